What follows belongs to an exercise in optimizing a design on an open flow for small area and a short achievable clock period; a production flow would make more cautious choices. Where RTL was checked, it was by simulation tests only, not by an equivalence proof against the original. The runs stand in the order in which they began. Some may have run side by side, so a run need not build on the results above it, and the first need not be the original design. The series may have gaps, and a smaller design here may also do less where the tests do not look. Function not checked in runs 2 to 4, 6, 8 to 11, 18, 19, 22, 23, 26, 28, 30, 31, 34, 48, 50 and 52: the RTL went through the layout flow alone.

==> flow/design.v <==
module sigma_delta_dac_3rdorder(
  input clk,
  input reset_n,
  input [15:0] d, 
  output reg q
);
wire clk_ena=1'b1;
wire [23:0] w_data_in_p0;
wire [23:0] w_data_err_p0;
wire [23:0] w_data_int_p0;
reg  [23:0] r_data_fwd_p1;
assign w_data_in_p0  = { {5{!d[15]}}, d[14:0],4'b0 };
assign w_data_err_p0 = w_data_in_p0 - w_data_qt_p2;
assign w_data_int_p0 = { {3{w_data_err_p0[23]}}, w_data_err_p0[22:2] }  
                     + r_data_fwd_p1;
always @(negedge reset_n or posedge clk)
  if (!reset_n)
    r_data_fwd_p1 <= 24'd0;
  else if (clk_ena)
    r_data_fwd_p1 <= w_data_int_p0;
wire [23:0] w_data_fb1_p1;
wire [23:0] w_data_fb2_p1;
wire [23:0] w_data_lpf_p1;
reg  [23:0] r_data_lpf_p2;
assign w_data_fb1_p1 = { {3{r_data_fwd_p1[23]}}, r_data_fwd_p1[22:2] }  
                     - { {3{w_data_qt_p2[23]}},  w_data_qt_p2[22:2] };  
assign w_data_fb2_p1 = w_data_fb1_p1
                     - { {14{r_data_fwd_p2[23]}}, r_data_fwd_p2[22:13] };  
assign w_data_lpf_p1 = w_data_fb2_p1 + r_data_lpf_p2;
always @(negedge reset_n or posedge clk)
  if (!reset_n)
    r_data_lpf_p2 <= 24'd0;
  else if (clk_ena)
    r_data_lpf_p2 <= w_data_lpf_p1;
wire [23:0] w_data_fb3_p1;
wire [23:0] w_data_int_p1;
reg  [23:0] r_data_fwd_p2;
assign w_data_fb3_p1 = { {2{w_data_lpf_p1[23]}}, w_data_lpf_p1[22:1] }  
                     - { {2{w_data_qt_p2[23]}},  w_data_qt_p2[22:1] };  
assign w_data_int_p1 = w_data_fb3_p1 + r_data_fwd_p2;
always @(negedge reset_n or posedge clk)
  if (!reset_n)
    r_data_fwd_p2 <= 24'd0;
  else if (clk_ena)
    r_data_fwd_p2 <= w_data_int_p1;
wire [23:0] w_data_qt_p2;
assign w_data_qt_p2 = (r_data_fwd_p2[23]) ? 24'hF00000 : 24'h100000;
always @(negedge reset_n or posedge clk)
  if (!reset_n)
    q <= 1'b0;
  else if (clk_ena)
    q <= ~r_data_fwd_p2[23];
endmodule
==> flow/run.sh <==
#!/bin/bash
# synth_recipe.tcl (not shown) runs the flow's synth.tcl, then flattens the netlist and writes it again
# the make line also repeats each setting of config.mk as NAME=value (left out here)
make -C /OpenROAD-flow-scripts/flow DESIGN_CONFIG=/design/flow/config.mk WORK_HOME=/design/flow/orfs CLKGATE_MAP_FILE= SYNTH_SCRIPT=/design/flow/synth_recipe.tcl finish
==> flow/config.mk <==
export PLATFORM = sky130hd
export DESIGN_NAME = sigma_delta_dac_3rdorder
export DESIGN_NICKNAME = sigma_delta_dac_3rdorder
export VERILOG_FILES = /design/flow/design.v
export SDC_FILE = /design/flow/constraint.sdc
export NUM_CORES = 4
export LEC_CHECK = 0
export CAP_MARGIN = 20
export CORE_MARGIN = 2
export CORE_UTILIZATION = 40
export SLEW_MARGIN = 20
==> flow/constraint.sdc <==
create_clock -name core_clock -period 7.0 [get_ports {clk}]
set_input_delay 1.4000 -clock core_clock [delete_from_list [all_inputs] [get_ports {clk}]]
set_output_delay 1.4000 -clock core_clock [all_outputs]
set_load 0.01 [all_outputs]
==> results of run 1 <==
[worst register-to-register path: stages, from the launching register on]
cell       delay (ns)
dfrtp_1          0.34
inv_1            0.05
ha_1             0.29
fa_1             0.43
inv_1            0.06
ha_1             0.15
inv_1            0.05
fa_1             0.40
nor2b_1          0.12
o21ai_1          0.08
a21oi_1          0.37
o2111ai_1        0.37
nand3_1          0.15
nor4bb_1         0.46
fa_1             0.51
ha_1             0.36
a21o_1           0.19
or2_2            0.28
o31ai_1          0.21
a211oi_1         0.09
o211ai_1         0.10
[registers in the layout, summed over array words and instances (netlist names)]
signal and flops:
q 1, r_data_fwd_p2 24, r_data_lpf_p2 24, r_data_fwd_p1 22
[layer usage]
| layer | wire length, um | vias to the layer above | share of wire | GRT usage |
|---|---|---|---|---|
| met5 | 0 | - | 0 | 0 |
| met4 | 263 | 0 | 0.017 | 0.0499 |
| met3 | 555 | 20 | 0.035 | 0.0343 |
| met2 | 7480 | 105 | 0.47 | 0.294 |
| met1 | 7460 | 2587 | 0.47 | 0.226 |
| li1 | - | 2839 | - | - |
[Yosys cell counts (4+ instances only)]
master      n
inv_1     164
ha_1      109
dfrtp_1    71
a21oi_1    60
nand2_1    51
xnor2_1    44
a21o_1     34
nor2_1     30
fa_1       27
xor2_1     26
o21ai_0    22
nand3_1    17
nor3_1     13
clkbuf_1   12
nand4_1    11
o211ai_1   11
o21a_1     11
and2_1     10
o21bai_1    8
a211oi_1    7
and3_1      7
a31oi_1     6
nand2b_1    5
nor2b_1     5
nor3b_1     4
o21ai_1     4
[cell families after synthesis]
kind of cell             Yosys count  share of synthesized area
multiplexers                       2                    0.00313
flip-flops                        71                      0.247
adder cells (fa/ha/maj)          136                      0.265
buffers and inverters            180                     0.0954
AND/OR/NAND/NOR                  173                      0.124
XOR/XNOR                          70                     0.0853
AO/OA/AOI/OAI                    195                      0.180
[stage by stage]
step	instance area, um^2	setup WS (ns)	hold WS (ns)	utilization
3_5_place_dp	7590	1.85	0.471	0.427
5_1_grt	7930	1.39	0.515	0.446
2_1_floorplan	7190	1.86	0.456	-
6_report	7930	1.85	0.481	0.446
4_1_cts	7910	1.81	0.486	0.445
3_3_place_gp	7590	1.85	0.466	0.427
[layout by cell type (no fill, tap or decap), types with 8 or more instances in the layout]
cell	n
inv_1	164
ha_1	109
dfrtp_1	71
a21oi_1	60
nand2_1	51
xnor2_1	44
a21o_1	34
nor2_1	30
fa_1	27
xor2_1	26
o21ai_0	22
nand3_1	17
clkdlybuf4s50_1	17
nor3_1	13
o21a_1	11
nand4_1	11
o211ai_1	11
and2_1	10
clkbuf_16	9
o21bai_1	8
[layout make-up]
class	count	area (um^2)	area share
repair buffers	20	205	0.0259
flip-flops and latches	71	1780	0.224
multi-input cells	576	4720	0.596
clock buffers	9	225	0.0284
clock inverters	7	96.3	0.0121
inverters	164	616	0.0776
well taps	229	287	0.0361
[worst max path at each step]
| stage | end | slack [ns] | startpoint | cells past startpoint |
|---|---|---|---|---|
| 4_1_cts | r_data_fwd_p2[23] | 1.81 | r_data_fwd_p1[2] | 20 |
| 3_5_place_dp | r_data_fwd_p2[23] | 1.85 | r_data_fwd_p2[23] | 21 |
| 3_3_place_gp | r_data_fwd_p2[23] | 1.85 | r_data_fwd_p2[23] | 21 |
| 5_1_grt | r_data_fwd_p2[22] | 1.39 | r_data_fwd_p1[2] | 22 |
| 6_report | r_data_fwd_p2[23] | 1.85 | r_data_fwd_p1[2] | 20 |
| 2_1_floorplan | r_data_fwd_p2[23] | 1.86 | r_data_fwd_p2[23] | 22 |
==> reports/summary.txt, run 1 <==
status: finished clean
Starting Density: 0.404
CP Capture Type: flop
H-tree depth: 3
Largest delay share family, worst path: adder cells
fin. max-slew vios: 0
Hold Crit Depth: 1
Yosys cell types: 64
CTS Buf Count: 9
Synthesis Warnings: 1
Clock Tree Root: clkbuf_16
fin cells: 1,076
reg2reg end: r_data_fwd_p2[23]
Tmin final: 5.15 ns
Main synth FF type: dfrtp_1
Fmax achieved: 194 MHz
period utilization: 0.736
asr flop ratio synth: 1.00
initial antenna violation count: 0
fraction of layout cells with a size suffix above 1: 0.0354
Slew Limit Headroom: 0.597
final setup fails: 0
dpl cells: 1,059
# DRC: 0
Worst-Skew Late Latency: 0.34 ns
DR vias: 5,551
All-Layer GR Usage: 0.173
DIE AREA: 19,100 um^2
# IOs: 19
post-CTS resize count: 0
largest cells by area after synthesis: dfrtp_1, ha_1, inv_1
#FFs+latches synth: 71
via-per-instance ratio: 5.16
first-pass GRT wire length: 26.9 mm
crit path cell chain: inv_1, ha_1, fa_1, inv_1, ha_1, inv_1, fa_1, nor2b_1, o21ai_1, a21oi_1, o2111ai_1, nand3_1, nor4bb_1, fa_1, ha_1, a21o_1, or2_2, o31ai_1, a211oi_1, o211ai_1
Filler Cells Inserted: 1,782
EDFF count, synth: 0
min-delay src: r_data_fwd_p2[0]
n_diodes: 0
CP required: 7.26 ns
Post-Synthesis Cells: 827
worst stage delay on the critical path: 0.51 ns
Crit-path slowest cell: fa_1
FP Rows: 49
CTS Buffer Depth: 2
Clock Skew: 0.00658 ns
drt initial violations: 276
Routed Antenna Nets: 0
peak fanout along the critical path: 5
dpl hpwl: 12.6 mm
Die Ht: 138 um
CTS Sinks: 71
gpl congestion: 0.898
vias in the first global route: 5,520
Worst-path clk slew: 0.06 ns
average wire per cell in the routed design: 14.6 um
CTS tree: yes
DR pass1 iterations: 6
syn_nets: 981
PortBufs: 18
routed wire length: 15.8 mm
Avg Inst Size Synth: 8.69 um^2
Reg-to-Reg Start: r_data_fwd_p1[2]
R2R depth: 20
Final Hold Viols: 0
Hold Crit Class: flop to flop
Layout area overhead: 10.3%
CP Data Arrival Time: 5.41 ns
Register-to-Register Setup Slack: 1.85 ns
GRT overflow: 0
Synth top area share: 0.247
WP buf/inv: 3
CTS Hold Bufs: 0
Post-CTS Setup Repair Bufs: 0
synthesized cell area: 7190 um^2
Worst-Margin Slew: 0.598 ns
Worst setup SP type: flop
setup TNS: 0 ns
RSZ-0062 raised after global routing: false
max cap viols: 0
largest net degree at the start of global routing: 72
Worst Hold End: r_data_fwd_p2[0]
Crit Path Class: flop to flop
Core Box Area: 17,800 um^2
sequential-to-total area share from yosys stat: 0.247
Die W: 138 um
Final nets: 996
Yosys top cell by area: dfrtp_1
Power of run 1 is left out: the tool's default activity adds up to more than one toggle a clock period on the data nets, which glitch-free logic cannot reach.
==> inputs of run 2 (changes only) <==
==> flow/design.v (replaced) <==
module sigma_delta_dac_3rdorder(
  input clk,
  input reset_n,
  input [15:0] d,
  output reg q
);
reg  [21:0] a;
reg  [23:0] l;
reg  [23:0] f;
wire        s = f[23];
wire [21:0] a_in = { {5{~s}}, d[15], ~d[15], d[14:0] };
wire [21:0] a_nx = a + a_in;
wire [23:0] o2 = { {2{a[21]}}, a };
wire [23:0] o3 = { {5{~s}}, s, {8{~s}}, ~f[22:13] };
wire [23:0] x  = l ^ o2 ^ o3;
wire [23:0] y  = { (l[22:0] & o2[22:0]) | (l[22:0] & o3[22:0]) | (o2[22:0] & o3[22:0]), 1'b1 };
wire [24:0] l_sum = {1'b0, x} + {1'b0, y};
wire [23:0] fc = { f[23:19] + {~s, ~s, ~s, ~s, 1'b1}, f[18:0] };
wire [23:0] xs = { 1'b0, x[23:1] };
wire [23:0] ys = { 1'b0, y[23:1] };
wire [23:0] s1 = fc ^ xs ^ ys;
wire [23:0] c1 = (fc & xs) | (fc & ys) | (xs & ys);
wire [23:0] t  = s1 + { c1[22:0], x[0] };
wire [23:0] f_nx = { t[23] ^ l_sum[23] ^ l_sum[24], t[22:0] };
always @(negedge reset_n or posedge clk)
  if (!reset_n) begin
    a <= 22'd0;
    l <= 24'd0;
    f <= 24'd0;
    q <= 1'b0;
  end else begin
    a <= a_nx;
    l <= l_sum[23:0];
    f <= f_nx;
    q <= ~s;
  end
endmodule
==> run 2 against run 1 <==
Core utilization is 1.0 points higher. Clock skew is 0.00062 ns higher. Count of clock-buffer cells in the layout is 3 higher. Non-clock buffer count is 2 lower. Cell area is 8.6% lower. Flip-flop and latch count stayed put. Wire length is 8.4% lower. Global-route usage is 0.55 points higher.
==> reports/summary.txt, run 2 <==
status: finished clean
# DRC: 0
Tmin final: 4.26 ns
asr flop ratio synth: 1.00
H-tree depth: 3
CP Data Arrival Time: 4.47 ns
Slew Limit Headroom: 0.374
initial antenna violation count: 0
Worst setup SP type: flop
period utilization: 0.609
sequential-to-total area share from yosys stat: 0.273
Crit Path Class: flop to flop
Layout area overhead: 11.3%
most frequent cells in the layout: inv_1, ha_1, dfrtp_1, fa_1, a21oi_1
Post-CTS Setup Repair Bufs: 0
synthesized cell area: 6510 um^2
Filler Cells Inserted: 1,532
DIE AREA: 17,300 um^2
Core Box Area: 15,900 um^2
DR vias: 4,826
fraction of layout cells with a size suffix above 1: 0.0351
CP Capture Type: flop
Clock Tree Root: clkbuf_16
n_diodes: 0
GRT overflow: 0
Hold Crit Class: flop to flop
Final Hold Viols: 0
count leader, synth: inv_1
Yosys cell types: 57
EDFF count, synth: 0
All-Layer GR Usage: 0.179
gpl congestion: 0.881
Fmax achieved: 235 MHz
Worst-path clk slew: 0.06 ns
CTS Buffer Depth: 2
Avg Inst Size Synth: 9.55 um^2
CTS Sinks: 71
Die Ht: 132 um
Core Util, Final: 0.456
Post-Synthesis Cells: 682
most common cell after layout, fill and taps aside: inv_1
max cap viols: 0
first-pass GRT wire length: 24.7 mm
Clock Skew: 0.00720 ns
Synth top area share: 0.273
Worst-Skew Late Latency: 0.34 ns
Starting Density: 0.410
via-per-instance ratio: 5.20
#FFs+latches synth: 71
biggest regs: f x24, l x24, a x22
# IOs: 19
Worst-Margin Slew: 0.939 ns
peak fanout along the critical path: 15
post-CTS resize count: 0
PortBufs: 18
average wire per cell in the routed design: 15.6 um
CTS Hold Bufs: 0
most frequent cells after synthesis: inv_1, dfrtp_1, ha_1, fa_1, a21oi_1
vias in the first global route: 5,056
DR pass1 iterations: 5
dpl hpwl: 11.5 mm
Synthesis Warnings: 1
FP Rows: 46
CP required: 7.21 ns
Yosys top cell by area: dfrtp_1
routed wire length: 14.4 mm
CTS Buf Count: 9
fin. max-slew vios: 0
Die W: 132 um
RSZ-0062 raised after global routing: false
setup TNS: 0 ns
Main synth FF type: dfrtp_1
syn_nets: 821
drt initial violations: 225
final setup fails: 0
CTS tree: yes
largest net degree at the start of global routing: 72
largest cells by area after synthesis: dfrtp_1, fa_1, ha_1
Final nets: 847
Routed Antenna Nets: 0
## run 2: changes by cell type after synthesis, sizes merged, moves of 5 or more
cell / previous run / this run
nor2b: 6 / 14
nand2: 51 / 30
clkbuf: 12 / 3
fa: 27 / 50
ha: 109 / 71
nand4: 11 / 6
nor2: 31 / 36
a21o: 34 / 25
inv: 164 / 118
xor2: 26 / 19
a21oi: 60 / 46
and2: 10 / 3
## run 2: logic make-up after synthesis
logic type / Yosys count / synth area share
AO/OA/AOI/OAI: 164 / 0.172
XOR/XNOR: 63 / 0.0868
adder cells (fa/ha/maj): 121 / 0.290
buffers and inverters: 121 / 0.0697
flip-flops: 71 / 0.273
AND/OR/NAND/NOR: 142 / 0.109
## run 2: final timing paths
check                      cells past startpoint     to    start  slack (ns)
min in group asynchronous                      1   a[3]  reset_n        1.20
setup reg to reg                              12  f[23]    f[23]        2.74
max in group asynchronous                      1  l[13]  reset_n        5.19
hold / removal                                 1   a[0]     a[0]        0.50
setup / recovery                              12  f[23]    f[23]        2.74
hold reg to reg                                1   a[0]     a[0]        0.50
## run 2: layout make-up
type                       count  area (um^2)  area share
clock inverter                 3         42.5     0.00587
sequential                    71         1780       0.245
tap                          216          270      0.0373
inverter                     118          443      0.0611
clock buffer                  12          256      0.0354
multi-input combinational    490         4280       0.591
timing repair buffer          18          178      0.0245
## run 2: through the flow
step | cells | setup WS, ns | hold WS [ns] | cell area [um^2]
after floorplan | 682 | 3.31 | 0.478 | 6520
after CTS | 928 | 2.76 | 0.509 | 7250
final | 928 | 2.74 | 0.503 | 7250
after detailed placement | 913 | 2.63 | 0.495 | 6950
after global placement | 913 | 2.69 | 0.493 | 6950
after global routing | 928 | 2.53 | 0.549 | 7250
## run 2: worst max-delay path, stage by stage (launching register included)
cell      delay [ns]
dfrtp_1         0.87
fa_1            0.54
inv_1           0.11
fa_1            0.43
ha_1            0.36
a21oi_1         0.23
o21ai_0         0.12
a31oi_1         0.24
o41ai_2         0.15
a221oi_2        0.32
o211ai_1        0.19
xnor2_1         0.23
xnor3_1         0.34
## run 2: layer usage
metal / vias up / GRT usage / part of all wire
met3: 27 / 0.0212 / 0.028
li1: 2374 / - / -
met4: 0 / 0.0779 / 0.031
met5: - / 0 / 0
met1: 2327 / 0.246 / 0.49
met2: 98 / 0.285 / 0.46
Power of run 2 is left out for the same reason.
==> inputs of run 3 (changes only) <==
--- a/flow/config.mk
+++ b/flow/config.mk
@@ -8,4 +8,5 @@
 export CAP_MARGIN = 20
 export CORE_MARGIN = 2
 export CORE_UTILIZATION = 40
+export SETUP_SLACK_MARGIN = 4.0
 export SLEW_MARGIN = 20
==> run 3 against run 2 <==
Critical path depth is 4 higher. Worst hold slack gained 0.050 ns. Die area is the same. Sequential share of layout area down 4.3 points. Via count grew 12%. Clock skew increased by 0.00076 ns. Global-route usage increased by 2.1 points. Fmax up 13%. Core utilization is 10 points higher. Critical endpoint is now f[14]. Largest cell class unchanged.
==> reports/summary.txt, run 3 <==
Largest delay share family, worst path: adder cells
Final nets: 929
Worst path most repeated cell: inv_2
Synth Area in Simple Gates: 0.109
Worst-path clk slew: 0.06 ns
Worst setup SP type: flop
first-pass GRT wire length: 27.4 mm
Clock Skew: 0.00796 ns
Synth top area share: 0.273
H-tree depth: 3
DIE AREA: 17,300 um^2
Layout area overhead: 35.7%
synthesized cell area: 6510 um^2
routed wire length: 17.6 mm
Synth Area in Compound Gates: 0.171
most frequent cells in the layout: inv_1, buf_4, dfrtp_1, fa_1, xnor2_1
CTS Hold Bufs: 0
most frequent cells after synthesis: inv_1, dfrtp_1, ha_1, fa_1, a21oi_1
R2R depth: 16
Core Box Area: 15,900 um^2
Final Hold Viols: 0
Hold Crit Class: flop to flop
Avg Inst Size Synth: 9.55 um^2
Synthesis Warnings: 1
CP required: 7.23 ns
gpl congestion: 0.853
period utilization: 0.541
EDFF count, synth: 0
Yosys cell types: 57
crit path cell chain: inv_2, fa_1, inv_2, fa_1, inv_2, ha_4, inv_2, fa_2, nor2b_2, o21ai_2, a21boi_2, o211ai_1, a21boi_2, o311ai_2, or4b_4, o311ai_2
CTS tree: yes
Tmin final: 3.79 ns
vias in the first global route: 5,455
worst stage delay on the critical path: 0.54 ns
Synth Area in Adders: 0.290
Clock Tree Root: clkbuf_16
fin. max-slew vios: 0
PortBufs: 18
Worst-Skew Late Latency: 0.35 ns
#FFs+latches synth: 71
WP depth: 16
post-synthesis mux area share: 0
sequential-to-total area share from yosys stat: 0.273
# IOs: 19
dpl hpwl: 11.9 mm
Register-to-Register Setup Slack: 3.21 ns
biggest regs: f x24, l x24, a x22
CP Capture Type: flop
CTS Buf Count: 9
All-Layer GR Usage: 0.200
Post-Synthesis Cells: 682
FP Rows: 46
Slew Limit Headroom: 0.367
syn_nets: 821
Post-Synth XOR/XNOR Area: 0.0868
CTS Sinks: 71
Main synth FF type: dfrtp_1
Die W: 132 um
Crit-path slowest cell: fa_1
largest family of logic cells by synthesized area: adder cells
via-per-instance ratio: 5.36
# DRC: 0
initial antenna violation count: 0
GRT overflow: 0
n_diodes: 0
fraction of layout cells with a size suffix above 1: 0.318
WP buf/inv: 4
Hold Crit Depth: 1
largest cells by area after synthesis: dfrtp_1, fa_1, ha_1
Die Ht: 132 um
DR pass1 iterations: 5
Worst-Margin Slew: 0.949 ns
peak fanout along the critical path: 2
asr flop ratio synth: 1.00
max cap viols: 0
most common cell after layout, fill and taps aside: inv_1
Starting Density: 0.410
largest net degree at the start of global routing: 72
CTS Buffer Depth: 2
Crit Path Class: flop to flop
RSZ-0062 raised after global routing: true
setup TNS: 0 ns
status: finished clean
drt initial violations: 385
Fmax achieved: 264 MHz
CP Data Arrival Time: 4.02 ns
count leader, synth: inv_1
DR vias: 5,414
average wire per cell in the routed design: 17.4 um
Yosys top cell by area: dfrtp_1
Routed Antenna Nets: 0
final setup fails: 0
-- run 3: cell counts after synthesis --
No cell type changed its count.
-- run 3: cell type report --
cell class	count	area, um^2
clock inverter	3	42.5
clock buffer	13	250
fill	1323	7050
timing repair buffer	100	838
inverter	118	447
sequential	71	1790
multi-input combinational	490	5200
tap	216	270
-- run 3: repair_timing --
item | 4_1_cts | 5_1_grt
pin swaps | 63 | 79
setup endpoints to repair | 36 | 38
endpoints found under the hold margin | 0 | 0
setup buffers | 50 | 32
resized for setup | 125 | 69
-- run 3: worst paths after layout --
| kind | startpoint | endpoint |
|---|---|---|
| max in group asynchronous | reset_n | f[23] |
| worst max register to register | f[14] | f[14] |
| worst min register to register | a[0] | a[0] |
| worst max-delay path | f[14] | f[14] |
| min in group asynchronous | reset_n | a[6] |
| worst min-delay path | a[0] | a[0] |
-- run 3: cells by family (layout without fill, tap and decap cells) --
family / after synthesis / in the layout
AND/OR/NAND/NOR: 142 / 142
buffers and inverters: 121 / 234
flip-flops: 71 / 71
XOR/XNOR: 63 / 63
AO/OA/AOI/OAI: 164 / 164
adder cells (fa/ha/maj): 121 / 121
-- run 3: worst register-to-register path, stage by stage, from the launching register on --
cell and delay (ns):
dfrtp_2 0.41, inv_2 0.05, fa_1 0.54, inv_2 0.06, fa_1 0.54, inv_2 0.06, ha_4 0.15, inv_2 0.04
fa_2 0.21, nor2b_2 0.05, o21ai_2 0.14, a21boi_2 0.09, o211ai_1 0.29, a21boi_2 0.13, o311ai_2 0.29, or4b_4 0.51
o311ai_2 0.10
-- run 3: per-layer routing --
layer / routed length, um / track usage / vias up
li1: - / - / 2544
met2: 8660 / 0.337 / 122
met5: 0 / 0 / -
met3: 688 / 0.0305 / 25
met1: 7930 / 0.263 / 2723
met4: 283 / 0.0628 / 0
-- run 3: through the flow --
| step | utilization | cell area [um^2] | setup slack, ns | std cells | hold WS [ns] |
|---|---|---|---|---|---|
| 4_1_cts | 0.521 | 8280 | 3.26 | 979 | 0.542 |
| 5_1_grt | 0.556 | 8840 | 3.11 | 1011 | 0.567 |
| 3_5_place_dp | 0.445 | 7060 | 3.04 | 913 | 0.547 |
| 2_1_floorplan | - | 6630 | 3.53 | 682 | 0.530 |
| 6_report | 0.556 | 8840 | 3.21 | 1011 | 0.554 |
| 3_3_place_gp | 0.445 | 7060 | 3.06 | 913 | 0.541 |
Power of run 3 is left out for the same reason.
==> inputs of run 4 (changes only) <==
--- a/flow/config.mk
+++ b/flow/config.mk
@@ -5,8 +5,8 @@
 export SDC_FILE = /design/flow/constraint.sdc
 export NUM_CORES = 4
 export LEC_CHECK = 0
+export ABC_AREA = 1
 export CAP_MARGIN = 20
 export CORE_MARGIN = 2
 export CORE_UTILIZATION = 40
-export SETUP_SLACK_MARGIN = 4.0
 export SLEW_MARGIN = 20
==> run 4 against run 3 <==
Area after synthesis rose by 11%. Setup slack got worse by 0.12 ns. Largest cell class unchanged. Fmax fell by 2.9%. Core utilization fell by 11 points. Non-clock buffer count fell by 82. Worst hold slack got worse by 0.038 ns. Flip-flop and latch count did not move.
==> reports/summary.txt, run 4 <==
CTS Buf Count: 9
first-pass GRT wire length: 30.5 mm
Hold Crit Class: flop to flop
largest cells by area after synthesis: dfrtp_1, fa_1, ha_1
biggest regs: f x24, l x24, a x22
post-synthesis mux area share: 0
Crit-path slowest cell: dfrtp_1
status: finished clean
largest net degree at the start of global routing: 72
Yosys cell types: 37
fin. max-slew vios: 0
CP Capture Type: flop
Routed Antenna Nets: 0
Avg Inst Size Synth: 7.90 um^2
FP Rows: 49
Worst-Margin Slew: 0.761 ns
Largest delay share family, worst path: adder cells
CTS tree: yes
Yosys top cell by area: dfrtp_1
Synthesis Warnings: 1
Post-Synth XOR/XNOR Area: 0.0741
# IOs: 19
via-per-instance ratio: 4.92
Final nets: 1,080
Clock Skew: 0.00869 ns
max cap viols: 0
count leader, synth: nand2_1
worst stage delay on the critical path: 0.83 ns
most frequent cells in the layout: nand2_1, inv_1, ha_1, dfrtp_1, a21oi_1
crit path cell chain: inv_1, ha_1, a21oi_1, nand2_1, xor2_1, fa_1, ha_1, nand2_1, inv_1, nand2_1, nand2_1, a21oi_1, nand4_1, nand2_1, nand2_1, nand3_1, nand2_1
Post-CTS Setup Repair Bufs: 0
period utilization: 0.557
CP Data Arrival Time: 4.14 ns
Filler Cells Inserted: 1,801
R2R depth: 17
vias in the first global route: 5,977
Hold Crit Depth: 1
EDFF count, synth: 0
GRT overflow: 0
largest family of logic cells by synthesized area: adder cells
Synth Area in Compound Gates: 0.110
Clock Tree Root: clkbuf_16
RSZ-0062 raised after global routing: false
synthesized cell area: 7210 um^2
Tmin final: 3.90 ns
WP depth: 17
final setup fails: 0
dpl hpwl: 15.4 mm
routed wire length: 18.2 mm
Starting Density: 0.404
n_diodes: 0
fraction of layout cells with a size suffix above 1: 0.0634
Die W: 138 um
PortBufs: 18
Worst-path clk slew: 0.06 ns
All-Layer GR Usage: 0.204
CTS Sinks: 71
gpl congestion: 0.875
Main synth FF type: dfrtp_1
sequential-to-total area share from yosys stat: 0.246
most frequent cells after synthesis: nand2_1, inv_1, dfrtp_1, ha_1, a21oi_1
CTS Hold Bufs: 0
DR vias: 5,783
Reg-to-Reg Start: f[23]
Final Hold Viols: 0
H-tree depth: 3
average wire per cell in the routed design: 15.5 um
Worst setup SP type: flop
peak fanout along the critical path: 15
Core Box Area: 17,800 um^2
asr flop ratio synth: 1.00
setup TNS: 0 ns
Fmax achieved: 256 MHz
Crit Path Class: flop to flop
Post-Synthesis Cells: 912
DIE AREA: 19,100 um^2
Worst path most repeated cell: nand2_1
initial antenna violation count: 0
Synth Area in Adders: 0.262
Die Ht: 138 um
Worst-Skew Late Latency: 0.35 ns
WP buf/inv: 2
CP required: 7.24 ns
post-CTS resize count: 0
CTS Buffer Depth: 2
min-delay src: a[0]
syn_nets: 1,051
DR pass1 iterations: 5
Synth top area share: 0.246
#FFs+latches synth: 71
drt initial violations: 334
# DRC: 0
Critical path origin: f[23]
Synth Area in Simple Gates: 0.213
Slew Limit Headroom: 0.493
most common cell after layout, fill and taps aside: nand2_1
Layout area overhead: 11.6%
run 4: path summary, 6_finish.rpt:
| path | endpoint | slack (ns) |
|---|---|---|
| max in group asynchronous | f[21] | 5.39 |
| max | f[23] | 3.10 |
| max reg2reg | f[23] | 3.10 |
| min in group asynchronous | f[23] | 1.05 |
| min reg2reg | a[0] | 0.52 |
| min | a[0] | 0.52 |
run 4: area by class of cell:
| type | count | area, um^2 | share of cell area |
|---|---|---|---|
| clock inverters | 7 | 145 | 0.0180 |
| inverters | 181 | 679 | 0.0844 |
| repair buffers | 18 | 181 | 0.0225 |
| flip-flops and latches | 71 | 1780 | 0.221 |
| multi-input cells | 660 | 4750 | 0.591 |
| clock buffers | 9 | 225 | 0.0280 |
| well taps | 229 | 287 | 0.0356 |
run 4: stage by stage:
step,setup slack (ns),util,hold WS [ns],std cells,area (um^2)
after floorplan,3.60,-,0.478,912,7210
after global placement,3.24,0.430,0.497,1159,7670
after detailed placement,3.14,0.430,0.517,1159,7670
after CTS,3.13,0.451,0.526,1175,8040
after global routing,2.72,0.451,0.561,1175,8050
final,3.10,0.451,0.515,1175,8050
run 4: routing by layer:
metal  part of all wire  global-route usage
met1               0.48               0.282
met2               0.47               0.335
met3              0.030              0.0339
met4              0.020              0.0542
met5                  0                   0
run 4: cells by family after synthesis:
logic type               count (synthesis)
adder cells (fa/ha/maj)                121
AO/OA/AOI/OAI                          132
buffers and inverters                  181
AND/OR/NAND/NOR                        346
flip-flops                              71
XOR/XNOR                                61
Power of run 4 is left out for the same reason.
==> run 5: too many edits to list; what changed since run 4 <==
flow/design.v: 37 -> 352 lines; modules unchanged: 0
  sigma_delta_dac_3rdorder: edited, 37 -> 352 lines, not shown
--- a/flow/config.mk
+++ b/flow/config.mk
@@ -5,7 +5,6 @@
 export SDC_FILE = /design/flow/constraint.sdc
 export NUM_CORES = 4
 export LEC_CHECK = 0
-export ABC_AREA = 1
 export CAP_MARGIN = 20
 export CORE_MARGIN = 2
 export CORE_UTILIZATION = 40
==> run 5 against run 4 <==
Die area fell by 21%. Cell count fell by 39%. Area after synthesis shrank 22%. Via count decreased by 40%.
==> reports/summary.txt, run 5 <==
post-CTS resize count: 0
peak fanout along the critical path: 4
Worst-path clk slew: 0.06 ns
# DRC: 0
# IOs: 19
most common cell after layout, fill and taps aside: inv_1
Register-to-Register Setup Slack: 2.92 ns
Worst-Skew Late Latency: 0.33 ns
Worst-Margin Slew: 0.947 ns
max reg flops: 24
Die W: 123 um
CP Data Arrival Time: 4.46 ns
CTS Buf Count: 9
max cap viols: 0
largest cells by area after synthesis: dfrtp_1, fa_1, ha_1
Core Box Area: 13,800 um^2
count leader, synth: inv_1
H-tree depth: 3
initial antenna violation count: 0
syn_nets: 652
Avg Inst Size Synth: 11.1 um^2
Final nets: 681
Synth Area in Compound Gates: 0.115
CTS tree: yes
Hold Crit Depth: 1
setup TNS: 0 ns
sequential-to-total area share from yosys stat: 0.317
CTS Hold Bufs: 0
vias in the first global route: 3,848
Routed Antenna Nets: 0
CTS Sinks: 71
PortBufs: 18
Yosys top cell by area: dfrtp_1
Filler Cells Inserted: 1,325
Setup Slack @ Placement: 2.43 ns
gpl congestion: 0.849
Synthesis Warnings: 1
Slew Limit Headroom: 0.369
period utilization: 0.601
R2R depth: 12
Crit-path slowest cell: nor4bb_1
CP required: 7.25 ns
largest register by flop count: lr
worst setup margin: 2.79 ns
Yosys cell types: 39
largest family of logic cells by synthesized area: adder cells
status: finished clean
synthesized cell area: 5620 um^2
via-per-instance ratio: 4.83
Post-CTS Setup Repair Bufs: 0
Clock Skew: 0.00303 ns
DR vias: 3,470
routed wire length: 10.1 mm
biggest regs: lr x24, f x23, ao x22
CP Capture Type: flop
final setup fails: 0
Layout area overhead: 12.7%
post-synthesis mux area share: 0
All-Layer GR Usage: 0.156
asr flop ratio synth: 1.00
most frequent cells in the layout: inv_1, ha_1, dfrtp_1, fa_1, a21oi_1
Fmax achieved: 238 MHz
Post-Synth XOR/XNOR Area: 0.0733
Starting Density: 0.408
Crit Path Class: input pin to flop
Die Ht: 123 um
Worst setup SP type: input pin
EDFF count, synth: 0
n_diodes: 0
DR pass1 iterations: 4
average wire per cell in the routed design: 14.0 um
hold slack: 0.514 ns
drt initial violations: 156
Synth top area share: 0.307
worst stage delay on the critical path: 0.47 ns
crit path cell chain: clkdlybuf4s50_1, ha_1, inv_1, fa_1, nor2b_1, o31a_1, o41a_1, o211a_1, a31oi_2, a31o_4, nor4bb_1, a2111oi_4, xor2_1
Synth Area in Simple Gates: 0.0655
dpl hpwl: 8.05 mm
min-delay src: ao[0]
Hold Crit Class: flop to flop
largest net degree at the start of global routing: 72
first-pass GRT wire length: 18.1 mm
most frequent cells after synthesis: inv_1, dfrtp_1, ha_1, fa_1, a21oi_1
Main synth FF type: dfrtp_1
FP Rows: 43
RSZ-0062 raised after global routing: false
Worst Hold End: ao[0]
Clock Tree Root: clkbuf_16
fraction of layout cells with a size suffix above 1: 0.0409
GRT overflow: 0
Synth Area in Adders: 0.371
DIE AREA: 15,000 um^2
Tmin final: 4.21 ns
Reg-to-Reg Start: nf23
reg2reg end: nf23
Final Hold Viols: 0
#FFs+latches synth: 71
CTS Buffer Depth: 2
Post-Synthesis Cells: 504
fin. max-slew vios: 0
-- run 5: changes by cell type in the layout (fill, tap and decap cells not counted), sizes merged, moves of 8 or more --
cell | before | now
nand4 | 16 | 2
xor2 | 38 | 23
a21oi | 67 | 30
nor3 | 17 | 8
fa | 50 | 61
o21a | 3 | 11
nor2 | 68 | 23
nand2b | 0 | 8
inv | 181 | 87
nand3 | 37 | 6
nand2 | 197 | 10
o21ai | 33 | 13
-- run 5: worst max-delay path: cells and delay by family --
kind                     cells  cell delay (ns)
AND/OR/NAND/NOR              2             0.64
AO/OA/AOI/OAI                6             1.16
buffers and inverters        2             0.51
XOR/XNOR                     1             0.16
adder cells (fa/ha/maj)      2             0.58
-- run 5: worst max path at each step --
stage | startpoint | end | slack, ns | depth (start not counted)
2_1_floorplan | d[0] | ao[21] | 3.32 | 12
3_3_place_gp | d[0] | ao[21] | 2.50 | 13
3_5_place_dp | d[0] | ao[21] | 2.43 | 13
4_1_cts | d[0] | ao[21] | 2.77 | 13
5_1_grt | d[0] | ao[21] | 2.60 | 13
6_report | d[0] | ao[21] | 2.79 | 13
-- run 5: layout make-up --
cell class / count / area, um^2 / share of cell area
tap: 180 / 225 / 0.0356
clock buffer: 13 / 270 / 0.0427
multi-input combinational: 346 / 3510 / 0.555
sequential: 71 / 1780 / 0.281
inverter: 87 / 327 / 0.0516
timing repair buffer: 18 / 178 / 0.0281
clock inverter: 3 / 40.0 / 0.00632
-- run 5: through the flow --
stage | instance area (um^2) | utilization | instances
2_1_floorplan | 5620 | - | 504
3_3_place_gp | 6020 | 0.437 | 702
3_5_place_dp | 6020 | 0.437 | 702
4_1_cts | 6330 | 0.460 | 718
5_1_grt | 6330 | 0.460 | 718
6_report | 6330 | 0.460 | 718
-- run 5: routing by layer --
| metal | track usage | up-vias | share of wire |
|---|---|---|---|
| met5 | 0 | - | 0 |
| met3 | 0.0279 | 12 | 0.027 |
| met2 | 0.252 | 37 | 0.46 |
| li1 | - | 1720 | - |
| met4 | 0.0453 | 0 | 0.014 |
| met1 | 0.216 | 1701 | 0.50 |
Power of run 5 is left out for the same reason.
==> inputs of run 6 (changes only) <==
--- a/flow/design.v
+++ b/flow/design.v
@@ -7,8 +7,8 @@
 reg  [21:0] ao;
 reg  [23:0] lr;
 reg  [22:0] f;
-reg         nf23;
-wire        s = ~nf23;
+reg         nf23;   
+reg         s;      
 wire [23:0] l = lr ^ 24'd0;
 wire [21:0] a_in = { {5{nf23}}, d[15], ~d[15], d[14:0] };
 wire [21:0] a_sum_p = ao ^ a_in;
@@ -341,12 +341,14 @@
     lr   <= 24'd0;
     f    <= 23'd0;
     nf23 <= 1'b1;
+    s    <= 1'b0;
     q    <= 1'b0;
   end else begin
     ao   <= a_sum[21:0];
     lr   <= l_sum[23:0] ^ 24'd0;
     f    <= t[22:0];
     nf23 <= ~(t[23] ^ l_sum[23] ^ l_sum[24]);
+    s    <= t[23] ^ l_sum[23] ^ l_sum[24];
     q    <= nf23;
   end
 endmodule
==> run 6 against run 5 <==
Still clean. Global-route usage up 0.75 points. Cell area about the same. Synthesized cell count down 2.2%. Critical path depth up 1. Setup slack better by 0.030 ns. Cell count down 1.5%. Core utilization down 0.22 points. Highest routed layer unchanged.
==> reports/summary.txt, run 6 <==
Routed Antenna Nets: 0
All-Layer GR Usage: 0.164
Yosys cell types: 45
Die Ht: 123 um
#FFs+latches synth: 72
Die W: 123 um
CP required: 7.27 ns
gpl congestion: 0.808
GRT overflow: 0
Fmax achieved: 239 MHz
setup TNS: 0 ns
Final nets: 668
Core Util, Final: 0.458
Worst Hold End: ao[0]
largest net degree at the start of global routing: 73
Main synth FF type: dfrtp_1
# IOs: 19
post-CTS resize count: 0
most frequent cells in the layout: inv_1, dfrtp_1, ha_1, fa_1, xnor2_1
Final Hold Viols: 0
count leader, synth: inv_1
Reg-to-Reg Start: f[14]
Worst-Skew Late Latency: 0.34 ns
largest register by flop count: lr
sequential-to-total area share from yosys stat: 0.319
peak fanout along the critical path: 3
EDFF count, synth: 0
Worst-Margin Slew: 0.980 ns
first-pass GRT wire length: 18.6 mm
Avg Inst Size Synth: 11.5 um^2
Hold Crit Depth: 1
CTS Sinks: 72
Post-Synthesis Cells: 493
CTS Buffer Depth: 2
Starting Density: 0.409
Clock Tree Root: clkbuf_16
drt initial violations: 137
reg2reg end: s
fin. max-slew vios: 0
DR pass1 iterations: 4
synthesized cell area: 5660 um^2
status: finished clean
DIE AREA: 15,100 um^2
FP Rows: 43
via-per-instance ratio: 4.94
Worst-path clk slew: 0.06 ns
most common cell after layout, fill and taps aside: inv_1
average wire per cell in the routed design: 14.9 um
final setup fails: 0
CP Capture Type: flop
# DRC: 0
CTS Hold Bufs: 0
PortBufs: 18
CTS Buf Count: 9
n_diodes: 0
max cap viols: 0
dpl hpwl: 8.46 mm
initial antenna violation count: 0
CTS tree: yes
max reg flops: 24
Slew Limit Headroom: 0.347
Post-CTS Setup Repair Bufs: 0
biggest regs: lr x24, f x23, ao x22
largest cells by area after synthesis: dfrtp_1, fa_1, ha_1
Register-to-Register Setup Slack: 2.82 ns
min-delay src: ao[0]
vias in the first global route: 3,925
Core Box Area: 13,800 um^2
fraction of layout cells with a size suffix above 1: 0.0531
Yosys top cell by area: dfrtp_1
routed wire length: 10.6 mm
Worst setup SP type: flop
Clock Skew: 0.00537 ns
DR vias: 3,491
R2R depth: 14
asr flop ratio synth: 1.00
most frequent cells after synthesis: inv_1, dfrtp_1, ha_1, fa_1, xnor2_1
H-tree depth: 3
Synth top area share: 0.310
RSZ-0062 raised after global routing: false
Hold Crit Class: flop to flop
period utilization: 0.597
Layout area overhead: 11.9%
Crit Path Class: flop to flop
syn_nets: 639
Synthesis Warnings: 1
Tmin final: 4.18 ns
CP Data Arrival Time: 4.45 ns
==> run 6: changes by cell type after synthesis, sizes merged, moves of 3 or more <==
cell    before  now
a211oi       3    0
a21o        16   22
a21oi       30   26
nand2b       8    2
nor2        23   18
o21a        11    7
o21ai       13    9
o21bai       3    6
xnor2       24   35
==> run 6: final cells by class <==
class / instances / area (um^2)
clock buffers: 13 / 250
inverters: 86 / 323
repair buffers: 18 / 178
flip-flops and latches: 72 / 1800
multi-input cells: 335 / 3530
fillers: 1280 / 7500
clock inverters: 3 / 17.5
well taps: 180 / 225
==> run 6: how the worst max path moves through the flow <==
stage / slack [ns] / startpoint / to / cells after the start
final: 2.82 / f[14] / s / 14
after global routing: 2.50 / ao[1] / s / 15
after CTS: 2.78 / nf23 / s / 12
after detailed placement: 2.58 / d[0] / ao[17] / 13
after global placement: 2.60 / d[0] / ao[16] / 13
after floorplan: 3.24 / f[14] / s / 14
==> run 6: logic make-up (layout without fill, tap and decap cells) <==
family | after synthesis | count (layout) | synth area share
buffers and inverters | 86 | 120 | 0.0571
AND/OR/NAND/NOR | 58 | 58 | 0.0498
XOR/XNOR | 56 | 56 | 0.0867
AO/OA/AOI/OAI | 93 | 93 | 0.123
adder cells (fa/ha/maj) | 128 | 128 | 0.364
flip-flops | 72 | 72 | 0.319
==> run 6: critical path: stages (launching register included) <==
cell and delay, ns:
dfrtp_1 0.43, fa_1 0.52, inv_1 0.07, fa_1 0.44, ha_1 0.22, fa_1 0.43, a21o_1 0.18, a21o_1 0.23
a2111oi_4 0.42, o21a_1 0.28, o21ai_1 0.16, nand4_1 0.15, nand3_1 0.15, a41oi_2 0.27, xor2_1 0.16
==> run 6: per-stage QoR <==
step	instance area (um^2)	worst slack, ns	hold WS (ns)	cells
after floorplan	5660	3.24	0.466	493
after global placement	6060	2.60	0.479	691
after detailed placement	6060	2.58	0.506	691
after CTS	6330	2.78	0.524	707
after global routing	6330	2.50	0.564	707
final	6330	2.82	0.517	707
==> run 6: layer usage <==
layer / global-route usage / vias up / part of all wire
li1: - / 1689 / -
met5: 0 / - / 0
met1: 0.200 / 1748 / 0.46
met2: 0.284 / 40 / 0.50
met3: 0.0369 / 14 / 0.031
met4: 0.0589 / 0 / 0.017
Power of run 6 is left out for the same reason.
==> inputs of run 7 (changes only) <==
--- a/flow/design.v
+++ b/flow/design.v
@@ -7,8 +7,8 @@
 reg  [21:0] ao;
 reg  [23:0] lr;
 reg  [22:0] f;
-reg         nf23;   
-reg         s;      
+reg         nf23;
+wire        s = ~nf23;
 wire [23:0] l = lr ^ 24'd0;
 wire [21:0] a_in = { {5{nf23}}, d[15], ~d[15], d[14:0] };
 wire [21:0] a_sum_p = ao ^ a_in;
@@ -341,14 +341,12 @@
     lr   <= 24'd0;
     f    <= 23'd0;
     nf23 <= 1'b1;
-    s    <= 1'b0;
     q    <= 1'b0;
   end else begin
     ao   <= a_sum[21:0];
     lr   <= l_sum[23:0] ^ 24'd0;
     f    <= t[22:0];
     nf23 <= ~(t[23] ^ l_sum[23] ^ l_sum[24]);
-    s    <= t[23] ^ l_sum[23] ^ l_sum[24];
     q    <= nf23;
   end
 endmodule
--- a/flow/config.mk
+++ b/flow/config.mk
@@ -8,4 +8,5 @@
 export CAP_MARGIN = 20
 export CORE_MARGIN = 2
 export CORE_UTILIZATION = 40
+export SETUP_SLACK_MARGIN = 3.0
 export SLEW_MARGIN = 20
==> run 7 against run 6 <==
Global-route usage decreased by 0.76 points. Flip-flop and latch count decreased by 1. Core utilization grew 1.0 points. Worst hold slack better by 0.037 ns. Highest routed layer unchanged. Largest cell class unchanged. Critical endpoint is now ao[15].
==> reports/summary.txt, run 7 <==
status: finished clean
CTS Buffer Depth: 2
Register-to-Register Setup Slack: 3.19 ns
largest cells by area after synthesis: dfrtp_1, fa_1, ha_1
asr flop ratio synth: 1.00
Die W: 123 um
CP Capture Type: flop
drt initial violations: 137
All-Layer GR Usage: 0.156
FP Rows: 43
CTS Buf Count: 9
via-per-instance ratio: 4.82
average wire per cell in the routed design: 14.2 um
count leader, synth: inv_1
Worst setup SP type: input pin
most common cell after layout, fill and taps aside: inv_1
R2R depth: 11
biggest regs: lr x24, f x23, ao x22
hold slack: 0.554 ns
Yosys top cell by area: dfrtp_1
CTS tree: yes
Synth top area share: 0.307
largest register by flop count: lr
largest family of logic cells by synthesized area: adder cells
PortBufs: 18
gpl congestion: 0.849
Clock Tree Root: clkbuf_16
peak fanout along the critical path: 3
max cap viols: 0
CTS Sinks: 71
syn_nets: 652
max reg flops: 24
Hold Crit Class: flop to flop
post-synthesis mux area share: 0
Fmax achieved: 257 MHz
DR pass1 iterations: 4
GRT overflow: 0
initial antenna violation count: 0
Worst-path clk slew: 0.06 ns
Post-Synth XOR/XNOR Area: 0.0733
# IOs: 19
Synth Area in Simple Gates: 0.0655
Critical path origin: d[1]
sequential-to-total area share from yosys stat: 0.317
Yosys cell types: 39
Worst-Skew Late Latency: 0.33 ns
Reg-to-Reg Start: nf23
Main synth FF type: dfrtp_1
Synthesis Warnings: 1
Core Box Area: 13,800 um^2
period utilization: 0.556
RSZ-0062 raised after global routing: true
most frequent cells after synthesis: inv_1, dfrtp_1, ha_1, fa_1, a21oi_1
synthesized cell area: 5620 um^2
Clock Skew: 0.00344 ns
Synth Area in Adders: 0.371
Routed Antenna Nets: 0
dpl hpwl: 8.05 mm
CTS Hold Bufs: 0
DIE AREA: 15,000 um^2
Metal-1 WL: 5.11 mm
H-tree depth: 3
met3 WL post-DR: 259 um
Post-Synthesis Cells: 504
Slew Limit Headroom: 0.371
DR vias: 3,473
Tmin final: 3.89 ns
Avg Inst Size Synth: 11.1 um^2
largest net degree at the start of global routing: 72
Worst setup endpoint: ao[15]
EDFF count, synth: 0
# DRC: 0
Worst-Margin Slew: 0.944 ns
#FFs+latches synth: 71
final setup fails: 0
Met2 Wirelength: 4.75 mm
max layer used: met4
reg2reg end: f[20]
fin. max-slew vios: 0
n_diodes: 0
Starting Density: 0.408
Die Ht: 123 um
Layout area overhead: 14.7%
CP required: 7.26 ns
CP Data Arrival Time: 4.15 ns
first-pass GRT wire length: 18.1 mm
Final Hold Viols: 0
fraction of layout cells with a size suffix above 1: 0.0702
setup TNS: 0 ns
most frequent cells in the layout: inv_1, dfrtp_1, ha_1, fa_1, a21oi_1
Final nets: 684
vias in the first global route: 3,843
routed wire length: 10.3 mm
Crit Path Class: input pin to flop
Synth Area in Compound Gates: 0.115
[run 7: worst min-delay path by stage]
| stage | startpoint | endpoint | cells past startpoint |
|---|---|---|---|
| 2_1_floorplan | ao[0] | ao[0] | 1 |
| 3_3_place_gp | ao[0] | ao[0] | 1 |
| 3_5_place_dp | ao[0] | ao[0] | 1 |
| 4_1_cts | ao[0] | ao[0] | 1 |
| 5_1_grt | ao[0] | ao[0] | 1 |
| 6_report | ao[0] | ao[0] | 1 |
[run 7: logic make-up (layout without fill, tap and decap cells)]
family | after synthesis | in the layout
and+or+nand+nor | 74 | 74
buffers and inverters | 87 | 124
xor gates and xnor gates | 47 | 47
adders and majority gates | 130 | 130
DFF | 71 | 71
AOI/OAI and AO/OA | 95 | 95
[run 7: worst max-delay path, stage by stage]
cell and delay [ns]:
clkdlybuf4s50_1 0.40, inv_1 0.07, fa_2 0.25, nor2b_2 0.06, o31a_1 0.30, o41a_1 0.44, o211a_4 0.29, buf_6 0.12
o211ai_1 0.22, a21boi_1 0.13, o21a_1 0.22, nor2_2 0.12, xnor2_1 0.12
[run 7: stage by stage]
stage / instances / util / area, um^2 / worst slack (ns)
2_1_floorplan: 504 / - / 5620 / 3.32
4_1_cts: 718 / 0.460 / 6340 / 2.87
6_report: 721 / 0.468 / 6440 / 3.11
3_3_place_gp: 702 / 0.437 / 6020 / 2.50
3_5_place_dp: 702 / 0.437 / 6020 / 2.43
5_1_grt: 721 / 0.468 / 6440 / 2.98
[run 7: routing by layer]
metal,up-vias,track usage
met5,-,0
li1,1723,-
met1,1707,0.216
met3,12,0.0279
met2,31,0.252
met4,0,0.0453
[run 7: final cells by class]
cell class | instances | area [um^2]
Clock buffer | 13 | 270
Clock inverter | 3 | 40.0
Fill cell | 1324 | 7330
Inverter | 87 | 327
Multi-Input combinational cell | 346 | 3580
Sequential cell | 71 | 1780
Tap cell | 180 | 225
Timing Repair Buffer | 21 | 213
[run 7: what timing repair did]
action                     CTS  global route
gates resized for setup      2            19
cloned                       0             0
buffers inserted             0             3
pin swaps                    0            14
setup endpoints to repair    3            12
Power of run 7 is left out for the same reason.
==> inputs of run 8 (changes only) <==
--- a/flow/design.v
+++ b/flow/design.v
@@ -7,8 +7,8 @@
 reg  [21:0] ao;
 reg  [23:0] lr;
 reg  [22:0] f;
-reg         nf23;
-wire        s = ~nf23;
+reg         nf23;   
+reg         s;      
 wire [23:0] l = lr ^ 24'd0;
 wire [21:0] a_in = { {5{nf23}}, d[15], ~d[15], d[14:0] };
 wire [21:0] a_sum_p = ao ^ a_in;
@@ -341,12 +341,14 @@
     lr   <= 24'd0;
     f    <= 23'd0;
     nf23 <= 1'b1;
+    s    <= 1'b0;
     q    <= 1'b0;
   end else begin
     ao   <= a_sum[21:0];
     lr   <= l_sum[23:0] ^ 24'd0;
     f    <= t[22:0];
     nf23 <= ~(t[23] ^ l_sum[23] ^ l_sum[24]);
+    s    <= t[23] ^ l_sum[23] ^ l_sum[24];
     q    <= nf23;
   end
 endmodule
==> run 8 against run 7 <==
Setup slack worse by 0.022 ns. Register-to-register slack got worse by 0.02 ns. Synthesized cell count decreased by 2.2%. Worst hold slack better by 0.0017 ns. Area after synthesis grew 0.67%. Count of clock-buffer cells in the layout did not move. Sequential share of layout area rose by 0.22 points. Wire length rose by 5.1%.
==> reports/summary.txt, run 8 <==
largest cells by area after synthesis: dfrtp_1, fa_1, ha_1
# IOs: 19
CTS Sinks: 72
RSZ-0062 raised after global routing: true
Core Util, Final: 0.469
CP Data Arrival Time: 4.16 ns
vias in the first global route: 3,940
routed wire length: 10.8 mm
Tmin final: 3.91 ns
most common cell after layout, fill and taps aside: inv_1
initial antenna violation count: 0
peak fanout along the critical path: 4
Worst-path clk slew: 0.06 ns
Layout area overhead: 14.7%
largest family of logic cells by synthesized area: adder cells
Routed Antenna Nets: 0
Core Box Area: 13,800 um^2
dpl hpwl: 8.46 mm
Worst-Margin Slew: 0.988 ns
average wire per cell in the routed design: 15.0 um
Crit Path Class: input pin to flop
largest net degree at the start of global routing: 73
CP required: 7.24 ns
syn_nets: 639
All-Layer GR Usage: 0.164
first-pass GRT wire length: 18.6 mm
EDFF count, synth: 0
#FFs+latches synth: 72
Filler Cells Inserted: 1,274
Synth Area in Adders: 0.364
Fmax achieved: 255 MHz
Worst-Skew Late Latency: 0.34 ns
crit path cell chain: clkdlybuf4s50_1, inv_1, fa_2, nor2b_1, o21ai_1, a21bo_2, a311o_2, nor2_2, o21a_1, a21oi_2, fa_2, inv_1
most frequent cells after synthesis: inv_1, dfrtp_1, ha_1, fa_1, xnor2_1
worst stage delay on the critical path: 0.53 ns
setup TNS: 0 ns
n_diodes: 0
Die Ht: 123 um
status: finished clean
Yosys cell types: 45
biggest regs: lr x24, f x23, ao x22
Yosys top cell by area: dfrtp_1
Slew Limit Headroom: 0.341
max reg flops: 24
gpl congestion: 0.808
CP Capture Type: flop
asr flop ratio synth: 1.00
Synth Area in Compound Gates: 0.123
drt initial violations: 107
Final Hold Viols: 0
Clock Tree Root: clkbuf_16
Synthesis Warnings: 1
Worst setup SP type: input pin
CTS Buffer Depth: 2
DR vias: 3,536
fraction of layout cells with a size suffix above 1: 0.111
Avg Inst Size Synth: 11.5 um^2
CTS Buf Count: 9
FP Rows: 43
sequential-to-total area share from yosys stat: 0.319
largest register by flop count: lr
DIE AREA: 15,100 um^2
synthesized cell area: 5660 um^2
post-synthesis mux area share: 0
Hold Crit Class: flop to flop
Die W: 123 um
# DRC: 0
most frequent cells in the layout: inv_1, dfrtp_1, ha_1, fa_1, xnor2_1
via-per-instance ratio: 4.90
period utilization: 0.559
Synth top area share: 0.310
count leader, synth: inv_1
final setup fails: 0
Crit-path slowest cell: fa_2
Final nets: 682
Main synth FF type: dfrtp_1
Post-Synthesis Cells: 493
fin. max-slew vios: 0
PortBufs: 18
hold slack: 0.556 ns
Starting Density: 0.409
H-tree depth: 3
Post-Synth XOR/XNOR Area: 0.0867
DR pass1 iterations: 4
GRT overflow: 0
Synth Area in Simple Gates: 0.0498
fin cells: 721
max cap viols: 0
dpl cells: 691
Clock Skew: 0.00511 ns
CTS tree: yes
[run 8: cell types whose count changed after synthesis, moves of 3 or more]
cell      change
o21bai_1      +3
a21o_1        +5
xnor2_1      +11
o21ai_0       -3
a21oi_1       -7
o21ai_1       -3
a31oi_1       +3
a21oi_2       +3
nand2b_1      -6
o21a_1        -4
nor2_1        -5
a211oi_1      -3
[run 8: critical path, delay by kind of cell]
| family | cells | cell delay, ns |
|---|---|---|
| AO/OA/AOI/OAI | 5 | 1.02 |
| adder cells (fa/ha/maj) | 2 | 0.91 |
| buffers and inverters | 3 | 0.54 |
| AND/OR/NAND/NOR | 2 | 0.27 |
[run 8: cell type report]
type	count	area, um^2	area share
inverter	86	323	0.0498
clock buffer	13	250	0.0386
sequential	72	1810	0.279
clock inverter	3	17.5	0.00270
timing repair buffer	32	289	0.0446
multi-input combinational	335	3570	0.551
tap	180	225	0.0347
[run 8: stage by stage]
stage / setup WS, ns / cell area (um^2)
after detailed placement: 2.58 / 6060
after global placement: 2.60 / 6060
final: 3.09 / 6480
after floorplan: 3.24 / 5660
after global routing: 2.97 / 6480
after CTS: 3.01 / 6350
[run 8: final timing paths]
kind	to	startpoint	depth (start not counted)	slack [ns]
max in group asynchronous	f[22]	reset_n	1	5.14
min reg2reg	ao[0]	ao[0]	1	0.56
min	ao[0]	ao[0]	1	0.56
max	ao[16]	d[1]	12	3.09
max reg2reg	f[15]	f[14]	15	3.17
min in group asynchronous	lr[2]	reset_n	1	1.20
[run 8: cells by family (layout without fill, tap and decap cells)]
kind of cell / after synthesis / in the layout
AOI/OAI and AO/OA: 93 / 93
xor gates and xnor gates: 56 / 56
adders and majority gates: 128 / 128
buffers and inverters: 86 / 134
DFF: 72 / 72
and+or+nand+nor: 58 / 58
[run 8: per-layer routing]
metal | global-route usage | share of wire
met1 | 0.200 | 0.46
met2 | 0.285 | 0.50
met3 | 0.0369 | 0.032
met4 | 0.0589 | 0.014
met5 | 0 | 0
[run 8: timing repair]
action,CTS,global route
setup endpoints to repair,9,14
resized for setup,3,19
setup buffers,2,12
pin swaps,6,21
hold buffers,0,0
endpoints found under the hold margin,0,0
Power of run 8 is left out for the same reason.
==> inputs of run 9 (changes only) <==
--- a/flow/config.mk
+++ b/flow/config.mk
@@ -8,5 +8,5 @@
 export CAP_MARGIN = 20
 export CORE_MARGIN = 2
 export CORE_UTILIZATION = 40
-export SETUP_SLACK_MARGIN = 3.0
+export SETUP_SLACK_MARGIN = 3.5
 export SLEW_MARGIN = 20
==> run 9 against run 8 <==
Non-clock buffer count up 9. Cell count up 1.1%. Sequential share of layout area down 1.3 points. Worst hold slack better by 0.0086 ns. Core utilization up 2.2 points. Via count up 2.0%. Critical endpoint is now f[11]. Count of clock-buffer cells in the layout down 2. Cell area up 4.8%. Global-route usage up 0.60 points. Die area unchanged. Clock skew up 0.0016 ns.
==> reports/summary.txt, run 9 <==
first-pass GRT wire length: 19.2 mm
GRT overflow: 0
Clock Skew: 0.00672 ns
Met2 Wirelength: 5.70 mm
CTS tree: yes
synthesized cell area: 5660 um^2
Die Ht: 123 um
Hold Crit Class: flop to flop
Crit Path Class: flop to flop
count leader, synth: inv_1
routed wire length: 11.1 mm
Starting Density: 0.409
Post-Synthesis Cells: 493
Main synth FF type: dfrtp_1
most frequent cells after synthesis: inv_1, dfrtp_1, ha_1, fa_1, xnor2_1
CTS Sinks: 72
period utilization: 0.544
DIE AREA: 15,100 um^2
Final Hold Viols: 0
Synthesis Warnings: 1
final setup fails: 0
via-per-instance ratio: 4.95
syn_nets: 639
Worst-Skew Late Latency: 0.34 ns
min-delay src: ao[0]
Die W: 123 um
CP Data Arrival Time: 4.06 ns
fin. max-slew vios: 0
Synth Area in Compound Gates: 0.123
most frequent cells in the layout: inv_1, dfrtp_1, fa_1, ha_1, xnor2_1
Avg Inst Size Synth: 11.5 um^2
Final nets: 691
average wire per cell in the routed design: 15.2 um
Reg-to-Reg Start: ao[0]
largest cells by area after synthesis: dfrtp_1, fa_1, ha_1
RSZ-0062 raised after global routing: true
DR vias: 3,607
# IOs: 19
largest net degree at the start of global routing: 73
max cap viols: 0
drt initial violations: 93
dpl hpwl: 8.48 mm
Register-to-Register Setup Slack: 3.19 ns
Clock Tree Root: clkbuf_16
status: finished clean
Critical path origin: ao[0]
PortBufs: 18
DR pass1 iterations: 4
Worst setup SP type: flop
most common cell after layout, fill and taps aside: inv_1
post-synthesis mux area share: 0
gpl congestion: 0.796
Synth Area in Simple Gates: 0.0498
Slew Limit Headroom: 0.360
peak fanout along the critical path: 2
max layer used: met4
Layout area overhead: 20.1%
Metal-1 WL: 4.98 mm
CP required: 7.26 ns
max reg flops: 24
asr flop ratio synth: 1.00
#FFs+latches synth: 72
Yosys top cell by area: dfrtp_1
Worst-path clk slew: 0.05 ns
largest register by flop count: lr
fraction of layout cells with a size suffix above 1: 0.182
Routed Antenna Nets: 0
sequential-to-total area share from yosys stat: 0.319
largest family of logic cells by synthesized area: adder cells
initial antenna violation count: 0
Synth Area in Adders: 0.364
biggest regs: lr x24, f x23, ao x22
Fmax achieved: 263 MHz
Synth top area share: 0.310
All-Layer GR Usage: 0.170
Tmin final: 3.81 ns
met3 WL post-DR: 296 um
Post-Synth XOR/XNOR Area: 0.0867
CTS Buffer Depth: 2
Core Box Area: 13,800 um^2
CTS Buf Count: 9
setup TNS: 0 ns
EDFF count, synth: 0
FP Rows: 43
CTS Hold Bufs: 0
CP Capture Type: flop
n_diodes: 0
H-tree depth: 3
Yosys cell types: 45
Worst-Margin Slew: 0.960 ns
vias in the first global route: 4,045
# DRC: 0
==> run 9: cell counts after synthesis <==
Identical to the previous run, type by type.
==> run 9: worst paths after layout <==
check                        end  depth (start not counted)
setup reg to reg           f[11]                         17
min in group asynchronous  ao[3]                          1
hold reg to reg            ao[0]                          1
hold / removal             ao[0]                          1
max in group asynchronous  f[19]                          1
setup / recovery           f[11]                         17
==> run 9: metal layers <==
layer | track usage | vias up
li1 | - | 1741
met3 | 0.0424 | 10
met2 | 0.301 | 30
met1 | 0.204 | 1826
met4 | 0.0489 | 0
met5 | 0 | -
==> run 9: cell families after synthesis <==
| logic type | count (synthesis) |
|---|---|
| fa+ha+maj | 128 |
| compound gates | 93 |
| buf+inv | 86 |
| flops | 72 |
| simple gates | 58 |
| xor+xnor | 56 |
==> run 9: layout make-up <==
cell class	count	area [um^2]
Fill cell	1219	7030
Multi-Input combinational cell	335	3780
Sequential cell	72	1810
Timing Repair Buffer	41	368
Inverter	86	323
Clock buffer	11	243
Tap cell	180	225
Clock inverter	4	45.0
==> run 9: timing repair <==
item                                   CTS  global route
resized for setup                       28            28
gates cloned                             0             0
endpoints found under the hold margin    0             0
setup endpoints to repair               25            23
buffers inserted                        14             9
pin swaps                               24            25
==> run 9: critical path: stages (launching register included) <==
cell and delay (ns):
dfrtp_1 0.39, inv_1 0.08, fa_1 0.40, inv_1 0.12, fa_1 0.45, ha_2 0.20
fa_2 0.36, a21o_1 0.17, a21o_1 0.21, a2111oi_4 0.36, buf_4 0.18, buf_6 0.10
o21bai_4 0.07, a21oi_2 0.16, nor2b_2 0.06, o21a_1 0.19, nor2_2 0.09, xnor2_1 0.13
==> run 9: metrics by stage <==
| stage | cell area (um^2) | utilization | instances | hold WS [ns] | setup slack, ns |
|---|---|---|---|---|---|
| 2_1_floorplan | 5710 | - | 493 | 0.511 | 3.43 |
| 3_3_place_gp | 6110 | 0.442 | 691 | 0.525 | 2.68 |
| 3_5_place_dp | 6110 | 0.442 | 691 | 0.536 | 2.65 |
| 4_1_cts | 6590 | 0.477 | 720 | 0.549 | 3.17 |
| 5_1_grt | 6790 | 0.491 | 729 | 0.577 | 3.02 |
| 6_report | 6790 | 0.491 | 729 | 0.565 | 3.19 |
Power of run 9 is left out for the same reason.
--- run 10: outline of the changes from run 9 ---
flow/design.v: 354 -> 378 lines; modules unchanged: 0
  sigma_delta_dac_3rdorder: edited, 354 -> 378 lines, not shown
--- a/flow/config.mk
+++ b/flow/config.mk
@@ -8,5 +8,5 @@
 export CAP_MARGIN = 20
 export CORE_MARGIN = 2
 export CORE_UTILIZATION = 40
-export SETUP_SLACK_MARGIN = 3.5
+export SETUP_SLACK_MARGIN = 3.0
 export SLEW_MARGIN = 20
==> run 10 against run 9 <==
Die area is 1.0% lower. Cell area is 3.2% lower. Count of clock-buffer cells in the layout is 2 lower. Synthesized cell count is 7.5% higher.
==> reports/summary.txt, run 10 <==
dpl hpwl: 8.70 mm
CP Data Arrival Time: 4.28 ns
H-tree depth: 3
vias in the first global route: 4,077
#FFs+latches synth: 72
Post-Synthesis Cells: 530
most frequent cells after synthesis: dfrtp_1, ha_1, inv_1, fa_1, nor2_1
CP required: 7.22 ns
Worst-Skew Late Latency: 0.35 ns
drt initial violations: 165
Layout area overhead: 17.6%
Hold Crit Class: flop to flop
Synthesis Warnings: 1
Starting Density: 0.406
Final Hold Viols: 0
Filler Cells Inserted: 1,305
max reg flops: 24
Worst setup SP type: flop
most common cell after layout, fill and taps aside: dfrtp_1
post-synthesis mux area share: 0
Synth Area in Adders: 0.325
largest cells by area after synthesis: dfrtp_1, fa_1, ha_1
CTS Hold Bufs: 0
status: finished clean
DR vias: 3,809
GRT overflow: 0
initial antenna violation count: 0
biggest regs: lr x24, f x23, ao x22
max cap viols: 0
Die W: 122 um
Tmin final: 4.06 ns
via-per-instance ratio: 5.02
Synth top area share: 0.313
n_diodes: 0
average wire per cell in the routed design: 14.8 um
# IOs: 19
routed wire length: 11.3 mm
Clock Tree Root: clkbuf_16
largest family of logic cells by synthesized area: adder cells
Main synth FF type: dfrtp_1
CTS Sinks: 72
DIE AREA: 14,900 um^2
Crit Path Class: flop to flop
Crit-path slowest cell: fa_1
gpl congestion: 0.818
DR pass1 iterations: 4
Routed Antenna Nets: 0
first-pass GRT wire length: 20.0 mm
CTS Buf Count: 9
PortBufs: 18
final setup fails: 0
largest net degree at the start of global routing: 73
setup TNS: 0 ns
Final nets: 709
worst stage delay on the critical path: 0.54 ns
FP Rows: 43
Yosys top cell by area: dfrtp_1
asr flop ratio synth: 1.00
Yosys cell types: 40
RSZ-0062 raised after global routing: true
Synth Area in Simple Gates: 0.0832
Synth Area in Compound Gates: 0.132
EDFF count, synth: 0
sequential-to-total area share from yosys stat: 0.323
# DRC: 0
Fmax achieved: 246 MHz
Avg Inst Size Synth: 10.6 um^2
synthesized cell area: 5590 um^2
most frequent cells in the layout: dfrtp_1, inv_1, ha_1, fa_1, nor2_1
fraction of layout cells with a size suffix above 1: 0.102
Worst-Margin Slew: 0.939 ns
crit path cell chain: inv_2, fa_1, inv_1, fa_1, inv_2, ha_4, or3_4, o221ai_4, o22ai_4, a21bo_2, a221o_1, a21o_1, o41a_1, xnor2_2, xor2_1
syn_nets: 665
CP Capture Type: flop
largest register by flop count: lr
Die Ht: 122 um
Post-Synth XOR/XNOR Area: 0.0906
Slew Limit Headroom: 0.374
CTS Buffer Depth: 2
Clock Skew: 0.00490 ns
Worst-path clk slew: 0.06 ns
period utilization: 0.580
fin. max-slew vios: 0
fin cells: 759
Core Box Area: 13,800 um^2
All-Layer GR Usage: 0.176
CTS tree: yes
peak fanout along the critical path: 4
dpl cells: 728
[run 10: cell types whose count changed in the layout (fill, tap and decap cells not counted), sizes merged, moves of 7 or more]
cell           previous run  this run
buf                      25        16
fa                       61        47
nor2                     18        46
clkdlybuf4s50            10        17
inv                      86        71
o21a                      7        17
nor3                      7        16
[run 10: final cells by class]
cell class                      count  area [um^2]  area share
Clock inverter                      7         95.1      0.0145
Multi-Input combinational cell    388         3670       0.558
Tap cell                          180          225      0.0342
Timing Repair Buffer               33          290      0.0441
Inverter                           70          263      0.0400
Clock buffer                        9          225      0.0342
Sequential cell                    72         1810       0.275
[run 10: path summary, 6_finish.rpt]
kind / startpoint / end / slack, ns / depth (start not counted)
hold / removal: ao[0] / ao[0] / 0.53 / 1
min in group asynchronous: reset_n / lr[19] / 1.19 / 1
setup / recovery: f[15] / s / 2.94 / 15
hold reg to reg: ao[0] / ao[0] / 0.53 / 1
max in group asynchronous: reset_n / f[16] / 5.16 / 1
setup reg to reg: f[15] / s / 2.94 / 15
[run 10: through the flow]
step	setup slack, ns	cell area (um^2)	util	hold WS, ns
after floorplan	3.02	5600	-	0.480
after global placement	2.54	6000	0.436	0.522
after detailed placement	2.43	6000	0.436	0.522
after CTS	2.89	6490	0.472	0.536
after global routing	2.79	6580	0.477	0.568
final	2.94	6580	0.477	0.533
[run 10: cell families (layout without fill, tap and decap cells)]
kind of cell             after synthesis  after routing
AO/OA/AOI/OAI                        111            111
buffers and inverters                 70            119
flip-flops                            72             72
AND/OR/NAND/NOR                      103            103
adder cells (fa/ha/maj)              117            117
XOR/XNOR                              57             57
[run 10: critical path: cells and delay by family, from the launching register on]
| family | cells | cell delay (ns) |
|---|---|---|
| AO/OA/AOI/OAI | 6 | 1.51 |
| adder cells (fa/ha/maj) | 3 | 1.18 |
| AND/OR/NAND/NOR | 1 | 0.38 |
| flip-flops | 1 | 0.37 |
| XOR/XNOR | 2 | 0.34 |
| buffers and inverters | 3 | 0.16 |
[run 10: timing repair]
item	in CTS	in global routing
buffers inserted	12	3
gates resized for setup	17	12
setup endpoints to repair	10	7
gates cloned	0	0
pin swaps	9	6
[run 10: layer usage]
layer	GRT usage	wire (um)	vias up
li1	-	-	1891
met1	0.218	5000	1874
met2	0.298	5690	30
met3	0.0469	335	14
met4	0.0553	245	0
met5	0	0	-
Power of run 10 is left out for the same reason.
==> inputs of run 11 (changes only) <==
--- a/flow/design.v
+++ b/flow/design.v
@@ -9,8 +9,9 @@
 reg  [22:0] f;
 reg         nf23;   
 reg         s;      
+reg         na;     
 wire [23:0] l = lr ^ 24'd0;
-wire [21:0] a_in = { {5{nf23}}, d[15], ~d[15], d[14:0] };
+wire [21:0] a_in = { {5{na}}, d[15], ~d[15], d[14:0] };
 wire [21:0] a_sum_p = ao ^ a_in;
 wire [21:0] a_sum_g0 = ao & a_in;
 wire a_sum_G1 = a_sum_g0[1] | ((a_sum_p[1] & ao[0]) & a_in[0]);
@@ -366,6 +367,7 @@
     f    <= 23'd0;
     nf23 <= 1'b1;
     s    <= 1'b0;
+    na   <= 1'b1;
     q    <= 1'b0;
   end else begin
     ao   <= a_sum[21:0];
@@ -373,6 +375,7 @@
     f    <= t[22:0];
     nf23 <= ~(t[23] ^ l_sum[23] ^ l_sum[24]);
     s    <= t[23] ^ l_sum[23] ^ l_sum[24];
-    q    <= nf23;
+    na   <= (t[23] ^ l_sum[24]) ~^ l_sum[23];
+    q    <= na;
   end
 endmodule
==> run 11 against run 10 <==
Still clean on timing, DRC and antenna. Area after synthesis rose by 3.6%. First-iteration DRC count fell by 30%. Flip-flop and latch count rose by 1. Cell area rose by 1.0%. Setup slack improved by 0.19 ns. Synthesized cell count fell by 0.75%. Clock skew barely moved. Wire length fell by 0.11%. Global-route usage fell by 1.7 points. Register-to-register slack improved by 0.19 ns.
==> reports/summary.txt, run 11 <==
synthesized cell area: 5790 um^2
Yosys cell types: 53
CTS Sinks: 73
Clock Tree Root: clkbuf_16
average wire per cell in the routed design: 14.9 um
crit path cell chain: fa_1, inv_2, fa_1, ha_4, or3_4, o2111a_2, a311oi_4, o211a_4, o41ai_4, o41ai_4, xnor2_2, xor2_1
# DRC: 0
Largest delay share family, worst path: compound AO/OA/AOI/OAI gates
routed wire length: 11.3 mm
syn_nets: 661
CP Capture Type: flop
Hold Crit Class: flop to flop
Hold Crit Depth: 0
Worst-Skew Late Latency: 0.34 ns
#FFs+latches synth: 73
via-per-instance ratio: 4.97
max reg flops: 24
Final Hold Viols: 0
Worst setup SP type: flop
n_diodes: 0
Synth Area in Compound Gates: 0.145
Slew Limit Headroom: 0.536
CP Data Arrival Time: 4.14 ns
Worst-path clk slew: 0.05 ns
Yosys top cell by area: dfrtp_1
Post-Synth XOR/XNOR Area: 0.101
Tmin final: 3.87 ns
Avg Inst Size Synth: 11.0 um^2
setup TNS: 0 ns
CTS tree: yes
largest cells by area after synthesis: dfrtp_1, fa_1, ha_1
Final nets: 705
Core Box Area: 14,000 um^2
Worst Hold End: q
PortBufs: 18
first-pass GRT wire length: 19.6 mm
count leader, synth: inv_1
Crit-path slowest cell: fa_1
Register-to-Register Setup Slack: 3.13 ns
# IOs: 19
most frequent cells after synthesis: inv_1, dfrtp_1, ha_1, xnor2_1, fa_1
GRT overflow: 0
Reg-to-Reg Start: f[16]
min-delay src: na
Synthesis Warnings: 1
Die W: 124 um
Starting Density: 0.414
WP buf/inv: 1
EDFF count, synth: 0
Routed Antenna Nets: 0
Crit Path Class: flop to flop
largest net degree at the start of global routing: 74
initial antenna violation count: 0
dpl hpwl: 8.91 mm
DR vias: 3,755
final setup fails: 0
worst stage delay on the critical path: 0.52 ns
CTS Buffer Depth: 2
CTS Buf Count: 9
vias in the first global route: 4,014
Main synth FF type: dfrtp_1
DR pass1 iterations: 5
drt initial violations: 115
asr flop ratio synth: 1.00
sequential-to-total area share from yosys stat: 0.316
peak fanout along the critical path: 4
post-synthesis mux area share: 0
Synth Area in Adders: 0.314
RSZ-0062 raised after global routing: false
Fmax achieved: 258 MHz
Worst-Margin Slew: 0.696 ns
H-tree depth: 3
Layout area overhead: 14.7%
reg2reg end: na
gpl congestion: 0.865
biggest regs: lr x24, f x23, ao x22
Post-Synthesis Cells: 526
Synth Area in Simple Gates: 0.0784
Synth top area share: 0.302
period utilization: 0.553
CP required: 7.27 ns
status: finished clean
largest family of logic cells by synthesized area: adder cells
fraction of layout cells with a size suffix above 1: 0.101
DIE AREA: 15,500 um^2
most frequent cells in the layout: inv_1, dfrtp_1, ha_1, xnor2_1, fa_1
Clock Skew: 0.00539 ns
R2R depth: 12
Die Ht: 124 um
All-Layer GR Usage: 0.158
FP Rows: 43
max cap viols: 0
fin. max-slew vios: 0
largest register by flop count: lr
==> run 11: final cells by class <==
cell class                 count  area (um^2)
inverter                      71          267
tap                          180          225
clock buffer                  15          248
sequential                    73         1840
multi-input combinational    382         3740
fill                        1304         7340
timing repair buffer          33          294
clock inverter                 1         30.0
==> run 11: worst max path at each step <==
stage           from     end  cells after the start
3_3_place_gp    d[2]  ao[21]                     11
5_1_grt        f[17]      na                     14
2_1_floorplan  ao[2]      na                     13
3_5_place_dp    d[2]  ao[21]                     11
6_report       f[16]      na                     12
4_1_cts        f[17]      na                     14
==> run 11: repair_timing <==
item                                    CTS  global route
resized for setup                         2            10
buffers inserted                          0            14
hold buffers                              0             0
pin swaps                                 0            12
endpoints found under the setup margin    3             5
==> run 11: cells by family after synthesis <==
group,count (synthesis)
fa+ha+maj,117
compound gates,107
simple gates,91
flops,73
buf+inv,71
xor+xnor,67
==> run 11: routing by layer <==
layer / GRT usage / part of all wire / vias to the layer above
li1: - / - / 1879
met1: 0.209 / 0.47 / 1835
met2: 0.258 / 0.48 / 25
met3: 0.0296 / 0.021 / 16
met4: 0.0628 / 0.024 / 0
met5: 0 / 0 / -
==> run 11: stage by stage <==
stage               cell area [um^2]  hold slack (ns)   util  setup WS (ns)  cells
global route                    6640            0.471  0.475           3.01    755
CTS                             6490            0.462  0.464           3.02    741
detailed placement              6200            0.455  0.444           2.86    725
floorplan                       5790            0.428      -           3.30    526
global placement                6200            0.456  0.444           2.91    725
finish                          6640            0.462  0.475           3.13    755
Power of run 11 is left out for the same reason.
==> inputs of run 12 (changes only) <==
==> flow/design.v: back to that of run 5 <==
--- a/flow/config.mk
+++ b/flow/config.mk
@@ -8,5 +8,8 @@
 export CAP_MARGIN = 20
 export CORE_MARGIN = 2
 export CORE_UTILIZATION = 40
+export CTS_BUF_LIST = sky130_fd_sc_hd__clkbuf_8
+export CTS_CLUSTER_DIAMETER = 100
+export CTS_CLUSTER_SIZE = 40
 export SETUP_SLACK_MARGIN = 3.0
 export SLEW_MARGIN = 20
==> run 12 against run 11 <==
Global-route usage fell by 0.061 points. Setup slack lost 0.051 ns. Area after synthesis decreased by 3.0%. Count of clock-buffer cells in the layout fell by 3. Largest cell class unchanged. Highest routed layer unchanged.
==> reports/summary.txt, run 12 <==
Layout area overhead: 12.9%
count leader, synth: inv_1
final setup fails: 0
footprint of the multi-input gates: 3590 um^2
Avg Inst Size Synth: 11.1 um^2
register cell area after layout: 1780 um^2
Worst setup SP type: input pin
most frequent cells after synthesis: inv_1, dfrtp_1, ha_1, fa_1, a21oi_1
setup TNS: 0 ns
Clock Tree Root: clkbuf_8
Worst-Margin Slew: 0.938 ns
largest cells by area after synthesis: dfrtp_1, fa_1, ha_1
DIE AREA: 15,000 um^2
Yosys cell types: 39
RSZ-0062 raised after global routing: false
biggest regs: lr x24, f x23, ao x22
CTS Buffer Depth: 2
Filler Cells Inserted: 1,328
status: finished clean
Routed Antenna Nets: 0
GRT overflow: 0
fin cells: 721
vias in the first global route: 3,845
Worst-path clk slew: 0.08 ns
Critical path origin: d[1]
average wire per cell in the routed design: 14.3 um
All-Layer GR Usage: 0.158
Starting Density: 0.408
Main synth FF type: dfrtp_1
DR pass1 iterations: 4
CP Capture Type: flop
via-per-instance ratio: 4.86
most common cell after layout, fill and taps aside: inv_1
CP Data Arrival Time: 4.21 ns
syn_nets: 652
synthesized cell area: 5620 um^2
first-pass GRT wire length: 18.1 mm
Post-Synthesis Cells: 504
Reg-to-Reg Start: nf23
Die W: 123 um
Clock Skew: 0.00838 ns
sequential-to-total area share from yosys stat: 0.317
gpl congestion: 0.849
dpl cells: 702
min-delay src: ao[0]
peak fanout along the critical path: 3
initial antenna violation count: 0
Core Box Area: 13,800 um^2
largest register by flop count: lr
CTS tree: yes
CTS Buf Count: 9
largest net degree at the start of global routing: 72
Crit Path Class: input pin to flop
drt initial violations: 136
DR vias: 3,504
Fmax achieved: 255 MHz
asr flop ratio synth: 1.00
#FFs+latches synth: 71
# DRC: 0
most frequent cells in the layout: inv_1, dfrtp_1, ha_1, fa_1, a21oi_1
dpl hpwl: 8.05 mm
Final nets: 684
Die Ht: 123 um
max reg flops: 24
fraction of layout cells with a size suffix above 1: 0.0739
PortBufs: 18
Synth top area share: 0.307
Slew Limit Headroom: 0.375
Synthesis Warnings: 1
CTS Sinks: 71
H-tree depth: 3
max cap viols: 0
EDFF count, synth: 0
Worst-Skew Late Latency: 0.36 ns
routed wire length: 10.3 mm
CP required: 7.29 ns
fin. max-slew vios: 0
Tmin final: 3.92 ns
FP Rows: 43
period utilization: 0.560
# IOs: 19
Yosys top cell by area: dfrtp_1
CTS Hold Bufs: 0
Final Hold Viols: 0
n_diodes: 0
Hold Crit Class: flop to flop
## run 12: cell types whose count changed after synthesis, moves of 4 or more
cell | previous run | this run
xnor2_1 | 51 | 24
fa_1 | 47 | 61
xor2_1 | 16 | 23
inv_1 | 71 | 87
or3_1 | 7 | 1
o21ai_1 | 0 | 4
nor2_1 | 37 | 23
nand2b_1 | 0 | 8
a21oi_1 | 26 | 30
o21bai_1 | 8 | 3
## run 12: logic make-up after synthesis
group,count (synthesis),share of synthesized area
fa+ha+maj,130,0.371
buf+inv,87,0.0581
xor+xnor,47,0.0733
flops,71,0.317
simple gates,74,0.0655
compound gates,95,0.115
## run 12: final timing paths
path / to / slack, ns / cells past startpoint
max: ao[15] / 3.08 / 13
min: ao[0] / 0.56 / 1
max reg2reg: f[20] / 3.19 / 11
min reg2reg: ao[0] / 0.56 / 1
max in group asynchronous: ao[15] / 5.22 / 1
min in group asynchronous: ao[5] / 1.18 / 1
## run 12: layout make-up
class	count	area share
Clock buffer	12	0.0260
Clock inverter	4	0.00690
Inverter	87	0.0515
Multi-Input combinational cell	346	0.566
Sequential cell	71	0.281
Tap cell	180	0.0355
Timing Repair Buffer	21	0.0329
## run 12: stage by stage
step	hold slack, ns	util	worst slack, ns	area (um^2)
2_1_floorplan	0.466	-	3.32	5620
4_1_cts	0.530	0.453	2.91	6240
6_report	0.559	0.461	3.08	6340
3_3_place_gp	0.488	0.437	2.50	6020
5_1_grt	0.583	0.461	3.00	6340
3_5_place_dp	0.511	0.437	2.43	6020
## run 12: timing repair
item	CTS	global route
gates resized for setup	2	20
hold endpoints to repair	0	0
pin swaps	0	16
buffers inserted	0	3
setup endpoints to repair	3	13
## run 12: critical path: stages
cell and delay (ns):
clkdlybuf4s50_1 0.40, inv_1 0.07, fa_2 0.25, nor2b_2 0.06, o31a_1 0.30, o41a_1 0.45, o211a_4 0.29, buf_4 0.14
o211ai_1 0.25, a21boi_1 0.13, o21a_1 0.23, nor2_2 0.12, xnor2_1 0.12
## run 12: per-layer routing
metal,global-route usage,share of wire,up-vias,wire length [um]
met5,0,0,-,0
met4,0.0582,0.018,0,184
met3,0.0274,0.026,12,268
met2,0.251,0.46,37,4720
met1,0.217,0.50,1732,5110
li1,-,-,1723,-
Power of run 12 is left out for the same reason.
==> inputs of run 13 (changes only) <==
==> flow/flow/run.sh (new file) <==
#!/bin/bash
# The standard layout (standard.sh), with two changes to how it is made:
#  - clock tree synthesis without dummy loads, from clkbuf_8 buffers only;
#  - port buffers of the smallest buffer cell (every port still gets one).
# Each tool's full output is in the ORFS logs under orfs/logs; make's own
# output is in standard.log.
bash standard.sh \
  "CTS_ARGS=-sink_clustering_enable -repair_clock_nets -buf_list sky130_fd_sc_hd__clkbuf_8 -dont_use_dummy_load" \
  "BUFFER_PORTS_ARGS=-buffer_cell sky130_fd_sc_hd__buf_1" \
  finish > standard.log 2>&1
==> flow/standard.sh (new file) <==
#!/bin/bash
# synth_recipe.tcl (not shown) runs the flow's synth.tcl, then flattens the netlist and writes it again
# the make line also repeats each setting of config.mk as NAME=value (left out here)
make -C /OpenROAD-flow-scripts/flow DESIGN_CONFIG=/design/flow/config.mk WORK_HOME=/design/flow/orfs CLKGATE_MAP_FILE= SYNTH_SCRIPT=/design/flow/synth_recipe.tcl "${@:-finish}"
--- a/flow/config.mk
+++ b/flow/config.mk
@@ -9,7 +9,5 @@
 export CORE_MARGIN = 2
 export CORE_UTILIZATION = 40
 export CTS_BUF_LIST = sky130_fd_sc_hd__clkbuf_8
-export CTS_CLUSTER_DIAMETER = 100
-export CTS_CLUSTER_SIZE = 40
 export SETUP_SLACK_MARGIN = 3.0
 export SLEW_MARGIN = 20
removed: flow/run.sh
==> run 13 against run 12 <==
Die area stayed put. Still clean. Fmax is 3.5% higher. Critical path depth stayed put. Clock skew is 0.0032 ns higher. Setup slack better by 0.13 ns. Area after synthesis stayed put. Sequential share of layout area is 1.3 points higher. Highest routed layer unchanged.
==> reports/summary.txt, run 13 <==
status: finished clean
Die Ht: 123 um
Final nets: 682
largest net degree at the start of global routing: 72
n_diodes: 0
drt initial violations: 89
DR vias: 3,439
dpl cells: 702
Tmin final: 3.79 ns
peak fanout along the critical path: 4
Starting Density: 0.408
CTS Sinks: 71
Layout area overhead: 8.00%
CP Capture Type: flop
period utilization: 0.541
Worst-Margin Slew: 0.943 ns
fin cells: 712
biggest regs: lr x24, f x23, ao x22
routed wire length: 9.97 mm
average wire per cell in the routed design: 14.0 um
first-pass GRT wire length: 18.1 mm
worst stage delay on the critical path: 0.45 ns
FP Rows: 43
fraction of layout cells with a size suffix above 1: 0.0376
register cell area after layout: 1780 um^2
asr flop ratio synth: 1.00
H-tree depth: 3
Main synth FF type: dfrtp_1
largest register by flop count: lr
initial antenna violation count: 0
fin. max-slew vios: 0
Avg Inst Size Synth: 11.1 um^2
footprint of the multi-input gates: 3530 um^2
Fmax achieved: 264 MHz
RSZ-0062 raised after global routing: true
via-per-instance ratio: 4.83
EDFF count, synth: 0
largest cells by area after synthesis: dfrtp_1, fa_1, ha_1
GRT overflow: 0
PortBufs: 18
most frequent cells after synthesis: inv_1, dfrtp_1, ha_1, fa_1, a21oi_1
synthesized cell area: 5620 um^2
count leader, synth: inv_1
max reg flops: 24
# IOs: 19
most frequent cells in the layout: inv_1, ha_1, dfrtp_1, fa_1, a21oi_1
dpl hpwl: 8.01 mm
Worst-path clk slew: 0.07 ns
DR pass1 iterations: 4
final setup fails: 0
setup TNS: 0 ns
CTS Buf Count: 9
max cap viols: 0
CP required: 7.27 ns
design area: 6070 um^2
Synthesis Warnings: 1
Worst-Skew Late Latency: 0.35 ns
CP Data Arrival Time: 4.06 ns
Crit Path Class: input pin to flop
Yosys cell types: 39
Final Hold Viols: 0
Crit-path slowest cell: nor4bb_1
Post-Synthesis Cells: 504
DIE AREA: 15,000 um^2
Filler Cells Inserted: 1,355
Routed Antenna Nets: 0
gpl congestion: 0.807
syn_nets: 652
most common cell after layout, fill and taps aside: inv_1
crit path cell chain: buf_1, ha_1, inv_1, fa_1, nor2b_1, o31a_1, o41a_1, o211a_1, a31oi_2, a31o_4, nor4bb_1, a2111oi_4, xor2_1
vias in the first global route: 3,855
Hold Crit Class: flop to flop
Worst setup SP type: input pin
# DRC: 0
Slew Limit Headroom: 0.372
CTS tree: yes
Clock Tree Root: clkbuf_8
sequential-to-total area share from yosys stat: 0.317
Die W: 123 um
CTS Buffer Depth: 2
Clock Skew: 0.0115 ns
Core Box Area: 13,800 um^2
Post-DP Area: 5910 um^2
Yosys top cell by area: dfrtp_1
All-Layer GR Usage: 0.157
#FFs+latches synth: 71
Synth top area share: 0.307
## run 13: through the flow
stage | utilization | hold WS [ns] | worst slack (ns)
after floorplan | - | 0.466 | 3.32
after global placement | 0.429 | 0.492 | 2.89
after detailed placement | 0.429 | 0.502 | 2.82
after CTS | 0.439 | 0.520 | 3.10
after global routing | 0.440 | 0.533 | 2.96
final | 0.440 | 0.515 | 3.21
## run 13: layout make-up
class                      instances  share of cell area
clock buffer                       9              0.0204
timing repair buffer              19              0.0136
tap                              180              0.0371
inverter                          87              0.0538
multi-input combinational        346               0.581
sequential                        71               0.294
## run 13: final timing paths
kind / end / start / depth (start not counted) / slack [ns]
max in group asynchronous: lr[18] / reset_n / 1 / 5.20
min in group asynchronous: ao[5] / reset_n / 1 / 1.20
worst max register to register: nf23 / nf23 / 12 / 3.22
worst min register to register: ao[0] / ao[0] / 1 / 0.51
worst max-delay path: ao[21] / d[0] / 13 / 3.21
worst min-delay path: ao[0] / ao[0] / 1 / 0.51
## run 13: per-layer routing
layer  track usage  vias to the layer above  wire length, um
li1              -                     1713                -
met4        0.0625                        0              190
met1         0.217                     1674             4910
met5             0                        -                0
met3        0.0232                       15              309
met2         0.248                       37             4560
## run 13: cells by family (layout without fill, tap and decap cells)
| logic type | after synthesis | count (layout) | share of synthesized area |
|---|---|---|---|
| AOI/OAI and AO/OA | 95 | 95 | 0.115 |
| xor gates and xnor gates | 47 | 47 | 0.0733 |
| adders and majority gates | 130 | 130 | 0.371 |
| buffers and inverters | 87 | 115 | 0.0581 |
| DFF | 71 | 71 | 0.317 |
| and+or+nand+nor | 74 | 74 | 0.0655 |
## run 13: what timing repair did
item / 4_1_cts / 5_1_grt
setup endpoints to repair: 2 / 3
gates resized for setup: 1 / 3
pin swaps: 0 / 0
hold buffers: 0 / 0
buffers inserted: 0 / 1
## run 13: critical path, delay by kind of cell
kind / cells / cell delay, ns
compound gates: 6 / 1.17
buf+inv: 2 / 0.12
simple gates: 2 / 0.62
fa+ha+maj: 2 / 0.57
xor+xnor: 1 / 0.17
Power of run 13 is left out for the same reason.
==> inputs of run 14 (changes only) <==
==> flow/flow/run.sh (replaced) <==
#!/bin/bash
# The standard layout (standard.sh), with two changes to how it is made:
#  - clock tree synthesis with its own options (below), without dummy loads;
#  - port buffers of the smallest buffer cell (every port still gets one).
# Each tool's full output is in the ORFS logs under orfs/logs; make's own
# output is in standard.log.
bash standard.sh \
  "CTS_ARGS=-sink_clustering_enable -repair_clock_nets -buf_list sky130_fd_sc_hd__clkbuf_8 -dont_use_dummy_load -sink_clustering_size 30 -sink_clustering_max_diameter 150" \
  "BUFFER_PORTS_ARGS=-buffer_cell sky130_fd_sc_hd__buf_1" \
  finish > standard.log 2>&1
--- a/flow/config.mk
+++ b/flow/config.mk
@@ -8,6 +8,5 @@
 export CAP_MARGIN = 20
 export CORE_MARGIN = 2
 export CORE_UTILIZATION = 40
-export CTS_BUF_LIST = sky130_fd_sc_hd__clkbuf_8
 export SETUP_SLACK_MARGIN = 3.0
 export SLEW_MARGIN = 20
==> run 14 against run 13 <==
Register-to-register slack hardly changed. Sequential share of layout area stayed put. First-iteration DRC count stayed put. Global-route usage is the same. Die area did not move. Critical endpoint unchanged.
==> reports/summary.txt, run 14 <==
first-pass GRT wire length: 18.1 mm
#FFs+latches synth: 71
PortBufs: 18
Hold Crit Class: flop to flop
WP depth: 13
Die Ht: 123 um
synthesized cell area: 5620 um^2
Filler Cells Inserted: 1,355
Synth Area in Simple Gates: 0.0655
count leader, synth: inv_1
worst stage delay on the critical path: 0.45 ns
Tmin final: 3.79 ns
DR vias: 3,439
DR pass1 iterations: 4
largest cells by area after synthesis: dfrtp_1, fa_1, ha_1
Yosys top cell by area: dfrtp_1
peak fanout along the critical path: 4
worst setup margin: 3.21 ns
Setup Slack @ Placement: 2.82 ns
Fmax achieved: 264 MHz
Slew Limit Headroom: 0.372
initial antenna violation count: 0
status: finished clean
Starting Density: 0.408
EDFF count, synth: 0
Register-to-Register Setup Slack: 3.22 ns
fin. max-slew vios: 0
R2R depth: 12
Reg-to-Reg Start: nf23
fraction of layout cells with a size suffix above 1: 0.0376
Hold Crit Depth: 1
Layout area overhead: 8.00%
Post-Synthesis Cells: 504
Clock Tree Root: clkbuf_8
FP Rows: 43
period utilization: 0.541
GRT overflow: 0
routed wire length: 9.97 mm
Routed Antenna Nets: 0
Yosys cell types: 39
All-Layer GR Usage: 0.157
Worst-Skew Late Latency: 0.35 ns
# IOs: 19
vias in the first global route: 3,855
gpl congestion: 0.807
most frequent cells in the layout: inv_1, ha_1, dfrtp_1, fa_1, a21oi_1
setup TNS: 0 ns
biggest regs: lr x24, f x23, ao x22
CTS tree: yes
CTS Buf Count: 9
via-per-instance ratio: 4.83
# DRC: 0
Post-Synth XOR/XNOR Area: 0.0733
Main synth FF type: dfrtp_1
Synth Area in Adders: 0.371
final setup fails: 0
drt initial violations: 89
Worst setup SP type: input pin
post-synthesis mux area share: 0
Die W: 123 um
WP buf/inv: 2
syn_nets: 652
footprint of the multi-input gates: 3530 um^2
Worst-Margin Slew: 0.943 ns
largest register by flop count: lr
largest family of logic cells by synthesized area: adder cells
CTS Hold Bufs: 0
Synthesis Warnings: 1
CTS Buffer Depth: 2
CP Capture Type: flop
n_diodes: 0
Final nets: 682
DIE AREA: 15,000 um^2
Largest delay share family, worst path: compound AO/OA/AOI/OAI gates
Worst-path clk slew: 0.07 ns
Synth Area in Compound Gates: 0.115
CTS Sinks: 71
crit path cell chain: buf_1, ha_1, inv_1, fa_1, nor2b_1, o31a_1, o41a_1, o211a_1, a31oi_2, a31o_4, nor4bb_1, a2111oi_4, xor2_1
dpl hpwl: 8.01 mm
RSZ-0062 raised after global routing: true
most frequent cells after synthesis: inv_1, dfrtp_1, ha_1, fa_1, a21oi_1
Synth top area share: 0.307
Critical path origin: d[0]
H-tree depth: 3
Final Hold Viols: 0
min-delay src: ao[0]
max cap viols: 0
CP Data Arrival Time: 4.06 ns
Avg Inst Size Synth: 11.1 um^2
most common cell after layout, fill and taps aside: inv_1
CP required: 7.27 ns
register cell area after layout: 1780 um^2
largest net degree at the start of global routing: 72
average wire per cell in the routed design: 14.0 um
Crit Path Class: input pin to flop
sequential-to-total area share from yosys stat: 0.317
max reg flops: 24
asr flop ratio synth: 1.00
Clock Skew: 0.0115 ns
Core Box Area: 13,800 um^2
Crit-path slowest cell: nor4bb_1
run 14: logic make-up after synthesis:
kind of cell	after synthesis
DFF	71
and+or+nand+nor	74
adders and majority gates	130
AOI/OAI and AO/OA	95
buffers and inverters	87
xor gates and xnor gates	47
run 14: worst paths after layout:
path,to
max reg2reg,nf23
max,ao[21]
min reg2reg,ao[0]
max in group asynchronous,lr[18]
min in group asynchronous,ao[5]
min,ao[0]
run 14: cell type report:
cell class	instances	area share
multi-input cells	346	0.581
flip-flops and latches	71	0.294
inverters	87	0.0538
well taps	180	0.0371
clock buffers	9	0.0204
repair buffers	19	0.0136
run 14: per-stage QoR:
step	utilization	hold slack, ns	cells	area [um^2]
after floorplan	-	0.466	504	5620
after global placement	0.429	0.492	702	5910
after detailed placement	0.429	0.502	702	5910
after CTS	0.439	0.520	711	6040
after global routing	0.440	0.533	712	6070
final	0.440	0.515	712	6070
run 14: timing repair:
| item | in CTS | in global routing |
|---|---|---|
| resized for setup | 1 | 3 |
| endpoints found under the hold margin | 0 | 0 |
| endpoints found under the setup margin | 2 | 3 |
| buffers inserted | 0 | 1 |
run 14: layer usage:
metal | share of wire | GRT usage | wire length [um] | vias up
li1 | - | - | - | 1713
met1 | 0.49 | 0.217 | 4910 | 1674
met2 | 0.46 | 0.248 | 4560 | 37
met3 | 0.031 | 0.0232 | 309 | 15
met4 | 0.019 | 0.0625 | 190 | 0
met5 | 0 | 0 | 0 | -
Power of run 14 is left out for the same reason.
==> inputs of run 15 (changes only) <==
==> flow/flow/run.sh (replaced) <==
#!/bin/bash
# The standard layout (standard.sh), with two changes to how it is made:
#  - clock tree synthesis with its own options (below), without dummy loads;
#  - port buffers of the smallest buffer cell (every port still gets one).
# Each tool's full output is in the ORFS logs under orfs/logs; make's own
# output is in standard.log.
bash standard.sh \
  "CTS_ARGS=-repair_clock_nets -buf_list sky130_fd_sc_hd__clkbuf_8 -dont_use_dummy_load" \
  "BUFFER_PORTS_ARGS=-buffer_cell sky130_fd_sc_hd__buf_1" \
  finish > standard.log 2>&1
==> run 15 against run 14 <==
Still clean on timing, DRC and antenna. Core utilization stayed put. Flip-flop and latch count stayed put. Fmax stayed put. Count of clock-buffer cells in the layout stayed put. Cell count stayed put. Global-route usage stayed put. Critical path depth stayed put. First-iteration DRC count stayed put. Synthesized cell count stayed put. Largest cell class unchanged.
==> reports/summary.txt, run 15 <==
hold slack: 0.515 ns
max cap viols: 0
#FFs+latches synth: 71
Worst-Margin Slew: 0.943 ns
CP Data Arrival Time: 4.06 ns
fraction of layout cells with a size suffix above 1: 0.0376
CP required: 7.27 ns
status: finished clean
asr flop ratio synth: 1.00
vias in the first global route: 3,855
# DRC: 0
CTS Buffer Depth: 2
drt initial violations: 89
most common cell after layout, fill and taps aside: inv_1
dpl hpwl: 8.01 mm
Core Util, Final: 0.440
# IOs: 19
CTS tree: yes
DIE AREA: 15,000 um^2
RSZ-0062 raised after global routing: true
Fmax achieved: 264 MHz
n_diodes: 0
EDFF count, synth: 0
Layout area overhead: 8.00%
average wire per cell in the routed design: 14.0 um
largest register by flop count: lr
Final nets: 682
Avg Inst Size Synth: 11.1 um^2
Post-Synthesis Cells: 504
most frequent cells after synthesis: inv_1, dfrtp_1, ha_1, fa_1, a21oi_1
CP Capture Type: flop
first-pass GRT wire length: 18.1 mm
period utilization: 0.541
largest cells by area after synthesis: dfrtp_1, fa_1, ha_1
Final Hold Viols: 0
Die Ht: 123 um
Hold Crit Class: flop to flop
fin. max-slew vios: 0
GRT overflow: 0
Slew Limit Headroom: 0.372
routed wire length: 9.97 mm
initial antenna violation count: 0
biggest regs: lr x24, f x23, ao x22
Yosys cell types: 39
sequential-to-total area share from yosys stat: 0.317
CTS Buf Count: 9
gpl congestion: 0.807
most frequent cells in the layout: inv_1, ha_1, dfrtp_1, fa_1, a21oi_1
final setup fails: 0
H-tree depth: 3
Core Box Area: 13,800 um^2
setup TNS: 0 ns
via-per-instance ratio: 4.83
Clock Skew: 0.0115 ns
Crit Path Class: input pin to flop
Die W: 123 um
PortBufs: 18
count leader, synth: inv_1
DR pass1 iterations: 4
Yosys top cell by area: dfrtp_1
Synth top area share: 0.307
Worst-path clk slew: 0.07 ns
Worst setup SP type: input pin
syn_nets: 652
All-Layer GR Usage: 0.157
Routed Antenna Nets: 0
peak fanout along the critical path: 4
synthesized cell area: 5620 um^2
Clock Tree Root: clkbuf_8
CTS Sinks: 71
DR vias: 3,439
CTS Hold Bufs: 0
Starting Density: 0.408
Tmin final: 3.79 ns
largest net degree at the start of global routing: 72
max reg flops: 24
Synthesis Warnings: 1
Main synth FF type: dfrtp_1
FP Rows: 43
Worst-Skew Late Latency: 0.35 ns
-- run 15: final cells by class --
type	count	area [um^2]
tap	180	225
timing repair buffer	19	82.6
clock buffer	9	124
fill	1355	7710
multi-input combinational	346	3530
sequential	71	1780
inverter	87	327
-- run 15: what timing repair did --
| action | in CTS | in global routing |
|---|---|---|
| setup buffers | 0 | 1 |
| resized for setup | 1 | 3 |
| setup endpoints to repair | 2 | 3 |
-- run 15: final timing paths --
| path | startpoint | end | slack, ns | cells past startpoint |
|---|---|---|---|---|
| max in group asynchronous | reset_n | lr[18] | 5.20 | 1 |
| worst max-delay path | d[0] | ao[21] | 3.21 | 13 |
| min in group asynchronous | reset_n | ao[5] | 1.20 | 1 |
| worst max register to register | nf23 | nf23 | 3.22 | 12 |
| worst min register to register | ao[0] | ao[0] | 0.51 | 1 |
| worst min-delay path | ao[0] | ao[0] | 0.51 | 1 |
-- run 15: logic make-up (layout without fill, tap and decap cells) --
logic type / after synthesis / after routing / synth area share
flops: 71 / 71 / 0.317
xor+xnor: 47 / 47 / 0.0733
compound gates: 95 / 95 / 0.115
fa+ha+maj: 130 / 130 / 0.371
buf+inv: 87 / 115 / 0.0581
simple gates: 74 / 74 / 0.0655
-- run 15: layer usage --
layer  wire length, um  part of all wire  up-vias  global-route usage
li1                  -                 -     1713                   -
met1              4910              0.49     1674               0.217
met2              4560              0.46       37               0.248
met3               309             0.031       15              0.0232
met4               190             0.019        0              0.0625
met5                 0                 0        -                   0
-- run 15: per-stage QoR --
step / std cells / worst slack (ns) / cell area [um^2]
after global routing: 712 / 2.96 / 6070
after global placement: 702 / 2.89 / 5910
after detailed placement: 702 / 2.82 / 5910
after CTS: 711 / 3.10 / 6040
final: 712 / 3.21 / 6070
after floorplan: 504 / 3.32 / 5620
-- run 15: critical path, stage by stage --
cell	delay [ns]
buf_1	0.07
ha_1	0.14
inv_1	0.05
fa_1	0.43
nor2b_1	0.17
o31a_1	0.16
o41a_1	0.21
o211a_1	0.32
a31oi_2	0.14
a31o_4	0.24
nor4bb_1	0.45
a2111oi_4	0.10
xor2_1	0.17
Power of run 15 is left out for the same reason.
==> inputs of run 16 (changes only) <==
--- a/flow/flow/run.sh
+++ b/flow/flow/run.sh
@@ -5,6 +5,6 @@
 # Each tool's full output is in the ORFS logs under orfs/logs; make's own
 # output is in standard.log.
 bash standard.sh \
-  "CTS_ARGS=-repair_clock_nets -buf_list sky130_fd_sc_hd__clkbuf_8 -dont_use_dummy_load" \
+  "CTS_ARGS=-sink_clustering_enable -repair_clock_nets -buf_list sky130_fd_sc_hd__clkbuf_8 -dont_use_dummy_load" \
   "BUFFER_PORTS_ARGS=-buffer_cell sky130_fd_sc_hd__buf_1" \
   finish > standard.log 2>&1
--- a/flow/config.mk
+++ b/flow/config.mk
@@ -8,5 +8,5 @@
 export CAP_MARGIN = 20
 export CORE_MARGIN = 2
 export CORE_UTILIZATION = 40
-export SETUP_SLACK_MARGIN = 3.0
+export SETUP_SLACK_MARGIN = 3.6
 export SLEW_MARGIN = 20
==> run 16 against run 15 <==
Area after synthesis is the same. Wire length is 7.5% higher. Via count increased by 4.5%. Critical path type is now flop to flop. Register-to-register slack better by 0.22 ns. Flip-flop and latch count unchanged. Sequential share of layout area shrank 2.5 points. Global-route usage grew 0.68 points.
==> reports/summary.txt, run 16 <==
status: finished clean
Routed Antenna Nets: 0
CP Capture Type: flop
Starting Density: 0.408
Fmax achieved: 281 MHz
drt initial violations: 155
Synth top area share: 0.307
#FFs+latches synth: 71
routed wire length: 10.7 mm
Main synth FF type: dfrtp_1
largest cells by area after synthesis: dfrtp_1, fa_1, ha_1
footprint of the multi-input gates: 3830 um^2
Hold Crit Class: flop to flop
period utilization: 0.508
Clock Tree Root: clkbuf_8
Crit Path Class: flop to flop
gpl congestion: 0.804
biggest regs: lr x24, f x23, ao x22
largest register by flop count: lr
CP required: 7.29 ns
reg2reg end: f[16]
Tmin final: 3.56 ns
initial antenna violation count: 0
register cell area after layout: 1780 um^2
fraction of layout cells with a size suffix above 1: 0.186
Register-to-Register Setup Slack: 3.44 ns
Avg Inst Size Synth: 11.1 um^2
largest net degree at the start of global routing: 72
design area: 6640 um^2
GR Layer Usage met3: 0.0274
H-tree depth: 3
most frequent cells in the layout: inv_1, dfrtp_1, ha_1, fa_1, buf_4
Slew Limit Headroom: 0.361
# IOs: 19
DIE AREA: 15,000 um^2
Yosys top cell by area: dfrtp_1
FP Rows: 43
dpl hpwl: 7.96 mm
fin. max-slew vios: 0
R2R depth: 13
DR pass1 iterations: 4
Critical path origin: f[14]
Die Ht: 123 um
GRT overflow: 0
CTS Sinks: 71
Worst-Margin Slew: 0.958 ns
RSZ-0062 raised after global routing: true
CTS Buf Count: 9
CP Data Arrival Time: 3.85 ns
All-Layer GR Usage: 0.164
PortBufs: 18
via-per-instance ratio: 4.83
setup TNS: 0 ns
average wire per cell in the routed design: 14.4 um
vias in the first global route: 3,995
sequential-to-total area share from yosys stat: 0.317
Final Hold Viols: 0
Worst-path clk slew: 0.07 ns
# DRC: 0
Worst setup endpoint: f[16]
Yosys cell types: 39
count leader, synth: inv_1
CTS tree: yes
first-pass GRT wire length: 18.9 mm
Clock Skew: 0.0250 ns
Post-DP Area: 5970 um^2
Die W: 123 um
met1 usage: 0.227
most common cell after layout, fill and taps aside: inv_1
Layout area overhead: 18.2%
final setup fails: 0
Worst setup SP type: flop
Reg-to-Reg Start: f[14]
CTS Buffer Depth: 2
Synthesis Warnings: 1
Filler Cells Inserted: 1,270
most frequent cells after synthesis: inv_1, dfrtp_1, ha_1, fa_1, a21oi_1
Post-Synthesis Cells: 504
n_diodes: 0
DR vias: 3,593
max reg flops: 24
Final nets: 714
EDFF count, synth: 0
peak fanout along the critical path: 3
Top Usage Layer GRT: met2
max cap viols: 0
Core Box Area: 13,800 um^2
syn_nets: 652
asr flop ratio synth: 1.00
synthesized cell area: 5620 um^2
met2 Use GR: 0.266
Worst-Skew Late Latency: 0.36 ns
run 16: metal layers:
metal  wire length (um)  part of all wire
met1               5200              0.49
met2               5090              0.48
met5                  0                 0
met3                221             0.021
met4                198             0.018
run 16: worst max-delay path, cell delays in order, from the launching register on:
cell,delay [ns]
dfrtp_1,0.40
fa_1,0.53
inv_2,0.05
fa_1,0.44
ha_2,0.19
fa_2,0.34
a21o_1,0.18
nand4_1,0.12
a21oi_2,0.10
o21a_1,0.21
o21a_1,0.22
a21oi_2,0.22
fa_1,0.44
inv_1,0.06
run 16: cell families (layout without fill, tap and decap cells):
logic type	count (synthesis)	in the layout	synth area share
compound gates	95	95	0.115
fa+ha+maj	130	130	0.371
xor+xnor	47	47	0.0733
flops	71	71	0.317
buf+inv	87	147	0.0581
simple gates	74	74	0.0655
run 16: how the worst min path moves through the flow:
stage	start	to	cells past startpoint
floorplan	ao[0]	ao[0]	1
global placement	ao[0]	ao[0]	1
detailed placement	ao[0]	ao[0]	1
CTS	ao[0]	ao[0]	2
global route	ao[5]	ao[5]	2
finish	ao[8]	ao[8]	1
run 16: timing repair:
action,4_1_cts,5_1_grt
setup buffers,26,7
setup endpoints to repair,23,24
hold buffers,0,0
pin swaps,33,21
resized for setup,33,26
run 16: area by class of cell:
class	instances	area share
sequential	71	0.269
timing repair buffer	51	0.0522
tap	180	0.0339
inverter	87	0.0492
multi-input combinational	346	0.578
clock buffer	9	0.0187
run 16: metrics by stage:
| stage | std cells | hold slack (ns) | worst slack [ns] | utilization |
|---|---|---|---|---|
| floorplan | 504 | 0.511 | 3.45 | - |
| global placement | 702 | 0.523 | 3.01 | 0.434 |
| detailed placement | 702 | 0.530 | 2.97 | 0.434 |
| CTS | 737 | 0.605 | 3.41 | 0.469 |
| global route | 744 | 0.663 | 3.27 | 0.482 |
| finish | 744 | 0.620 | 3.44 | 0.482 |
Power of run 16 is left out for the same reason.
==> inputs of run 17 (changes only) <==
--- a/flow/config.mk
+++ b/flow/config.mk
@@ -8,5 +8,5 @@
 export CAP_MARGIN = 20
 export CORE_MARGIN = 2
 export CORE_UTILIZATION = 40
-export SETUP_SLACK_MARGIN = 3.6
+export SETUP_SLACK_MARGIN = 3.3
 export SLEW_MARGIN = 20
==> run 17 against run 16 <==
Still clean on timing, DRC and antenna. Critical path depth up 1. Synthesized cell count did not move. Flip-flop and latch count is the same. Non-clock buffer count down 22. First-iteration DRC count is 22% lower. Clock skew fell by 0.013 ns. Die area unchanged. Cell area fell by 5.4%. Via count is 2.4% lower. Setup slack got worse by 0.033 ns. Count of clock-buffer cells in the layout stayed put. Highest routed layer unchanged.
==> reports/summary.txt, run 17 <==
DIE AREA: 15,000 um^2
Post-Synth XOR/XNOR Area: 0.0733
most frequent cells after synthesis: inv_1, dfrtp_1, ha_1, fa_1, a21oi_1
Worst-Margin Slew: 0.959 ns
CP required: 7.28 ns
Core Box Area: 13,800 um^2
PortBufs: 18
setup TNS: 0 ns
Hold Crit Class: flop to flop
Post-Synthesis Cells: 504
status: finished clean
worst setup margin: 3.41 ns
Worst-Skew Late Latency: 0.36 ns
Reg-to-Reg Start: nf23
Die W: 123 um
Critical path origin: d[0]
Synth Area in Simple Gates: 0.0655
first-pass GRT wire length: 18.4 mm
DR pass1 iterations: 4
Final nets: 692
Starting Density: 0.408
R2R depth: 12
gpl congestion: 0.807
Synth Area in Adders: 0.371
count leader, synth: inv_1
#FFs+latches synth: 71
final setup fails: 0
Routed Antenna Nets: 0
largest net degree at the start of global routing: 72
largest register by flop count: lr
GRT overflow: 0
dpl hpwl: 8.01 mm
Slew Limit Headroom: 0.361
period utilization: 0.513
Tmin final: 3.59 ns
Yosys cell types: 39
fraction of layout cells with a size suffix above 1: 0.105
Synth top area share: 0.307
# IOs: 19
FP Rows: 43
worst stage delay on the critical path: 0.44 ns
max reg flops: 24
Avg Inst Size Synth: 11.1 um^2
Worst-path clk slew: 0.07 ns
synthesized cell area: 5620 um^2
EDFF count, synth: 0
asr flop ratio synth: 1.00
Final Hold Viols: 0
n_diodes: 0
via-per-instance ratio: 4.85
peak fanout along the critical path: 4
crit path cell chain: buf_1, ha_1, inv_2, fa_2, nor2b_1, o31a_1, o41a_1, o211a_4, a31oi_4, a31o_4, buf_4, o21bai_2, a21oi_2, xnor2_1
post-synthesis mux area share: 0
Main synth FF type: dfrtp_1
drt initial violations: 121
largest family of logic cells by synthesized area: adder cells
Fmax achieved: 278 MHz
Yosys top cell by area: dfrtp_1
Crit Path Class: input pin to flop
Clock Skew: 0.0124 ns
max cap viols: 0
Synthesis Warnings: 1
fin. max-slew vios: 0
min-delay src: ao[0]
Hold Crit Depth: 1
initial antenna violation count: 0
Setup Slack @ Placement: 2.82 ns
Synth Area in Compound Gates: 0.115
# DRC: 0
H-tree depth: 3
CP Data Arrival Time: 3.87 ns
biggest regs: lr x24, f x23, ao x22
Die Ht: 123 um
routed wire length: 10.3 mm
CTS tree: yes
CTS Hold Bufs: 0
syn_nets: 652
All-Layer GR Usage: 0.160
Crit-path slowest cell: o41a_1
vias in the first global route: 3,905
CTS Buf Count: 9
sequential-to-total area share from yosys stat: 0.317
most frequent cells in the layout: inv_1, dfrtp_1, ha_1, fa_1
CTS Buffer Depth: 2
CTS Sinks: 71
Layout area overhead: 11.8%
RSZ-0062 raised after global routing: true
largest cells by area after synthesis: dfrtp_1, fa_1, ha_1
CP Capture Type: flop
average wire per cell in the routed design: 14.3 um
DR vias: 3,505
Clock Tree Root: clkbuf_8
Worst setup SP type: input pin
most common cell after layout, fill and taps aside: inv_1
[run 17: cell counts after synthesis]
No cell type changed its count.
[run 17: repair_timing]
item | 4_1_cts | 5_1_grt
pin swaps | 5 | 26
gates resized for setup | 10 | 27
buffers inserted | 5 | 6
setup endpoints to repair | 12 | 11
[run 17: cell type report]
cell class	count	area, um^2
clock buffers	9	124
fillers	1335	7490
inverters	87	327
multi-input cells	346	3670
flip-flops and latches	71	1780
well taps	180	225
repair buffers	29	158
[run 17: logic make-up after synthesis]
family,count (synthesis)
XOR/XNOR,47
adder cells (fa/ha/maj),130
buffers and inverters,87
AND/OR/NAND/NOR,74
AO/OA/AOI/OAI,95
flip-flops,71
[run 17: worst max-delay path: cells and delay by family]
kind	cells	cell delay [ns]
compound gates	7	1.58
fa+ha+maj	2	0.43
buf+inv	3	0.24
xor+xnor	1	0.13
simple gates	1	0.07
[run 17: path summary, 6_finish.rpt]
path                       endpoint  slack (ns)
min reg2reg                   ao[0]        0.52
min                           ao[0]        0.52
max reg2reg                    nf23        3.41
min in group asynchronous     ao[5]        1.19
max in group asynchronous     ao[2]        5.16
max                          ao[20]        3.41
[run 17: metal layers]
layer	GRT usage	vias up	share of wire
met1	0.222	1718	0.50
li1	-	1734	-
met3	0.0232	17	0.023
met2	0.255	36	0.45
met5	0	-	0
met4	0.0625	0	0.023
[run 17: per-stage QoR]
| step | cell area, um^2 | cells | utilization | hold slack (ns) |
|---|---|---|---|---|
| floorplan | 5620 | 504 | - | 0.466 |
| CTS | 6120 | 716 | 0.444 | 0.520 |
| finish | 6280 | 722 | 0.456 | 0.518 |
| global placement | 5910 | 702 | 0.429 | 0.492 |
| global route | 6280 | 722 | 0.456 | 0.533 |
| detailed placement | 5910 | 702 | 0.429 | 0.502 |
Power of run 17 is left out for the same reason.
==> inputs of run 18 (changes only) <==
==> flow/design.v: back to that of run 11 <==
==> run 18 against run 17 <==
Still clean. Worst hold slack lost 0.037 ns. Via count grew 6.2%. Core utilization up 0.99 points. Largest cell class unchanged.
==> reports/summary.txt, run 18 <==
worst stage delay on the critical path: 0.57 ns
Avg Inst Size Synth: 11.0 um^2
Largest delay share family, worst path: adder cells
Tmin final: 3.70 ns
Clock Tree Root: clkbuf_8
Layout area overhead: 12.5%
synthesized cell area: 5790 um^2
Routed Antenna Nets: 0
RSZ-0062 raised after global routing: true
Worst-Margin Slew: 0.971 ns
#FFs+latches synth: 73
Main synth FF type: dfrtp_1
DR pass1 iterations: 4
average wire per cell in the routed design: 15.1 um
sequential-to-total area share from yosys stat: 0.316
FP Rows: 43
Worst setup SP type: flop
largest net degree at the start of global routing: 74
CTS Sinks: 73
fin. max-slew vios: 0
final setup fails: 0
largest register by flop count: lr
# DRC: 0
largest family of logic cells by synthesized area: adder cells
max reg flops: 24
Core Util, Final: 0.466
period utilization: 0.529
initial antenna violation count: 0
post-synthesis mux area share: 0
Synth Area in Compound Gates: 0.145
most frequent cells after synthesis: inv_1, dfrtp_1, ha_1, xnor2_1, fa_1
Post-Synthesis Cells: 526
first-pass GRT wire length: 19.7 mm
peak fanout along the critical path: 4
largest cells by area after synthesis: dfrtp_1, fa_1, ha_1
gpl congestion: 0.788
GRT overflow: 0
biggest regs: lr x24, f x23, ao x22
CTS Buffer Depth: 2
Yosys cell types: 53
CTS tree: yes
max cap viols: 0
All-Layer GR Usage: 0.159
syn_nets: 661
most frequent cells in the layout: inv_1, dfrtp_1, ha_1, xnor2_1, fa_1
via-per-instance ratio: 4.94
Starting Density: 0.414
Crit-path slowest cell: fa_1
routed wire length: 11.4 mm
fraction of layout cells with a size suffix above 1: 0.124
asr flop ratio synth: 1.00
DR vias: 3,723
DIE AREA: 15,500 um^2
CTS Buf Count: 9
Worst-Skew Late Latency: 0.37 ns
Synth top area share: 0.302
EDFF count, synth: 0
dpl hpwl: 8.91 mm
n_diodes: 0
Post-Synth XOR/XNOR Area: 0.101
Yosys top cell by area: dfrtp_1
Core Box Area: 14,000 um^2
crit path cell chain: fa_1, inv_1, fa_1, inv_2, ha_4, or3_4, o2111a_2, a311oi_4, o211a_4, o41ai_4, o41ai_4, xnor2_2, xor2_1
Hold Crit Class: flop to flop
Worst-path clk slew: 0.07 ns
drt initial violations: 87
Synth Area in Simple Gates: 0.0784
CP Data Arrival Time: 3.99 ns
CP Capture Type: flop
Final nets: 710
Die Ht: 124 um
Synth Area in Adders: 0.314
Crit Path Class: flop to flop
# IOs: 19
WP buf/inv: 2
CP required: 7.28 ns
Synthesis Warnings: 1
Die W: 124 um
Final Hold Viols: 0
Slew Limit Headroom: 0.353
CTS Hold Bufs: 0
PortBufs: 18
Fmax achieved: 270 MHz
H-tree depth: 3
Clock Skew: 0.0155 ns
count leader, synth: inv_1
setup TNS: 0 ns
vias in the first global route: 4,088
status: finished clean
[run 18: changes by cell type after synthesis, moves of 3 or more]
cell	change
xor2_1	-7
inv_1	-16
or3_1	+6
a21oi_1	-4
fa_1	-14
o21bai_1	+5
xnor2_1	+27
o21ai_1	-4
a311oi_1	+3
nor2_1	+14
and3_1	-3
nand2b_1	-8
[run 18: cell type report]
type	count	area [um^2]
Multi-Input combinational cell	382	3840
Sequential cell	73	1830
Inverter	71	267
Fill cell	1306	7470
Clock buffer	9	124
Tap cell	180	225
Timing Repair Buffer	38	225
[run 18: layer usage]
metal  share of wire  global-route usage  wire (um)
met5               0                   0          0
met4           0.031              0.0753        352
met3           0.020              0.0232        230
met2            0.47               0.255       5360
met1            0.48               0.212       5420
[run 18: path summary, 6_finish.rpt]
kind / slack, ns / cells after the start / to / start
max in group asynchronous: 5.18 / 1 / ao[12] / reset_n
max: 3.30 / 13 / na / ao[4]
max reg2reg: 3.30 / 13 / na / ao[4]
min in group asynchronous: 1.17 / 1 / ao[5] / reset_n
min: 0.48 / 0 / q / na
min reg2reg: 0.48 / 0 / q / na
[run 18: worst reg2reg max path, cell delays in order (launching register included)]
cell and delay (ns):
dfrtp_1 0.41, fa_1 0.57, inv_1 0.06, fa_1 0.49
inv_2 0.05, ha_4 0.15, or3_4 0.36, o2111a_2 0.29
a311oi_4 0.28, o211a_4 0.23, o41ai_4 0.09, o41ai_4 0.27
xnor2_2 0.19, xor2_1 0.19
[run 18: kinds of logic (layout without fill, tap and decap cells)]
kind of cell,count (synthesis),after routing
flops,73,73
xor+xnor,67,67
compound gates,107,107
buf+inv,71,118
fa+ha+maj,117,117
simple gates,91,91
[run 18: through the flow]
| stage | setup WS, ns | std cells | area, um^2 | hold slack (ns) |
|---|---|---|---|---|
| 2_1_floorplan | 3.33 | 526 | 5800 | 0.428 |
| 3_3_place_gp | 3.10 | 725 | 6110 | 0.469 |
| 3_5_place_dp | 3.00 | 725 | 6110 | 0.469 |
| 4_1_cts | 3.25 | 743 | 6310 | 0.482 |
| 5_1_grt | 3.14 | 753 | 6520 | 0.491 |
| 6_report | 3.30 | 753 | 6520 | 0.480 |
[run 18: timing repair]
item                       in CTS  in global routing
buffers inserted                9                 10
resized for setup               4                 23
pin swaps                       5                  9
setup endpoints to repair      11                 15
Power of run 18 is left out for the same reason.
--- run 19: outline of the changes from run 18 ---
flow/design.v: 381 -> 671 lines; modules unchanged: 0
  sigma_delta_dac_3rdorder: edited, 381 -> 671 lines, not shown
==> run 19 against run 18 <==
Synthesized cell count rose by 2.5%. Cell count is 1.9% higher. Critical path depth is 2 higher. Global-route usage is 0.37 points higher. Wire length up 4.2%. Register-to-register slack got worse by 0.06 ns. Worst hold slack gained 0.18 ns. Setup slack got worse by 0.056 ns. Critical endpoint is now nf23.
==> reports/summary.txt, run 19 <==
most frequent cells after synthesis: ha_1, inv_1, fa_1, xnor2_1, dfrtp_1
largest net degree at the start of global routing: 72
most frequent cells in the layout: ha_1, inv_1, xnor2_1, fa_1, dfrtp_1
GRT overflow: 0
status: finished clean
FP Rows: 44
Avg Inst Size Synth: 10.8 um^2
#FFs+latches synth: 71
H-tree depth: 3
sequential-to-total area share from yosys stat: 0.311
Synth Area in Adders: 0.332
Slew Limit Headroom: 0.385
post-synthesis mux area share: 0
drt initial violations: 91
DR pass1 iterations: 4
Tmin final: 3.76 ns
Crit-path slowest cell: fa_1
Largest delay share family, worst path: compound AO/OA/AOI/OAI gates
Clock Tree Root: clkbuf_8
CTS Buffer Depth: 2
via-per-instance ratio: 5.08
Clock Skew: 0.0240 ns
period utilization: 0.537
largest cells by area after synthesis: fa_1, dfrtp_1, ha_1
Routed Antenna Nets: 0
final setup fails: 0
# DRC: 0
Synthesis Warnings: 1
setup TNS: 0 ns
RSZ-0062 raised after global routing: true
register cell area after layout: 1820 um^2
max reg flops: 24
EDFF count, synth: 0
most common cell after layout, fill and taps aside: ha_1
peak fanout along the critical path: 3
CP Data Arrival Time: 4.05 ns
CTS Buf Count: 9
routed wire length: 11.8 mm
Worst setup SP type: flop
CTS Sinks: 71
count leader, synth: ha_1
vias in the first global route: 4,181
DIE AREA: 15,600 um^2
WP buf/inv: 2
syn_nets: 682
CP Capture Type: flop
biggest regs: lr x24, fr x23, aor x22
asr flop ratio synth: 1.00
max cap viols: 0
Layout area overhead: 12.8%
Die W: 125 um
crit path cell chain: inv_2, fa_1, inv_2, fa_1, ha_4, o21ai_2, o21bai_2, o2111ai_2, a31o_4, a221oi_4, o2111ai_2, and2_4, o21a_1, nor2_2, xnor2_1
Worst-Skew Late Latency: 0.37 ns
gpl congestion: 0.857
Crit Path Class: flop to flop
first-pass GRT wire length: 19.9 mm
largest register by flop count: lr
Yosys top cell by area: fa_1
dpl hpwl: 9.25 mm
Post-Synthesis Cells: 539
DR vias: 3,900
Main synth FF type: dfrtp_1
average wire per cell in the routed design: 15.4 um
Core Util, Final: 0.457
Core Box Area: 14,400 um^2
Starting Density: 0.405
CP required: 7.29 ns
Final nets: 728
Die Ht: 125 um
Worst-path clk slew: 0.07 ns
Hold Crit Class: flop to flop
initial antenna violation count: 0
Post-Synth XOR/XNOR Area: 0.0945
CTS tree: yes
Filler Cells Inserted: 1,344
fin. max-slew vios: 0
largest family of logic cells by synthesized area: adder cells
worst stage delay on the critical path: 0.54 ns
# IOs: 19
fraction of layout cells with a size suffix above 1: 0.166
Yosys cell types: 48
footprint of the multi-input gates: 3940 um^2
Synth Area in Compound Gates: 0.136
Synth Area in Simple Gates: 0.0831
synthesized cell area: 5840 um^2
Final Hold Viols: 0
n_diodes: 0
Synth top area share: 0.171
Fmax achieved: 266 MHz
PortBufs: 18
All-Layer GR Usage: 0.163
Worst-Margin Slew: 0.922 ns
run 19: worst paths after layout:
path                            startpoint       to  slack (ns)  cells past startpoint
worst min register to register     aor[19]  aor[19]        0.66                      2
worst max-delay path                 lr[2]     nf23        3.24                     15
min in group asynchronous          reset_n   fr[14]        1.29                      2
worst min-delay path               aor[19]  aor[19]        0.66                      2
max in group asynchronous          reset_n   lr[14]        5.12                      2
worst max register to register       lr[2]     nf23        3.24                     15
run 19: layout make-up:
cell class | count | share of cell area
sequential | 71 | 0.276
inverter | 68 | 0.0388
clock buffer | 9 | 0.0188
tap | 184 | 0.0350
timing repair buffer | 35 | 0.0332
multi-input combinational | 400 | 0.598
run 19: repair_timing:
action	4_1_cts	5_1_grt
pin swaps	21	9
endpoints found under the hold margin	0	0
setup endpoints to repair	8	19
cloned	0	0
gates resized for setup	9	22
hold buffers	0	0
buffers inserted	8	8
run 19: cells by family after synthesis:
family	count (synthesis)
and+or+nand+nor	97
DFF	71
adders and majority gates	125
AOI/OAI and AO/OA	115
buffers and inverters	68
xor gates and xnor gates	63
run 19: tightest hold or removal path, cell delays in order, from the launching register on:
cell     delay (ns)
dfrtp_1        0.38
ha_1           0.18
xor2_1         0.07
run 19: layer usage:
| layer | track usage | routed length (um) | vias up |
|---|---|---|---|
| li1 | - | - | 1908 |
| met5 | 0 | 0 | - |
| met2 | 0.270 | 5870 | 44 |
| met1 | 0.203 | 5300 | 1928 |
| met3 | 0.0442 | 424 | 20 |
| met4 | 0.0614 | 247 | 0 |
run 19: metrics by stage:
step / std cells / hold slack (ns) / cell area (um^2) / setup WS, ns
global route: 767 / 0.695 / 6590 / 3.07
detailed placement: 742 / 0.660 / 6150 / 2.90
floorplan: 539 / 0.619 / 5840 / 3.36
CTS: 759 / 0.670 / 6380 / 3.10
finish: 767 / 0.661 / 6590 / 3.24
global placement: 742 / 0.643 / 6150 / 2.99
Power of run 19 is left out for the same reason.
==> inputs of run 20 (changes only) <==
==> flow/design.v (replaced) <==
module sigma_delta_dac_3rdorder(
  input clk,
  input reset_n,
  input [15:0] d,
  output reg q
);
reg  [21:0] ao;
reg  [23:0] lr;
reg  [22:0] fr;
reg         nf23;
wire        s = ~nf23;
wire [23:0] l = lr ^ 24'd0;
wire [22:0] f = fr ^ 23'h7fe000;
wire [21:0] a_in = { {5{nf23}}, d[15], ~d[15], d[14:0] };
wire [21:0] a_sum_p = ao ^ a_in;
wire [21:0] a_sum_g0 = ao & a_in;
wire a_sum_G1 = a_sum_g0[1] | (a_sum_p[1] & a_sum_g0[0]);
wire a_sum_G2 = a_sum_g0[3] | (a_sum_p[3] & a_sum_g0[2]);
wire a_sum_P2 = a_sum_p[3] & a_sum_p[2];
wire a_sum_G3 = a_sum_g0[5] | (a_sum_p[5] & a_sum_g0[4]);
wire a_sum_P3 = a_sum_p[5] & a_sum_p[4];
wire a_sum_G4 = a_sum_g0[7] | (a_sum_p[7] & a_sum_g0[6]);
wire a_sum_P4 = a_sum_p[7] & a_sum_p[6];
wire a_sum_G5 = a_sum_g0[9] | (a_sum_p[9] & a_sum_g0[8]);
wire a_sum_P5 = a_sum_p[9] & a_sum_p[8];
wire a_sum_G6 = a_sum_g0[11] | (a_sum_p[11] & a_sum_g0[10]);
wire a_sum_P6 = a_sum_p[11] & a_sum_p[10];
wire a_sum_G7 = a_sum_g0[13] | (a_sum_p[13] & a_sum_g0[12]);
wire a_sum_P7 = a_sum_p[13] & a_sum_p[12];
wire a_sum_G8 = a_sum_g0[15] | (a_sum_p[15] & a_sum_g0[14]);
wire a_sum_P8 = a_sum_p[15] & a_sum_p[14];
wire a_sum_G9 = a_sum_g0[17] | (a_sum_p[17] & a_sum_g0[16]);
wire a_sum_P9 = a_sum_p[17] & a_sum_p[16];
wire a_sum_G10 = a_sum_g0[19] | (a_sum_p[19] & a_sum_g0[18]);
wire a_sum_P10 = a_sum_p[19] & a_sum_p[18];
wire a_sum_G11 = a_sum_g0[21] | (a_sum_p[21] & a_sum_g0[20]);
wire a_sum_P11 = a_sum_p[21] & a_sum_p[20];
wire a_sum_G12 = a_sum_g0[2] | (a_sum_p[2] & a_sum_G1);
wire a_sum_G13 = a_sum_G2 | (a_sum_P2 & a_sum_G1);
wire a_sum_G14 = a_sum_g0[6] | (a_sum_p[6] & a_sum_G3);
wire a_sum_P14 = a_sum_p[6] & a_sum_P3;
wire a_sum_G15 = a_sum_G4 | (a_sum_P4 & a_sum_G3);
wire a_sum_P15 = a_sum_P4 & a_sum_P3;
wire a_sum_G16 = a_sum_g0[10] | (a_sum_p[10] & a_sum_G5);
wire a_sum_P16 = a_sum_p[10] & a_sum_P5;
wire a_sum_G17 = a_sum_G6 | (a_sum_P6 & a_sum_G5);
wire a_sum_P17 = a_sum_P6 & a_sum_P5;
wire a_sum_G18 = a_sum_g0[14] | (a_sum_p[14] & a_sum_G7);
wire a_sum_P18 = a_sum_p[14] & a_sum_P7;
wire a_sum_G19 = a_sum_G8 | (a_sum_P8 & a_sum_G7);
wire a_sum_P19 = a_sum_P8 & a_sum_P7;
wire a_sum_G20 = a_sum_g0[18] | (a_sum_p[18] & a_sum_G9);
wire a_sum_P20 = a_sum_p[18] & a_sum_P9;
wire a_sum_G21 = a_sum_G10 | (a_sum_P10 & a_sum_G9);
wire a_sum_P21 = a_sum_P10 & a_sum_P9;
wire a_sum_G22 = a_sum_g0[4] | (a_sum_p[4] & a_sum_G13);
wire a_sum_G23 = a_sum_G3 | (a_sum_P3 & a_sum_G13);
wire a_sum_G24 = a_sum_G14 | (a_sum_P14 & a_sum_G13);
wire a_sum_G25 = a_sum_G15 | (a_sum_P15 & a_sum_G13);
wire a_sum_G26 = a_sum_g0[12] | (a_sum_p[12] & a_sum_G17);
wire a_sum_P26 = a_sum_p[12] & a_sum_P17;
wire a_sum_G27 = a_sum_G7 | (a_sum_P7 & a_sum_G17);
wire a_sum_P27 = a_sum_P7 & a_sum_P17;
wire a_sum_G28 = a_sum_G18 | (a_sum_P18 & a_sum_G17);
wire a_sum_P28 = a_sum_P18 & a_sum_P17;
wire a_sum_G29 = a_sum_G19 | (a_sum_P19 & a_sum_G17);
wire a_sum_P29 = a_sum_P19 & a_sum_P17;
wire a_sum_G30 = a_sum_g0[20] | (a_sum_p[20] & a_sum_G21);
wire a_sum_P30 = a_sum_p[20] & a_sum_P21;
wire a_sum_G31 = a_sum_G11 | (a_sum_P11 & a_sum_G21);
wire a_sum_P31 = a_sum_P11 & a_sum_P21;
wire a_sum_G32 = a_sum_g0[8] | (a_sum_p[8] & a_sum_G25);
wire a_sum_G33 = a_sum_G5 | (a_sum_P5 & a_sum_G25);
wire a_sum_G34 = a_sum_G16 | (a_sum_P16 & a_sum_G25);
wire a_sum_G35 = a_sum_G17 | (a_sum_P17 & a_sum_G25);
wire a_sum_G36 = a_sum_G26 | (a_sum_P26 & a_sum_G25);
wire a_sum_G37 = a_sum_G27 | (a_sum_P27 & a_sum_G25);
wire a_sum_G38 = a_sum_G28 | (a_sum_P28 & a_sum_G25);
wire a_sum_G39 = a_sum_G29 | (a_sum_P29 & a_sum_G25);
wire a_sum_G40 = a_sum_g0[16] | (a_sum_p[16] & a_sum_G39);
wire a_sum_G41 = a_sum_G9 | (a_sum_P9 & a_sum_G39);
wire a_sum_G42 = a_sum_G20 | (a_sum_P20 & a_sum_G39);
wire a_sum_G43 = a_sum_G21 | (a_sum_P21 & a_sum_G39);
wire a_sum_G44 = a_sum_G30 | (a_sum_P30 & a_sum_G39);
wire a_sum_G45 = a_sum_G31 | (a_sum_P31 & a_sum_G39);
wire [22:0] a_sum;
assign a_sum[0] = a_sum_p[0];
assign a_sum[1] = a_sum_p[1] ^ a_sum_g0[0];
assign a_sum[2] = a_sum_p[2] ^ a_sum_G1;
assign a_sum[3] = a_sum_p[3] ^ a_sum_G12;
assign a_sum[4] = a_sum_p[4] ^ a_sum_G13;
assign a_sum[5] = a_sum_p[5] ^ a_sum_G22;
assign a_sum[6] = a_sum_p[6] ^ a_sum_G23;
assign a_sum[7] = a_sum_p[7] ^ a_sum_G24;
assign a_sum[8] = a_sum_p[8] ^ a_sum_G25;
assign a_sum[9] = a_sum_p[9] ^ a_sum_G32;
assign a_sum[10] = a_sum_p[10] ^ a_sum_G33;
assign a_sum[11] = a_sum_p[11] ^ a_sum_G34;
assign a_sum[12] = a_sum_p[12] ^ a_sum_G35;
assign a_sum[13] = a_sum_p[13] ^ a_sum_G36;
assign a_sum[14] = a_sum_p[14] ^ a_sum_G37;
assign a_sum[15] = a_sum_p[15] ^ a_sum_G38;
assign a_sum[16] = a_sum_p[16] ^ a_sum_G39;
assign a_sum[17] = a_sum_p[17] ^ a_sum_G40;
assign a_sum[18] = a_sum_p[18] ^ a_sum_G41;
assign a_sum[19] = a_sum_p[19] ^ a_sum_G42;
assign a_sum[20] = a_sum_p[20] ^ a_sum_G43;
assign a_sum[21] = a_sum_p[21] ^ a_sum_G44;
assign a_sum[22] = a_sum_G45;
wire [23:0] o2 = { 2'b00, ao };
wire [23:0] o3 = { 2'b11, s, nf23, nf23, s, {8{nf23}}, ~f[22:13] };
wire [23:0] x  = l ^ o2 ^ o3;
wire [23:0] y  = { (l[22:0] & o2[22:0]) | (l[22:0] & o3[22:0]) | (o2[22:0] & o3[22:0]), 1'b1 };
wire [23:0] l_sum_p = x ^ y;
wire [23:0] l_sum_g0 = x & y;
wire l_sum_G1 = l_sum_g0[1] | (l_sum_p[1] & l_sum_g0[0]);
wire l_sum_G2 = l_sum_g0[3] | (l_sum_p[3] & l_sum_g0[2]);
wire l_sum_P2 = l_sum_p[3] & l_sum_p[2];
wire l_sum_G3 = l_sum_g0[5] | (l_sum_p[5] & l_sum_g0[4]);
wire l_sum_P3 = l_sum_p[5] & l_sum_p[4];
wire l_sum_G4 = l_sum_g0[7] | (l_sum_p[7] & l_sum_g0[6]);
wire l_sum_P4 = l_sum_p[7] & l_sum_p[6];
wire l_sum_G5 = l_sum_g0[9] | (l_sum_p[9] & l_sum_g0[8]);
wire l_sum_P5 = l_sum_p[9] & l_sum_p[8];
wire l_sum_G6 = l_sum_g0[11] | (l_sum_p[11] & l_sum_g0[10]);
wire l_sum_P6 = l_sum_p[11] & l_sum_p[10];
wire l_sum_G7 = l_sum_g0[13] | (l_sum_p[13] & l_sum_g0[12]);
wire l_sum_P7 = l_sum_p[13] & l_sum_p[12];
wire l_sum_G8 = l_sum_g0[15] | (l_sum_p[15] & l_sum_g0[14]);
wire l_sum_P8 = l_sum_p[15] & l_sum_p[14];
wire l_sum_G9 = l_sum_g0[17] | (l_sum_p[17] & l_sum_g0[16]);
wire l_sum_P9 = l_sum_p[17] & l_sum_p[16];
wire l_sum_G10 = l_sum_g0[19] | (l_sum_p[19] & l_sum_g0[18]);
wire l_sum_P10 = l_sum_p[19] & l_sum_p[18];
wire l_sum_G11 = l_sum_g0[21] | (l_sum_p[21] & l_sum_g0[20]);
wire l_sum_P11 = l_sum_p[21] & l_sum_p[20];
wire l_sum_G12 = l_sum_g0[23] | (l_sum_p[23] & l_sum_g0[22]);
wire l_sum_P12 = l_sum_p[23] & l_sum_p[22];
wire l_sum_G13 = l_sum_g0[2] | (l_sum_p[2] & l_sum_G1);
wire l_sum_G14 = l_sum_G2 | (l_sum_P2 & l_sum_G1);
wire l_sum_G15 = l_sum_g0[6] | (l_sum_p[6] & l_sum_G3);
wire l_sum_P15 = l_sum_p[6] & l_sum_P3;
wire l_sum_G16 = l_sum_G4 | (l_sum_P4 & l_sum_G3);
wire l_sum_P16 = l_sum_P4 & l_sum_P3;
wire l_sum_G17 = l_sum_g0[10] | (l_sum_p[10] & l_sum_G5);
wire l_sum_P17 = l_sum_p[10] & l_sum_P5;
wire l_sum_G18 = l_sum_G6 | (l_sum_P6 & l_sum_G5);
wire l_sum_P18 = l_sum_P6 & l_sum_P5;
wire l_sum_G19 = l_sum_g0[14] | (l_sum_p[14] & l_sum_G7);
wire l_sum_P19 = l_sum_p[14] & l_sum_P7;
wire l_sum_G20 = l_sum_G8 | (l_sum_P8 & l_sum_G7);
wire l_sum_P20 = l_sum_P8 & l_sum_P7;
wire l_sum_G21 = l_sum_g0[18] | (l_sum_p[18] & l_sum_G9);
wire l_sum_P21 = l_sum_p[18] & l_sum_P9;
wire l_sum_G22 = l_sum_G10 | (l_sum_P10 & l_sum_G9);
wire l_sum_P22 = l_sum_P10 & l_sum_P9;
wire l_sum_G23 = l_sum_g0[22] | (l_sum_p[22] & l_sum_G11);
wire l_sum_P23 = l_sum_p[22] & l_sum_P11;
wire l_sum_G24 = l_sum_G12 | (l_sum_P12 & l_sum_G11);
wire l_sum_P24 = l_sum_P12 & l_sum_P11;
wire l_sum_G25 = l_sum_g0[4] | (l_sum_p[4] & l_sum_G14);
wire l_sum_G26 = l_sum_G3 | (l_sum_P3 & l_sum_G14);
wire l_sum_G27 = l_sum_G15 | (l_sum_P15 & l_sum_G14);
wire l_sum_G28 = l_sum_G16 | (l_sum_P16 & l_sum_G14);
wire l_sum_G29 = l_sum_g0[12] | (l_sum_p[12] & l_sum_G18);
wire l_sum_P29 = l_sum_p[12] & l_sum_P18;
wire l_sum_G30 = l_sum_G7 | (l_sum_P7 & l_sum_G18);
wire l_sum_P30 = l_sum_P7 & l_sum_P18;
wire l_sum_G31 = l_sum_G19 | (l_sum_P19 & l_sum_G18);
wire l_sum_P31 = l_sum_P19 & l_sum_P18;
wire l_sum_G32 = l_sum_G20 | (l_sum_P20 & l_sum_G18);
wire l_sum_P32 = l_sum_P20 & l_sum_P18;
wire l_sum_G33 = l_sum_g0[20] | (l_sum_p[20] & l_sum_G22);
wire l_sum_P33 = l_sum_p[20] & l_sum_P22;
wire l_sum_G34 = l_sum_G11 | (l_sum_P11 & l_sum_G22);
wire l_sum_P34 = l_sum_P11 & l_sum_P22;
wire l_sum_G35 = l_sum_G23 | (l_sum_P23 & l_sum_G22);
wire l_sum_P35 = l_sum_P23 & l_sum_P22;
wire l_sum_G36 = l_sum_G24 | (l_sum_P24 & l_sum_G22);
wire l_sum_P36 = l_sum_P24 & l_sum_P22;
wire l_sum_G37 = l_sum_g0[8] | (l_sum_p[8] & l_sum_G28);
wire l_sum_G38 = l_sum_G5 | (l_sum_P5 & l_sum_G28);
wire l_sum_G39 = l_sum_G17 | (l_sum_P17 & l_sum_G28);
wire l_sum_G40 = l_sum_G18 | (l_sum_P18 & l_sum_G28);
wire l_sum_G41 = l_sum_G29 | (l_sum_P29 & l_sum_G28);
wire l_sum_G42 = l_sum_G30 | (l_sum_P30 & l_sum_G28);
wire l_sum_G43 = l_sum_G31 | (l_sum_P31 & l_sum_G28);
wire l_sum_G44 = l_sum_G32 | (l_sum_P32 & l_sum_G28);
wire l_sum_G45 = l_sum_g0[16] | (l_sum_p[16] & l_sum_G44);
wire l_sum_G46 = l_sum_G9 | (l_sum_P9 & l_sum_G44);
wire l_sum_G47 = l_sum_G21 | (l_sum_P21 & l_sum_G44);
wire l_sum_G48 = l_sum_G22 | (l_sum_P22 & l_sum_G44);
wire l_sum_G49 = l_sum_G33 | (l_sum_P33 & l_sum_G44);
wire l_sum_G50 = l_sum_G34 | (l_sum_P34 & l_sum_G44);
wire l_sum_G51 = l_sum_G35 | (l_sum_P35 & l_sum_G44);
wire l_sum_G52 = l_sum_G36 | (l_sum_P36 & l_sum_G44);
wire [24:0] l_sum;
assign l_sum[0] = l_sum_p[0];
assign l_sum[1] = l_sum_p[1] ^ l_sum_g0[0];
assign l_sum[2] = l_sum_p[2] ^ l_sum_G1;
assign l_sum[3] = l_sum_p[3] ^ l_sum_G13;
assign l_sum[4] = l_sum_p[4] ^ l_sum_G14;
assign l_sum[5] = l_sum_p[5] ^ l_sum_G25;
assign l_sum[6] = l_sum_p[6] ^ l_sum_G26;
assign l_sum[7] = l_sum_p[7] ^ l_sum_G27;
assign l_sum[8] = l_sum_p[8] ^ l_sum_G28;
assign l_sum[9] = l_sum_p[9] ^ l_sum_G37;
assign l_sum[10] = l_sum_p[10] ^ l_sum_G38;
assign l_sum[11] = l_sum_p[11] ^ l_sum_G39;
assign l_sum[12] = l_sum_p[12] ^ l_sum_G40;
assign l_sum[13] = l_sum_p[13] ^ l_sum_G41;
assign l_sum[14] = l_sum_p[14] ^ l_sum_G42;
assign l_sum[15] = l_sum_p[15] ^ l_sum_G43;
assign l_sum[16] = l_sum_p[16] ^ l_sum_G44;
assign l_sum[17] = l_sum_p[17] ^ l_sum_G45;
assign l_sum[18] = l_sum_p[18] ^ l_sum_G46;
assign l_sum[19] = l_sum_p[19] ^ l_sum_G47;
assign l_sum[20] = l_sum_p[20] ^ l_sum_G48;
assign l_sum[21] = l_sum_p[21] ^ l_sum_G49;
assign l_sum[22] = l_sum_p[22] ^ l_sum_G50;
assign l_sum[23] = l_sum_p[23] ^ l_sum_G51;
assign l_sum[24] = l_sum_G52;
wire [4:0]  fh = { s, f[22:19] } + { nf23, nf23, nf23, nf23, 1'b1 };
wire [23:0] fc = { fh, f[18:0] };
wire [23:0] xs = { 1'b0, x[23:1] };
wire [23:0] ys = { 1'b0, y[23:1] };
wire [23:0] s1 = fc ^ xs ^ ys;
wire [23:0] c1 = (fc & xs) | (fc & ys) | (xs & ys);
wire [23:0] c1s = { c1[22:0], x[0] };
wire [23:0] t_p = s1 ^ c1s;
wire [23:0] t_g0 = s1 & c1s;
wire t_G1 = t_g0[1] | (t_p[1] & t_g0[0]);
wire t_G2 = t_g0[3] | (t_p[3] & t_g0[2]);
wire t_P2 = t_p[3] & t_p[2];
wire t_G3 = t_g0[5] | (t_p[5] & t_g0[4]);
wire t_P3 = t_p[5] & t_p[4];
wire t_G4 = t_g0[7] | (t_p[7] & t_g0[6]);
wire t_P4 = t_p[7] & t_p[6];
wire t_G5 = t_g0[9] | (t_p[9] & t_g0[8]);
wire t_P5 = t_p[9] & t_p[8];
wire t_G6 = t_g0[11] | (t_p[11] & t_g0[10]);
wire t_P6 = t_p[11] & t_p[10];
wire t_G7 = t_g0[13] | (t_p[13] & t_g0[12]);
wire t_P7 = t_p[13] & t_p[12];
wire t_G8 = t_g0[15] | (t_p[15] & t_g0[14]);
wire t_P8 = t_p[15] & t_p[14];
wire t_G9 = t_g0[17] | (t_p[17] & t_g0[16]);
wire t_P9 = t_p[17] & t_p[16];
wire t_G10 = t_g0[19] | (t_p[19] & t_g0[18]);
wire t_P10 = t_p[19] & t_p[18];
wire t_G11 = t_g0[21] | (t_p[21] & t_g0[20]);
wire t_P11 = t_p[21] & t_p[20];
wire t_G12 = t_g0[23] | (t_p[23] & t_g0[22]);
wire t_P12 = t_p[23] & t_p[22];
wire t_G13 = t_g0[2] | (t_p[2] & t_G1);
wire t_G14 = t_G2 | (t_P2 & t_G1);
wire t_G15 = t_g0[6] | (t_p[6] & t_G3);
wire t_P15 = t_p[6] & t_P3;
wire t_G16 = t_G4 | (t_P4 & t_G3);
wire t_P16 = t_P4 & t_P3;
wire t_G17 = t_g0[10] | (t_p[10] & t_G5);
wire t_P17 = t_p[10] & t_P5;
wire t_G18 = t_G6 | (t_P6 & t_G5);
wire t_P18 = t_P6 & t_P5;
wire t_G19 = t_g0[14] | (t_p[14] & t_G7);
wire t_P19 = t_p[14] & t_P7;
wire t_G20 = t_G8 | (t_P8 & t_G7);
wire t_P20 = t_P8 & t_P7;
wire t_G21 = t_g0[18] | (t_p[18] & t_G9);
wire t_P21 = t_p[18] & t_P9;
wire t_G22 = t_G10 | (t_P10 & t_G9);
wire t_P22 = t_P10 & t_P9;
wire t_G23 = t_g0[22] | (t_p[22] & t_G11);
wire t_P23 = t_p[22] & t_P11;
wire t_G24 = t_G12 | (t_P12 & t_G11);
wire t_P24 = t_P12 & t_P11;
wire t_G25 = t_g0[4] | (t_p[4] & t_G14);
wire t_G26 = t_G3 | (t_P3 & t_G14);
wire t_G27 = t_G15 | (t_P15 & t_G14);
wire t_G28 = t_G16 | (t_P16 & t_G14);
wire t_G29 = t_g0[12] | (t_p[12] & t_G18);
wire t_P29 = t_p[12] & t_P18;
wire t_G30 = t_G7 | (t_P7 & t_G18);
wire t_P30 = t_P7 & t_P18;
wire t_G31 = t_G19 | (t_P19 & t_G18);
wire t_P31 = t_P19 & t_P18;
wire t_G32 = t_G20 | (t_P20 & t_G18);
wire t_P32 = t_P20 & t_P18;
wire t_G33 = t_g0[20] | (t_p[20] & t_G22);
wire t_P33 = t_p[20] & t_P22;
wire t_G34 = t_G11 | (t_P11 & t_G22);
wire t_P34 = t_P11 & t_P22;
wire t_G35 = t_G23 | (t_P23 & t_G22);
wire t_P35 = t_P23 & t_P22;
wire t_G36 = t_G24 | (t_P24 & t_G22);
wire t_P36 = t_P24 & t_P22;
wire t_G37 = t_g0[8] | (t_p[8] & t_G28);
wire t_G38 = t_G5 | (t_P5 & t_G28);
wire t_G39 = t_G17 | (t_P17 & t_G28);
wire t_G40 = t_G18 | (t_P18 & t_G28);
wire t_G41 = t_G29 | (t_P29 & t_G28);
wire t_G42 = t_G30 | (t_P30 & t_G28);
wire t_G43 = t_G31 | (t_P31 & t_G28);
wire t_G44 = t_G32 | (t_P32 & t_G28);
wire t_G45 = t_g0[16] | (t_p[16] & t_G44);
wire t_G46 = t_G9 | (t_P9 & t_G44);
wire t_G47 = t_G21 | (t_P21 & t_G44);
wire t_G48 = t_G22 | (t_P22 & t_G44);
wire t_G49 = t_G33 | (t_P33 & t_G44);
wire t_G50 = t_G34 | (t_P34 & t_G44);
wire t_G51 = t_G35 | (t_P35 & t_G44);
wire t_G52 = t_G36 | (t_P36 & t_G44);
wire [24:0] t;
assign t[0] = t_p[0];
assign t[1] = t_p[1] ^ t_g0[0];
assign t[2] = t_p[2] ^ t_G1;
assign t[3] = t_p[3] ^ t_G13;
assign t[4] = t_p[4] ^ t_G14;
assign t[5] = t_p[5] ^ t_G25;
assign t[6] = t_p[6] ^ t_G26;
assign t[7] = t_p[7] ^ t_G27;
assign t[8] = t_p[8] ^ t_G28;
assign t[9] = t_p[9] ^ t_G37;
assign t[10] = t_p[10] ^ t_G38;
assign t[11] = t_p[11] ^ t_G39;
assign t[12] = t_p[12] ^ t_G40;
assign t[13] = t_p[13] ^ t_G41;
assign t[14] = t_p[14] ^ t_G42;
assign t[15] = t_p[15] ^ t_G43;
assign t[16] = t_p[16] ^ t_G44;
assign t[17] = t_p[17] ^ t_G45;
assign t[18] = t_p[18] ^ t_G46;
assign t[19] = t_p[19] ^ t_G47;
assign t[20] = t_p[20] ^ t_G48;
assign t[21] = t_p[21] ^ t_G49;
assign t[22] = t_p[22] ^ t_G50;
assign t[23] = t_p[23] ^ t_G51;
assign t[24] = t_G52;
always @(negedge reset_n or posedge clk)
  if (!reset_n) begin
    ao   <= 22'h200000;
    lr   <= 24'd0;
    fr   <= 23'h7fe000;
    nf23 <= 1'b1;
    q    <= 1'b0;
  end else begin
    ao   <= a_sum[21:0];
    lr   <= l_sum[23:0] ^ 24'd0;
    fr   <= t[22:0] ^ 23'h7fe000;
    nf23 <= ~(t[23] ^ l_sum[23] ^ l_sum[24]);
    q    <= nf23;
  end
endmodule
==> run 20 against run 19 <==
Still clean on timing, DRC and antenna. Register-to-register slack better by 0.22 ns. Count of clock-buffer cells in the layout unchanged. Cell area down 7.5%. Critical path type unchanged. Largest cell class unchanged.
==> reports/summary.txt, run 20 <==
Largest delay share family, worst path: adder cells
DR pass1 iterations: 4
fraction of layout cells with a size suffix above 1: 0.0849
Crit-path slowest cell: dfstp_2
CP Capture Type: flop
Fmax achieved: 283 MHz
Synth top area share: 0.265
Tmin final: 3.53 ns
asr flop ratio synth: 1.00
Core Box Area: 13,800 um^2
crit path cell chain: fa_1, fa_1, ha_1, fa_2, a211oi_2, o21ai_1, and2_1, nand2_1, nand2_1, fa_1, xor2_1
final setup fails: 0
most frequent cells after synthesis: inv_1, ha_1, fa_1, dfrtp_1, a21oi_1
period utilization: 0.505
max cap viols: 0
average wire per cell in the routed design: 14.4 um
CTS Buf Count: 9
drt initial violations: 140
Yosys top cell by area: dfrtp_1
setup TNS: 0 ns
Final Hold Viols: 0
register cell area after layout: 1800 um^2
footprint of the multi-input gates: 3560 um^2
Worst-Margin Slew: 0.928 ns
CP required: 7.24 ns
fin. max-slew vios: 0
CTS Sinks: 71
PortBufs: 18
Worst path most repeated cell: fa_1
CTS Hold Bufs: 0
most common cell after layout, fill and taps aside: inv_1
Routed Antenna Nets: 0
Post-Synthesis Cells: 498
GRT overflow: 0
Clock Tree Root: clkbuf_8
RSZ-0062 raised after global routing: false
All-Layer GR Usage: 0.159
largest net degree at the start of global routing: 72
# IOs: 19
max reg flops: 24
worst stage delay on the critical path: 0.57 ns
EDFF count, synth: 0
Synthesis Warnings: 1
biggest regs: lr x24, fr x23, ao x22
Filler Cells Inserted: 1,352
CTS tree: yes
Main synth FF type: dfrtp_1
Yosys cell types: 39
vias in the first global route: 3,754
Clock Skew: 0.0205 ns
CTS Buffer Depth: 2
H-tree depth: 3
largest cells by area after synthesis: dfrtp_1, fa_1, ha_1
DIE AREA: 14,900 um^2
Worst-path clk slew: 0.08 ns
dpl hpwl: 8.19 mm
Worst-Skew Late Latency: 0.36 ns
n_diodes: 0
Layout area overhead: 9.29%
Starting Density: 0.405
Worst setup SP type: flop
Slew Limit Headroom: 0.381
DR vias: 3,460
Hold Crit Class: flop to flop
CP Data Arrival Time: 3.78 ns
peak fanout along the critical path: 3
Avg Inst Size Synth: 11.2 um^2
initial antenna violation count: 0
count leader, synth: inv_1
#FFs+latches synth: 71
Final nets: 680
status: finished clean
largest register by flop count: lr
first-pass GRT wire length: 18.0 mm
hold slack: 0.570 ns
synthesized cell area: 5580 um^2
Die Ht: 122 um
sequential-to-total area share from yosys stat: 0.321
# DRC: 0
Die W: 122 um
via-per-instance ratio: 4.87
most frequent cells in the layout: inv_1, ha_1, fa_1, dfrtp_1, a21oi_1
routed wire length: 10.2 mm
syn_nets: 646
WP buf/inv: 0
FP Rows: 43
gpl congestion: 0.781
Crit Path Class: flop to flop
==> run 20: what timing repair did <==
| item | in CTS | in global routing |
|---|---|---|
| resized for setup | 10 | 11 |
| pin swaps | 2 | 9 |
| endpoints found under the setup margin | 13 | 10 |
| setup buffers | 1 | 4 |
==> run 20: final timing paths <==
kind / from / end / slack (ns) / cells past startpoint
worst min register to register: ao[0] / ao[0] / 0.57 / 1
max in group asynchronous: reset_n / lr[11] / 5.21 / 1
min in group asynchronous: reset_n / lr[9] / 1.18 / 1
worst max-delay path: fr[14] / fr[9] / 3.47 / 11
worst max register to register: fr[14] / fr[9] / 3.47 / 11
worst min-delay path: ao[0] / ao[0] / 0.57 / 1
==> run 20: final cells by class <==
class	instances	area share
multi-input combinational	352	0.584
sequential	71	0.295
inverter	75	0.0462
tap	180	0.0370
clock buffer	9	0.0203
timing repair buffer	23	0.0179
==> run 20: per-stage QoR <==
| stage | instances | utilization | setup WS [ns] | area [um^2] |
|---|---|---|---|---|
| after detailed placement | 696 | 0.426 | 2.86 | 5870 |
| after CTS | 706 | 0.438 | 3.31 | 6030 |
| after floorplan | 498 | - | 3.43 | 5580 |
| after global routing | 710 | 0.442 | 3.31 | 6090 |
| after global placement | 696 | 0.426 | 2.96 | 5870 |
| final | 710 | 0.442 | 3.47 | 6090 |
==> run 20: logic make-up after synthesis <==
family | Yosys count | synth area share
compound gates | 95 | 0.109
xor+xnor | 52 | 0.0817
fa+ha+maj | 130 | 0.374
buf+inv | 75 | 0.0505
flops | 71 | 0.321
mux | 1 | 0.00180
simple gates | 74 | 0.0615
==> run 20: metal layers <==
metal / wire (um) / track usage / part of all wire
met1: 4900 / 0.214 / 0.48
met2: 4820 / 0.255 / 0.47
met3: 242 / 0.0225 / 0.024
met4: 226 / 0.0690 / 0.022
met5: 0 / 0 / 0
Power of run 20 is left out for the same reason.
==> inputs of run 21 (changes only) <==
==> flow/flow/run.sh (replaced) <==
#!/bin/bash
# The standard layout (standard.sh) with changes to how it is made:
#  - clock tree synthesis with its own options (below), without dummy loads;
#  - port buffers of the smallest buffer cell (every port still gets one);
#  - extra make settings: SYNTH_ARGS=-noabc
# Each tool's full output is in the ORFS logs under orfs/logs; make's own
# output is in standard.log.
bash standard.sh \
  "CTS_ARGS=-sink_clustering_enable -repair_clock_nets -buf_list sky130_fd_sc_hd__clkbuf_8 -dont_use_dummy_load" \
  "BUFFER_PORTS_ARGS=-buffer_cell sky130_fd_sc_hd__buf_1" \
  SYNTH_ARGS=-noabc \
  finish > standard.log 2>&1
==> run 21 against run 20 <==
Critical endpoint is now fr[22]. Synthesized cell count shrank 1.8%. Die area rose by 1.2%. Non-clock buffer count increased by 9. Wire length grew 11%. Via count is 4.3% higher. Clock skew is 0.0031 ns lower. Flip-flop and latch count stayed put. Cell count unchanged. Setup slack worse by 0.11 ns. Fmax fell by 3.1%. Largest cell class unchanged.
==> reports/summary.txt, run 21 <==
status: finished clean
worst setup margin: 3.35 ns
Clock Skew: 0.0174 ns
largest cells by area after synthesis: dfrtp_1, fa_1, ha_1
Die Ht: 123 um
Crit-path slowest cell: dfstp_4
# IOs: 19
Hold Crit Depth: 1
Worst Hold End: ao[0]
DIE AREA: 15,100 um^2
Worst-Skew Late Latency: 0.37 ns
asr flop ratio synth: 1.00
Routed Antenna Nets: 0
peak fanout along the critical path: 8
Slew Limit Headroom: 0.375
most common cell after layout, fill and taps aside: ha_1
CP Data Arrival Time: 3.93 ns
Clock Tree Root: clkbuf_8
sequential-to-total area share from yosys stat: 0.317
CTS tree: yes
Worst path most repeated cell: fa_1
Avg Inst Size Synth: 11.5 um^2
#FFs+latches synth: 71
# DRC: 0
min-delay src: ao[0]
Starting Density: 0.408
Register-to-Register Setup Slack: 3.35 ns
largest register by flop count: lr
Fmax achieved: 274 MHz
H-tree depth: 3
fraction of layout cells with a size suffix above 1: 0.151
Setup Slack @ Placement: 2.90 ns
CTS Sinks: 71
Core Box Area: 13,800 um^2
Filler Cells Inserted: 1,269
gpl congestion: 0.751
Yosys top cell by area: dfrtp_1
CP required: 7.28 ns
Reg-to-Reg Start: nf23
most frequent cells in the layout: ha_1, dfrtp_1, fa_1, inv_1, xor2_1
DR vias: 3,609
Worst-Margin Slew: 0.938 ns
Hold Crit Class: flop to flop
PortBufs: 18
DR pass1 iterations: 4
first-pass GRT wire length: 19.2 mm
GRT overflow: 0
Largest delay share family, worst path: compound AO/OA/AOI/OAI gates
CTS Hold Bufs: 0
WP depth: 12
setup TNS: 0 ns
WP buf/inv: 2
RSZ-0062 raised after global routing: true
CTS Buf Count: 9
syn_nets: 637
R2R depth: 12
Worst setup SP type: flop
All-Layer GR Usage: 0.169
max reg flops: 24
FP Rows: 43
Layout area overhead: 11.8%
Post-Synthesis Cells: 489
period utilization: 0.521
Tmin final: 3.65 ns
n_diodes: 0
fin. max-slew vios: 0
Main synth FF type: dfrtp_1
routed wire length: 11.3 mm
most frequent cells after synthesis: ha_1, fa_1, dfrtp_1, inv_1
worst stage delay on the critical path: 0.69 ns
average wire per cell in the routed design: 15.9 um
Crit Path Class: flop to flop
Final Hold Viols: 0
Synth top area share: 0.262
crit path cell chain: buf_4, fa_1, fa_1, ha_4, a21o_1, a21oi_2, nor2b_1, o41a_1, o211ai_1, nand2_1, buf_6, a221o_1
max cap viols: 0
via-per-instance ratio: 5.08
biggest regs: lr x24, fr x23, ao x22
CTS Buffer Depth: 2
Die W: 123 um
Synthesis Warnings: 1
count leader, synth: ha_1
Final nets: 680
CP Capture Type: flop
largest net degree at the start of global routing: 72
final setup fails: 0
vias in the first global route: 3,935
Worst-path clk slew: 0.07 ns
synthesized cell area: 5650 um^2
initial antenna violation count: 0
EDFF count, synth: 0
dpl hpwl: 8.90 mm
Yosys cell types: 53
reg2reg end: fr[22]
drt initial violations: 119
-- run 21: changes by cell type in the layout (fill, tap and decap cells not counted), moves of 5 or more --
cell	change
inv_1	-27
a21oi_1	-14
nand2_1	-8
buf_4	+7
o21a_1	+7
and3_1	+6
nand3_1	+6
ha_1	-5
inv_2	+5
xnor2_1	-5
-- run 21: kinds of logic after synthesis --
| kind of cell | count (synthesis) | synth area share |
|---|---|---|
| compound gates | 100 | 0.123 |
| xor+xnor | 45 | 0.0698 |
| fa+ha+maj | 130 | 0.369 |
| buf+inv | 53 | 0.0352 |
| flops | 71 | 0.317 |
| simple gates | 90 | 0.0853 |
-- run 21: area by class of cell --
cell class | count | area (um^2) | share of cell area
Timing Repair Buffer | 32 | 184 | 0.0291
Sequential cell | 71 | 1800 | 0.284
Inverter | 53 | 199 | 0.0315
Multi-Input combinational cell | 365 | 3780 | 0.600
Tap cell | 180 | 225 | 0.0357
Clock buffer | 9 | 124 | 0.0196
-- run 21: how the worst max path moves through the flow --
stage                     slack (ns)   start  endpoint
after detailed placement        2.90    d[0]    ao[21]
after floorplan                 3.33    nf23    fr[17]
after global placement          2.96    d[0]    ao[15]
after CTS                       3.27  fr[14]    fr[17]
after global routing            3.20    nf23      nf23
final                           3.35    nf23    fr[22]
-- run 21: repair_timing --
| action | 4_1_cts | 5_1_grt |
|---|---|---|
| pin swaps | 1 | 16 |
| endpoints found under the setup margin | 12 | 13 |
| resized for setup | 7 | 29 |
| setup buffers | 4 | 10 |
-- run 21: layer usage --
metal | up-vias | routed length [um] | GRT usage
met5 | - | 0 | 0
met4 | 0 | 188 | 0.0596
met3 | 13 | 287 | 0.0386
met2 | 32 | 5670 | 0.282
met1 | 1799 | 5150 | 0.215
li1 | 1765 | - | -
-- run 21: metrics by stage --
| stage | cell area, um^2 | util | hold slack, ns | std cells |
|---|---|---|---|---|
| 2_1_floorplan | 5650 | - | 0.507 | 489 |
| 4_1_cts | 6120 | 0.443 | 0.543 | 700 |
| 6_report | 6310 | 0.457 | 0.536 | 710 |
| 3_3_place_gp | 5940 | 0.430 | 0.529 | 687 |
| 5_1_grt | 6310 | 0.457 | 0.556 | 710 |
| 3_5_place_dp | 5940 | 0.430 | 0.527 | 687 |
Power of run 21 is left out for the same reason.
==> run 22: too many edits to list; what changed since run 21 <==
flow/design.v: 353 -> 377 lines; modules unchanged: 0
  sigma_delta_dac_3rdorder: edited, 353 -> 377 lines, not shown
==> flow/flow/run.sh (replaced) <==
#!/bin/bash
# The standard layout (standard.sh) with changes to how it is made:
#  - clock tree synthesis with its own options (below), without dummy loads;
#  - port buffers of the smallest buffer cell (every port still gets one);
#  - extra make settings: 
# Each tool's full output is in the ORFS logs under orfs/logs; make's own
# output is in standard.log.
bash standard.sh \
  "CTS_ARGS=-sink_clustering_enable -repair_clock_nets -buf_list sky130_fd_sc_hd__clkbuf_8 -dont_use_dummy_load" \
  "BUFFER_PORTS_ARGS=-buffer_cell sky130_fd_sc_hd__buf_1" \
   \
  finish > standard.log 2>&1
--- a/flow/config.mk
+++ b/flow/config.mk
@@ -8,5 +8,5 @@
 export CAP_MARGIN = 20
 export CORE_MARGIN = 2
 export CORE_UTILIZATION = 40
-export SETUP_SLACK_MARGIN = 3.3
+export SETUP_SLACK_MARGIN = 3.6
 export SLEW_MARGIN = 20
==> run 22 against run 21 <==
Clock skew is 0.0046 ns lower. Fmax is 0.32% lower. Register-to-register slack hardly changed. Flip-flop and latch count stayed put. Non-clock buffer count is 8 higher. Core utilization is 1.8 points higher. Via count is 6.7% higher. Sequential share of layout area is 1.3 points lower. Critical path type unchanged. Highest routed layer unchanged.
==> reports/summary.txt, run 22 <==
Worst-path clk slew: 0.07 ns
Post-DP Area: 6060 um^2
Die Ht: 124 um
# IOs: 19
routed wire length: 11.6 mm
final setup fails: 0
Reg-to-Reg Start: nf23
R2R depth: 11
Post-Synthesis Cells: 535
GRT overflow: 0
dpl hpwl: 9.04 mm
first-pass GRT wire length: 20.1 mm
CTS tree: yes
#FFs+latches synth: 71
Worst Hold End: ao[0]
min-delay src: ao[0]
Core Box Area: 13,900 um^2
Clock Skew: 0.0128 ns
Die W: 124 um
max cap viols: 0
drt initial violations: 84
Hold Crit Depth: 1
CTS Buffer Depth: 2
worst setup margin: 3.34 ns
peak fanout along the critical path: 6
EDFF count, synth: 0
Clock Tree Root: clkbuf_8
biggest regs: lr x24, fr x23, ao x22
Layout area overhead: 15.4%
n_diodes: 0
sequential-to-total area share from yosys stat: 0.313
Tmin final: 3.66 ns
CP Capture Type: flop
gpl congestion: 0.817
asr flop ratio synth: 1.00
Yosys top cell by area: dfrtp_1
Synthesis Warnings: 1
FP Rows: 43
syn_nets: 672
largest net degree at the start of global routing: 72
Register-to-Register Setup Slack: 3.34 ns
Routed Antenna Nets: 0
Worst-Skew Late Latency: 0.37 ns
Starting Density: 0.411
synthesized cell area: 5730 um^2
largest register by flop count: lr
setup TNS: 0 ns
vias in the first global route: 4,275
RSZ-0062 raised after global routing: true
Avg Inst Size Synth: 10.7 um^2
DR pass1 iterations: 4
Worst-Margin Slew: 0.945 ns
average wire per cell in the routed design: 15.2 um
most frequent cells after synthesis: inv_1, ha_1, dfrtp_1, fa_1, xnor2_1
H-tree depth: 3
Crit Path Class: flop to flop
most frequent cells in the layout: inv_1, ha_1, dfrtp_1, fa_1, xnor2_1
Slew Limit Headroom: 0.370
DIE AREA: 15,300 um^2
hold slack: 0.620 ns
CP required: 7.29 ns
fin. max-slew vios: 0
CTS Buf Count: 9
Main synth FF type: dfrtp_1
All-Layer GR Usage: 0.173
fraction of layout cells with a size suffix above 1: 0.166
Fmax achieved: 273 MHz
largest cells by area after synthesis: dfrtp_1, fa_1, ha_1
initial antenna violation count: 0
# DRC: 0
via-per-instance ratio: 5.04
PortBufs: 18
Worst setup SP type: flop
CTS Hold Bufs: 0
CTS Sinks: 71
Yosys cell types: 49
reg2reg end: nf23
Final Hold Viols: 0
Synth top area share: 0.258
period utilization: 0.523
CP Data Arrival Time: 3.95 ns
Setup Slack @ Placement: 3.02 ns
design area: 6610 um^2
DR vias: 3,850
status: finished clean
count leader, synth: inv_1
Hold Crit Class: flop to flop
max reg flops: 24
most common cell after layout, fill and taps aside: inv_1
Final nets: 723
[run 22: cell types whose count changed after synthesis, moves of 7 or more]
cell,change
inv_1,+34
xnor2_1,+20
a21oi_1,+16
fa_1,-14
nor2_1,+12
a21o_1,+7
[run 22: how the worst max path moves through the flow]
stage / start / slack [ns] / depth (start not counted) / to
6_report: nf23 / 3.34 / 11 / nf23
3_5_place_dp: nf23 / 3.02 / 11 / nf23
3_3_place_gp: nf23 / 3.20 / 11 / nf23
2_1_floorplan: nf23 / 3.46 / 11 / fr[22]
5_1_grt: nf23 / 3.15 / 14 / nf23
4_1_cts: nf23 / 3.32 / 11 / nf23
[run 22: cell families after synthesis]
logic type	count (synthesis)	share of synthesized area
flops	71	0.313
compound gates	112	0.141
fa+ha+maj	119	0.321
mux	2	0.00349
simple gates	82	0.0694
buf+inv	87	0.0570
xor+xnor	62	0.0948
[run 22: routing by layer]
metal | global-route usage | vias to the layer above | part of all wire
li1 | - | 1895 | -
met1 | 0.219 | 1908 | 0.46
met2 | 0.293 | 34 | 0.50
met3 | 0.0357 | 13 | 0.025
met4 | 0.0625 | 0 | 0.015
met5 | 0 | - | 0
[run 22: layout make-up]
cell class                      count  area, um^2
Tap cell                          180         225
Sequential cell                    71        1800
Multi-Input combinational cell    377        3890
Fill cell                        1321        7320
Inverter                           87         327
Timing Repair Buffer               40         248
Clock buffer                        9         124
[run 22: what timing repair did]
action,CTS,global route
pin swaps,23,23
gates resized for setup,21,26
buffers inserted,12,10
setup endpoints to repair,17,19
[run 22: through the flow]
stage,std cells,utilization
floorplan,535,-
global placement,733,0.435
detailed placement,733,0.435
CTS,754,0.459
global route,764,0.475
finish,764,0.475
[run 22: worst max-delay path: stages, from the launching register on]
cell and delay (ns):
dfstp_4 0.68, fa_1 0.47, fa_1 0.54, ha_4 0.22, a21o_1 0.17, a311oi_2 0.25
nor3b_4 0.24, o32a_1 0.27, o31ai_4 0.10, o41ai_2 0.32, xnor2_1 0.17, xnor2_1 0.14
Power of run 22 is left out for the same reason.
==> run 23: too many edits to list; what changed since run 22 <==
flow/design.v: 377 -> 361 lines; modules unchanged: 0
  sigma_delta_dac_3rdorder: edited, 377 -> 361 lines, not shown
==> run 23 against run 22 <==
Die area is 2.0% lower. Wire length is 5.4% lower. Fmax decreased by 2.3%. Cell count down 5.5%. Setup slack worse by 0.085 ns. Flip-flop and latch count did not move. Sequential share of layout area rose by 0.97 points. Global-route usage fell by 0.31 points. First-iteration DRC count is 38% higher. Non-clock buffer count shrank 7. Critical endpoint unchanged.
==> reports/summary.txt, run 23 <==
Synth top area share: 0.263
max reg flops: 24
Critical path origin: nf23
design area: 6380 um^2
peak fanout along the critical path: 8
status: finished clean
Tmin final: 3.74 ns
DR pass1 iterations: 4
Crit-path slowest cell: dfstp_4
first-pass GRT wire length: 19.6 mm
Worst-Skew Late Latency: 0.36 ns
n_diodes: 0
Hold Crit Class: flop to flop
dpl cells: 698
biggest regs: lr x24, fr x23, ao x22
CTS Sinks: 71
Final nets: 688
largest register by flop count: lr
gpl congestion: 0.813
most common cell after layout, fill and taps aside: ha_1
Worst Hold End: ao[0]
Slew Limit Headroom: 0.380
H-tree depth: 3
reg2reg end: nf23
#FFs+latches synth: 71
GRT overflow: 0
Yosys cell types: 48
setup TNS: 0 ns
Reg-to-Reg Start: nf23
FP Rows: 43
worst stage delay on the critical path: 0.71 ns
Layout area overhead: 13.8%
Fmax achieved: 267 MHz
synthesized cell area: 5610 um^2
Worst path most repeated cell: a21o_1
# IOs: 19
CTS Buf Count: 9
max cap viols: 0
period utilization: 0.535
fin. max-slew vios: 0
most frequent cells after synthesis: ha_1, inv_1, dfrtp_1, fa_1, nor2_1
initial antenna violation count: 0
Worst setup SP type: flop
Final Hold Viols: 0
fin cells: 722
min-delay src: ao[0]
asr flop ratio synth: 1.00
Clock Tree Root: clkbuf_8
Core Box Area: 13,800 um^2
Clock Skew: 0.0112 ns
RSZ-0062 raised after global routing: true
Yosys top cell by area: dfrtp_1
Worst-Margin Slew: 0.930 ns
Die W: 122 um
CP Capture Type: flop
count leader, synth: ha_1
largest cells by area after synthesis: dfrtp_1, fa_1, ha_1
PortBufs: 18
Filler Cells Inserted: 1,332
Register-to-Register Setup Slack: 3.26 ns
DR vias: 3,653
Post-DP Area: 5970 um^2
Hold Crit Depth: 1
# DRC: 0
sequential-to-total area share from yosys stat: 0.319
fraction of layout cells with a size suffix above 1: 0.164
register cell area after layout: 1800 um^2
routed wire length: 11.0 mm
Synthesis Warnings: 1
Routed Antenna Nets: 0
most frequent cells in the layout: ha_1, inv_1, dfrtp_1, fa_1
CTS Buffer Depth: 2
R2R depth: 14
final setup fails: 0
syn_nets: 644
Die Ht: 122 um
All-Layer GR Usage: 0.170
Avg Inst Size Synth: 11.2 um^2
CTS tree: yes
CP Data Arrival Time: 4.03 ns
footprint of the multi-input gates: 3810 um^2
CP required: 7.29 ns
drt initial violations: 116
Starting Density: 0.407
via-per-instance ratio: 5.06
Worst-path clk slew: 0.07 ns
Post-Synthesis Cells: 500
vias in the first global route: 4,135
average wire per cell in the routed design: 15.3 um
largest net degree at the start of global routing: 72
DIE AREA: 15,000 um^2
crit path cell chain: fa_1, inv_2, fa_1, inv_2, ha_4, a21o_1, a21o_1, a21o_1, or3_4, o221ai_4, o21ai_4, a311oi_2, xnor2_1, xnor2_1
EDFF count, synth: 0
Main synth FF type: dfrtp_1
hold slack: 0.593 ns
Crit Path Class: flop to flop
dpl hpwl: 8.42 mm
==> run 23: kinds of logic (layout without fill, tap and decap cells) <==
family,after synthesis,in the layout,synth area share
AND/OR/NAND/NOR,96,96,0.0874
adder cells (fa/ha/maj),126,126,0.356
AO/OA/AOI/OAI,95,95,0.119
buffers and inverters,63,105,0.0421
flip-flops,71,71,0.319
XOR/XNOR,49,49,0.0765
==> run 23: final cells by class <==
class	instances	share of cell area
Multi-Input combinational cell	366	0.597
Sequential cell	71	0.281
Inverter	63	0.0370
Tap cell	180	0.0353
Timing Repair Buffer	33	0.0300
Clock buffer	9	0.0194
==> run 23: worst max-delay path: cells and delay by family, from the launching register on <==
family / cells / cell delay (ns)
AO/OA/AOI/OAI: 6 / 1.06
flip-flops: 1 / 0.71
AND/OR/NAND/NOR: 1 / 0.35
buffers and inverters: 2 / 0.16
XOR/XNOR: 2 / 0.30
adder cells (fa/ha/maj): 3 / 1.09
==> run 23: how the worst max path moves through the flow <==
stage,endpoint,slack (ns),cells past startpoint
finish,nf23,3.26,14
global route,nf23,3.04,14
global placement,ao[21],2.99,13
floorplan,nf23,3.31,14
CTS,nf23,3.24,14
detailed placement,ao[21],2.97,13
==> run 23: repair_timing <==
action | CTS | global route
setup buffers | 8 | 7
pin swaps | 14 | 10
setup endpoints to repair | 24 | 22
hold buffers | 0 | 0
gates resized for setup | 22 | 18
==> run 23: layer usage <==
metal	wire, um	vias to the layer above	GRT usage
li1	-	1791	-
met1	5410	1825	0.231
met2	5190	24	0.276
met3	211	13	0.0251
met4	210	0	0.0661
met5	0	-	0
==> run 23: through the flow <==
step	utilization	setup WS, ns
3_3_place_gp	0.433	2.99
3_5_place_dp	0.433	2.97
5_1_grt	0.463	3.04
2_1_floorplan	-	3.31
6_report	0.463	3.26
4_1_cts	0.456	3.24
Power of run 23 is left out for the same reason.
==> inputs of run 24 (changes only) <==
==> flow/design.v: back to that of run 20 <==
==> run 24 against run 23 <==
Global-route usage fell by 0.74 points. Still clean. Die area is 0.63% lower. Fmax is 9.0% higher. Critical path type unchanged. Wire length fell by 2.3%. Area after synthesis is 0.65% lower. Non-clock buffer count down 4. Register-to-register slack better by 0.31 ns.
==> reports/summary.txt, run 24 <==
status: finished clean
Crit Path Class: flop to flop
Slew Limit Headroom: 0.374
DR vias: 3,526
CTS Sinks: 71
largest register by flop count: lr
EDFF count, synth: 0
reg2reg end: fr[9]
n_diodes: 0
Avg Inst Size Synth: 11.2 um^2
fraction of layout cells with a size suffix above 1: 0.127
Post-Synthesis Cells: 498
max cap viols: 0
Worst-Skew Late Latency: 0.36 ns
CTS tree: yes
Yosys top cell by area: dfrtp_1
Die Ht: 122 um
Layout area overhead: 11.4%
Filler Cells Inserted: 1,315
Yosys cell types: 39
Register-to-Register Setup Slack: 3.56 ns
dpl hpwl: 8.30 mm
Top Usage Layer GRT: met2
Starting Density: 0.405
H-tree depth: 3
CP required: 7.25 ns
met3 WL post-DR: 209 um
CP Data Arrival Time: 3.69 ns
All-Layer GR Usage: 0.163
Synth top area share: 0.265
# DRC: 0
largest cells by area after synthesis: dfrtp_1, fa_1, ha_1
Routed Antenna Nets: 0
syn_nets: 646
Hold Crit Class: flop to flop
DR pass1 iterations: 4
setup TNS: 0 ns
Clock Tree Root: clkbuf_8
synthesized cell area: 5580 um^2
Worst setup SP type: flop
CP Capture Type: flop
Final Hold Viols: 0
gpl congestion: 0.797
Core Box Area: 13,800 um^2
PortBufs: 18
Synthesis Warnings: 1
CTS Hold Bufs: 0
drt initial violations: 118
Tmin final: 3.44 ns
GR Layer Usage met3: 0.0187
met2 Use GR: 0.261
DIE AREA: 14,900 um^2
sequential-to-total area share from yosys stat: 0.321
CTS Buffer Depth: 2
GRT overflow: 0
Metal-1 WL: 5.11 mm
RSZ-0062 raised after global routing: true
Worst-Margin Slew: 0.939 ns
R2R depth: 12
count leader, synth: inv_1
largest net degree at the start of global routing: 72
via-per-instance ratio: 4.92
peak fanout along the critical path: 3
max reg flops: 24
asr flop ratio synth: 1.00
FP Rows: 43
Critical path origin: fr[14]
most frequent cells in the layout: inv_1, ha_1, dfrtp_1, fa_1, a21oi_1
Die W: 122 um
Final nets: 686
average wire per cell in the routed design: 15.0 um
most frequent cells after synthesis: inv_1, ha_1, fa_1, dfrtp_1, a21oi_1
most common cell after layout, fill and taps aside: inv_1
routed wire length: 10.8 mm
Met2 Wirelength: 5.21 mm
Worst-path clk slew: 0.07 ns
biggest regs: lr x24, fr x23, ao x22
max layer used: met4
final setup fails: 0
Fmax achieved: 291 MHz
met1 usage: 0.222
#FFs+latches synth: 71
first-pass GRT wire length: 18.4 mm
Main synth FF type: dfrtp_1
CTS Buf Count: 9
Worst setup endpoint: fr[9]
Clock Skew: 0.00738 ns
initial antenna violation count: 0
vias in the first global route: 3,822
Reg-to-Reg Start: fr[14]
# IOs: 19
period utilization: 0.491
fin. max-slew vios: 0
[run 24: cell types whose count changed in the layout (fill, tap and decap cells not counted), sizes merged, moves of 6 or more]
cell | before | now
nor3 | 11 | 5
a21oi | 27 | 37
inv | 63 | 75
o21a | 8 | 2
nand2 | 11 | 23
nor2b | 8 | 2
a21o | 19 | 12
nor2 | 31 | 22
[run 24: worst min path at each step]
stage	start	endpoint	depth (start not counted)
floorplan	ao[0]	ao[0]	1
global route	ao[0]	ao[0]	1
finish	ao[0]	ao[0]	1
detailed placement	ao[0]	ao[0]	1
CTS	ao[0]	ao[0]	1
global placement	ao[0]	ao[0]	1
[run 24: cell type report]
cell class	instances	area (um^2)	area share
inverters	75	282	0.0453
repair buffers	29	161	0.0260
clock buffers	9	124	0.0200
well taps	180	225	0.0363
flip-flops and latches	71	1800	0.289
multi-input cells	352	3620	0.583
[run 24: cells by family (layout without fill, tap and decap cells)]
logic type,after synthesis,after routing,share of synthesized area
fa+ha+maj,130,130,0.374
compound gates,95,95,0.109
buf+inv,75,113,0.0505
simple gates,74,74,0.0615
flops,71,71,0.321
xor+xnor,52,52,0.0817
mux,1,1,0.00180
[run 24: stage by stage]
step | setup WS (ns) | util | instance area [um^2] | std cells | hold slack [ns]
after floorplan | 3.60 | - | 5590 | 498 | 0.507
after CTS | 3.51 | 0.447 | 6150 | 715 | 0.588
after detailed placement | 3.19 | 0.427 | 5890 | 696 | 0.568
after global placement | 3.29 | 0.427 | 5890 | 696 | 0.549
final | 3.56 | 0.451 | 6210 | 716 | 0.565
after global routing | 3.40 | 0.451 | 6210 | 716 | 0.601
[run 24: worst max-delay path: stages (launching register included)]
cell and delay, ns:
dfstp_2 0.55, fa_2 0.47, fa_1 0.45, ha_2 0.19, fa_2 0.38, a211oi_4 0.27, buf_4 0.16, o21ai_2 0.05
and2_4 0.17, nand2_2 0.07, nand2_2 0.06, fa_2 0.34, xor2_1 0.15
[run 24: timing repair]
| action | CTS | global route |
|---|---|---|
| setup endpoints to repair | 17 | 26 |
| resized for setup | 19 | 17 |
| setup buffers | 10 | 1 |
| gates cloned | 0 | 0 |
| pin swaps | 19 | 6 |
| endpoints found under the hold margin | 0 | 0 |
Power of run 24 is left out for the same reason.
==> inputs of run 25 (changes only) <==
--- a/flow/config.mk
+++ b/flow/config.mk
@@ -8,5 +8,5 @@
 export CAP_MARGIN = 20
 export CORE_MARGIN = 2
 export CORE_UTILIZATION = 40
-export SETUP_SLACK_MARGIN = 3.6
+export SETUP_SLACK_MARGIN = 3.9
 export SLEW_MARGIN = 20
==> run 25 against run 24 <==
Count of clock-buffer cells in the layout stayed put. Critical path depth grew 1. Non-clock buffer count rose by 20. Area after synthesis is the same. Flip-flop and latch count unchanged.
==> reports/summary.txt, run 25 <==
status: finished clean
Core Box Area: 13,800 um^2
Starting Density: 0.405
peak fanout along the critical path: 3
FP Rows: 43
biggest regs: lr x24, fr x23, ao x22
CTS Sinks: 71
Worst-Margin Slew: 0.927 ns
Main synth FF type: dfrtp_1
worst stage delay on the critical path: 0.54 ns
PortBufs: 18
Yosys top cell by area: dfrtp_1
Fmax achieved: 289 MHz
R2R depth: 13
setup TNS: 0 ns
# IOs: 19
CTS Hold Bufs: 0
Final nets: 706
crit path cell chain: fa_1, fa_1, ha_2, fa_2, a211oi_4, nor3_2, o21ai_2, buf_4, a21boi_1, o21a_1, buf_4, nor2_2, xor2_1
average wire per cell in the routed design: 14.6 um
Worst setup SP type: flop
Slew Limit Headroom: 0.382
routed wire length: 10.8 mm
CTS Buf Count: 9
Layout area overhead: 18.3%
largest cells by area after synthesis: dfrtp_1, fa_1, ha_1
DR pass1 iterations: 6
fin. max-slew vios: 0
register cell area after layout: 1800 um^2
Final Hold Viols: 0
Crit Path Class: flop to flop
Avg Inst Size Synth: 11.2 um^2
H-tree depth: 3
# DRC: 0
Crit-path slowest cell: dfstp_2
count leader, synth: inv_1
dpl hpwl: 8.17 mm
drt initial violations: 124
period utilization: 0.494
max cap viols: 0
Synthesis Warnings: 1
sequential-to-total area share from yosys stat: 0.321
RSZ-0062 raised after global routing: true
DIE AREA: 14,900 um^2
Clock Skew: 0.0118 ns
CTS tree: yes
asr flop ratio synth: 1.00
syn_nets: 646
largest net degree at the start of global routing: 72
Hold Crit Class: flop to flop
final setup fails: 0
Post-Synthesis Cells: 498
most frequent cells after synthesis: inv_1, ha_1, fa_1, dfrtp_1, a21oi_1
CP Data Arrival Time: 3.75 ns
Die Ht: 122 um
n_diodes: 0
Tmin final: 3.46 ns
Clock Tree Root: clkbuf_8
via-per-instance ratio: 4.91
All-Layer GR Usage: 0.166
footprint of the multi-input gates: 3810 um^2
fraction of layout cells with a size suffix above 1: 0.221
initial antenna violation count: 0
Worst-Skew Late Latency: 0.37 ns
GRT overflow: 0
EDFF count, synth: 0
Die W: 122 um
#FFs+latches synth: 71
vias in the first global route: 3,957
max reg flops: 24
DR vias: 3,615
Worst-path clk slew: 0.07 ns
Routed Antenna Nets: 0
most frequent cells in the layout: inv_1, ha_1, dfrtp_1, fa_1
gpl congestion: 0.810
most common cell after layout, fill and taps aside: inv_1
CTS Buffer Depth: 2
Synth top area share: 0.265
Hold Crit Depth: 1
Filler Cells Inserted: 1,282
first-pass GRT wire length: 19.0 mm
synthesized cell area: 5580 um^2
CP Capture Type: flop
largest register by flop count: lr
Yosys cell types: 39
CP required: 7.30 ns
-- run 25: stage by stage --
| stage | cell area [um^2] | hold slack (ns) | utilization | std cells | setup slack [ns] |
|---|---|---|---|---|---|
| CTS | 6350 | 0.582 | 0.461 | 723 | 3.50 |
| global route | 6600 | 0.619 | 0.479 | 736 | 3.37 |
| floorplan | 5680 | 0.546 | - | 498 | 3.72 |
| detailed placement | 5980 | 0.566 | 0.434 | 696 | 3.31 |
| global placement | 5980 | 0.563 | 0.434 | 696 | 3.35 |
| finish | 6600 | 0.584 | 0.479 | 736 | 3.54 |
-- run 25: per-layer routing --
layer | vias up | wire (um) | global-route usage | part of all wire
met5 | - | 0 | 0 | 0
met4 | 0 | 216 | 0.0711 | 0.020
met3 | 13 | 222 | 0.0234 | 0.021
met2 | 39 | 5280 | 0.267 | 0.49
met1 | 1815 | 5060 | 0.224 | 0.47
li1 | 1748 | - | - | -
-- run 25: cells by family after synthesis --
kind of cell,after synthesis,synth area share
buf+inv,75,0.0505
fa+ha+maj,130,0.374
compound gates,95,0.109
flops,71,0.321
xor+xnor,52,0.0817
simple gates,74,0.0615
mux,1,0.00180
-- run 25: path summary, 6_finish.rpt --
| check | from | to | slack [ns] |
|---|---|---|---|
| worst max-delay path | fr[14] | fr[14] | 3.54 |
| worst min-delay path | ao[0] | ao[0] | 0.58 |
| max in group asynchronous | reset_n | ao[12] | 5.23 |
| worst max register to register | fr[14] | fr[14] | 3.54 |
| worst min register to register | ao[0] | ao[0] | 0.58 |
| min in group asynchronous | reset_n | lr[9] | 1.18 |
-- run 25: what timing repair did --
item / 4_1_cts / 5_1_grt
endpoints found under the hold margin: 0 / 0
setup endpoints to repair: 27 / 40
gates resized for setup: 31 / 39
buffers inserted: 18 / 13
pin swaps: 32 / 37
-- run 25: worst max-delay path: cells and delay by family, from the launching register on --
kind	cells	cell delay, ns
adders and majority gates	4	1.47
AOI/OAI and AO/OA	4	0.79
DFF	1	0.54
buffers and inverters	2	0.27
and+or+nand+nor	2	0.16
xor gates and xnor gates	1	0.16
-- run 25: area by class of cell --
cell class                 instances  share of cell area
sequential                        71               0.272
timing repair buffer              49              0.0539
tap                              180              0.0341
clock buffer                       9              0.0188
inverter                          75              0.0427
multi-input combinational        352               0.578
Power of run 25 is left out for the same reason.
==> inputs of run 26 (changes only) <==
--- a/flow/design.v
+++ b/flow/design.v
@@ -229,113 +229,187 @@
 wire [23:0] c1s = { c1[22:0], x[0] };
 wire [23:0] t_p = s1 ^ c1s;
 wire [23:0] t_g0 = s1 & c1s;
-wire t_G1 = t_g0[1] | (t_p[1] & t_g0[0]);
-wire t_G2 = t_g0[3] | (t_p[3] & t_g0[2]);
-wire t_P2 = t_p[3] & t_p[2];
-wire t_G3 = t_g0[5] | (t_p[5] & t_g0[4]);
-wire t_P3 = t_p[5] & t_p[4];
-wire t_G4 = t_g0[7] | (t_p[7] & t_g0[6]);
-wire t_P4 = t_p[7] & t_p[6];
-wire t_G5 = t_g0[9] | (t_p[9] & t_g0[8]);
-wire t_P5 = t_p[9] & t_p[8];
-wire t_G6 = t_g0[11] | (t_p[11] & t_g0[10]);
-wire t_P6 = t_p[11] & t_p[10];
-wire t_G7 = t_g0[13] | (t_p[13] & t_g0[12]);
-wire t_P7 = t_p[13] & t_p[12];
-wire t_G8 = t_g0[15] | (t_p[15] & t_g0[14]);
-wire t_P8 = t_p[15] & t_p[14];
-wire t_G9 = t_g0[17] | (t_p[17] & t_g0[16]);
-wire t_P9 = t_p[17] & t_p[16];
-wire t_G10 = t_g0[19] | (t_p[19] & t_g0[18]);
-wire t_P10 = t_p[19] & t_p[18];
-wire t_G11 = t_g0[21] | (t_p[21] & t_g0[20]);
-wire t_P11 = t_p[21] & t_p[20];
-wire t_G12 = t_g0[23] | (t_p[23] & t_g0[22]);
-wire t_P12 = t_p[23] & t_p[22];
-wire t_G13 = t_g0[2] | (t_p[2] & t_G1);
-wire t_G14 = t_G2 | (t_P2 & t_G1);
-wire t_G15 = t_g0[6] | (t_p[6] & t_G3);
-wire t_P15 = t_p[6] & t_P3;
-wire t_G16 = t_G4 | (t_P4 & t_G3);
-wire t_P16 = t_P4 & t_P3;
-wire t_G17 = t_g0[10] | (t_p[10] & t_G5);
-wire t_P17 = t_p[10] & t_P5;
-wire t_G18 = t_G6 | (t_P6 & t_G5);
-wire t_P18 = t_P6 & t_P5;
-wire t_G19 = t_g0[14] | (t_p[14] & t_G7);
-wire t_P19 = t_p[14] & t_P7;
-wire t_G20 = t_G8 | (t_P8 & t_G7);
-wire t_P20 = t_P8 & t_P7;
-wire t_G21 = t_g0[18] | (t_p[18] & t_G9);
-wire t_P21 = t_p[18] & t_P9;
-wire t_G22 = t_G10 | (t_P10 & t_G9);
-wire t_P22 = t_P10 & t_P9;
-wire t_G23 = t_g0[22] | (t_p[22] & t_G11);
-wire t_P23 = t_p[22] & t_P11;
-wire t_G24 = t_G12 | (t_P12 & t_G11);
-wire t_P24 = t_P12 & t_P11;
-wire t_G25 = t_g0[4] | (t_p[4] & t_G14);
-wire t_G26 = t_G3 | (t_P3 & t_G14);
-wire t_G27 = t_G15 | (t_P15 & t_G14);
-wire t_G28 = t_G16 | (t_P16 & t_G14);
-wire t_G29 = t_g0[12] | (t_p[12] & t_G18);
-wire t_P29 = t_p[12] & t_P18;
-wire t_G30 = t_G7 | (t_P7 & t_G18);
-wire t_P30 = t_P7 & t_P18;
-wire t_G31 = t_G19 | (t_P19 & t_G18);
-wire t_P31 = t_P19 & t_P18;
-wire t_G32 = t_G20 | (t_P20 & t_G18);
-wire t_P32 = t_P20 & t_P18;
-wire t_G33 = t_g0[20] | (t_p[20] & t_G22);
-wire t_P33 = t_p[20] & t_P22;
-wire t_G34 = t_G11 | (t_P11 & t_G22);
-wire t_P34 = t_P11 & t_P22;
-wire t_G35 = t_G23 | (t_P23 & t_G22);
-wire t_P35 = t_P23 & t_P22;
-wire t_G36 = t_G24 | (t_P24 & t_G22);
-wire t_P36 = t_P24 & t_P22;
-wire t_G37 = t_g0[8] | (t_p[8] & t_G28);
-wire t_G38 = t_G5 | (t_P5 & t_G28);
-wire t_G39 = t_G17 | (t_P17 & t_G28);
-wire t_G40 = t_G18 | (t_P18 & t_G28);
-wire t_G41 = t_G29 | (t_P29 & t_G28);
-wire t_G42 = t_G30 | (t_P30 & t_G28);
-wire t_G43 = t_G31 | (t_P31 & t_G28);
-wire t_G44 = t_G32 | (t_P32 & t_G28);
-wire t_G45 = t_g0[16] | (t_p[16] & t_G44);
-wire t_G46 = t_G9 | (t_P9 & t_G44);
-wire t_G47 = t_G21 | (t_P21 & t_G44);
-wire t_G48 = t_G22 | (t_P22 & t_G44);
-wire t_G49 = t_G33 | (t_P33 & t_G44);
-wire t_G50 = t_G34 | (t_P34 & t_G44);
-wire t_G51 = t_G35 | (t_P35 & t_G44);
-wire t_G52 = t_G36 | (t_P36 & t_G44);
+wire t_G1 = t_g0[23] | (t_p[23] & t_g0[22]);
+wire t_P1 = t_p[23] & t_p[22];
+wire t_G2 = t_g0[22] | (t_p[22] & t_g0[21]);
+wire t_P2 = t_p[22] & t_p[21];
+wire t_G3 = t_g0[21] | (t_p[21] & t_g0[20]);
+wire t_P3 = t_p[21] & t_p[20];
+wire t_G4 = t_g0[20] | (t_p[20] & t_g0[19]);
+wire t_P4 = t_p[20] & t_p[19];
+wire t_G5 = t_g0[19] | (t_p[19] & t_g0[18]);
+wire t_P5 = t_p[19] & t_p[18];
+wire t_G6 = t_g0[18] | (t_p[18] & t_g0[17]);
+wire t_P6 = t_p[18] & t_p[17];
+wire t_G7 = t_g0[17] | (t_p[17] & t_g0[16]);
+wire t_P7 = t_p[17] & t_p[16];
+wire t_G8 = t_g0[16] | (t_p[16] & t_g0[15]);
+wire t_P8 = t_p[16] & t_p[15];
+wire t_G9 = t_g0[15] | (t_p[15] & t_g0[14]);
+wire t_P9 = t_p[15] & t_p[14];
+wire t_G10 = t_g0[14] | (t_p[14] & t_g0[13]);
+wire t_P10 = t_p[14] & t_p[13];
+wire t_G11 = t_g0[13] | (t_p[13] & t_g0[12]);
+wire t_P11 = t_p[13] & t_p[12];
+wire t_G12 = t_g0[12] | (t_p[12] & t_g0[11]);
+wire t_P12 = t_p[12] & t_p[11];
+wire t_G13 = t_g0[11] | (t_p[11] & t_g0[10]);
+wire t_P13 = t_p[11] & t_p[10];
+wire t_G14 = t_g0[10] | (t_p[10] & t_g0[9]);
+wire t_P14 = t_p[10] & t_p[9];
+wire t_G15 = t_g0[9] | (t_p[9] & t_g0[8]);
+wire t_P15 = t_p[9] & t_p[8];
+wire t_G16 = t_g0[8] | (t_p[8] & t_g0[7]);
+wire t_P16 = t_p[8] & t_p[7];
+wire t_G17 = t_g0[7] | (t_p[7] & t_g0[6]);
+wire t_P17 = t_p[7] & t_p[6];
+wire t_G18 = t_g0[6] | (t_p[6] & t_g0[5]);
+wire t_P18 = t_p[6] & t_p[5];
+wire t_G19 = t_g0[5] | (t_p[5] & t_g0[4]);
+wire t_P19 = t_p[5] & t_p[4];
+wire t_G20 = t_g0[4] | (t_p[4] & t_g0[3]);
+wire t_P20 = t_p[4] & t_p[3];
+wire t_G21 = t_g0[3] | (t_p[3] & t_g0[2]);
+wire t_P21 = t_p[3] & t_p[2];
+wire t_G22 = t_g0[2] | (t_p[2] & t_g0[1]);
+wire t_P22 = t_p[2] & t_p[1];
+wire t_G23 = t_g0[1] | (t_p[1] & t_g0[0]);
+wire t_G24 = t_G1 | (t_P1 & t_G3);
+wire t_P24 = t_P1 & t_P3;
+wire t_G25 = t_G2 | (t_P2 & t_G4);
+wire t_P25 = t_P2 & t_P4;
+wire t_G26 = t_G3 | (t_P3 & t_G5);
+wire t_P26 = t_P3 & t_P5;
+wire t_G27 = t_G4 | (t_P4 & t_G6);
+wire t_P27 = t_P4 & t_P6;
+wire t_G28 = t_G5 | (t_P5 & t_G7);
+wire t_P28 = t_P5 & t_P7;
+wire t_G29 = t_G6 | (t_P6 & t_G8);
+wire t_P29 = t_P6 & t_P8;
+wire t_G30 = t_G7 | (t_P7 & t_G9);
+wire t_P30 = t_P7 & t_P9;
+wire t_G31 = t_G8 | (t_P8 & t_G10);
+wire t_P31 = t_P8 & t_P10;
+wire t_G32 = t_G9 | (t_P9 & t_G11);
+wire t_P32 = t_P9 & t_P11;
+wire t_G33 = t_G10 | (t_P10 & t_G12);
+wire t_P33 = t_P10 & t_P12;
+wire t_G34 = t_G11 | (t_P11 & t_G13);
+wire t_P34 = t_P11 & t_P13;
+wire t_G35 = t_G12 | (t_P12 & t_G14);
+wire t_P35 = t_P12 & t_P14;
+wire t_G36 = t_G13 | (t_P13 & t_G15);
+wire t_P36 = t_P13 & t_P15;
+wire t_G37 = t_G14 | (t_P14 & t_G16);
+wire t_P37 = t_P14 & t_P16;
+wire t_G38 = t_G15 | (t_P15 & t_G17);
+wire t_P38 = t_P15 & t_P17;
+wire t_G39 = t_G16 | (t_P16 & t_G18);
+wire t_P39 = t_P16 & t_P18;
+wire t_G40 = t_G17 | (t_P17 & t_G19);
+wire t_P40 = t_P17 & t_P19;
+wire t_G41 = t_G18 | (t_P18 & t_G20);
+wire t_P41 = t_P18 & t_P20;
+wire t_G42 = t_G19 | (t_P19 & t_G21);
+wire t_P42 = t_P19 & t_P21;
+wire t_G43 = t_G20 | (t_P20 & t_G22);
+wire t_P43 = t_P20 & t_P22;
+wire t_G44 = t_G21 | (t_P21 & t_G23);
+wire t_G45 = t_G22 | (t_P22 & t_g0[0]);
+wire t_G46 = t_G24 | (t_P24 & t_G28);
+wire t_P46 = t_P24 & t_P28;
+wire t_G47 = t_G25 | (t_P25 & t_G29);
+wire t_P47 = t_P25 & t_P29;
+wire t_G48 = t_G26 | (t_P26 & t_G30);
+wire t_P48 = t_P26 & t_P30;
+wire t_G49 = t_G27 | (t_P27 & t_G31);
+wire t_P49 = t_P27 & t_P31;
+wire t_G50 = t_G28 | (t_P28 & t_G32);
+wire t_P50 = t_P28 & t_P32;
+wire t_G51 = t_G29 | (t_P29 & t_G33);
+wire t_P51 = t_P29 & t_P33;
+wire t_G52 = t_G30 | (t_P30 & t_G34);
+wire t_P52 = t_P30 & t_P34;
+wire t_G53 = t_G31 | (t_P31 & t_G35);
+wire t_P53 = t_P31 & t_P35;
+wire t_G54 = t_G32 | (t_P32 & t_G36);
+wire t_P54 = t_P32 & t_P36;
+wire t_G55 = t_G33 | (t_P33 & t_G37);
+wire t_P55 = t_P33 & t_P37;
+wire t_G56 = t_G34 | (t_P34 & t_G38);
+wire t_P56 = t_P34 & t_P38;
+wire t_G57 = t_G35 | (t_P35 & t_G39);
+wire t_P57 = t_P35 & t_P39;
+wire t_G58 = t_G36 | (t_P36 & t_G40);
+wire t_P58 = t_P36 & t_P40;
+wire t_G59 = t_G37 | (t_P37 & t_G41);
+wire t_P59 = t_P37 & t_P41;
+wire t_G60 = t_G38 | (t_P38 & t_G42);
+wire t_P60 = t_P38 & t_P42;
+wire t_G61 = t_G39 | (t_P39 & t_G43);
+wire t_P61 = t_P39 & t_P43;
+wire t_G62 = t_G40 | (t_P40 & t_G44);
+wire t_G63 = t_G41 | (t_P41 & t_G45);
+wire t_G64 = t_G42 | (t_P42 & t_G23);
+wire t_G65 = t_G43 | (t_P43 & t_g0[0]);
+wire t_G66 = t_G46 | (t_P46 & t_G54);
+wire t_P66 = t_P46 & t_P54;
+wire t_G67 = t_G47 | (t_P47 & t_G55);
+wire t_P67 = t_P47 & t_P55;
+wire t_G68 = t_G48 | (t_P48 & t_G56);
+wire t_P68 = t_P48 & t_P56;
+wire t_G69 = t_G49 | (t_P49 & t_G57);
+wire t_P69 = t_P49 & t_P57;
+wire t_G70 = t_G50 | (t_P50 & t_G58);
+wire t_P70 = t_P50 & t_P58;
+wire t_G71 = t_G51 | (t_P51 & t_G59);
+wire t_P71 = t_P51 & t_P59;
+wire t_G72 = t_G52 | (t_P52 & t_G60);
+wire t_P72 = t_P52 & t_P60;
+wire t_G73 = t_G53 | (t_P53 & t_G61);
+wire t_P73 = t_P53 & t_P61;
+wire t_G74 = t_G54 | (t_P54 & t_G62);
+wire t_G75 = t_G55 | (t_P55 & t_G63);
+wire t_G76 = t_G56 | (t_P56 & t_G64);
+wire t_G77 = t_G57 | (t_P57 & t_G65);
+wire t_G78 = t_G58 | (t_P58 & t_G44);
+wire t_G79 = t_G59 | (t_P59 & t_G45);
+wire t_G80 = t_G60 | (t_P60 & t_G23);
+wire t_G81 = t_G61 | (t_P61 & t_g0[0]);
+wire t_G82 = t_G66 | (t_P66 & t_G62);
+wire t_G83 = t_G67 | (t_P67 & t_G63);
+wire t_G84 = t_G68 | (t_P68 & t_G64);
+wire t_G85 = t_G69 | (t_P69 & t_G65);
+wire t_G86 = t_G70 | (t_P70 & t_G44);
+wire t_G87 = t_G71 | (t_P71 & t_G45);
+wire t_G88 = t_G72 | (t_P72 & t_G23);
+wire t_G89 = t_G73 | (t_P73 & t_g0[0]);
 wire [24:0] t;
 assign t[0] = t_p[0];
 assign t[1] = t_p[1] ^ t_g0[0];
-assign t[2] = t_p[2] ^ t_G1;
-assign t[3] = t_p[3] ^ t_G13;
-assign t[4] = t_p[4] ^ t_G14;
-assign t[5] = t_p[5] ^ t_G25;
-assign t[6] = t_p[6] ^ t_G26;
-assign t[7] = t_p[7] ^ t_G27;
-assign t[8] = t_p[8] ^ t_G28;
-assign t[9] = t_p[9] ^ t_G37;
-assign t[10] = t_p[10] ^ t_G38;
-assign t[11] = t_p[11] ^ t_G39;
-assign t[12] = t_p[12] ^ t_G40;
-assign t[13] = t_p[13] ^ t_G41;
-assign t[14] = t_p[14] ^ t_G42;
-assign t[15] = t_p[15] ^ t_G43;
-assign t[16] = t_p[16] ^ t_G44;
-assign t[17] = t_p[17] ^ t_G45;
-assign t[18] = t_p[18] ^ t_G46;
-assign t[19] = t_p[19] ^ t_G47;
-assign t[20] = t_p[20] ^ t_G48;
-assign t[21] = t_p[21] ^ t_G49;
-assign t[22] = t_p[22] ^ t_G50;
-assign t[23] = t_p[23] ^ t_G51;
-assign t[24] = t_G52;
+assign t[2] = t_p[2] ^ t_G23;
+assign t[3] = t_p[3] ^ t_G45;
+assign t[4] = t_p[4] ^ t_G44;
+assign t[5] = t_p[5] ^ t_G65;
+assign t[6] = t_p[6] ^ t_G64;
+assign t[7] = t_p[7] ^ t_G63;
+assign t[8] = t_p[8] ^ t_G62;
+assign t[9] = t_p[9] ^ t_G81;
+assign t[10] = t_p[10] ^ t_G80;
+assign t[11] = t_p[11] ^ t_G79;
+assign t[12] = t_p[12] ^ t_G78;
+assign t[13] = t_p[13] ^ t_G77;
+assign t[14] = t_p[14] ^ t_G76;
+assign t[15] = t_p[15] ^ t_G75;
+assign t[16] = t_p[16] ^ t_G74;
+assign t[17] = t_p[17] ^ t_G89;
+assign t[18] = t_p[18] ^ t_G88;
+assign t[19] = t_p[19] ^ t_G87;
+assign t[20] = t_p[20] ^ t_G86;
+assign t[21] = t_p[21] ^ t_G85;
+assign t[22] = t_p[22] ^ t_G84;
+assign t[23] = t_p[23] ^ t_G83;
+assign t[24] = t_G82;
 always @(negedge reset_n or posedge clk)
   if (!reset_n) begin
     ao   <= 22'h200000;
--- a/flow/config.mk
+++ b/flow/config.mk
@@ -8,5 +8,5 @@
 export CAP_MARGIN = 20
 export CORE_MARGIN = 2
 export CORE_UTILIZATION = 40
-export SETUP_SLACK_MARGIN = 3.9
+export SETUP_SLACK_MARGIN = 3.6
 export SLEW_MARGIN = 20
==> run 26 against run 25 <==
Register-to-register slack improved by 0.02 ns. Flip-flop and latch count stayed put. Synthesized cell count grew 8.0%. Critical path depth fell by 2. First-iteration DRC count up 100%. Setup slack improved by 0.016 ns. Cell count increased by 5.0%. Global-route usage up 0.36 points.
==> reports/summary.txt, run 26 <==
CP required: 7.27 ns
Clock Skew: 0.0245 ns
largest register by flop count: lr
most frequent cells after synthesis: inv_1, ha_1, dfrtp_1, fa_1, a21oi_1
Fmax achieved: 291 MHz
register cell area after layout: 1800 um^2
syn_nets: 683
Starting Density: 0.407
reg2reg end: nf23
CP Data Arrival Time: 3.71 ns
fraction of layout cells with a size suffix above 1: 0.200
Worst-Margin Slew: 0.949 ns
CP Capture Type: flop
Setup Slack @ Placement: 3.22 ns
asr flop ratio synth: 1.00
n_diodes: 0
count leader, synth: inv_1
Synth top area share: 0.251
min-delay src: ao[0]
Routed Antenna Nets: 0
Clock Tree Root: clkbuf_8
PortBufs: 18
fin. max-slew vios: 0
DR vias: 3,927
largest family of logic cells by synthesized area: adder cells
footprint of the multi-input gates: 4110 um^2
Hold Crit Depth: 1
All-Layer GR Usage: 0.169
Synth Area in Compound Gates: 0.144
CTS Buf Count: 9
DIE AREA: 15,700 um^2
drt initial violations: 254
Final Hold Viols: 0
Worst Hold End: ao[0]
status: finished clean
CTS Sinks: 71
final setup fails: 0
GRT overflow: 0
# IOs: 19
largest cells by area after synthesis: dfrtp_1, fa_1, ha_1
Post-Synth XOR/XNOR Area: 0.0789
Final nets: 736
max reg flops: 24
Worst-path clk slew: 0.07 ns
RSZ-0062 raised after global routing: true
FP Rows: 44
Avg Inst Size Synth: 10.9 um^2
initial antenna violation count: 0
dpl hpwl: 9.47 mm
gpl congestion: 0.858
period utilization: 0.491
biggest regs: lr x24, fr x23, ao x22
Main synth FF type: dfrtp_1
most common cell after layout, fill and taps aside: inv_1
R2R depth: 11
EDFF count, synth: 0
Die W: 125 um
synthesized cell area: 5890 um^2
largest net degree at the start of global routing: 72
post-synthesis mux area share: 0
Worst-Skew Late Latency: 0.35 ns
Synth Area in Simple Gates: 0.0852
CTS Buffer Depth: 2
Slew Limit Headroom: 0.367
#FFs+latches synth: 71
vias in the first global route: 4,200
Yosys top cell by area: dfrtp_1
Core Box Area: 14,500 um^2
# DRC: 0
CTS tree: yes
routed wire length: 12.3 mm
max cap viols: 0
Yosys cell types: 54
via-per-instance ratio: 5.08
Crit Path Class: flop to flop
Reg-to-Reg Start: fr[15]
Worst setup SP type: flop
average wire per cell in the routed design: 15.9 um
DR pass1 iterations: 4
Register-to-Register Setup Slack: 3.56 ns
H-tree depth: 3
worst setup margin: 3.56 ns
sequential-to-total area share from yosys stat: 0.304
setup TNS: 0 ns
Die Ht: 125 um
Layout area overhead: 15.5%
Synthesis Warnings: 1
Core Util, Final: 0.470
first-pass GRT wire length: 21.2 mm
Synth Area in Adders: 0.343
Tmin final: 3.44 ns
Post-Synthesis Cells: 538
Filler Cells Inserted: 1,325
most frequent cells in the layout: inv_1, ha_1, dfrtp_1, fa_1, xnor2_1
Hold Crit Class: flop to flop
peak fanout along the critical path: 4
## run 26: changes by cell type in the layout (fill, tap and decap cells not counted), sizes merged, moves of 5 or more
cell	delta
a21o	+5
nor2b	+5
buf	-7
nor3	+5
o21ai	-5
o21a	+14
## run 26: metal layers
| metal | up-vias | track usage | wire [um] |
|---|---|---|---|
| met1 | 1931 | 0.240 | 5810 |
| met5 | - | 0 | 0 |
| met4 | 0 | 0.0451 | 179 |
| li1 | 1932 | - | - |
| met2 | 51 | 0.270 | 5850 |
| met3 | 13 | 0.0282 | 454 |
## run 26: final cells by class
type / count / share of cell area
clock buffer: 9 / 0.0182
inverter: 71 / 0.0392
multi-input combinational: 396 / 0.605
sequential: 71 / 0.264
tap: 184 / 0.0339
timing repair buffer: 42 / 0.0394
## run 26: critical path, stage by stage (launching register included)
cell	delay (ns)
dfstp_2	0.56
fa_2	0.48
fa_1	0.48
ha_1	0.29
a21o_1	0.17
a21oi_2	0.18
nor2b_2	0.10
o211ai_1	0.32
a31oi_2	0.18
a221o_1	0.36
a21oi_2	0.13
xnor2_1	0.12
## run 26: per-stage QoR
stage	hold WS [ns]	instance area, um^2	instances
6_report	0.560	6800	773
5_1_grt	0.575	6800	773
4_1_cts	0.550	6640	767
3_3_place_gp	0.529	6220	740
3_5_place_dp	0.531	6220	740
2_1_floorplan	0.511	5920	538
## run 26: kinds of logic (layout without fill, tap and decap cells)
logic type / after synthesis / after routing
adders and majority gates: 127 / 127
and+or+nand+nor: 98 / 98
AOI/OAI and AO/OA: 118 / 118
buffers and inverters: 71 / 122
xor gates and xnor gates: 53 / 53
DFF: 71 / 71
## run 26: worst max path at each step
| stage | startpoint | to | slack [ns] | cells past startpoint |
|---|---|---|---|---|
| after global routing | fr[17] | nf23 | 3.44 | 11 |
| after detailed placement | d[0] | ao[16] | 3.22 | 14 |
| after global placement | d[0] | ao[16] | 3.28 | 14 |
| final | fr[15] | nf23 | 3.56 | 11 |
| after CTS | nf23 | nf23 | 3.54 | 10 |
| after floorplan | d[0] | ao[16] | 3.56 | 13 |
## run 26: timing repair
item,in CTS,in global routing
pin swaps,36,27
resized for setup,37,25
setup buffers,18,6
hold buffers,0,0
gates cloned,0,0
endpoints found under the setup margin,17,18
Power of run 26 is left out for the same reason.
==> inputs of run 27 (changes only) <==
==> flow/design.v: back to that of run 20 <==
--- a/flow/config.mk
+++ b/flow/config.mk
@@ -7,6 +7,6 @@
 export LEC_CHECK = 0
 export CAP_MARGIN = 20
 export CORE_MARGIN = 2
-export CORE_UTILIZATION = 40
+export CORE_UTILIZATION = 60
 export SETUP_SLACK_MARGIN = 3.6
 export SLEW_MARGIN = 20
==> run 27 against run 26 <==
Fmax is 0.92% higher. Global-route usage is 6.7 points higher. Cell count is 17% lower. Critical path depth is 1 lower. Flip-flop and latch count stayed put. Count of clock-buffer cells in the layout stayed put. Die area is 36% lower. Wire length is 14% lower. Sequential share of layout area is 2.9 points higher.
==> reports/summary.txt, run 27 <==
CP Data Arrival Time: 3.68 ns
syn_nets: 646
fraction of layout cells with a size suffix above 1: 0.118
design area: 6120 um^2
sequential-to-total area share from yosys stat: 0.321
# IOs: 19
CTS tree: yes
most frequent cells in the layout: inv_1, ha_1, dfrtp_1, fa_1, a21oi_1
Post-CTS Setup Repair Bufs: 6
average wire per cell in the routed design: 16.5 um
Worst Hold End: ao[0]
WP buf/inv: 0
Clock Skew: 0.0134 ns
Reg-to-Reg Start: nf23
FP Rows: 35
Yosys cell types: 39
Slew Limit Headroom: 0.397
RSZ-0062 raised after global routing: true
Synthesis Warnings: 1
Tmin final: 3.41 ns
CTS Hold Bufs: 0
Post-Synthesis Cells: 498
initial antenna violation count: 0
Die W: 100 um
max reg flops: 24
Avg Inst Size Synth: 11.2 um^2
PortBufs: 18
All-Layer GR Usage: 0.236
drt initial violations: 94
Worst-Margin Slew: 0.905 ns
dpl hpwl: 8.37 mm
final setup fails: 0
largest net degree at the start of global routing: 72
# DRC: 0
CTS Sinks: 71
most common cell after layout, fill and taps aside: inv_1
biggest regs: lr x24, fr x23, ao x22
largest cells by area after synthesis: dfrtp_1, fa_1, ha_1
Hold Crit Class: flop to flop
routed wire length: 10.6 mm
n_diodes: 0
Synth top area share: 0.265
Routed Antenna Nets: 0
Crit-path slowest cell: dfstp_4
DR vias: 3,521
Largest delay share family, worst path: adder cells
fin. max-slew vios: 0
Final Hold Viols: 0
Main synth FF type: dfrtp_1
post-CTS resize count: 23
Crit Path Class: flop to flop
via-per-instance ratio: 5.48
Layout area overhead: 9.85%
worst stage delay on the critical path: 0.68 ns
Core Box Area: 9110 um^2
asr flop ratio synth: 1.00
peak fanout along the critical path: 4
first-pass GRT wire length: 18.0 mm
max cap viols: 0
synthesized cell area: 5580 um^2
Post-DP Area: 5800 um^2
Die Ht: 100 um
CTS Buffer Depth: 2
DR pass1 iterations: 4
Final nets: 682
CP Capture Type: flop
Hold Crit Depth: 1
DIE AREA: 10,100 um^2
Worst path most repeated cell: fa_1
setup TNS: 0 ns
vias in the first global route: 3,754
EDFF count, synth: 0
status: finished clean
Fmax achieved: 293 MHz
min-delay src: ao[0]
R2R depth: 10
Worst setup SP type: flop
Register-to-Register Setup Slack: 3.59 ns
Worst-Skew Late Latency: 0.35 ns
crit path cell chain: fa_1, fa_1, ha_4, nand4_1, o22ai_1, o21ai_2, a21oi_4, nor2_4, fa_1, xor2_1
count leader, synth: inv_1
Core Util, Final: 0.672
most frequent cells after synthesis: inv_1, ha_1, fa_1, dfrtp_1, a21oi_1
Worst-path clk slew: 0.08 ns
CTS Buf Count: 9
#FFs+latches synth: 71
period utilization: 0.487
CP required: 7.27 ns
Yosys top cell by area: dfrtp_1
Starting Density: 0.612
gpl congestion: 0.835
largest register by flop count: lr
Clock Tree Root: clkbuf_8
reg2reg end: fr[17]
GRT overflow: 0
H-tree depth: 3
[run 27: changes by cell type in the layout (fill, tap and decap cells not counted), sizes merged, moves of 3 or more]
cell | previous run | this run
fa | 57 | 61
a21o | 17 | 12
nor2b | 7 | 2
buf | 41 | 25
o21ai | 14 | 19
nand4 | 2 | 5
xnor2 | 28 | 25
inv | 71 | 75
nor3 | 10 | 5
a31o | 4 | 0
and4 | 4 | 0
o21a | 16 | 2
[run 27: worst register-to-register path, cell delays in order, from the launching register on]
cell     delay, ns
dfstp_4       0.68
fa_1          0.47
fa_1          0.49
ha_4          0.31
nand4_1       0.14
o22ai_1       0.22
o21ai_2       0.13
a21oi_4       0.22
nor2_4        0.07
fa_1          0.44
xor2_1        0.15
[run 27: final cells by class]
| type | count | area [um^2] |
|---|---|---|
| clock buffers | 9 | 124 |
| fillers | 738 | 2980 |
| inverters | 75 | 282 |
| multi-input cells | 352 | 3650 |
| flip-flops and latches | 71 | 1800 |
| well taps | 111 | 139 |
| repair buffers | 25 | 136 |
[run 27: cells by family (layout without fill, tap and decap cells)]
logic type / Yosys count / after routing / synth area share
XOR/XNOR: 52 / 52 / 0.0817
AND/OR/NAND/NOR: 74 / 74 / 0.0615
AO/OA/AOI/OAI: 95 / 95 / 0.109
adder cells (fa/ha/maj): 130 / 130 / 0.374
flip-flops: 71 / 71 / 0.321
buffers and inverters: 75 / 109 / 0.0505
multiplexers: 1 / 1 / 0.00180
[run 27: stage by stage]
step / setup slack, ns / std cells / hold slack, ns
finish: 3.59 / 643 / 0.549
global route: 3.45 / 643 / 0.585
CTS: 3.59 / 642 / 0.562
detailed placement: 3.17 / 627 / 0.542
global placement: 3.27 / 627 / 0.540
floorplan: 3.60 / 498 / 0.507
[run 27: worst max path at each step]
stage,from,endpoint,slack (ns),cells after the start
4_1_cts,nf23,nf23,3.59,12
2_1_floorplan,nf23,nf23,3.60,10
6_report,nf23,fr[17],3.59,10
3_3_place_gp,nf23,nf23,3.27,10
3_5_place_dp,nf23,nf23,3.17,10
5_1_grt,fr[19],nf23,3.45,10
[run 27: routing by layer]
layer / part of all wire / routed length, um / global-route usage
met5: 0 / 0 / 0
met4: 0.022 / 233 / 0.0706
met3: 0.029 / 306 / 0.0515
met2: 0.47 / 4940 / 0.365
met1: 0.48 / 5110 / 0.339
Power of run 27 is left out for the same reason.
==> inputs of run 28 (changes only) <==
--- a/flow/design.v
+++ b/flow/design.v
@@ -336,7 +336,7 @@
 assign t[22] = t_p[22] ^ t_G50;
 assign t[23] = t_p[23] ^ t_G51;
 assign t[24] = t_G52;
-always @(negedge reset_n or posedge clk)
+always @(posedge clk)
   if (!reset_n) begin
     ao   <= 22'h200000;
     lr   <= 24'd0;
--- a/flow/config.mk
+++ b/flow/config.mk
@@ -7,6 +7,6 @@
 export LEC_CHECK = 0
 export CAP_MARGIN = 20
 export CORE_MARGIN = 2
-export CORE_UTILIZATION = 60
+export CORE_UTILIZATION = 40
 export SETUP_SLACK_MARGIN = 3.6
 export SLEW_MARGIN = 20
==> run 28 against run 27 <==
Still clean on timing, DRC and antenna. Count of clock-buffer cells in the layout stayed put. Cell count increased by 21%. Wire length rose by 8.3%. Clock skew up 0.0030 ns. Core utilization down 20 points. Fmax is 0.79% lower. Sequential share of layout area decreased by 6.6 points. Setup slack got worse by 0.027 ns. Worst hold slack better by 0.084 ns. Critical path depth grew 2. Global-route usage is 6.3 points lower. Area after synthesis is 1.4% lower. Highest routed layer unchanged.
==> reports/summary.txt, run 28 <==
Clock Tree Root: clkbuf_8
largest cells by area after synthesis: dfxtp_1, fa_1, ha_1
CP Data Arrival Time: 3.68 ns
status: finished clean
R2R depth: 12
Avg Inst Size Synth: 9.85 um^2
largest net degree at the start of global routing: 47
EDFF count, synth: 0
DR pass1 iterations: 4
Routed Antenna Nets: 0
Slew Limit Headroom: 0.380
n_diodes: 0
largest register by flop count: lr
Fmax achieved: 291 MHz
CTS Sinks: 71
DIE AREA: 14,700 um^2
routed wire length: 11.5 mm
PortBufs: 18
Clock Skew: 0.0164 ns
vias in the first global route: 4,071
Register-to-Register Setup Slack: 3.56 ns
Post-Synthesis Cells: 558
initial antenna violation count: 0
Core Util, Final: 0.473
gpl congestion: 0.820
Worst Hold End: ao[0]
Main synth FF type: dfxtp_1
Layout area overhead: 14.7%
synthesized cell area: 5500 um^2
worst setup margin: 3.56 ns
min-delay src: ao[0]
dpl cells: 746
fraction of layout cells with a size suffix above 1: 0.140
Hold Crit Depth: 2
Die Ht: 121 um
# IOs: 19
period utilization: 0.491
Yosys top cell by area: dfxtp_1
Synth top area share: 0.259
average wire per cell in the routed design: 14.7 um
dpl hpwl: 8.52 mm
All-Layer GR Usage: 0.173
syn_nets: 706
Synthesis Warnings: 1
H-tree depth: 3
Worst-Margin Slew: 0.928 ns
hold slack: 0.633 ns
Top Usage Layer GRT: met2
DR vias: 3,895
most frequent cells in the layout: inv_1, ha_1, dfxtp_1, fa_1, nor2_1
Crit Path Class: flop to flop
# DRC: 0
GRT overflow: 0
Reg-to-Reg Start: lr[1]
CTS Buf Count: 9
GR Layer Usage met3: 0.0258
drt initial violations: 168
Hold Crit Class: flop to flop
Tmin final: 3.44 ns
FP Rows: 42
most frequent cells after synthesis: dfxtp_1, ha_1, inv_1, fa_1, nor2_1
Yosys cell types: 47
#FFs+latches synth: 71
biggest regs: lr x24, fr x23, ao x22
Final nets: 755
Die W: 121 um
max reg flops: 24
reg2reg end: fr[14]
sequential-to-total area share from yosys stat: 0.259
final setup fails: 0
CTS Buffer Depth: 2
via-per-instance ratio: 4.99
CP Capture Type: flop
CP required: 7.24 ns
fin. max-slew vios: 0
fin cells: 781
max cap viols: 0
Worst-Skew Late Latency: 0.37 ns
peak fanout along the critical path: 3
count leader, synth: dfxtp_1
asr flop ratio synth: 0
Starting Density: 0.412
Worst-path clk slew: 0.07 ns
first-pass GRT wire length: 19.8 mm
Post-DP Area: 5780 um^2
met1 usage: 0.245
Final Hold Viols: 0
RSZ-0062 raised after global routing: true
Setup Slack @ Placement: 3.05 ns
design area: 6310 um^2
setup TNS: 0 ns
Worst setup SP type: flop
Core Box Area: 13,300 um^2
met2 Use GR: 0.263
CTS tree: yes
==> run 28: changes by cell type after synthesis, sizes merged, moves of 6 or more <==
cell   change
xor2      -12
dfxtp     +71
dfstp     -12
dfrtp     -59
o21a       +6
nor3      +11
inv        -8
and2      +14
nor2      +27
==> run 28: metal layers <==
metal,up-vias,wire (um)
met2,46,5170
li1,1957,-
met5,-,0
met3,18,302
met4,0,312
met1,1874,5680
==> run 28: kinds of logic (layout without fill, tap and decap cells) <==
| logic type | Yosys count | after routing | share of synthesized area |
|---|---|---|---|
| AND/OR/NAND/NOR | 138 | 138 | 0.120 |
| adder cells (fa/ha/maj) | 130 | 130 | 0.379 |
| AO/OA/AOI/OAI | 99 | 99 | 0.118 |
| buffers and inverters | 74 | 121 | 0.0505 |
| flip-flops | 71 | 71 | 0.259 |
| XOR/XNOR | 45 | 45 | 0.0717 |
| multiplexers | 1 | 1 | 0.00182 |
==> run 28: cell type report <==
| cell class | count | area, um^2 |
|---|---|---|
| Clock buffer | 9 | 124 |
| Timing Repair Buffer | 45 | 274 |
| Inverter | 67 | 251 |
| Fill cell | 1270 | 7040 |
| Tap cell | 176 | 220 |
| Sequential cell | 71 | 1430 |
| Multi-Input combinational cell | 413 | 4010 |
==> run 28: what timing repair did <==
item | in CTS | in global routing
pin swaps | 15 | 28
gates cloned | 0 | 0
setup endpoints to repair | 21 | 23
gates resized for setup | 25 | 29
hold buffers | 0 | 0
buffers inserted | 12 | 14
hold endpoints to repair | 0 | 0
==> run 28: worst max path at each step <==
stage / to / cells after the start / start
5_1_grt: fr[14] / 12 / lr[1]
3_3_place_gp: ao[20] / 12 / d[0]
4_1_cts: nf23 / 12 / lr[1]
2_1_floorplan: fr[16] / 11 / ao[1]
3_5_place_dp: ao[17] / 13 / d[0]
6_report: fr[14] / 12 / lr[1]
==> run 28: worst max-delay path: stages (launching register included) <==
cell and delay [ns]:
dfxtp_2 0.33, fa_1 0.58, fa_1 0.43, ha_2 0.19, fa_2 0.37, a211oi_4 0.26
o211a_1 0.24, o21ai_0 0.20, a21oi_1 0.26, inv_1 0.06, a21oi_1 0.19, xnor2_1 0.15
nand2_1 0.06
Power of run 28 is left out for the same reason.
==> inputs of run 29 (changes only) <==
--- a/flow/design.v
+++ b/flow/design.v
@@ -336,7 +336,7 @@
 assign t[22] = t_p[22] ^ t_G50;
 assign t[23] = t_p[23] ^ t_G51;
 assign t[24] = t_G52;
-always @(posedge clk)
+always @(negedge reset_n or posedge clk)
   if (!reset_n) begin
     ao   <= 22'h200000;
     lr   <= 24'd0;
--- a/flow/config.mk
+++ b/flow/config.mk
@@ -7,6 +7,6 @@
 export LEC_CHECK = 0
 export CAP_MARGIN = 20
 export CORE_MARGIN = 2
-export CORE_UTILIZATION = 40
+export CORE_UTILIZATION = 75
 export SETUP_SLACK_MARGIN = 3.6
 export SLEW_MARGIN = 20
==> run 29 against run 28 <==
Die area is 45% lower. Count of clock-buffer cells in the layout unchanged. First-iteration DRC count decreased by 18%. Non-clock buffer count shrank 16. Sequential share of layout area is 6.4 points higher. Flip-flop and latch count is the same. Register-to-register slack lost 0.06 ns. Cell area shrank 2.2%. Via count is 5.0% lower. Synthesized cell count shrank 11%.
==> reports/summary.txt, run 29 <==
Largest delay share family, worst path: adder cells
most frequent cells in the layout: inv_1, ha_1, dfrtp_1, fa_1, a21oi_1
n_diodes: 0
register cell area after layout: 1800 um^2
Filler Cells Inserted: 389
dpl cells: 615
Setup Slack @ Placement: 3.24 ns
Synth top area share: 0.265
Hold Crit Class: flop to flop
fraction of area in multi-input gates: 0.596
Worst setup SP type: flop
EDFF count, synth: 0
# DRC: 0
drt initial violations: 137
Yosys cell types: 39
fin. max-slew vios: 0
Signal inverters: 75
Seq Cell Count: 71
# IOs: 19
most common cell after layout, fill and taps aside: inv_1
Worst path most repeated cell: fa_2
Post-Synthesis Cells: 498
largest register by flop count: lr
most frequent cells after synthesis: inv_1, ha_1, fa_1, dfrtp_1, a21oi_1
Final nets: 686
sequential fraction of total cell area: 0.291
Tmin final: 3.49 ns
Core Box Area: 7210 um^2
Non-clk bufs: 29
CP Capture Type: flop
count leader, synth: inv_1
peak fanout along the critical path: 3
max cap viols: 0
syn_nets: 646
CTS Sinks: 71
max reg flops: 24
H-tree depth: 3
Avg Inst Size Synth: 11.2 um^2
Starting Density: 0.773
via-per-instance ratio: 5.83
CTS Hold Bufs: 0
Routed Antenna Nets: 0
initial antenna violation count: 0
worst setup margin: 3.51 ns
Layout area overhead: 10.6%
GRT overflow: 0
worst stage delay on the critical path: 0.54 ns
#FFs+latches synth: 71
Crit-path slowest cell: dfstp_2
CP Data Arrival Time: 3.78 ns
setup TNS: 0 ns
largest cells by area after synthesis: dfrtp_1, fa_1, ha_1
final setup fails: 0
clk cell area share: 0.0201
RSZ-0062 raised after global routing: true
WP buf/inv: 1
Die Ht: 90.2 um
status: finished clean
period utilization: 0.499
Worst-Margin Slew: 0.984 ns
Fmax achieved: 286 MHz
largest class: multi-input combinational cells
Clock Tree Root: clkbuf_8
Worst-path clk slew: 0.07 ns
fraction of layout cells with a size suffix above 1: 0.132
gpl congestion: 0.864
Synthesis Warnings: 1
Final Hold Viols: 0
CTS tree: yes
non-clk buf share: 0.0270
CTS Buffer Depth: 2
vias in the first global route: 4,109
Die W: 90.2 um
Worst-Skew Late Latency: 0.36 ns
FP Rows: 31
footprint of the multi-input gates: 3680 um^2
DR pass1 iterations: 4
synthesized cell area: 5580 um^2
routed wire length: 11.6 mm
clock buffers: 9
crit path cell chain: fa_2, fa_1, ha_2, fa_2, a211oi_2, nor3_2, o21ai_2, buf_4, a21boi_4, o21a_1, o21ai_1, nand2b_1, xnor2_1
largest net degree at the start of global routing: 72
Slew Limit Headroom: 0.344
tapcell count: 99
fin cells: 635
CP required: 7.29 ns
average wire per cell in the routed design: 18.3 um
Main synth FF type: dfrtp_1
CTS Buf Count: 9
comb_multi_in: 352
All-Layer GR Usage: 0.309
sequential-to-total area share from yosys stat: 0.321
biggest regs: lr x24, fr x23, ao x22
first-pass GRT wire length: 19.3 mm
Yosys top cell by area: dfrtp_1
DR vias: 3,699
PortBufs: 18
asr flop ratio synth: 1.00
dpl hpwl: 8.53 mm
DIE AREA: 8140 um^2
Clock Skew: 0.0105 ns
Crit Path Class: flop to flop
-- run 29: cell count changes after synthesis, moves of 6 or more --
cell / before / now
and2_1: 16 / 3
dfrtp_1: 0 / 59
dfstp_2: 0 / 12
dfxtp_1: 71 / 0
inv_1: 66 / 75
nor2_1: 49 / 22
nor3_1: 15 / 5
o21a_1: 8 / 2
o21ai_0: 13 / 19
xor2_1: 15 / 27
-- run 29: per-layer routing --
| metal | global-route usage | up-vias | share of wire |
|---|---|---|---|
| met5 | 0 | - | 0 |
| met2 | 0.502 | 88 | 0.50 |
| met1 | 0.411 | 1854 | 0.42 |
| met4 | 0.135 | 0 | 0.031 |
| li1 | - | 1725 | - |
| met3 | 0.0587 | 32 | 0.040 |
-- run 29: per-stage QoR --
stage                     utilization  cell area (um^2)  hold slack [ns]
final                           0.855              6170            0.619
after global placement          0.802              5780            0.550
after CTS                       0.840              6060            0.621
after floorplan                     -              5590            0.507
after detailed placement        0.802              5780            0.601
after global routing            0.855              6170            0.639
-- run 29: path summary, 6_finish.rpt --
| kind | from | end | slack [ns] | depth (start not counted) |
|---|---|---|---|---|
| worst max-delay path | fr[14] | fr[15] | 3.51 | 13 |
| worst min-delay path | ao[0] | ao[0] | 0.62 | 1 |
| worst max register to register | fr[14] | fr[15] | 3.51 | 13 |
| worst min register to register | ao[0] | ao[0] | 0.62 | 1 |
| max in group asynchronous | reset_n | fr[9] | 5.15 | 1 |
| min in group asynchronous | reset_n | ao[7] | 1.22 | 1 |
-- run 29: kinds of logic (layout without fill, tap and decap cells) --
group / Yosys count / after routing / share of synthesized area
AOI/OAI and AO/OA: 95 / 95 / 0.109
buffers and inverters: 75 / 113 / 0.0505
and+or+nand+nor: 74 / 74 / 0.0615
xor gates and xnor gates: 52 / 52 / 0.0817
DFF: 71 / 71 / 0.321
muxes: 1 / 1 / 0.00180
adders and majority gates: 130 / 130 / 0.374
-- run 29: repair_timing --
| item | 4_1_cts | 5_1_grt |
|---|---|---|
| endpoints found under the setup margin | 15 | 24 |
| gates cloned | 0 | 0 |
| buffers inserted | 9 | 2 |
| resized for setup | 19 | 19 |
| endpoints found under the hold margin | 0 | 0 |
| pin swaps | 22 | 17 |
Power of run 29 is left out for the same reason.
==> inputs of run 30 (changes only) <==
--- a/flow/design.v
+++ b/flow/design.v
@@ -7,11 +7,12 @@
 reg  [21:0] ao;
 reg  [23:0] lr;
 reg  [22:0] fr;
-reg         nf23;
-wire        s = ~nf23;
+reg         nf23;   
+reg         s;      
+reg         na;     
 wire [23:0] l = lr ^ 24'd0;
 wire [22:0] f = fr ^ 23'h7fe000;
-wire [21:0] a_in = { {5{nf23}}, d[15], ~d[15], d[14:0] };
+wire [21:0] a_in = { {5{na}}, d[15], ~d[15], d[14:0] };
 wire [21:0] a_sum_p = ao ^ a_in;
 wire [21:0] a_sum_g0 = ao & a_in;
 wire a_sum_G1 = a_sum_g0[1] | (a_sum_p[1] & a_sum_g0[0]);
@@ -220,7 +221,7 @@
 assign l_sum[22] = l_sum_p[22] ^ l_sum_G50;
 assign l_sum[23] = l_sum_p[23] ^ l_sum_G51;
 assign l_sum[24] = l_sum_G52;
-wire [4:0]  fh = { s, f[22:19] } + { nf23, nf23, nf23, nf23, 1'b1 };
+wire [4:0]  fh = { s, f[22:19] } + { ~s, ~s, ~s, ~s, 1'b1 };
 wire [23:0] fc = { fh, f[18:0] };
 wire [23:0] xs = { 1'b0, x[23:1] };
 wire [23:0] ys = { 1'b0, y[23:1] };
@@ -342,12 +343,16 @@
     lr   <= 24'd0;
     fr   <= 23'h7fe000;
     nf23 <= 1'b1;
+    s    <= 1'b0;
+    na   <= 1'b1;
     q    <= 1'b0;
   end else begin
     ao   <= a_sum[21:0];
     lr   <= l_sum[23:0] ^ 24'd0;
     fr   <= t[22:0] ^ 23'h7fe000;
     nf23 <= ~(t[23] ^ l_sum[23] ^ l_sum[24]);
-    q    <= nf23;
+    s    <= t[23] ^ l_sum[23] ^ l_sum[24];
+    na   <= (t[23] ^ l_sum[24]) ~^ l_sum[23];
+    q    <= na;
   end
 endmodule
--- a/flow/config.mk
+++ b/flow/config.mk
@@ -7,6 +7,6 @@
 export LEC_CHECK = 0
 export CAP_MARGIN = 20
 export CORE_MARGIN = 2
-export CORE_UTILIZATION = 75
+export CORE_UTILIZATION = 60
 export SETUP_SLACK_MARGIN = 3.6
 export SLEW_MARGIN = 20
==> run 30 against run 29 <==
Die area up 28%. Area after synthesis up 3.6%. Register-to-register slack worse by 0.31 ns. Cell count up 5.5%. Setup slack worse by 0.31 ns. Flip-flop and latch count up 2. Count of clock-buffer cells in the layout unchanged. Cell area up 4.8%. Still clean on timing, DRC and antenna. Core utilization down 16 points. Clock skew up 0.010 ns. First-iteration DRC count down 39%. Via count down 3.9%.
==> reports/summary.txt, run 30 <==
max layer used: met4
fin cells: 670
largest register by flop count: lr
Worst setup endpoint: s
WP depth: 12
All-Layer GR Usage: 0.229
status: finished clean
most frequent cells after synthesis: inv_1, ha_1, fa_1, dfrtp_1, a21oi_1
#FFs+latches synth: 73
fraction of layout cells with a size suffix above 1: 0.165
average wire per cell in the routed design: 15.8 um
Avg Inst Size Synth: 11.6 um^2
Met2 Wirelength: 5.05 mm
dpl hpwl: 8.39 mm
synthesized cell area: 5770 um^2
dpl cells: 645
CP Data Arrival Time: 4.01 ns
Reg-to-Reg Start: fr[14]
largest net degree at the start of global routing: 74
Worst setup SP type: flop
n_diodes: 0
Clock Skew: 0.0207 ns
worst stage delay on the critical path: 0.56 ns
Worst-path clk slew: 0.08 ns
gpl congestion: 0.863
met3 WL post-DR: 212 um
PortBufs: 18
RSZ-0062 raised after global routing: true
Worst-Margin Slew: 0.950 ns
Slew Limit Headroom: 0.367
Fmax achieved: 263 MHz
Critical path origin: fr[14]
final setup fails: 0
EDFF count, synth: 0
Final Hold Viols: 0
Final nets: 689
sequential-to-total area share from yosys stat: 0.319
biggest regs: lr x24, fr x23, ao x22
Synthesis Warnings: 1
via-per-instance ratio: 5.31
Crit Path Class: flop to flop
# IOs: 19
Metal-1 WL: 5.25 mm
Die W: 102 um
period utilization: 0.543
CP required: 7.21 ns
Post-Synthesis Cells: 498
drt initial violations: 84
Clock Tree Root: clkbuf_8
R2R depth: 12
CTS Sinks: 73
syn_nets: 644
reg2reg end: s
Worst path most repeated cell: fa_2
DR vias: 3,555
asr flop ratio synth: 1.00
peak fanout along the critical path: 3
Core Box Area: 9280 um^2
Largest delay share family, worst path: adder cells
crit path cell chain: fa_2, fa_1, ha_2, fa_2, a211oi_4, o211ai_2, nor4b_4, o41a_1, o211a_4, nor4_4, a311oi_4, xor2_1
max reg flops: 24
Crit-path slowest cell: dfstp_2
count leader, synth: inv_1
Register-to-Register Setup Slack: 3.20 ns
Worst-Skew Late Latency: 0.34 ns
Main synth FF type: dfrtp_1
Starting Density: 0.622
Synth top area share: 0.260
initial antenna violation count: 0
Hold Crit Class: flop to flop
DIE AREA: 10,400 um^2
H-tree depth: 3
Layout area overhead: 12.0%
CTS Buf Count: 9
Yosys top cell by area: dfrtp_1
largest cells by area after synthesis: dfrtp_1, fa_1, ha_1
Routed Antenna Nets: 0
routed wire length: 10.6 mm
most frequent cells in the layout: inv_1, ha_1, dfrtp_1, fa_1, a21oi_1
WP buf/inv: 0
Tmin final: 3.80 ns
first-pass GRT wire length: 18.1 mm
DR pass1 iterations: 4
vias in the first global route: 3,756
CP Capture Type: flop
FP Rows: 35
GRT overflow: 0
fin. max-slew vios: 0
max cap viols: 0
CTS Buffer Depth: 2
Die Ht: 102 um
setup TNS: 0 ns
most common cell after layout, fill and taps aside: inv_1
CTS tree: yes
# DRC: 0
Yosys cell types: 57
[run 30: cell count changes after synthesis, sizes merged, moves of 3 or more]
cell	change
nor2	+3
a21oi	-7
nand2b	+3
nor3	+4
o21a	+6
inv	-7
nand2	-12
[run 30: routing by layer]
layer | vias to the layer above | GRT usage
met2 | 29 | 0.367
met3 | 9 | 0.0260
met4 | 0 | 0.0533
met1 | 1755 | 0.339
met5 | - | 0
li1 | 1762 | -
[run 30: layout make-up]
type / count / area [um^2]
inverter: 68 / 255
fill: 739 / 2820
multi-input combinational: 357 / 3880
timing repair buffer: 34 / 199
tap: 129 / 161
clock buffer: 9 / 124
sequential: 73 / 1850
[run 30: worst min path at each step]
stage / start / depth (start not counted) / endpoint
2_1_floorplan: na / 0 / q
3_3_place_gp: na / 0 / q
4_1_cts: na / 0 / q
5_1_grt: na / 0 / q
3_5_place_dp: na / 0 / q
6_report: na / 0 / q
[run 30: kinds of logic (layout without fill, tap and decap cells)]
family	count (synthesis)	after routing	share of synthesized area
adder cells (fa/ha/maj)	128	128	0.357
buffers and inverters	68	111	0.0442
AO/OA/AOI/OAI	96	96	0.118
AND/OR/NAND/NOR	82	82	0.0817
flip-flops	73	73	0.319
XOR/XNOR	51	51	0.0806
[run 30: timing repair]
action / in CTS / in global routing
setup buffers: 8 / 8
hold buffers: 0 / 0
pin swaps: 7 / 20
endpoints found under the hold margin: 0 / 0
gates resized for setup: 11 / 30
setup endpoints to repair: 24 / 26
[run 30: stage by stage]
step           setup WS [ns]  hold slack [ns]  cell area [um^2]  utilization
2_1_floorplan           3.34            0.428              5790            -
3_3_place_gp            3.07            0.463              6020        0.649
3_5_place_dp            3.02            0.475              6020        0.649
4_1_cts                 3.17            0.474              6260        0.674
5_1_grt                 3.07            0.479              6460        0.696
6_report                3.20            0.480              6460        0.696
Power of run 30 is left out for the same reason.
==> inputs of run 31 (changes only) <==
--- a/flow/design.v
+++ b/flow/design.v
@@ -7,12 +7,11 @@
 reg  [21:0] ao;
 reg  [23:0] lr;
 reg  [22:0] fr;
-reg         nf23;   
-reg         s;      
-reg         na;     
+reg         nf23;
+wire        s = ~nf23;
 wire [23:0] l = lr ^ 24'd0;
 wire [22:0] f = fr ^ 23'h7fe000;
-wire [21:0] a_in = { {5{na}}, d[15], ~d[15], d[14:0] };
+wire [21:0] a_in = { {5{nf23}}, d[15], ~d[15], d[14:0] };
 wire [21:0] a_sum_p = ao ^ a_in;
 wire [21:0] a_sum_g0 = ao & a_in;
 wire a_sum_G1 = a_sum_g0[1] | (a_sum_p[1] & a_sum_g0[0]);
@@ -36,78 +35,60 @@
 wire a_sum_P10 = a_sum_p[19] & a_sum_p[18];
 wire a_sum_G11 = a_sum_g0[21] | (a_sum_p[21] & a_sum_g0[20]);
 wire a_sum_P11 = a_sum_p[21] & a_sum_p[20];
-wire a_sum_G12 = a_sum_g0[2] | (a_sum_p[2] & a_sum_G1);
-wire a_sum_G13 = a_sum_G2 | (a_sum_P2 & a_sum_G1);
-wire a_sum_G14 = a_sum_g0[6] | (a_sum_p[6] & a_sum_G3);
-wire a_sum_P14 = a_sum_p[6] & a_sum_P3;
-wire a_sum_G15 = a_sum_G4 | (a_sum_P4 & a_sum_G3);
-wire a_sum_P15 = a_sum_P4 & a_sum_P3;
-wire a_sum_G16 = a_sum_g0[10] | (a_sum_p[10] & a_sum_G5);
-wire a_sum_P16 = a_sum_p[10] & a_sum_P5;
-wire a_sum_G17 = a_sum_G6 | (a_sum_P6 & a_sum_G5);
-wire a_sum_P17 = a_sum_P6 & a_sum_P5;
-wire a_sum_G18 = a_sum_g0[14] | (a_sum_p[14] & a_sum_G7);
-wire a_sum_P18 = a_sum_p[14] & a_sum_P7;
-wire a_sum_G19 = a_sum_G8 | (a_sum_P8 & a_sum_G7);
-wire a_sum_P19 = a_sum_P8 & a_sum_P7;
-wire a_sum_G20 = a_sum_g0[18] | (a_sum_p[18] & a_sum_G9);
-wire a_sum_P20 = a_sum_p[18] & a_sum_P9;
-wire a_sum_G21 = a_sum_G10 | (a_sum_P10 & a_sum_G9);
-wire a_sum_P21 = a_sum_P10 & a_sum_P9;
-wire a_sum_G22 = a_sum_g0[4] | (a_sum_p[4] & a_sum_G13);
-wire a_sum_G23 = a_sum_G3 | (a_sum_P3 & a_sum_G13);
-wire a_sum_G24 = a_sum_G14 | (a_sum_P14 & a_sum_G13);
-wire a_sum_G25 = a_sum_G15 | (a_sum_P15 & a_sum_G13);
-wire a_sum_G26 = a_sum_g0[12] | (a_sum_p[12] & a_sum_G17);
-wire a_sum_P26 = a_sum_p[12] & a_sum_P17;
-wire a_sum_G27 = a_sum_G7 | (a_sum_P7 & a_sum_G17);
-wire a_sum_P27 = a_sum_P7 & a_sum_P17;
-wire a_sum_G28 = a_sum_G18 | (a_sum_P18 & a_sum_G17);
-wire a_sum_P28 = a_sum_P18 & a_sum_P17;
-wire a_sum_G29 = a_sum_G19 | (a_sum_P19 & a_sum_G17);
-wire a_sum_P29 = a_sum_P19 & a_sum_P17;
-wire a_sum_G30 = a_sum_g0[20] | (a_sum_p[20] & a_sum_G21);
-wire a_sum_P30 = a_sum_p[20] & a_sum_P21;
-wire a_sum_G31 = a_sum_G11 | (a_sum_P11 & a_sum_G21);
-wire a_sum_P31 = a_sum_P11 & a_sum_P21;
-wire a_sum_G32 = a_sum_g0[8] | (a_sum_p[8] & a_sum_G25);
-wire a_sum_G33 = a_sum_G5 | (a_sum_P5 & a_sum_G25);
-wire a_sum_G34 = a_sum_G16 | (a_sum_P16 & a_sum_G25);
-wire a_sum_G35 = a_sum_G17 | (a_sum_P17 & a_sum_G25);
-wire a_sum_G36 = a_sum_G26 | (a_sum_P26 & a_sum_G25);
-wire a_sum_G37 = a_sum_G27 | (a_sum_P27 & a_sum_G25);
-wire a_sum_G38 = a_sum_G28 | (a_sum_P28 & a_sum_G25);
-wire a_sum_G39 = a_sum_G29 | (a_sum_P29 & a_sum_G25);
-wire a_sum_G40 = a_sum_g0[16] | (a_sum_p[16] & a_sum_G39);
-wire a_sum_G41 = a_sum_G9 | (a_sum_P9 & a_sum_G39);
-wire a_sum_G42 = a_sum_G20 | (a_sum_P20 & a_sum_G39);
-wire a_sum_G43 = a_sum_G21 | (a_sum_P21 & a_sum_G39);
-wire a_sum_G44 = a_sum_G30 | (a_sum_P30 & a_sum_G39);
-wire a_sum_G45 = a_sum_G31 | (a_sum_P31 & a_sum_G39);
+wire a_sum_G12 = a_sum_G2 | (a_sum_P2 & a_sum_G1);
+wire a_sum_G13 = a_sum_G4 | (a_sum_P4 & a_sum_G3);
+wire a_sum_P13 = a_sum_P4 & a_sum_P3;
+wire a_sum_G14 = a_sum_G6 | (a_sum_P6 & a_sum_G5);
+wire a_sum_P14 = a_sum_P6 & a_sum_P5;
+wire a_sum_G15 = a_sum_G8 | (a_sum_P8 & a_sum_G7);
+wire a_sum_P15 = a_sum_P8 & a_sum_P7;
+wire a_sum_G16 = a_sum_G10 | (a_sum_P10 & a_sum_G9);
+wire a_sum_P16 = a_sum_P10 & a_sum_P9;
+wire a_sum_G17 = a_sum_G13 | (a_sum_P13 & a_sum_G12);
+wire a_sum_G18 = a_sum_G15 | (a_sum_P15 & a_sum_G14);
+wire a_sum_P18 = a_sum_P15 & a_sum_P14;
+wire a_sum_G19 = a_sum_G18 | (a_sum_P18 & a_sum_G17);
+wire a_sum_G20 = a_sum_G14 | (a_sum_P14 & a_sum_G17);
+wire a_sum_G21 = a_sum_G16 | (a_sum_P16 & a_sum_G19);
+wire a_sum_G22 = a_sum_G3 | (a_sum_P3 & a_sum_G12);
+wire a_sum_G23 = a_sum_G5 | (a_sum_P5 & a_sum_G17);
+wire a_sum_G24 = a_sum_G7 | (a_sum_P7 & a_sum_G20);
+wire a_sum_G25 = a_sum_G9 | (a_sum_P9 & a_sum_G19);
+wire a_sum_G26 = a_sum_G11 | (a_sum_P11 & a_sum_G21);
+wire a_sum_G27 = a_sum_g0[2] | (a_sum_p[2] & a_sum_G1);
+wire a_sum_G28 = a_sum_g0[4] | (a_sum_p[4] & a_sum_G12);
+wire a_sum_G29 = a_sum_g0[6] | (a_sum_p[6] & a_sum_G22);
+wire a_sum_G30 = a_sum_g0[8] | (a_sum_p[8] & a_sum_G17);
+wire a_sum_G31 = a_sum_g0[10] | (a_sum_p[10] & a_sum_G23);
+wire a_sum_G32 = a_sum_g0[12] | (a_sum_p[12] & a_sum_G20);
+wire a_sum_G33 = a_sum_g0[14] | (a_sum_p[14] & a_sum_G24);
+wire a_sum_G34 = a_sum_g0[16] | (a_sum_p[16] & a_sum_G19);
+wire a_sum_G35 = a_sum_g0[18] | (a_sum_p[18] & a_sum_G25);
+wire a_sum_G36 = a_sum_g0[20] | (a_sum_p[20] & a_sum_G21);
 wire [22:0] a_sum;
 assign a_sum[0] = a_sum_p[0];
 assign a_sum[1] = a_sum_p[1] ^ a_sum_g0[0];
 assign a_sum[2] = a_sum_p[2] ^ a_sum_G1;
-assign a_sum[3] = a_sum_p[3] ^ a_sum_G12;
-assign a_sum[4] = a_sum_p[4] ^ a_sum_G13;
-assign a_sum[5] = a_sum_p[5] ^ a_sum_G22;
-assign a_sum[6] = a_sum_p[6] ^ a_sum_G23;
-assign a_sum[7] = a_sum_p[7] ^ a_sum_G24;
-assign a_sum[8] = a_sum_p[8] ^ a_sum_G25;
-assign a_sum[9] = a_sum_p[9] ^ a_sum_G32;
-assign a_sum[10] = a_sum_p[10] ^ a_sum_G33;
-assign a_sum[11] = a_sum_p[11] ^ a_sum_G34;
-assign a_sum[12] = a_sum_p[12] ^ a_sum_G35;
-assign a_sum[13] = a_sum_p[13] ^ a_sum_G36;
-assign a_sum[14] = a_sum_p[14] ^ a_sum_G37;
-assign a_sum[15] = a_sum_p[15] ^ a_sum_G38;
-assign a_sum[16] = a_sum_p[16] ^ a_sum_G39;
-assign a_sum[17] = a_sum_p[17] ^ a_sum_G40;
-assign a_sum[18] = a_sum_p[18] ^ a_sum_G41;
-assign a_sum[19] = a_sum_p[19] ^ a_sum_G42;
-assign a_sum[20] = a_sum_p[20] ^ a_sum_G43;
-assign a_sum[21] = a_sum_p[21] ^ a_sum_G44;
-assign a_sum[22] = a_sum_G45;
+assign a_sum[3] = a_sum_p[3] ^ a_sum_G27;
+assign a_sum[4] = a_sum_p[4] ^ a_sum_G12;
+assign a_sum[5] = a_sum_p[5] ^ a_sum_G28;
+assign a_sum[6] = a_sum_p[6] ^ a_sum_G22;
+assign a_sum[7] = a_sum_p[7] ^ a_sum_G29;
+assign a_sum[8] = a_sum_p[8] ^ a_sum_G17;
+assign a_sum[9] = a_sum_p[9] ^ a_sum_G30;
+assign a_sum[10] = a_sum_p[10] ^ a_sum_G23;
+assign a_sum[11] = a_sum_p[11] ^ a_sum_G31;
+assign a_sum[12] = a_sum_p[12] ^ a_sum_G20;
+assign a_sum[13] = a_sum_p[13] ^ a_sum_G32;
+assign a_sum[14] = a_sum_p[14] ^ a_sum_G24;
+assign a_sum[15] = a_sum_p[15] ^ a_sum_G33;
+assign a_sum[16] = a_sum_p[16] ^ a_sum_G19;
+assign a_sum[17] = a_sum_p[17] ^ a_sum_G34;
+assign a_sum[18] = a_sum_p[18] ^ a_sum_G25;
+assign a_sum[19] = a_sum_p[19] ^ a_sum_G35;
+assign a_sum[20] = a_sum_p[20] ^ a_sum_G21;
+assign a_sum[21] = a_sum_p[21] ^ a_sum_G36;
+assign a_sum[22] = a_sum_G26;
 wire [23:0] o2 = { 2'b00, ao };
 wire [23:0] o3 = { 2'b11, s, nf23, nf23, s, {8{nf23}}, ~f[22:13] };
 wire [23:0] x  = l ^ o2 ^ o3;
@@ -221,7 +202,7 @@
 assign l_sum[22] = l_sum_p[22] ^ l_sum_G50;
 assign l_sum[23] = l_sum_p[23] ^ l_sum_G51;
 assign l_sum[24] = l_sum_G52;
-wire [4:0]  fh = { s, f[22:19] } + { ~s, ~s, ~s, ~s, 1'b1 };
+wire [4:0]  fh = { s, f[22:19] } + { nf23, nf23, nf23, nf23, 1'b1 };
 wire [23:0] fc = { fh, f[18:0] };
 wire [23:0] xs = { 1'b0, x[23:1] };
 wire [23:0] ys = { 1'b0, y[23:1] };
@@ -343,16 +324,12 @@
     lr   <= 24'd0;
     fr   <= 23'h7fe000;
     nf23 <= 1'b1;
-    s    <= 1'b0;
-    na   <= 1'b1;
     q    <= 1'b0;
   end else begin
     ao   <= a_sum[21:0];
     lr   <= l_sum[23:0] ^ 24'd0;
     fr   <= t[22:0] ^ 23'h7fe000;
     nf23 <= ~(t[23] ^ l_sum[23] ^ l_sum[24]);
-    s    <= t[23] ^ l_sum[23] ^ l_sum[24];
-    na   <= (t[23] ^ l_sum[24]) ~^ l_sum[23];
-    q    <= na;
+    q    <= nf23;
   end
 endmodule
==> run 31 against run 30 <==
Area after synthesis is 2.4% lower. Synthesized cell count is 2.4% lower. Cell area is 0.25% lower. Register-to-register slack better by 0.05 ns. Flip-flop and latch count is 2 lower. Largest cell class unchanged. Non-clock buffer count is 10 higher. Critical endpoint is now fr[20]. Clock skew is 0.0053 ns lower. Cell count is 3.0% lower. Highest routed layer unchanged. Count of clock-buffer cells in the layout stayed put. First-iteration DRC count is 29% lower.
==> reports/summary.txt, run 31 <==
status: finished clean
WP buf/inv: 2
Layout area overhead: 14.5%
Main synth FF type: dfrtp_1
Worst setup SP type: flop
EDFF count, synth: 0
Worst-Skew Late Latency: 0.35 ns
Die W: 101 um
Synth Area in Simple Gates: 0.0773
All-Layer GR Usage: 0.238
Hold Crit Class: flop to flop
Routed Antenna Nets: 0
Crit Path Class: flop to flop
most frequent cells in the layout: inv_1, ha_1, dfrtp_1, fa_1, xor2_1
peak fanout along the critical path: 3
RSZ-0062 raised after global routing: true
sequential-to-total area share from yosys stat: 0.318
most common cell after layout, fill and taps aside: inv_1
DIE AREA: 10,200 um^2
Synth top area share: 0.262
gpl congestion: 0.787
DR vias: 3,546
synthesized cell area: 5630 um^2
FP Rows: 35
H-tree depth: 3
max reg flops: 24
final setup fails: 0
GRT overflow: 0
Die Ht: 101 um
fraction of layout cells with a size suffix above 1: 0.193
Post-Synthesis Cells: 486
biggest regs: lr x24, fr x23, ao x22
first-pass GRT wire length: 18.2 mm
Final nets: 694
setup TNS: 0 ns
CTS tree: yes
Avg Inst Size Synth: 11.6 um^2
period utilization: 0.536
largest cells by area after synthesis: dfrtp_1, fa_1, ha_1
Clock Skew: 0.0153 ns
routed wire length: 10.8 mm
reg2reg end: fr[20]
initial antenna violation count: 0
Filler Cells Inserted: 672
largest net degree at the start of global routing: 72
# DRC: 0
post-synthesis mux area share: 0
Synth Area in Compound Gates: 0.0960
Core Box Area: 9150 um^2
Synthesis Warnings: 1
count leader, synth: inv_1
Worst path most repeated cell: fa_1
drt initial violations: 60
Starting Density: 0.615
min-delay src: ao[0]
largest register by flop count: lr
Yosys cell types: 42
via-per-instance ratio: 5.46
asr flop ratio synth: 1.00
Tmin final: 3.75 ns
CTS Buf Count: 9
largest family of logic cells by synthesized area: adder cells
CTS Sinks: 71
Worst Hold End: ao[0]
worst stage delay on the critical path: 0.54 ns
CP required: 7.31 ns
Register-to-Register Setup Slack: 3.25 ns
Fmax achieved: 267 MHz
average wire per cell in the routed design: 16.7 um
most frequent cells after synthesis: inv_1, ha_1, fa_1, dfrtp_1
#FFs+latches synth: 71
# IOs: 19
CTS Hold Bufs: 0
DR pass1 iterations: 4
PortBufs: 18
Synth Area in Adders: 0.389
dpl hpwl: 8.12 mm
Largest delay share family, worst path: adder cells
Worst-path clk slew: 0.08 ns
Clock Tree Root: clkbuf_8
Final Hold Viols: 0
crit path cell chain: fa_1, fa_1, ha_2, fa_2, a211oi_4, o21ai_2, and3_4, o211ai_4, o211ai_2, buf_4, buf_6, and2_4, o21a_1, nor3_2, or2_4
n_diodes: 0
syn_nets: 639
fin. max-slew vios: 0
vias in the first global route: 3,776
CTS Buffer Depth: 2
Yosys top cell by area: dfrtp_1
CP Data Arrival Time: 4.06 ns
Crit-path slowest cell: dfstp_2
Hold Crit Depth: 1
CP Capture Type: flop
max cap viols: 0
R2R depth: 15
Slew Limit Headroom: 0.370
Reg-to-Reg Start: fr[14]
Worst-Margin Slew: 0.945 ns
Post-Synth XOR/XNOR Area: 0.0715
## run 31: changes by cell type in the layout (fill, tap and decap cells not counted), sizes merged, moves of 4 or more
cell | previous run | this run
nand2 | 11 | 15
a21oi | 30 | 19
fa | 61 | 67
xor2 | 27 | 23
buf | 34 | 43
nor3 | 9 | 5
a21o | 14 | 18
o21a | 8 | 2
inv | 68 | 72
nand3 | 5 | 10
## run 31: worst max-delay path by stage
stage,end,cells past startpoint,start
3_3_place_gp,ao[20],14,d[0]
2_1_floorplan,ao[20],13,d[0]
4_1_cts,nf23,13,fr[14]
5_1_grt,fr[20],17,nf23
3_5_place_dp,ao[20],14,d[0]
6_report,fr[20],15,fr[14]
## run 31: cells by family after synthesis
kind of cell / count (synthesis)
fa+ha+maj: 135
buf+inv: 72
flops: 71
xor+xnor: 46
compound gates: 77
simple gates: 85
## run 31: layout make-up
type | instances | area (um^2) | area share
multi-input cells | 343 | 3800 | 0.590
clock buffers | 9 | 124 | 0.0192
well taps | 111 | 139 | 0.0215
inverters | 72 | 270 | 0.0419
flip-flops and latches | 71 | 1800 | 0.279
repair buffers | 44 | 314 | 0.0487
## run 31: repair_timing
action / 4_1_cts / 5_1_grt
resized for setup: 13 / 33
setup buffers: 16 / 10
endpoints found under the setup margin: 16 / 25
pin swaps: 17 / 24
## run 31: per-stage QoR
stage	util	worst slack, ns	instance area [um^2]	cells	hold slack (ns)
detailed placement	0.647	2.97	5930	615	0.607
global route	0.705	3.14	6450	650	0.642
finish	0.705	3.25	6450	650	0.612
global placement	0.647	3.06	5930	615	0.586
CTS	0.680	3.25	6230	640	0.621
floorplan	-	3.41	5720	486	0.546
## run 31: per-layer routing
metal | routed length (um) | share of wire | track usage
met5 | 0 | 0 | 0
met2 | 5140 | 0.47 | 0.374
met3 | 196 | 0.018 | 0.0437
met1 | 5360 | 0.50 | 0.346
met4 | 127 | 0.012 | 0.0624
Power of run 31 is left out for the same reason.
==> inputs of run 32 (changes only) <==
==> flow/design.v: back to that of run 20 <==
--- a/flow/config.mk
+++ b/flow/config.mk
@@ -8,5 +8,6 @@
 export CAP_MARGIN = 20
 export CORE_MARGIN = 2
 export CORE_UTILIZATION = 60
-export SETUP_SLACK_MARGIN = 3.6
+export SETUP_SLACK_MARGIN = 3.5
 export SLEW_MARGIN = 20
+export TNS_END_PERCENT = 0
==> run 32 against run 31 <==
Count of clock-buffer cells in the layout did not move. Global-route usage fell by 1.1 points. Area after synthesis fell by 1.0%. Sequential share of layout area rose by 1.5 points. Via count fell by 1.6%. Critical path depth fell by 4. Critical path type unchanged. Register-to-register slack improved by 0.24 ns. Cell count fell by 0.46%. Setup slack improved by 0.24 ns. Critical endpoint is now nf23. Wire length fell by 7.2%.
==> reports/summary.txt, run 32 <==
average wire per cell in the routed design: 15.5 um
RSZ-0062 raised after global routing: true
syn_nets: 646
dpl cells: 627
# IOs: 19
Avg Inst Size Synth: 11.2 um^2
status: finished clean
Synth top area share: 0.265
Hold Crit Class: flop to flop
largest net degree at the start of global routing: 72
Synthesis Warnings: 1
Layout area overhead: 9.76%
largest register by flop count: lr
max reg flops: 24
Crit Path Class: flop to flop
All-Layer GR Usage: 0.227
Yosys cell types: 39
Tmin final: 3.51 ns
max cap viols: 0
Worst-Skew Late Latency: 0.34 ns
DIE AREA: 10,100 um^2
fin cells: 647
Post-Synth XOR/XNOR Area: 0.0817
dpl hpwl: 7.89 mm
EDFF count, synth: 0
Worst-path clk slew: 0.07 ns
CP required: 7.27 ns
setup TNS: 0 ns
final setup fails: 0
biggest regs: lr x24, fr x23, ao x22
Core Util, Final: 0.672
most frequent cells after synthesis: inv_1, ha_1, fa_1, dfrtp_1, a21oi_1
DR pass1 iterations: 4
Setup Slack @ Placement: 2.96 ns
Yosys top cell by area: dfrtp_1
gpl congestion: 0.812
CTS Buffer Depth: 2
Fmax achieved: 285 MHz
synthesized cell area: 5580 um^2
fin. max-slew vios: 0
routed wire length: 10.0 mm
vias in the first global route: 3,753
Filler Cells Inserted: 729
Synth Area in Simple Gates: 0.0615
Final nets: 686
Slew Limit Headroom: 0.405
Die W: 100 um
largest family of logic cells by synthesized area: adder cells
CP Capture Type: flop
fraction of layout cells with a size suffix above 1: 0.110
Synth Area in Compound Gates: 0.109
CP Data Arrival Time: 3.78 ns
largest cells by area after synthesis: dfrtp_1, fa_1, ha_1
drt initial violations: 105
design area: 6120 um^2
sequential-to-total area share from yosys stat: 0.321
peak fanout along the critical path: 7
n_diodes: 0
Starting Density: 0.612
hold slack: 0.538 ns
most common cell after layout, fill and taps aside: inv_1
Worst-Margin Slew: 0.893 ns
Post-Synthesis Cells: 498
count leader, synth: inv_1
asr flop ratio synth: 1.00
Post-DP Area: 5790 um^2
Die Ht: 100 um
DR vias: 3,490
Routed Antenna Nets: 0
CTS tree: yes
#FFs+latches synth: 71
initial antenna violation count: 0
CTS Buf Count: 9
Worst setup SP type: flop
PortBufs: 18
H-tree depth: 3
worst setup margin: 3.49 ns
Final Hold Viols: 0
FP Rows: 35
post-synthesis mux area share: 0.00180
via-per-instance ratio: 5.39
first-pass GRT wire length: 17.6 mm
GRT overflow: 0
Clock Tree Root: clkbuf_8
period utilization: 0.501
Synth Area in Adders: 0.374
Core Box Area: 9110 um^2
Main synth FF type: dfrtp_1
most frequent cells in the layout: inv_1, ha_1, dfrtp_1, fa_1, a21oi_1
CTS Sinks: 71
# DRC: 0
Clock Skew: 0.0156 ns
==> run 32: cell types whose count changed in the layout (fill, tap and decap cells not counted), moves of 6 or more <==
| cell | delta |
|---|---|
| nand2_1 | +10 |
| ha_1 | +6 |
| a21oi_1 | +19 |
| buf_4 | -7 |
| a21o_1 | -7 |
| buf_6 | -8 |
| fa_2 | -8 |
==> run 32: cells by family (layout without fill, tap and decap cells) <==
kind of cell             count (synthesis)  count (layout)
AO/OA/AOI/OAI                           95              95
XOR/XNOR                                52              52
adder cells (fa/ha/maj)                130             130
buffers and inverters                   75             113
flip-flops                              71              71
multiplexers                             1               1
AND/OR/NAND/NOR                         74              74
==> run 32: routing by layer <==
layer / vias to the layer above / routed length, um / GRT usage
met4: 0 / 119 / 0.0590
met5: - / 0 / 0
li1: 1717 / - / -
met2: 41 / 4800 / 0.357
met3: 11 / 193 / 0.0383
met1: 1721 / 4930 / 0.332
==> run 32: path summary, 6_finish.rpt <==
| check | start | endpoint | slack (ns) | depth (start not counted) |
|---|---|---|---|---|
| setup / recovery | nf23 | nf23 | 3.49 | 11 |
| setup reg to reg | nf23 | nf23 | 3.49 | 11 |
| max in group asynchronous | reset_n | fr[5] | 5.23 | 1 |
| hold / removal | ao[0] | ao[0] | 0.54 | 1 |
| hold reg to reg | ao[0] | ao[0] | 0.54 | 1 |
| min in group asynchronous | reset_n | ao[3] | 1.18 | 1 |
==> run 32: repair_timing <==
action / CTS / global route
endpoints found under the setup margin: 17 / 17
hold buffers: 0 / 0
buffers inserted: 6 / 5
cloned: 0 / 0
resized for setup: 17 / 14
pin swaps: 14 / 10
endpoints found under the hold margin: 0 / 0
==> run 32: cell type report <==
type	count	area, um^2	area share
Multi-Input combinational cell	352	3630	0.593
Sequential cell	71	1800	0.293
Inverter	75	282	0.0460
Timing Repair Buffer	29	154	0.0251
Tap cell	111	139	0.0227
Clock buffer	9	124	0.0202
==> run 32: worst max-delay path: stages (launching register included) <==
cell	delay, ns
dfstp_4	0.68
fa_2	0.48
fa_1	0.63
ha_4	0.23
buf_4	0.14
a21o_1	0.19
a221oi_4	0.28
a21oi_2	0.14
o21ai_2	0.24
a21boi_2	0.10
o211ai_1	0.20
xnor2_1	0.14
Power of run 32 is left out for the same reason.
==> inputs of run 33 (changes only) <==
--- a/flow/config.mk
+++ b/flow/config.mk
@@ -8,6 +8,6 @@
 export CAP_MARGIN = 20
 export CORE_MARGIN = 2
 export CORE_UTILIZATION = 60
-export SETUP_SLACK_MARGIN = 3.5
+export SETUP_SLACK_MARGIN = 3.7
 export SLEW_MARGIN = 20
 export TNS_END_PERCENT = 0
==> run 33 against run 32 <==
Still clean. Cell count fell by 0.62%. Fmax rose by 0.34%. Area after synthesis did not move. Flip-flop and latch count did not move. Core utilization fell by 0.56 points. Die area did not move. Critical endpoint is now fr[9].
==> reports/summary.txt, run 33 <==
CP required: 7.24 ns
Slew Limit Headroom: 0.383
Metal-1 WL: 4.91 mm
Final nets: 682
reg2reg end: fr[9]
vias in the first global route: 3,743
Core Box Area: 9110 um^2
R2R depth: 11
DR pass1 iterations: 4
DR vias: 3,490
CTS Sinks: 71
max cap viols: 0
largest net degree at the start of global routing: 72
Worst-Margin Slew: 0.925 ns
count leader, synth: inv_1
Layout area overhead: 8.84%
Final Hold Viols: 0
Die W: 100 um
Crit Path Class: flop to flop
final setup fails: 0
via-per-instance ratio: 5.43
CTS tree: yes
Met2 Wirelength: 4.96 mm
H-tree depth: 3
setup TNS: 0 ns
Starting Density: 0.612
CP Data Arrival Time: 3.73 ns
# IOs: 19
Synth top area share: 0.265
PortBufs: 18
EDFF count, synth: 0
Die Ht: 100 um
FP Rows: 35
Fmax achieved: 286 MHz
CTS Buffer Depth: 2
drt initial violations: 124
Tmin final: 3.50 ns
Yosys top cell by area: dfrtp_1
largest register by flop count: lr
most frequent cells in the layout: inv_1, ha_1, dfrtp_1, fa_1, a21oi_1
DIE AREA: 10,100 um^2
Crit-path slowest cell: dfstp_2
Reg-to-Reg Start: fr[14]
Clock Tree Root: clkbuf_8
worst stage delay on the critical path: 0.54 ns
met3 WL post-DR: 288 um
Setup Slack @ Placement: 3.12 ns
most common cell after layout, fill and taps aside: inv_1
Hold Crit Depth: 1
n_diodes: 0
largest cells by area after synthesis: dfrtp_1, fa_1, ha_1
min-delay src: ao[0]
Avg Inst Size Synth: 11.2 um^2
synthesized cell area: 5580 um^2
CTS Buf Count: 9
dpl hpwl: 8.25 mm
GRT overflow: 0
average wire per cell in the routed design: 16.0 um
WP buf/inv: 0
Worst Hold End: ao[0]
# DRC: 0
Post-Synthesis Cells: 498
max layer used: met4
#FFs+latches synth: 71
Main synth FF type: dfrtp_1
All-Layer GR Usage: 0.231
fraction of layout cells with a size suffix above 1: 0.102
peak fanout along the critical path: 3
worst setup margin: 3.50 ns
Worst-path clk slew: 0.07 ns
asr flop ratio synth: 1.00
Worst-Skew Late Latency: 0.35 ns
Largest delay share family, worst path: adder cells
Register-to-Register Setup Slack: 3.50 ns
Worst setup SP type: flop
initial antenna violation count: 0
Yosys cell types: 39
most frequent cells after synthesis: inv_1, ha_1, fa_1, dfrtp_1, a21oi_1
CP Capture Type: flop
hold slack: 0.559 ns
Hold Crit Class: flop to flop
Filler Cells Inserted: 736
routed wire length: 10.3 mm
syn_nets: 646
sequential-to-total area share from yosys stat: 0.321
Synthesis Warnings: 1
gpl congestion: 0.809
crit path cell chain: fa_1, fa_1, ha_2, fa_2, a211oi_4, o21ai_2, and2_1, nand2_1, nand2_1, fa_2, xor2_1
RSZ-0062 raised after global routing: true
fin. max-slew vios: 0
status: finished clean
period utilization: 0.499
biggest regs: lr x24, fr x23, ao x22
Clock Skew: 0.0211 ns
max reg flops: 24
first-pass GRT wire length: 17.8 mm
Routed Antenna Nets: 0
run 33: area by class of cell:
type | instances | area, um^2 | share of cell area
Inverter | 75 | 282 | 0.0464
Tap cell | 111 | 139 | 0.0229
Timing Repair Buffer | 25 | 136 | 0.0225
Sequential cell | 71 | 1800 | 0.296
Clock buffer | 9 | 124 | 0.0204
Multi-Input combinational cell | 352 | 3590 | 0.592
run 33: what timing repair did:
action                                  in CTS  in global routing
pin swaps                                   12                 11
buffers inserted                             6                  1
endpoints found under the setup margin      26                 29
hold buffers                                 0                  0
resized for setup                            9                 10
run 33: logic make-up after synthesis:
logic type | share of synthesized area
AOI/OAI and AO/OA | 0.109
xor gates and xnor gates | 0.0817
adders and majority gates | 0.374
buffers and inverters | 0.0505
DFF | 0.321
muxes | 0.00180
and+or+nand+nor | 0.0615
run 33: stage by stage:
stage | cell area (um^2) | util | std cells
after floorplan | 5600 | - | 498
after global placement | 5810 | 0.638 | 627
after detailed placement | 5810 | 0.638 | 627
after CTS | 6020 | 0.661 | 642
after global routing | 6070 | 0.666 | 643
final | 6070 | 0.666 | 643
run 33: worst reg2reg max path, stage by stage (launching register included):
cell,delay (ns)
dfstp_2,0.54
fa_1,0.46
fa_1,0.46
ha_2,0.19
fa_2,0.37
a211oi_4,0.34
o21ai_2,0.11
and2_1,0.20
nand2_1,0.07
nand2_1,0.09
fa_2,0.41
xor2_1,0.15
run 33: per-layer routing:
layer  track usage  vias up
li1              -     1712
met1         0.326     1727
met2         0.376       37
met3        0.0397       14
met4        0.0611        0
met5             0        -
run 33: worst max-delay path by stage:
| stage | end | start | slack [ns] | cells past startpoint |
|---|---|---|---|---|
| final | fr[9] | fr[14] | 3.50 | 11 |
| after global routing | nf23 | fr[14] | 3.37 | 12 |
| after CTS | fr[17] | nf23 | 3.49 | 10 |
| after detailed placement | ao[20] | d[0] | 3.12 | 12 |
| after global placement | ao[17] | d[0] | 3.19 | 12 |
| after floorplan | fr[17] | nf23 | 3.68 | 10 |
Power of run 33 is left out for the same reason.
==> inputs of run 34 (changes only) <==
==> flow/design.v: back to that of run 22 <==
--- a/flow/config.mk
+++ b/flow/config.mk
@@ -8,6 +8,6 @@
 export CAP_MARGIN = 20
 export CORE_MARGIN = 2
 export CORE_UTILIZATION = 60
-export SETUP_SLACK_MARGIN = 3.7
+export SETUP_SLACK_MARGIN = 3.6
 export SLEW_MARGIN = 20
 export TNS_END_PERCENT = 0
==> run 34 against run 33 <==
Sequential share of layout area fell by 1.2 points. Critical endpoint is now nf23. Cell count rose by 9.8%. First-iteration DRC count fell by 17%. Via count rose by 9.6%. Wire length rose by 11%. Largest cell class unchanged. Worst hold slack improved by 0.0050 ns. Area after synthesis rose by 2.8%.
==> reports/summary.txt, run 34 <==
Hold Crit Class: flop to flop
Slew Limit Headroom: 0.332
Yosys cell types: 49
# IOs: 19
RSZ-0062 raised after global routing: true
vias in the first global route: 4,121
Core Box Area: 9240 um^2
dpl cells: 682
fraction of layout cells with a size suffix above 1: 0.121
# DRC: 0
Avg Inst Size Synth: 10.7 um^2
largest net degree at the start of global routing: 72
Worst-Skew Late Latency: 0.35 ns
#FFs+latches synth: 71
CTS Hold Bufs: 0
synthesized cell area: 5730 um^2
design area: 6330 um^2
CTS Sinks: 71
EDFF count, synth: 0
Post-Synth XOR/XNOR Area: 0.0948
CTS Buffer Depth: 2
Main synth FF type: dfrtp_1
most common cell after layout, fill and taps aside: inv_1
Post-DP Area: 5990 um^2
setup TNS: 0 ns
most frequent cells after synthesis: inv_1, ha_1, dfrtp_1, fa_1, xnor2_1
Synthesis Warnings: 1
largest register by flop count: lr
Worst-Margin Slew: 1.00 ns
Die Ht: 102 um
gpl congestion: 0.851
CP Data Arrival Time: 3.99 ns
Yosys top cell by area: dfrtp_1
drt initial violations: 103
GRT overflow: 0
status: finished clean
All-Layer GR Usage: 0.250
largest cells by area after synthesis: dfrtp_1, fa_1, ha_1
Final nets: 716
CTS Buf Count: 9
Worst-path clk slew: 0.07 ns
fin. max-slew vios: 0
syn_nets: 672
max cap viols: 0
CTS tree: yes
Clock Skew: 0.0161 ns
Synth Area in Compound Gates: 0.141
count leader, synth: inv_1
dpl hpwl: 8.97 mm
H-tree depth: 3
Synth Area in Adders: 0.321
asr flop ratio synth: 1.00
Worst setup SP type: flop
most frequent cells in the layout: inv_1, ha_1, dfrtp_1, fa_1, xnor2_1
Starting Density: 0.620
Clock Tree Root: clkbuf_8
period utilization: 0.531
Layout area overhead: 10.5%
average wire per cell in the routed design: 16.2 um
Synth Area in Simple Gates: 0.0694
FP Rows: 35
post-synthesis mux area share: 0.00349
PortBufs: 18
via-per-instance ratio: 5.42
first-pass GRT wire length: 19.6 mm
Filler Cells Inserted: 739
Die W: 102 um
max reg flops: 24
CP Capture Type: flop
Post-Synthesis Cells: 535
peak fanout along the critical path: 6
biggest regs: lr x24, fr x23, ao x22
sequential-to-total area share from yosys stat: 0.313
Tmin final: 3.71 ns
Crit Path Class: flop to flop
DR vias: 3,825
Synth top area share: 0.258
Final Hold Viols: 0
Fmax achieved: 269 MHz
fin cells: 706
initial antenna violation count: 0
largest family of logic cells by synthesized area: adder cells
DR pass1 iterations: 4
final setup fails: 0
DIE AREA: 10,300 um^2
routed wire length: 11.4 mm
Routed Antenna Nets: 0
CP required: 7.27 ns
n_diodes: 0
run 34: cell types whose count changed in the layout (fill, tap and decap cells not counted), moves of 8 or more:
| cell | before | now |
|---|---|---|
| nor2_1 | 21 | 34 |
| a21o_1 | 11 | 21 |
| nand2_1 | 23 | 11 |
| fa_1 | 58 | 45 |
| buf_4 | 7 | 15 |
| xnor2_1 | 25 | 41 |
| inv_1 | 75 | 86 |
run 34: timing repair:
item	in CTS	in global routing
setup buffers	8	7
pin swaps	9	18
resized for setup	9	11
setup endpoints to repair	18	24
run 34: through the flow:
step	worst slack, ns	hold WS [ns]	utilization
detailed placement	3.12	0.550	0.648
global route	3.17	0.594	0.685
global placement	3.23	0.547	0.648
finish	3.29	0.564	0.685
CTS	3.35	0.567	0.675
floorplan	3.46	0.528	-
run 34: cell families (layout without fill, tap and decap cells):
group	after synthesis	in the layout
compound gates	112	112
xor+xnor	62	62
fa+ha+maj	119	119
buf+inv	87	129
flops	71	71
mux	2	2
simple gates	82	82
run 34: area by class of cell:
cell class / count / area [um^2] / area share
Multi-Input combinational cell: 377 / 3740 / 0.591
Timing Repair Buffer: 33 / 184 / 0.0291
Tap cell: 129 / 161 / 0.0255
Sequential cell: 71 / 1800 / 0.284
Clock buffer: 9 / 124 / 0.0196
Inverter: 87 / 327 / 0.0516
run 34: per-layer routing:
layer  GRT usage  wire length, um  vias up  part of all wire
li1            -                -     1879                 -
met1       0.314             5090     1903              0.44
met2       0.444             6020       36              0.53
met3      0.0531              227        7             0.020
met4      0.0530              106        0            0.0093
met5           0                0        -                 0
run 34: worst max-delay path: stages, from the launching register on:
cell and delay (ns):
dfstp_4 0.50, buf_4 0.15, buf_4 0.15, fa_1 0.51, inv_1 0.07, fa_1 0.50, inv_2 0.05, ha_4 0.26
and4_1 0.20, nand2_1 0.07, o32a_1 0.40, o31ai_2 0.30, o41ai_2 0.13, xnor2_1 0.21, xnor2_1 0.14
run 34: path summary, 6_finish.rpt:
path / startpoint / end / slack [ns] / cells past startpoint
hold reg to reg: ao[0] / ao[0] / 0.56 / 1
setup / recovery: nf23 / nf23 / 3.29 / 14
min in group asynchronous: reset_n / ao[1] / 1.21 / 1
setup reg to reg: nf23 / nf23 / 3.29 / 14
hold / removal: ao[0] / ao[0] / 0.56 / 1
max in group asynchronous: reset_n / ao[16] / 5.11 / 1
Power of run 34 is left out for the same reason.
==> inputs of run 35 (changes only) <==
==> flow/design.v: back to that of run 20 <==
==> flow/flow/run.sh (replaced) <==
#!/bin/bash
# The standard layout (standard.sh) with changes to how it is made:
#  - clock tree synthesis with its own options (below), without dummy loads;
#  - port buffers of the smallest buffer cell (every port still gets one);
#  - extra make settings: SYNTH_ARGS=-noabc
# Each tool's full output is in the ORFS logs under orfs/logs; make's own
# output is in standard.log.
bash standard.sh \
  "CTS_ARGS=-sink_clustering_enable -repair_clock_nets -buf_list sky130_fd_sc_hd__clkbuf_8 -dont_use_dummy_load" \
  "BUFFER_PORTS_ARGS=-buffer_cell sky130_fd_sc_hd__buf_1" \
  SYNTH_ARGS=-noabc \
  finish > standard.log 2>&1
==> run 35 against run 34 <==
Flip-flop and latch count is the same. Synthesized cell count shrank 8.6%. Count of clock-buffer cells in the layout is the same. Worst hold slack gained 0.0050 ns. Cell area shrank 0.89%. Critical endpoint is now fr[17].
==> reports/summary.txt, run 35 <==
CTS Sinks: 71
Die Ht: 101 um
EDFF count, synth: 0
Tmin final: 3.68 ns
Crit-path slowest cell: dfstp_2
Core Box Area: 9200 um^2
synthesized cell area: 5650 um^2
Critical path origin: fr[14]
Synth top area share: 0.262
average wire per cell in the routed design: 17.3 um
Avg Inst Size Synth: 11.5 um^2
Worst setup endpoint: fr[17]
Filler Cells Inserted: 738
worst stage delay on the critical path: 0.56 ns
All-Layer GR Usage: 0.245
post-synthesis mux area share: 0
sequential-to-total area share from yosys stat: 0.317
routed wire length: 11.2 mm
Slew Limit Headroom: 0.684
Starting Density: 0.614
drt initial violations: 77
setup TNS: 0 ns
Reg-to-Reg Start: fr[14]
period utilization: 0.526
count leader, synth: ha_1
WP buf/inv: 1
via-per-instance ratio: 5.62
fraction of layout cells with a size suffix above 1: 0.152
Hold Crit Class: flop to flop
RSZ-0062 raised after global routing: true
largest net degree at the start of global routing: 72
# DRC: 0
initial antenna violation count: 0
CP required: 7.25 ns
Synth Area in Compound Gates: 0.123
Worst-path clk slew: 0.09 ns
#FFs+latches synth: 71
Clock Skew: 0.0290 ns
CTS Hold Bufs: 0
most common cell after layout, fill and taps aside: ha_1
Post-Synth XOR/XNOR Area: 0.0698
fin. max-slew vios: 0
PortBufs: 18
CTS Buf Count: 9
Layout area overhead: 11.1%
Synthesis Warnings: 1
Post-Synthesis Cells: 489
R2R depth: 12
most frequent cells after synthesis: ha_1, fa_1, dfrtp_1, inv_1
gpl congestion: 0.809
CP Capture Type: flop
Yosys cell types: 53
FP Rows: 35
dpl hpwl: 8.89 mm
final setup fails: 0
asr flop ratio synth: 1.00
largest cells by area after synthesis: dfrtp_1, fa_1, ha_1
n_diodes: 0
crit path cell chain: fa_2, fa_1, ha_2, fa_2, a21o_1, nand3_2, a211o_1, buf_4, a21boi_2, a211o_1, fa_1, xnor2_1
Register-to-Register Setup Slack: 3.32 ns
max reg flops: 24
syn_nets: 637
Crit Path Class: flop to flop
Routed Antenna Nets: 0
status: finished clean
Synth Area in Adders: 0.369
CP Data Arrival Time: 3.93 ns
Worst setup SP type: flop
CTS Buffer Depth: 2
vias in the first global route: 3,936
Synth Area in Simple Gates: 0.0853
largest family of logic cells by synthesized area: adder cells
reg2reg end: fr[17]
Yosys top cell by area: dfrtp_1
max cap viols: 0
WP depth: 12
Worst-Margin Slew: 0.471 ns
most frequent cells in the layout: ha_1, dfrtp_1, fa_1, inv_1, xor2_1
Final nets: 684
CTS tree: yes
largest register by flop count: lr
# IOs: 19
biggest regs: lr x24, fr x23, ao x22
DIE AREA: 10,200 um^2
H-tree depth: 3
Clock Tree Root: clkbuf_8
Final Hold Viols: 0
Worst-Skew Late Latency: 0.35 ns
Largest delay share family, worst path: adder cells
DR vias: 3,627
Die W: 101 um
first-pass GRT wire length: 19.1 mm
GRT overflow: 0
Fmax achieved: 272 MHz
peak fanout along the critical path: 4
Main synth FF type: dfrtp_1
DR pass1 iterations: 4
run 35: cell count changes in the layout (fill, tap and decap cells not counted), sizes merged, moves of 4 or more:
cell and change:
a211oi +4, a21o -7, a21oi -15, a31oi -4, and3 +4, fa +14, inv -34, nand2 +4
nand3 +5, nor2 -12, nor2b +4, o211ai +4, o21ai +6, xnor2 -20
run 35: area by class of cell:
cell class	count	area, um^2	share of cell area
inverters	53	199	0.0317
flip-flops and latches	71	1800	0.286
clock buffers	9	124	0.0197
repair buffers	36	239	0.0381
well taps	111	139	0.0221
multi-input cells	365	3780	0.602
run 35: cells by family after synthesis:
logic type	after synthesis
adders and majority gates	130
AOI/OAI and AO/OA	100
and+or+nand+nor	90
DFF	71
buffers and inverters	53
xor gates and xnor gates	45
run 35: stage by stage:
stage          cells  setup WS [ns]  utilization  hold WS, ns  area, um^2
6_report         645           3.32        0.682        0.569        6270
3_5_place_dp     618           3.10        0.640        0.561        5880
3_3_place_gp     618           3.12        0.640        0.533        5880
2_1_floorplan    489           3.59            -        0.507        5670
5_1_grt          645           3.20        0.682        0.588        6270
4_1_cts          638           3.34        0.670        0.582        6160
run 35: worst reg2reg max path, stage by stage, from the launching register on:
cell and delay (ns):
dfstp_2 0.56, fa_2 0.46, fa_1 0.48, ha_2 0.21
fa_2 0.36, a21o_1 0.20, nand3_2 0.09, a211o_1 0.21
buf_4 0.14, a21boi_2 0.07, a211o_1 0.28, fa_1 0.38
xnor2_1 0.15
run 35: layer usage:
layer	routed length, um	track usage	vias up
met5	0	0	-
li1	-	-	1767
met4	220	0.0811	0
met1	5160	0.329	1819
met2	5640	0.416	28
met3	158	0.0291	13
run 35: what timing repair did:
| action | in CTS | in global routing |
|---|---|---|
| buffers inserted | 11 | 6 |
| pin swaps | 10 | 12 |
| hold endpoints to repair | 0 | 0 |
| resized for setup | 15 | 10 |
| gates cloned | 0 | 0 |
| setup endpoints to repair | 21 | 26 |
run 35: worst min path at each step:
stage	startpoint	endpoint	slack, ns	cells after the start
after floorplan	ao[0]	ao[0]	0.51	1
after global placement	ao[0]	ao[0]	0.53	1
after detailed placement	ao[0]	ao[0]	0.56	1
after CTS	ao[0]	ao[0]	0.58	1
after global routing	ao[0]	ao[0]	0.59	1
final	ao[0]	ao[0]	0.57	1
Power of run 35 is left out for the same reason.
==> inputs of run 36 (changes only) <==
==> flow/flow/run.sh (replaced) <==
#!/bin/bash
# The standard layout (standard.sh) with changes to how it is made:
#  - clock tree synthesis with its own options (below), without dummy loads;
#  - port buffers of the smallest buffer cell (every port still gets one);
#  - extra make settings: 
# Each tool's full output is in the ORFS logs under orfs/logs; make's own
# output is in standard.log.
bash standard.sh \
  "CTS_ARGS=-sink_clustering_enable -repair_clock_nets -buf_list sky130_fd_sc_hd__clkbuf_8 -dont_use_dummy_load" \
  "BUFFER_PORTS_ARGS=-buffer_cell sky130_fd_sc_hd__buf_1" \
   \
  finish > standard.log 2>&1
--- a/flow/config.mk
+++ b/flow/config.mk
@@ -8,6 +8,7 @@
 export CAP_MARGIN = 20
 export CORE_MARGIN = 2
 export CORE_UTILIZATION = 60
+export GPL_TIMING_DRIVEN = 1
 export SETUP_SLACK_MARGIN = 3.6
 export SLEW_MARGIN = 20
 export TNS_END_PERCENT = 0
==> run 36 against run 35 <==
Still clean. Die area down 1.2%. Core utilization down 1.3 points. Cell area down 2.8%. Fmax increased by 8.1%. Critical path depth fell by 2. Worst hold slack got worse by 0.020 ns. Cell count shrank 0.47%. Global-route usage fell by 0.92 points. Flip-flop and latch count did not move. Clock skew is 0.016 ns lower. Critical path type unchanged. Largest cell class unchanged.
==> reports/summary.txt, run 36 <==
Metal-1 WL: 5.08 mm
Routed Antenna Nets: 0
peak fanout along the critical path: 4
Fmax achieved: 294 MHz
Hold Crit Depth: 1
Final Hold Viols: 0
average wire per cell in the routed design: 16.4 um
GRT overflow: 0
Worst-Skew Late Latency: 0.35 ns
Worst-path clk slew: 0.08 ns
All-Layer GR Usage: 0.236
period utilization: 0.486
Worst path most repeated cell: fa_1
fin. max-slew vios: 0
max reg flops: 24
Starting Density: 0.612
max layer used: met4
# DRC: 0
synthesized cell area: 5580 um^2
sequential-to-total area share from yosys stat: 0.321
Core Util, Final: 0.670
CP required: 7.28 ns
asr flop ratio synth: 1.00
n_diodes: 0
CP Capture Type: flop
Post-DP Area: 5800 um^2
DR vias: 3,494
count leader, synth: inv_1
#FFs+latches synth: 71
Slew Limit Headroom: 0.396
most common cell after layout, fill and taps aside: inv_1
dpl cells: 627
largest register by flop count: lr
Final nets: 681
most frequent cells after synthesis: inv_1, ha_1, fa_1, dfrtp_1, a21oi_1
Clock Tree Root: clkbuf_8
Yosys top cell by area: dfrtp_1
Worst-Margin Slew: 0.905 ns
DIE AREA: 10,100 um^2
WP buf/inv: 0
Synthesis Warnings: 1
most frequent cells in the layout: inv_1, ha_1, fa_1, dfrtp_1, a21oi_1
Die W: 100 um
CTS tree: yes
FP Rows: 35
setup TNS: 0 ns
Avg Inst Size Synth: 11.2 um^2
design area: 6100 um^2
# IOs: 19
WP depth: 10
Largest delay share family, worst path: adder cells
Core Box Area: 9110 um^2
CTS Buffer Depth: 2
EDFF count, synth: 0
Tmin final: 3.40 ns
dpl hpwl: 8.37 mm
vias in the first global route: 3,749
PortBufs: 18
Crit-path slowest cell: dfstp_4
H-tree depth: 3
Clock Skew: 0.0130 ns
first-pass GRT wire length: 17.9 mm
Hold Crit Class: flop to flop
Main synth FF type: dfrtp_1
initial antenna violation count: 0
largest cells by area after synthesis: dfrtp_1, fa_1, ha_1
DR pass1 iterations: 6
Post-Synthesis Cells: 498
fin cells: 642
worst stage delay on the critical path: 0.68 ns
biggest regs: lr x24, fr x23, ao x22
max cap viols: 0
gpl congestion: 0.835
final setup fails: 0
routed wire length: 10.5 mm
RSZ-0062 raised after global routing: true
largest net degree at the start of global routing: 72
Worst setup SP type: flop
CTS Sinks: 71
Crit Path Class: flop to flop
Met2 Wirelength: 4.88 mm
status: finished clean
CTS Buf Count: 9
met3 WL post-DR: 319 um
drt initial violations: 72
fraction of layout cells with a size suffix above 1: 0.105
R2R depth: 10
Die Ht: 100 um
crit path cell chain: fa_1, fa_1, ha_1, and2_1, a221oi_4, a21oi_4, o21ai_4, a21boi_2, o211ai_1, xnor2_1
Layout area overhead: 9.38%
via-per-instance ratio: 5.44
Synth top area share: 0.265
CP Data Arrival Time: 3.68 ns
Yosys cell types: 39
syn_nets: 646
-- run 36: cell count changes after synthesis, moves of 7 or more --
cell	previous run	this run
inv_1	53	75
a21oi_1	24	37
nand2_1	15	23
o21a_1	9	2
-- run 36: path summary, 6_finish.rpt --
kind	startpoint	to	slack [ns]
worst max-delay path	nf23	nf23	3.60
worst min-delay path	ao[0]	ao[0]	0.55
worst max register to register	nf23	nf23	3.60
worst min register to register	ao[0]	ao[0]	0.55
max in group asynchronous	reset_n	fr[6]	5.22
min in group asynchronous	reset_n	ao[7]	1.16
-- run 36: area by class of cell --
| type | instances | area (um^2) |
|---|---|---|
| flip-flops and latches | 71 | 1800 |
| well taps | 111 | 139 |
| inverters | 75 | 282 |
| clock buffers | 9 | 124 |
| multi-input cells | 352 | 3630 |
| repair buffers | 24 | 129 |
| fillers | 739 | 3010 |
-- run 36: kinds of logic (layout without fill, tap and decap cells) --
logic type | Yosys count | in the layout | share of synthesized area
AOI/OAI and AO/OA | 95 | 95 | 0.109
xor gates and xnor gates | 52 | 52 | 0.0817
adders and majority gates | 130 | 130 | 0.374
buffers and inverters | 75 | 108 | 0.0505
DFF | 71 | 71 | 0.321
muxes | 1 | 1 | 0.00180
and+or+nand+nor | 74 | 74 | 0.0615
-- run 36: metal layers --
layer / track usage / vias up
met5: 0 / -
met4: 0.0706 / 0
met3: 0.0515 / 15
met2: 0.364 / 54
met1: 0.338 / 1723
li1: - / 1702
-- run 36: per-stage QoR --
step	hold slack, ns	setup WS [ns]
global route	0.585	3.45
CTS	0.562	3.58
global placement	0.540	3.27
detailed placement	0.542	3.17
finish	0.549	3.60
floorplan	0.507	3.60
-- run 36: repair_timing --
item | 4_1_cts | 5_1_grt
buffers inserted | 6 | 0
hold buffers | 0 | 0
hold endpoints to repair | 0 | 0
endpoints found under the setup margin | 15 | 18
gates resized for setup | 21 | 8
pin swaps | 12 | 6
Power of run 36 is left out for the same reason.
==> inputs of run 37 (changes only) <==
--- a/flow/config.mk
+++ b/flow/config.mk
@@ -8,7 +8,7 @@
 export CAP_MARGIN = 20
 export CORE_MARGIN = 2
 export CORE_UTILIZATION = 60
-export GPL_TIMING_DRIVEN = 1
+export PLACE_DENSITY = 0.8
 export SETUP_SLACK_MARGIN = 3.6
 export SLEW_MARGIN = 20
 export TNS_END_PERCENT = 0
==> run 37 against run 36 <==
Still clean on timing, DRC and antenna. Clock skew increased by 0.013 ns. Fmax decreased by 3.6%. Cell area increased by 0.16%. Die area unchanged. Cell count increased by 1.2%. Count of clock-buffer cells in the layout unchanged. Setup slack got worse by 0.13 ns. Critical path type unchanged. Largest cell class unchanged.
==> reports/summary.txt, run 37 <==
status: finished clean
FP Rows: 35
Synth top area share: 0.265
EDFF count, synth: 0
period utilization: 0.505
max reg flops: 24
GRT overflow: 0
Final nets: 689
H-tree depth: 3
most frequent cells after synthesis: inv_1, ha_1, fa_1, dfrtp_1, a21oi_1
CP required: 7.26 ns
Core Box Area: 9110 um^2
Layout area overhead: 9.56%
DR pass1 iterations: 4
most frequent cells in the layout: inv_1, ha_1, dfrtp_1, fa_1, a21oi_1
# DRC: 0
asr flop ratio synth: 1.00
Slew Limit Headroom: 0.391
synthesized cell area: 5580 um^2
Avg Inst Size Synth: 11.2 um^2
vias in the first global route: 3,887
design area: 6110 um^2
fraction of layout cells with a size suffix above 1: 0.113
CTS Buffer Depth: 2
Hold Crit Class: flop to flop
CTS Hold Bufs: 0
Synthesis Warnings: 1
Main synth FF type: dfrtp_1
Yosys top cell by area: dfrtp_1
setup TNS: 0 ns
footprint of the multi-input gates: 3590 um^2
fin. max-slew vios: 0
largest register by flop count: lr
largest net degree at the start of global routing: 72
most common cell after layout, fill and taps aside: inv_1
biggest regs: lr x24, fr x23, ao x22
Fmax achieved: 283 MHz
CP Data Arrival Time: 3.79 ns
dpl hpwl: 8.15 mm
sequential-to-total area share from yosys stat: 0.321
max cap viols: 0
Post-DP Area: 5800 um^2
Crit Path Class: flop to flop
Yosys cell types: 39
drt initial violations: 89
All-Layer GR Usage: 0.232
register cell area after layout: 1800 um^2
average wire per cell in the routed design: 16.0 um
CTS Sinks: 71
Routed Antenna Nets: 0
Clock Tree Root: clkbuf_8
CTS Buf Count: 9
n_diodes: 0
RSZ-0062 raised after global routing: true
syn_nets: 646
via-per-instance ratio: 5.57
Worst-Skew Late Latency: 0.35 ns
final setup fails: 0
CP Capture Type: flop
Worst-path clk slew: 0.09 ns
# IOs: 19
Final Hold Viols: 0
#FFs+latches synth: 71
Filler Cells Inserted: 698
largest cells by area after synthesis: dfrtp_1, fa_1, ha_1
Clock Skew: 0.0259 ns
routed wire length: 10.4 mm
DR vias: 3,620
dpl cells: 628
Die Ht: 100 um
gpl congestion: 0.848
PortBufs: 18
first-pass GRT wire length: 18.1 mm
Worst setup SP type: flop
peak fanout along the critical path: 7
Tmin final: 3.53 ns
DIE AREA: 10,100 um^2
CTS tree: yes
Die W: 100 um
fin cells: 650
Post-Synthesis Cells: 498
initial antenna violation count: 0
Worst-Margin Slew: 0.914 ns
Starting Density: 0.612
count leader, synth: inv_1
run 37: kinds of logic (layout without fill, tap and decap cells):
| logic type | after synthesis | count (layout) | share of synthesized area |
|---|---|---|---|
| mux | 1 | 1 | 0.00180 |
| fa+ha+maj | 130 | 130 | 0.374 |
| xor+xnor | 52 | 52 | 0.0817 |
| buf+inv | 75 | 116 | 0.0505 |
| compound gates | 95 | 95 | 0.109 |
| flops | 71 | 71 | 0.321 |
| simple gates | 74 | 74 | 0.0615 |
run 37: worst paths after layout:
path / start / endpoint / slack [ns] / depth (start not counted)
worst max-delay path: nf23 / fr[17] / 3.47 / 11
worst min-delay path: ao[0] / ao[0] / 0.60 / 1
worst max register to register: nf23 / fr[17] / 3.47 / 11
worst min register to register: ao[0] / ao[0] / 0.60 / 1
max in group asynchronous: reset_n / ao[2] / 5.11 / 2
min in group asynchronous: reset_n / ao[7] / 1.27 / 2
run 37: final cells by class:
class | count | share of cell area
tap | 111 | 0.0227
inverter | 75 | 0.0461
sequential | 71 | 0.294
timing repair buffer | 32 | 0.0285
multi-input combinational | 352 | 0.588
clock buffer | 9 | 0.0203
run 37: repair_timing:
item | in CTS | in global routing
pin swaps | 9 | 7
setup endpoints to repair | 20 | 25
resized for setup | 8 | 12
setup buffers | 9 | 4
run 37: per-stage QoR:
stage | util | setup slack [ns] | hold slack (ns)
2_1_floorplan | - | 3.60 | 0.507
3_3_place_gp | 0.637 | 3.32 | 0.539
3_5_place_dp | 0.637 | 3.19 | 0.586
4_1_cts | 0.661 | 3.49 | 0.606
5_1_grt | 0.671 | 3.35 | 0.622
6_report | 0.671 | 3.47 | 0.599
run 37: routing by layer:
layer  up-vias  routed length, um  part of all wire  GRT usage
met5         -                  0                 0          0
met4         0                218             0.021     0.0801
met3        18                191             0.018     0.0327
met2        37               5300              0.51      0.387
met1      1837               4670              0.45      0.313
li1       1728                  -                 -          -
run 37: worst max-delay path, cell delays in order, from the launching register on:
cell and delay, ns:
dfstp_4 0.68, fa_1 0.47, fa_1 0.49, ha_4 0.31
nand4_1 0.14, nor3_2 0.24, o21ai_1 0.08, buf_4 0.15
a21oi_2 0.19, nor2_2 0.09, fa_1 0.47, xor2_1 0.16
Power of run 37 is left out for the same reason.
==> inputs of run 38 (changes only) <==
--- a/flow/config.mk
+++ b/flow/config.mk
@@ -8,7 +8,6 @@
 export CAP_MARGIN = 20
 export CORE_MARGIN = 2
 export CORE_UTILIZATION = 60
-export PLACE_DENSITY = 0.8
 export SETUP_SLACK_MARGIN = 3.6
 export SLEW_MARGIN = 20
 export TNS_END_PERCENT = 0
==> run 38 against run 37 <==
Highest routed layer unchanged. Worst hold slack worse by 0.050 ns. First-iteration DRC count is 19% lower. Largest cell class unchanged. Critical path depth down 1. Critical endpoint is now nf23.
==> reports/summary.txt, run 38 <==
Routed Antenna Nets: 0
Yosys cell types: 39
Worst-Margin Slew: 0.905 ns
footprint of the multi-input gates: 3630 um^2
most frequent cells after synthesis: inv_1, ha_1, fa_1, dfrtp_1, a21oi_1
CTS tree: yes
Synthesis Warnings: 1
Worst path most repeated cell: fa_1
Register-to-Register Setup Slack: 3.60 ns
Clock Tree Root: clkbuf_8
synthesized cell area: 5580 um^2
first-pass GRT wire length: 17.9 mm
most frequent cells in the layout: inv_1, ha_1, fa_1, dfrtp_1, a21oi_1
drt initial violations: 72
Layout area overhead: 9.38%
biggest regs: lr x24, fr x23, ao x22
DIE AREA: 10,100 um^2
syn_nets: 646
EDFF count, synth: 0
average wire per cell in the routed design: 16.4 um
fin. max-slew vios: 0
GRT overflow: 0
Slew Limit Headroom: 0.396
CP required: 7.28 ns
period utilization: 0.486
Core Util, Final: 0.670
DR vias: 3,494
register cell area after layout: 1800 um^2
All-Layer GR Usage: 0.236
RSZ-0062 raised after global routing: true
Fmax achieved: 294 MHz
dpl hpwl: 8.37 mm
max cap viols: 0
fraction of layout cells with a size suffix above 1: 0.105
largest cells by area after synthesis: dfrtp_1, fa_1, ha_1
peak fanout along the critical path: 4
initial antenna violation count: 0
#FFs+latches synth: 71
Final nets: 681
setup TNS: 0 ns
CTS Sinks: 71
DR pass1 iterations: 6
n_diodes: 0
crit path cell chain: fa_1, fa_1, ha_1, and2_1, a221oi_4, a21oi_4, o21ai_4, a21boi_2, o211ai_1, xnor2_1
Die Ht: 100 um
sequential-to-total area share from yosys stat: 0.321
# IOs: 19
Clock Skew: 0.0130 ns
H-tree depth: 3
via-per-instance ratio: 5.44
asr flop ratio synth: 1.00
Worst-Skew Late Latency: 0.35 ns
Hold Crit Class: flop to flop
Crit Path Class: flop to flop
gpl congestion: 0.835
largest net degree at the start of global routing: 72
status: finished clean
# DRC: 0
Core Box Area: 9110 um^2
routed wire length: 10.5 mm
count leader, synth: inv_1
Worst-path clk slew: 0.08 ns
PortBufs: 18
most common cell after layout, fill and taps aside: inv_1
Main synth FF type: dfrtp_1
Worst setup SP type: flop
WP buf/inv: 0
max reg flops: 24
Post-Synthesis Cells: 498
vias in the first global route: 3,749
Filler Cells Inserted: 739
Crit-path slowest cell: dfstp_4
final setup fails: 0
Synth top area share: 0.265
Die W: 100 um
CTS Buf Count: 9
Avg Inst Size Synth: 11.2 um^2
Reg-to-Reg Start: nf23
Tmin final: 3.40 ns
Final Hold Viols: 0
worst stage delay on the critical path: 0.68 ns
FP Rows: 35
CTS Buffer Depth: 2
CP Data Arrival Time: 3.68 ns
largest register by flop count: lr
Critical path origin: nf23
Largest delay share family, worst path: adder cells
Starting Density: 0.612
min-delay src: ao[0]
Yosys top cell by area: dfrtp_1
CP Capture Type: flop
## run 38: final cells by class
class,instances,share of cell area
sequential,71,0.294
inverter,75,0.0462
tap,111,0.0228
timing repair buffer,24,0.0211
multi-input combinational,352,0.595
clock buffer,9,0.0203
## run 38: repair_timing
action / 4_1_cts / 5_1_grt
resized for setup: 21 / 8
setup buffers: 6 / 0
setup endpoints to repair: 15 / 18
pin swaps: 12 / 6
hold buffers: 0 / 0
## run 38: worst paths after layout
check                           cells after the start  endpoint
worst max-delay path                               10      nf23
worst min-delay path                                1     ao[0]
worst max register to register                     10      nf23
worst min register to register                      1     ao[0]
max in group asynchronous                           1     fr[6]
min in group asynchronous                           1     ao[7]
## run 38: cells by family after synthesis
kind of cell	Yosys count	share of synthesized area
AO/OA/AOI/OAI	95	0.109
XOR/XNOR	52	0.0817
buffers and inverters	75	0.0505
AND/OR/NAND/NOR	74	0.0615
multiplexers	1	0.00180
flip-flops	71	0.321
adder cells (fa/ha/maj)	130	0.374
## run 38: stage by stage
stage          worst slack, ns  hold WS, ns  std cells  area, um^2
2_1_floorplan             3.60        0.507        498        5590
3_3_place_gp              3.27        0.540        627        5800
3_5_place_dp              3.17        0.542        627        5800
4_1_cts                   3.58        0.562        642        6050
5_1_grt                   3.45        0.585        642        6100
6_report                  3.60        0.549        642        6100
## run 38: layer usage
layer  global-route usage  part of all wire  up-vias
met1                0.338              0.48     1723
met2                0.364              0.46       54
met4               0.0706             0.022        0
li1                     -                 -     1702
met5                    0                 0        -
met3               0.0515             0.030       15
Power of run 38 is left out for the same reason.
==> inputs of run 39 (changes only) <==
==> flow/flow/run.sh (replaced) <==
#!/bin/bash
# The standard layout (standard.sh) with changes to how it is made:
#  - clock tree synthesis with its own options (below), without dummy loads;
#  - port buffers of the smallest buffer cell (every port still gets one);
#  - extra make settings: SKIP_GATE_CLONING=1
# Each tool's full output is in the ORFS logs under orfs/logs; make's own
# output is in standard.log.
bash standard.sh \
  "CTS_ARGS=-sink_clustering_enable -repair_clock_nets -buf_list sky130_fd_sc_hd__clkbuf_8 -dont_use_dummy_load" \
  "BUFFER_PORTS_ARGS=-buffer_cell sky130_fd_sc_hd__buf_1" \
  SKIP_GATE_CLONING=1 \
  finish > standard.log 2>&1
==> run 39 against run 38 <==
Core utilization unchanged. Via count unchanged. Critical path depth unchanged. Wire length is the same. Die area unchanged. Clock skew did not move. Count of clock-buffer cells in the layout stayed put. Sequential share of layout area did not move. Synthesized cell count did not move. First-iteration DRC count stayed put. Register-to-register slack about the same. Setup slack is the same. Critical endpoint unchanged.
==> reports/summary.txt, run 39 <==
status: finished clean
fraction of layout cells with a size suffix above 1: 0.105
initial antenna violation count: 0
syn_nets: 646
CP Data Arrival Time: 3.68 ns
Synth top area share: 0.265
period utilization: 0.486
All-Layer GR Usage: 0.236
Worst Hold End: ao[0]
Final Hold Viols: 0
average wire per cell in the routed design: 16.4 um
Die W: 100 um
Reg-to-Reg Start: nf23
Worst-Skew Late Latency: 0.35 ns
Hold Crit Depth: 1
via-per-instance ratio: 5.44
first-pass GRT wire length: 17.9 mm
worst stage delay on the critical path: 0.68 ns
vias in the first global route: 3,749
asr flop ratio synth: 1.00
R2R depth: 10
routed wire length: 10.5 mm
dpl hpwl: 8.37 mm
RSZ-0062 raised after global routing: true
Slew Limit Headroom: 0.396
GRT overflow: 0
DR vias: 3,494
most frequent cells in the layout: inv_1, ha_1, fa_1, dfrtp_1, a21oi_1
#FFs+latches synth: 71
Die Ht: 100 um
DIE AREA: 10,100 um^2
count leader, synth: inv_1
Post-Synthesis Cells: 498
CTS tree: yes
drt initial violations: 72
PortBufs: 18
Synth Area in Compound Gates: 0.109
Layout area overhead: 9.38%
CTS Sinks: 71
register cell area after layout: 1800 um^2
most common cell after layout, fill and taps aside: inv_1
CP Capture Type: flop
Worst setup SP type: flop
gpl congestion: 0.835
biggest regs: lr x24, fr x23, ao x22
# DRC: 0
Largest delay share family, worst path: adder cells
peak fanout along the critical path: 4
CP required: 7.28 ns
crit path cell chain: fa_1, fa_1, ha_1, and2_1, a221oi_4, a21oi_4, o21ai_4, a21boi_2, o211ai_1, xnor2_1
Post-Synth XOR/XNOR Area: 0.0817
Clock Tree Root: clkbuf_8
largest family of logic cells by synthesized area: adder cells
largest register by flop count: lr
Synthesis Warnings: 1
Crit-path slowest cell: dfstp_4
final setup fails: 0
Avg Inst Size Synth: 11.2 um^2
Worst path most repeated cell: fa_1
CTS Buffer Depth: 2
Yosys top cell by area: dfrtp_1
Hold Crit Class: flop to flop
max reg flops: 24
Main synth FF type: dfrtp_1
Routed Antenna Nets: 0
footprint of the multi-input gates: 3630 um^2
sequential-to-total area share from yosys stat: 0.321
Register-to-Register Setup Slack: 3.60 ns
reg2reg end: nf23
Core Box Area: 9110 um^2
FP Rows: 35
CTS Hold Bufs: 0
synthesized cell area: 5580 um^2
Crit Path Class: flop to flop
DR pass1 iterations: 6
Worst-Margin Slew: 0.905 ns
largest cells by area after synthesis: dfrtp_1, fa_1, ha_1
Synth Area in Simple Gates: 0.0615
Filler Cells Inserted: 739
min-delay src: ao[0]
max cap viols: 0
H-tree depth: 3
most frequent cells after synthesis: inv_1, ha_1, fa_1, dfrtp_1, a21oi_1
Synth Area in Adders: 0.374
Tmin final: 3.40 ns
Worst-path clk slew: 0.08 ns
EDFF count, synth: 0
fin. max-slew vios: 0
# IOs: 19
Final nets: 681
Starting Density: 0.612
setup TNS: 0 ns
Clock Skew: 0.0130 ns
Fmax achieved: 294 MHz
n_diodes: 0
WP buf/inv: 0
Yosys cell types: 39
CTS Buf Count: 9
post-synthesis mux area share: 0.00180
largest net degree at the start of global routing: 72
run 39: cell counts in the layout (fill, tap and decap cells not counted):
Identical to the previous run, type by type.
run 39: per-layer routing:
metal,vias up,global-route usage,wire (um)
met3,15,0.0515,319
met5,-,0,0
met2,54,0.364,4880
met1,1723,0.338,5080
met4,0,0.0706,233
li1,1702,-,-
run 39: area by class of cell:
class / count / share of cell area
Multi-Input combinational cell: 352 / 0.595
Sequential cell: 71 / 0.294
Inverter: 75 / 0.0462
Tap cell: 111 / 0.0228
Timing Repair Buffer: 24 / 0.0211
Clock buffer: 9 / 0.0203
run 39: worst max path at each step:
stage	startpoint	endpoint	slack, ns	cells past startpoint
floorplan	nf23	nf23	3.60	10
global placement	nf23	nf23	3.27	10
detailed placement	nf23	nf23	3.17	10
CTS	ao[2]	fr[9]	3.58	10
global route	fr[14]	nf23	3.45	12
finish	nf23	nf23	3.60	10
run 39: timing repair:
action | CTS | global route
pin swaps | 12 | 6
endpoints found under the setup margin | 15 | 18
gates cloned | 0 | 0
setup buffers | 6 | 0
resized for setup | 21 | 8
run 39: cells by family (layout without fill, tap and decap cells):
kind of cell | after synthesis | after routing
multiplexers | 1 | 1
adder cells (fa/ha/maj) | 130 | 130
XOR/XNOR | 52 | 52
flip-flops | 71 | 71
AND/OR/NAND/NOR | 74 | 74
buffers and inverters | 75 | 108
AO/OA/AOI/OAI | 95 | 95
run 39: worst register-to-register path, cell delays in order (launching register included):
cell      delay [ns]
dfstp_4         0.68
fa_1            0.47
fa_1            0.48
ha_1            0.37
and2_1          0.22
a221oi_4        0.36
a21oi_4         0.13
o21ai_4         0.19
a21boi_2        0.08
o211ai_1        0.21
xnor2_1         0.14
run 39: metrics by stage:
step / util / hold slack [ns] / instances / worst slack, ns / cell area [um^2]
after global routing: 0.670 / 0.585 / 642 / 3.45 / 6100
after floorplan: - / 0.507 / 498 / 3.60 / 5590
after detailed placement: 0.637 / 0.542 / 627 / 3.17 / 5800
after global placement: 0.637 / 0.540 / 627 / 3.27 / 5800
after CTS: 0.664 / 0.562 / 642 / 3.58 / 6050
final: 0.670 / 0.549 / 642 / 3.60 / 6100
Power of run 39 is left out for the same reason.
==> inputs of run 40 (changes only) <==
==> flow/flow/run.sh (replaced) <==
#!/bin/bash
# The standard layout (standard.sh) with changes to how it is made:
#  - synthesis: synth_recipe.tcl with the final ABC mapping script
#    flow/abc_map.script (flow/synth_abc.tcl);
#  - clock tree synthesis with clkbuf_8 buffers and no dummy loads;
#  - port buffers of the smallest buffer cell (every port still gets one).
# Each tool's full output is in the ORFS logs under orfs/logs; make's own
# output is in standard.log.
export FLOW_ABC_SCRIPT=$PWD/flow/abc_map.script
bash standard.sh \
  "SYNTH_SCRIPT=$PWD/flow/synth_abc.tcl" \
  "CTS_ARGS=-sink_clustering_enable -repair_clock_nets -buf_list sky130_fd_sc_hd__clkbuf_8 -dont_use_dummy_load" \
  "BUFFER_PORTS_ARGS=-buffer_cell sky130_fd_sc_hd__buf_1" \
   finish > standard.log 2>&1
==> flow/flow/abc_map.script (new file) <==
strash
dch -f
map -p
topo
stime -c
buffer -c
upsize -c
dnsize -c
==> flow/flow/synth_abc.tcl (new file) <==
# synth_recipe.tcl (the standard synthesis) with one change: the final ABC
# technology mapping runs flow/abc_map.script instead of ORFS's
# abc_speed.script.  Registers, flattening and renaming are as in
# synth_recipe.tcl.
proc synth {args} { yosys synth -nofsm -noshare {*}$args }
proc abc {args} {
  set i [lsearch -exact $args -script]
  if { $i >= 0 } { lset args [expr {$i + 1}] $::env(FLOW_ABC_SCRIPT) }
  puts "abc with script $::env(FLOW_ABC_SCRIPT)"
  yosys abc {*}$args
}
source $::env(SCRIPTS_DIR)/synth.tcl
# left out here: clear keep_hierarchy, flatten, clean up, hide names made inside functions, write 1_2_yosys.v
==> run 40 against run 39 <==
Still clean. Cell count is 14% higher. Global-route usage is 1.6 points higher. Setup slack better by 0.053 ns. Critical path type unchanged. Largest cell class unchanged.
==> reports/summary.txt, run 40 <==
crit path cell chain: buf_8, buf_12, fa_1, xnor2_1, fa_1, inv_1, ha_2, inv_1, nor4_4, inv_2, a21oi_4, o22ai_2, nand4_1, nand3_1, nand2_1
Crit Path Class: flop to flop
Critical path origin: nf23
max cap viols: 0
Worst setup SP type: flop
Synthesis Warnings: 1
fraction of layout cells with a size suffix above 1: 0.155
Clock Tree Root: clkbuf_8
Crit-path slowest cell: dfstp_4
Die W: 104 um
hold slack: 0.551 ns
# IOs: 19
syn_nets: 705
CP Capture Type: flop
Filler Cells Inserted: 758
dpl hpwl: 9.53 mm
PortBufs: 18
DR vias: 4,003
R2R depth: 15
design area: 6750 um^2
first-pass GRT wire length: 21.2 mm
CTS Buf Count: 9
Core Box Area: 9770 um^2
min-delay src: ao[0]
Post-Synthesis Cells: 557
Register-to-Register Setup Slack: 3.65 ns
largest net degree at the start of global routing: 72
GRT overflow: 0
RSZ-0062 raised after global routing: true
n_diodes: 0
routed wire length: 12.4 mm
DIE AREA: 10,900 um^2
peak fanout along the critical path: 11
Worst-path clk slew: 0.07 ns
synthesized cell area: 6020 um^2
Routed Antenna Nets: 0
CTS Hold Bufs: 0
Worst-Margin Slew: 0.925 ns
most frequent cells after synthesis: inv_1, ha_1, fa_1, dfrtp_1, xor2_1
worst stage delay on the critical path: 0.49 ns
biggest regs: lr x24, fr x23, ao x22
reg2reg end: nf23
sequential-to-total area share from yosys stat: 0.298
Clock Skew: 0.0163 ns
Reg-to-Reg Start: nf23
Die Ht: 104 um
average wire per cell in the routed design: 16.9 um
max reg flops: 24
WP buf/inv: 5
Largest delay share family, worst path: adder cells
FP Rows: 36
vias in the first global route: 4,432
final setup fails: 0
# DRC: 0
Main synth FF type: dfrtp_1
most common cell after layout, fill and taps aside: inv_1
CTS Buffer Depth: 2
Yosys top cell by area: dfrtp_1
setup TNS: 0 ns
Avg Inst Size Synth: 10.8 um^2
gpl congestion: 0.869
largest register by flop count: lr
count leader, synth: inv_1
Yosys cell types: 56
#FFs+latches synth: 71
Final Hold Viols: 0
CP Data Arrival Time: 3.65 ns
largest cells by area after synthesis: dfrtp_1, fa_1, ha_1
Final nets: 750
Fmax achieved: 298 MHz
status: finished clean
EDFF count, synth: 0
Tmin final: 3.35 ns
via-per-instance ratio: 5.46
period utilization: 0.479
fin. max-slew vios: 0
Worst Hold End: ao[0]
most frequent cells in the layout: inv_1, ha_1, dfrtp_1, fa_1, xor2_1
Synth top area share: 0.245
CP required: 7.30 ns
Starting Density: 0.616
WP depth: 15
initial antenna violation count: 0
Hold Crit Depth: 1
CTS tree: yes
Hold Crit Class: flop to flop
H-tree depth: 3
Post-DP Area: 6260 um^2
All-Layer GR Usage: 0.252
Worst-Skew Late Latency: 0.37 ns
CTS Sinks: 71
drt initial violations: 125
DR pass1 iterations: 4
asr flop ratio synth: 1.00
Layout area overhead: 12.1%
Slew Limit Headroom: 0.384
run 40: layer usage:
| layer | share of wire | routed length (um) | vias up | track usage |
|---|---|---|---|---|
| li1 | - | - | 1965 | - |
| met1 | 0.49 | 6030 | 1968 | 0.347 |
| met2 | 0.47 | 5790 | 55 | 0.393 |
| met3 | 0.032 | 397 | 15 | 0.0620 |
| met4 | 0.016 | 202 | 0 | 0.0888 |
| met5 | 0 | 0 | - | 0 |
run 40: layout make-up:
type | instances | area, um^2 | area share
clock buffers | 9 | 124 | 0.0184
repair buffers | 34 | 224 | 0.0332
well taps | 133 | 166 | 0.0247
inverters | 103 | 387 | 0.0573
multi-input cells | 383 | 4050 | 0.600
flip-flops and latches | 71 | 1800 | 0.266
run 40: worst max-delay path by stage:
stage,slack (ns),endpoint
after global routing,3.52,fr[17]
after global placement,3.29,fr[17]
after floorplan,3.62,fr[17]
after detailed placement,3.16,nf23
final,3.65,nf23
after CTS,3.60,fr[17]
run 40: through the flow:
stage           util  std cells  setup WS (ns)
2_1_floorplan      -        557           3.62
3_3_place_gp   0.640        708           3.29
3_5_place_dp   0.640        708           3.16
4_1_cts        0.680        731           3.60
5_1_grt        0.690        733           3.52
6_report       0.690        733           3.65
run 40: logic make-up after synthesis:
| kind of cell | count (synthesis) | share of synthesized area |
|---|---|---|
| adders and majority gates | 130 | 0.346 |
| AOI/OAI and AO/OA | 104 | 0.128 |
| buffers and inverters | 103 | 0.0642 |
| and+or+nand+nor | 102 | 0.0956 |
| DFF | 71 | 0.298 |
| xor gates and xnor gates | 47 | 0.0684 |
run 40: repair_timing:
action                     CTS  global route
setup buffers               14             2
gates cloned                 0             0
pin swaps                   16            10
resized for setup           23            17
setup endpoints to repair   12            14
Power of run 40 is left out for the same reason.
==> inputs of run 41 (changes only) <==
==> flow/flow/abc_map.script (replaced) <==
strash
dch -f
map
topo
stime -c
buffer -c
upsize -c
dnsize -c
==> run 41 against run 40 <==
Non-clock buffer count is 5 higher. Area after synthesis decreased by 0.71%. Synthesized cell count rose by 3.9%. Setup slack worse by 0.039 ns. Critical path type unchanged. Critical endpoint unchanged.
==> reports/summary.txt, run 41 <==
Hold Crit Depth: 1
Worst-Margin Slew: 0.920 ns
CTS tree: yes
Crit Path Class: flop to flop
initial antenna violation count: 0
Final Hold Viols: 0
first-pass GRT wire length: 20.4 mm
biggest regs: lr x24, fr x23, ao x22
fraction of layout cells with a size suffix above 1: 0.196
FP Rows: 36
Largest delay share family, worst path: adder cells
count leader, synth: inv_1
largest net degree at the start of global routing: 72
fin. max-slew vios: 0
CTS Buffer Depth: 2
Starting Density: 0.615
Synth top area share: 0.247
Die W: 104 um
dpl hpwl: 9.39 mm
Routed Antenna Nets: 0
Worst Hold End: ao[0]
most frequent cells in the layout: inv_1, dfrtp_1, ha_1, fa_1, nand2_1
largest register by flop count: lr
register cell area after layout: 1800 um^2
Crit-path slowest cell: fa_2
max reg flops: 24
PortBufs: 18
status: finished clean
Core Box Area: 9730 um^2
period utilization: 0.484
All-Layer GR Usage: 0.241
Worst setup SP type: flop
Reg-to-Reg Start: nf23
gpl congestion: 0.840
worst stage delay on the critical path: 0.53 ns
H-tree depth: 3
GRT overflow: 0
min-delay src: ao[0]
n_diodes: 0
Avg Inst Size Synth: 10.3 um^2
Tmin final: 3.39 ns
Clock Tree Root: clkbuf_8
CP required: 7.28 ns
# IOs: 19
Worst-path clk slew: 0.08 ns
Worst-Skew Late Latency: 0.36 ns
WP buf/inv: 4
CTS Sinks: 71
Clock Skew: 0.0188 ns
DIE AREA: 10,800 um^2
Filler Cells Inserted: 745
CP Capture Type: flop
DR vias: 4,063
most frequent cells after synthesis: inv_1, ha_1, fa_1, dfrtp_1, nand2_1
CTS Hold Bufs: 0
most common cell after layout, fill and taps aside: inv_1
Yosys cell types: 46
via-per-instance ratio: 5.35
largest cells by area after synthesis: dfrtp_1, fa_1, ha_1
routed wire length: 12.0 mm
Fmax achieved: 295 MHz
Slew Limit Headroom: 0.387
synthesized cell area: 5980 um^2
vias in the first global route: 4,229
drt initial violations: 122
DR pass1 iterations: 4
#FFs+latches synth: 71
max cap viols: 0
Post-Synthesis Cells: 579
Worst path most repeated cell: buf_6
reg2reg end: nf23
peak fanout along the critical path: 7
EDFF count, synth: 0
sequential-to-total area share from yosys stat: 0.300
Final nets: 777
crit path cell chain: buf_6, fa_2, inv_1, fa_1, inv_2, ha_4, nand2_4, nor4_4, o21ai_2, buf_6, a21o_1, o211ai_2, nand4_1, nand3_1, nand2_1
Register-to-Register Setup Slack: 3.61 ns
footprint of the multi-input gates: 4040 um^2
asr flop ratio synth: 1.00
setup TNS: 0 ns
RSZ-0062 raised after global routing: true
CP Data Arrival Time: 3.67 ns
Synthesis Warnings: 1
Layout area overhead: 13.4%
Main synth FF type: dfrtp_1
CTS Buf Count: 9
final setup fails: 0
R2R depth: 15
Yosys top cell by area: dfrtp_1
Die Ht: 104 um
syn_nets: 727
Hold Crit Class: flop to flop
average wire per cell in the routed design: 15.7 um
# DRC: 0
## run 41: cell count changes in the layout (fill, tap and decap cells not counted), moves of 9 or more
cell | before | now
inv_2 | 1 | 12
nand2_1 | 21 | 40
inv_1 | 102 | 93
o21ai_1 | 4 | 16
nor2_1 | 5 | 31
## run 41: metal layers
layer  global-route usage  vias up  routed length, um  part of all wire
met5                    0        -                  0                 0
met1                0.341     2015               5690              0.48
met3               0.0384       14                240             0.020
li1                     -     1995                  -                 -
met4               0.0695        0                157             0.013
met2                0.388       39               5880              0.49
## run 41: per-stage QoR
| step | utilization | instances | instance area [um^2] | worst slack, ns | hold slack (ns) |
|---|---|---|---|---|---|
| 2_1_floorplan | - | 579 | 5980 | 3.69 | 0.507 |
| 6_report | 0.697 | 760 | 6780 | 3.61 | 0.539 |
| 3_3_place_gp | 0.639 | 730 | 6220 | 3.39 | 0.521 |
| 5_1_grt | 0.697 | 760 | 6780 | 3.45 | 0.577 |
| 3_5_place_dp | 0.639 | 730 | 6220 | 3.29 | 0.533 |
| 4_1_cts | 0.674 | 754 | 6560 | 3.57 | 0.553 |
## run 41: logic make-up after synthesis
family,Yosys count,share of synthesized area
adders and majority gates,130,0.349
and+or+nand+nor,126,0.103
buffers and inverters,107,0.0676
AOI/OAI and AO/OA,104,0.121
DFF,71,0.300
xor gates and xnor gates,41,0.0601
## run 41: what timing repair did
item                       4_1_cts  5_1_grt
setup endpoints to repair       10       15
setup buffers                   15        6
hold endpoints to repair         0        0
gates resized for setup         17       38
pin swaps                       12       23
## run 41: worst max-delay path by stage
stage | from | end | slack (ns) | cells past startpoint
2_1_floorplan | nf23 | fr[17] | 3.69 | 10
3_3_place_gp | nf23 | fr[17] | 3.39 | 10
3_5_place_dp | nf23 | fr[17] | 3.29 | 10
4_1_cts | nf23 | fr[19] | 3.57 | 16
5_1_grt | fr[14] | fr[19] | 3.45 | 13
6_report | nf23 | nf23 | 3.61 | 15
## run 41: area by class of cell
| cell class | count | area share |
|---|---|---|
| flip-flops and latches | 71 | 0.265 |
| inverters | 107 | 0.0600 |
| clock buffers | 9 | 0.0183 |
| multi-input cells | 401 | 0.596 |
| repair buffers | 39 | 0.0365 |
| well taps | 133 | 0.0245 |
Power of run 41 is left out for the same reason.
==> inputs of run 42 (changes only) <==
==> flow/flow/abc_map.script (replaced) <==
strash
dch -f
map -a
topo
stime -c
buffer -c
upsize -c
dnsize -c
--- a/flow/config.mk
+++ b/flow/config.mk
@@ -8,6 +8,6 @@
 export CAP_MARGIN = 20
 export CORE_MARGIN = 2
 export CORE_UTILIZATION = 60
-export SETUP_SLACK_MARGIN = 3.6
+export SETUP_SLACK_MARGIN = 3.3
 export SLEW_MARGIN = 20
 export TNS_END_PERCENT = 0
==> run 42 against run 41 <==
Non-clock buffer count fell by 9. Core utilization fell by 3.4 points. Critical path depth grew 2. Flip-flop and latch count unchanged. Register-to-register slack lost 0.21 ns. Critical path type unchanged. Cell area decreased by 11%. Synthesized cell count down 10%. Highest routed layer unchanged. Die area decreased by 5.8%. Still clean.
==> reports/summary.txt, run 42 <==
Worst path most repeated cell: inv_2
Clock Tree Root: clkbuf_8
setup TNS: 0 ns
Crit Path Class: flop to flop
Hold Crit Depth: 1
sequential-to-total area share from yosys stat: 0.319
DR pass1 iterations: 4
Avg Inst Size Synth: 10.8 um^2
via-per-instance ratio: 5.17
Filler Cells Inserted: 754
status: finished clean
#FFs+latches synth: 71
worst stage delay on the critical path: 0.56 ns
drt initial violations: 77
largest net degree at the start of global routing: 72
CP Data Arrival Time: 3.87 ns
Synth Area in Adders: 0.371
most frequent cells in the layout: inv_1, ha_1, fa_1, dfrtp_1, xor2_1
Layout area overhead: 8.02%
H-tree depth: 3
synthesized cell area: 5620 um^2
Yosys cell types: 39
Synth Area in Compound Gates: 0.0844
CTS Buffer Depth: 2
Post-Synthesis Cells: 519
Worst Hold End: ao[0]
Tmin final: 3.60 ns
n_diodes: 0
Reg-to-Reg Start: fr[14]
post-synthesis mux area share: 0
Synthesis Warnings: 1
CP Capture Type: flop
EDFF count, synth: 0
Final Hold Viols: 0
Die Ht: 101 um
All-Layer GR Usage: 0.228
Worst-path clk slew: 0.07 ns
Register-to-Register Setup Slack: 3.40 ns
gpl congestion: 0.803
Worst-Skew Late Latency: 0.35 ns
Routed Antenna Nets: 0
Worst setup SP type: flop
fin. max-slew vios: 0
reg2reg end: nf23
GRT overflow: 0
# DRC: 0
max cap viols: 0
average wire per cell in the routed design: 14.8 um
Yosys top cell by area: dfrtp_1
Starting Density: 0.614
min-delay src: ao[0]
DIE AREA: 10,200 um^2
CTS Buf Count: 9
max reg flops: 24
CTS Hold Bufs: 0
Post-Synth XOR/XNOR Area: 0.0871
Hold Crit Class: flop to flop
Main synth FF type: dfrtp_1
most frequent cells after synthesis: inv_1, ha_1, fa_1, dfrtp_1, xor2_1
Core Box Area: 9150 um^2
CTS tree: yes
count leader, synth: inv_1
Slew Limit Headroom: 0.354
Final nets: 708
FP Rows: 35
Largest delay share family, worst path: adder cells
initial antenna violation count: 0
Synth Area in Simple Gates: 0.0677
largest register by flop count: lr
Synth top area share: 0.263
R2R depth: 17
DR vias: 3,459
most common cell after layout, fill and taps aside: inv_1
first-pass GRT wire length: 17.5 mm
largest cells by area after synthesis: dfrtp_1, fa_1, ha_1
peak fanout along the critical path: 3
routed wire length: 9.91 mm
largest family of logic cells by synthesized area: adder cells
Worst-Margin Slew: 0.969 ns
dpl hpwl: 8.01 mm
# IOs: 19
Clock Skew: 0.00973 ns
CTS Sinks: 71
Crit-path slowest cell: dfstp_2
period utilization: 0.514
CP required: 7.27 ns
fraction of layout cells with a size suffix above 1: 0.108
crit path cell chain: fa_1, fa_1, ha_2, fa_2, nand3_1, nand2_1, inv_2, nor3_1, nor2_1, inv_2, nand3_2, nand2_2, inv_2, o221ai_2, xor2_1, xnor2_1, xor2_1
Fmax achieved: 278 MHz
RSZ-0062 raised after global routing: true
PortBufs: 18
Die W: 101 um
biggest regs: lr x24, fr x23, ao x22
vias in the first global route: 3,750
asr flop ratio synth: 1.00
final setup fails: 0
syn_nets: 667
WP buf/inv: 3
[run 42: cell types whose count changed after synthesis, moves of 4 or more]
cell / previous run / this run
nand2_1: 42 / 26
nand3_1: 17 / 7
xor2_1: 28 / 40
nand4_1: 11 / 4
nand2_2: 5 / 1
a21oi_2: 6 / 2
o21ai_2: 5 / 1
o21ai_1: 15 / 7
a211oi_1: 1 / 6
o21bai_1: 5 / 1
[run 42: area by class of cell]
cell class / instances / area, um^2 / share of cell area
Multi-Input combinational cell: 342 / 3450 / 0.569
Sequential cell: 71 / 1800 / 0.296
Inverter: 106 / 398 / 0.0656
Timing Repair Buffer: 30 / 161 / 0.0266
Tap cell: 111 / 139 / 0.0229
Clock buffer: 9 / 124 / 0.0204
[run 42: layer usage]
layer	GRT usage	vias up	part of all wire
met1	0.299	1686	0.46
met5	0	-	0
met2	0.384	31	0.50
met4	0.0717	0	0.014
met3	0.0423	9	0.020
li1	-	1733	-
[run 42: worst max path at each step]
stage               depth (start not counted)  endpoint  slack, ns   start
global placement                           14    ao[17]       3.07    d[0]
global route                               17      nf23       3.21  fr[14]
finish                                     17      nf23       3.40  fr[14]
detailed placement                         14    ao[17]       3.03    d[0]
floorplan                                  16      nf23       3.41    nf23
CTS                                        16      nf23       3.32    nf23
[run 42: per-stage QoR]
step	worst slack (ns)	utilization	cells	hold WS (ns)	instance area [um^2]
2_1_floorplan	3.41	-	519	0.507	5620
3_3_place_gp	3.07	0.637	648	0.533	5830
3_5_place_dp	3.03	0.637	648	0.538	5830
4_1_cts	3.32	0.658	665	0.555	6020
5_1_grt	3.21	0.663	669	0.567	6070
6_report	3.40	0.663	669	0.545	6070
[run 42: repair_timing]
| action | CTS | global route |
|---|---|---|
| setup buffers | 8 | 4 |
| cloned | 0 | 0 |
| gates resized for setup | 2 | 6 |
| pin swaps | 3 | 3 |
| setup endpoints to repair | 7 | 8 |
[run 42: kinds of logic after synthesis]
logic type / Yosys count
fa+ha+maj: 130
flops: 71
xor+xnor: 55
compound gates: 72
simple gates: 85
buf+inv: 106
Power of run 42 is left out for the same reason.
==> inputs of run 43 (changes only) <==
--- a/flow/config.mk
+++ b/flow/config.mk
@@ -8,6 +8,6 @@
 export CAP_MARGIN = 20
 export CORE_MARGIN = 2
 export CORE_UTILIZATION = 60
-export SETUP_SLACK_MARGIN = 3.3
+export SETUP_SLACK_MARGIN = 3.6
 export SLEW_MARGIN = 20
 export TNS_END_PERCENT = 0
==> run 43 against run 42 <==
Clock skew up 0.0076 ns. Synthesized cell count unchanged. Register-to-register slack worse by 0.03 ns. Via count up 1.9%. Fmax down 0.84%. Setup slack worse by 0.031 ns. Largest cell class unchanged. Critical endpoint unchanged. Count of clock-buffer cells in the layout unchanged. Core utilization up 0.79 points. Non-clock buffer count up 1.
==> reports/summary.txt, run 43 <==
syn_nets: 667
count leader, synth: inv_1
vias in the first global route: 3,840
CTS Sinks: 71
Core Box Area: 9150 um^2
GRT overflow: 0
Clock Tree Root: clkbuf_8
hold slack: 0.556 ns
CP required: 7.27 ns
largest net degree at the start of global routing: 72
max cap viols: 0
n_diodes: 0
Crit-path slowest cell: dfstp_2
initial antenna violation count: 0
Routed Antenna Nets: 0
largest register by flop count: lr
#FFs+latches synth: 71
routed wire length: 10.2 mm
Layout area overhead: 9.31%
# DRC: 0
Crit Path Class: flop to flop
Synthesis Warnings: 1
final setup fails: 0
Worst setup SP type: flop
EDFF count, synth: 0
period utilization: 0.518
RSZ-0062 raised after global routing: true
reg2reg end: nf23
Die W: 101 um
Slew Limit Headroom: 0.379
DR vias: 3,524
asr flop ratio synth: 1.00
worst stage delay on the critical path: 0.55 ns
CP Capture Type: flop
Post-Synthesis Cells: 519
fin. max-slew vios: 0
Register-to-Register Setup Slack: 3.37 ns
R2R depth: 17
most frequent cells after synthesis: inv_1, ha_1, fa_1, dfrtp_1, xor2_1
Worst Hold End: ao[0]
setup TNS: 0 ns
Hold Crit Class: flop to flop
most frequent cells in the layout: inv_1, ha_1, fa_1, dfrtp_1, xor2_1
average wire per cell in the routed design: 15.2 um
Largest delay share family, worst path: adder cells
first-pass GRT wire length: 17.9 mm
CTS tree: yes
Die Ht: 101 um
CP Data Arrival Time: 3.90 ns
Hold Crit Depth: 1
peak fanout along the critical path: 3
min-delay src: ao[0]
H-tree depth: 3
Fmax achieved: 276 MHz
Clock Skew: 0.0173 ns
Final Hold Viols: 0
WP buf/inv: 3
max reg flops: 24
Yosys cell types: 39
dpl hpwl: 8.27 mm
# IOs: 19
All-Layer GR Usage: 0.231
largest cells by area after synthesis: dfrtp_1, fa_1, ha_1
Final nets: 709
sequential-to-total area share from yosys stat: 0.319
status: finished clean
Worst-Margin Slew: 0.932 ns
DIE AREA: 10,200 um^2
fraction of layout cells with a size suffix above 1: 0.120
CTS Buffer Depth: 2
FP Rows: 35
Main synth FF type: dfrtp_1
synthesized cell area: 5620 um^2
Avg Inst Size Synth: 10.8 um^2
Worst-path clk slew: 0.07 ns
gpl congestion: 0.854
crit path cell chain: fa_1, fa_1, ha_2, fa_1, nand3_1, nand2_1, inv_2, nor3_1, nor2_1, inv_2, nand3_1, nand2_2, inv_2, o221ai_2, xor2_1, xnor2_1, xor2_1
Tmin final: 3.63 ns
DR pass1 iterations: 4
via-per-instance ratio: 5.26
Yosys top cell by area: dfrtp_1
most common cell after layout, fill and taps aside: inv_1
CTS Hold Bufs: 0
Synth top area share: 0.263
Reg-to-Reg Start: fr[14]
drt initial violations: 55
Starting Density: 0.614
Worst-Skew Late Latency: 0.35 ns
PortBufs: 18
CTS Buf Count: 9
biggest regs: lr x24, fr x23, ao x22
WP depth: 17
-- run 43: cell type report --
type,instances,area [um^2]
Clock buffer,9,124
Fill cell,732,3010
Inverter,106,398
Multi-Input combinational cell,342,3500
Sequential cell,71,1800
Tap cell,111,139
Timing Repair Buffer,31,181
-- run 43: how the worst max path moves through the flow --
stage               slack [ns]      to   start
floorplan                 3.52    nf23    nf23
detailed placement        3.19  ao[16]    d[0]
finish                    3.37    nf23  fr[14]
global placement          3.23  ao[17]    d[0]
global route              3.18    nf23    nf23
CTS                       3.38    nf23    nf23
-- run 43: logic make-up (layout without fill, tap and decap cells) --
kind of cell             after synthesis  count (layout)  share of synthesized area
adder cells (fa/ha/maj)              130             130                      0.371
flip-flops                            71              71                      0.319
AO/OA/AOI/OAI                         72              72                     0.0844
buffers and inverters                106             146                     0.0708
AND/OR/NAND/NOR                       85              85                     0.0677
XOR/XNOR                              55              55                     0.0871
-- run 43: per-stage QoR --
step,setup WS [ns],area (um^2),util,cells
finish,3.37,6140,0.671,670
CTS,3.38,6090,0.666,669
global placement,3.23,5850,0.639,648
global route,3.18,6140,0.671,670
floorplan,3.52,5640,-,519
detailed placement,3.19,5850,0.639,648
-- run 43: what timing repair did --
action,CTS,global route
setup endpoints to repair,12,17
buffers inserted,12,1
resized for setup,4,5
pin swaps,6,4
-- run 43: per-layer routing --
layer | vias to the layer above | routed length (um) | global-route usage
li1 | 1740 | - | -
met1 | 1742 | 4690 | 0.302
met2 | 28 | 5050 | 0.389
met3 | 14 | 261 | 0.0506
met4 | 0 | 185 | 0.0685
met5 | - | 0 | 0
Power of run 43 is left out for the same reason.
==> inputs of run 44 (changes only) <==
==> flow/flow/run.sh (replaced) <==
#!/bin/bash
# The standard layout (standard.sh) with changes to how it is made:
#  - clock tree synthesis with its own options (below), without dummy loads;
#  - port buffers of the smallest buffer cell (every port still gets one);
#  - extra make settings: 
# Each tool's full output is in the ORFS logs under orfs/logs; make's own
# output is in standard.log.
bash standard.sh \
  "CTS_ARGS=-sink_clustering_enable -repair_clock_nets -buf_list sky130_fd_sc_hd__clkbuf_8 -dont_use_dummy_load" \
  "BUFFER_PORTS_ARGS=-buffer_cell sky130_fd_sc_hd__buf_1" \
   \
  finish > standard.log 2>&1
--- a/flow/config.mk
+++ b/flow/config.mk
@@ -5,9 +5,9 @@
 export SDC_FILE = /design/flow/constraint.sdc
 export NUM_CORES = 4
 export LEC_CHECK = 0
-export CAP_MARGIN = 20
+export CAP_MARGIN = 0
 export CORE_MARGIN = 2
 export CORE_UTILIZATION = 60
 export SETUP_SLACK_MARGIN = 3.6
-export SLEW_MARGIN = 20
+export SLEW_MARGIN = 0
 export TNS_END_PERCENT = 0
removed: flow/flow/abc_map.script
removed: flow/flow/synth_abc.tcl
==> run 44 against run 43 <==
Die area is 0.73% lower. Register-to-register slack better by 0.22 ns. Cell count is 4.2% lower. Via count fell by 0.85%. Area after synthesis fell by 0.76%. Core utilization decreased by 0.14 points. First-iteration DRC count grew 31%. Critical endpoint unchanged.
==> reports/summary.txt, run 44 <==
largest cells by area after synthesis: dfrtp_1, fa_1, ha_1
CTS Sinks: 71
routed wire length: 10.5 mm
DIE AREA: 10,100 um^2
crit path cell chain: fa_1, fa_1, ha_1, and2_1, a221oi_4, a21oi_4, o21ai_4, a21boi_2, o211ai_1, xnor2_1
Crit-path slowest cell: dfstp_4
Worst-path clk slew: 0.08 ns
setup TNS: 0 ns
fin. max-slew vios: 0
Reg-to-Reg Start: nf23
min-delay src: ao[0]
EDFF count, synth: 0
reg2reg end: nf23
status: finished clean
fraction of layout cells with a size suffix above 1: 0.105
CTS tree: yes
Die W: 100 um
FP Rows: 35
Final nets: 681
via-per-instance ratio: 5.44
#FFs+latches synth: 71
Yosys cell types: 39
Tmin final: 3.40 ns
Worst-Skew Late Latency: 0.35 ns
max cap viols: 0
WP buf/inv: 0
count leader, synth: inv_1
Register-to-Register Setup Slack: 3.60 ns
GRT overflow: 0
Synthesis Warnings: 1
period utilization: 0.486
peak fanout along the critical path: 4
Final Hold Viols: 0
Fmax achieved: 294 MHz
# IOs: 19
# DRC: 0
All-Layer GR Usage: 0.236
R2R depth: 10
largest net degree at the start of global routing: 72
Synth top area share: 0.265
most common cell after layout, fill and taps aside: inv_1
Hold Crit Depth: 1
drt initial violations: 72
Worst Hold End: ao[0]
Routed Antenna Nets: 0
sequential-to-total area share from yosys stat: 0.321
Post-Synthesis Cells: 498
Starting Density: 0.612
Worst path most repeated cell: fa_1
Yosys top cell by area: dfrtp_1
CP required: 7.28 ns
H-tree depth: 3
DR pass1 iterations: 6
biggest regs: lr x24, fr x23, ao x22
gpl congestion: 0.835
most frequent cells in the layout: inv_1, ha_1, fa_1, dfrtp_1, a21oi_1
dpl hpwl: 8.37 mm
Layout area overhead: 9.38%
worst stage delay on the critical path: 0.68 ns
PortBufs: 18
Crit Path Class: flop to flop
max reg flops: 24
Clock Skew: 0.0130 ns
CTS Buf Count: 9
CP Capture Type: flop
Clock Tree Root: clkbuf_8
CP Data Arrival Time: 3.68 ns
Worst-Margin Slew: 0.983 ns
syn_nets: 646
Avg Inst Size Synth: 11.2 um^2
synthesized cell area: 5580 um^2
RSZ-0062 raised after global routing: true
final setup fails: 0
Largest delay share family, worst path: adder cells
CTS Buffer Depth: 2
Slew Limit Headroom: 0.345
average wire per cell in the routed design: 16.4 um
first-pass GRT wire length: 17.9 mm
Main synth FF type: dfrtp_1
Hold Crit Class: flop to flop
Core Box Area: 9110 um^2
Worst setup SP type: flop
Die Ht: 100 um
largest register by flop count: lr
most frequent cells after synthesis: inv_1, ha_1, fa_1, dfrtp_1, a21oi_1
vias in the first global route: 3,749
n_diodes: 0
asr flop ratio synth: 1.00
DR vias: 3,494
initial antenna violation count: 0
-- run 44: metrics by stage --
stage / hold slack (ns) / std cells / setup WS [ns] / area, um^2 / util
final: 0.549 / 642 / 3.60 / 6100 / 0.670
after global routing: 0.585 / 642 / 3.45 / 6100 / 0.670
after CTS: 0.562 / 642 / 3.58 / 6050 / 0.664
after detailed placement: 0.542 / 627 / 3.17 / 5800 / 0.637
after global placement: 0.540 / 627 / 3.27 / 5800 / 0.637
after floorplan: 0.507 / 498 / 3.60 / 5590 / -
-- run 44: kinds of logic after synthesis --
logic type,Yosys count,share of synthesized area
mux,1,0.00180
xor+xnor,52,0.0817
buf+inv,75,0.0505
fa+ha+maj,130,0.374
simple gates,74,0.0615
flops,71,0.321
compound gates,95,0.109
-- run 44: timing repair --
action	in CTS	in global routing
pin swaps	12	6
hold buffers	0	0
buffers inserted	6	0
resized for setup	21	8
endpoints found under the setup margin	15	18
-- run 44: worst max-delay path by stage --
stage	start	end	slack, ns	cells past startpoint
2_1_floorplan	nf23	nf23	3.60	10
3_3_place_gp	nf23	nf23	3.27	10
3_5_place_dp	nf23	nf23	3.17	10
4_1_cts	ao[2]	fr[9]	3.58	10
5_1_grt	fr[14]	nf23	3.45	12
6_report	nf23	nf23	3.60	10
-- run 44: cell type report --
| type | instances | area (um^2) |
|---|---|---|
| flip-flops and latches | 71 | 1800 |
| multi-input cells | 352 | 3630 |
| well taps | 111 | 139 |
| clock buffers | 9 | 124 |
| inverters | 75 | 282 |
| fillers | 739 | 3010 |
| repair buffers | 24 | 129 |
-- run 44: metal layers --
layer  GRT usage  wire length (um)  vias to the layer above
met1       0.338              5080                     1723
met3      0.0515               318                       15
li1            -                 -                     1702
met2       0.364              4880                       54
met4      0.0706               233                        0
met5           0                 0                        -
Power of run 44 is left out for the same reason.
==> inputs of run 45 (changes only) <==
--- a/flow/config.mk
+++ b/flow/config.mk
@@ -5,9 +5,9 @@
 export SDC_FILE = /design/flow/constraint.sdc
 export NUM_CORES = 4
 export LEC_CHECK = 0
-export CAP_MARGIN = 0
+export CAP_MARGIN = 20
 export CORE_MARGIN = 2
-export CORE_UTILIZATION = 60
+export CORE_UTILIZATION = 50
 export SETUP_SLACK_MARGIN = 3.6
-export SLEW_MARGIN = 0
+export SLEW_MARGIN = 20
 export TNS_END_PERCENT = 0
==> run 45 against run 44 <==
Count of clock-buffer cells in the layout unchanged. Cell area decreased by 0.25%. Flip-flop and latch count unchanged. Global-route usage decreased by 3.0 points. Setup slack got worse by 0.14 ns. Via count increased by 0.80%. Largest cell class unchanged. Register-to-register slack got worse by 0.14 ns. Non-clock buffer count increased by 4. Die area increased by 19%. Worst hold slack got worse by 0.0027 ns. Cell count increased by 5.1%.
==> reports/summary.txt, run 45 <==
status: finished clean
period utilization: 0.507
CP Capture Type: flop
syn_nets: 646
Main synth FF type: dfrtp_1
PortBufs: 18
Reg-to-Reg Start: fr[14]
max reg flops: 24
max cap viols: 0
Worst-Skew Late Latency: 0.37 ns
CTS Hold Bufs: 0
via-per-instance ratio: 5.22
Critical path origin: fr[14]
Filler Cells Inserted: 928
register cell area after layout: 1800 um^2
first-pass GRT wire length: 18.5 mm
initial antenna violation count: 0
CTS Sinks: 71
largest cells by area after synthesis: dfrtp_1, fa_1, ha_1
largest net degree at the start of global routing: 72
Die W: 110 um
asr flop ratio synth: 1.00
average wire per cell in the routed design: 15.4 um
most frequent cells in the layout: inv_1, ha_1, fa_1, dfrtp_1, a21oi_1
CP required: 7.24 ns
Die Ht: 110 um
EDFF count, synth: 0
Synth top area share: 0.265
Routed Antenna Nets: 0
Worst-Margin Slew: 0.920 ns
DR pass1 iterations: 5
Tmin final: 3.55 ns
Post-Synthesis Cells: 498
fin. max-slew vios: 0
# DRC: 0
Starting Density: 0.514
Yosys cell types: 39
largest register by flop count: lr
Core Box Area: 10,800 um^2
# IOs: 19
setup TNS: 0 ns
Clock Skew: 0.0254 ns
RSZ-0062 raised after global routing: true
CTS Buffer Depth: 2
vias in the first global route: 3,834
min-delay src: ao[0]
Yosys top cell by area: dfrtp_1
DR vias: 3,522
Slew Limit Headroom: 0.387
gpl congestion: 0.805
footprint of the multi-input gates: 3560 um^2
FP Rows: 38
sequential-to-total area share from yosys stat: 0.321
most frequent cells after synthesis: inv_1, ha_1, fa_1, dfrtp_1, a21oi_1
Crit Path Class: flop to flop
Worst-path clk slew: 0.08 ns
#FFs+latches synth: 71
Final nets: 685
Synthesis Warnings: 1
CTS Buf Count: 9
Clock Tree Root: clkbuf_8
Worst setup SP type: flop
count leader, synth: inv_1
most common cell after layout, fill and taps aside: inv_1
GRT overflow: 0
peak fanout along the critical path: 3
drt initial violations: 169
DIE AREA: 12,000 um^2
Final Hold Viols: 0
Avg Inst Size Synth: 11.2 um^2
H-tree depth: 3
Layout area overhead: 9.11%
All-Layer GR Usage: 0.206
final setup fails: 0
dpl hpwl: 8.14 mm
biggest regs: lr x24, fr x23, ao x22
synthesized cell area: 5580 um^2
fraction of layout cells with a size suffix above 1: 0.0991
CP Data Arrival Time: 3.79 ns
n_diodes: 0
routed wire length: 10.4 mm
Fmax achieved: 282 MHz
Hold Crit Class: flop to flop
CTS tree: yes
run 45: changes by cell type in the layout (fill, tap and decap cells not counted), sizes merged:
cell and change:
buf +5, clkbuf -1
run 45: path summary, 6_finish.rpt:
check | end | slack (ns) | cells past startpoint
min in group asynchronous | ao[1] | 1.16 | 1
max in group asynchronous | lr[7] | 5.22 | 1
worst max register to register | fr[9] | 3.45 | 11
worst min-delay path | ao[0] | 0.55 | 1
worst min register to register | ao[0] | 0.55 | 1
worst max-delay path | fr[9] | 3.45 | 11
run 45: what timing repair did:
| action | in CTS | in global routing |
|---|---|---|
| cloned | 0 | 0 |
| endpoints found under the setup margin | 21 | 28 |
| resized for setup | 14 | 1 |
| pin swaps | 12 | 4 |
| setup buffers | 10 | 0 |
run 45: worst max-delay path: stages, from the launching register on:
cell and delay (ns):
dfstp_2 0.56, fa_1 0.45, fa_1 0.46, ha_2 0.20, fa_2 0.37, a211oi_4 0.33, o21ai_1 0.14, and2_4 0.20
nand2_1 0.06, nand2_1 0.07, fa_1 0.43, xor2_1 0.15
run 45: cell families after synthesis:
group	after synthesis	synth area share
buf+inv	75	0.0505
xor+xnor	52	0.0817
mux	1	0.00180
fa+ha+maj	130	0.374
compound gates	95	0.109
flops	71	0.321
simple gates	74	0.0615
run 45: cell type report:
type	instances	share of cell area
clock buffer	9	0.0204
inverter	75	0.0463
multi-input combinational	352	0.585
sequential	71	0.295
tap	140	0.0288
timing repair buffer	28	0.0241
run 45: layer usage:
| metal | vias to the layer above | track usage | part of all wire |
|---|---|---|---|
| met1 | 1723 | 0.283 | 0.48 |
| met3 | 24 | 0.0504 | 0.038 |
| met2 | 63 | 0.321 | 0.46 |
| met4 | 0 | 0.0723 | 0.021 |
| li1 | 1712 | - | - |
| met5 | - | 0 | 0 |
run 45: per-stage QoR:
step	hold slack [ns]	area (um^2)	util	worst slack (ns)	cells
after CTS	0.550	6080	0.561	3.47	675
after global routing	0.602	6080	0.561	3.34	675
final	0.546	6080	0.561	3.45	675
after global placement	0.517	5840	0.538	3.22	656
after detailed placement	0.530	5840	0.538	3.15	656
after floorplan	0.507	5590	-	3.60	498
Power of run 45 is left out for the same reason.
==> inputs of run 46 (changes only) <==
--- a/flow/config.mk
+++ b/flow/config.mk
@@ -7,7 +7,7 @@
 export LEC_CHECK = 0
 export CAP_MARGIN = 20
 export CORE_MARGIN = 2
-export CORE_UTILIZATION = 50
+export CORE_UTILIZATION = 65
 export SETUP_SLACK_MARGIN = 3.6
 export SLEW_MARGIN = 20
 export TNS_END_PERCENT = 0
==> run 46 against run 45 <==
Area after synthesis unchanged. Die area decreased by 22%. Synthesized cell count unchanged. Critical path depth decreased by 1. Critical endpoint is now fr[17]. Highest routed layer unchanged.
==> reports/summary.txt, run 46 <==
status: finished clean
syn_nets: 646
FP Rows: 33
vias in the first global route: 3,948
CTS Buf Count: 9
Fmax achieved: 288 MHz
average wire per cell in the routed design: 16.8 um
Yosys top cell by area: dfrtp_1
Post-Synthesis Cells: 498
initial antenna violation count: 0
Yosys cell types: 39
Synth top area share: 0.265
Main synth FF type: dfrtp_1
reg2reg end: fr[17]
fraction of layout cells with a size suffix above 1: 0.112
Worst setup endpoint: fr[17]
fin. max-slew vios: 0
most frequent cells in the layout: inv_1, ha_1, dfrtp_1, fa_1, a21oi_1
PortBufs: 18
WP depth: 10
Routed Antenna Nets: 0
n_diodes: 0
H-tree depth: 3
Worst-Skew Late Latency: 0.35 ns
CP Data Arrival Time: 3.75 ns
Starting Density: 0.675
Synthesis Warnings: 1
DIE AREA: 9330 um^2
WP buf/inv: 0
CTS Buffer Depth: 2
Crit Path Class: flop to flop
max cap viols: 0
All-Layer GR Usage: 0.254
gpl congestion: 0.794
Tmin final: 3.48 ns
period utilization: 0.497
DR pass1 iterations: 5
Reg-to-Reg Start: nf23
CP Capture Type: flop
peak fanout along the critical path: 6
RSZ-0062 raised after global routing: true
R2R depth: 10
GRT overflow: 0
Register-to-Register Setup Slack: 3.52 ns
CP required: 7.27 ns
# DRC: 0
EDFF count, synth: 0
dpl hpwl: 8.26 mm
Avg Inst Size Synth: 11.2 um^2
Worst path most repeated cell: fa_1
Slew Limit Headroom: 0.379
biggest regs: lr x24, fr x23, ao x22
Die W: 96.6 um
CTS Sinks: 71
setup TNS: 0 ns
routed wire length: 10.7 mm
Die Ht: 96.6 um
Critical path origin: nf23
Hold Crit Class: flop to flop
most frequent cells after synthesis: inv_1, ha_1, fa_1, dfrtp_1, a21oi_1
#FFs+latches synth: 71
# IOs: 19
worst stage delay on the critical path: 0.68 ns
CTS Hold Bufs: 0
Worst-path clk slew: 0.07 ns
asr flop ratio synth: 1.00
synthesized cell area: 5580 um^2
most common cell after layout, fill and taps aside: inv_1
Final Hold Viols: 0
Clock Tree Root: clkbuf_8
via-per-instance ratio: 5.57
largest net degree at the start of global routing: 72
largest cells by area after synthesis: dfrtp_1, fa_1, ha_1
crit path cell chain: fa_1, fa_1, ha_4, nand4_1, nor3_2, o21ai_2, a21oi_4, nor2_4, fa_1, xor2_1
Layout area overhead: 9.34%
Clock Skew: 0.00994 ns
sequential-to-total area share from yosys stat: 0.321
Final nets: 684
DR vias: 3,561
CTS tree: yes
Worst-Margin Slew: 0.932 ns
drt initial violations: 80
largest register by flop count: lr
count leader, synth: inv_1
Core Box Area: 8260 um^2
Largest delay share family, worst path: adder cells
Worst setup SP type: flop
first-pass GRT wire length: 18.6 mm
final setup fails: 0
Crit-path slowest cell: dfstp_4
max reg flops: 24
-- run 46: cell counts after synthesis --
Identical to the previous run, type by type.
-- run 46: kinds of logic (layout without fill, tap and decap cells) --
family,after synthesis,after routing,synth area share
adder cells (fa/ha/maj),130,130,0.374
AO/OA/AOI/OAI,95,95,0.109
buffers and inverters,75,111,0.0505
AND/OR/NAND/NOR,74,74,0.0615
flip-flops,71,71,0.321
XOR/XNOR,52,52,0.0817
multiplexers,1,1,0.00180
-- run 46: worst reg2reg max path: cells and delay by family (launching register included) --
| family | cells | cell delay, ns |
|---|---|---|
| xor+xnor | 1 | 0.15 |
| simple gates | 3 | 0.48 |
| fa+ha+maj | 4 | 1.71 |
| compound gates | 2 | 0.38 |
| flops | 1 | 0.68 |
-- run 46: worst min-delay path by stage --
stage | start | to | slack [ns] | cells past startpoint
detailed placement | ao[0] | ao[0] | 0.56 | 1
floorplan | ao[0] | ao[0] | 0.51 | 1
global route | ao[0] | ao[0] | 0.62 | 1
finish | ao[0] | ao[0] | 0.58 | 1
CTS | ao[0] | ao[0] | 0.59 | 1
global placement | ao[0] | ao[0] | 0.54 | 1
-- run 46: routing by layer --
metal	up-vias	wire length [um]	track usage
met5	-	0	0
li1	1720	-	-
met4	0	216	0.0769
met3	15	329	0.0470
met1	1760	5040	0.353
met2	66	5130	0.410
-- run 46: repair_timing --
item                       CTS  global route
setup endpoints to repair   24            24
pin swaps                   10            13
setup buffers                6             3
gates resized for setup     10            19
-- run 46: cell type report --
| cell class | count | area, um^2 |
|---|---|---|
| multi-input cells | 352 | 3620 |
| fillers | 607 | 2160 |
| flip-flops and latches | 71 | 1800 |
| inverters | 75 | 282 |
| repair buffers | 27 | 139 |
| well taps | 105 | 131 |
| clock buffers | 9 | 124 |
-- run 46: through the flow --
stage | util | instance area (um^2) | cells | setup slack [ns] | hold WS [ns]
final | 0.738 | 6100 | 639 | 3.52 | 0.576
after global routing | 0.738 | 6100 | 639 | 3.40 | 0.617
after CTS | 0.726 | 5990 | 636 | 3.49 | 0.588
after detailed placement | 0.701 | 5790 | 621 | 3.03 | 0.564
after global placement | 0.701 | 5790 | 621 | 3.18 | 0.536
after floorplan | - | 5590 | 498 | 3.60 | 0.507
Power of run 46 is left out for the same reason.
==> inputs of run 47 (changes only) <==
--- a/flow/config.mk
+++ b/flow/config.mk
@@ -7,7 +7,7 @@
 export LEC_CHECK = 0
 export CAP_MARGIN = 20
 export CORE_MARGIN = 2
-export CORE_UTILIZATION = 65
-export SETUP_SLACK_MARGIN = 3.6
+export CORE_UTILIZATION = 60
+export SETUP_SLACK_MARGIN = 3.65
 export SLEW_MARGIN = 20
 export TNS_END_PERCENT = 0
==> run 47 against run 46 <==
Synthesized cell count unchanged. Flip-flop and latch count did not move. Non-clock buffer count rose by 3. Core utilization shrank 7.0 points. Worst hold slack got worse by 0.0092 ns. Critical path type unchanged. Critical endpoint is now fr[19]. Fmax increased by 0.27%. Count of clock-buffer cells in the layout stayed put. Cell count rose by 1.4%. Die area increased by 8.0%.
==> reports/summary.txt, run 47 <==
status: finished clean
dpl cells: 627
register cell area after layout: 1800 um^2
#FFs+latches synth: 71
period utilization: 0.495
Filler Cells Inserted: 720
CP Data Arrival Time: 3.72 ns
sequential-to-total area share from yosys stat: 0.321
Routed Antenna Nets: 0
Avg Inst Size Synth: 11.2 um^2
CTS Buf Count: 9
Clock Skew: 0.0257 ns
n_diodes: 0
first-pass GRT wire length: 17.9 mm
Core Box Area: 9110 um^2
GRT overflow: 0
Worst-Skew Late Latency: 0.35 ns
largest net degree at the start of global routing: 72
worst stage delay on the critical path: 0.55 ns
most common cell after layout, fill and taps aside: inv_1
dpl hpwl: 8.16 mm
# IOs: 19
Die Ht: 100 um
synthesized cell area: 5580 um^2
final setup fails: 0
routed wire length: 10.3 mm
largest register by flop count: lr
Crit Path Class: flop to flop
max reg flops: 24
# DRC: 0
Main synth FF type: dfrtp_1
syn_nets: 646
setup TNS: 0 ns
average wire per cell in the routed design: 15.9 um
largest cells by area after synthesis: dfrtp_1, fa_1, ha_1
PortBufs: 18
CP Capture Type: flop
asr flop ratio synth: 1.00
CTS Sinks: 71
max cap viols: 0
Fmax achieved: 288 MHz
via-per-instance ratio: 5.39
vias in the first global route: 3,741
crit path cell chain: fa_1, fa_1, ha_2, fa_2, a211oi_4, nor3_2, o21ai_2, a21oi_2, nor2_2, o21bai_1, a21oi_1, xor2_1
H-tree depth: 3
drt initial violations: 89
biggest regs: lr x24, fr x23, ao x22
peak fanout along the critical path: 3
CTS Buffer Depth: 2
Final Hold Viols: 0
Synth top area share: 0.265
gpl congestion: 0.782
All-Layer GR Usage: 0.234
DR vias: 3,493
Largest delay share family, worst path: adder cells
fraction of layout cells with a size suffix above 1: 0.104
Post-Synthesis Cells: 498
DR pass1 iterations: 4
FP Rows: 35
Hold Crit Class: flop to flop
Worst-Margin Slew: 0.926 ns
DIE AREA: 10,100 um^2
Layout area overhead: 9.11%
Yosys top cell by area: dfrtp_1
Starting Density: 0.612
WP buf/inv: 0
most frequent cells after synthesis: inv_1, ha_1, fa_1, dfrtp_1, a21oi_1
CTS tree: yes
Slew Limit Headroom: 0.383
Worst-path clk slew: 0.08 ns
Tmin final: 3.47 ns
CP required: 7.25 ns
Synthesis Warnings: 1
fin cells: 648
initial antenna violation count: 0
Worst setup SP type: flop
Yosys cell types: 39
Clock Tree Root: clkbuf_8
footprint of the multi-input gates: 3570 um^2
Crit-path slowest cell: dfstp_2
RSZ-0062 raised after global routing: true
fin. max-slew vios: 0
most frequent cells in the layout: inv_1, ha_1, fa_1, dfrtp_1, a21oi_1
EDFF count, synth: 0
Worst path most repeated cell: fa_1
Die W: 100 um
Final nets: 687
count leader, synth: inv_1
## run 47: cell counts after synthesis
Identical to the previous run, type by type.
## run 47: timing repair
item / in CTS / in global routing
endpoints found under the setup margin: 24 / 28
pin swaps: 13 / 5
hold buffers: 0 / 0
setup buffers: 12 / 0
gates resized for setup: 13 / 3
## run 47: logic make-up (layout without fill, tap and decap cells)
kind of cell | after synthesis | count (layout) | share of synthesized area
DFF | 71 | 71 | 0.321
buffers and inverters | 75 | 114 | 0.0505
AOI/OAI and AO/OA | 95 | 95 | 0.109
adders and majority gates | 130 | 130 | 0.374
xor gates and xnor gates | 52 | 52 | 0.0817
and+or+nand+nor | 74 | 74 | 0.0615
muxes | 1 | 1 | 0.00180
## run 47: metal layers
metal | global-route usage | share of wire | vias up
met1 | 0.328 | 0.48 | 1716
met4 | 0.0643 | 0.018 | 0
met5 | 0 | 0 | -
met3 | 0.0467 | 0.030 | 15
met2 | 0.374 | 0.48 | 40
li1 | - | - | 1722
## run 47: worst paths after layout
| kind | start | cells after the start | slack [ns] | endpoint |
|---|---|---|---|---|
| hold reg to reg | ao[0] | 1 | 0.57 | ao[0] |
| min in group asynchronous | reset_n | 1 | 1.16 | fr[0] |
| hold / removal | ao[0] | 1 | 0.57 | ao[0] |
| setup reg to reg | fr[14] | 12 | 3.53 | fr[19] |
| setup / recovery | fr[14] | 12 | 3.53 | fr[19] |
| max in group asynchronous | reset_n | 1 | 5.19 | lr[20] |
## run 47: cell type report
type | instances | area share
multi-input combinational | 352 | 0.587
sequential | 71 | 0.295
inverter | 75 | 0.0463
timing repair buffer | 30 | 0.0286
tap | 111 | 0.0228
clock buffer | 9 | 0.0204
## run 47: metrics by stage
stage | setup slack [ns] | area [um^2] | hold WS [ns] | utilization
3_5_place_dp | 3.17 | 5810 | 0.559 | 0.637
5_1_grt | 3.36 | 6080 | 0.603 | 0.668
3_3_place_gp | 3.22 | 5810 | 0.533 | 0.637
4_1_cts | 3.51 | 6070 | 0.579 | 0.667
6_report | 3.53 | 6080 | 0.567 | 0.668
2_1_floorplan | 3.63 | 5600 | 0.507 | -
Power of run 47 is left out for the same reason.
==> inputs of run 48 (changes only) <==
--- a/flow/design.v
+++ b/flow/design.v
@@ -136,90 +136,68 @@
 wire l_sum_P11 = l_sum_p[21] & l_sum_p[20];
 wire l_sum_G12 = l_sum_g0[23] | (l_sum_p[23] & l_sum_g0[22]);
 wire l_sum_P12 = l_sum_p[23] & l_sum_p[22];
-wire l_sum_G13 = l_sum_g0[2] | (l_sum_p[2] & l_sum_G1);
-wire l_sum_G14 = l_sum_G2 | (l_sum_P2 & l_sum_G1);
-wire l_sum_G15 = l_sum_g0[6] | (l_sum_p[6] & l_sum_G3);
-wire l_sum_P15 = l_sum_p[6] & l_sum_P3;
-wire l_sum_G16 = l_sum_G4 | (l_sum_P4 & l_sum_G3);
-wire l_sum_P16 = l_sum_P4 & l_sum_P3;
-wire l_sum_G17 = l_sum_g0[10] | (l_sum_p[10] & l_sum_G5);
-wire l_sum_P17 = l_sum_p[10] & l_sum_P5;
-wire l_sum_G18 = l_sum_G6 | (l_sum_P6 & l_sum_G5);
-wire l_sum_P18 = l_sum_P6 & l_sum_P5;
-wire l_sum_G19 = l_sum_g0[14] | (l_sum_p[14] & l_sum_G7);
-wire l_sum_P19 = l_sum_p[14] & l_sum_P7;
-wire l_sum_G20 = l_sum_G8 | (l_sum_P8 & l_sum_G7);
-wire l_sum_P20 = l_sum_P8 & l_sum_P7;
-wire l_sum_G21 = l_sum_g0[18] | (l_sum_p[18] & l_sum_G9);
-wire l_sum_P21 = l_sum_p[18] & l_sum_P9;
-wire l_sum_G22 = l_sum_G10 | (l_sum_P10 & l_sum_G9);
-wire l_sum_P22 = l_sum_P10 & l_sum_P9;
-wire l_sum_G23 = l_sum_g0[22] | (l_sum_p[22] & l_sum_G11);
-wire l_sum_P23 = l_sum_p[22] & l_sum_P11;
-wire l_sum_G24 = l_sum_G12 | (l_sum_P12 & l_sum_G11);
-wire l_sum_P24 = l_sum_P12 & l_sum_P11;
-wire l_sum_G25 = l_sum_g0[4] | (l_sum_p[4] & l_sum_G14);
-wire l_sum_G26 = l_sum_G3 | (l_sum_P3 & l_sum_G14);
-wire l_sum_G27 = l_sum_G15 | (l_sum_P15 & l_sum_G14);
-wire l_sum_G28 = l_sum_G16 | (l_sum_P16 & l_sum_G14);
-wire l_sum_G29 = l_sum_g0[12] | (l_sum_p[12] & l_sum_G18);
-wire l_sum_P29 = l_sum_p[12] & l_sum_P18;
-wire l_sum_G30 = l_sum_G7 | (l_sum_P7 & l_sum_G18);
-wire l_sum_P30 = l_sum_P7 & l_sum_P18;
-wire l_sum_G31 = l_sum_G19 | (l_sum_P19 & l_sum_G18);
-wire l_sum_P31 = l_sum_P19 & l_sum_P18;
-wire l_sum_G32 = l_sum_G20 | (l_sum_P20 & l_sum_G18);
-wire l_sum_P32 = l_sum_P20 & l_sum_P18;
-wire l_sum_G33 = l_sum_g0[20] | (l_sum_p[20] & l_sum_G22);
-wire l_sum_P33 = l_sum_p[20] & l_sum_P22;
-wire l_sum_G34 = l_sum_G11 | (l_sum_P11 & l_sum_G22);
-wire l_sum_P34 = l_sum_P11 & l_sum_P22;
-wire l_sum_G35 = l_sum_G23 | (l_sum_P23 & l_sum_G22);
-wire l_sum_P35 = l_sum_P23 & l_sum_P22;
-wire l_sum_G36 = l_sum_G24 | (l_sum_P24 & l_sum_G22);
-wire l_sum_P36 = l_sum_P24 & l_sum_P22;
-wire l_sum_G37 = l_sum_g0[8] | (l_sum_p[8] & l_sum_G28);
-wire l_sum_G38 = l_sum_G5 | (l_sum_P5 & l_sum_G28);
-wire l_sum_G39 = l_sum_G17 | (l_sum_P17 & l_sum_G28);
-wire l_sum_G40 = l_sum_G18 | (l_sum_P18 & l_sum_G28);
-wire l_sum_G41 = l_sum_G29 | (l_sum_P29 & l_sum_G28);
-wire l_sum_G42 = l_sum_G30 | (l_sum_P30 & l_sum_G28);
-wire l_sum_G43 = l_sum_G31 | (l_sum_P31 & l_sum_G28);
-wire l_sum_G44 = l_sum_G32 | (l_sum_P32 & l_sum_G28);
-wire l_sum_G45 = l_sum_g0[16] | (l_sum_p[16] & l_sum_G44);
-wire l_sum_G46 = l_sum_G9 | (l_sum_P9 & l_sum_G44);
-wire l_sum_G47 = l_sum_G21 | (l_sum_P21 & l_sum_G44);
-wire l_sum_G48 = l_sum_G22 | (l_sum_P22 & l_sum_G44);
-wire l_sum_G49 = l_sum_G33 | (l_sum_P33 & l_sum_G44);
-wire l_sum_G50 = l_sum_G34 | (l_sum_P34 & l_sum_G44);
-wire l_sum_G51 = l_sum_G35 | (l_sum_P35 & l_sum_G44);
-wire l_sum_G52 = l_sum_G36 | (l_sum_P36 & l_sum_G44);
+wire l_sum_G13 = l_sum_G2 | (l_sum_P2 & l_sum_G1);
+wire l_sum_G14 = l_sum_G4 | (l_sum_P4 & l_sum_G3);
+wire l_sum_P14 = l_sum_P4 & l_sum_P3;
+wire l_sum_G15 = l_sum_G6 | (l_sum_P6 & l_sum_G5);
+wire l_sum_P15 = l_sum_P6 & l_sum_P5;
+wire l_sum_G16 = l_sum_G8 | (l_sum_P8 & l_sum_G7);
+wire l_sum_P16 = l_sum_P8 & l_sum_P7;
+wire l_sum_G17 = l_sum_G10 | (l_sum_P10 & l_sum_G9);
+wire l_sum_P17 = l_sum_P10 & l_sum_P9;
+wire l_sum_G18 = l_sum_G12 | (l_sum_P12 & l_sum_G11);
+wire l_sum_P18 = l_sum_P12 & l_sum_P11;
+wire l_sum_G19 = l_sum_G14 | (l_sum_P14 & l_sum_G13);
+wire l_sum_G20 = l_sum_G16 | (l_sum_P16 & l_sum_G15);
+wire l_sum_P20 = l_sum_P16 & l_sum_P15;
+wire l_sum_G21 = l_sum_G18 | (l_sum_P18 & l_sum_G17);
+wire l_sum_P21 = l_sum_P18 & l_sum_P17;
+wire l_sum_G22 = l_sum_G20 | (l_sum_P20 & l_sum_G19);
+wire l_sum_G23 = l_sum_G21 | (l_sum_P21 & l_sum_G22);
+wire l_sum_G24 = l_sum_G15 | (l_sum_P15 & l_sum_G19);
+wire l_sum_G25 = l_sum_G17 | (l_sum_P17 & l_sum_G22);
+wire l_sum_G26 = l_sum_G3 | (l_sum_P3 & l_sum_G13);
+wire l_sum_G27 = l_sum_G5 | (l_sum_P5 & l_sum_G19);
+wire l_sum_G28 = l_sum_G7 | (l_sum_P7 & l_sum_G24);
+wire l_sum_G29 = l_sum_G9 | (l_sum_P9 & l_sum_G22);
+wire l_sum_G30 = l_sum_G11 | (l_sum_P11 & l_sum_G25);
+wire l_sum_G31 = l_sum_g0[2] | (l_sum_p[2] & l_sum_G1);
+wire l_sum_G32 = l_sum_g0[4] | (l_sum_p[4] & l_sum_G13);
+wire l_sum_G33 = l_sum_g0[6] | (l_sum_p[6] & l_sum_G26);
+wire l_sum_G34 = l_sum_g0[8] | (l_sum_p[8] & l_sum_G19);
+wire l_sum_G35 = l_sum_g0[10] | (l_sum_p[10] & l_sum_G27);
+wire l_sum_G36 = l_sum_g0[12] | (l_sum_p[12] & l_sum_G24);
+wire l_sum_G37 = l_sum_g0[14] | (l_sum_p[14] & l_sum_G28);
+wire l_sum_G38 = l_sum_g0[16] | (l_sum_p[16] & l_sum_G22);
+wire l_sum_G39 = l_sum_g0[18] | (l_sum_p[18] & l_sum_G29);
+wire l_sum_G40 = l_sum_g0[20] | (l_sum_p[20] & l_sum_G25);
+wire l_sum_G41 = l_sum_g0[22] | (l_sum_p[22] & l_sum_G30);
 wire [24:0] l_sum;
 assign l_sum[0] = l_sum_p[0];
 assign l_sum[1] = l_sum_p[1] ^ l_sum_g0[0];
 assign l_sum[2] = l_sum_p[2] ^ l_sum_G1;
-assign l_sum[3] = l_sum_p[3] ^ l_sum_G13;
-assign l_sum[4] = l_sum_p[4] ^ l_sum_G14;
-assign l_sum[5] = l_sum_p[5] ^ l_sum_G25;
+assign l_sum[3] = l_sum_p[3] ^ l_sum_G31;
+assign l_sum[4] = l_sum_p[4] ^ l_sum_G13;
+assign l_sum[5] = l_sum_p[5] ^ l_sum_G32;
 assign l_sum[6] = l_sum_p[6] ^ l_sum_G26;
-assign l_sum[7] = l_sum_p[7] ^ l_sum_G27;
-assign l_sum[8] = l_sum_p[8] ^ l_sum_G28;
-assign l_sum[9] = l_sum_p[9] ^ l_sum_G37;
-assign l_sum[10] = l_sum_p[10] ^ l_sum_G38;
-assign l_sum[11] = l_sum_p[11] ^ l_sum_G39;
-assign l_sum[12] = l_sum_p[12] ^ l_sum_G40;
-assign l_sum[13] = l_sum_p[13] ^ l_sum_G41;
-assign l_sum[14] = l_sum_p[14] ^ l_sum_G42;
-assign l_sum[15] = l_sum_p[15] ^ l_sum_G43;
-assign l_sum[16] = l_sum_p[16] ^ l_sum_G44;
-assign l_sum[17] = l_sum_p[17] ^ l_sum_G45;
-assign l_sum[18] = l_sum_p[18] ^ l_sum_G46;
-assign l_sum[19] = l_sum_p[19] ^ l_sum_G47;
-assign l_sum[20] = l_sum_p[20] ^ l_sum_G48;
-assign l_sum[21] = l_sum_p[21] ^ l_sum_G49;
-assign l_sum[22] = l_sum_p[22] ^ l_sum_G50;
-assign l_sum[23] = l_sum_p[23] ^ l_sum_G51;
-assign l_sum[24] = l_sum_G52;
+assign l_sum[7] = l_sum_p[7] ^ l_sum_G33;
+assign l_sum[8] = l_sum_p[8] ^ l_sum_G19;
+assign l_sum[9] = l_sum_p[9] ^ l_sum_G34;
+assign l_sum[10] = l_sum_p[10] ^ l_sum_G27;
+assign l_sum[11] = l_sum_p[11] ^ l_sum_G35;
+assign l_sum[12] = l_sum_p[12] ^ l_sum_G24;
+assign l_sum[13] = l_sum_p[13] ^ l_sum_G36;
+assign l_sum[14] = l_sum_p[14] ^ l_sum_G28;
+assign l_sum[15] = l_sum_p[15] ^ l_sum_G37;
+assign l_sum[16] = l_sum_p[16] ^ l_sum_G22;
+assign l_sum[17] = l_sum_p[17] ^ l_sum_G38;
+assign l_sum[18] = l_sum_p[18] ^ l_sum_G29;
+assign l_sum[19] = l_sum_p[19] ^ l_sum_G39;
+assign l_sum[20] = l_sum_p[20] ^ l_sum_G25;
+assign l_sum[21] = l_sum_p[21] ^ l_sum_G40;
+assign l_sum[22] = l_sum_p[22] ^ l_sum_G30;
+assign l_sum[23] = l_sum_p[23] ^ l_sum_G41;
+assign l_sum[24] = l_sum_G23;
 wire [4:0]  fh = { s, f[22:19] } + { nf23, nf23, nf23, nf23, 1'b1 };
 wire [23:0] fc = { fh, f[18:0] };
 wire [23:0] xs = { 1'b0, x[23:1] };
--- a/flow/config.mk
+++ b/flow/config.mk
@@ -8,6 +8,6 @@
 export CAP_MARGIN = 20
 export CORE_MARGIN = 2
 export CORE_UTILIZATION = 60
-export SETUP_SLACK_MARGIN = 3.65
+export SETUP_SLACK_MARGIN = 3.6
 export SLEW_MARGIN = 20
 export TNS_END_PERCENT = 0
==> run 48 against run 47 <==
Count of clock-buffer cells in the layout stayed put. Area after synthesis is 1.8% higher. Worst hold slack worse by 0.040 ns. Cell count shrank 0.31%. Core utilization up 1.8 points. Flip-flop and latch count did not move. Die area up 1.7%.
==> reports/summary.txt, run 48 <==
Core Box Area: 9200 um^2
Yosys cell types: 42
CTS Buf Count: 9
synthesized cell area: 5670 um^2
first-pass GRT wire length: 18.3 mm
Worst-path clk slew: 0.08 ns
Clock Tree Root: clkbuf_8
Worst Hold End: ao[0]
max cap viols: 0
Filler Cells Inserted: 707
initial antenna violation count: 0
peak fanout along the critical path: 3
CP Capture Type: flop
average wire per cell in the routed design: 15.9 um
Starting Density: 0.617
CP required: 7.27 ns
min-delay src: ao[0]
Crit Path Class: flop to flop
Layout area overhead: 11.1%
Fmax achieved: 237 MHz
largest net degree at the start of global routing: 72
fraction of layout cells with a size suffix above 1: 0.138
Worst setup SP type: flop
drt initial violations: 71
Routed Antenna Nets: 0
DIE AREA: 10,300 um^2
Synth top area share: 0.260
Worst-Skew Late Latency: 0.34 ns
FP Rows: 35
Clock Skew: 0.0187 ns
period utilization: 0.603
H-tree depth: 3
Critical path origin: fr[13]
Hold Crit Depth: 1
vias in the first global route: 3,774
biggest regs: lr x24, fr x23, ao x22
# IOs: 19
largest cells by area after synthesis: dfrtp_1, fa_1, ha_1
GRT overflow: 0
Main synth FF type: dfrtp_1
sequential-to-total area share from yosys stat: 0.316
reg2reg end: nf23
Worst-Margin Slew: 0.994 ns
#FFs+latches synth: 71
All-Layer GR Usage: 0.232
count leader, synth: inv_1
Tmin final: 4.22 ns
Yosys top cell by area: dfrtp_1
final setup fails: 0
CTS Buffer Depth: 2
largest register by flop count: lr
CTS tree: yes
# DRC: 0
EDFF count, synth: 0
routed wire length: 10.3 mm
CTS Sinks: 71
most frequent cells after synthesis: inv_1, ha_1, fa_1, dfrtp_1, a21oi_1
syn_nets: 644
Slew Limit Headroom: 0.337
Register-to-Register Setup Slack: 2.78 ns
Die W: 101 um
most common cell after layout, fill and taps aside: inv_1
Avg Inst Size Synth: 11.6 um^2
n_diodes: 0
CP Data Arrival Time: 4.49 ns
RSZ-0062 raised after global routing: true
PortBufs: 18
asr flop ratio synth: 1.00
setup TNS: 0 ns
Die Ht: 101 um
R2R depth: 21
Post-Synthesis Cells: 489
Reg-to-Reg Start: fr[13]
fin. max-slew vios: 0
Synthesis Warnings: 1
dpl hpwl: 8.01 mm
DR pass1 iterations: 4
Final Hold Viols: 0
most frequent cells in the layout: inv_1, ha_1, fa_1, dfrtp_1, xor2_1
gpl congestion: 0.797
status: finished clean
DR vias: 3,513
via-per-instance ratio: 5.44
Final nets: 692
Hold Crit Class: flop to flop
max reg flops: 24
run 48: changes by cell type after synthesis, sizes merged, moves of 5 or more:
| cell | before | now |
|---|---|---|
| a21oi | 37 | 25 |
| nand2 | 23 | 13 |
| fa | 61 | 68 |
| nor2 | 22 | 15 |
| a21o | 12 | 18 |
| xnor2 | 25 | 19 |
| nor3 | 5 | 10 |
run 48: area by class of cell:
cell class / count / area (um^2) / share of cell area
Tap cell: 111 / 139 / 0.0220
Clock buffer: 9 / 124 / 0.0196
Sequential cell: 71 / 1800 / 0.285
Inverter: 72 / 270 / 0.0429
Timing Repair Buffer: 37 / 221 / 0.0351
Multi-Input combinational cell: 346 / 3750 / 0.595
run 48: critical path, cell delays in order, from the launching register on:
cell,delay (ns)
dfstp_2,0.54
inv_2,0.04
fa_2,0.57
fa_2,0.24
nor2b_2,0.05
o211ai_1,0.26
nand3_2,0.16
a31oi_4,0.25
o31ai_4,0.08
a21oi_2,0.18
o21bai_2,0.08
nand3_1,0.08
nand2_1,0.07
fa_2,0.35
xor2_2,0.17
xnor2_2,0.16
xnor2_2,0.15
buf_4,0.15
a21oi_2,0.10
o21ai_1,0.07
a31oi_1,0.22
xor2_1,0.18
run 48: repair_timing:
item | 4_1_cts | 5_1_grt
hold buffers | 0 | 0
pin swaps | 16 | 12
endpoints found under the setup margin | 31 | 34
resized for setup | 20 | 7
buffers inserted | 14 | 5
run 48: cell families after synthesis:
family                     after synthesis  synth area share
DFF                                     71             0.316
xor gates and xnor gates                42            0.0648
buffers and inverters                   72            0.0476
AOI/OAI and AO/OA                       92             0.111
adders and majority gates              137             0.392
and+or+nand+nor                         75            0.0688
run 48: per-stage QoR:
step,instance area [um^2],hold WS (ns),utilization,instances,setup slack [ns]
2_1_floorplan,5690,0.466,-,489,2.80
3_3_place_gp,5900,0.483,0.641,618,2.45
3_5_place_dp,5900,0.522,0.641,618,2.23
4_1_cts,6220,0.540,0.677,641,2.81
5_1_grt,6300,0.553,0.686,646,2.64
6_report,6300,0.527,0.686,646,2.78
run 48: how the worst max path moves through the flow:
stage	end	cells past startpoint
2_1_floorplan	nf23	20
3_3_place_gp	nf23	20
3_5_place_dp	nf23	20
4_1_cts	nf23	21
5_1_grt	nf23	21
6_report	nf23	21
run 48: metal layers:
layer	routed length, um	track usage
met4	165	0.0634
met5	0	0
met3	274	0.0269
met2	4770	0.352
met1	5040	0.360
Power of run 48 is left out for the same reason.
==> inputs of run 49 (changes only) <==
==> flow/design.v: back to that of run 5 <==
==> run 49 against run 48 <==
Cell area fell by 0.67%. Core utilization decreased by 0.14 points. Critical path depth decreased by 8. Non-clock buffer count fell by 4. Global-route usage down 0.38 points. Critical path type unchanged.
==> reports/summary.txt, run 49 <==
status: finished clean
asr flop ratio synth: 1.00
worst setup margin: 3.43 ns
period utilization: 0.510
GRT overflow: 0
Final Hold Viols: 0
RSZ-0062 raised after global routing: true
Worst setup SP type: flop
Register-to-Register Setup Slack: 3.43 ns
hold slack: 0.494 ns
max reg flops: 24
Final nets: 696
Routed Antenna Nets: 0
Reg-to-Reg Start: nf23
CP required: 7.26 ns
synthesized cell area: 5620 um^2
Avg Inst Size Synth: 11.1 um^2
PortBufs: 18
max cap viols: 0
most frequent cells after synthesis: inv_1, dfrtp_1, ha_1, fa_1, a21oi_1
met2 Use GR: 0.353
R2R depth: 13
# DRC: 0
Clock Tree Root: clkbuf_8
Die Ht: 101 um
Hold Crit Class: flop to flop
dpl hpwl: 7.93 mm
gpl congestion: 0.817
largest register by flop count: lr
initial antenna violation count: 0
first-pass GRT wire length: 17.8 mm
Hold Crit Depth: 1
Filler Cells Inserted: 723
Core Util, Final: 0.684
DIE AREA: 10,200 um^2
EDFF count, synth: 0
Clock Skew: 0.0177 ns
H-tree depth: 3
vias in the first global route: 3,760
dpl cells: 633
CTS tree: yes
fin. max-slew vios: 0
Starting Density: 0.614
Yosys cell types: 39
peak fanout along the critical path: 6
Slew Limit Headroom: 0.385
Setup Slack @ Placement: 3.01 ns
biggest regs: lr x24, f x23, ao x22
most common cell after layout, fill and taps aside: inv_1
fin cells: 657
#FFs+latches synth: 71
Die W: 101 um
GR Layer Usage met3: 0.0257
FP Rows: 35
register cell area after layout: 1780 um^2
Worst-path clk slew: 0.08 ns
Tmin final: 3.57 ns
Core Box Area: 9150 um^2
Fmax achieved: 280 MHz
CP Capture Type: flop
Crit Path Class: flop to flop
average wire per cell in the routed design: 15.4 um
Top Usage Layer GRT: met2
CTS Sinks: 71
Yosys top cell by area: dfrtp_1
Post-DP Area: 5840 um^2
final setup fails: 0
met1 usage: 0.341
min-delay src: ao[0]
CP Data Arrival Time: 3.83 ns
footprint of the multi-input gates: 3690 um^2
largest net degree at the start of global routing: 72
reg2reg end: f[22]
largest cells by area after synthesis: dfrtp_1, fa_1, ha_1
DR pass1 iterations: 4
n_diodes: 0
most frequent cells in the layout: inv_1, dfrtp_1, ha_1, fa_1, a21oi_1
via-per-instance ratio: 5.37
design area: 6260 um^2
fraction of layout cells with a size suffix above 1: 0.108
Synth top area share: 0.307
syn_nets: 652
All-Layer GR Usage: 0.229
CTS Hold Bufs: 0
sequential-to-total area share from yosys stat: 0.317
Worst Hold End: ao[0]
Post-Synthesis Cells: 504
Synthesis Warnings: 1
routed wire length: 10.1 mm
Main synth FF type: dfrtp_1
count leader, synth: inv_1
Worst-Skew Late Latency: 0.35 ns
DR vias: 3,528
CTS Buffer Depth: 2
CTS Buf Count: 9
Worst-Margin Slew: 0.922 ns
Layout area overhead: 11.5%
drt initial violations: 101
# IOs: 19
setup TNS: 0 ns
==> run 49: cell types whose count changed in the layout (fill, tap and decap cells not counted), sizes merged, moves of 5 or more <==
| cell | change |
|---|---|
| dfstp | -10 |
| nor2 | +8 |
| dfrtp | +10 |
| fa | -7 |
| o21ai | -6 |
| inv | +15 |
| o21a | +7 |
| xnor2 | +5 |
| a21oi | +5 |
==> run 49: worst max-delay path, cell delays in order (launching register included) <==
cell,delay (ns)
dfstp_4,0.70
buf_4,0.14
fa_1,0.46
fa_1,0.48
ha_1,0.23
a21o_1,0.18
a21o_1,0.15
a21o_1,0.18
a31oi_4,0.17
a21oi_2,0.10
o21a_1,0.24
buf_4,0.15
a21oi_1,0.16
xnor2_1,0.13
==> run 49: cells by family (layout without fill, tap and decap cells) <==
logic type,Yosys count,after routing,synth area share
AO/OA/AOI/OAI,95,95,0.115
XOR/XNOR,47,47,0.0733
adder cells (fa/ha/maj),130,130,0.371
buffers and inverters,87,129,0.0581
flip-flops,71,71,0.317
AND/OR/NAND/NOR,74,74,0.0655
==> run 49: worst max path at each step <==
stage	start	end	slack, ns	depth (start not counted)
final	nf23	f[22]	3.43	13
after global routing	nf23	nf23	3.28	13
after CTS	ao[1]	f[16]	3.44	14
after detailed placement	d[0]	ao[16]	3.01	12
after global placement	d[0]	ao[21]	3.06	13
after floorplan	d[0]	ao[16]	3.39	11
==> run 49: area by class of cell <==
type                    count  share of cell area
clock buffers               9              0.0198
inverters                  87              0.0521
multi-input cells         346               0.589
flip-flops and latches     71               0.285
well taps                 111              0.0222
repair buffers             33              0.0320
==> run 49: metal layers <==
metal	up-vias	wire (um)
met4	0	138
met1	1737	5080
met3	11	177
met2	34	4720
li1	1746	-
met5	-	0
==> run 49: timing repair <==
item | in CTS | in global routing
setup buffers | 11 | 4
resized for setup | 22 | 9
pin swaps | 23 | 10
setup endpoints to repair | 25 | 29
Power of run 49 is left out for the same reason.
==> inputs of run 50 (changes only) <==
--- a/flow/design.v
+++ b/flow/design.v
@@ -6,11 +6,13 @@
 );
 reg  [21:0] ao;
 reg  [23:0] lr;
-reg  [22:0] f;
-reg         nf23;
+reg  [22:0] fr;
+reg         nf23;   
+reg         na;     
 wire        s = ~nf23;
 wire [23:0] l = lr ^ 24'd0;
-wire [21:0] a_in = { {5{nf23}}, d[15], ~d[15], d[14:0] };
+wire [22:0] f = fr ^ 23'h7fe000;
+wire [21:0] a_in = { {5{na}}, d[15], ~d[15], d[14:0] };
 wire [21:0] a_sum_p = ao ^ a_in;
 wire [21:0] a_sum_g0 = ao & a_in;
 wire a_sum_G1 = a_sum_g0[1] | (a_sum_p[1] & a_sum_g0[0]);
@@ -339,14 +341,16 @@
   if (!reset_n) begin
     ao   <= 22'h200000;
     lr   <= 24'd0;
-    f    <= 23'd0;
+    fr   <= 23'h7fe000;
     nf23 <= 1'b1;
+    na   <= 1'b1;
     q    <= 1'b0;
   end else begin
     ao   <= a_sum[21:0];
     lr   <= l_sum[23:0] ^ 24'd0;
-    f    <= t[22:0];
+    fr   <= t[22:0] ^ 23'h7fe000;
     nf23 <= ~(t[23] ^ l_sum[23] ^ l_sum[24]);
-    q    <= nf23;
+    na   <= (t[23] ^ l_sum[24]) ~^ l_sum[23];
+    q    <= na;
   end
 endmodule
==> run 50 against run 49 <==
Critical path depth up 1. Count of clock-buffer cells in the layout unchanged. Setup slack worse by 0.13 ns. Critical path type unchanged. Largest cell class unchanged.
==> reports/summary.txt, run 50 <==
status: finished clean
Routed Antenna Nets: 0
RSZ-0062 raised after global routing: true
synthesized cell area: 5650 um^2
Clock Skew: 0.0185 ns
GRT overflow: 0
largest net degree at the start of global routing: 73
Worst setup SP type: flop
reg2reg end: nf23
CTS Buf Count: 9
Yosys top cell by area: dfrtp_1
n_diodes: 0
Slew Limit Headroom: 0.350
#FFs+latches synth: 72
Worst-Margin Slew: 0.975 ns
CP required: 7.29 ns
Yosys cell types: 48
CP Data Arrival Time: 3.98 ns
Synthesis Warnings: 1
initial antenna violation count: 0
most common cell after layout, fill and taps aside: inv_1
Worst setup endpoint: nf23
Critical path origin: nf23
Reg-to-Reg Start: nf23
gpl congestion: 0.845
DR vias: 3,428
via-per-instance ratio: 5.44
most frequent cells after synthesis: inv_1, ha_1, fa_1, dfrtp_1, xor2_1
vias in the first global route: 3,684
peak fanout along the critical path: 5
asr flop ratio synth: 1.00
first-pass GRT wire length: 17.9 mm
DR pass1 iterations: 4
drt initial violations: 122
dpl hpwl: 8.24 mm
# IOs: 19
Starting Density: 0.614
Crit Path Class: flop to flop
DIE AREA: 10,200 um^2
Post-Synthesis Cells: 486
biggest regs: lr x24, fr x23, ao x22
Main synth FF type: dfrtp_1
H-tree depth: 3
Worst-Skew Late Latency: 0.37 ns
Die W: 101 um
fin cells: 630
All-Layer GR Usage: 0.233
final setup fails: 0
Register-to-Register Setup Slack: 3.30 ns
period utilization: 0.528
Clock Tree Root: clkbuf_8
CTS Buffer Depth: 2
max reg flops: 24
fin. max-slew vios: 0
Avg Inst Size Synth: 11.6 um^2
Final nets: 667
# DRC: 0
Setup Slack @ Placement: 3.03 ns
Hold Crit Class: flop to flop
most frequent cells in the layout: inv_1, ha_1, fa_1, dfrtp_1, xor2_1
EDFF count, synth: 0
CTS Sinks: 72
Fmax achieved: 270 MHz
CP Capture Type: flop
sequential-to-total area share from yosys stat: 0.322
average wire per cell in the routed design: 16.5 um
dpl cells: 615
Layout area overhead: 8.73%
PortBufs: 18
Synth top area share: 0.261
R2R depth: 14
largest cells by area after synthesis: dfrtp_1, fa_1, ha_1
setup TNS: 0 ns
Die Ht: 101 um
CTS tree: yes
routed wire length: 10.4 mm
FP Rows: 35
syn_nets: 632
fraction of layout cells with a size suffix above 1: 0.112
Tmin final: 3.70 ns
largest register by flop count: lr
worst setup margin: 3.30 ns
max cap viols: 0
Core Box Area: 9200 um^2
CTS Hold Bufs: 0
count leader, synth: inv_1
Worst-path clk slew: 0.07 ns
Final Hold Viols: 0
[run 50: changes by cell type after synthesis, moves of 3 or more]
cell,delta
dfstp_2,+11
a21o_1,+7
dfrtp_1,-10
nor2_1,-4
nand2b_1,-4
or2_2,+3
nor2b_1,-4
inv_1,-13
xor2_1,+4
a21oi_1,-5
o21ai_1,-3
and4_1,+3
nand2_1,+4
[run 50: stage by stage]
stage	hold WS, ns	utilization	cell area [um^2]
finish	0.479	0.668	6140
floorplan	0.428	-	5730
CTS	0.478	0.664	6100
detailed placement	0.467	0.645	5940
global placement	0.464	0.645	5940
global route	0.484	0.668	6140
[run 50: area by class of cell]
class                           count  area [um^2]
Clock buffer                        9          124
Fill cell                         717         3050
Inverter                           74          278
Multi-Input combinational cell    340         3650
Sequential cell                    72         1820
Tap cell                          111          139
Timing Repair Buffer               24          129
[run 50: critical path, stage by stage (launching register included)]
cell	delay, ns
dfstp_4	0.68
buf_12	0.14
fa_1	0.43
inv_1	0.09
fa_1	0.44
inv_2	0.08
ha_4	0.20
a21o_1	0.15
a21o_1	0.17
a221o_1	0.35
a21oi_4	0.19
o41ai_4	0.11
and4_1	0.18
nor3_2	0.25
xnor2_1	0.16
[run 50: what timing repair did]
item | in CTS | in global routing
endpoints found under the hold margin | 0 | 0
setup endpoints to repair | 19 | 25
buffers inserted | 4 | 2
resized for setup | 1 | 6
pin swaps | 2 | 13
gates cloned | 0 | 0
[run 50: kinds of logic (layout without fill, tap and decap cells)]
family,Yosys count,in the layout,synth area share
adder cells (fa/ha/maj),128,128,0.365
AO/OA/AOI/OAI,92,92,0.122
buffers and inverters,74,107,0.0492
flip-flops,72,72,0.322
AND/OR/NAND/NOR,68,68,0.0618
XOR/XNOR,51,51,0.0791
multiplexers,1,1,0.00177
[run 50: per-layer routing]
layer	share of wire	track usage
met1	0.50	0.343
met4	0.019	0.0790
met5	0	0
met2	0.46	0.348
met3	0.026	0.0465
[run 50: worst min path at each step]
stage / endpoint / startpoint / cells after the start / slack, ns
5_1_grt: q / na / 0 / 0.48
2_1_floorplan: q / na / 0 / 0.43
3_5_place_dp: q / na / 0 / 0.47
3_3_place_gp: q / na / 0 / 0.46
4_1_cts: q / na / 0 / 0.48
6_report: q / na / 0 / 0.48
Power of run 50 is left out for the same reason.
==> inputs of run 51 (changes only) <==
--- a/flow/design.v
+++ b/flow/design.v
@@ -7,12 +7,11 @@
 reg  [21:0] ao;
 reg  [23:0] lr;
 reg  [22:0] fr;
-reg         nf23;   
-reg         na;     
+reg         nf23;
 wire        s = ~nf23;
 wire [23:0] l = lr ^ 24'd0;
 wire [22:0] f = fr ^ 23'h7fe000;
-wire [21:0] a_in = { {5{na}}, d[15], ~d[15], d[14:0] };
+wire [21:0] a_in = { {5{nf23}}, d[15], ~d[15], d[14:0] };
 wire [21:0] a_sum_p = ao ^ a_in;
 wire [21:0] a_sum_g0 = ao & a_in;
 wire a_sum_G1 = a_sum_g0[1] | (a_sum_p[1] & a_sum_g0[0]);
@@ -343,14 +342,12 @@
     lr   <= 24'd0;
     fr   <= 23'h7fe000;
     nf23 <= 1'b1;
-    na   <= 1'b1;
     q    <= 1'b0;
   end else begin
     ao   <= a_sum[21:0];
     lr   <= l_sum[23:0] ^ 24'd0;
     fr   <= t[22:0] ^ 23'h7fe000;
     nf23 <= ~(t[23] ^ l_sum[23] ^ l_sum[24]);
-    na   <= (t[23] ^ l_sum[24]) ~^ l_sum[23];
-    q    <= na;
+    q    <= nf23;
   end
 endmodule
==> flow/flow/run.sh (replaced) <==
#!/bin/bash
# The standard layout (standard.sh) with two changes to how it is made:
#  - clock tree synthesis from clkbuf_8 buffers only, without dummy loads;
#  - port buffers of the smallest buffer cell (every port still gets one).
# Synthesis, floorplan, power grid, placement, routing and the rest are
# standard.sh's.  Each tool's full output is in the ORFS logs under
# orfs/logs; make's own output is in standard.log.
bash standard.sh \
  "CTS_ARGS=-sink_clustering_enable -repair_clock_nets -buf_list sky130_fd_sc_hd__clkbuf_8 -dont_use_dummy_load" \
  "BUFFER_PORTS_ARGS=-buffer_cell sky130_fd_sc_hd__buf_1" \
  finish > standard.log 2>&1
==> run 51 against run 50 <==
Largest cell class unchanged. Count of clock-buffer cells in the layout unchanged. Critical endpoint unchanged. Non-clock buffer count unchanged. Sequential share of layout area shrank 0.22 points. Highest routed layer unchanged. Worst hold slack gained 0.070 ns. Setup slack better by 0.30 ns.
==> reports/summary.txt, run 51 <==
CTS Sinks: 71
via-per-instance ratio: 5.44
worst setup margin: 3.60 ns
fraction of layout cells with a size suffix above 1: 0.105
Hold Crit Depth: 1
# IOs: 19
CP Capture Type: flop
Clock Skew: 0.0130 ns
Routed Antenna Nets: 0
largest cells by area after synthesis: dfrtp_1, fa_1, ha_1
fin. max-slew vios: 0
most frequent cells after synthesis: inv_1, ha_1, fa_1, dfrtp_1, a21oi_1
status: finished clean
Post-Synthesis Cells: 498
Critical path origin: nf23
PortBufs: 18
Slew Limit Headroom: 0.396
worst stage delay on the critical path: 0.68 ns
DR vias: 3,494
Worst path most repeated cell: fa_1
Worst setup endpoint: nf23
design area: 6100 um^2
initial antenna violation count: 0
gpl congestion: 0.835
Hold Crit Class: flop to flop
dpl hpwl: 8.37 mm
DR pass1 iterations: 6
CTS Buf Count: 9
reg2reg end: nf23
max reg flops: 24
Worst setup SP type: flop
Largest delay share family, worst path: adder cells
sequential-to-total area share from yosys stat: 0.321
synthesized cell area: 5580 um^2
period utilization: 0.486
Avg Inst Size Synth: 11.2 um^2
#FFs+latches synth: 71
DIE AREA: 10,100 um^2
RSZ-0062 raised after global routing: true
Fmax achieved: 294 MHz
crit path cell chain: fa_1, fa_1, ha_1, and2_1, a221oi_4, a21oi_4, o21ai_4, a21boi_2, o211ai_1, xnor2_1
EDFF count, synth: 0
CP required: 7.28 ns
Yosys top cell by area: dfrtp_1
drt initial violations: 72
Crit-path slowest cell: dfstp_4
count leader, synth: inv_1
Setup Slack @ Placement: 3.17 ns
Layout area overhead: 9.38%
CP Data Arrival Time: 3.68 ns
Die Ht: 100 um
Final Hold Viols: 0
GRT overflow: 0
Synthesis Warnings: 1
most common cell after layout, fill and taps aside: inv_1
peak fanout along the critical path: 4
All-Layer GR Usage: 0.236
Die W: 100 um
Main synth FF type: dfrtp_1
average wire per cell in the routed design: 16.4 um
Final nets: 681
first-pass GRT wire length: 17.9 mm
Worst-Margin Slew: 0.905 ns
vias in the first global route: 3,749
Yosys cell types: 39
R2R depth: 10
Post-DP Area: 5800 um^2
Core Box Area: 9110 um^2
Worst-Skew Late Latency: 0.35 ns
n_diodes: 0
most frequent cells in the layout: inv_1, ha_1, fa_1, dfrtp_1, a21oi_1
setup TNS: 0 ns
biggest regs: lr x24, fr x23, ao x22
Worst-path clk slew: 0.08 ns
# DRC: 0
Crit Path Class: flop to flop
syn_nets: 646
WP buf/inv: 0
CTS Buffer Depth: 2
Reg-to-Reg Start: nf23
max cap viols: 0
CTS tree: yes
H-tree depth: 3
largest net degree at the start of global routing: 72
final setup fails: 0
asr flop ratio synth: 1.00
Starting Density: 0.612
dpl cells: 627
largest register by flop count: lr
Tmin final: 3.40 ns
WP depth: 10
Clock Tree Root: clkbuf_8
routed wire length: 10.5 mm
fin cells: 642
FP Rows: 35
Register-to-Register Setup Slack: 3.60 ns
Synth top area share: 0.265
[run 51: how the worst min path moves through the flow]
stage / from / slack, ns / endpoint
finish: ao[0] / 0.55 / ao[0]
global route: ao[0] / 0.58 / ao[0]
CTS: ao[0] / 0.56 / ao[0]
detailed placement: ao[0] / 0.54 / ao[0]
global placement: ao[0] / 0.54 / ao[0]
floorplan: ao[0] / 0.51 / ao[0]
[run 51: metrics by stage]
stage / utilization / hold slack (ns)
floorplan: - / 0.507
global placement: 0.637 / 0.540
detailed placement: 0.637 / 0.542
CTS: 0.664 / 0.562
global route: 0.670 / 0.585
finish: 0.670 / 0.549
[run 51: per-layer routing]
layer / routed length, um / share of wire / GRT usage / vias up
li1: - / - / - / 1702
met1: 5080 / 0.48 / 0.338 / 1723
met2: 4880 / 0.46 / 0.364 / 54
met3: 319 / 0.030 / 0.0515 / 15
met4: 233 / 0.022 / 0.0706 / 0
met5: 0 / 0 / 0 / -
[run 51: kinds of logic (layout without fill, tap and decap cells)]
group,after synthesis,count (layout),synth area share
adder cells (fa/ha/maj),130,130,0.374
XOR/XNOR,52,52,0.0817
flip-flops,71,71,0.321
buffers and inverters,75,108,0.0505
AND/OR/NAND/NOR,74,74,0.0615
multiplexers,1,1,0.00180
AO/OA/AOI/OAI,95,95,0.109
[run 51: layout make-up]
class                      count  area (um^2)
multi-input combinational    352         3630
timing repair buffer          24          129
fill                         739         3010
tap                          111          139
sequential                    71         1800
inverter                      75          282
clock buffer                   9          124
[run 51: timing repair]
item	in CTS	in global routing
endpoints found under the setup margin	15	18
hold buffers	0	0
hold endpoints to repair	0	0
gates resized for setup	21	8
buffers inserted	6	0
pin swaps	12	6
Power of run 51 is left out for the same reason.
==> inputs of run 52 (changes only) <==
==> flow/design.v: back to that of run 23 <==
==> flow/flow/run.sh (replaced) <==
#!/bin/bash
# The standard layout (standard.sh) with changes to how it is made:
#  - clock tree synthesis with its own options (below), without dummy loads;
#  - port buffers of the smallest buffer cell (every port still gets one);
#  - extra make settings: 
# Each tool's full output is in the ORFS logs under orfs/logs; make's own
# output is in standard.log.
bash standard.sh \
  "CTS_ARGS=-sink_clustering_enable -repair_clock_nets -buf_list sky130_fd_sc_hd__clkbuf_8 -dont_use_dummy_load" \
  "BUFFER_PORTS_ARGS=-buffer_cell sky130_fd_sc_hd__buf_1" \
   \
  finish > standard.log 2>&1
==> run 52 against run 51 <==
Still clean. Via count grew 2.6%. Critical path depth grew 4. Flip-flop and latch count is the same. Clock skew is essentially flat. Count of clock-buffer cells in the layout is the same. Critical endpoint unchanged. Highest routed layer unchanged.
==> reports/summary.txt, run 52 <==
synthesized cell area: 5610 um^2
largest register by flop count: lr
GR Layer Usage met3: 0.0492
EDFF count, synth: 0
CTS tree: yes
fin. max-slew vios: 0
Main synth FF type: dfrtp_1
hold slack: 0.536 ns
GRT overflow: 0
peak fanout along the critical path: 8
Synth Area in Compound Gates: 0.119
Clock Skew: 0.0129 ns
syn_nets: 644
largest net degree at the start of global routing: 72
initial antenna violation count: 0
Final nets: 678
Synthesis Warnings: 1
Clock Tree Root: clkbuf_8
count leader, synth: ha_1
sequential-to-total area share from yosys stat: 0.319
status: finished clean
fin cells: 643
gpl congestion: 0.845
most frequent cells in the layout: ha_1, inv_1, dfrtp_1, fa_1, nor2_1
PortBufs: 18
most common cell after layout, fill and taps aside: ha_1
CTS Buffer Depth: 2
Slew Limit Headroom: 0.386
Top Usage Layer GRT: met2
biggest regs: lr x24, fr x23, ao x22
Synth Area in Simple Gates: 0.0874
H-tree depth: 3
vias in the first global route: 3,949
Core Box Area: 9150 um^2
CP Capture Type: flop
Worst-Skew Late Latency: 0.36 ns
Post-Synthesis Cells: 500
Crit Path Class: flop to flop
Final Hold Viols: 0
dpl hpwl: 8.32 mm
# IOs: 19
DR pass1 iterations: 4
# DRC: 0
routed wire length: 10.6 mm
CTS Hold Bufs: 0
final setup fails: 0
via-per-instance ratio: 5.58
asr flop ratio synth: 1.00
setup TNS: 0 ns
Tmin final: 3.77 ns
Setup Slack @ Placement: 2.95 ns
Yosys top cell by area: dfrtp_1
CTS Sinks: 71
Routed Antenna Nets: 0
CP Data Arrival Time: 4.05 ns
n_diodes: 0
CTS Buf Count: 9
Post-Synth XOR/XNOR Area: 0.0765
Synth Area in Adders: 0.356
DIE AREA: 10,100 um^2
largest cells by area after synthesis: dfrtp_1, fa_1, ha_1
DR vias: 3,585
Worst-path clk slew: 0.07 ns
fraction of layout cells with a size suffix above 1: 0.0808
FP Rows: 35
Layout area overhead: 7.38%
Hold Crit Class: flop to flop
most frequent cells after synthesis: ha_1, inv_1, dfrtp_1, fa_1, nor2_1
Worst setup SP type: flop
dpl cells: 629
Starting Density: 0.613
largest family of logic cells by synthesized area: adder cells
Worst-Margin Slew: 0.920 ns
period utilization: 0.538
first-pass GRT wire length: 18.8 mm
max cap viols: 0
average wire per cell in the routed design: 16.4 um
max reg flops: 24
All-Layer GR Usage: 0.243
Die W: 101 um
Die Ht: 101 um
worst setup margin: 3.23 ns
RSZ-0062 raised after global routing: true
Avg Inst Size Synth: 11.2 um^2
met1 usage: 0.344
met2 Use GR: 0.379
post-synthesis mux area share: 0
drt initial violations: 142
CP required: 7.28 ns
Yosys cell types: 48
Synth top area share: 0.263
Fmax achieved: 265 MHz
#FFs+latches synth: 71
==> run 52: path summary, 6_finish.rpt <==
kind                       startpoint      to  slack (ns)  depth (start not counted)
max in group asynchronous     reset_n  lr[22]        5.23                          1
min                             ao[0]   ao[0]        0.54                          1
max                              nf23    nf23        3.23                         14
max reg2reg                      nf23    nf23        3.23                         14
min reg2reg                     ao[0]   ao[0]        0.54                          1
min in group asynchronous     reset_n   fr[1]        1.17                          1
==> run 52: layout make-up <==
type / instances / area, um^2
multi-input combinational: 366 / 3610
fill: 723 / 3130
tap: 111 / 139
inverter: 63 / 236
clock buffer: 9 / 124
sequential: 71 / 1800
timing repair buffer: 23 / 116
==> run 52: worst max-delay path, stage by stage, from the launching register on <==
cell	delay [ns]
dfstp_4	0.70
fa_1	0.46
inv_1	0.10
fa_1	0.45
inv_2	0.08
ha_4	0.21
a21o_1	0.15
a21o_1	0.18
a21o_1	0.18
or3_4	0.34
o221ai_4	0.18
o21ai_2	0.12
a311oi_2	0.24
xnor2_1	0.16
xnor2_1	0.14
==> run 52: cell families after synthesis <==
family / count (synthesis)
adders and majority gates: 126
and+or+nand+nor: 96
AOI/OAI and AO/OA: 95
DFF: 71
buffers and inverters: 63
xor gates and xnor gates: 49
==> run 52: timing repair <==
| item | in CTS | in global routing |
|---|---|---|
| pin swaps | 2 | 1 |
| resized for setup | 1 | 4 |
| setup buffers | 5 | 0 |
| setup endpoints to repair | 28 | 30 |
==> run 52: metal layers <==
| metal | vias to the layer above | routed length [um] |
|---|---|---|
| met5 | - | 0 |
| met2 | 65 | 4920 |
| li1 | 1768 | - |
| met4 | 0 | 197 |
| met1 | 1737 | 5010 |
| met3 | 15 | 423 |
==> run 52: through the flow <==
| step | instance area (um^2) | utilization |
|---|---|---|
| 5_1_grt | 6030 | 0.658 |
| 3_5_place_dp | 5840 | 0.638 |
| 3_3_place_gp | 5840 | 0.638 |
| 6_report | 6030 | 0.658 |
| 2_1_floorplan | 5630 | - |
| 4_1_cts | 6010 | 0.656 |
Power of run 52 is left out for the same reason.
==> inputs of run 53 (changes only) <==
==> flow/design.v: back to that of run 20 <==
--- a/flow/config.mk
+++ b/flow/config.mk
@@ -7,7 +7,7 @@
 export LEC_CHECK = 0
 export CAP_MARGIN = 20
 export CORE_MARGIN = 2
-export CORE_UTILIZATION = 60
+export CORE_UTILIZATION = 55
 export SETUP_SLACK_MARGIN = 3.6
 export SLEW_MARGIN = 20
 export TNS_END_PERCENT = 0
==> run 53 against run 52 <==
Still clean. Critical path depth decreased by 3. Count of clock-buffer cells in the layout unchanged. Synthesized cell count decreased by 0.40%. Clock skew decreased by 0.0021 ns. First-iteration DRC count decreased by 24%. Wire length decreased by 1.3%. Area after synthesis decreased by 0.65%. Critical path type unchanged. Critical endpoint is now fr[9]. Largest cell class unchanged. Highest routed layer unchanged.
==> reports/summary.txt, run 53 <==
status: finished clean
CP required: 7.26 ns
CTS tree: yes
largest cells by area after synthesis: dfrtp_1, fa_1, ha_1
via-per-instance ratio: 5.23
Layout area overhead: 8.95%
Synth top area share: 0.265
Fmax achieved: 291 MHz
Setup Slack @ Placement: 3.23 ns
gpl congestion: 0.774
largest net degree at the start of global routing: 72
Starting Density: 0.568
first-pass GRT wire length: 18.7 mm
CTS Hold Bufs: 0
Clock Skew: 0.0108 ns
RSZ-0062 raised after global routing: true
EDFF count, synth: 0
max cap viols: 0
Hold Crit Depth: 1
worst setup margin: 3.57 ns
Yosys cell types: 39
CTS Buf Count: 9
hold slack: 0.568 ns
Tmin final: 3.43 ns
sequential-to-total area share from yosys stat: 0.321
DR vias: 3,469
max reg flops: 24
All-Layer GR Usage: 0.226
fin cells: 663
Routed Antenna Nets: 0
setup TNS: 0 ns
# DRC: 0
GRT overflow: 0
H-tree depth: 3
FP Rows: 36
Die W: 105 um
period utilization: 0.490
Worst-Margin Slew: 0.915 ns
Yosys top cell by area: dfrtp_1
CTS Buffer Depth: 2
Final Hold Viols: 0
Avg Inst Size Synth: 11.2 um^2
Die Ht: 105 um
n_diodes: 0
R2R depth: 11
PortBufs: 18
Crit Path Class: flop to flop
asr flop ratio synth: 1.00
most common cell after layout, fill and taps aside: inv_1
Hold Crit Class: flop to flop
synthesized cell area: 5580 um^2
CP Capture Type: flop
#FFs+latches synth: 71
CTS Sinks: 71
average wire per cell in the routed design: 15.7 um
Slew Limit Headroom: 0.390
fin. max-slew vios: 0
Worst setup SP type: flop
vias in the first global route: 3,783
drt initial violations: 108
fraction of layout cells with a size suffix above 1: 0.0906
dpl hpwl: 8.23 mm
Worst-Skew Late Latency: 0.37 ns
Worst-path clk slew: 0.07 ns
count leader, synth: inv_1
Main synth FF type: dfrtp_1
CP Data Arrival Time: 3.69 ns
Clock Tree Root: clkbuf_8
most frequent cells after synthesis: inv_1, ha_1, fa_1, dfrtp_1, a21oi_1
dpl cells: 649
Filler Cells Inserted: 857
Final nets: 680
DIE AREA: 11,000 um^2
most frequent cells in the layout: inv_1, ha_1, fa_1, dfrtp_1, a21oi_1
biggest regs: lr x24, fr x23, ao x22
DR pass1 iterations: 4
initial antenna violation count: 0
Synthesis Warnings: 1
largest register by flop count: lr
final setup fails: 0
footprint of the multi-input gates: 3590 um^2
routed wire length: 10.4 mm
peak fanout along the critical path: 3
register cell area after layout: 1800 um^2
syn_nets: 646
Post-Synthesis Cells: 498
# IOs: 19
Core Box Area: 9820 um^2
[run 53: cell types whose count changed after synthesis, sizes merged, moves of 7 or more]
cell / previous run / this run
nor2: 31 / 22
inv: 63 / 75
a21oi: 27 / 37
nand2: 11 / 23
a21o: 19 / 12
[run 53: kinds of logic after synthesis]
| group | share of synthesized area |
|---|---|
| simple gates | 0.0615 |
| fa+ha+maj | 0.374 |
| buf+inv | 0.0505 |
| compound gates | 0.109 |
| mux | 0.00180 |
| xor+xnor | 0.0817 |
| flops | 0.321 |
[run 53: metrics by stage]
| stage | area, um^2 | util |
|---|---|---|
| after floorplan | 5590 | - |
| after global placement | 5830 | 0.593 |
| after detailed placement | 5830 | 0.593 |
| after CTS | 6040 | 0.615 |
| after global routing | 6070 | 0.619 |
| final | 6070 | 0.619 |
[run 53: final timing paths]
path	startpoint	end	slack [ns]
worst max-delay path	fr[14]	fr[9]	3.57
worst min-delay path	ao[0]	ao[0]	0.57
worst max register to register	fr[14]	fr[9]	3.57
worst min register to register	ao[0]	ao[0]	0.57
max in group asynchronous	reset_n	lr[4]	5.24
min in group asynchronous	reset_n	ao[4]	1.15
[run 53: worst max-delay path, cell delays in order, from the launching register on]
cell and delay (ns):
dfstp_2 0.56, fa_1 0.44, fa_1 0.45, ha_2 0.19
fa_2 0.38, a211oi_4 0.27, o21ai_1 0.11, and2_1 0.20
nand2_1 0.07, nand2_1 0.07, fa_1 0.44, xor2_1 0.15
[run 53: cell type report]
class	count	area share
repair buffers	23	0.0200
flip-flops and latches	71	0.296
inverters	75	0.0463
clock buffers	9	0.0204
multi-input cells	352	0.590
well taps	133	0.0274
[run 53: per-layer routing]
layer / wire length [um] / GRT usage / share of wire
met1: 5020 / 0.323 / 0.48
met4: 184 / 0.0762 / 0.018
met3: 387 / 0.0549 / 0.037
met2: 4820 / 0.340 / 0.46
met5: 0 / 0 / 0
[run 53: repair_timing]
item                                    CTS  global route
resized for setup                        11             7
endpoints found under the setup margin   16            26
pin swaps                                10             5
setup buffers                             5             0
Power of run 53 is left out for the same reason.
==> inputs of run 54 (changes only) <==
==> flow/flow/run.sh (replaced) <==
#!/bin/bash
# The standard layout (standard.sh) with changes to how it is made:
#  - clock tree synthesis with its own options (below), without dummy loads;
#  - port buffers of the smallest buffer cell (every port still gets one);
#  - extra make settings: SKIP_LAST_GASP=1
# Each tool's full output is in the ORFS logs under orfs/logs; make's own
# output is in standard.log.
bash standard.sh \
  "CTS_ARGS=-sink_clustering_enable -repair_clock_nets -buf_list sky130_fd_sc_hd__clkbuf_8 -dont_use_dummy_load" \
  "BUFFER_PORTS_ARGS=-buffer_cell sky130_fd_sc_hd__buf_1" \
  SKIP_LAST_GASP=1 \
  finish > standard.log 2>&1
--- a/flow/config.mk
+++ b/flow/config.mk
@@ -7,7 +7,7 @@
 export LEC_CHECK = 0
 export CAP_MARGIN = 20
 export CORE_MARGIN = 2
-export CORE_UTILIZATION = 55
+export CORE_UTILIZATION = 60
 export SETUP_SLACK_MARGIN = 3.6
 export SLEW_MARGIN = 20
 export TNS_END_PERCENT = 0
==> run 54 against run 53 <==
Wire length increased by 0.99%. Core utilization increased by 5.1 points. Sequential share of layout area decreased by 0.12 points. Flip-flop and latch count unchanged. Area after synthesis unchanged. Clock skew increased by 0.0022 ns. First-iteration DRC count decreased by 33%. Setup slack improved by 0.029 ns. Die area decreased by 8.0%. Synthesized cell count unchanged. Critical path depth decreased by 1. Critical path type unchanged.
==> reports/summary.txt, run 54 <==
status: finished clean
Worst Hold End: ao[0]
Synth Area in Adders: 0.374
count leader, synth: inv_1
Register-to-Register Setup Slack: 3.60 ns
DR pass1 iterations: 6
CTS tree: yes
Filler Cells Inserted: 739
Post-DP Area: 5800 um^2
average wire per cell in the routed design: 16.4 um
peak fanout along the critical path: 4
H-tree depth: 3
CTS Hold Bufs: 0
min-delay src: ao[0]
Worst path most repeated cell: fa_1
hold slack: 0.549 ns
routed wire length: 10.5 mm
Post-Synthesis Cells: 498
via-per-instance ratio: 5.44
drt initial violations: 72
Worst setup SP type: flop
Worst-path clk slew: 0.08 ns
Core Box Area: 9110 um^2
largest family of logic cells by synthesized area: adder cells
R2R depth: 10
largest net degree at the start of global routing: 72
max cap viols: 0
sequential-to-total area share from yosys stat: 0.321
Layout area overhead: 9.38%
most frequent cells after synthesis: inv_1, ha_1, fa_1, dfrtp_1, a21oi_1
asr flop ratio synth: 1.00
fin. max-slew vios: 0
Worst-Skew Late Latency: 0.35 ns
Final Hold Viols: 0
Synth Area in Simple Gates: 0.0615
Clock Tree Root: clkbuf_8
final setup fails: 0
DIE AREA: 10,100 um^2
synthesized cell area: 5580 um^2
Die W: 100 um
Post-Synth XOR/XNOR Area: 0.0817
Synth top area share: 0.265
FP Rows: 35
DR vias: 3,494
CP Capture Type: flop
setup TNS: 0 ns
GR Layer Usage met3: 0.0515
Routed Antenna Nets: 0
biggest regs: lr x24, fr x23, ao x22
#FFs+latches synth: 71
Yosys cell types: 39
CTS Buffer Depth: 2
# DRC: 0
largest cells by area after synthesis: dfrtp_1, fa_1, ha_1
post-synthesis mux area share: 0.00180
period utilization: 0.486
Tmin final: 3.40 ns
Crit-path slowest cell: dfstp_4
initial antenna violation count: 0
first-pass GRT wire length: 17.9 mm
# IOs: 19
All-Layer GR Usage: 0.236
crit path cell chain: fa_1, fa_1, ha_1, and2_1, a221oi_4, a21oi_4, o21ai_4, a21boi_2, o211ai_1, xnor2_1
vias in the first global route: 3,749
Clock Skew: 0.0130 ns
Fmax achieved: 294 MHz
CTS Sinks: 71
Avg Inst Size Synth: 11.2 um^2
PortBufs: 18
Hold Crit Class: flop to flop
design area: 6100 um^2
largest register by flop count: lr
CP Data Arrival Time: 3.68 ns
Yosys top cell by area: dfrtp_1
worst stage delay on the critical path: 0.68 ns
max reg flops: 24
CP required: 7.28 ns
Largest delay share family, worst path: adder cells
Hold Crit Depth: 1
Die Ht: 100 um
fraction of layout cells with a size suffix above 1: 0.105
reg2reg end: nf23
RSZ-0062 raised after global routing: true
Starting Density: 0.612
Reg-to-Reg Start: nf23
Synthesis Warnings: 1
WP buf/inv: 0
met1 usage: 0.338
met2 Use GR: 0.364
Main synth FF type: dfrtp_1
Final nets: 681
GRT overflow: 0
EDFF count, synth: 0
Synth Area in Compound Gates: 0.109
most common cell after layout, fill and taps aside: inv_1
Slew Limit Headroom: 0.396
most frequent cells in the layout: inv_1, ha_1, fa_1, dfrtp_1, a21oi_1
gpl congestion: 0.835
Top Usage Layer GRT: met2
syn_nets: 646
Worst-Margin Slew: 0.905 ns
CTS Buf Count: 9
n_diodes: 0
Crit Path Class: flop to flop
dpl hpwl: 8.37 mm
[run 54: what timing repair did]
| item | 4_1_cts | 5_1_grt |
|---|---|---|
| pin swaps | 12 | 6 |
| hold endpoints to repair | 0 | 0 |
| resized for setup | 21 | 8 |
| setup buffers | 6 | 0 |
| setup endpoints to repair | 15 | 18 |
[run 54: worst max path at each step]
stage / end / depth (start not counted) / startpoint / slack [ns]
global placement: nf23 / 10 / nf23 / 3.27
detailed placement: nf23 / 10 / nf23 / 3.17
finish: nf23 / 10 / nf23 / 3.60
floorplan: nf23 / 10 / nf23 / 3.60
global route: nf23 / 12 / fr[14] / 3.45
CTS: fr[9] / 10 / ao[2] / 3.58
[run 54: per-layer routing]
metal | part of all wire | wire [um]
met3 | 0.030 | 319
met5 | 0 | 0
met1 | 0.48 | 5080
met4 | 0.022 | 233
met2 | 0.46 | 4880
[run 54: logic make-up (layout without fill, tap and decap cells)]
logic type,Yosys count,after routing
buffers and inverters,75,108
adders and majority gates,130,130
DFF,71,71
muxes,1,1
AOI/OAI and AO/OA,95,95
and+or+nand+nor,74,74
xor gates and xnor gates,52,52
[run 54: area by class of cell]
cell class | count | area (um^2) | share of cell area
Timing Repair Buffer | 24 | 129 | 0.0211
Multi-Input combinational cell | 352 | 3630 | 0.595
Inverter | 75 | 282 | 0.0462
Sequential cell | 71 | 1800 | 0.294
Tap cell | 111 | 139 | 0.0228
Clock buffer | 9 | 124 | 0.0203
[run 54: per-stage QoR]
stage / std cells / worst slack (ns) / util
2_1_floorplan: 498 / 3.60 / -
3_3_place_gp: 627 / 3.27 / 0.637
3_5_place_dp: 627 / 3.17 / 0.637
4_1_cts: 642 / 3.58 / 0.664
5_1_grt: 642 / 3.45 / 0.670
6_report: 642 / 3.60 / 0.670
Power of run 54 is left out for the same reason.
==> inputs of run 55 (changes only) <==
==> flow/flow/run.sh (replaced) <==
#!/bin/bash
# The standard layout (standard.sh) with two changes to how it is made:
#  - clock tree synthesis from clkbuf_8 buffers only, without dummy loads;
#  - port buffers of the smallest buffer cell (every port still gets one).
# Synthesis, floorplan, power grid, placement, routing and the rest are
# standard.sh's.  Each tool's full output is in the ORFS logs under
# orfs/logs; make's own output is in standard.log.
bash standard.sh \
  "CTS_ARGS=-sink_clustering_enable -repair_clock_nets -buf_list sky130_fd_sc_hd__clkbuf_8 -dont_use_dummy_load" \
  "BUFFER_PORTS_ARGS=-buffer_cell sky130_fd_sc_hd__buf_1" \
  finish > standard.log 2>&1
--- a/flow/config.mk
+++ b/flow/config.mk
@@ -7,7 +7,7 @@
 export LEC_CHECK = 0
 export CAP_MARGIN = 20
 export CORE_MARGIN = 2
-export CORE_UTILIZATION = 60
+export CORE_UTILIZATION = 55
 export SETUP_SLACK_MARGIN = 3.6
 export SLEW_MARGIN = 20
 export TNS_END_PERCENT = 0
==> run 55 against run 54 <==
First-iteration DRC count up 50%. Worst hold slack better by 0.019 ns. Cell area down 0.39%. Die area up 8.7%. Wire length down 0.98%. Count of clock-buffer cells in the layout unchanged. Clock skew down 0.0022 ns. Cell count up 3.3%. Flip-flop and latch count unchanged. Non-clock buffer count down 1.
==> reports/summary.txt, run 55 <==
status: finished clean
Crit Path Class: flop to flop
Final nets: 680
setup TNS: 0 ns
Die W: 105 um
Register-to-Register Setup Slack: 3.57 ns
# IOs: 19
Starting Density: 0.568
asr flop ratio synth: 1.00
Hold Crit Class: flop to flop
Tmin final: 3.43 ns
Worst-Skew Late Latency: 0.37 ns
period utilization: 0.490
via-per-instance ratio: 5.23
Clock Skew: 0.0108 ns
Post-Synthesis Cells: 498
Slew Limit Headroom: 0.390
CP required: 7.26 ns
Critical path origin: fr[14]
Worst setup SP type: flop
CP Capture Type: flop
Synth Area in Adders: 0.374
Reg-to-Reg Start: fr[14]
Synth top area share: 0.265
most frequent cells in the layout: inv_1, ha_1, fa_1, dfrtp_1, a21oi_1
Post-Synth XOR/XNOR Area: 0.0817
CTS Buf Count: 9
Clock Tree Root: clkbuf_8
DIE AREA: 11,000 um^2
most frequent cells after synthesis: inv_1, ha_1, fa_1, dfrtp_1, a21oi_1
Main synth FF type: dfrtp_1
GRT overflow: 0
reg2reg end: fr[9]
largest register by flop count: lr
R2R depth: 11
Synth Area in Simple Gates: 0.0615
WP depth: 11
Yosys cell types: 39
Filler Cells Inserted: 857
initial antenna violation count: 0
Largest delay share family, worst path: adder cells
fraction of layout cells with a size suffix above 1: 0.0906
drt initial violations: 108
vias in the first global route: 3,783
Core Box Area: 9820 um^2
Layout area overhead: 8.95%
most common cell after layout, fill and taps aside: inv_1
Worst setup endpoint: fr[9]
Worst-Margin Slew: 0.915 ns
syn_nets: 646
FP Rows: 36
average wire per cell in the routed design: 15.7 um
dpl hpwl: 8.23 mm
synthesized cell area: 5580 um^2
Synthesis Warnings: 1
largest net degree at the start of global routing: 72
# DRC: 0
All-Layer GR Usage: 0.226
PortBufs: 18
max cap viols: 0
largest cells by area after synthesis: dfrtp_1, fa_1, ha_1
biggest regs: lr x24, fr x23, ao x22
RSZ-0062 raised after global routing: true
post-synthesis mux area share: 0.00180
crit path cell chain: fa_1, fa_1, ha_2, fa_2, a211oi_4, o21ai_1, and2_1, nand2_1, nand2_1, fa_1, xor2_1
WP buf/inv: 0
peak fanout along the critical path: 3
Fmax achieved: 291 MHz
sequential-to-total area share from yosys stat: 0.321
routed wire length: 10.4 mm
Routed Antenna Nets: 0
fin. max-slew vios: 0
H-tree depth: 3
Synth Area in Compound Gates: 0.109
Avg Inst Size Synth: 11.2 um^2
Final Hold Viols: 0
Crit-path slowest cell: dfstp_2
Worst path most repeated cell: fa_1
Die Ht: 105 um
#FFs+latches synth: 71
gpl congestion: 0.774
Worst-path clk slew: 0.07 ns
Yosys top cell by area: dfrtp_1
CTS Sinks: 71
final setup fails: 0
CP Data Arrival Time: 3.69 ns
min-delay src: ao[0]
EDFF count, synth: 0
DR pass1 iterations: 4
n_diodes: 0
CTS Hold Bufs: 0
first-pass GRT wire length: 18.7 mm
DR vias: 3,469
CTS Buffer Depth: 2
largest family of logic cells by synthesized area: adder cells
max reg flops: 24
count leader, synth: inv_1
CTS tree: yes
worst stage delay on the critical path: 0.56 ns
run 55: cell count changes in the layout (fill, tap and decap cells not counted), sizes merged:
cell | before | now
buf | 24 | 23
run 55: worst min path at each step:
stage	depth (start not counted)	to
after global placement	1	ao[0]
final	1	ao[0]
after global routing	1	ao[0]
after floorplan	1	ao[0]
after detailed placement	1	ao[0]
after CTS	1	ao[0]
run 55: cell type report:
type / instances / area, um^2 / area share
inverter: 75 / 282 / 0.0463
timing repair buffer: 23 / 121 / 0.0200
sequential: 71 / 1800 / 0.296
multi-input combinational: 352 / 3590 / 0.590
tap: 133 / 166 / 0.0274
clock buffer: 9 / 124 / 0.0204
run 55: logic make-up (layout without fill, tap and decap cells):
kind of cell,Yosys count,in the layout
AND/OR/NAND/NOR,74,74
AO/OA/AOI/OAI,95,95
buffers and inverters,75,107
XOR/XNOR,52,52
flip-flops,71,71
multiplexers,1,1
adder cells (fa/ha/maj),130,130
run 55: what timing repair did:
action                     CTS  global route
gates resized for setup     11             7
hold endpoints to repair     0             0
gates cloned                 0             0
setup buffers                5             0
pin swaps                   10             5
setup endpoints to repair   16            26
run 55: layer usage:
layer  part of all wire  track usage  vias up  wire (um)
met5                  0            0        -          0
met4              0.018       0.0762        0        184
met3              0.037       0.0549       19        387
met2               0.46        0.340       52       4820
met1               0.48        0.323     1695       5020
li1                   -            -     1703          -
run 55: per-stage QoR:
stage / hold WS, ns / area (um^2) / util / std cells / worst slack (ns)
finish: 0.568 / 6070 / 0.619 / 663 / 3.57
detailed placement: 0.550 / 5830 / 0.593 / 649 / 3.23
floorplan: 0.507 / 5590 / - / 498 / 3.60
CTS: 0.572 / 6040 / 0.615 / 663 / 3.52
global route: 0.586 / 6070 / 0.619 / 663 / 3.40
global placement: 0.539 / 5830 / 0.593 / 649 / 3.26
Power of run 55 is left out for the same reason.

-- static timing again, ports no longer ideal --
In the flow no input, the clock included, has a driving cell. The finished layouts below were timed again as built, in two steps. Step 1: set_driving_cell puts a clkbuf_16 on clk and a buf_2 on each other input, an assumption about the parent block. Step 2 moves the port delays by t, midway between the first and last clock arrival at a register: inputs arrive t later, outputs are due t later. That takes back most of the time a late clock gives input paths. Slacks: no drivers / after step 1 / after step 2; pairs: no drivers / after step 1.
run | shift t [ns] | setup WS [ns] | hold WS [ns] | worst setup path after step 2 | worst data-port slew with drivers (ns)
run 1 | 0.380 | 1.848 / 1.848 / 1.848 | 0.481 / 0.481 / 0.481 | register to register | 0.05
run 2 | 0.371 | 2.737 / 2.737 / 2.602 | 0.503 / 0.503 / 0.503 | input to register | 0.05
run 3 | 0.383 | 3.214 / 3.214 / 3.214 | 0.554 / 0.554 / 0.554 | register to register | 0.05
run 4 | 0.390 | 3.099 / 3.099 / 3.099 | 0.515 / 0.515 / 0.515 | register to register | 0.04
run 5 | 0.365 | 2.792 / 2.803 / 2.438 | 0.514 / 0.514 / 0.514 | input to register | 0.04
run 6 | 0.383 | 2.822 / 2.822 / 2.551 | 0.517 / 0.517 / 0.517 | input to register | 0.04
run 7 | 0.365 | 3.108 / 3.123 / 2.758 | 0.554 / 0.554 / 0.554 | input to register | 0.04
run 8 | 0.381 | 3.085 / 3.102 / 2.721 | 0.556 / 0.556 / 0.556 | input to register | 0.04
run 9 | 0.382 | 3.194 / 3.194 / 3.161 | 0.565 / 0.565 / 0.565 | input to register | 0.04
run 10 | 0.385 | 2.937 / 2.937 / 2.810 | 0.533 / 0.533 / 0.533 | input to register | 0.03
run 11 | 0.383 | 3.129 / 3.129 / 2.845 | 0.462 / 0.462 / 0.462 | input to register | 0.04
run 12 | 0.390 | 3.078 / 3.090 / 2.700 | 0.559 / 0.559 / 0.559 | input to register | 0.04
run 13 | 0.382 | 3.212 / 3.217 / 2.839 | 0.515 / 0.515 / 0.515 | input to register | 0.03
run 14 | 0.382 | 3.212 / 3.217 / 2.839 | 0.515 / 0.515 / 0.515 | input to register | 0.03
run 15 | 0.382 | 3.212 / 3.217 / 2.839 | 0.515 / 0.515 / 0.515 | input to register | 0.03
run 16 | 0.374 | 3.442 / 3.442 / 3.118 | 0.620 / 0.620 / 0.620 | input to register | 0.04
run 17 | 0.385 | 3.409 / 3.409 / 3.036 | 0.518 / 0.518 / 0.518 | input to register | 0.03
run 18 | 0.393 | 3.298 / 3.298 / 3.143 | 0.480 / 0.480 / 0.480 | input to register | 0.03
run 19 | 0.390 | 3.242 / 3.242 / 3.015 | 0.661 / 0.661 / 0.661 | input to register | 0.04
run 20 | 0.386 | 3.466 / 3.466 / 3.218 | 0.570 / 0.570 / 0.570 | input to register | 0.03
run 21 | 0.392 | 3.352 / 3.352 / 3.154 | 0.536 / 0.536 / 0.536 | input to register | 0.03
run 22 | 0.400 | 3.340 / 3.340 / 3.340 | 0.620 / 0.620 / 0.620 | register to register | 0.04
run 23 | 0.391 | 3.255 / 3.255 / 3.230 | 0.593 / 0.593 / 0.593 | input to register | 0.03
run 24 | 0.394 | 3.563 / 3.563 / 3.438 | 0.565 / 0.565 / 0.565 | input to register | 0.03
run 25 | 0.397 | 3.544 / 3.544 / 3.521 | 0.584 / 0.584 / 0.584 | input to register | 0.04
run 26 | 0.373 | 3.560 / 3.560 / 3.263 | 0.560 / 0.560 / 0.560 | input to register | 0.04
run 27 | 0.376 | 3.591 / 3.591 / 3.356 | 0.549 / 0.549 / 0.549 | input to register | 0.04
run 28 | 0.390 | 3.564 / 3.564 / 3.278 | 0.633 / 0.633 / 0.633 | input to register | 0.04
run 29 | 0.385 | 3.508 / 3.508 / 3.424 | 0.619 / 0.619 / 0.619 | input to register | 0.05
run 30 | 0.364 | 3.200 / 3.200 / 3.200 | 0.480 / 0.480 / 0.480 | register to register | 0.03
run 31 | 0.383 | 3.250 / 3.250 / 2.959 | 0.612 / 0.612 / 0.612 | input to register | 0.04
run 32 | 0.368 | 3.493 / 3.493 / 3.310 | 0.538 / 0.538 / 0.538 | input to register | 0.04
run 33 | 0.370 | 3.505 / 3.505 / 3.224 | 0.559 / 0.559 / 0.559 | input to register | 0.03
run 34 | 0.380 | 3.287 / 3.287 / 3.249 | 0.564 / 0.564 / 0.564 | input to register | 0.04
run 35 | 0.369 | 3.320 / 3.320 / 3.085 | 0.569 / 0.569 / 0.569 | input to register | 0.04
run 36 | 0.376 | 3.597 / 3.597 / 3.304 | 0.549 / 0.549 / 0.549 | input to register | 0.04
run 37 | 0.373 | 3.468 / 3.468 / 3.315 | 0.599 / 0.599 / 0.599 | input to register | 0.04
run 38 | 0.376 | 3.597 / 3.597 / 3.304 | 0.549 / 0.549 / 0.549 | input to register | 0.04
run 39 | 0.376 | 3.597 / 3.597 / 3.304 | 0.549 / 0.549 / 0.549 | input to register | 0.04
run 40 | 0.397 | 3.649 / 3.649 / 3.282 | 0.551 / 0.551 / 0.551 | input to register | 0.03
run 41 | 0.383 | 3.610 / 3.610 / 3.361 | 0.539 / 0.539 / 0.539 | input to register | 0.03
run 42 | 0.379 | 3.403 / 3.403 / 3.132 | 0.545 / 0.545 / 0.545 | input to register | 0.03
run 43 | 0.373 | 3.373 / 3.373 / 3.213 | 0.556 / 0.556 / 0.556 | input to register | 0.04
run 44 | 0.376 | 3.597 / 3.597 / 3.304 | 0.549 / 0.549 / 0.549 | input to register | 0.04
run 45 | 0.394 | 3.453 / 3.453 / 3.141 | 0.546 / 0.546 / 0.546 | input to register | 0.03
run 46 | 0.379 | 3.523 / 3.523 / 3.223 | 0.576 / 0.576 / 0.576 | input to register | 0.04
run 47 | 0.372 | 3.532 / 3.532 / 3.179 | 0.567 / 0.567 / 0.567 | input to register | 0.04
run 48 | 0.364 | 2.782 / 2.782 / 2.782 | 0.527 / 0.527 / 0.527 | register to register | 0.03
run 49 | 0.374 | 3.428 / 3.428 / 3.124 | 0.494 / 0.494 / 0.494 | input to register | 0.03
run 50 | 0.392 | 3.301 / 3.301 / 3.107 | 0.479 / 0.479 / 0.479 | input to register | 0.03
run 51 | 0.376 | 3.597 / 3.597 / 3.304 | 0.549 / 0.549 / 0.549 | input to register | 0.04
run 52 | 0.388 | 3.232 / 3.232 / 2.962 | 0.536 / 0.536 / 0.536 | input to register | 0.04
run 53 | 0.401 | 3.568 / 3.568 / 3.303 | 0.568 / 0.568 / 0.568 | input to register | 0.04
run 54 | 0.376 | 3.597 / 3.597 / 3.304 | 0.549 / 0.549 / 0.549 | input to register | 0.04
run 55 | 0.401 | 3.568 / 3.568 / 3.303 | 0.568 / 0.568 / 0.568 | input to register | 0.04
After both steps setup and hold are still met in every run listed. The setup slack of run 12, which loses most, moves by +0.012 ns with the drivers and by -0.378 ns with both steps.
